What follows belongs to an exercise in optimizing a design on an open flow for small area, a short achievable clock period and few clock cycles; a production flow would make more cautious choices. Where RTL was checked, it was by simulation tests only, not by an equivalence proof against the original. Order is by start time. A run may have started before the one above it ended, and the first run may already hold edits. The series may have gaps, and a smaller design here may also do less where the tests do not look. No functional check of the RTL was part of runs 2 to 9, 14 to 17 and 20.

`flow/run.sh`:
```
#!/bin/bash
# synth_recipe.tcl (not shown) runs the flow's synth.tcl, then flattens the netlist and writes it again
# the make line also repeats each setting of config.mk as NAME=value (left out here)
make -C /OpenROAD-flow-scripts/flow DESIGN_CONFIG=/design/flow/config.mk WORK_HOME=/design/flow/orfs CLKGATE_MAP_FILE= SYNTH_SCRIPT=/design/flow/synth_recipe.tcl finish
```
`flow/config.mk`:
```
export PLATFORM = sky130hd
export DESIGN_NAME = complex_mean_square
export DESIGN_NICKNAME = complex_mean_square
export VERILOG_FILES = /design/flow/design.v
export SDC_FILE = /design/flow/constraint.sdc
export NUM_CORES = 4
export LEC_CHECK = 0
export CAP_MARGIN = 20
export CORE_MARGIN = 2
export CORE_UTILIZATION = 40
export SLEW_MARGIN = 20
```
`flow/constraint.sdc`:
```
create_clock -name core_clock -period 13.5 [get_ports {i_clk}]
set_input_delay 2.7000 -clock core_clock [delete_from_list [all_inputs] [get_ports {i_clk}]]
set_output_delay 2.7000 -clock core_clock [all_outputs]
set_load 0.01 [all_outputs]
```
`flow/design.v`:
```
module complex_adder_subtractor #(
    parameter WIDTH=32
) (
    input [WIDTH-1:0] a,
    input [WIDTH-1:0] b,
    input addNotSub,
    output reg [WIDTH-1:0] result
);
    always @(*) begin
        if (addNotSub) begin
            result[WIDTH-1:WIDTH/2] = a[WIDTH-1:WIDTH/2] + b[WIDTH-1:WIDTH/2];
            result[WIDTH/2-1:0] = a[WIDTH/2-1:0] + b[WIDTH/2-1:0];
        end else begin
            result[WIDTH-1:WIDTH/2] = a[WIDTH-1:WIDTH/2] - b[WIDTH-1:WIDTH/2];
            result[WIDTH/2-1:0] = a[WIDTH/2-1:0] - b[WIDTH/2-1:0];
        end
    end
endmodule
module complex_multiplier #(
    parameter WIDTH=32
) (
    input [WIDTH-1:0] a,
    input [WIDTH-1:0] b,
    output [2*WIDTH-1:0] result
);
    wire signed [WIDTH-1:0] a_real = { {(WIDTH/2+1){a[WIDTH/2-1]}}, a[WIDTH/2-1:0] };
    wire signed [WIDTH-1:0] b_real = { {(WIDTH/2+1){b[WIDTH/2-1]}}, b[WIDTH/2-1:0] };
    wire signed [WIDTH-1:0] a_img = { {(WIDTH/2+1){a[WIDTH-1]}}, a[WIDTH-1:WIDTH/2] };
    wire signed [WIDTH-1:0] b_img = { {(WIDTH/2+1){b[WIDTH-1]}}, b[WIDTH-1:WIDTH/2] };
    wire signed [WIDTH-1:0] result_real = a_real * b_real - a_img * b_img;
    wire signed [WIDTH-1:0] result_img = a_real * b_img + a_img * b_real;
    assign result[WIDTH-1:0] = result_real;
    assign result[2*WIDTH-1:WIDTH] = result_img;
endmodule
module complex_mean_square (
    input wire i_clk,
    input wire i_arst,
    input wire i_en,
    input wire [2:0] i_log2_samples,
    input wire        i_valid,
    input wire [31:0] i_y,
    input wire [31:0] i_y_hat,
    output reg        o_valid,
    output reg [63:0] o_data
);
    wire [31:0] y_diff_w;
    wire [63:0] sq_diff_complex_w;
    wire        sq_diff_valid_w;
    wire [63:0] sum_res_w;
    wire [8:0]  num_samples_w = 1 << i_log2_samples;
    reg [8:0]  sample_rx_cnt_r;
    reg [8:0]  sample_proc_cnt_r;
    reg [1:0]  state_r, next_state_r;
    localparam S_IDLE      = 2'b00;
    localparam S_INIT      = 2'b01;
    localparam S_COMPUTING = 2'b10;
    localparam S_FINALIZE  = 2'b11;
    complex_adder_subtractor #(.WIDTH(32)) y_difference_module (
        .a(i_y),
        .b(i_y_hat),
        .addNotSub(1'b0),
        .result(y_diff_w)
    );
    complex_multiplier cpow_calculator (
        .a(y_diff_w),
        .b(y_diff_w),
        .result(sq_diff_complex_w)
    );
    assign sq_diff_valid_w = i_valid;
    complex_adder_subtractor #(.WIDTH(64)) square_sum (
        .a(o_data),  
        .b(sq_diff_complex_w),
        .addNotSub(1'b1),
        .result(sum_res_w)
    );
    always @(posedge i_clk or posedge i_arst) begin
        if (i_arst)
            state_r <= S_IDLE;
        else
            state_r <= next_state_r;
    end
    always @(*) begin
        next_state_r = state_r;
        case (state_r)
            S_IDLE:      if (i_en) next_state_r = S_INIT;
            S_INIT:      next_state_r = S_COMPUTING;
            S_COMPUTING: if (sample_rx_cnt_r == num_samples_w && sample_proc_cnt_r == num_samples_w)
                             next_state_r = S_FINALIZE;
            S_FINALIZE:  next_state_r = S_IDLE;
            default:     next_state_r = S_IDLE;
        endcase
    end
    always @(posedge i_clk or posedge i_arst) begin
        if (i_arst) begin
            o_valid           <= 1'b0;
            o_data            <= 64'b0;
            sample_rx_cnt_r   <= 9'b0;
            sample_proc_cnt_r <= 9'b0;
        end else begin
            o_valid <= 1'b0;  
            case (state_r)
                S_INIT: begin
                    o_data            <= 64'b0;
                    sample_rx_cnt_r   <= 9'b0;
                    sample_proc_cnt_r <= 9'b0;
                end
                S_COMPUTING: begin
                    sample_rx_cnt_r <= sample_rx_cnt_r;
                    sample_proc_cnt_r <= sample_proc_cnt_r;
                    if (i_valid && sample_rx_cnt_r < num_samples_w) begin
                        sample_rx_cnt_r <= sample_rx_cnt_r + 1;
                    end
                    if (sq_diff_valid_w && !(sample_proc_cnt_r == num_samples_w)) begin
                        sample_proc_cnt_r <= sample_proc_cnt_r + 1;
                        o_data <= sum_res_w;
                    end
                end
                S_FINALIZE: begin
					o_valid        <= 1'b1;  
					o_data[31:0]   <= $signed(o_data[31:0]) >>> i_log2_samples;
					o_data[63:32]  <= $signed(o_data[63:32]) >>> i_log2_samples;
                end
            endcase
        end
    end
endmodule
```
==> run_results.csv, run 1 <==
group,metric,value,unit
sta,worst_max_slew_margin_expressed_relative_to_the_limit,0.2597,
global_routing,via_count_of_the_first_global_routing_pass,29563,
sta,final-setup-viol-count,0,
clock_tree,root_buffer,"clkbuf_16",
clock_tree,tritoncts_num_sinks,85,
drt,routed_wl,108800,um
floorplanning,die_w,306.9,um
worst_setup_path,crit_path_start_kind,"primary input",
logic_synthesis,syn_avg_cell_area,9.129,um^2
drt,vias,27811,
worst_setup_path,timing.reg2reg.worst_path_depth,21,
global_routing,grt_pass1_wl,172900,um
clock_tree,clock_tree_from_tritoncts,"yes",
clock_tree,path_clk_slew,0.08,ns
worst_hold_path,min-delay-path-class,"flop to flop",
layout,layout-drive-gt1-share,0.06363,
sta,timing_hold_violations_final,0,
sta,finalCriticalPeriod,12.93,ns
worst_setup_path,crit_path_max_incr_delay,0.57,ns
drt,dr.first_iter.drc_count,2030,
floorplanning,die-height,306.9,um
placement,place_hpwl,88610,um
clock_tree,numCtsBuffers,9,
layout,fillCellCount,8775,
logic_synthesis,post_synth_num_cell_types,89,
sta,rsz0062_at_grt,"false",
drt,post_detailed_route_via_to_cell_ratio,5.229,
logic_synthesis,post_synth_inst_count,4019,
floorplanning,initial_utilization,0.4021,
logic_synthesis,synth_sequential_area_ratio,0.05797,
sta,fmaxAchievable,0.07736,GHz
sta,maxSlewViolCount,0,
sta,fin_tns_setup,0,ns
worst_setup_path,r2r_path_end,"o_data[31]$_DFFE_PP0P_",
logic_synthesis,muxShareOfSynthArea,0.03632,
logic_synthesis,synthTopCellsByArea,"fa_1 45%, ha_1 11%, inv_1 9.8%, dfrtp_1 5.8%, nand2_1 4.1%",
worst_setup_path,timing.critical_path.slowest_stage_cell,"fa_1",
sta,worstMarginPinSlew,1.106,ns
logic_synthesis,synth_async_sr_flop_share,1.000,
floorplanning,die_area,94160,um^2
logic_synthesis,synthMostInstantiatedCell,"inv_1",
sta,post_route_skew,0.01284,ns
logic_synthesis,yosys.area.top_type_share,0.4496,
worst_setup_path,rr_startpoint,"o_data[15]$_DFFE_PP0P_",
job,max_cap_viol_count,0,
worst_setup_path,critPathMostFrequentCell,"fa_1",
placement,globalplace.congestion,0.9146,
drt,post-route-drc-count,0,
clock_tree,clock_latency,0.37,ns
layout,n_antenna_cell,0,
worst_setup_path,setup.worst_path.end_class,"flop",
layout,syn_to_final_growth,9.743,%
logic_synthesis,synth_top_family_by_area,"adder cells",
logic_synthesis,most_frequent_cells_after_synthesis,"959 x inv_1, 824 x fa_1, 402 x nand2_1, 332 x nor2_1, 321 x ha_1",
worst_setup_path,reg2reg_slack,6.51,ns
placement,place.port_buffers,135,
floorplanning,design.portCount,136,
worst_setup_path,setup_crit_end,"o_data[31]$_DFFE_PP0P_",
logic_synthesis,syn_std_cell_area,36690,um^2
drt,final_antenna_net_count,0,
logic_synthesis,synth_compound_gate_area_share,0.08706,
worst_setup_path,critPathLaunch,"i_y_hat[0]",
clock_tree,max-clock-path-buffers,2,
logic_synthesis,synth_edf_count,0,
logic_synthesis,share_of_the_synthesized_netlist_area_taken_by_xor_and_xnor_gates,0.03724,
logic_synthesis,synth_warnings,3,
logic_synthesis,yosys_register_bits,85,
global_routing,initial_antenna_violation_count,1,
clock_tree,h_tree_depth,3,
worst_setup_path,cp_data_arrival_time,13.16,ns
floorplanning,row_count,111,
logic_synthesis,synth_flop_cell,"dfrtp_1",
worst_setup_path,crit_required,13.73,ns
logic_synthesis,synth_top_cell_by_area,"fa_1",
worst_setup_path,setup.worst_path.class,"primary input to flop",
floorplanning,core_area,91250,um^2
global_routing,gr-usage-all-layers,0.2398,
global_routing,grt_max_degree,77,
global_routing,globalRoute.totalOverflow,0,
layout,fin_nets,5344,
drt,drt_pass1_iterations,5,
logic_synthesis,synth-simple-area-share,0.1055,
worst_setup_path,worstPathMaxFanout,10,
drt,wl_per_cell,20.46,um
logic_synthesis,synth_fa_ha_area_frac,0.5591,
outcome,status,"timing/DRC/antenna clean",
sta,layout_worst_path_cycle_share,0.9575,
[logic make-up (layout without fill, tap and decap cells)]
kind of cell | count (synthesis) | in the layout
xor+xnor | 156 | 156
flops | 85 | 85
fa+ha+maj | 1145 | 1145
simple gates | 916 | 916
buf+inv | 1122 | 1236
compound gates | 494 | 494
mux | 101 | 101
[worst max-delay path: cells and delay by family]
family | cells | cell delay (ns)
adder cells (fa/ha/maj) | 11 | 4.96
buffers and inverters | 9 | 1.29
XOR/XNOR | 2 | 0.37
AO/OA/AOI/OAI | 16 | 3.29
AND/OR/NAND/NOR | 3 | 0.51
[worst min-delay path by stage]
stage | depth (start not counted) | from | end | slack [ns]
CTS | 1 | sample_rx_cnt_r[7]$_DFFE_PP0P_ | sample_rx_cnt_r[7]$_DFFE_PP0P_ | 0.52
global route | 1 | sample_rx_cnt_r[7]$_DFFE_PP0P_ | sample_rx_cnt_r[7]$_DFFE_PP0P_ | 0.54
detailed placement | 1 | sample_rx_cnt_r[7]$_DFFE_PP0P_ | sample_rx_cnt_r[7]$_DFFE_PP0P_ | 0.51
global placement | 1 | sample_rx_cnt_r[7]$_DFFE_PP0P_ | sample_rx_cnt_r[7]$_DFFE_PP0P_ | 0.50
floorplan | 1 | sample_rx_cnt_r[7]$_DFFE_PP0P_ | sample_rx_cnt_r[7]$_DFFE_PP0P_ | 0.47
finish | 1 | sample_rx_cnt_r[7]$_DFFE_PP0P_ | sample_rx_cnt_r[7]$_DFFE_PP0P_ | 0.52
[registers in the layout, summed over array words and instances, names as in the netlist]
name	count
sample_proc_cnt_r	9
sample_rx_cnt_r	9
o_data	64
o_valid	1
state_r	2
[metal layers]
metal | wire [um] | global-route usage
met5 | 0 | 0
met3 | 6355 | 0.03329
met1 | 45520 | 0.3238
met4 | 4273 | 0.07832
met2 | 52670 | 0.3985
[layout by cell type, fill, tap and decap left out, drive strengths merged, types with 18 or more instances in the layout]
cell type	count
and2	20
dfrtp	85
nand2b	34
mux4	21
a21oi	118
a22oi	34
clkdlybuf4s50	132
ha	321
xnor2	112
nor3	22
nand3	29
nor2b	18
nor2	332
xor2	44
a21o	44
fa	824
nand2	402
o211ai	21
inv	966
o21a	21
mux2i	33
o21ai	148
buf	114
mux2	47
[metrics by stage]
stage,cells,cell area (um^2),hold slack (ns),worst slack [ns],utilization
detailed placement,5302,39960,0.5077,0.1334,0.4380
CTS,5318,40240,0.5181,0.4831,0.4410
global placement,5302,39960,0.4965,0.2761,0.4380
finish,5319,40260,0.5215,0.5733,0.4413
global route,5319,40260,0.5408,0.03209,0.4413
floorplan,4019,36690,0.4682,1.261,-
[layout make-up]
class / count / area, um^2 / area share
multi-input cells: 2812 / 30490 / 0.7572
inverters: 974 / 3662 / 0.09095
repair buffers: 246 / 2225 / 0.05525
flip-flops and latches: 85 / 2127 / 0.05283
well taps: 1186 / 1484 / 0.03685
clock buffers: 12 / 246.5 / 0.006122
clock inverters: 4 / 30.03 / 0.0007458
[repair_timing]
action                     in CTS  in global routing
gates resized for setup         0                  4
setup endpoints to repair       0                  6
hold endpoints to repair        0                  0
hold buffers                    0                  0
setup buffers                   0                  1
Testbench counts, summed over its fixed seeds: cycles 15,043.
Power of run 1 is not shown: default switching activity piles up to over one toggle a cycle in this logic, so the estimate is an artifact.
==> run 2, diff against run 1 <==
==> flow/design.v (replaced) <==
module csa_fa (
    input  a,
    input  b,
    input  c,
    output s,
    output co
);
    assign s  = a ^ b ^ c;
    assign co = (a & b) | (a & c) | (b & c);
endmodule
module complex_adder_subtractor #(
    parameter WIDTH=32
) (
    input [WIDTH-1:0] a,
    input [WIDTH-1:0] b,
    input addNotSub,
    output reg [WIDTH-1:0] result
);
    always @(*) begin
        if (addNotSub) begin
            result[WIDTH-1:WIDTH/2] = a[WIDTH-1:WIDTH/2] + b[WIDTH-1:WIDTH/2];
            result[WIDTH/2-1:0] = a[WIDTH/2-1:0] + b[WIDTH/2-1:0];
        end else begin
            result[WIDTH-1:WIDTH/2] = a[WIDTH-1:WIDTH/2] - b[WIDTH-1:WIDTH/2];
            result[WIDTH/2-1:0] = a[WIDTH/2-1:0] - b[WIDTH/2-1:0];
        end
    end
endmodule
module complex_multiplier (
    input  [31:0] a,
    output [63:0] result
);
    wire [15:0] x = a[15:0];
    wire [15:0] y = a[31:16];
    wire r_0 = ~(x[0] ^ ~(y[0]));
    wire r_1 = x[0] | ~(y[0]);
    wire r_2 = ~(x[0] & x[1] ^ x[1]);
    wire r_3 = x[0] & x[1] | x[1];
    wire r_4, r_5;
    csa_fa r_fa2 (.a(~(y[0] & y[1])), .b(~(y[1])), .c(r_2), .s(r_4), .co(r_5));
    wire r_6 = ~(x[0] & x[2] ^ ~(y[0] & y[2]));
    wire r_7 = x[0] & x[2] | ~(y[0] & y[2]);
    wire r_8, r_9;
    csa_fa r_fa4 (.a(r_3), .b(r_6), .c(r_5), .s(r_8), .co(r_9));
    wire r_10 = ~(x[0] & x[3] ^ x[1] & x[2]);
    wire r_11 = x[0] & x[3] | x[1] & x[2];
    wire r_12, r_13;
    csa_fa r_fa6 (.a(x[2]), .b(~(y[0] & y[3])), .c(~(y[1] & y[2])), .s(r_12), .co(r_13));
    wire r_14, r_15;
    csa_fa r_fa7 (.a(~(y[2])), .b(r_7), .c(r_10), .s(r_14), .co(r_15));
    wire r_16, r_17;
    csa_fa r_fa8 (.a(r_12), .b(r_14), .c(r_9), .s(r_16), .co(r_17));
    wire r_18 = ~(x[0] & x[4] ^ x[1] & x[3]);
    wire r_19 = x[0] & x[4] | x[1] & x[3];
    wire r_20, r_21;
    csa_fa r_fa10 (.a(~(y[0] & y[4])), .b(~(y[1] & y[3])), .c(r_11), .s(r_20), .co(r_21));
    wire r_22, r_23;
    csa_fa r_fa11 (.a(r_13), .b(r_18), .c(r_15), .s(r_22), .co(r_23));
    wire r_24, r_25;
    csa_fa r_fa12 (.a(r_20), .b(r_22), .c(r_17), .s(r_24), .co(r_25));
    wire r_26 = ~(x[0] & x[5] ^ x[1] & x[4]);
    wire r_27 = x[0] & x[5] | x[1] & x[4];
    wire r_28, r_29;
    csa_fa r_fa14 (.a(x[2] & x[3]), .b(x[3]), .c(~(y[0] & y[5])), .s(r_28), .co(r_29));
    wire r_30, r_31;
    csa_fa r_fa15 (.a(~(y[1] & y[4])), .b(~(y[2] & y[3])), .c(~(y[3])), .s(r_30), .co(r_31));
    wire r_32, r_33;
    csa_fa r_fa16 (.a(r_19), .b(r_26), .c(r_28), .s(r_32), .co(r_33));
    wire r_34, r_35;
    csa_fa r_fa17 (.a(r_30), .b(r_21), .c(r_32), .s(r_34), .co(r_35));
    wire r_36, r_37;
    csa_fa r_fa18 (.a(r_23), .b(r_34), .c(r_25), .s(r_36), .co(r_37));
    wire r_38 = ~(x[0] & x[6] ^ x[1] & x[5]);
    wire r_39 = x[0] & x[6] | x[1] & x[5];
    wire r_40, r_41;
    csa_fa r_fa20 (.a(x[2] & x[4]), .b(~(y[0] & y[6])), .c(~(y[1] & y[5])), .s(r_40), .co(r_41));
    wire r_42, r_43;
    csa_fa r_fa21 (.a(~(y[2] & y[4])), .b(r_27), .c(r_29), .s(r_42), .co(r_43));
    wire r_44, r_45;
    csa_fa r_fa22 (.a(r_31), .b(r_38), .c(r_40), .s(r_44), .co(r_45));
    wire r_46, r_47;
    csa_fa r_fa23 (.a(r_33), .b(r_42), .c(r_44), .s(r_46), .co(r_47));
    wire r_48, r_49;
    csa_fa r_fa24 (.a(r_35), .b(r_46), .c(r_37), .s(r_48), .co(r_49));
    wire r_50 = ~(x[0] & x[7] ^ x[1] & x[6]);
    wire r_51 = x[0] & x[7] | x[1] & x[6];
    wire r_52, r_53;
    csa_fa r_fa26 (.a(x[2] & x[5]), .b(x[3] & x[4]), .c(x[4]), .s(r_52), .co(r_53));
    wire r_54, r_55;
    csa_fa r_fa27 (.a(~(y[0] & y[7])), .b(~(y[1] & y[6])), .c(~(y[2] & y[5])), .s(r_54), .co(r_55));
    wire r_56, r_57;
    csa_fa r_fa28 (.a(~(y[3] & y[4])), .b(~(y[4])), .c(r_39), .s(r_56), .co(r_57));
    wire r_58, r_59;
    csa_fa r_fa29 (.a(r_41), .b(r_50), .c(r_52), .s(r_58), .co(r_59));
    wire r_60, r_61;
    csa_fa r_fa30 (.a(r_54), .b(r_43), .c(r_45), .s(r_60), .co(r_61));
    wire r_62, r_63;
    csa_fa r_fa31 (.a(r_56), .b(r_58), .c(r_47), .s(r_62), .co(r_63));
    wire r_64, r_65;
    csa_fa r_fa32 (.a(r_60), .b(r_62), .c(r_49), .s(r_64), .co(r_65));
    wire r_66 = ~(x[0] & x[8] ^ x[1] & x[7]);
    wire r_67 = x[0] & x[8] | x[1] & x[7];
    wire r_68, r_69;
    csa_fa r_fa34 (.a(x[2] & x[6]), .b(x[3] & x[5]), .c(~(y[0] & y[8])), .s(r_68), .co(r_69));
    wire r_70, r_71;
    csa_fa r_fa35 (.a(~(y[1] & y[7])), .b(~(y[2] & y[6])), .c(~(y[3] & y[5])), .s(r_70), .co(r_71));
    wire r_72, r_73;
    csa_fa r_fa36 (.a(r_51), .b(r_53), .c(r_55), .s(r_72), .co(r_73));
    wire r_74, r_75;
    csa_fa r_fa37 (.a(r_66), .b(r_68), .c(r_70), .s(r_74), .co(r_75));
    wire r_76, r_77;
    csa_fa r_fa38 (.a(r_57), .b(r_59), .c(r_72), .s(r_76), .co(r_77));
    wire r_78, r_79;
    csa_fa r_fa39 (.a(r_74), .b(r_61), .c(r_76), .s(r_78), .co(r_79));
    wire r_80, r_81;
    csa_fa r_fa40 (.a(r_63), .b(r_78), .c(r_65), .s(r_80), .co(r_81));
    wire r_82 = ~(x[0] & x[9] ^ x[1] & x[8]);
    wire r_83 = x[0] & x[9] | x[1] & x[8];
    wire r_84, r_85;
    csa_fa r_fa42 (.a(x[2] & x[7]), .b(x[3] & x[6]), .c(x[4] & x[5]), .s(r_84), .co(r_85));
    wire r_86, r_87;
    csa_fa r_fa43 (.a(x[5]), .b(~(y[0] & y[9])), .c(~(y[1] & y[8])), .s(r_86), .co(r_87));
    wire r_88, r_89;
    csa_fa r_fa44 (.a(~(y[2] & y[7])), .b(~(y[3] & y[6])), .c(~(y[4] & y[5])), .s(r_88), .co(r_89));
    wire r_90, r_91;
    csa_fa r_fa45 (.a(~(y[5])), .b(r_67), .c(r_69), .s(r_90), .co(r_91));
    wire r_92, r_93;
    csa_fa r_fa46 (.a(r_71), .b(r_82), .c(r_84), .s(r_92), .co(r_93));
    wire r_94, r_95;
    csa_fa r_fa47 (.a(r_86), .b(r_88), .c(r_73), .s(r_94), .co(r_95));
    wire r_96, r_97;
    csa_fa r_fa48 (.a(r_75), .b(r_90), .c(r_92), .s(r_96), .co(r_97));
    wire r_98, r_99;
    csa_fa r_fa49 (.a(r_77), .b(r_94), .c(r_96), .s(r_98), .co(r_99));
    wire r_100, r_101;
    csa_fa r_fa50 (.a(r_79), .b(r_98), .c(r_81), .s(r_100), .co(r_101));
    wire r_102 = ~(x[0] & x[10] ^ x[1] & x[9]);
    wire r_103 = x[0] & x[10] | x[1] & x[9];
    wire r_104, r_105;
    csa_fa r_fa52 (.a(x[2] & x[8]), .b(x[3] & x[7]), .c(x[4] & x[6]), .s(r_104), .co(r_105));
    wire r_106, r_107;
    csa_fa r_fa53 (.a(~(y[0] & y[10])), .b(~(y[1] & y[9])), .c(~(y[2] & y[8])), .s(r_106), .co(r_107));
    wire r_108, r_109;
    csa_fa r_fa54 (.a(~(y[3] & y[7])), .b(~(y[4] & y[6])), .c(r_83), .s(r_108), .co(r_109));
    wire r_110, r_111;
    csa_fa r_fa55 (.a(r_85), .b(r_87), .c(r_89), .s(r_110), .co(r_111));
    wire r_112, r_113;
    csa_fa r_fa56 (.a(r_102), .b(r_104), .c(r_106), .s(r_112), .co(r_113));
    wire r_114, r_115;
    csa_fa r_fa57 (.a(r_91), .b(r_93), .c(r_108), .s(r_114), .co(r_115));
    wire r_116, r_117;
    csa_fa r_fa58 (.a(r_110), .b(r_112), .c(r_95), .s(r_116), .co(r_117));
    wire r_118, r_119;
    csa_fa r_fa59 (.a(r_97), .b(r_114), .c(r_116), .s(r_118), .co(r_119));
    wire r_120, r_121;
    csa_fa r_fa60 (.a(r_99), .b(r_118), .c(r_101), .s(r_120), .co(r_121));
    wire r_122 = ~(x[0] & x[11] ^ x[1] & x[10]);
    wire r_123 = x[0] & x[11] | x[1] & x[10];
    wire r_124, r_125;
    csa_fa r_fa62 (.a(x[2] & x[9]), .b(x[3] & x[8]), .c(x[4] & x[7]), .s(r_124), .co(r_125));
    wire r_126, r_127;
    csa_fa r_fa63 (.a(x[5] & x[6]), .b(x[6]), .c(~(y[0] & y[11])), .s(r_126), .co(r_127));
    wire r_128, r_129;
    csa_fa r_fa64 (.a(~(y[1] & y[10])), .b(~(y[2] & y[9])), .c(~(y[3] & y[8])), .s(r_128), .co(r_129));
    wire r_130, r_131;
    csa_fa r_fa65 (.a(~(y[4] & y[7])), .b(~(y[5] & y[6])), .c(~(y[6])), .s(r_130), .co(r_131));
    wire r_132, r_133;
    csa_fa r_fa66 (.a(r_103), .b(r_105), .c(r_107), .s(r_132), .co(r_133));
    wire r_134, r_135;
    csa_fa r_fa67 (.a(r_122), .b(r_124), .c(r_126), .s(r_134), .co(r_135));
    wire r_136, r_137;
    csa_fa r_fa68 (.a(r_128), .b(r_130), .c(r_109), .s(r_136), .co(r_137));
    wire r_138, r_139;
    csa_fa r_fa69 (.a(r_111), .b(r_113), .c(r_132), .s(r_138), .co(r_139));
    wire r_140, r_141;
    csa_fa r_fa70 (.a(r_134), .b(r_115), .c(r_136), .s(r_140), .co(r_141));
    wire r_142, r_143;
    csa_fa r_fa71 (.a(r_138), .b(r_117), .c(r_140), .s(r_142), .co(r_143));
    wire r_144, r_145;
    csa_fa r_fa72 (.a(r_119), .b(r_142), .c(r_121), .s(r_144), .co(r_145));
    wire r_146 = ~(x[0] & x[12] ^ x[1] & x[11]);
    wire r_147 = x[0] & x[12] | x[1] & x[11];
    wire r_148, r_149;
    csa_fa r_fa74 (.a(x[2] & x[10]), .b(x[3] & x[9]), .c(x[4] & x[8]), .s(r_148), .co(r_149));
    wire r_150, r_151;
    csa_fa r_fa75 (.a(x[5] & x[7]), .b(~(y[0] & y[12])), .c(~(y[1] & y[11])), .s(r_150), .co(r_151));
    wire r_152, r_153;
    csa_fa r_fa76 (.a(~(y[2] & y[10])), .b(~(y[3] & y[9])), .c(~(y[4] & y[8])), .s(r_152), .co(r_153));
    wire r_154, r_155;
    csa_fa r_fa77 (.a(~(y[5] & y[7])), .b(r_123), .c(r_125), .s(r_154), .co(r_155));
    wire r_156, r_157;
    csa_fa r_fa78 (.a(r_127), .b(r_129), .c(r_131), .s(r_156), .co(r_157));
    wire r_158, r_159;
    csa_fa r_fa79 (.a(r_146), .b(r_148), .c(r_150), .s(r_158), .co(r_159));
    wire r_160, r_161;
    csa_fa r_fa80 (.a(r_152), .b(r_133), .c(r_135), .s(r_160), .co(r_161));
    wire r_162, r_163;
    csa_fa r_fa81 (.a(r_154), .b(r_156), .c(r_158), .s(r_162), .co(r_163));
    wire r_164, r_165;
    csa_fa r_fa82 (.a(r_137), .b(r_139), .c(r_160), .s(r_164), .co(r_165));
    wire r_166, r_167;
    csa_fa r_fa83 (.a(r_162), .b(r_141), .c(r_164), .s(r_166), .co(r_167));
    wire r_168, r_169;
    csa_fa r_fa84 (.a(r_143), .b(r_166), .c(r_145), .s(r_168), .co(r_169));
    wire r_170 = ~(x[0] & x[13] ^ x[1] & x[12]);
    wire r_171 = x[0] & x[13] | x[1] & x[12];
    wire r_172, r_173;
    csa_fa r_fa86 (.a(x[2] & x[11]), .b(x[3] & x[10]), .c(x[4] & x[9]), .s(r_172), .co(r_173));
    wire r_174, r_175;
    csa_fa r_fa87 (.a(x[5] & x[8]), .b(x[6] & x[7]), .c(x[7]), .s(r_174), .co(r_175));
    wire r_176, r_177;
    csa_fa r_fa88 (.a(~(y[0] & y[13])), .b(~(y[1] & y[12])), .c(~(y[2] & y[11])), .s(r_176), .co(r_177));
    wire r_178, r_179;
    csa_fa r_fa89 (.a(~(y[3] & y[10])), .b(~(y[4] & y[9])), .c(~(y[5] & y[8])), .s(r_178), .co(r_179));
    wire r_180, r_181;
    csa_fa r_fa90 (.a(~(y[6] & y[7])), .b(~(y[7])), .c(r_147), .s(r_180), .co(r_181));
    wire r_182, r_183;
    csa_fa r_fa91 (.a(r_149), .b(r_151), .c(r_153), .s(r_182), .co(r_183));
    wire r_184, r_185;
    csa_fa r_fa92 (.a(r_170), .b(r_172), .c(r_174), .s(r_184), .co(r_185));
    wire r_186, r_187;
    csa_fa r_fa93 (.a(r_176), .b(r_178), .c(r_155), .s(r_186), .co(r_187));
    wire r_188, r_189;
    csa_fa r_fa94 (.a(r_157), .b(r_159), .c(r_180), .s(r_188), .co(r_189));
    wire r_190, r_191;
    csa_fa r_fa95 (.a(r_182), .b(r_184), .c(r_161), .s(r_190), .co(r_191));
    wire r_192, r_193;
    csa_fa r_fa96 (.a(r_186), .b(r_163), .c(r_188), .s(r_192), .co(r_193));
    wire r_194, r_195;
    csa_fa r_fa97 (.a(r_165), .b(r_190), .c(r_192), .s(r_194), .co(r_195));
    wire r_196, r_197;
    csa_fa r_fa98 (.a(r_167), .b(r_194), .c(r_169), .s(r_196), .co(r_197));
    wire r_198 = ~(x[0] & x[14] ^ x[1] & x[13]);
    wire r_199 = x[0] & x[14] | x[1] & x[13];
    wire r_200, r_201;
    csa_fa r_fa100 (.a(x[2] & x[12]), .b(x[3] & x[11]), .c(x[4] & x[10]), .s(r_200), .co(r_201));
    wire r_202, r_203;
    csa_fa r_fa101 (.a(x[5] & x[9]), .b(x[6] & x[8]), .c(~(y[0] & y[14])), .s(r_202), .co(r_203));
    wire r_204, r_205;
    csa_fa r_fa102 (.a(~(y[1] & y[13])), .b(~(y[2] & y[12])), .c(~(y[3] & y[11])), .s(r_204), .co(r_205));
    wire r_206, r_207;
    csa_fa r_fa103 (.a(~(y[4] & y[10])), .b(~(y[5] & y[9])), .c(~(y[6] & y[8])), .s(r_206), .co(r_207));
    wire r_208, r_209;
    csa_fa r_fa104 (.a(r_171), .b(r_173), .c(r_175), .s(r_208), .co(r_209));
    wire r_210, r_211;
    csa_fa r_fa105 (.a(r_177), .b(r_179), .c(r_198), .s(r_210), .co(r_211));
    wire r_212, r_213;
    csa_fa r_fa106 (.a(r_200), .b(r_202), .c(r_204), .s(r_212), .co(r_213));
    wire r_214, r_215;
    csa_fa r_fa107 (.a(r_206), .b(r_181), .c(r_183), .s(r_214), .co(r_215));
    wire r_216, r_217;
    csa_fa r_fa108 (.a(r_185), .b(r_208), .c(r_210), .s(r_216), .co(r_217));
    wire r_218, r_219;
    csa_fa r_fa109 (.a(r_212), .b(r_187), .c(r_189), .s(r_218), .co(r_219));
    wire r_220, r_221;
    csa_fa r_fa110 (.a(r_214), .b(r_216), .c(r_191), .s(r_220), .co(r_221));
    wire r_222, r_223;
    csa_fa r_fa111 (.a(r_193), .b(r_218), .c(r_220), .s(r_222), .co(r_223));
    wire r_224, r_225;
    csa_fa r_fa112 (.a(r_195), .b(r_222), .c(r_197), .s(r_224), .co(r_225));
    wire r_226 = ~(~(x[0] & x[15]) ^ x[1] & x[14]);
    wire r_227 = ~(x[0] & x[15]) | x[1] & x[14];
    wire r_228, r_229;
    csa_fa r_fa114 (.a(x[2] & x[13]), .b(x[3] & x[12]), .c(x[4] & x[11]), .s(r_228), .co(r_229));
    wire r_230, r_231;
    csa_fa r_fa115 (.a(x[5] & x[10]), .b(x[6] & x[9]), .c(x[7] & x[8]), .s(r_230), .co(r_231));
    wire r_232, r_233;
    csa_fa r_fa116 (.a(x[8]), .b(y[0] & y[15]), .c(~(y[1] & y[14])), .s(r_232), .co(r_233));
    wire r_234, r_235;
    csa_fa r_fa117 (.a(~(y[2] & y[13])), .b(~(y[3] & y[12])), .c(~(y[4] & y[11])), .s(r_234), .co(r_235));
    wire r_236, r_237;
    csa_fa r_fa118 (.a(~(y[5] & y[10])), .b(~(y[6] & y[9])), .c(~(y[7] & y[8])), .s(r_236), .co(r_237));
    wire r_238, r_239;
    csa_fa r_fa119 (.a(~(y[8])), .b(r_199), .c(r_201), .s(r_238), .co(r_239));
    wire r_240, r_241;
    csa_fa r_fa120 (.a(r_203), .b(r_205), .c(r_207), .s(r_240), .co(r_241));
    wire r_242, r_243;
    csa_fa r_fa121 (.a(r_226), .b(r_228), .c(r_230), .s(r_242), .co(r_243));
    wire r_244, r_245;
    csa_fa r_fa122 (.a(r_232), .b(r_234), .c(r_236), .s(r_244), .co(r_245));
    wire r_246, r_247;
    csa_fa r_fa123 (.a(r_209), .b(r_211), .c(r_213), .s(r_246), .co(r_247));
    wire r_248, r_249;
    csa_fa r_fa124 (.a(r_238), .b(r_240), .c(r_242), .s(r_248), .co(r_249));
    wire r_250, r_251;
    csa_fa r_fa125 (.a(r_244), .b(r_215), .c(r_217), .s(r_250), .co(r_251));
    wire r_252, r_253;
    csa_fa r_fa126 (.a(r_246), .b(r_248), .c(r_219), .s(r_252), .co(r_253));
    wire r_254, r_255;
    csa_fa r_fa127 (.a(r_250), .b(r_221), .c(r_252), .s(r_254), .co(r_255));
    wire r_256, r_257;
    csa_fa r_fa128 (.a(r_223), .b(r_254), .c(r_225), .s(r_256), .co(r_257));
    wire r_258, r_259;
    csa_fa r_fa129 (.a(~(x[1] & x[15])), .b(x[2] & x[14]), .c(x[3] & x[13]), .s(r_258), .co(r_259));
    wire r_260, r_261;
    csa_fa r_fa130 (.a(x[4] & x[12]), .b(x[5] & x[11]), .c(x[6] & x[10]), .s(r_260), .co(r_261));
    wire r_262, r_263;
    csa_fa r_fa131 (.a(x[7] & x[9]), .b(y[1] & y[15]), .c(~(y[2] & y[14])), .s(r_262), .co(r_263));
    wire r_264, r_265;
    csa_fa r_fa132 (.a(~(y[3] & y[13])), .b(~(y[4] & y[12])), .c(~(y[5] & y[11])), .s(r_264), .co(r_265));
    wire r_266, r_267;
    csa_fa r_fa133 (.a(~(y[6] & y[10])), .b(~(y[7] & y[9])), .c(r_227), .s(r_266), .co(r_267));
    wire r_268, r_269;
    csa_fa r_fa134 (.a(r_229), .b(r_231), .c(r_233), .s(r_268), .co(r_269));
    wire r_270, r_271;
    csa_fa r_fa135 (.a(r_235), .b(r_237), .c(r_258), .s(r_270), .co(r_271));
    wire r_272, r_273;
    csa_fa r_fa136 (.a(r_260), .b(r_262), .c(r_264), .s(r_272), .co(r_273));
    wire r_274, r_275;
    csa_fa r_fa137 (.a(r_239), .b(r_241), .c(r_243), .s(r_274), .co(r_275));
    wire r_276, r_277;
    csa_fa r_fa138 (.a(r_245), .b(r_266), .c(r_268), .s(r_276), .co(r_277));
    wire r_278, r_279;
    csa_fa r_fa139 (.a(r_270), .b(r_272), .c(r_247), .s(r_278), .co(r_279));
    wire r_280, r_281;
    csa_fa r_fa140 (.a(r_249), .b(r_274), .c(r_276), .s(r_280), .co(r_281));
    wire r_282, r_283;
    csa_fa r_fa141 (.a(r_251), .b(r_278), .c(r_280), .s(r_282), .co(r_283));
    wire r_284, r_285;
    csa_fa r_fa142 (.a(r_253), .b(r_282), .c(r_255), .s(r_284), .co(r_285));
    wire r_286, r_287;
    csa_fa r_fa143 (.a(~(x[2] & x[15])), .b(x[3] & x[14]), .c(x[4] & x[13]), .s(r_286), .co(r_287));
    wire r_288, r_289;
    csa_fa r_fa144 (.a(x[5] & x[12]), .b(x[6] & x[11]), .c(x[7] & x[10]), .s(r_288), .co(r_289));
    wire r_290, r_291;
    csa_fa r_fa145 (.a(x[8] & x[9]), .b(x[9]), .c(y[2] & y[15]), .s(r_290), .co(r_291));
    wire r_292, r_293;
    csa_fa r_fa146 (.a(~(y[3] & y[14])), .b(~(y[4] & y[13])), .c(~(y[5] & y[12])), .s(r_292), .co(r_293));
    wire r_294, r_295;
    csa_fa r_fa147 (.a(~(y[6] & y[11])), .b(~(y[7] & y[10])), .c(~(y[8] & y[9])), .s(r_294), .co(r_295));
    wire r_296, r_297;
    csa_fa r_fa148 (.a(~(y[9])), .b(r_259), .c(r_261), .s(r_296), .co(r_297));
    wire r_298, r_299;
    csa_fa r_fa149 (.a(r_263), .b(r_265), .c(r_286), .s(r_298), .co(r_299));
    wire r_300, r_301;
    csa_fa r_fa150 (.a(r_288), .b(r_290), .c(r_292), .s(r_300), .co(r_301));
    wire r_302, r_303;
    csa_fa r_fa151 (.a(r_294), .b(r_267), .c(r_269), .s(r_302), .co(r_303));
    wire r_304, r_305;
    csa_fa r_fa152 (.a(r_271), .b(r_273), .c(r_296), .s(r_304), .co(r_305));
    wire r_306, r_307;
    csa_fa r_fa153 (.a(r_298), .b(r_300), .c(r_275), .s(r_306), .co(r_307));
    wire r_308, r_309;
    csa_fa r_fa154 (.a(r_277), .b(r_302), .c(r_304), .s(r_308), .co(r_309));
    wire r_310, r_311;
    csa_fa r_fa155 (.a(r_279), .b(r_281), .c(r_306), .s(r_310), .co(r_311));
    wire r_312, r_313;
    csa_fa r_fa156 (.a(r_308), .b(r_283), .c(r_310), .s(r_312), .co(r_313));
    wire r_314, r_315;
    csa_fa r_fa157 (.a(~(x[3] & x[15])), .b(x[4] & x[14]), .c(x[5] & x[13]), .s(r_314), .co(r_315));
    wire r_316, r_317;
    csa_fa r_fa158 (.a(x[6] & x[12]), .b(x[7] & x[11]), .c(x[8] & x[10]), .s(r_316), .co(r_317));
    wire r_318, r_319;
    csa_fa r_fa159 (.a(y[3] & y[15]), .b(~(y[4] & y[14])), .c(~(y[5] & y[13])), .s(r_318), .co(r_319));
    wire r_320, r_321;
    csa_fa r_fa160 (.a(~(y[6] & y[12])), .b(~(y[7] & y[11])), .c(~(y[8] & y[10])), .s(r_320), .co(r_321));
    wire r_322, r_323;
    csa_fa r_fa161 (.a(r_287), .b(r_289), .c(r_291), .s(r_322), .co(r_323));
    wire r_324, r_325;
    csa_fa r_fa162 (.a(r_293), .b(r_295), .c(r_314), .s(r_324), .co(r_325));
    wire r_326, r_327;
    csa_fa r_fa163 (.a(r_316), .b(r_318), .c(r_320), .s(r_326), .co(r_327));
    wire r_328, r_329;
    csa_fa r_fa164 (.a(r_297), .b(r_299), .c(r_301), .s(r_328), .co(r_329));
    wire r_330, r_331;
    csa_fa r_fa165 (.a(r_322), .b(r_324), .c(r_326), .s(r_330), .co(r_331));
    wire r_332, r_333;
    csa_fa r_fa166 (.a(r_303), .b(r_305), .c(r_328), .s(r_332), .co(r_333));
    wire r_334, r_335;
    csa_fa r_fa167 (.a(r_330), .b(r_307), .c(r_309), .s(r_334), .co(r_335));
    wire r_336, r_337;
    csa_fa r_fa168 (.a(r_332), .b(r_311), .c(r_334), .s(r_336), .co(r_337));
    wire r_338, r_339;
    csa_fa r_fa169 (.a(~(x[4] & x[15])), .b(x[5] & x[14]), .c(x[6] & x[13]), .s(r_338), .co(r_339));
    wire r_340, r_341;
    csa_fa r_fa170 (.a(x[7] & x[12]), .b(x[8] & x[11]), .c(x[9] & x[10]), .s(r_340), .co(r_341));
    wire r_342, r_343;
    csa_fa r_fa171 (.a(x[10]), .b(y[4] & y[15]), .c(~(y[5] & y[14])), .s(r_342), .co(r_343));
    wire r_344, r_345;
    csa_fa r_fa172 (.a(~(y[6] & y[13])), .b(~(y[7] & y[12])), .c(~(y[8] & y[11])), .s(r_344), .co(r_345));
    wire r_346, r_347;
    csa_fa r_fa173 (.a(~(y[9] & y[10])), .b(~(y[10])), .c(r_315), .s(r_346), .co(r_347));
    wire r_348, r_349;
    csa_fa r_fa174 (.a(r_317), .b(r_319), .c(r_321), .s(r_348), .co(r_349));
    wire r_350, r_351;
    csa_fa r_fa175 (.a(r_338), .b(r_340), .c(r_342), .s(r_350), .co(r_351));
    wire r_352, r_353;
    csa_fa r_fa176 (.a(r_344), .b(r_323), .c(r_325), .s(r_352), .co(r_353));
    wire r_354, r_355;
    csa_fa r_fa177 (.a(r_327), .b(r_346), .c(r_348), .s(r_354), .co(r_355));
    wire r_356, r_357;
    csa_fa r_fa178 (.a(r_350), .b(r_329), .c(r_331), .s(r_356), .co(r_357));
    wire r_358, r_359;
    csa_fa r_fa179 (.a(r_352), .b(r_354), .c(r_333), .s(r_358), .co(r_359));
    wire r_360, r_361;
    csa_fa r_fa180 (.a(r_356), .b(r_335), .c(r_358), .s(r_360), .co(r_361));
    wire r_362, r_363;
    csa_fa r_fa181 (.a(~(x[5] & x[15])), .b(x[6] & x[14]), .c(x[7] & x[13]), .s(r_362), .co(r_363));
    wire r_364, r_365;
    csa_fa r_fa182 (.a(x[8] & x[12]), .b(x[9] & x[11]), .c(y[5] & y[15]), .s(r_364), .co(r_365));
    wire r_366, r_367;
    csa_fa r_fa183 (.a(~(y[6] & y[14])), .b(~(y[7] & y[13])), .c(~(y[8] & y[12])), .s(r_366), .co(r_367));
    wire r_368, r_369;
    csa_fa r_fa184 (.a(~(y[9] & y[11])), .b(r_339), .c(r_341), .s(r_368), .co(r_369));
    wire r_370, r_371;
    csa_fa r_fa185 (.a(r_343), .b(r_345), .c(r_362), .s(r_370), .co(r_371));
    wire r_372, r_373;
    csa_fa r_fa186 (.a(r_364), .b(r_366), .c(r_347), .s(r_372), .co(r_373));
    wire r_374, r_375;
    csa_fa r_fa187 (.a(r_349), .b(r_351), .c(r_368), .s(r_374), .co(r_375));
    wire r_376, r_377;
    csa_fa r_fa188 (.a(r_370), .b(r_353), .c(r_355), .s(r_376), .co(r_377));
    wire r_378, r_379;
    csa_fa r_fa189 (.a(r_372), .b(r_374), .c(r_357), .s(r_378), .co(r_379));
    wire r_380, r_381;
    csa_fa r_fa190 (.a(r_376), .b(r_359), .c(r_378), .s(r_380), .co(r_381));
    wire r_382, r_383;
    csa_fa r_fa191 (.a(~(x[6] & x[15])), .b(x[7] & x[14]), .c(x[8] & x[13]), .s(r_382), .co(r_383));
    wire r_384, r_385;
    csa_fa r_fa192 (.a(x[9] & x[12]), .b(x[10] & x[11]), .c(x[11]), .s(r_384), .co(r_385));
    wire r_386, r_387;
    csa_fa r_fa193 (.a(y[6] & y[15]), .b(~(y[7] & y[14])), .c(~(y[8] & y[13])), .s(r_386), .co(r_387));
    wire r_388, r_389;
    csa_fa r_fa194 (.a(~(y[9] & y[12])), .b(~(y[10] & y[11])), .c(~(y[11])), .s(r_388), .co(r_389));
    wire r_390, r_391;
    csa_fa r_fa195 (.a(r_363), .b(r_365), .c(r_367), .s(r_390), .co(r_391));
    wire r_392, r_393;
    csa_fa r_fa196 (.a(r_382), .b(r_384), .c(r_386), .s(r_392), .co(r_393));
    wire r_394, r_395;
    csa_fa r_fa197 (.a(r_388), .b(r_369), .c(r_371), .s(r_394), .co(r_395));
    wire r_396, r_397;
    csa_fa r_fa198 (.a(r_390), .b(r_392), .c(r_373), .s(r_396), .co(r_397));
    wire r_398, r_399;
    csa_fa r_fa199 (.a(r_375), .b(r_394), .c(r_377), .s(r_398), .co(r_399));
    wire r_400, r_401;
    csa_fa r_fa200 (.a(r_396), .b(r_379), .c(r_398), .s(r_400), .co(r_401));
    wire r_402, r_403;
    csa_fa r_fa201 (.a(~(x[7] & x[15])), .b(x[8] & x[14]), .c(x[9] & x[13]), .s(r_402), .co(r_403));
    wire r_404, r_405;
    csa_fa r_fa202 (.a(x[10] & x[12]), .b(y[7] & y[15]), .c(~(y[8] & y[14])), .s(r_404), .co(r_405));
    wire r_406, r_407;
    csa_fa r_fa203 (.a(~(y[9] & y[13])), .b(~(y[10] & y[12])), .c(r_383), .s(r_406), .co(r_407));
    wire r_408, r_409;
    csa_fa r_fa204 (.a(r_385), .b(r_387), .c(r_389), .s(r_408), .co(r_409));
    wire r_410, r_411;
    csa_fa r_fa205 (.a(r_402), .b(r_404), .c(r_391), .s(r_410), .co(r_411));
    wire r_412, r_413;
    csa_fa r_fa206 (.a(r_393), .b(r_406), .c(r_408), .s(r_412), .co(r_413));
    wire r_414, r_415;
    csa_fa r_fa207 (.a(r_395), .b(r_410), .c(r_412), .s(r_414), .co(r_415));
    wire r_416, r_417;
    csa_fa r_fa208 (.a(r_397), .b(r_414), .c(r_399), .s(r_416), .co(r_417));
    wire r_418, r_419;
    csa_fa r_fa209 (.a(~(x[8] & x[15])), .b(x[9] & x[14]), .c(x[10] & x[13]), .s(r_418), .co(r_419));
    wire r_420, r_421;
    csa_fa r_fa210 (.a(x[11] & x[12]), .b(x[12]), .c(y[8] & y[15]), .s(r_420), .co(r_421));
    wire r_422, r_423;
    csa_fa r_fa211 (.a(~(y[9] & y[14])), .b(~(y[10] & y[13])), .c(~(y[11] & y[12])), .s(r_422), .co(r_423));
    wire r_424, r_425;
    csa_fa r_fa212 (.a(~(y[12])), .b(r_403), .c(r_405), .s(r_424), .co(r_425));
    wire r_426, r_427;
    csa_fa r_fa213 (.a(r_418), .b(r_420), .c(r_422), .s(r_426), .co(r_427));
    wire r_428, r_429;
    csa_fa r_fa214 (.a(r_407), .b(r_409), .c(r_424), .s(r_428), .co(r_429));
    wire r_430, r_431;
    csa_fa r_fa215 (.a(r_426), .b(r_411), .c(r_413), .s(r_430), .co(r_431));
    wire r_432, r_433;
    csa_fa r_fa216 (.a(r_428), .b(r_415), .c(r_430), .s(r_432), .co(r_433));
    wire r_434, r_435;
    csa_fa r_fa217 (.a(~(x[9] & x[15])), .b(x[10] & x[14]), .c(x[11] & x[13]), .s(r_434), .co(r_435));
    wire r_436, r_437;
    csa_fa r_fa218 (.a(y[9] & y[15]), .b(~(y[10] & y[14])), .c(~(y[11] & y[13])), .s(r_436), .co(r_437));
    wire r_438, r_439;
    csa_fa r_fa219 (.a(r_419), .b(r_421), .c(r_423), .s(r_438), .co(r_439));
    wire r_440, r_441;
    csa_fa r_fa220 (.a(r_434), .b(r_436), .c(r_425), .s(r_440), .co(r_441));
    wire r_442, r_443;
    csa_fa r_fa221 (.a(r_427), .b(r_438), .c(r_429), .s(r_442), .co(r_443));
    wire r_444, r_445;
    csa_fa r_fa222 (.a(r_440), .b(r_431), .c(r_442), .s(r_444), .co(r_445));
    wire r_446, r_447;
    csa_fa r_fa223 (.a(~(x[10] & x[15])), .b(x[11] & x[14]), .c(x[12] & x[13]), .s(r_446), .co(r_447));
    wire r_448, r_449;
    csa_fa r_fa224 (.a(x[13]), .b(y[10] & y[15]), .c(~(y[11] & y[14])), .s(r_448), .co(r_449));
    wire r_450, r_451;
    csa_fa r_fa225 (.a(~(y[12] & y[13])), .b(~(y[13])), .c(r_435), .s(r_450), .co(r_451));
    wire r_452, r_453;
    csa_fa r_fa226 (.a(r_437), .b(r_446), .c(r_448), .s(r_452), .co(r_453));
    wire r_454, r_455;
    csa_fa r_fa227 (.a(r_439), .b(r_450), .c(r_452), .s(r_454), .co(r_455));
    wire r_456, r_457;
    csa_fa r_fa228 (.a(r_441), .b(r_454), .c(r_443), .s(r_456), .co(r_457));
    wire r_458, r_459;
    csa_fa r_fa229 (.a(~(x[11] & x[15])), .b(x[12] & x[14]), .c(y[11] & y[15]), .s(r_458), .co(r_459));
    wire r_460, r_461;
    csa_fa r_fa230 (.a(~(y[12] & y[14])), .b(r_447), .c(r_449), .s(r_460), .co(r_461));
    wire r_462, r_463;
    csa_fa r_fa231 (.a(r_458), .b(r_451), .c(r_453), .s(r_462), .co(r_463));
    wire r_464, r_465;
    csa_fa r_fa232 (.a(r_460), .b(r_455), .c(r_462), .s(r_464), .co(r_465));
    wire r_466, r_467;
    csa_fa r_fa233 (.a(~(x[12] & x[15])), .b(x[13] & x[14]), .c(x[14]), .s(r_466), .co(r_467));
    wire r_468, r_469;
    csa_fa r_fa234 (.a(y[12] & y[15]), .b(~(y[13] & y[14])), .c(~(y[14])), .s(r_468), .co(r_469));
    wire r_470, r_471;
    csa_fa r_fa235 (.a(r_459), .b(r_466), .c(r_468), .s(r_470), .co(r_471));
    wire r_472, r_473;
    csa_fa r_fa236 (.a(r_461), .b(r_470), .c(r_463), .s(r_472), .co(r_473));
    wire r_474, r_475;
    csa_fa r_fa237 (.a(~(x[13] & x[15])), .b(y[13] & y[15]), .c(r_467), .s(r_474), .co(r_475));
    wire r_476, r_477;
    csa_fa r_fa238 (.a(r_469), .b(r_471), .c(r_474), .s(r_476), .co(r_477));
    wire r_478, r_479;
    csa_fa r_fa239 (.a(~(x[14] & x[15])), .b(x[15]), .c(y[14] & y[15]), .s(r_478), .co(r_479));
    wire r_480, r_481;
    csa_fa r_fa240 (.a(~(y[15])), .b(r_478), .c(r_475), .s(r_480), .co(r_481));
    wire i_0, i_1;
    csa_fa i_fa0 (.a(x[0] & y[2]), .b(x[1] & y[1]), .c(x[2] & y[0]), .s(i_0), .co(i_1));
    wire i_2, i_3;
    csa_fa i_fa1 (.a(x[0] & y[3]), .b(x[1] & y[2]), .c(x[2] & y[1]), .s(i_2), .co(i_3));
    wire i_4, i_5;
    csa_fa i_fa2 (.a(x[3] & y[0]), .b(i_1), .c(i_2), .s(i_4), .co(i_5));
    wire i_6, i_7;
    csa_fa i_fa3 (.a(x[0] & y[4]), .b(x[1] & y[3]), .c(x[2] & y[2]), .s(i_6), .co(i_7));
    wire i_8, i_9;
    csa_fa i_fa4 (.a(x[3] & y[1]), .b(x[4] & y[0]), .c(i_3), .s(i_8), .co(i_9));
    wire i_10, i_11;
    csa_fa i_fa5 (.a(i_6), .b(i_5), .c(i_8), .s(i_10), .co(i_11));
    wire i_12, i_13;
    csa_fa i_fa6 (.a(x[0] & y[5]), .b(x[1] & y[4]), .c(x[2] & y[3]), .s(i_12), .co(i_13));
    wire i_14, i_15;
    csa_fa i_fa7 (.a(x[3] & y[2]), .b(x[4] & y[1]), .c(x[5] & y[0]), .s(i_14), .co(i_15));
    wire i_16, i_17;
    csa_fa i_fa8 (.a(i_7), .b(i_12), .c(i_14), .s(i_16), .co(i_17));
    wire i_18, i_19;
    csa_fa i_fa9 (.a(i_9), .b(i_16), .c(i_11), .s(i_18), .co(i_19));
    wire i_20, i_21;
    csa_fa i_fa10 (.a(x[0] & y[6]), .b(x[1] & y[5]), .c(x[2] & y[4]), .s(i_20), .co(i_21));
    wire i_22, i_23;
    csa_fa i_fa11 (.a(x[3] & y[3]), .b(x[4] & y[2]), .c(x[5] & y[1]), .s(i_22), .co(i_23));
    wire i_24, i_25;
    csa_fa i_fa12 (.a(x[6] & y[0]), .b(i_13), .c(i_15), .s(i_24), .co(i_25));
    wire i_26, i_27;
    csa_fa i_fa13 (.a(i_20), .b(i_22), .c(i_17), .s(i_26), .co(i_27));
    wire i_28, i_29;
    csa_fa i_fa14 (.a(i_24), .b(i_26), .c(i_19), .s(i_28), .co(i_29));
    wire i_30, i_31;
    csa_fa i_fa15 (.a(x[0] & y[7]), .b(x[1] & y[6]), .c(x[2] & y[5]), .s(i_30), .co(i_31));
    wire i_32, i_33;
    csa_fa i_fa16 (.a(x[3] & y[4]), .b(x[4] & y[3]), .c(x[5] & y[2]), .s(i_32), .co(i_33));
    wire i_34, i_35;
    csa_fa i_fa17 (.a(x[6] & y[1]), .b(x[7] & y[0]), .c(i_21), .s(i_34), .co(i_35));
    wire i_36, i_37;
    csa_fa i_fa18 (.a(i_23), .b(i_30), .c(i_32), .s(i_36), .co(i_37));
    wire i_38, i_39;
    csa_fa i_fa19 (.a(i_25), .b(i_34), .c(i_36), .s(i_38), .co(i_39));
    wire i_40, i_41;
    csa_fa i_fa20 (.a(i_27), .b(i_38), .c(i_29), .s(i_40), .co(i_41));
    wire i_42, i_43;
    csa_fa i_fa21 (.a(x[0] & y[8]), .b(x[1] & y[7]), .c(x[2] & y[6]), .s(i_42), .co(i_43));
    wire i_44, i_45;
    csa_fa i_fa22 (.a(x[3] & y[5]), .b(x[4] & y[4]), .c(x[5] & y[3]), .s(i_44), .co(i_45));
    wire i_46, i_47;
    csa_fa i_fa23 (.a(x[6] & y[2]), .b(x[7] & y[1]), .c(x[8] & y[0]), .s(i_46), .co(i_47));
    wire i_48, i_49;
    csa_fa i_fa24 (.a(i_31), .b(i_33), .c(i_42), .s(i_48), .co(i_49));
    wire i_50, i_51;
    csa_fa i_fa25 (.a(i_44), .b(i_46), .c(i_35), .s(i_50), .co(i_51));
    wire i_52, i_53;
    csa_fa i_fa26 (.a(i_37), .b(i_48), .c(i_50), .s(i_52), .co(i_53));
    wire i_54, i_55;
    csa_fa i_fa27 (.a(i_39), .b(i_52), .c(i_41), .s(i_54), .co(i_55));
    wire i_56, i_57;
    csa_fa i_fa28 (.a(x[0] & y[9]), .b(x[1] & y[8]), .c(x[2] & y[7]), .s(i_56), .co(i_57));
    wire i_58, i_59;
    csa_fa i_fa29 (.a(x[3] & y[6]), .b(x[4] & y[5]), .c(x[5] & y[4]), .s(i_58), .co(i_59));
    wire i_60, i_61;
    csa_fa i_fa30 (.a(x[6] & y[3]), .b(x[7] & y[2]), .c(x[8] & y[1]), .s(i_60), .co(i_61));
    wire i_62, i_63;
    csa_fa i_fa31 (.a(x[9] & y[0]), .b(i_43), .c(i_45), .s(i_62), .co(i_63));
    wire i_64, i_65;
    csa_fa i_fa32 (.a(i_47), .b(i_56), .c(i_58), .s(i_64), .co(i_65));
    wire i_66, i_67;
    csa_fa i_fa33 (.a(i_60), .b(i_49), .c(i_62), .s(i_66), .co(i_67));
    wire i_68, i_69;
    csa_fa i_fa34 (.a(i_64), .b(i_51), .c(i_66), .s(i_68), .co(i_69));
    wire i_70, i_71;
    csa_fa i_fa35 (.a(i_53), .b(i_68), .c(i_55), .s(i_70), .co(i_71));
    wire i_72, i_73;
    csa_fa i_fa36 (.a(x[0] & y[10]), .b(x[1] & y[9]), .c(x[2] & y[8]), .s(i_72), .co(i_73));
    wire i_74, i_75;
    csa_fa i_fa37 (.a(x[3] & y[7]), .b(x[4] & y[6]), .c(x[5] & y[5]), .s(i_74), .co(i_75));
    wire i_76, i_77;
    csa_fa i_fa38 (.a(x[6] & y[4]), .b(x[7] & y[3]), .c(x[8] & y[2]), .s(i_76), .co(i_77));
    wire i_78, i_79;
    csa_fa i_fa39 (.a(x[9] & y[1]), .b(x[10] & y[0]), .c(i_57), .s(i_78), .co(i_79));
    wire i_80, i_81;
    csa_fa i_fa40 (.a(i_59), .b(i_61), .c(i_72), .s(i_80), .co(i_81));
    wire i_82, i_83;
    csa_fa i_fa41 (.a(i_74), .b(i_76), .c(i_63), .s(i_82), .co(i_83));
    wire i_84, i_85;
    csa_fa i_fa42 (.a(i_65), .b(i_78), .c(i_80), .s(i_84), .co(i_85));
    wire i_86, i_87;
    csa_fa i_fa43 (.a(i_67), .b(i_82), .c(i_84), .s(i_86), .co(i_87));
    wire i_88, i_89;
    csa_fa i_fa44 (.a(i_69), .b(i_86), .c(i_71), .s(i_88), .co(i_89));
    wire i_90, i_91;
    csa_fa i_fa45 (.a(x[0] & y[11]), .b(x[1] & y[10]), .c(x[2] & y[9]), .s(i_90), .co(i_91));
    wire i_92, i_93;
    csa_fa i_fa46 (.a(x[3] & y[8]), .b(x[4] & y[7]), .c(x[5] & y[6]), .s(i_92), .co(i_93));
    wire i_94, i_95;
    csa_fa i_fa47 (.a(x[6] & y[5]), .b(x[7] & y[4]), .c(x[8] & y[3]), .s(i_94), .co(i_95));
    wire i_96, i_97;
    csa_fa i_fa48 (.a(x[9] & y[2]), .b(x[10] & y[1]), .c(x[11] & y[0]), .s(i_96), .co(i_97));
    wire i_98, i_99;
    csa_fa i_fa49 (.a(i_73), .b(i_75), .c(i_77), .s(i_98), .co(i_99));
    wire i_100, i_101;
    csa_fa i_fa50 (.a(i_90), .b(i_92), .c(i_94), .s(i_100), .co(i_101));
    wire i_102, i_103;
    csa_fa i_fa51 (.a(i_96), .b(i_79), .c(i_81), .s(i_102), .co(i_103));
    wire i_104, i_105;
    csa_fa i_fa52 (.a(i_98), .b(i_100), .c(i_83), .s(i_104), .co(i_105));
    wire i_106, i_107;
    csa_fa i_fa53 (.a(i_85), .b(i_102), .c(i_104), .s(i_106), .co(i_107));
    wire i_108, i_109;
    csa_fa i_fa54 (.a(i_87), .b(i_106), .c(i_89), .s(i_108), .co(i_109));
    wire i_110, i_111;
    csa_fa i_fa55 (.a(x[0] & y[12]), .b(x[1] & y[11]), .c(x[2] & y[10]), .s(i_110), .co(i_111));
    wire i_112, i_113;
    csa_fa i_fa56 (.a(x[3] & y[9]), .b(x[4] & y[8]), .c(x[5] & y[7]), .s(i_112), .co(i_113));
    wire i_114, i_115;
    csa_fa i_fa57 (.a(x[6] & y[6]), .b(x[7] & y[5]), .c(x[8] & y[4]), .s(i_114), .co(i_115));
    wire i_116, i_117;
    csa_fa i_fa58 (.a(x[9] & y[3]), .b(x[10] & y[2]), .c(x[11] & y[1]), .s(i_116), .co(i_117));
    wire i_118, i_119;
    csa_fa i_fa59 (.a(x[12] & y[0]), .b(i_91), .c(i_93), .s(i_118), .co(i_119));
    wire i_120, i_121;
    csa_fa i_fa60 (.a(i_95), .b(i_97), .c(i_110), .s(i_120), .co(i_121));
    wire i_122, i_123;
    csa_fa i_fa61 (.a(i_112), .b(i_114), .c(i_116), .s(i_122), .co(i_123));
    wire i_124, i_125;
    csa_fa i_fa62 (.a(i_99), .b(i_101), .c(i_118), .s(i_124), .co(i_125));
    wire i_126, i_127;
    csa_fa i_fa63 (.a(i_120), .b(i_122), .c(i_103), .s(i_126), .co(i_127));
    wire i_128, i_129;
    csa_fa i_fa64 (.a(i_124), .b(i_105), .c(i_126), .s(i_128), .co(i_129));
    wire i_130, i_131;
    csa_fa i_fa65 (.a(i_107), .b(i_128), .c(i_109), .s(i_130), .co(i_131));
    wire i_132, i_133;
    csa_fa i_fa66 (.a(x[0] & y[13]), .b(x[1] & y[12]), .c(x[2] & y[11]), .s(i_132), .co(i_133));
    wire i_134, i_135;
    csa_fa i_fa67 (.a(x[3] & y[10]), .b(x[4] & y[9]), .c(x[5] & y[8]), .s(i_134), .co(i_135));
    wire i_136, i_137;
    csa_fa i_fa68 (.a(x[6] & y[7]), .b(x[7] & y[6]), .c(x[8] & y[5]), .s(i_136), .co(i_137));
    wire i_138, i_139;
    csa_fa i_fa69 (.a(x[9] & y[4]), .b(x[10] & y[3]), .c(x[11] & y[2]), .s(i_138), .co(i_139));
    wire i_140, i_141;
    csa_fa i_fa70 (.a(x[12] & y[1]), .b(x[13] & y[0]), .c(i_111), .s(i_140), .co(i_141));
    wire i_142, i_143;
    csa_fa i_fa71 (.a(i_113), .b(i_115), .c(i_117), .s(i_142), .co(i_143));
    wire i_144, i_145;
    csa_fa i_fa72 (.a(i_132), .b(i_134), .c(i_136), .s(i_144), .co(i_145));
    wire i_146, i_147;
    csa_fa i_fa73 (.a(i_138), .b(i_119), .c(i_121), .s(i_146), .co(i_147));
    wire i_148, i_149;
    csa_fa i_fa74 (.a(i_123), .b(i_140), .c(i_142), .s(i_148), .co(i_149));
    wire i_150, i_151;
    csa_fa i_fa75 (.a(i_144), .b(i_125), .c(i_146), .s(i_150), .co(i_151));
    wire i_152, i_153;
    csa_fa i_fa76 (.a(i_148), .b(i_127), .c(i_150), .s(i_152), .co(i_153));
    wire i_154, i_155;
    csa_fa i_fa77 (.a(i_129), .b(i_152), .c(i_131), .s(i_154), .co(i_155));
    wire i_156, i_157;
    csa_fa i_fa78 (.a(x[0] & y[14]), .b(x[1] & y[13]), .c(x[2] & y[12]), .s(i_156), .co(i_157));
    wire i_158, i_159;
    csa_fa i_fa79 (.a(x[3] & y[11]), .b(x[4] & y[10]), .c(x[5] & y[9]), .s(i_158), .co(i_159));
    wire i_160, i_161;
    csa_fa i_fa80 (.a(x[6] & y[8]), .b(x[7] & y[7]), .c(x[8] & y[6]), .s(i_160), .co(i_161));
    wire i_162, i_163;
    csa_fa i_fa81 (.a(x[9] & y[5]), .b(x[10] & y[4]), .c(x[11] & y[3]), .s(i_162), .co(i_163));
    wire i_164, i_165;
    csa_fa i_fa82 (.a(x[12] & y[2]), .b(x[13] & y[1]), .c(x[14] & y[0]), .s(i_164), .co(i_165));
    wire i_166, i_167;
    csa_fa i_fa83 (.a(i_133), .b(i_135), .c(i_137), .s(i_166), .co(i_167));
    wire i_168, i_169;
    csa_fa i_fa84 (.a(i_139), .b(i_156), .c(i_158), .s(i_168), .co(i_169));
    wire i_170, i_171;
    csa_fa i_fa85 (.a(i_160), .b(i_162), .c(i_164), .s(i_170), .co(i_171));
    wire i_172, i_173;
    csa_fa i_fa86 (.a(i_141), .b(i_143), .c(i_145), .s(i_172), .co(i_173));
    wire i_174, i_175;
    csa_fa i_fa87 (.a(i_166), .b(i_168), .c(i_170), .s(i_174), .co(i_175));
    wire i_176, i_177;
    csa_fa i_fa88 (.a(i_147), .b(i_149), .c(i_172), .s(i_176), .co(i_177));
    wire i_178, i_179;
    csa_fa i_fa89 (.a(i_174), .b(i_151), .c(i_176), .s(i_178), .co(i_179));
    wire i_180, i_181;
    csa_fa i_fa90 (.a(i_153), .b(i_178), .c(i_155), .s(i_180), .co(i_181));
    wire i_182, i_183;
    csa_fa i_fa91 (.a(~(x[0] & y[15])), .b(x[1] & y[14]), .c(x[2] & y[13]), .s(i_182), .co(i_183));
    wire i_184, i_185;
    csa_fa i_fa92 (.a(x[3] & y[12]), .b(x[4] & y[11]), .c(x[5] & y[10]), .s(i_184), .co(i_185));
    wire i_186, i_187;
    csa_fa i_fa93 (.a(x[6] & y[9]), .b(x[7] & y[8]), .c(x[8] & y[7]), .s(i_186), .co(i_187));
    wire i_188, i_189;
    csa_fa i_fa94 (.a(x[9] & y[6]), .b(x[10] & y[5]), .c(x[11] & y[4]), .s(i_188), .co(i_189));
    wire i_190, i_191;
    csa_fa i_fa95 (.a(x[12] & y[3]), .b(x[13] & y[2]), .c(x[14] & y[1]), .s(i_190), .co(i_191));
    wire i_192, i_193;
    csa_fa i_fa96 (.a(~(x[15] & y[0])), .b(i_157), .c(i_159), .s(i_192), .co(i_193));
    wire i_194, i_195;
    csa_fa i_fa97 (.a(i_161), .b(i_163), .c(i_165), .s(i_194), .co(i_195));
    wire i_196, i_197;
    csa_fa i_fa98 (.a(i_182), .b(i_184), .c(i_186), .s(i_196), .co(i_197));
    wire i_198, i_199;
    csa_fa i_fa99 (.a(i_188), .b(i_190), .c(i_167), .s(i_198), .co(i_199));
    wire i_200, i_201;
    csa_fa i_fa100 (.a(i_169), .b(i_171), .c(i_192), .s(i_200), .co(i_201));
    wire i_202, i_203;
    csa_fa i_fa101 (.a(i_194), .b(i_196), .c(i_173), .s(i_202), .co(i_203));
    wire i_204, i_205;
    csa_fa i_fa102 (.a(i_198), .b(i_175), .c(i_200), .s(i_204), .co(i_205));
    wire i_206, i_207;
    csa_fa i_fa103 (.a(i_177), .b(i_202), .c(i_204), .s(i_206), .co(i_207));
    wire i_208, i_209;
    csa_fa i_fa104 (.a(i_179), .b(i_206), .c(i_181), .s(i_208), .co(i_209));
    wire i_210 = ~(~(x[1] & y[15]) ^ x[2] & y[14]);
    wire i_211 = ~(x[1] & y[15]) | x[2] & y[14];
    wire i_212, i_213;
    csa_fa i_fa106 (.a(x[3] & y[13]), .b(x[4] & y[12]), .c(x[5] & y[11]), .s(i_212), .co(i_213));
    wire i_214, i_215;
    csa_fa i_fa107 (.a(x[6] & y[10]), .b(x[7] & y[9]), .c(x[8] & y[8]), .s(i_214), .co(i_215));
    wire i_216, i_217;
    csa_fa i_fa108 (.a(x[9] & y[7]), .b(x[10] & y[6]), .c(x[11] & y[5]), .s(i_216), .co(i_217));
    wire i_218, i_219;
    csa_fa i_fa109 (.a(x[12] & y[4]), .b(x[13] & y[3]), .c(x[14] & y[2]), .s(i_218), .co(i_219));
    wire i_220, i_221;
    csa_fa i_fa110 (.a(~(x[15] & y[1])), .b(i_183), .c(i_185), .s(i_220), .co(i_221));
    wire i_222, i_223;
    csa_fa i_fa111 (.a(i_187), .b(i_189), .c(i_191), .s(i_222), .co(i_223));
    wire i_224, i_225;
    csa_fa i_fa112 (.a(i_210), .b(i_212), .c(i_214), .s(i_224), .co(i_225));
    wire i_226, i_227;
    csa_fa i_fa113 (.a(i_216), .b(i_218), .c(i_193), .s(i_226), .co(i_227));
    wire i_228, i_229;
    csa_fa i_fa114 (.a(i_195), .b(i_197), .c(i_220), .s(i_228), .co(i_229));
    wire i_230, i_231;
    csa_fa i_fa115 (.a(i_222), .b(i_224), .c(i_199), .s(i_230), .co(i_231));
    wire i_232, i_233;
    csa_fa i_fa116 (.a(i_201), .b(i_226), .c(i_228), .s(i_232), .co(i_233));
    wire i_234, i_235;
    csa_fa i_fa117 (.a(i_203), .b(i_230), .c(i_205), .s(i_234), .co(i_235));
    wire i_236, i_237;
    csa_fa i_fa118 (.a(i_232), .b(i_207), .c(i_234), .s(i_236), .co(i_237));
    wire i_238, i_239;
    csa_fa i_fa119 (.a(~(x[2] & y[15])), .b(x[3] & y[14]), .c(x[4] & y[13]), .s(i_238), .co(i_239));
    wire i_240, i_241;
    csa_fa i_fa120 (.a(x[5] & y[12]), .b(x[6] & y[11]), .c(x[7] & y[10]), .s(i_240), .co(i_241));
    wire i_242, i_243;
    csa_fa i_fa121 (.a(x[8] & y[9]), .b(x[9] & y[8]), .c(x[10] & y[7]), .s(i_242), .co(i_243));
    wire i_244, i_245;
    csa_fa i_fa122 (.a(x[11] & y[6]), .b(x[12] & y[5]), .c(x[13] & y[4]), .s(i_244), .co(i_245));
    wire i_246, i_247;
    csa_fa i_fa123 (.a(x[14] & y[3]), .b(~(x[15] & y[2])), .c(i_211), .s(i_246), .co(i_247));
    wire i_248, i_249;
    csa_fa i_fa124 (.a(i_213), .b(i_215), .c(i_217), .s(i_248), .co(i_249));
    wire i_250, i_251;
    csa_fa i_fa125 (.a(i_219), .b(i_238), .c(i_240), .s(i_250), .co(i_251));
    wire i_252, i_253;
    csa_fa i_fa126 (.a(i_242), .b(i_244), .c(i_221), .s(i_252), .co(i_253));
    wire i_254, i_255;
    csa_fa i_fa127 (.a(i_223), .b(i_225), .c(i_246), .s(i_254), .co(i_255));
    wire i_256, i_257;
    csa_fa i_fa128 (.a(i_248), .b(i_250), .c(i_227), .s(i_256), .co(i_257));
    wire i_258, i_259;
    csa_fa i_fa129 (.a(i_229), .b(i_252), .c(i_254), .s(i_258), .co(i_259));
    wire i_260, i_261;
    csa_fa i_fa130 (.a(i_231), .b(i_256), .c(i_233), .s(i_260), .co(i_261));
    wire i_262, i_263;
    csa_fa i_fa131 (.a(i_258), .b(i_235), .c(i_260), .s(i_262), .co(i_263));
    wire i_264, i_265;
    csa_fa i_fa132 (.a(~(x[3] & y[15])), .b(x[4] & y[14]), .c(x[5] & y[13]), .s(i_264), .co(i_265));
    wire i_266, i_267;
    csa_fa i_fa133 (.a(x[6] & y[12]), .b(x[7] & y[11]), .c(x[8] & y[10]), .s(i_266), .co(i_267));
    wire i_268, i_269;
    csa_fa i_fa134 (.a(x[9] & y[9]), .b(x[10] & y[8]), .c(x[11] & y[7]), .s(i_268), .co(i_269));
    wire i_270, i_271;
    csa_fa i_fa135 (.a(x[12] & y[6]), .b(x[13] & y[5]), .c(x[14] & y[4]), .s(i_270), .co(i_271));
    wire i_272, i_273;
    csa_fa i_fa136 (.a(~(x[15] & y[3])), .b(i_239), .c(i_241), .s(i_272), .co(i_273));
    wire i_274, i_275;
    csa_fa i_fa137 (.a(i_243), .b(i_245), .c(i_264), .s(i_274), .co(i_275));
    wire i_276, i_277;
    csa_fa i_fa138 (.a(i_266), .b(i_268), .c(i_270), .s(i_276), .co(i_277));
    wire i_278, i_279;
    csa_fa i_fa139 (.a(i_247), .b(i_249), .c(i_251), .s(i_278), .co(i_279));
    wire i_280, i_281;
    csa_fa i_fa140 (.a(i_272), .b(i_274), .c(i_276), .s(i_280), .co(i_281));
    wire i_282, i_283;
    csa_fa i_fa141 (.a(i_253), .b(i_255), .c(i_278), .s(i_282), .co(i_283));
    wire i_284, i_285;
    csa_fa i_fa142 (.a(i_280), .b(i_257), .c(i_259), .s(i_284), .co(i_285));
    wire i_286, i_287;
    csa_fa i_fa143 (.a(i_282), .b(i_261), .c(i_284), .s(i_286), .co(i_287));
    wire i_288, i_289;
    csa_fa i_fa144 (.a(~(x[4] & y[15])), .b(x[5] & y[14]), .c(x[6] & y[13]), .s(i_288), .co(i_289));
    wire i_290, i_291;
    csa_fa i_fa145 (.a(x[7] & y[12]), .b(x[8] & y[11]), .c(x[9] & y[10]), .s(i_290), .co(i_291));
    wire i_292, i_293;
    csa_fa i_fa146 (.a(x[10] & y[9]), .b(x[11] & y[8]), .c(x[12] & y[7]), .s(i_292), .co(i_293));
    wire i_294, i_295;
    csa_fa i_fa147 (.a(x[13] & y[6]), .b(x[14] & y[5]), .c(~(x[15] & y[4])), .s(i_294), .co(i_295));
    wire i_296, i_297;
    csa_fa i_fa148 (.a(i_265), .b(i_267), .c(i_269), .s(i_296), .co(i_297));
    wire i_298, i_299;
    csa_fa i_fa149 (.a(i_271), .b(i_288), .c(i_290), .s(i_298), .co(i_299));
    wire i_300, i_301;
    csa_fa i_fa150 (.a(i_292), .b(i_294), .c(i_273), .s(i_300), .co(i_301));
    wire i_302, i_303;
    csa_fa i_fa151 (.a(i_275), .b(i_277), .c(i_296), .s(i_302), .co(i_303));
    wire i_304, i_305;
    csa_fa i_fa152 (.a(i_298), .b(i_279), .c(i_300), .s(i_304), .co(i_305));
    wire i_306, i_307;
    csa_fa i_fa153 (.a(i_281), .b(i_302), .c(i_283), .s(i_306), .co(i_307));
    wire i_308, i_309;
    csa_fa i_fa154 (.a(i_304), .b(i_285), .c(i_306), .s(i_308), .co(i_309));
    wire i_310, i_311;
    csa_fa i_fa155 (.a(~(x[5] & y[15])), .b(x[6] & y[14]), .c(x[7] & y[13]), .s(i_310), .co(i_311));
    wire i_312, i_313;
    csa_fa i_fa156 (.a(x[8] & y[12]), .b(x[9] & y[11]), .c(x[10] & y[10]), .s(i_312), .co(i_313));
    wire i_314, i_315;
    csa_fa i_fa157 (.a(x[11] & y[9]), .b(x[12] & y[8]), .c(x[13] & y[7]), .s(i_314), .co(i_315));
    wire i_316, i_317;
    csa_fa i_fa158 (.a(x[14] & y[6]), .b(~(x[15] & y[5])), .c(i_289), .s(i_316), .co(i_317));
    wire i_318, i_319;
    csa_fa i_fa159 (.a(i_291), .b(i_293), .c(i_295), .s(i_318), .co(i_319));
    wire i_320, i_321;
    csa_fa i_fa160 (.a(i_310), .b(i_312), .c(i_314), .s(i_320), .co(i_321));
    wire i_322, i_323;
    csa_fa i_fa161 (.a(i_297), .b(i_299), .c(i_316), .s(i_322), .co(i_323));
    wire i_324, i_325;
    csa_fa i_fa162 (.a(i_318), .b(i_320), .c(i_301), .s(i_324), .co(i_325));
    wire i_326, i_327;
    csa_fa i_fa163 (.a(i_303), .b(i_322), .c(i_305), .s(i_326), .co(i_327));
    wire i_328, i_329;
    csa_fa i_fa164 (.a(i_324), .b(i_307), .c(i_326), .s(i_328), .co(i_329));
    wire i_330, i_331;
    csa_fa i_fa165 (.a(~(x[6] & y[15])), .b(x[7] & y[14]), .c(x[8] & y[13]), .s(i_330), .co(i_331));
    wire i_332, i_333;
    csa_fa i_fa166 (.a(x[9] & y[12]), .b(x[10] & y[11]), .c(x[11] & y[10]), .s(i_332), .co(i_333));
    wire i_334, i_335;
    csa_fa i_fa167 (.a(x[12] & y[9]), .b(x[13] & y[8]), .c(x[14] & y[7]), .s(i_334), .co(i_335));
    wire i_336, i_337;
    csa_fa i_fa168 (.a(~(x[15] & y[6])), .b(i_311), .c(i_313), .s(i_336), .co(i_337));
    wire i_338, i_339;
    csa_fa i_fa169 (.a(i_315), .b(i_330), .c(i_332), .s(i_338), .co(i_339));
    wire i_340, i_341;
    csa_fa i_fa170 (.a(i_334), .b(i_317), .c(i_319), .s(i_340), .co(i_341));
    wire i_342, i_343;
    csa_fa i_fa171 (.a(i_321), .b(i_336), .c(i_338), .s(i_342), .co(i_343));
    wire i_344, i_345;
    csa_fa i_fa172 (.a(i_323), .b(i_340), .c(i_342), .s(i_344), .co(i_345));
    wire i_346, i_347;
    csa_fa i_fa173 (.a(i_325), .b(i_344), .c(i_327), .s(i_346), .co(i_347));
    wire i_348, i_349;
    csa_fa i_fa174 (.a(~(x[7] & y[15])), .b(x[8] & y[14]), .c(x[9] & y[13]), .s(i_348), .co(i_349));
    wire i_350, i_351;
    csa_fa i_fa175 (.a(x[10] & y[12]), .b(x[11] & y[11]), .c(x[12] & y[10]), .s(i_350), .co(i_351));
    wire i_352, i_353;
    csa_fa i_fa176 (.a(x[13] & y[9]), .b(x[14] & y[8]), .c(~(x[15] & y[7])), .s(i_352), .co(i_353));
    wire i_354, i_355;
    csa_fa i_fa177 (.a(i_331), .b(i_333), .c(i_335), .s(i_354), .co(i_355));
    wire i_356, i_357;
    csa_fa i_fa178 (.a(i_348), .b(i_350), .c(i_352), .s(i_356), .co(i_357));
    wire i_358, i_359;
    csa_fa i_fa179 (.a(i_337), .b(i_339), .c(i_354), .s(i_358), .co(i_359));
    wire i_360, i_361;
    csa_fa i_fa180 (.a(i_356), .b(i_341), .c(i_343), .s(i_360), .co(i_361));
    wire i_362, i_363;
    csa_fa i_fa181 (.a(i_358), .b(i_360), .c(i_345), .s(i_362), .co(i_363));
    wire i_364, i_365;
    csa_fa i_fa182 (.a(~(x[8] & y[15])), .b(x[9] & y[14]), .c(x[10] & y[13]), .s(i_364), .co(i_365));
    wire i_366, i_367;
    csa_fa i_fa183 (.a(x[11] & y[12]), .b(x[12] & y[11]), .c(x[13] & y[10]), .s(i_366), .co(i_367));
    wire i_368, i_369;
    csa_fa i_fa184 (.a(x[14] & y[9]), .b(~(x[15] & y[8])), .c(i_349), .s(i_368), .co(i_369));
    wire i_370, i_371;
    csa_fa i_fa185 (.a(i_351), .b(i_353), .c(i_364), .s(i_370), .co(i_371));
    wire i_372, i_373;
    csa_fa i_fa186 (.a(i_366), .b(i_355), .c(i_357), .s(i_372), .co(i_373));
    wire i_374, i_375;
    csa_fa i_fa187 (.a(i_368), .b(i_370), .c(i_359), .s(i_374), .co(i_375));
    wire i_376, i_377;
    csa_fa i_fa188 (.a(i_372), .b(i_361), .c(i_374), .s(i_376), .co(i_377));
    wire i_378, i_379;
    csa_fa i_fa189 (.a(~(x[9] & y[15])), .b(x[10] & y[14]), .c(x[11] & y[13]), .s(i_378), .co(i_379));
    wire i_380, i_381;
    csa_fa i_fa190 (.a(x[12] & y[12]), .b(x[13] & y[11]), .c(x[14] & y[10]), .s(i_380), .co(i_381));
    wire i_382, i_383;
    csa_fa i_fa191 (.a(~(x[15] & y[9])), .b(i_365), .c(i_367), .s(i_382), .co(i_383));
    wire i_384, i_385;
    csa_fa i_fa192 (.a(i_378), .b(i_380), .c(i_369), .s(i_384), .co(i_385));
    wire i_386, i_387;
    csa_fa i_fa193 (.a(i_371), .b(i_382), .c(i_373), .s(i_386), .co(i_387));
    wire i_388, i_389;
    csa_fa i_fa194 (.a(i_384), .b(i_375), .c(i_386), .s(i_388), .co(i_389));
    wire i_390, i_391;
    csa_fa i_fa195 (.a(~(x[10] & y[15])), .b(x[11] & y[14]), .c(x[12] & y[13]), .s(i_390), .co(i_391));
    wire i_392, i_393;
    csa_fa i_fa196 (.a(x[13] & y[12]), .b(x[14] & y[11]), .c(~(x[15] & y[10])), .s(i_392), .co(i_393));
    wire i_394, i_395;
    csa_fa i_fa197 (.a(i_379), .b(i_381), .c(i_390), .s(i_394), .co(i_395));
    wire i_396, i_397;
    csa_fa i_fa198 (.a(i_392), .b(i_383), .c(i_394), .s(i_396), .co(i_397));
    wire i_398, i_399;
    csa_fa i_fa199 (.a(i_385), .b(i_396), .c(i_387), .s(i_398), .co(i_399));
    wire i_400, i_401;
    csa_fa i_fa200 (.a(~(x[11] & y[15])), .b(x[12] & y[14]), .c(x[13] & y[13]), .s(i_400), .co(i_401));
    wire i_402, i_403;
    csa_fa i_fa201 (.a(x[14] & y[12]), .b(~(x[15] & y[11])), .c(i_391), .s(i_402), .co(i_403));
    wire i_404, i_405;
    csa_fa i_fa202 (.a(i_393), .b(i_400), .c(i_395), .s(i_404), .co(i_405));
    wire i_406, i_407;
    csa_fa i_fa203 (.a(i_402), .b(i_397), .c(i_404), .s(i_406), .co(i_407));
    wire i_408, i_409;
    csa_fa i_fa204 (.a(~(x[12] & y[15])), .b(x[13] & y[14]), .c(x[14] & y[13]), .s(i_408), .co(i_409));
    wire i_410, i_411;
    csa_fa i_fa205 (.a(~(x[15] & y[12])), .b(i_401), .c(i_408), .s(i_410), .co(i_411));
    wire i_412, i_413;
    csa_fa i_fa206 (.a(i_403), .b(i_410), .c(i_405), .s(i_412), .co(i_413));
    wire i_414, i_415;
    csa_fa i_fa207 (.a(~(x[13] & y[15])), .b(x[14] & y[14]), .c(~(x[15] & y[13])), .s(i_414), .co(i_415));
    wire i_416, i_417;
    csa_fa i_fa208 (.a(i_409), .b(i_414), .c(i_411), .s(i_416), .co(i_417));
    wire i_418, i_419;
    csa_fa i_fa209 (.a(~(x[14] & y[15])), .b(~(x[15] & y[14])), .c(i_415), .s(i_418), .co(i_419));
    assign result[31:0]  = {r_479, r_477, r_476, r_465, r_464, r_445, r_433, r_432, r_416, r_381, r_361, r_337, r_313, r_312, r_284, r_256, r_224, r_196, r_168, r_144, r_120, r_100, r_80, r_64, r_48, r_36, r_24, r_16, r_8, r_4, 1'b1, r_0} + {r_481, r_480, r_473, r_472, r_457, r_456, r_444, r_417, r_401, r_400, r_380, r_360, r_336, r_285, r_257, 1'b0, 1'b0, 1'b0, 1'b0, 1'b0, 1'b0, 1'b0, 1'b0, 1'b0, 1'b0, 1'b0, 1'b0, 1'b0, 1'b0, 1'b0, r_1, 1'b0};
    assign result[63:32] = {x[15] & y[15], i_418, i_416, i_407, i_406, i_389, i_377, i_376, i_362, i_346, i_309, i_287, i_263, i_237, i_236, i_208, i_180, i_154, i_130, i_108, i_88, i_70, i_54, i_40, i_28, i_18, i_10, i_4, i_0, x[0] & y[1], x[0] & y[0], 1'b0} + {i_419, i_417, i_413, i_412, i_399, i_398, i_388, i_363, i_347, i_329, i_328, i_308, i_286, i_262, i_209, 1'b0, 1'b0, 1'b0, 1'b0, 1'b0, 1'b0, 1'b0, 1'b0, 1'b0, 1'b0, 1'b0, 1'b0, 1'b0, 1'b0, x[1] & y[0], 1'b0, 1'b0};
endmodule
module complex_mean_square (
    input wire i_clk,
    input wire i_arst,
    input wire i_en,
    input wire [2:0] i_log2_samples,
    input wire        i_valid,
    input wire [31:0] i_y,
    input wire [31:0] i_y_hat,
    output reg        o_valid,
    output reg [63:0] o_data
);
    reg        busy_r;       
    reg        skip_r;       
    reg        take_en_r;    
    reg  [6:0] cnt_r;        
    reg  [2:0] k_r;          
    reg        first1_r, last1_r, first2_r, last2_r;
    wire       start = ~busy_r & i_en;
    wire       take  = take_en_r & i_valid;
    wire [6:0] n_m1  = ~(7'h7f << k_r);
    wire       last  = take & (cnt_r == n_m1);
    always @(posedge i_clk or posedge i_arst) begin
        if (i_arst) begin
            busy_r    <= 1'b0;
            skip_r    <= 1'b0;
            take_en_r <= 1'b0;
            first1_r  <= 1'b0;
            last1_r   <= 1'b0;
            first2_r  <= 1'b0;
            last2_r   <= 1'b0;
            o_valid   <= 1'b0;
        end else begin
            if (start) begin
                busy_r <= 1'b1;
                skip_r <= 1'b1;
            end
            if (skip_r) begin
                skip_r    <= 1'b0;
                take_en_r <= 1'b1;
            end
            if (last)
                take_en_r <= 1'b0;
            first1_r <= take & (cnt_r == 7'd0);
            last1_r  <= last;
            first2_r <= first1_r;
            last2_r  <= last1_r;
            o_valid  <= last2_r;
            if (last2_r)
                busy_r <= 1'b0;
        end
    end
    always @(posedge i_clk) begin
        if (start) begin
            k_r   <= i_log2_samples;
            cnt_r <= 7'd0;
        end else if (take) begin
            cnt_r <= cnt_r + 7'd1;
        end
    end
    wire [31:0] diff;
    complex_adder_subtractor #(.WIDTH(32)) y_difference_module (
        .a(i_y),
        .b(i_y_hat),
        .addNotSub(1'b0),
        .result(diff)
    );
    reg [31:0] d1_r;
    always @(posedge i_clk)
        d1_r <= take ? diff : 32'd0;
    wire [63:0] sq;
    complex_multiplier cpow_calculator (
        .a(d1_r),
        .result(sq)
    );
    reg [63:0] p2_r;
    always @(posedge i_clk)
        p2_r <= sq;
    wire [31:0] sum_re = (first2_r ? 32'd0 : o_data[31:0])  + p2_r[31:0];
    wire [31:0] sum_im = (first2_r ? 32'd0 : o_data[63:32]) + p2_r[63:32];
    wire [2:0]  sh     = last2_r ? k_r : 3'd0;
    always @(posedge i_clk) begin
        o_data[31:0]  <= $signed(sum_re) >>> sh;
        o_data[63:32] <= $signed(sum_im) >>> sh;
    end
endmodule
--- a/flow/config.mk
+++ b/flow/config.mk
@@ -9,3 +9,5 @@
 export CORE_MARGIN = 2
 export CORE_UTILIZATION = 40
 export SLEW_MARGIN = 20
+export SYNTH_HIERARCHICAL = 1
+export SYNTH_MINIMUM_KEEP_SIZE = 0
==> run 2 against run 1 <==
Worst hold slack lost 0.17 ns. Final area shrank 28%. Largest cell class unchanged. Critical path type is now flop to flop. Worst setup slack gained 4.2 ns. Still clean. Critical endpoint is now p2_r[63]$_DFF_P_. Wire length shrank 29%.
==> run_results.csv, run 2 <==
group,metric,value,unit
layout,fin_nets,3528,
sta,fmaxAchievable,0.1144,GHz
worst_setup_path,crit_required,13.89,ns
floorplanning,die_w,261.5,um
clock_tree,numCtsBuffers,17,
floorplanning,die_area,68370,um^2
worst_setup_path,crit_path_max_incr_delay,0.78,ns
placement,placed_cells,3714,
layout,layout.cells.most_common_list,"438 x fa_1, 321 x nand2_1, 311 x and2_1, 167 x a21oi_1, 166 x dfxtp_1",
worst_setup_path,worstPathMaxFanout,17,
layout,instances_no_fill,3747,
placement,place.port_buffers,135,
floorplanning,design.portCount,136,
layout,final_util,0.4429,
global_routing,gr-usage-all-layers,0.2346,
logic_synthesis,yosys.area.top_type_share,0.3306,
drt,vias,20901,
logic_synthesis,synth_flop_cell,"dfxtp_1",
global_routing,via_count_of_the_first_global_routing_pass,22418,
clock_tree,h_tree_depth,4,
worst_setup_path,critPathMostFrequentCell,"fa_1",
sta,timing_hold_violations_final,0,
sta,rsz0062_at_grt,"false",
floorplanning,row_count,94,
logic_synthesis,synth_top_cell_by_area,"fa_1",
sta,worst_max_slew_margin_expressed_relative_to_the_limit,0.3086,
sta,hold-worst-slack,0.3525,ns
placement,globalplace.congestion,0.9289,
sta,layout_worst_path_cycle_share,0.6475,
drt,post_detailed_route_via_to_cell_ratio,5.578,
layout,syn_to_final_growth,9.814,%
layout,commonest_non_fill_non_tap_cell_in_the_layout,"fa_1",
drt,post-route-drc-count,0,
worst_setup_path,crit_path_start_kind,"flop",
drt,wl_per_cell,20.56,um
clock_tree,cts.repair_timing.setup_buffer_count,0,
outcome,status,"timing/DRC/antenna clean",
logic_synthesis,post_synth_num_cell_types,100,
clock_tree,max-clock-path-buffers,2,
layout,fillCellCount,6348,
layout,layout-drive-gt1-share,0.04650,
worst_setup_path,critical_path_cell_count,23,
worst_setup_path,cp_data_arrival_time,9.13,ns
drt,final_antenna_net_count,0,
worst_hold_path,timing.hold.worst_path_depth,0,
logic_synthesis,synthTopCellsByArea,"fa_1 33%, dfxtp_1 13%, and2_1 7.4%, ha_1 7.1%, nand2_1 4.6%",
global_routing,grt_pass1_wl,124100,um
logic_synthesis,yosys_register_bits,178,
logic_synthesis,post_synth_inst_count,2854,
clock_tree,path_clk_slew,0.09,ns
logic_synthesis,synth_sequential_area_ratio,0.1370,
worst_setup_path,timing.critical_path.max_delay_family,"adder cells",
sta,final-setup-viol-count,0,
clock_tree,tritoncts_num_sinks,178,
worst_setup_path,crit_chain,"inv_1 -> nor2_1 -> fa_1 -> fa_1 -> fa_1 -> fa_1 -> fa_1 -> fa_1 -> fa_1 -> fa_1 -> fa_1 -> fa_1 -> fa_1 -> fa_1 -> fa_1 -> fa_1 -> ha_1 -> nand3_1 -> nor3_2 -> nand3_1 -> a2111oi_0 -> nor3_1 -> xnor2_1",
global_routing,globalRoute.totalOverflow,0,
drt,drt_pass1_iterations,7,
logic_synthesis,syn_std_cell_area,26520,um^2
worst_setup_path,timing.reg2reg.worst_path_depth,23,
global_routing,grt_max_degree,65,
logic_synthesis,synth_edf_count,3,
worst_setup_path,crit_buf_inv,1,
job,max_cap_viol_count,0,
worst_setup_path,timing.critical_path.slowest_stage_cell,"dfxtp_1",
layout,layout_top_registers,"o_data (64), p2_r (64), d1_r (32)",
floorplanning,initial_utilization,0.4034,
logic_synthesis,syn_avg_cell_area,9.292,um^2
clock_tree,root_buffer,"clkbuf_16",
clock_tree,post_cts_sizing,0,
drt,routed_wl,77020,um
sta,worstMarginPinSlew,1.036,ns
logic_synthesis,most_frequent_cells_after_synthesis,"438 x fa_1, 324 x nand2_1, 313 x and2_1, 168 x clkbuf_1",
floorplanning,die-height,261.5,um
sta,fin_tns_setup,0,ns
worst_setup_path,setup.worst_path.end_class,"flop",
floorplanning,core_area,65750,um^2
clock_tree,clock_latency,0.51,ns
clock_tree,clock_tree_from_tritoncts,"yes",
global_routing,initial_antenna_violation_count,1,
worst_hold_path,min-delay-path-class,"flop to flop",
logic_synthesis,synth_warnings,8,
logic_synthesis,synth_async_sr_flop_share,0.04494,
sta,finalCriticalPeriod,8.742,ns
drt,dr.first_iter.drc_count,1357,
sta,maxSlewViolCount,0,
worst_setup_path,setup.worst_path.class,"flop to flop",
placement,place_hpwl,59780,um
logic_synthesis,synthMostInstantiatedCell,"fa_1",
clock_tree,quantity_of_hold_fixing_buffers_added_after_cts,0,
sta,post_route_skew,0.01668,ns
## run 2: kinds of logic (layout without fill, tap and decap cells)
family,Yosys count,count (layout),synth area share
simple gates,1057,1057,0.2070
fa+ha+maj,588,588,0.4014
compound gates,517,517,0.1270
buf+inv,262,288,0.03751
flops,178,178,0.1370
xor+xnor,171,171,0.05704
mux,79,79,0.03274
other cells,2,5,0.0002832
## run 2: worst paths after layout
path | slack, ns | end | from
setup / recovery | 4.76 | p2_r[63]$_DFF_P_ | d1_r[0]$_SDFF_PN0_
hold / removal | 0.35 | first2_r$_DFF_PP0_ | first1_r$_DFF_PP0_
hold reg to reg | 0.35 | first2_r$_DFF_PP0_ | first1_r$_DFF_PP0_
max in group asynchronous | 10.81 | first2_r$_DFF_PP0_ | i_arst
min in group asynchronous | 2.44 | o_valid$_DFF_PP0_ | i_arst
setup reg to reg | 4.76 | p2_r[63]$_DFF_P_ | d1_r[0]$_SDFF_PN0_
## run 2: Yosys stat by module (local to each module, per instance), excerpt
module | flip-flops and latches | copies in the design | cell area (um^2)
complex_multiplier | 0 | 1 | 5389
complex_mean_square | 178 | 1 | 10400
csa_fa | 0 | 434 | 20.02
## run 2: layer usage
layer | vias to the layer above | GRT usage | share of wire
met5 | - | 0 | 0
met1 | 10487 | 0.3060 | 0.44
li1 | 9607 | - | -
met4 | 0 | 0.08365 | 0.031
met3 | 141 | 0.03852 | 0.057
met2 | 666 | 0.3934 | 0.48
## run 2: final cells by class
cell class | count | area (um^2) | area share
Multi-Input combinational cell | 2416 | 21910 | 0.7523
Inverter | 84 | 315.3 | 0.01083
Tap cell | 864 | 1081 | 0.03712
Antenna cell | 1 | 2.502 | 0.00008593
Timing Repair Buffer | 172 | 1629 | 0.05594
Sequential cell | 178 | 3636 | 0.1249
Clock inverter | 15 | 123.9 | 0.004253
Clock buffer | 17 | 425.4 | 0.01461
## run 2: per-stage QoR
step                      cell area (um^2)  setup slack, ns
after floorplan                      26530            5.418
final                                29120            4.758
after global placement               28570            4.945
after CTS                            29120            4.728
after global routing                 29120            4.367
after detailed placement             28570            4.756
Power of run 2 is left out for the same reason.
==> run 3, diff against run 2 <==
==> flow/design.v (replaced) <==
module csa_fa (
    input  a,
    input  b,
    input  c,
    output s,
    output co
);
    assign s  = a ^ b ^ c;
    assign co = (a & b) | (a & c) | (b & c);
endmodule
module csa_ha (
    input  a,
    input  b,
    output s,
    output co
);
    assign s  = a ^ b;
    assign co = a & b;
endmodule
module complex_adder_subtractor #(
    parameter WIDTH=32
) (
    input [WIDTH-1:0] a,
    input [WIDTH-1:0] b,
    input addNotSub,
    output reg [WIDTH-1:0] result
);
    always @(*) begin
        if (addNotSub) begin
            result[WIDTH-1:WIDTH/2] = a[WIDTH-1:WIDTH/2] + b[WIDTH-1:WIDTH/2];
            result[WIDTH/2-1:0] = a[WIDTH/2-1:0] + b[WIDTH/2-1:0];
        end else begin
            result[WIDTH-1:WIDTH/2] = a[WIDTH-1:WIDTH/2] - b[WIDTH-1:WIDTH/2];
            result[WIDTH/2-1:0] = a[WIDTH/2-1:0] - b[WIDTH/2-1:0];
        end
    end
endmodule
module complex_multiplier (
    input  [31:0] a,
    output [63:0] result
);
    wire [15:0] x = a[15:0];
    wire [15:0] y = a[31:16];
    wire r_0 = ~(x[0] & x[11] ^ x[1] & x[10]);
    wire r_1 = x[0] & x[11] | x[1] & x[10];
    wire r_2 = ~(x[0] & x[12]);
    wire r_3 = ~(x[0] & x[13] ^ x[1] & x[12]);
    wire r_4 = x[0] & x[13] | x[1] & x[12];
    wire r_5, r_6;
    csa_fa r_fa2 (.a(x[2] & x[11]), .b(x[3] & x[10]), .c(x[4] & x[9]), .s(r_5), .co(r_6));
    wire r_7, r_8;
    csa_ha r_ha1 (.a(x[5] & x[8]), .b(x[6] & x[7]), .s(r_7), .co(r_8));
    wire r_9 = ~(x[0] & x[14] ^ x[1] & x[13]);
    wire r_10 = x[0] & x[14] | x[1] & x[13];
    wire r_11, r_12;
    csa_fa r_fa4 (.a(x[2] & x[12]), .b(x[3] & x[11]), .c(x[4] & x[10]), .s(r_11), .co(r_12));
    wire r_13, r_14;
    csa_ha r_ha2 (.a(x[5] & x[9]), .b(x[6] & x[8]), .s(r_13), .co(r_14));
    wire r_15 = ~(~(x[0] & x[15]) ^ x[1] & x[14]);
    wire r_16 = ~(x[0] & x[15]) | x[1] & x[14];
    wire r_17, r_18;
    csa_fa r_fa6 (.a(x[2] & x[13]), .b(x[3] & x[12]), .c(x[4] & x[11]), .s(r_17), .co(r_18));
    wire r_19, r_20;
    csa_fa r_fa7 (.a(x[5] & x[10]), .b(x[6] & x[9]), .c(x[7] & x[8]), .s(r_19), .co(r_20));
    wire r_21, r_22;
    csa_fa r_fa8 (.a(x[8]), .b(y[0] & y[15]), .c(~(y[1] & y[14])), .s(r_21), .co(r_22));
    wire r_23, r_24;
    csa_ha r_ha3 (.a(~(y[2] & y[13])), .b(~(y[3] & y[12])), .s(r_23), .co(r_24));
    wire r_25, r_26;
    csa_fa r_fa9 (.a(~(x[1] & x[15])), .b(x[2] & x[14]), .c(x[3] & x[13]), .s(r_25), .co(r_26));
    wire r_27, r_28;
    csa_fa r_fa10 (.a(x[4] & x[12]), .b(x[5] & x[11]), .c(x[6] & x[10]), .s(r_27), .co(r_28));
    wire r_29, r_30;
    csa_fa r_fa11 (.a(x[7] & x[9]), .b(y[1] & y[15]), .c(~(y[2] & y[14])), .s(r_29), .co(r_30));
    wire r_31, r_32;
    csa_fa r_fa12 (.a(~(x[2] & x[15])), .b(x[3] & x[14]), .c(x[4] & x[13]), .s(r_31), .co(r_32));
    wire r_33, r_34;
    csa_fa r_fa13 (.a(x[5] & x[12]), .b(x[6] & x[11]), .c(x[7] & x[10]), .s(r_33), .co(r_34));
    wire r_35, r_36;
    csa_fa r_fa14 (.a(x[8] & x[9]), .b(x[9]), .c(y[2] & y[15]), .s(r_35), .co(r_36));
    wire r_37, r_38;
    csa_fa r_fa15 (.a(~(x[3] & x[15])), .b(x[4] & x[14]), .c(x[5] & x[13]), .s(r_37), .co(r_38));
    wire r_39, r_40;
    csa_fa r_fa16 (.a(~(x[4] & x[15])), .b(x[5] & x[14]), .c(x[6] & x[13]), .s(r_39), .co(r_40));
    wire r_41 = ~(x[0] & x[7] ^ x[1] & x[6]);
    wire r_42 = x[0] & x[7] | x[1] & x[6];
    wire r_43 = ~(x[0] & x[8]);
    wire r_44 = ~(x[0] & x[9] ^ x[1] & x[8]);
    wire r_45 = x[0] & x[9] | x[1] & x[8];
    wire r_46, r_47;
    csa_fa r_fa19 (.a(x[2] & x[7]), .b(x[3] & x[6]), .c(x[4] & x[5]), .s(r_46), .co(r_47));
    wire r_48, r_49;
    csa_ha r_ha5 (.a(x[5]), .b(~(y[0] & y[9])), .s(r_48), .co(r_49));
    wire r_50 = ~(x[0] & x[10] ^ x[1] & x[9]);
    wire r_51 = x[0] & x[10] | x[1] & x[9];
    wire r_52, r_53;
    csa_fa r_fa21 (.a(x[2] & x[8]), .b(x[3] & x[7]), .c(x[4] & x[6]), .s(r_52), .co(r_53));
    wire r_54, r_55;
    csa_ha r_ha6 (.a(~(y[0] & y[10])), .b(~(y[1] & y[9])), .s(r_54), .co(r_55));
    wire r_56, r_57;
    csa_fa r_fa22 (.a(x[2] & x[9]), .b(x[3] & x[8]), .c(x[4] & x[7]), .s(r_56), .co(r_57));
    wire r_58, r_59;
    csa_fa r_fa23 (.a(x[5] & x[6]), .b(x[6]), .c(~(y[0] & y[11])), .s(r_58), .co(r_59));
    wire r_60, r_61;
    csa_fa r_fa24 (.a(~(y[1] & y[10])), .b(~(y[2] & y[9])), .c(~(y[3] & y[8])), .s(r_60), .co(r_61));
    wire r_62, r_63;
    csa_ha r_ha7 (.a(~(y[4] & y[7])), .b(~(y[5] & y[6])), .s(r_62), .co(r_63));
    wire r_64, r_65;
    csa_fa r_fa25 (.a(x[1] & x[11]), .b(x[2] & x[10]), .c(x[3] & x[9]), .s(r_64), .co(r_65));
    wire r_66, r_67;
    csa_fa r_fa26 (.a(x[4] & x[8]), .b(x[5] & x[7]), .c(~(y[0] & y[12])), .s(r_66), .co(r_67));
    wire r_68, r_69;
    csa_fa r_fa27 (.a(~(y[1] & y[11])), .b(~(y[2] & y[10])), .c(~(y[3] & y[9])), .s(r_68), .co(r_69));
    wire r_70, r_71;
    csa_fa r_fa28 (.a(~(y[4] & y[8])), .b(~(y[5] & y[7])), .c(r_2), .s(r_70), .co(r_71));
    wire r_72, r_73;
    csa_fa r_fa29 (.a(x[7]), .b(~(y[0] & y[13])), .c(~(y[1] & y[12])), .s(r_72), .co(r_73));
    wire r_74, r_75;
    csa_fa r_fa30 (.a(~(y[2] & y[11])), .b(~(y[3] & y[10])), .c(~(y[4] & y[9])), .s(r_74), .co(r_75));
    wire r_76, r_77;
    csa_fa r_fa31 (.a(~(y[5] & y[8])), .b(~(y[6] & y[7])), .c(~(y[7])), .s(r_76), .co(r_77));
    wire r_78, r_79;
    csa_fa r_fa32 (.a(x[0] & x[12]), .b(r_7), .c(r_3), .s(r_78), .co(r_79));
    wire r_80, r_81;
    csa_fa r_fa33 (.a(~(y[0] & y[14])), .b(~(y[1] & y[13])), .c(~(y[2] & y[12])), .s(r_80), .co(r_81));
    wire r_82, r_83;
    csa_fa r_fa34 (.a(~(y[3] & y[11])), .b(~(y[4] & y[10])), .c(~(y[5] & y[9])), .s(r_82), .co(r_83));
    wire r_84, r_85;
    csa_fa r_fa35 (.a(~(y[6] & y[8])), .b(r_8), .c(r_13), .s(r_84), .co(r_85));
    wire r_86, r_87;
    csa_fa r_fa36 (.a(r_4), .b(r_6), .c(r_9), .s(r_86), .co(r_87));
    wire r_88, r_89;
    csa_fa r_fa37 (.a(~(y[4] & y[11])), .b(~(y[5] & y[10])), .c(~(y[6] & y[9])), .s(r_88), .co(r_89));
    wire r_90, r_91;
    csa_fa r_fa38 (.a(~(y[7] & y[8])), .b(~(y[8])), .c(r_14), .s(r_90), .co(r_91));
    wire r_92, r_93;
    csa_fa r_fa39 (.a(r_23), .b(r_10), .c(r_12), .s(r_92), .co(r_93));
    wire r_94, r_95;
    csa_fa r_fa40 (.a(r_15), .b(r_17), .c(r_19), .s(r_94), .co(r_95));
    wire r_96, r_97;
    csa_fa r_fa41 (.a(~(y[3] & y[13])), .b(~(y[4] & y[12])), .c(~(y[5] & y[11])), .s(r_96), .co(r_97));
    wire r_98, r_99;
    csa_fa r_fa42 (.a(~(y[6] & y[10])), .b(~(y[7] & y[9])), .c(r_24), .s(r_98), .co(r_99));
    wire r_100, r_101;
    csa_fa r_fa43 (.a(r_16), .b(r_18), .c(r_20), .s(r_100), .co(r_101));
    wire r_102, r_103;
    csa_fa r_fa44 (.a(r_22), .b(r_25), .c(r_27), .s(r_102), .co(r_103));
    wire r_104, r_105;
    csa_fa r_fa45 (.a(~(y[3] & y[14])), .b(~(y[4] & y[13])), .c(~(y[5] & y[12])), .s(r_104), .co(r_105));
    wire r_106, r_107;
    csa_fa r_fa46 (.a(~(y[6] & y[11])), .b(~(y[7] & y[10])), .c(~(y[8] & y[9])), .s(r_106), .co(r_107));
    wire r_108, r_109;
    csa_fa r_fa47 (.a(~(y[9])), .b(r_26), .c(r_28), .s(r_108), .co(r_109));
    wire r_110, r_111;
    csa_fa r_fa48 (.a(r_30), .b(r_31), .c(r_33), .s(r_110), .co(r_111));
    wire r_112, r_113;
    csa_fa r_fa49 (.a(x[6] & x[12]), .b(x[7] & x[11]), .c(x[8] & x[10]), .s(r_112), .co(r_113));
    wire r_114, r_115;
    csa_fa r_fa50 (.a(y[3] & y[15]), .b(~(y[4] & y[14])), .c(~(y[5] & y[13])), .s(r_114), .co(r_115));
    wire r_116, r_117;
    csa_fa r_fa51 (.a(~(y[6] & y[12])), .b(~(y[7] & y[11])), .c(~(y[8] & y[10])), .s(r_116), .co(r_117));
    wire r_118, r_119;
    csa_fa r_fa52 (.a(r_32), .b(r_34), .c(r_36), .s(r_118), .co(r_119));
    wire r_120, r_121;
    csa_fa r_fa53 (.a(x[7] & x[12]), .b(x[8] & x[11]), .c(x[9] & x[10]), .s(r_120), .co(r_121));
    wire r_122, r_123;
    csa_fa r_fa54 (.a(x[10]), .b(y[4] & y[15]), .c(~(y[5] & y[14])), .s(r_122), .co(r_123));
    wire r_124, r_125;
    csa_fa r_fa55 (.a(~(y[6] & y[13])), .b(~(y[7] & y[12])), .c(~(y[8] & y[11])), .s(r_124), .co(r_125));
    wire r_126, r_127;
    csa_fa r_fa56 (.a(~(y[9] & y[10])), .b(~(y[10])), .c(r_38), .s(r_126), .co(r_127));
    wire r_128, r_129;
    csa_fa r_fa57 (.a(~(x[5] & x[15])), .b(x[6] & x[14]), .c(x[7] & x[13]), .s(r_128), .co(r_129));
    wire r_130, r_131;
    csa_fa r_fa58 (.a(x[8] & x[12]), .b(x[9] & x[11]), .c(y[5] & y[15]), .s(r_130), .co(r_131));
    wire r_132, r_133;
    csa_fa r_fa59 (.a(~(y[6] & y[14])), .b(~(y[7] & y[13])), .c(~(y[8] & y[12])), .s(r_132), .co(r_133));
    wire r_134, r_135;
    csa_fa r_fa60 (.a(~(x[6] & x[15])), .b(x[7] & x[14]), .c(x[8] & x[13]), .s(r_134), .co(r_135));
    wire r_136, r_137;
    csa_fa r_fa61 (.a(x[9] & x[12]), .b(x[10] & x[11]), .c(x[11]), .s(r_136), .co(r_137));
    wire r_138, r_139;
    csa_fa r_fa62 (.a(y[6] & y[15]), .b(~(y[7] & y[14])), .c(~(y[8] & y[13])), .s(r_138), .co(r_139));
    wire r_140, r_141;
    csa_fa r_fa63 (.a(~(x[7] & x[15])), .b(x[8] & x[14]), .c(x[9] & x[13]), .s(r_140), .co(r_141));
    wire r_142, r_143;
    csa_fa r_fa64 (.a(~(x[8] & x[15])), .b(x[9] & x[14]), .c(x[10] & x[13]), .s(r_142), .co(r_143));
    wire r_144 = ~(x[0] & x[3]);
    wire r_145 = ~(x[0] & x[5] ^ x[1] & x[4]);
    wire r_146 = x[0] & x[5] | x[1] & x[4];
    wire r_147, r_148;
    csa_ha r_ha9 (.a(x[2] & x[3]), .b(x[3]), .s(r_147), .co(r_148));
    wire r_149 = ~(x[0] & x[6] ^ x[1] & x[5]);
    wire r_150 = x[0] & x[6] | x[1] & x[5];
    wire r_151, r_152;
    csa_ha r_ha10 (.a(x[2] & x[4]), .b(~(y[0] & y[6])), .s(r_151), .co(r_152));
    wire r_153, r_154;
    csa_fa r_fa67 (.a(x[2] & x[5]), .b(x[3] & x[4]), .c(x[4]), .s(r_153), .co(r_154));
    wire r_155, r_156;
    csa_fa r_fa68 (.a(~(y[0] & y[7])), .b(~(y[1] & y[6])), .c(~(y[2] & y[5])), .s(r_155), .co(r_156));
    wire r_157, r_158;
    csa_ha r_ha11 (.a(~(y[3] & y[4])), .b(~(y[4])), .s(r_157), .co(r_158));
    wire r_159, r_160;
    csa_fa r_fa69 (.a(x[1] & x[7]), .b(x[2] & x[6]), .c(x[3] & x[5]), .s(r_159), .co(r_160));
    wire r_161, r_162;
    csa_fa r_fa70 (.a(~(y[0] & y[8])), .b(~(y[1] & y[7])), .c(~(y[2] & y[6])), .s(r_161), .co(r_162));
    wire r_163, r_164;
    csa_fa r_fa71 (.a(~(y[3] & y[5])), .b(r_43), .c(r_42), .s(r_163), .co(r_164));
    wire r_165, r_166;
    csa_fa r_fa72 (.a(~(y[1] & y[8])), .b(~(y[2] & y[7])), .c(~(y[3] & y[6])), .s(r_165), .co(r_166));
    wire r_167, r_168;
    csa_fa r_fa73 (.a(~(y[4] & y[5])), .b(~(y[5])), .c(x[0] & x[8]), .s(r_167), .co(r_168));
    wire r_169, r_170;
    csa_fa r_fa74 (.a(r_48), .b(r_44), .c(r_46), .s(r_169), .co(r_170));
    wire r_171, r_172;
    csa_fa r_fa75 (.a(~(y[2] & y[8])), .b(~(y[3] & y[7])), .c(~(y[4] & y[6])), .s(r_171), .co(r_172));
    wire r_173, r_174;
    csa_fa r_fa76 (.a(r_49), .b(r_54), .c(r_45), .s(r_173), .co(r_174));
    wire r_175, r_176;
    csa_fa r_fa77 (.a(r_47), .b(r_50), .c(r_52), .s(r_175), .co(r_176));
    wire r_177, r_178;
    csa_fa r_fa78 (.a(~(y[6])), .b(r_55), .c(r_62), .s(r_177), .co(r_178));
    wire r_179, r_180;
    csa_fa r_fa79 (.a(r_51), .b(r_53), .c(r_0), .s(r_179), .co(r_180));
    wire r_181, r_182;
    csa_fa r_fa80 (.a(r_56), .b(r_58), .c(r_60), .s(r_181), .co(r_182));
    wire r_183, r_184;
    csa_fa r_fa81 (.a(r_63), .b(r_1), .c(r_57), .s(r_183), .co(r_184));
    wire r_185, r_186;
    csa_fa r_fa82 (.a(r_59), .b(r_61), .c(r_64), .s(r_185), .co(r_186));
    wire r_187, r_188;
    csa_fa r_fa83 (.a(r_66), .b(r_68), .c(r_70), .s(r_187), .co(r_188));
    wire r_189, r_190;
    csa_fa r_fa84 (.a(r_65), .b(r_67), .c(r_69), .s(r_189), .co(r_190));
    wire r_191, r_192;
    csa_fa r_fa85 (.a(r_5), .b(r_72), .c(r_74), .s(r_191), .co(r_192));
    wire r_193, r_194;
    csa_fa r_fa86 (.a(r_76), .b(r_71), .c(r_78), .s(r_193), .co(r_194));
    wire r_195, r_196;
    csa_fa r_fa87 (.a(r_73), .b(r_75), .c(r_77), .s(r_195), .co(r_196));
    wire r_197, r_198;
    csa_fa r_fa88 (.a(r_11), .b(r_80), .c(r_82), .s(r_197), .co(r_198));
    wire r_199, r_200;
    csa_fa r_fa89 (.a(r_84), .b(r_79), .c(r_86), .s(r_199), .co(r_200));
    wire r_201, r_202;
    csa_fa r_fa90 (.a(r_81), .b(r_83), .c(r_21), .s(r_201), .co(r_202));
    wire r_203, r_204;
    csa_fa r_fa91 (.a(r_88), .b(r_90), .c(r_85), .s(r_203), .co(r_204));
    wire r_205, r_206;
    csa_fa r_fa92 (.a(r_87), .b(r_92), .c(r_94), .s(r_205), .co(r_206));
    wire r_207, r_208;
    csa_fa r_fa93 (.a(r_89), .b(r_29), .c(r_96), .s(r_207), .co(r_208));
    wire r_209, r_210;
    csa_fa r_fa94 (.a(r_91), .b(r_98), .c(r_93), .s(r_209), .co(r_210));
    wire r_211, r_212;
    csa_fa r_fa95 (.a(r_95), .b(r_100), .c(r_102), .s(r_211), .co(r_212));
    wire r_213, r_214;
    csa_fa r_fa96 (.a(r_97), .b(r_35), .c(r_104), .s(r_213), .co(r_214));
    wire r_215, r_216;
    csa_fa r_fa97 (.a(r_106), .b(r_99), .c(r_101), .s(r_215), .co(r_216));
    wire r_217, r_218;
    csa_fa r_fa98 (.a(r_103), .b(r_108), .c(r_110), .s(r_217), .co(r_218));
    wire r_219, r_220;
    csa_fa r_fa99 (.a(r_105), .b(r_107), .c(r_37), .s(r_219), .co(r_220));
    wire r_221, r_222;
    csa_fa r_fa100 (.a(r_112), .b(r_114), .c(r_116), .s(r_221), .co(r_222));
    wire r_223, r_224;
    csa_fa r_fa101 (.a(r_109), .b(r_111), .c(r_118), .s(r_223), .co(r_224));
    wire r_225, r_226;
    csa_fa r_fa102 (.a(r_113), .b(r_115), .c(r_117), .s(r_225), .co(r_226));
    wire r_227, r_228;
    csa_fa r_fa103 (.a(r_39), .b(r_120), .c(r_122), .s(r_227), .co(r_228));
    wire r_229, r_230;
    csa_fa r_fa104 (.a(r_124), .b(r_119), .c(r_126), .s(r_229), .co(r_230));
    wire r_231, r_232;
    csa_fa r_fa105 (.a(~(y[9] & y[11])), .b(r_40), .c(r_121), .s(r_231), .co(r_232));
    wire r_233, r_234;
    csa_fa r_fa106 (.a(r_123), .b(r_125), .c(r_128), .s(r_233), .co(r_234));
    wire r_235, r_236;
    csa_fa r_fa107 (.a(r_130), .b(r_132), .c(r_127), .s(r_235), .co(r_236));
    wire r_237, r_238;
    csa_fa r_fa108 (.a(~(y[9] & y[12])), .b(~(y[10] & y[11])), .c(~(y[11])), .s(r_237), .co(r_238));
    wire r_239, r_240;
    csa_fa r_fa109 (.a(r_129), .b(r_131), .c(r_133), .s(r_239), .co(r_240));
    wire r_241, r_242;
    csa_fa r_fa110 (.a(r_134), .b(r_136), .c(r_138), .s(r_241), .co(r_242));
    wire r_243, r_244;
    csa_fa r_fa111 (.a(x[10] & x[12]), .b(y[7] & y[15]), .c(~(y[8] & y[14])), .s(r_243), .co(r_244));
    wire r_245, r_246;
    csa_fa r_fa112 (.a(~(y[9] & y[13])), .b(~(y[10] & y[12])), .c(r_135), .s(r_245), .co(r_246));
    wire r_247, r_248;
    csa_fa r_fa113 (.a(r_137), .b(r_139), .c(r_140), .s(r_247), .co(r_248));
    wire r_249, r_250;
    csa_fa r_fa114 (.a(x[11] & x[12]), .b(x[12]), .c(y[8] & y[15]), .s(r_249), .co(r_250));
    wire r_251, r_252;
    csa_fa r_fa115 (.a(~(y[9] & y[14])), .b(~(y[10] & y[13])), .c(~(y[11] & y[12])), .s(r_251), .co(r_252));
    wire r_253, r_254;
    csa_fa r_fa116 (.a(~(y[12])), .b(r_141), .c(r_142), .s(r_253), .co(r_254));
    wire r_255, r_256;
    csa_fa r_fa117 (.a(~(x[9] & x[15])), .b(x[10] & x[14]), .c(x[11] & x[13]), .s(r_255), .co(r_256));
    wire r_257, r_258;
    csa_fa r_fa118 (.a(y[9] & y[15]), .b(~(y[10] & y[14])), .c(~(y[11] & y[13])), .s(r_257), .co(r_258));
    wire r_259, r_260;
    csa_fa r_fa119 (.a(~(x[10] & x[15])), .b(x[11] & x[14]), .c(x[12] & x[13]), .s(r_259), .co(r_260));
    wire r_261, r_262;
    csa_fa r_fa120 (.a(x[13]), .b(y[10] & y[15]), .c(~(y[11] & y[14])), .s(r_261), .co(r_262));
    wire r_263 = ~(x[0] & x[1]);
    wire r_264, r_265;
    csa_fa r_fa121 (.a(x[1] & x[2]), .b(x[2]), .c(~(y[0] & y[3])), .s(r_264), .co(r_265));
    wire r_266 = ~(x[0] & x[4] ^ x[1] & x[3]);
    wire r_267 = x[0] & x[4] | x[1] & x[3];
    wire r_268, r_269;
    csa_ha r_ha13 (.a(~(y[0] & y[4])), .b(~(y[1] & y[3])), .s(r_268), .co(r_269));
    wire r_270, r_271;
    csa_fa r_fa123 (.a(~(y[0] & y[5])), .b(~(y[1] & y[4])), .c(~(y[2] & y[3])), .s(r_270), .co(r_271));
    wire r_272, r_273;
    csa_fa r_fa124 (.a(~(y[3])), .b(r_147), .c(r_145), .s(r_272), .co(r_273));
    wire r_274, r_275;
    csa_fa r_fa125 (.a(~(y[1] & y[5])), .b(~(y[2] & y[4])), .c(r_148), .s(r_274), .co(r_275));
    wire r_276, r_277;
    csa_fa r_fa126 (.a(r_151), .b(r_146), .c(r_149), .s(r_276), .co(r_277));
    wire r_278, r_279;
    csa_fa r_fa127 (.a(r_152), .b(r_157), .c(r_150), .s(r_278), .co(r_279));
    wire r_280, r_281;
    csa_fa r_fa128 (.a(r_41), .b(r_153), .c(r_155), .s(r_280), .co(r_281));
    wire r_282, r_283;
    csa_fa r_fa129 (.a(r_158), .b(r_154), .c(r_156), .s(r_282), .co(r_283));
    wire r_284, r_285;
    csa_fa r_fa130 (.a(r_159), .b(r_161), .c(r_163), .s(r_284), .co(r_285));
    wire r_286, r_287;
    csa_fa r_fa131 (.a(r_160), .b(r_162), .c(r_165), .s(r_286), .co(r_287));
    wire r_288, r_289;
    csa_fa r_fa132 (.a(r_167), .b(r_164), .c(r_169), .s(r_288), .co(r_289));
    wire r_290, r_291;
    csa_fa r_fa133 (.a(r_166), .b(r_171), .c(r_168), .s(r_290), .co(r_291));
    wire r_292, r_293;
    csa_fa r_fa134 (.a(r_170), .b(r_173), .c(r_175), .s(r_292), .co(r_293));
    wire r_294, r_295;
    csa_fa r_fa135 (.a(r_172), .b(r_177), .c(r_174), .s(r_294), .co(r_295));
    wire r_296, r_297;
    csa_fa r_fa136 (.a(r_176), .b(r_179), .c(r_181), .s(r_296), .co(r_297));
    wire r_298, r_299;
    csa_fa r_fa137 (.a(r_178), .b(r_180), .c(r_182), .s(r_298), .co(r_299));
    wire r_300, r_301;
    csa_fa r_fa138 (.a(r_183), .b(r_185), .c(r_187), .s(r_300), .co(r_301));
    wire r_302, r_303;
    csa_fa r_fa139 (.a(r_184), .b(r_186), .c(r_189), .s(r_302), .co(r_303));
    wire r_304, r_305;
    csa_fa r_fa140 (.a(r_191), .b(r_188), .c(r_193), .s(r_304), .co(r_305));
    wire r_306, r_307;
    csa_fa r_fa141 (.a(r_190), .b(r_192), .c(r_195), .s(r_306), .co(r_307));
    wire r_308, r_309;
    csa_fa r_fa142 (.a(r_197), .b(r_194), .c(r_199), .s(r_308), .co(r_309));
    wire r_310, r_311;
    csa_fa r_fa143 (.a(r_196), .b(r_198), .c(r_201), .s(r_310), .co(r_311));
    wire r_312, r_313;
    csa_fa r_fa144 (.a(r_203), .b(r_200), .c(r_205), .s(r_312), .co(r_313));
    wire r_314, r_315;
    csa_fa r_fa145 (.a(r_202), .b(r_207), .c(r_204), .s(r_314), .co(r_315));
    wire r_316, r_317;
    csa_fa r_fa146 (.a(r_209), .b(r_206), .c(r_211), .s(r_316), .co(r_317));
    wire r_318, r_319;
    csa_fa r_fa147 (.a(r_208), .b(r_213), .c(r_210), .s(r_318), .co(r_319));
    wire r_320, r_321;
    csa_fa r_fa148 (.a(r_215), .b(r_212), .c(r_217), .s(r_320), .co(r_321));
    wire r_322, r_323;
    csa_fa r_fa149 (.a(r_214), .b(r_219), .c(r_221), .s(r_322), .co(r_323));
    wire r_324, r_325;
    csa_fa r_fa150 (.a(r_216), .b(r_218), .c(r_223), .s(r_324), .co(r_325));
    wire r_326, r_327;
    csa_fa r_fa151 (.a(r_220), .b(r_222), .c(r_225), .s(r_326), .co(r_327));
    wire r_328, r_329;
    csa_fa r_fa152 (.a(r_227), .b(r_224), .c(r_229), .s(r_328), .co(r_329));
    wire r_330, r_331;
    csa_fa r_fa153 (.a(r_226), .b(r_228), .c(r_231), .s(r_330), .co(r_331));
    wire r_332, r_333;
    csa_fa r_fa154 (.a(r_233), .b(r_230), .c(r_235), .s(r_332), .co(r_333));
    wire r_334, r_335;
    csa_fa r_fa155 (.a(r_237), .b(r_232), .c(r_234), .s(r_334), .co(r_335));
    wire r_336, r_337;
    csa_fa r_fa156 (.a(r_239), .b(r_241), .c(r_236), .s(r_336), .co(r_337));
    wire r_338, r_339;
    csa_fa r_fa157 (.a(r_238), .b(r_243), .c(r_240), .s(r_338), .co(r_339));
    wire r_340, r_341;
    csa_fa r_fa158 (.a(r_242), .b(r_245), .c(r_247), .s(r_340), .co(r_341));
    wire r_342, r_343;
    csa_fa r_fa159 (.a(r_244), .b(r_249), .c(r_251), .s(r_342), .co(r_343));
    wire r_344, r_345;
    csa_fa r_fa160 (.a(r_246), .b(r_248), .c(r_253), .s(r_344), .co(r_345));
    wire r_346, r_347;
    csa_fa r_fa161 (.a(r_143), .b(r_250), .c(r_252), .s(r_346), .co(r_347));
    wire r_348, r_349;
    csa_fa r_fa162 (.a(r_255), .b(r_257), .c(r_254), .s(r_348), .co(r_349));
    wire r_350, r_351;
    csa_fa r_fa163 (.a(~(y[12] & y[13])), .b(~(y[13])), .c(r_256), .s(r_350), .co(r_351));
    wire r_352, r_353;
    csa_fa r_fa164 (.a(r_258), .b(r_259), .c(r_261), .s(r_352), .co(r_353));
    wire r_354, r_355;
    csa_fa r_fa165 (.a(~(x[11] & x[15])), .b(x[12] & x[14]), .c(y[11] & y[15]), .s(r_354), .co(r_355));
    wire r_356, r_357;
    csa_fa r_fa166 (.a(~(y[12] & y[14])), .b(r_260), .c(r_262), .s(r_356), .co(r_357));
    wire r_358, r_359;
    csa_fa r_fa167 (.a(~(x[12] & x[15])), .b(x[13] & x[14]), .c(x[14]), .s(r_358), .co(r_359));
    wire r_360, r_361;
    csa_fa r_fa168 (.a(y[12] & y[15]), .b(~(y[13] & y[14])), .c(~(y[14])), .s(r_360), .co(r_361));
    wire r_362, r_363;
    csa_ha r_ha14 (.a(x[1]), .b(~(y[0] & y[1])), .s(r_362), .co(r_363));
    wire r_364 = ~(x[0] & x[2] ^ ~(y[0] & y[2]));
    wire r_365 = x[0] & x[2] | ~(y[0] & y[2]);
    wire r_366, r_367;
    csa_fa r_fa170 (.a(~(y[1] & y[2])), .b(~(y[2])), .c(r_144), .s(r_366), .co(r_367));
    wire r_368, r_369;
    csa_fa r_fa171 (.a(x[0] & x[3]), .b(r_268), .c(r_265), .s(r_368), .co(r_369));
    wire r_370, r_371;
    csa_fa r_fa172 (.a(r_269), .b(r_267), .c(r_270), .s(r_370), .co(r_371));
    wire r_372, r_373;
    csa_fa r_fa173 (.a(r_271), .b(r_274), .c(r_273), .s(r_372), .co(r_373));
    wire r_374, r_375;
    csa_fa r_fa174 (.a(r_275), .b(r_277), .c(r_278), .s(r_374), .co(r_375));
    wire r_376, r_377;
    csa_fa r_fa175 (.a(r_279), .b(r_281), .c(r_282), .s(r_376), .co(r_377));
    wire r_378, r_379;
    csa_fa r_fa176 (.a(r_283), .b(r_286), .c(r_285), .s(r_378), .co(r_379));
    wire r_380, r_381;
    csa_fa r_fa177 (.a(r_287), .b(r_290), .c(r_289), .s(r_380), .co(r_381));
    wire r_382, r_383;
    csa_fa r_fa178 (.a(r_291), .b(r_294), .c(r_293), .s(r_382), .co(r_383));
    wire r_384, r_385;
    csa_fa r_fa179 (.a(r_295), .b(r_297), .c(r_298), .s(r_384), .co(r_385));
    wire r_386, r_387;
    csa_fa r_fa180 (.a(r_299), .b(r_302), .c(r_301), .s(r_386), .co(r_387));
    wire r_388, r_389;
    csa_fa r_fa181 (.a(r_303), .b(r_306), .c(r_305), .s(r_388), .co(r_389));
    wire r_390, r_391;
    csa_fa r_fa182 (.a(r_307), .b(r_310), .c(r_309), .s(r_390), .co(r_391));
    wire r_392, r_393;
    csa_fa r_fa183 (.a(r_311), .b(r_314), .c(r_313), .s(r_392), .co(r_393));
    wire r_394, r_395;
    csa_fa r_fa184 (.a(r_315), .b(r_318), .c(r_317), .s(r_394), .co(r_395));
    wire r_396, r_397;
    csa_fa r_fa185 (.a(r_322), .b(r_319), .c(r_324), .s(r_396), .co(r_397));
    wire r_398, r_399;
    csa_fa r_fa186 (.a(r_323), .b(r_326), .c(r_325), .s(r_398), .co(r_399));
    wire r_400, r_401;
    csa_fa r_fa187 (.a(r_327), .b(r_330), .c(r_329), .s(r_400), .co(r_401));
    wire r_402, r_403;
    csa_fa r_fa188 (.a(r_331), .b(r_334), .c(r_333), .s(r_402), .co(r_403));
    wire r_404, r_405;
    csa_fa r_fa189 (.a(r_335), .b(r_338), .c(r_340), .s(r_404), .co(r_405));
    wire r_406, r_407;
    csa_fa r_fa190 (.a(r_342), .b(r_339), .c(r_341), .s(r_406), .co(r_407));
    wire r_408, r_409;
    csa_fa r_fa191 (.a(r_343), .b(r_346), .c(r_345), .s(r_408), .co(r_409));
    wire r_410, r_411;
    csa_fa r_fa192 (.a(r_347), .b(r_350), .c(r_352), .s(r_410), .co(r_411));
    wire r_412, r_413;
    csa_fa r_fa193 (.a(r_354), .b(r_351), .c(r_353), .s(r_412), .co(r_413));
    wire r_414, r_415;
    csa_fa r_fa194 (.a(r_355), .b(r_358), .c(r_360), .s(r_414), .co(r_415));
    wire r_416, r_417;
    csa_fa r_fa195 (.a(~(x[13] & x[15])), .b(y[13] & y[15]), .c(r_359), .s(r_416), .co(r_417));
    wire r_418, r_419;
    csa_fa r_fa196 (.a(~(x[14] & x[15])), .b(x[15]), .c(y[14] & y[15]), .s(r_418), .co(r_419));
    wire r_420 = ~(x[0]);
    wire r_421, r_422;
    csa_ha r_ha16 (.a(~(y[1])), .b(r_263), .s(r_421), .co(r_422));
    wire r_423, r_424;
    csa_fa r_fa197 (.a(x[0] & x[1]), .b(r_363), .c(r_364), .s(r_423), .co(r_424));
    wire r_425, r_426;
    csa_fa r_fa198 (.a(r_365), .b(r_264), .c(r_366), .s(r_425), .co(r_426));
    wire r_427, r_428;
    csa_fa r_fa199 (.a(r_266), .b(r_367), .c(r_368), .s(r_427), .co(r_428));
    wire r_429, r_430;
    csa_fa r_fa200 (.a(r_369), .b(r_272), .c(r_370), .s(r_429), .co(r_430));
    wire r_431, r_432;
    csa_fa r_fa201 (.a(r_371), .b(r_276), .c(r_372), .s(r_431), .co(r_432));
    wire r_433, r_434;
    csa_fa r_fa202 (.a(r_280), .b(r_373), .c(r_374), .s(r_433), .co(r_434));
    wire r_435, r_436;
    csa_fa r_fa203 (.a(r_375), .b(r_284), .c(r_376), .s(r_435), .co(r_436));
    wire r_437, r_438;
    csa_fa r_fa204 (.a(r_377), .b(r_288), .c(r_378), .s(r_437), .co(r_438));
    wire r_439, r_440;
    csa_fa r_fa205 (.a(r_292), .b(r_379), .c(r_380), .s(r_439), .co(r_440));
    wire r_441, r_442;
    csa_fa r_fa206 (.a(r_296), .b(r_381), .c(r_382), .s(r_441), .co(r_442));
    wire r_443, r_444;
    csa_fa r_fa207 (.a(r_300), .b(r_383), .c(r_384), .s(r_443), .co(r_444));
    wire r_445, r_446;
    csa_fa r_fa208 (.a(r_385), .b(r_304), .c(r_386), .s(r_445), .co(r_446));
    wire r_447, r_448;
    csa_fa r_fa209 (.a(r_308), .b(r_387), .c(r_388), .s(r_447), .co(r_448));
    wire r_449, r_450;
    csa_fa r_fa210 (.a(r_312), .b(r_389), .c(r_390), .s(r_449), .co(r_450));
    wire r_451, r_452;
    csa_fa r_fa211 (.a(r_316), .b(r_391), .c(r_392), .s(r_451), .co(r_452));
    wire r_453, r_454;
    csa_fa r_fa212 (.a(r_320), .b(r_393), .c(r_394), .s(r_453), .co(r_454));
    wire r_455, r_456;
    csa_fa r_fa213 (.a(r_321), .b(r_395), .c(r_396), .s(r_455), .co(r_456));
    wire r_457, r_458;
    csa_fa r_fa214 (.a(r_328), .b(r_397), .c(r_398), .s(r_457), .co(r_458));
    wire r_459, r_460;
    csa_fa r_fa215 (.a(r_332), .b(r_399), .c(r_400), .s(r_459), .co(r_460));
    wire r_461, r_462;
    csa_fa r_fa216 (.a(r_336), .b(r_401), .c(r_402), .s(r_461), .co(r_462));
    wire r_463, r_464;
    csa_fa r_fa217 (.a(r_337), .b(r_404), .c(r_403), .s(r_463), .co(r_464));
    wire r_465, r_466;
    csa_fa r_fa218 (.a(r_344), .b(r_406), .c(r_405), .s(r_465), .co(r_466));
    wire r_467, r_468;
    csa_fa r_fa219 (.a(r_348), .b(r_407), .c(r_408), .s(r_467), .co(r_468));
    wire r_469, r_470;
    csa_fa r_fa220 (.a(r_349), .b(r_410), .c(r_409), .s(r_469), .co(r_470));
    wire r_471, r_472;
    csa_fa r_fa221 (.a(r_356), .b(r_411), .c(r_412), .s(r_471), .co(r_472));
    wire r_473, r_474;
    csa_fa r_fa222 (.a(r_357), .b(r_414), .c(r_413), .s(r_473), .co(r_474));
    wire r_475, r_476;
    csa_fa r_fa223 (.a(r_361), .b(r_415), .c(r_416), .s(r_475), .co(r_476));
    wire r_477, r_478;
    csa_fa r_fa224 (.a(~(y[15])), .b(r_418), .c(r_417), .s(r_477), .co(r_478));
    wire i_0, i_1;
    csa_ha i_ha0 (.a(x[0] & y[13]), .b(x[1] & y[12]), .s(i_0), .co(i_1));
    wire i_2, i_3;
    csa_fa i_fa0 (.a(x[0] & y[14]), .b(x[1] & y[13]), .c(x[2] & y[12]), .s(i_2), .co(i_3));
    wire i_4, i_5;
    csa_ha i_ha1 (.a(x[3] & y[11]), .b(x[4] & y[10]), .s(i_4), .co(i_5));
    wire i_6, i_7;
    csa_fa i_fa1 (.a(~(x[0] & y[15])), .b(x[1] & y[14]), .c(x[2] & y[13]), .s(i_6), .co(i_7));
    wire i_8, i_9;
    csa_fa i_fa2 (.a(x[3] & y[12]), .b(x[4] & y[11]), .c(x[5] & y[10]), .s(i_8), .co(i_9));
    wire i_10, i_11;
    csa_ha i_ha2 (.a(x[6] & y[9]), .b(x[7] & y[8]), .s(i_10), .co(i_11));
    wire i_12 = ~(~(x[1] & y[15]) ^ x[2] & y[14]);
    wire i_13 = ~(x[1] & y[15]) | x[2] & y[14];
    wire i_14, i_15;
    csa_fa i_fa4 (.a(x[3] & y[13]), .b(x[4] & y[12]), .c(x[5] & y[11]), .s(i_14), .co(i_15));
    wire i_16, i_17;
    csa_fa i_fa5 (.a(x[6] & y[10]), .b(x[7] & y[9]), .c(x[8] & y[8]), .s(i_16), .co(i_17));
    wire i_18, i_19;
    csa_fa i_fa6 (.a(~(x[2] & y[15])), .b(x[3] & y[14]), .c(x[4] & y[13]), .s(i_18), .co(i_19));
    wire i_20, i_21;
    csa_fa i_fa7 (.a(x[5] & y[12]), .b(x[6] & y[11]), .c(x[7] & y[10]), .s(i_20), .co(i_21));
    wire i_22, i_23;
    csa_fa i_fa8 (.a(~(x[3] & y[15])), .b(x[4] & y[14]), .c(x[5] & y[13]), .s(i_22), .co(i_23));
    wire i_24, i_25;
    csa_ha i_ha3 (.a(x[0] & y[9]), .b(x[1] & y[8]), .s(i_24), .co(i_25));
    wire i_26, i_27;
    csa_fa i_fa9 (.a(x[0] & y[10]), .b(x[1] & y[9]), .c(x[2] & y[8]), .s(i_26), .co(i_27));
    wire i_28, i_29;
    csa_ha i_ha4 (.a(x[3] & y[7]), .b(x[4] & y[6]), .s(i_28), .co(i_29));
    wire i_30, i_31;
    csa_fa i_fa10 (.a(x[0] & y[11]), .b(x[1] & y[10]), .c(x[2] & y[9]), .s(i_30), .co(i_31));
    wire i_32, i_33;
    csa_fa i_fa11 (.a(x[3] & y[8]), .b(x[4] & y[7]), .c(x[5] & y[6]), .s(i_32), .co(i_33));
    wire i_34, i_35;
    csa_ha i_ha5 (.a(x[6] & y[5]), .b(x[7] & y[4]), .s(i_34), .co(i_35));
    wire i_36, i_37;
    csa_fa i_fa12 (.a(x[0] & y[12]), .b(x[1] & y[11]), .c(x[2] & y[10]), .s(i_36), .co(i_37));
    wire i_38, i_39;
    csa_fa i_fa13 (.a(x[3] & y[9]), .b(x[4] & y[8]), .c(x[5] & y[7]), .s(i_38), .co(i_39));
    wire i_40, i_41;
    csa_fa i_fa14 (.a(x[6] & y[6]), .b(x[7] & y[5]), .c(x[8] & y[4]), .s(i_40), .co(i_41));
    wire i_42, i_43;
    csa_ha i_ha6 (.a(x[9] & y[3]), .b(x[10] & y[2]), .s(i_42), .co(i_43));
    wire i_44, i_45;
    csa_fa i_fa15 (.a(x[2] & y[11]), .b(x[3] & y[10]), .c(x[4] & y[9]), .s(i_44), .co(i_45));
    wire i_46, i_47;
    csa_fa i_fa16 (.a(x[5] & y[8]), .b(x[6] & y[7]), .c(x[7] & y[6]), .s(i_46), .co(i_47));
    wire i_48, i_49;
    csa_fa i_fa17 (.a(x[8] & y[5]), .b(x[9] & y[4]), .c(x[10] & y[3]), .s(i_48), .co(i_49));
    wire i_50, i_51;
    csa_fa i_fa18 (.a(x[11] & y[2]), .b(x[12] & y[1]), .c(x[13] & y[0]), .s(i_50), .co(i_51));
    wire i_52, i_53;
    csa_fa i_fa19 (.a(x[5] & y[9]), .b(x[6] & y[8]), .c(x[7] & y[7]), .s(i_52), .co(i_53));
    wire i_54, i_55;
    csa_fa i_fa20 (.a(x[8] & y[6]), .b(x[9] & y[5]), .c(x[10] & y[4]), .s(i_54), .co(i_55));
    wire i_56, i_57;
    csa_fa i_fa21 (.a(x[11] & y[3]), .b(x[12] & y[2]), .c(x[13] & y[1]), .s(i_56), .co(i_57));
    wire i_58, i_59;
    csa_fa i_fa22 (.a(x[14] & y[0]), .b(i_1), .c(i_4), .s(i_58), .co(i_59));
    wire i_60, i_61;
    csa_fa i_fa23 (.a(x[8] & y[7]), .b(x[9] & y[6]), .c(x[10] & y[5]), .s(i_60), .co(i_61));
    wire i_62, i_63;
    csa_fa i_fa24 (.a(x[11] & y[4]), .b(x[12] & y[3]), .c(x[13] & y[2]), .s(i_62), .co(i_63));
    wire i_64, i_65;
    csa_fa i_fa25 (.a(x[14] & y[1]), .b(~(x[15] & y[0])), .c(i_5), .s(i_64), .co(i_65));
    wire i_66, i_67;
    csa_fa i_fa26 (.a(i_10), .b(i_3), .c(i_6), .s(i_66), .co(i_67));
    wire i_68, i_69;
    csa_fa i_fa27 (.a(x[9] & y[7]), .b(x[10] & y[6]), .c(x[11] & y[5]), .s(i_68), .co(i_69));
    wire i_70, i_71;
    csa_fa i_fa28 (.a(x[12] & y[4]), .b(x[13] & y[3]), .c(x[14] & y[2]), .s(i_70), .co(i_71));
    wire i_72, i_73;
    csa_fa i_fa29 (.a(~(x[15] & y[1])), .b(i_11), .c(i_7), .s(i_72), .co(i_73));
    wire i_74, i_75;
    csa_fa i_fa30 (.a(i_9), .b(i_12), .c(i_14), .s(i_74), .co(i_75));
    wire i_76, i_77;
    csa_fa i_fa31 (.a(x[8] & y[9]), .b(x[9] & y[8]), .c(x[10] & y[7]), .s(i_76), .co(i_77));
    wire i_78, i_79;
    csa_fa i_fa32 (.a(x[11] & y[6]), .b(x[12] & y[5]), .c(x[13] & y[4]), .s(i_78), .co(i_79));
    wire i_80, i_81;
    csa_fa i_fa33 (.a(x[14] & y[3]), .b(~(x[15] & y[2])), .c(i_13), .s(i_80), .co(i_81));
    wire i_82, i_83;
    csa_fa i_fa34 (.a(i_15), .b(i_17), .c(i_18), .s(i_82), .co(i_83));
    wire i_84, i_85;
    csa_fa i_fa35 (.a(x[6] & y[12]), .b(x[7] & y[11]), .c(x[8] & y[10]), .s(i_84), .co(i_85));
    wire i_86, i_87;
    csa_fa i_fa36 (.a(x[9] & y[9]), .b(x[10] & y[8]), .c(x[11] & y[7]), .s(i_86), .co(i_87));
    wire i_88, i_89;
    csa_fa i_fa37 (.a(x[12] & y[6]), .b(x[13] & y[5]), .c(x[14] & y[4]), .s(i_88), .co(i_89));
    wire i_90, i_91;
    csa_fa i_fa38 (.a(~(x[15] & y[3])), .b(i_19), .c(i_21), .s(i_90), .co(i_91));
    wire i_92, i_93;
    csa_fa i_fa39 (.a(~(x[4] & y[15])), .b(x[5] & y[14]), .c(x[6] & y[13]), .s(i_92), .co(i_93));
    wire i_94, i_95;
    csa_fa i_fa40 (.a(x[7] & y[12]), .b(x[8] & y[11]), .c(x[9] & y[10]), .s(i_94), .co(i_95));
    wire i_96, i_97;
    csa_fa i_fa41 (.a(x[10] & y[9]), .b(x[11] & y[8]), .c(x[12] & y[7]), .s(i_96), .co(i_97));
    wire i_98, i_99;
    csa_fa i_fa42 (.a(x[13] & y[6]), .b(x[14] & y[5]), .c(~(x[15] & y[4])), .s(i_98), .co(i_99));
    wire i_100, i_101;
    csa_fa i_fa43 (.a(~(x[5] & y[15])), .b(x[6] & y[14]), .c(x[7] & y[13]), .s(i_100), .co(i_101));
    wire i_102, i_103;
    csa_fa i_fa44 (.a(x[8] & y[12]), .b(x[9] & y[11]), .c(x[10] & y[10]), .s(i_102), .co(i_103));
    wire i_104, i_105;
    csa_fa i_fa45 (.a(x[11] & y[9]), .b(x[12] & y[8]), .c(x[13] & y[7]), .s(i_104), .co(i_105));
    wire i_106, i_107;
    csa_fa i_fa46 (.a(~(x[6] & y[15])), .b(x[7] & y[14]), .c(x[8] & y[13]), .s(i_106), .co(i_107));
    wire i_108, i_109;
    csa_fa i_fa47 (.a(x[9] & y[12]), .b(x[10] & y[11]), .c(x[11] & y[10]), .s(i_108), .co(i_109));
    wire i_110, i_111;
    csa_fa i_fa48 (.a(~(x[7] & y[15])), .b(x[8] & y[14]), .c(x[9] & y[13]), .s(i_110), .co(i_111));
    wire i_112, i_113;
    csa_ha i_ha7 (.a(x[0] & y[6]), .b(x[1] & y[5]), .s(i_112), .co(i_113));
    wire i_114, i_115;
    csa_fa i_fa49 (.a(x[0] & y[7]), .b(x[1] & y[6]), .c(x[2] & y[5]), .s(i_114), .co(i_115));
    wire i_116, i_117;
    csa_ha i_ha8 (.a(x[3] & y[4]), .b(x[4] & y[3]), .s(i_116), .co(i_117));
    wire i_118, i_119;
    csa_fa i_fa50 (.a(x[0] & y[8]), .b(x[1] & y[7]), .c(x[2] & y[6]), .s(i_118), .co(i_119));
    wire i_120, i_121;
    csa_fa i_fa51 (.a(x[3] & y[5]), .b(x[4] & y[4]), .c(x[5] & y[3]), .s(i_120), .co(i_121));
    wire i_122, i_123;
    csa_ha i_ha9 (.a(x[6] & y[2]), .b(x[7] & y[1]), .s(i_122), .co(i_123));
    wire i_124, i_125;
    csa_fa i_fa52 (.a(x[2] & y[7]), .b(x[3] & y[6]), .c(x[4] & y[5]), .s(i_124), .co(i_125));
    wire i_126, i_127;
    csa_fa i_fa53 (.a(x[5] & y[4]), .b(x[6] & y[3]), .c(x[7] & y[2]), .s(i_126), .co(i_127));
    wire i_128, i_129;
    csa_fa i_fa54 (.a(x[8] & y[1]), .b(x[9] & y[0]), .c(i_24), .s(i_128), .co(i_129));
    wire i_130, i_131;
    csa_fa i_fa55 (.a(x[5] & y[5]), .b(x[6] & y[4]), .c(x[7] & y[3]), .s(i_130), .co(i_131));
    wire i_132, i_133;
    csa_fa i_fa56 (.a(x[8] & y[2]), .b(x[9] & y[1]), .c(x[10] & y[0]), .s(i_132), .co(i_133));
    wire i_134, i_135;
    csa_fa i_fa57 (.a(i_25), .b(i_28), .c(i_26), .s(i_134), .co(i_135));
    wire i_136, i_137;
    csa_fa i_fa58 (.a(x[8] & y[3]), .b(x[9] & y[2]), .c(x[10] & y[1]), .s(i_136), .co(i_137));
    wire i_138, i_139;
    csa_fa i_fa59 (.a(x[11] & y[0]), .b(i_29), .c(i_34), .s(i_138), .co(i_139));
    wire i_140, i_141;
    csa_fa i_fa60 (.a(i_27), .b(i_30), .c(i_32), .s(i_140), .co(i_141));
    wire i_142, i_143;
    csa_fa i_fa61 (.a(x[11] & y[1]), .b(x[12] & y[0]), .c(i_35), .s(i_142), .co(i_143));
    wire i_144, i_145;
    csa_fa i_fa62 (.a(i_42), .b(i_31), .c(i_33), .s(i_144), .co(i_145));
    wire i_146, i_147;
    csa_fa i_fa63 (.a(i_36), .b(i_38), .c(i_40), .s(i_146), .co(i_147));
    wire i_148, i_149;
    csa_fa i_fa64 (.a(i_43), .b(i_0), .c(i_37), .s(i_148), .co(i_149));
    wire i_150, i_151;
    csa_fa i_fa65 (.a(i_39), .b(i_41), .c(i_44), .s(i_150), .co(i_151));
    wire i_152, i_153;
    csa_fa i_fa66 (.a(i_46), .b(i_48), .c(i_50), .s(i_152), .co(i_153));
    wire i_154, i_155;
    csa_fa i_fa67 (.a(i_45), .b(i_47), .c(i_49), .s(i_154), .co(i_155));
    wire i_156, i_157;
    csa_fa i_fa68 (.a(i_51), .b(i_2), .c(i_52), .s(i_156), .co(i_157));
    wire i_158, i_159;
    csa_fa i_fa69 (.a(i_54), .b(i_56), .c(i_58), .s(i_158), .co(i_159));
    wire i_160, i_161;
    csa_fa i_fa70 (.a(i_53), .b(i_55), .c(i_57), .s(i_160), .co(i_161));
    wire i_162, i_163;
    csa_fa i_fa71 (.a(i_8), .b(i_60), .c(i_62), .s(i_162), .co(i_163));
    wire i_164, i_165;
    csa_fa i_fa72 (.a(i_64), .b(i_59), .c(i_66), .s(i_164), .co(i_165));
    wire i_166, i_167;
    csa_fa i_fa73 (.a(i_61), .b(i_63), .c(i_16), .s(i_166), .co(i_167));
    wire i_168, i_169;
    csa_fa i_fa74 (.a(i_68), .b(i_70), .c(i_65), .s(i_168), .co(i_169));
    wire i_170, i_171;
    csa_fa i_fa75 (.a(i_67), .b(i_72), .c(i_74), .s(i_170), .co(i_171));
    wire i_172, i_173;
    csa_fa i_fa76 (.a(i_69), .b(i_71), .c(i_20), .s(i_172), .co(i_173));
    wire i_174, i_175;
    csa_fa i_fa77 (.a(i_76), .b(i_78), .c(i_73), .s(i_174), .co(i_175));
    wire i_176, i_177;
    csa_fa i_fa78 (.a(i_75), .b(i_80), .c(i_82), .s(i_176), .co(i_177));
    wire i_178, i_179;
    csa_fa i_fa79 (.a(i_77), .b(i_79), .c(i_22), .s(i_178), .co(i_179));
    wire i_180, i_181;
    csa_fa i_fa80 (.a(i_84), .b(i_86), .c(i_88), .s(i_180), .co(i_181));
    wire i_182, i_183;
    csa_fa i_fa81 (.a(i_81), .b(i_83), .c(i_90), .s(i_182), .co(i_183));
    wire i_184, i_185;
    csa_fa i_fa82 (.a(i_23), .b(i_85), .c(i_87), .s(i_184), .co(i_185));
    wire i_186, i_187;
    csa_fa i_fa83 (.a(i_89), .b(i_92), .c(i_94), .s(i_186), .co(i_187));
    wire i_188, i_189;
    csa_fa i_fa84 (.a(i_96), .b(i_98), .c(i_91), .s(i_188), .co(i_189));
    wire i_190, i_191;
    csa_fa i_fa85 (.a(x[14] & y[6]), .b(~(x[15] & y[5])), .c(i_93), .s(i_190), .co(i_191));
    wire i_192, i_193;
    csa_fa i_fa86 (.a(i_95), .b(i_97), .c(i_99), .s(i_192), .co(i_193));
    wire i_194, i_195;
    csa_fa i_fa87 (.a(i_100), .b(i_102), .c(i_104), .s(i_194), .co(i_195));
    wire i_196, i_197;
    csa_fa i_fa88 (.a(x[12] & y[9]), .b(x[13] & y[8]), .c(x[14] & y[7]), .s(i_196), .co(i_197));
    wire i_198, i_199;
    csa_fa i_fa89 (.a(~(x[15] & y[6])), .b(i_101), .c(i_103), .s(i_198), .co(i_199));
    wire i_200, i_201;
    csa_fa i_fa90 (.a(i_105), .b(i_106), .c(i_108), .s(i_200), .co(i_201));
    wire i_202, i_203;
    csa_fa i_fa91 (.a(x[10] & y[12]), .b(x[11] & y[11]), .c(x[12] & y[10]), .s(i_202), .co(i_203));
    wire i_204, i_205;
    csa_fa i_fa92 (.a(x[13] & y[9]), .b(x[14] & y[8]), .c(~(x[15] & y[7])), .s(i_204), .co(i_205));
    wire i_206, i_207;
    csa_fa i_fa93 (.a(i_107), .b(i_109), .c(i_110), .s(i_206), .co(i_207));
    wire i_208, i_209;
    csa_fa i_fa94 (.a(~(x[8] & y[15])), .b(x[9] & y[14]), .c(x[10] & y[13]), .s(i_208), .co(i_209));
    wire i_210, i_211;
    csa_fa i_fa95 (.a(x[11] & y[12]), .b(x[12] & y[11]), .c(x[13] & y[10]), .s(i_210), .co(i_211));
    wire i_212, i_213;
    csa_fa i_fa96 (.a(x[14] & y[9]), .b(~(x[15] & y[8])), .c(i_111), .s(i_212), .co(i_213));
    wire i_214, i_215;
    csa_fa i_fa97 (.a(~(x[9] & y[15])), .b(x[10] & y[14]), .c(x[11] & y[13]), .s(i_214), .co(i_215));
    wire i_216, i_217;
    csa_fa i_fa98 (.a(x[12] & y[12]), .b(x[13] & y[11]), .c(x[14] & y[10]), .s(i_216), .co(i_217));
    wire i_218, i_219;
    csa_fa i_fa99 (.a(~(x[10] & y[15])), .b(x[11] & y[14]), .c(x[12] & y[13]), .s(i_218), .co(i_219));
    wire i_220, i_221;
    csa_ha i_ha10 (.a(x[0] & y[4]), .b(x[1] & y[3]), .s(i_220), .co(i_221));
    wire i_222, i_223;
    csa_fa i_fa100 (.a(x[0] & y[5]), .b(x[1] & y[4]), .c(x[2] & y[3]), .s(i_222), .co(i_223));
    wire i_224, i_225;
    csa_ha i_ha11 (.a(x[3] & y[2]), .b(x[4] & y[1]), .s(i_224), .co(i_225));
    wire i_226, i_227;
    csa_fa i_fa101 (.a(x[2] & y[4]), .b(x[3] & y[3]), .c(x[4] & y[2]), .s(i_226), .co(i_227));
    wire i_228, i_229;
    csa_fa i_fa102 (.a(x[5] & y[1]), .b(x[6] & y[0]), .c(i_112), .s(i_228), .co(i_229));
    wire i_230, i_231;
    csa_fa i_fa103 (.a(x[5] & y[2]), .b(x[6] & y[1]), .c(x[7] & y[0]), .s(i_230), .co(i_231));
    wire i_232, i_233;
    csa_fa i_fa104 (.a(i_113), .b(i_116), .c(i_114), .s(i_232), .co(i_233));
    wire i_234, i_235;
    csa_fa i_fa105 (.a(x[8] & y[0]), .b(i_117), .c(i_122), .s(i_234), .co(i_235));
    wire i_236, i_237;
    csa_fa i_fa106 (.a(i_115), .b(i_118), .c(i_120), .s(i_236), .co(i_237));
    wire i_238, i_239;
    csa_fa i_fa107 (.a(i_123), .b(i_119), .c(i_121), .s(i_238), .co(i_239));
    wire i_240, i_241;
    csa_fa i_fa108 (.a(i_124), .b(i_126), .c(i_128), .s(i_240), .co(i_241));
    wire i_242, i_243;
    csa_fa i_fa109 (.a(i_125), .b(i_127), .c(i_130), .s(i_242), .co(i_243));
    wire i_244, i_245;
    csa_fa i_fa110 (.a(i_132), .b(i_129), .c(i_134), .s(i_244), .co(i_245));
    wire i_246, i_247;
    csa_fa i_fa111 (.a(i_131), .b(i_133), .c(i_136), .s(i_246), .co(i_247));
    wire i_248, i_249;
    csa_fa i_fa112 (.a(i_138), .b(i_135), .c(i_140), .s(i_248), .co(i_249));
    wire i_250, i_251;
    csa_fa i_fa113 (.a(i_137), .b(i_142), .c(i_139), .s(i_250), .co(i_251));
    wire i_252, i_253;
    csa_fa i_fa114 (.a(i_141), .b(i_144), .c(i_146), .s(i_252), .co(i_253));
    wire i_254, i_255;
    csa_fa i_fa115 (.a(i_143), .b(i_145), .c(i_147), .s(i_254), .co(i_255));
    wire i_256, i_257;
    csa_fa i_fa116 (.a(i_148), .b(i_150), .c(i_152), .s(i_256), .co(i_257));
    wire i_258, i_259;
    csa_fa i_fa117 (.a(i_149), .b(i_151), .c(i_153), .s(i_258), .co(i_259));
    wire i_260, i_261;
    csa_fa i_fa118 (.a(i_154), .b(i_156), .c(i_158), .s(i_260), .co(i_261));
    wire i_262, i_263;
    csa_fa i_fa119 (.a(i_155), .b(i_157), .c(i_160), .s(i_262), .co(i_263));
    wire i_264, i_265;
    csa_fa i_fa120 (.a(i_162), .b(i_159), .c(i_164), .s(i_264), .co(i_265));
    wire i_266, i_267;
    csa_fa i_fa121 (.a(i_161), .b(i_163), .c(i_166), .s(i_266), .co(i_267));
    wire i_268, i_269;
    csa_fa i_fa122 (.a(i_168), .b(i_165), .c(i_170), .s(i_268), .co(i_269));
    wire i_270, i_271;
    csa_fa i_fa123 (.a(i_167), .b(i_172), .c(i_169), .s(i_270), .co(i_271));
    wire i_272, i_273;
    csa_fa i_fa124 (.a(i_174), .b(i_171), .c(i_176), .s(i_272), .co(i_273));
    wire i_274, i_275;
    csa_fa i_fa125 (.a(i_173), .b(i_178), .c(i_180), .s(i_274), .co(i_275));
    wire i_276, i_277;
    csa_fa i_fa126 (.a(i_175), .b(i_177), .c(i_182), .s(i_276), .co(i_277));
    wire i_278, i_279;
    csa_fa i_fa127 (.a(i_179), .b(i_181), .c(i_184), .s(i_278), .co(i_279));
    wire i_280, i_281;
    csa_fa i_fa128 (.a(i_186), .b(i_183), .c(i_188), .s(i_280), .co(i_281));
    wire i_282, i_283;
    csa_fa i_fa129 (.a(i_185), .b(i_187), .c(i_190), .s(i_282), .co(i_283));
    wire i_284, i_285;
    csa_fa i_fa130 (.a(i_192), .b(i_194), .c(i_189), .s(i_284), .co(i_285));
    wire i_286, i_287;
    csa_fa i_fa131 (.a(i_196), .b(i_191), .c(i_193), .s(i_286), .co(i_287));
    wire i_288, i_289;
    csa_fa i_fa132 (.a(i_195), .b(i_198), .c(i_200), .s(i_288), .co(i_289));
    wire i_290, i_291;
    csa_fa i_fa133 (.a(i_197), .b(i_202), .c(i_204), .s(i_290), .co(i_291));
    wire i_292, i_293;
    csa_fa i_fa134 (.a(i_199), .b(i_201), .c(i_206), .s(i_292), .co(i_293));
    wire i_294, i_295;
    csa_fa i_fa135 (.a(i_203), .b(i_205), .c(i_208), .s(i_294), .co(i_295));
    wire i_296, i_297;
    csa_fa i_fa136 (.a(i_210), .b(i_207), .c(i_212), .s(i_296), .co(i_297));
    wire i_298, i_299;
    csa_fa i_fa137 (.a(~(x[15] & y[9])), .b(i_209), .c(i_211), .s(i_298), .co(i_299));
    wire i_300, i_301;
    csa_fa i_fa138 (.a(i_214), .b(i_216), .c(i_213), .s(i_300), .co(i_301));
    wire i_302, i_303;
    csa_fa i_fa139 (.a(x[13] & y[12]), .b(x[14] & y[11]), .c(~(x[15] & y[10])), .s(i_302), .co(i_303));
    wire i_304, i_305;
    csa_fa i_fa140 (.a(i_215), .b(i_217), .c(i_218), .s(i_304), .co(i_305));
    wire i_306, i_307;
    csa_fa i_fa141 (.a(~(x[11] & y[15])), .b(x[12] & y[14]), .c(x[13] & y[13]), .s(i_306), .co(i_307));
    wire i_308, i_309;
    csa_fa i_fa142 (.a(x[14] & y[12]), .b(~(x[15] & y[11])), .c(i_219), .s(i_308), .co(i_309));
    wire i_310, i_311;
    csa_fa i_fa143 (.a(~(x[12] & y[15])), .b(x[13] & y[14]), .c(x[14] & y[13]), .s(i_310), .co(i_311));
    wire i_312, i_313;
    csa_ha i_ha12 (.a(x[0] & y[3]), .b(x[1] & y[2]), .s(i_312), .co(i_313));
    wire i_314, i_315;
    csa_fa i_fa144 (.a(x[2] & y[2]), .b(x[3] & y[1]), .c(x[4] & y[0]), .s(i_314), .co(i_315));
    wire i_316, i_317;
    csa_fa i_fa145 (.a(x[5] & y[0]), .b(i_221), .c(i_224), .s(i_316), .co(i_317));
    wire i_318, i_319;
    csa_fa i_fa146 (.a(i_225), .b(i_223), .c(i_226), .s(i_318), .co(i_319));
    wire i_320, i_321;
    csa_fa i_fa147 (.a(i_227), .b(i_230), .c(i_229), .s(i_320), .co(i_321));
    wire i_322, i_323;
    csa_fa i_fa148 (.a(i_231), .b(i_234), .c(i_233), .s(i_322), .co(i_323));
    wire i_324, i_325;
    csa_fa i_fa149 (.a(i_235), .b(i_237), .c(i_238), .s(i_324), .co(i_325));
    wire i_326, i_327;
    csa_fa i_fa150 (.a(i_239), .b(i_242), .c(i_241), .s(i_326), .co(i_327));
    wire i_328, i_329;
    csa_fa i_fa151 (.a(i_243), .b(i_246), .c(i_245), .s(i_328), .co(i_329));
    wire i_330, i_331;
    csa_fa i_fa152 (.a(i_247), .b(i_250), .c(i_249), .s(i_330), .co(i_331));
    wire i_332, i_333;
    csa_fa i_fa153 (.a(i_251), .b(i_253), .c(i_254), .s(i_332), .co(i_333));
    wire i_334, i_335;
    csa_fa i_fa154 (.a(i_255), .b(i_257), .c(i_258), .s(i_334), .co(i_335));
    wire i_336, i_337;
    csa_fa i_fa155 (.a(i_259), .b(i_262), .c(i_261), .s(i_336), .co(i_337));
    wire i_338, i_339;
    csa_fa i_fa156 (.a(i_263), .b(i_266), .c(i_265), .s(i_338), .co(i_339));
    wire i_340, i_341;
    csa_fa i_fa157 (.a(i_267), .b(i_270), .c(i_269), .s(i_340), .co(i_341));
    wire i_342, i_343;
    csa_fa i_fa158 (.a(i_274), .b(i_271), .c(i_276), .s(i_342), .co(i_343));
    wire i_344, i_345;
    csa_fa i_fa159 (.a(i_275), .b(i_278), .c(i_277), .s(i_344), .co(i_345));
    wire i_346, i_347;
    csa_fa i_fa160 (.a(i_279), .b(i_282), .c(i_281), .s(i_346), .co(i_347));
    wire i_348, i_349;
    csa_fa i_fa161 (.a(i_283), .b(i_286), .c(i_288), .s(i_348), .co(i_349));
    wire i_350, i_351;
    csa_fa i_fa162 (.a(i_290), .b(i_287), .c(i_289), .s(i_350), .co(i_351));
    wire i_352, i_353;
    csa_fa i_fa163 (.a(i_291), .b(i_294), .c(i_293), .s(i_352), .co(i_353));
    wire i_354, i_355;
    csa_fa i_fa164 (.a(i_295), .b(i_298), .c(i_297), .s(i_354), .co(i_355));
    wire i_356, i_357;
    csa_fa i_fa165 (.a(i_302), .b(i_299), .c(i_304), .s(i_356), .co(i_357));
    wire i_358, i_359;
    csa_fa i_fa166 (.a(i_303), .b(i_306), .c(i_305), .s(i_358), .co(i_359));
    wire i_360, i_361;
    csa_fa i_fa167 (.a(~(x[15] & y[12])), .b(i_307), .c(i_310), .s(i_360), .co(i_361));
    wire i_362, i_363;
    csa_fa i_fa168 (.a(~(x[13] & y[15])), .b(x[14] & y[14]), .c(~(x[15] & y[13])), .s(i_362), .co(i_363));
    wire i_364, i_365;
    csa_ha i_ha13 (.a(x[0] & y[2]), .b(x[1] & y[1]), .s(i_364), .co(i_365));
    wire i_366, i_367;
    csa_fa i_fa169 (.a(x[2] & y[1]), .b(x[3] & y[0]), .c(i_312), .s(i_366), .co(i_367));
    wire i_368, i_369;
    csa_fa i_fa170 (.a(i_313), .b(i_220), .c(i_314), .s(i_368), .co(i_369));
    wire i_370, i_371;
    csa_fa i_fa171 (.a(i_315), .b(i_222), .c(i_316), .s(i_370), .co(i_371));
    wire i_372, i_373;
    csa_fa i_fa172 (.a(i_317), .b(i_228), .c(i_318), .s(i_372), .co(i_373));
    wire i_374, i_375;
    csa_fa i_fa173 (.a(i_319), .b(i_232), .c(i_320), .s(i_374), .co(i_375));
    wire i_376, i_377;
    csa_fa i_fa174 (.a(i_236), .b(i_321), .c(i_322), .s(i_376), .co(i_377));
    wire i_378, i_379;
    csa_fa i_fa175 (.a(i_240), .b(i_323), .c(i_324), .s(i_378), .co(i_379));
    wire i_380, i_381;
    csa_fa i_fa176 (.a(i_325), .b(i_244), .c(i_326), .s(i_380), .co(i_381));
    wire i_382, i_383;
    csa_fa i_fa177 (.a(i_248), .b(i_327), .c(i_328), .s(i_382), .co(i_383));
    wire i_384, i_385;
    csa_fa i_fa178 (.a(i_252), .b(i_329), .c(i_330), .s(i_384), .co(i_385));
    wire i_386, i_387;
    csa_fa i_fa179 (.a(i_256), .b(i_331), .c(i_332), .s(i_386), .co(i_387));
    wire i_388, i_389;
    csa_fa i_fa180 (.a(i_260), .b(i_333), .c(i_334), .s(i_388), .co(i_389));
    wire i_390, i_391;
    csa_fa i_fa181 (.a(i_335), .b(i_264), .c(i_336), .s(i_390), .co(i_391));
    wire i_392, i_393;
    csa_fa i_fa182 (.a(i_268), .b(i_337), .c(i_338), .s(i_392), .co(i_393));
    wire i_394, i_395;
    csa_fa i_fa183 (.a(i_272), .b(i_339), .c(i_340), .s(i_394), .co(i_395));
    wire i_396, i_397;
    csa_fa i_fa184 (.a(i_273), .b(i_341), .c(i_342), .s(i_396), .co(i_397));
    wire i_398, i_399;
    csa_fa i_fa185 (.a(i_280), .b(i_343), .c(i_344), .s(i_398), .co(i_399));
    wire i_400, i_401;
    csa_fa i_fa186 (.a(i_284), .b(i_345), .c(i_346), .s(i_400), .co(i_401));
    wire i_402, i_403;
    csa_fa i_fa187 (.a(i_285), .b(i_348), .c(i_347), .s(i_402), .co(i_403));
    wire i_404, i_405;
    csa_fa i_fa188 (.a(i_292), .b(i_350), .c(i_349), .s(i_404), .co(i_405));
    wire i_406, i_407;
    csa_fa i_fa189 (.a(i_296), .b(i_351), .c(i_352), .s(i_406), .co(i_407));
    wire i_408, i_409;
    csa_fa i_fa190 (.a(i_300), .b(i_353), .c(i_354), .s(i_408), .co(i_409));
    wire i_410, i_411;
    csa_fa i_fa191 (.a(i_301), .b(i_356), .c(i_355), .s(i_410), .co(i_411));
    wire i_412, i_413;
    csa_fa i_fa192 (.a(i_308), .b(i_357), .c(i_358), .s(i_412), .co(i_413));
    wire i_414, i_415;
    csa_fa i_fa193 (.a(i_309), .b(i_360), .c(i_359), .s(i_414), .co(i_415));
    wire i_416, i_417;
    csa_fa i_fa194 (.a(i_311), .b(i_362), .c(i_361), .s(i_416), .co(i_417));
    wire i_418, i_419;
    csa_fa i_fa195 (.a(~(x[14] & y[15])), .b(~(x[15] & y[14])), .c(i_363), .s(i_418), .co(i_419));
    assign result[31:0]  = {r_419, r_476, r_475, r_472, r_471, r_468, r_466, r_465, r_463, r_460, r_458, r_456, r_454, r_452, r_450, r_448, r_446, r_444, r_442, r_440, r_438, r_436, r_434, r_432, r_430, r_428, r_426, r_424, r_422, r_362, 1'b1, ~(y[0])} + {r_478, r_477, r_474, r_473, r_470, r_469, r_467, r_464, r_462, r_461, r_459, r_457, r_455, r_453, r_451, r_449, r_447, r_445, r_443, r_441, r_439, r_437, r_435, r_433, r_431, r_429, r_427, r_425, r_423, r_421, x[0], r_420};
    assign result[63:32] = {x[15] & y[15], i_418, i_416, i_413, i_412, i_409, i_407, i_405, i_404, i_402, i_399, i_397, i_395, i_393, i_391, i_389, i_387, i_385, i_383, i_381, i_379, i_377, i_375, i_373, i_371, i_369, i_367, i_365, x[2] & y[0], x[0] & y[1], x[0] & y[0], 1'b0} + {i_419, i_417, i_415, i_414, i_411, i_410, i_408, i_406, i_403, i_401, i_400, i_398, i_396, i_394, i_392, i_390, i_388, i_386, i_384, i_382, i_380, i_378, i_376, i_374, i_372, i_370, i_368, i_366, i_364, x[1] & y[0], 1'b0, 1'b0};
endmodule
module complex_mean_square (
    input wire i_clk,
    input wire i_arst,
    input wire i_en,
    input wire [2:0] i_log2_samples,
    input wire        i_valid,
    input wire [31:0] i_y,
    input wire [31:0] i_y_hat,
    output reg        o_valid,
    output reg [63:0] o_data
);
    reg        busy_r;       
    reg        skip_r;       
    reg        take_en_r;    
    reg  [6:0] cnt_r;        
    reg  [2:0] k_r;          
    reg        first1_r, last1_r, first2_r, last2_r;
    wire       start = ~busy_r & i_en;
    wire       take  = take_en_r & i_valid;
    wire [6:0] n_m1  = ~(7'h7f << k_r);
    wire       last  = take & (cnt_r == n_m1);
    always @(posedge i_clk or posedge i_arst) begin
        if (i_arst) begin
            busy_r    <= 1'b0;
            skip_r    <= 1'b0;
            take_en_r <= 1'b0;
            first1_r  <= 1'b0;
            last1_r   <= 1'b0;
            first2_r  <= 1'b0;
            last2_r   <= 1'b0;
            o_valid   <= 1'b0;
        end else begin
            if (start) begin
                busy_r <= 1'b1;
                skip_r <= 1'b1;
            end
            if (skip_r) begin
                skip_r    <= 1'b0;
                take_en_r <= 1'b1;
            end
            if (last)
                take_en_r <= 1'b0;
            first1_r <= take & (cnt_r == 7'd0);
            last1_r  <= last;
            first2_r <= first1_r;
            last2_r  <= last1_r;
            o_valid  <= last2_r;
            if (last2_r)
                busy_r <= 1'b0;
        end
    end
    always @(posedge i_clk) begin
        if (start) begin
            k_r   <= i_log2_samples;
            cnt_r <= 7'd0;
        end else if (take) begin
            cnt_r <= cnt_r + 7'd1;
        end
    end
    wire [15:0] diff_re = i_y[15:0]  - i_y_hat[15:0];
    wire [15:0] diff_im = i_y[31:16] - i_y_hat[31:16];
    wire [31:0] diff    = {diff_im, diff_re};
    reg [31:0] d1_r;
    always @(posedge i_clk)
        d1_r <= take ? diff : 32'd0;
    wire [63:0] sq;
    complex_multiplier cpow_calculator (
        .a(d1_r),
        .result(sq)
    );
    reg [63:0] p2_r;
    always @(posedge i_clk)
        p2_r <= sq;
    wire [31:0] sum_re = (first2_r ? 32'd0 : o_data[31:0])  + p2_r[31:0];
    wire [31:0] sum_im = (first2_r ? 32'd0 : o_data[63:32]) + p2_r[63:32];
    wire [2:0]  sh     = last2_r ? k_r : 3'd0;
    always @(posedge i_clk) begin
        o_data[31:0]  <= $signed(sum_re) >>> sh;
        o_data[63:32] <= $signed(sum_im) >>> sh;
    end
endmodule
==> run 3 against run 2 <==
Via count up 2.4%. Synthesized area up 0.59%. Count of clock-buffer cells in the layout up 3. Sequential share of layout area is essentially flat. Critical endpoint unchanged. Non-clock buffer count shrank 3. Clock skew increased by 0.00079 ns. Final area up 0.46%. Synthesized cell count grew 3.4%.
==> run_results.csv, run 3 <==
group,metric,value,unit
layout,layout-drive-gt1-share,0.04475,
worst_setup_path,crit_chain,"nand2_1 -> fa_1 -> fa_1 -> fa_1 -> fa_1 -> fa_1 -> fa_1 -> ha_1 -> nand2_1 -> or4_1 -> a21oi_1 -> a211oi_1 -> o21ai_0 -> a21oi_1 -> xnor2_1",
logic_synthesis,synth_fa_ha_area_frac,0.4012,
logic_synthesis,synth_sequential_area_ratio,0.1362,
worst_setup_path,critPathMostFrequentCell,"fa_1",
worst_setup_path,timing.reg2reg.worst_path_depth,15,
logic_synthesis,synthMostInstantiatedCell,"fa_1",
logic_synthesis,yosys_register_bits,178,
sta,final-setup-viol-count,0,
layout,commonest_non_fill_non_tap_cell_in_the_layout,"fa_1",
layout,layout_top_registers,"o_data (64), p2_r (64), d1_r (32)",
worst_hold_path,whs_endpoint,"last2_r$_DFF_PP0_",
logic_synthesis,share_of_the_synthesized_netlist_area_taken_by_xor_and_xnor_gates,0.04395,
worst_setup_path,setup.worst_path.class,"flop to flop",
clock_tree,clock_latency,0.51,ns
logic_synthesis,yosys.area.top_type_share,0.3107,
worst_setup_path,crit_path_max_incr_delay,1.05,ns
layout,instances_no_fill,3836,
drt,final_antenna_net_count,0,
placement,globalplace.congestion,0.8911,
floorplanning,row_count,94,
logic_synthesis,synth_top_family_by_area,"adder cells",
drt,dr.first_iter.drc_count,1359,
worst_setup_path,cp_data_arrival_time,6.55,ns
placement,place.port_buffers,135,
clock_tree,root_buffer,"clkbuf_16",
placement,placed_cells,3804,
worst_setup_path,rr_startpoint,"d1_r[2]$_SDFF_PN0_",
logic_synthesis,synth-simple-area-share,0.2021,
logic_synthesis,synthTopCellsByArea,"fa_1 31%, dfxtp_1 13%, ha_1 9.1%, and2_1 7.2%, nand2_1 4.8%",
worst_setup_path,r2r_path_end,"p2_r[63]$_DFF_P_",
sta,fmaxAchievable,0.1621,GHz
sta,post_route_skew,0.01747,ns
sta,worstMarginPinSlew,1.099,ns
layout,layout.cells.most_common_list,"414 x fa_1, 338 x nand2_1, 306 x and2_1, 193 x ha_1, 187 x nor2_1",
global_routing,initial_antenna_violation_count,0,
drt,drt_pass1_iterations,6,
job,max_cap_viol_count,0,
global_routing,grt_max_degree,67,
floorplanning,initial_utilization,0.4050,
global_routing,globalRoute.totalOverflow,0,
drt,vias,21402,
logic_synthesis,synth_async_sr_flop_share,0.04494,
sta,worst_max_slew_margin_expressed_relative_to_the_limit,0.2665,
clock_tree,max-clock-path-buffers,2,
floorplanning,die_area,68770,um^2
logic_synthesis,most_frequent_cells_after_synthesis,"414 x fa_1, 341 x nand2_1, 308 x and2_1, 193 x ha_1, 187 x nor2_1",
layout,multiInputGateArea,21900,um^2
drt,routed_wl,72860,um
worst_hold_path,timing.hold.worst_path_depth,0,
worst_setup_path,critPathLaunch,"d1_r[2]$_SDFF_PN0_",
clock_tree,quantity_of_hold_fixing_buffers_added_after_cts,0,
clock_tree,path_clk_slew,0.08,ns
floorplanning,die-height,262.2,um
global_routing,gr-usage-all-layers,0.2143,
worst_setup_path,reg2reg_slack,7.33,ns
sta,layout_worst_path_cycle_share,0.4569,
layout,n_antenna_cell,0,
drt,post-route-drc-count,0,
worst_setup_path,crit_required,13.88,ns
worst_hold_path,hold_path.startpoint,"last1_r$_DFF_PP0_",
clock_tree,tritoncts_num_sinks,178,
logic_synthesis,synth_warnings,7,
logic_synthesis,post_synth_inst_count,2950,
worst_setup_path,setup.worst_path.end_class,"flop",
worst_setup_path,timing.critical_path.slowest_stage_cell,"dfxtp_1",
global_routing,via_count_of_the_first_global_routing_pass,22243,
worst_setup_path,worstPathMaxFanout,32,
clock_tree,cts.repair_timing.setup_buffer_count,0,
clock_tree,post_cts_sizing,0,
global_routing,grt_pass1_wl,118600,um
logic_synthesis,syn_avg_cell_area,9.042,um^2
drt,post_detailed_route_via_to_cell_ratio,5.579,
sta,rsz0062_at_grt,"false",
sta,timing_hold_violations_final,0,
logic_synthesis,post_synth_num_cell_types,99,
layout,final-seq-area,3638,um^2
clock_tree,numCtsBuffers,17,
logic_synthesis,syn_std_cell_area,26670,um^2
drt,wl_per_cell,18.99,um
sta,maxSlewViolCount,0,
logic_synthesis,synth_compound_gate_area_share,0.1493,
sta,fin_tns_setup,0,ns
clock_tree,clock_tree_from_tritoncts,"yes",
logic_synthesis,synth_top_cell_by_area,"fa_1",
floorplanning,die_w,262.2,um
placement,place_hpwl,55000,um
placement,place_worst_setup_slack,7.349,ns
worst_setup_path,crit_path_start_kind,"flop",
floorplanning,design.portCount,136,
sta,worst_slack,7.332,ns
sta,finalCriticalPeriod,6.168,ns
layout,syn_to_final_growth,9.677,%
clock_tree,h_tree_depth,4,
logic_synthesis,muxShareOfSynthArea,0.02383,
layout,fillCellCount,6369,
outcome,status,"timing/DRC/antenna clean",
layout,fin_nets,3637,
floorplanning,core_area,65860,um^2
logic_synthesis,synth_flop_cell,"dfxtp_1",
logic_synthesis,synth_edf_count,3,
worst_hold_path,min-delay-path-class,"flop to flop",
-- run 3: final cells by class --
| type | count | area share |
|---|---|---|
| clock buffers | 20 | 0.01561 |
| clock inverters | 12 | 0.004063 |
| inverters | 121 | 0.01552 |
| multi-input cells | 2472 | 0.7486 |
| flip-flops and latches | 178 | 0.1244 |
| well taps | 864 | 0.03695 |
| repair buffers | 169 | 0.05491 |
-- run 3: stage by stage --
stage / util / hold slack (ns) / area (um^2)
after floorplan: - / 0.3312 / 26670
after global placement: 0.4354 / 0.3326 / 28680
after detailed placement: 0.4354 / 0.3364 / 28680
after CTS: 0.4441 / 0.3517 / 29250
after global routing: 0.4442 / 0.3562 / 29260
final: 0.4442 / 0.3506 / 29260
-- run 3: worst max-delay path: cells and delay by family (launching register included) --
family,cells,cell delay (ns)
compound gates,4,0.67
xor+xnor,1,0.14
fa+ha+maj,7,3.27
flops,1,1.05
simple gates,3,0.88
-- run 3: per-module statistics from Yosys (local to each module, per instance) --
module | copies in the design | cells
complex_mean_square | 1 | 1389
complex_multiplier | 1 | 1126
csa_fa | 409 | 1
csa_ha | 26 | 1
-- run 3: kinds of logic after synthesis --
group	count (synthesis)
other	1
flip-flops	178
adder cells (fa/ha/maj)	607
AND/OR/NAND/NOR	1082
AO/OA/AOI/OAI	588
multiplexers	61
buffers and inverters	300
XOR/XNOR	133
-- run 3: worst max-delay path by stage --
stage	cells after the start	slack, ns	endpoint
final	15	7.33	p2_r[63]$_DFF_P_
after global routing	15	7.02	p2_r[63]$_DFF_P_
after CTS	15	7.34	p2_r[63]$_DFF_P_
after detailed placement	15	7.35	p2_r[63]$_DFF_P_
after global placement	15	7.61	p2_r[63]$_DFF_P_
after floorplan	18	8.12	p2_r[63]$_DFF_P_
-- run 3: metal layers --
| layer | part of all wire | global-route usage |
|---|---|---|
| met5 | 0 | 0 |
| met4 | 0.025 | 0.06419 |
| met3 | 0.065 | 0.03539 |
| met2 | 0.46 | 0.3486 |
| met1 | 0.45 | 0.2926 |
Power of run 3 is left out for the same reason.
==> run 4, diff against run 3 <==
--- a/flow/design.v
+++ b/flow/design.v
@@ -37,7 +37,7 @@
 endmodule
 module complex_multiplier (
     input  [31:0] a,
-    output [63:0] result
+    output [31:0] re_s, re_c, im_s, im_c
 );
     wire [15:0] x = a[15:0];
     wire [15:0] y = a[31:16];
@@ -940,8 +940,10 @@
     csa_fa i_fa194 (.a(i_311), .b(i_362), .c(i_361), .s(i_416), .co(i_417));
     wire i_418, i_419;
     csa_fa i_fa195 (.a(~(x[14] & y[15])), .b(~(x[15] & y[14])), .c(i_363), .s(i_418), .co(i_419));
-    assign result[31:0]  = {r_419, r_476, r_475, r_472, r_471, r_468, r_466, r_465, r_463, r_460, r_458, r_456, r_454, r_452, r_450, r_448, r_446, r_444, r_442, r_440, r_438, r_436, r_434, r_432, r_430, r_428, r_426, r_424, r_422, r_362, 1'b1, ~(y[0])} + {r_478, r_477, r_474, r_473, r_470, r_469, r_467, r_464, r_462, r_461, r_459, r_457, r_455, r_453, r_451, r_449, r_447, r_445, r_443, r_441, r_439, r_437, r_435, r_433, r_431, r_429, r_427, r_425, r_423, r_421, x[0], r_420};
-    assign result[63:32] = {x[15] & y[15], i_418, i_416, i_413, i_412, i_409, i_407, i_405, i_404, i_402, i_399, i_397, i_395, i_393, i_391, i_389, i_387, i_385, i_383, i_381, i_379, i_377, i_375, i_373, i_371, i_369, i_367, i_365, x[2] & y[0], x[0] & y[1], x[0] & y[0], 1'b0} + {i_419, i_417, i_415, i_414, i_411, i_410, i_408, i_406, i_403, i_401, i_400, i_398, i_396, i_394, i_392, i_390, i_388, i_386, i_384, i_382, i_380, i_378, i_376, i_374, i_372, i_370, i_368, i_366, i_364, x[1] & y[0], 1'b0, 1'b0};
+    assign re_s = {r_419, r_476, r_475, r_472, r_471, r_468, r_466, r_465, r_463, r_460, r_458, r_456, r_454, r_452, r_450, r_448, r_446, r_444, r_442, r_440, r_438, r_436, r_434, r_432, r_430, r_428, r_426, r_424, r_422, r_362, 1'b1, ~(y[0])};
+    assign re_c = {r_478, r_477, r_474, r_473, r_470, r_469, r_467, r_464, r_462, r_461, r_459, r_457, r_455, r_453, r_451, r_449, r_447, r_445, r_443, r_441, r_439, r_437, r_435, r_433, r_431, r_429, r_427, r_425, r_423, r_421, x[0], r_420};
+    assign im_s = {x[15] & y[15], i_418, i_416, i_413, i_412, i_409, i_407, i_405, i_404, i_402, i_399, i_397, i_395, i_393, i_391, i_389, i_387, i_385, i_383, i_381, i_379, i_377, i_375, i_373, i_371, i_369, i_367, i_365, x[2] & y[0], x[0] & y[1], x[0] & y[0], 1'b0};
+    assign im_c = {i_419, i_417, i_415, i_414, i_411, i_410, i_408, i_406, i_403, i_401, i_400, i_398, i_396, i_394, i_392, i_390, i_388, i_386, i_384, i_382, i_380, i_378, i_376, i_374, i_372, i_370, i_368, i_366, i_364, x[1] & y[0], 1'b0, 1'b0};
 endmodule
 module complex_mean_square (
     input wire i_clk,
@@ -1008,16 +1010,32 @@
     reg [31:0] d1_r;
     always @(posedge i_clk)
         d1_r <= take ? diff : 32'd0;
-    wire [63:0] sq;
+    wire [31:0] re_s, re_c, im_s, im_c;
     complex_multiplier cpow_calculator (
         .a(d1_r),
-        .result(sq)
+        .re_s(re_s), .re_c(re_c), .im_s(im_s), .im_c(im_c)
     );
-    reg [63:0] p2_r;
-    always @(posedge i_clk)
-        p2_r <= sq;
-    wire [31:0] sum_re = (first2_r ? 32'd0 : o_data[31:0])  + p2_r[31:0];
-    wire [31:0] sum_im = (first2_r ? 32'd0 : o_data[63:32]) + p2_r[63:32];
+    reg [31:0] re_s2_r, re_c2_r, im_s2_r, im_c2_r;
+    always @(posedge i_clk) begin
+        re_s2_r <= re_s;
+        re_c2_r <= re_c;
+        im_s2_r <= im_s;
+        im_c2_r <= im_c;
+    end
+    wire [31:0] acc_re = first2_r ? 32'd0 : o_data[31:0];
+    wire [31:0] acc_im = first2_r ? 32'd0 : o_data[63:32];
+    wire [31:0] cs_re_s, cs_re_c, cs_im_s, cs_im_c;
+    genvar gi;
+    generate
+        for (gi = 0; gi < 32; gi = gi + 1) begin : g_csa
+            csa_fa fa_re (.a(acc_re[gi]), .b(re_s2_r[gi]), .c(re_c2_r[gi]),
+                          .s(cs_re_s[gi]), .co(cs_re_c[gi]));
+            csa_fa fa_im (.a(acc_im[gi]), .b(im_s2_r[gi]), .c(im_c2_r[gi]),
+                          .s(cs_im_s[gi]), .co(cs_im_c[gi]));
+        end
+    endgenerate
+    wire [31:0] sum_re = cs_re_s + {cs_re_c[30:0], 1'b0};
+    wire [31:0] sum_im = cs_im_s + {cs_im_c[30:0], 1'b0};
     wire [2:0]  sh     = last2_r ? k_r : 3'd0;
     always @(posedge i_clk) begin
         o_data[31:0]  <= $signed(sum_re) >>> sh;
==> run 4 against run 3 <==
Sequential share of layout area rose by 4.5 points. Worst hold slack got worse by 0.00085 ns. Utilization fell by 0.51 points. Largest cell class unchanged. Die area rose by 0.58%. Wire length fell by 6.4%. Register-to-register slack improved by 1.1 ns. Critical path type is now primary input to flop. Cell count fell by 8.3%. Global-route usage fell by 1.5 points.
==> run_results.csv, run 4 <==
group,metric,value,unit
layout,syn_to_final_growth,8.170,%
floorplanning,initial_utilization,0.4059,
drt,drt_pass1_iterations,5,
logic_synthesis,synthMostInstantiatedCell,"fa_1",
worst_setup_path,cp_data_arrival_time,5.65,ns
floorplanning,die_area,69160,um^2
logic_synthesis,synth-simple-area-share,0.1828,
logic_synthesis,yosys_register_bits,242,
outcome,status,"timing/DRC/antenna clean",
worst_setup_path,timing.reg2reg.worst_path_depth,15,
placement,place.port_buffers,135,
logic_synthesis,most_frequent_cells_after_synthesis,"477 x fa_1, 343 x and2_1, 323 x nand2_1, 231 x dfxtp_1, 130 x ha_1",
sta,final-setup-viol-count,0,
drt,vias,18920,
global_routing,initial_antenna_violation_count,0,
global_routing,globalRoute.totalOverflow,0,
clock_tree,clock_tree_from_tritoncts,"yes",
job,max_cap_viol_count,0,
sta,rsz0062_at_grt,"false",
logic_synthesis,muxShareOfSynthArea,0.03031,
sta,post_route_skew,0.02907,ns
clock_tree,numCtsBuffers,30,
sta,maxSlewViolCount,0,
logic_synthesis,synthTopCellsByArea,"fa_1 36%, dfxtp_1 17%, and2_1 8.0%, ha_1 6.1%, nand2_1 4.5%",
clock_tree,h_tree_depth,1,
drt,post-route-drc-count,0,
worst_setup_path,timing.critical_path.slowest_stage_cell,"or4b_2",
clock_tree,post_cts_sizing,0,
drt,final_antenna_net_count,0,
logic_synthesis,synth_sequential_area_ratio,0.1832,
logic_synthesis,post_synth_num_cell_types,86,
layout,largest_register,"o_data",
logic_synthesis,share_of_the_synthesized_netlist_area_taken_by_xor_and_xnor_gates,0.02481,
sta,timing_hold_violations_final,0,
placement,globalplace.congestion,0.9293,
worst_hold_path,min-delay-path-class,"flop to flop",
global_routing,gr-usage-all-layers,0.1998,
placement,place_hpwl,49070,um
worst_setup_path,crit_required,14.02,ns
floorplanning,die-height,263.0,um
sta,fmaxAchievable,0.1947,GHz
floorplanning,core_area,66100,um^2
drt,dr.first_iter.drc_count,1314,
layout,fin_nets,3310,
logic_synthesis,synth_async_sr_flop_share,0.03306,
layout,largest_reg_flops,64,
drt,wl_per_cell,19.38,um
worst_setup_path,crit_path_start_kind,"primary input",
clock_tree,tritoncts_num_sinks,242,
logic_synthesis,synth_edf_count,3,
clock_tree,quantity_of_hold_fixing_buffers_added_after_cts,0,
clock_tree,path_clk_slew,0.06,ns
worst_setup_path,setup_crit_end,"d1_r[31]$_SDFF_PN0_",
worst_setup_path,worstPathMaxFanout,3,
clock_tree,clock_latency,0.60,ns
logic_synthesis,synth_top_cell_by_area,"fa_1",
sta,layout_worst_path_cycle_share,0.3804,
worst_hold_path,hold_path.startpoint,"last1_r$_DFF_PP0_",
floorplanning,design.portCount,136,
worst_setup_path,rr_startpoint,"first2_r$_DFF_PP0_",
worst_setup_path,setup.worst_path.end_class,"flop",
clock_tree,cts.repair_timing.setup_buffer_count,0,
sta,worst_max_slew_margin_expressed_relative_to_the_limit,0.4019,
logic_synthesis,synth_fa_ha_area_frac,0.4165,
sta,finalCriticalPeriod,5.135,ns
layout,n_antenna_cell,0,
worst_setup_path,reg2reg_slack,8.46,ns
worst_setup_path,crit_path_max_incr_delay,0.61,ns
layout,fillCellCount,6309,
layout,layout.cells.most_common_list,"477 x fa_1, 342 x and2_1, 320 x nand2_1, 228 x dfxtp_1, 135 x clkdlybuf4s50_1",
drt,post_detailed_route_via_to_cell_ratio,5.377,
floorplanning,row_count,94,
floorplanning,die_w,263.0,um
worst_hold_path,timing.hold.worst_path_depth,0,
worst_setup_path,setup.worst_path.class,"primary input to flop",
logic_synthesis,syn_avg_cell_area,9.937,um^2
sta,worstMarginPinSlew,0.8972,ns
logic_synthesis,post_synth_inst_count,2700,
logic_synthesis,synth_compound_gate_area_share,0.08884,
worst_setup_path,critPathLaunch,"i_y_hat[17]",
worst_setup_path,r2r_path_end,"o_data[54]$_DFF_P_",
logic_synthesis,syn_std_cell_area,26830,um^2
clock_tree,max-clock-path-buffers,3,
logic_synthesis,synth_flop_cell,"dfxtp_1",
logic_synthesis,synth_top_family_by_area,"adder cells",
global_routing,grt_pass1_wl,110700,um
clock_tree,root_buffer,"clkbuf_16",
drt,routed_wl,68220,um
worst_setup_path,crit_chain,"clkdlybuf4s50_1 -> inv_1 -> ha_1 -> nor2b_1 -> o21ai_0 -> a21boi_0 -> o21ai_0 -> a21oi_1 -> a41o_1 -> o41ai_1 -> o21a_1 -> or4b_2 -> nand3_1",
worst_setup_path,critPathMostFrequentCell,"o21ai_0",
sta,fin_tns_setup,0,ns
global_routing,via_count_of_the_first_global_routing_pass,20322,
layout,commonest_non_fill_non_tap_cell_in_the_layout,"fa_1",
logic_synthesis,yosys.area.top_type_share,0.3559,
layout,layout-drive-gt1-share,0.05198,
logic_synthesis,synth_warnings,7,
global_routing,grt_max_degree,63,
==> run 4: changes by cell type in the layout (fill, tap and decap cells not counted), moves of 18 or more <==
cell / previous run / this run
nor2_1: 187 / 111
dfxtp_1: 164 / 228
fa_1: 414 / 477
ha_1: 193 / 130
a21oi_1: 151 / 99
a21o_1: 70 / 28
and2_1: 306 / 342
xnor2_1: 78 / 48
o21ai_0: 116 / 90
xor2_1: 54 / 28
inv_1: 121 / 100
nand2_1: 338 / 320
==> run 4: per-module statistics from Yosys (local to each module, per instance) <==
| module | times used | flops+latches |
|---|---|---|
| csa_ha | 26 | 0 |
| complex_mean_square | 1 | 242 |
| csa_fa | 473 | 0 |
| complex_multiplier | 1 | 0 |
==> run 4: area by class of cell <==
cell class              instances  area, um^2  share of cell area
clock buffers                  41       852.1             0.02936
clock inverters                14       190.2            0.006553
inverters                     100       375.4             0.01293
multi-input cells            2085       19970              0.6880
flip-flops and latches        242        4920              0.1695
well taps                     864        1081             0.03725
repair buffers                173        1637             0.05639
==> run 4: how the worst min path moves through the flow <==
stage                              end  slack (ns)
finish               last2_r$_DFF_PP0_        0.35
global placement     last2_r$_DFF_PP0_        0.33
detailed placement   last2_r$_DFF_PP0_        0.34
CTS                  last2_r$_DFF_PP0_        0.35
floorplan           first2_r$_DFF_PP0_        0.33
global route         last2_r$_DFF_PP0_        0.36
==> run 4: through the flow <==
step	util	std cells	hold slack [ns]	instance area, um^2	setup slack (ns)
after global routing	0.4391	3519	0.3555	29020	8.090
after floorplan	-	2702	0.3312	26840	8.629
after CTS	0.4391	3519	0.3502	29020	8.371
after global placement	0.4233	3464	0.3336	27980	7.877
after detailed placement	0.4233	3464	0.3356	27980	7.785
final	0.4391	3519	0.3497	29020	8.365
==> run 4: layer usage <==
metal / up-vias / wire length, um / track usage / share of wire
met5: - / 0 / 0 / 0
met1: 9623 / 29440 / 0.2644 / 0.43
met4: 0 / 2124 / 0.06224 / 0.031
met3: 114 / 3951 / 0.02610 / 0.058
met2: 678 / 32700 / 0.3404 / 0.48
li1: 8505 / - / - / -
==> run 4: kinds of logic (layout without fill, tap and decap cells) <==
group,after synthesis,count (layout)
buf+inv,375,328
simple gates,961,961
mux,78,78
flops,242,242
xor+xnor,76,76
fa+ha+maj,607,607
other cells,2,4
compound gates,359,359
==> run 4: critical path: cells and delay by family <==
family | cells | cell delay [ns]
compound gates | 7 | 1.28
simple gates | 3 | 0.83
buf+inv | 2 | 0.57
fa+ha+maj | 1 | 0.26
Power of run 4 is left out for the same reason.
--- run 5: outline of the changes from run 4 ---
flow/design.v: 1044 -> 1574 lines; modules unchanged: 3
  sub16: new, 41 lines
  complex_multiplier: edited, 910 -> 1401 lines, shown in part
  complex_mean_square: edited, 97 -> 95 lines
==> module sub16 as of run 5 <==
module sub16 (
    input  [15:0] a,
    input  [15:0] b,
    output [15:0] d
);
    wire [15:0] nb = ~b;
    wire [15:0] p  = a ^ nb;
    wire [15:0] g  = {a[15:1] & nb[15:1], a[0] | nb[0]};
    wire [15:0] g1, p1, g2, p2, g3, p3, g4;
    genvar i;
    generate
        for (i = 0; i < 16; i = i + 1) begin : l
            if (i >= 1) begin
                assign g1[i] = g[i] | p[i] & g[i-1];
                assign p1[i] = p[i] & p[i-1];
            end else begin
                assign g1[i] = g[i];
                assign p1[i] = p[i];
            end
            if (i >= 2) begin
                assign g2[i] = g1[i] | p1[i] & g1[i-2];
                assign p2[i] = p1[i] & p1[i-2];
            end else begin
                assign g2[i] = g1[i];
                assign p2[i] = p1[i];
            end
            if (i >= 4) begin
                assign g3[i] = g2[i] | p2[i] & g2[i-4];
                assign p3[i] = p2[i] & p2[i-4];
            end else begin
                assign g3[i] = g2[i];
                assign p3[i] = p2[i];
            end
            if (i >= 8)
                assign g4[i] = g3[i] | p3[i] & g3[i-8];
            else
                assign g4[i] = g3[i];
        end
    endgenerate
    assign d = p ^ {g4[14:0], 1'b1};
endmodule
==> module complex_multiplier as of run 5, first 54 of 1401 lines <==
module complex_multiplier (
    input  [31:0] na,
    output [31:0] re_s, re_c, im_s, im_c
);
    wire [15:0] nx = na[15:0];
    wire [15:0] ny = na[31:16];
    wire r_0 = ~(nx[0] | nx[1]);
    wire r_1 = ~(nx[0] | nx[2]);
    wire r_2 = ~(nx[0] | nx[3]);
    wire r_3 = ~(nx[0] | nx[4]);
    wire r_4 = ~(nx[0] | nx[5]);
    wire r_5 = ~(nx[0] | nx[6]);
    wire r_6 = ~(nx[0] | nx[7]);
    wire r_7 = ~(nx[0] | nx[8]);
    wire r_8 = ~(nx[0] | nx[9]);
    wire r_9 = ~(nx[0] | nx[10]);
    wire r_10 = ~(nx[0] | nx[11]);
    wire r_11 = ~(nx[0] | nx[12]);
    wire r_12 = ~(nx[0] | nx[13]);
    wire r_13 = ~(nx[0] | nx[14]);
    wire r_14 = ~(nx[0] | nx[15]);
    wire r_15 = ~(nx[1] | nx[2]);
    wire r_16 = ~(nx[1] | nx[3]);
    wire r_17 = ~(nx[1] | nx[4]);
    wire r_18 = ~(nx[1] | nx[5]);
    wire r_19 = ~(nx[1] | nx[6]);
    wire r_20 = ~(nx[1] | nx[7]);
    wire r_21 = ~(nx[1] | nx[8]);
    wire r_22 = ~(nx[1] | nx[9]);
    wire r_23 = ~(nx[1] | nx[10]);
    wire r_24 = ~(nx[1] | nx[11]);
    wire r_25 = ~(nx[1] | nx[12]);
    wire r_26 = ~(nx[1] | nx[13]);
    wire r_27 = ~(nx[1] | nx[14]);
    wire r_28 = ~(nx[1] | nx[15]);
    wire r_29 = ~(nx[2] | nx[3]);
    wire r_30 = ~(nx[2] | nx[4]);
    wire r_31 = ~(nx[2] | nx[5]);
    wire r_32 = ~(nx[2] | nx[6]);
    wire r_33 = ~(nx[2] | nx[7]);
    wire r_34 = ~(nx[2] | nx[8]);
    wire r_35 = ~(nx[2] | nx[9]);
    wire r_36 = ~(nx[2] | nx[10]);
    wire r_37 = ~(nx[2] | nx[11]);
    wire r_38 = ~(nx[2] | nx[12]);
    wire r_39 = ~(nx[2] | nx[13]);
    wire r_40 = ~(nx[2] | nx[14]);
    wire r_41 = ~(nx[2] | nx[15]);
    wire r_42 = ~(nx[3] | nx[4]);
    wire r_43 = ~(nx[3] | nx[5]);
    wire r_44 = ~(nx[3] | nx[6]);
    wire r_45 = ~(nx[3] | nx[7]);
    wire r_46 = ~(nx[3] | nx[8]);
    wire r_47 = ~(nx[3] | nx[9]);
==> module complex_mean_square as of run 5 <==
module complex_mean_square (
    input wire i_clk,
    input wire i_arst,
    input wire i_en,
    input wire [2:0] i_log2_samples,
    input wire        i_valid,
    input wire [31:0] i_y,
    input wire [31:0] i_y_hat,
    output reg        o_valid,
    output reg [63:0] o_data
);
    reg        busy_r;       
    reg        skip_r;       
    reg        take_en_r;    
    reg  [6:0] cnt_r;        
    reg  [2:0] k_r;          
    reg        v1_r;         
    reg        last1_r, last2_r;
    wire       start = ~busy_r & i_en;
    wire       take  = take_en_r & i_valid;
    wire [6:0] n_m1  = ~(7'h7f << k_r);
    wire       last  = take & (cnt_r == n_m1);
    always @(posedge i_clk or posedge i_arst) begin
        if (i_arst) begin
            busy_r    <= 1'b0;
            skip_r    <= 1'b0;
            take_en_r <= 1'b0;
            v1_r      <= 1'b0;
            last1_r   <= 1'b0;
            last2_r   <= 1'b0;
            o_valid   <= 1'b0;
        end else begin
            if (start) begin
                busy_r <= 1'b1;
                skip_r <= 1'b1;
            end
            if (skip_r) begin
                skip_r    <= 1'b0;
                take_en_r <= 1'b1;
            end
            if (last)
                take_en_r <= 1'b0;
            v1_r    <= take;
            last1_r <= last;
            last2_r <= last1_r;
            o_valid <= last2_r;
            if (last2_r)
                busy_r <= 1'b0;
        end
    end
    always @(posedge i_clk) begin
        if (start) begin
            k_r   <= i_log2_samples;
            cnt_r <= 7'd0;
        end else if (take) begin
            cnt_r <= cnt_r + 7'd1;
        end
    end
    wire [15:0] diff_re, diff_im;
    sub16 sub_re (.a(i_y[15:0]),  .b(i_y_hat[15:0]),  .d(diff_re));
    sub16 sub_im (.a(i_y[31:16]), .b(i_y_hat[31:16]), .d(diff_im));
    reg [31:0] nd1_r;
    always @(posedge i_clk)
        nd1_r <= ~{diff_im, diff_re};
    wire [31:0] nd1 = nd1_r | {32{~v1_r}};
    wire [31:0] re_s, re_c, im_s, im_c;
    complex_multiplier cpow_calculator (
        .na(nd1),
        .re_s(re_s), .re_c(re_c), .im_s(im_s), .im_c(im_c)
    );
    reg [31:0] re_s2_r, re_c2_r, im_s2_r, im_c2_r;
    always @(posedge i_clk) begin
        re_s2_r <= re_s;
        re_c2_r <= re_c;
        im_s2_r <= im_s;
        im_c2_r <= im_c;
    end
    wire [31:0] cs_re_s, cs_re_c, cs_im_s, cs_im_c;
    genvar gi;
    generate
        for (gi = 0; gi < 32; gi = gi + 1) begin : g_csa
            csa_fa fa_re (.a(o_data[gi]), .b(re_s2_r[gi]), .c(re_c2_r[gi]),
                          .s(cs_re_s[gi]), .co(cs_re_c[gi]));
            csa_fa fa_im (.a(o_data[32+gi]), .b(im_s2_r[gi]), .c(im_c2_r[gi]),
                          .s(cs_im_s[gi]), .co(cs_im_c[gi]));
        end
    endgenerate
    wire [31:0] sum_re = cs_re_s + {cs_re_c[30:0], 1'b0};
    wire [31:0] sum_im = cs_im_s + {cs_im_c[30:0], 1'b0};
    wire [2:0]  sh     = last2_r ? k_r : 3'd0;
    wire [31:0] res_re = $signed(sum_re) >>> sh;
    wire [31:0] res_im = $signed(sum_im) >>> sh;
    always @(posedge i_clk)
        o_data <= busy_r ? {res_im, res_re} : 64'd0;
endmodule
==> run 5 against run 4 <==
Count of clock-buffer cells in the layout down 6. Worst setup slack better by 0.20 ns. Maximum frequency up 4.1%. Cell count up 3.0%. Global-route usage up 1.7 points. Flip-flop and latch count down 1. Via count up 3.7%. Critical path depth down 2. Register-to-register slack better by 0.10 ns. Wire length up 5.9%. Largest cell class unchanged. Worst hold slack better by 0.016 ns. First-iteration DRC count down 1.8%.
==> run_results.csv, run 5 <==
group,metric,value,unit
logic_synthesis,yosys.area.top_type_share,0.3603,
placement,place_hpwl,53620,um
worst_setup_path,setup.worst_path.class,"flop to flop",
drt,post_detailed_route_via_to_cell_ratio,5.414,
global_routing,grt_max_degree,45,
worst_setup_path,rr_startpoint,"v1_r$_DFF_PP0_",
logic_synthesis,synthTopCellsByArea,"fa_1 36%, dfxtp_1 17%, nor2_1 7.6%, ha_1 6.1%, inv_1 3.4%",
logic_synthesis,yosys_register_bits,241,
sta,finalCriticalPeriod,4.935,ns
floorplanning,row_count,94,
worst_setup_path,worstPathMaxFanout,32,
outcome,status,"timing/DRC/antenna clean",
job,max_cap_viol_count,0,
global_routing,gr-usage-all-layers,0.2171,
worst_hold_path,timing.hold.worst_path_depth,0,
clock_tree,h_tree_depth,1,
clock_tree,quantity_of_hold_fixing_buffers_added_after_cts,0,
worst_setup_path,cp_data_arrival_time,5.43,ns
layout,largest_register,"o_data",
drt,wl_per_cell,19.94,um
worst_setup_path,timing.reg2reg.worst_path_depth,11,
sta,maxSlewViolCount,0,
drt,dr.first_iter.drc_count,1291,
layout,largest_reg_flops,64,
layout,commonest_non_fill_non_tap_cell_in_the_layout,"nor2_1",
clock_tree,clock_tree_from_tritoncts,"yes",
floorplanning,die_w,261.4,um
logic_synthesis,synth_top_cell_by_area,"fa_1",
sta,rsz0062_at_grt,"false",
worst_setup_path,crit_required,13.99,ns
logic_synthesis,synth_top_family_by_area,"adder cells",
logic_synthesis,most_frequent_cells_after_synthesis,"534 x nor2_1, 477 x fa_1, 243 x inv_1, 231 x dfxtp_1, 130 x nand2_1",
logic_synthesis,synth_fa_ha_area_frac,0.4212,
floorplanning,die-height,261.4,um
layout,fin_nets,3415,
global_routing,via_count_of_the_first_global_routing_pass,21130,
worst_hold_path,hold_path.startpoint,"last1_r$_DFF_PP0_",
floorplanning,die_area,68340,um^2
clock_tree,post_cts_sizing,0,
logic_synthesis,synth_warnings,7,
sta,layout_worst_path_cycle_share,0.3656,
clock_tree,cts.repair_timing.setup_buffer_count,0,
floorplanning,core_area,65630,um^2
drt,vias,19614,
clock_tree,clock_latency,0.59,ns
global_routing,globalRoute.totalOverflow,0,
logic_synthesis,share_of_the_synthesized_netlist_area_taken_by_xor_and_xnor_gates,0.02743,
logic_synthesis,syn_std_cell_area,26500,um^2
sta,post_route_skew,0.02169,ns
worst_setup_path,r2r_path_end,"re_c2_r[17]$_DFF_P_",
logic_synthesis,muxShareOfSynthArea,0.01978,
clock_tree,root_buffer,"clkbuf_16",
logic_synthesis,synth_async_sr_flop_share,0.02905,
placement,place.port_buffers,135,
floorplanning,initial_utilization,0.4039,
clock_tree,path_clk_slew,0.06,ns
logic_synthesis,post_synth_num_cell_types,87,
layout,layout.cells.most_common_list,"534 x nor2_1, 477 x fa_1, 243 x inv_1, 231 x dfxtp_1, 135 x clkdlybuf4s50_1",
sta,worst_max_slew_margin_expressed_relative_to_the_limit,0.3125,
logic_synthesis,synth_flop_cell,"dfxtp_1",
sta,timing_hold_violations_final,0,
worst_setup_path,crit_path_start_kind,"flop",
drt,post-route-drc-count,0,
logic_synthesis,synthMostInstantiatedCell,"nor2_1",
layout,layout-drive-gt1-share,0.05256,
worst_hold_path,whs_endpoint,"last2_r$_DFF_PP0_",
logic_synthesis,synth_edf_count,3,
drt,routed_wl,72230,um
clock_tree,numCtsBuffers,29,
placement,globalplace.congestion,0.8912,
clock_tree,max-clock-path-buffers,3,
sta,worstMarginPinSlew,1.031,ns
layout,n_antenna_cell,0,
sta,fmaxAchievable,0.2026,GHz
drt,final_antenna_net_count,0,
logic_synthesis,synth_sequential_area_ratio,0.1845,
worst_setup_path,setup.worst_path.end_class,"flop",
worst_setup_path,reg2reg_slack,8.56,ns
floorplanning,design.portCount,136,
logic_synthesis,synth-simple-area-share,0.1459,
logic_synthesis,syn_avg_cell_area,9.489,um^2
layout,syn_to_final_growth,8.752,%
logic_synthesis,post_synth_inst_count,2793,
global_routing,initial_antenna_violation_count,0,
worst_hold_path,min-delay-path-class,"flop to flop",
global_routing,grt_pass1_wl,115800,um
drt,drt_pass1_iterations,5,
sta,final-setup-viol-count,0,
logic_synthesis,synth_compound_gate_area_share,0.1098,
sta,fin_tns_setup,0,ns
clock_tree,tritoncts_num_sinks,241,
==> run 5: cell types whose count changed after synthesis, moves of 47 or more <==
cell	delta
buf_2	+47
nand2_1	-193
nor2b_1	-72
nor2_1	+423
inv_1	+143
and2_1	-327
or2_1	+60
==> run 5: final cells by class <==
class / instances / area (um^2)
Clock buffer: 35 / 810.8
Fill cell: 6230 / 36800
Clock inverter: 17 / 270.3
Sequential cell: 241 / 4890
Multi-Input combinational cell: 2051 / 19230
Tap cell: 864 / 1081
Inverter: 243 / 912.1
Timing Repair Buffer: 172 / 1629
==> run 5: per-module statistics from Yosys (local to each module, per instance) <==
module               cell area (um^2)  times used  flops+latches
complex_mean_square             10970           1            241
complex_multiplier               4090           1              0
sub16                           873.3           2              0
csa_fa                          20.02         473              0
csa_ha                          12.51          18              0
==> run 5: how the worst max path moves through the flow <==
stage | from | end | slack [ns] | depth (start not counted)
after floorplan | i_y_hat[4] | nd1_r[15]$_DFF_P_ | 9.23 | 8
after global placement | i_y[0] | nd1_r[12]$_DFF_P_ | 8.54 | 10
after detailed placement | i_y_hat[24] | nd1_r[31]$_DFF_P_ | 8.54 | 9
after CTS | v1_r$_DFF_PP0_ | re_c2_r[17]$_DFF_P_ | 8.60 | 11
after global routing | v1_r$_DFF_PP0_ | re_c2_r[17]$_DFF_P_ | 8.41 | 11
final | v1_r$_DFF_PP0_ | re_c2_r[17]$_DFF_P_ | 8.56 | 11
==> run 5: metrics by stage <==
| step | setup slack (ns) | area [um^2] | instances | util | hold slack [ns] |
|---|---|---|---|---|---|
| 3_5_place_dp | 8.540 | 27740 | 3571 | 0.4227 | 0.3523 |
| 6_report | 8.565 | 28820 | 3623 | 0.4392 | 0.3658 |
| 4_1_cts | 8.597 | 28820 | 3623 | 0.4392 | 0.3689 |
| 2_1_floorplan | 9.233 | 26510 | 2795 | - | 0.3312 |
| 5_1_grt | 8.414 | 28820 | 3623 | 0.4392 | 0.3754 |
| 3_3_place_gp | 8.541 | 27740 | 3571 | 0.4227 | 0.3360 |
==> run 5: metal layers <==
layer | global-route usage | share of wire | vias up
met2 | 0.3718 | 0.49 | 770
met3 | 0.03058 | 0.064 | 160
met4 | 0.08112 | 0.041 | 0
li1 | - | - | 8776
met1 | 0.2791 | 0.41 | 9908
met5 | 0 | 0 | -
==> run 5: kinds of logic (layout without fill, tap and decap cells) <==
| kind of cell | Yosys count | after routing |
|---|---|---|
| xor+xnor | 83 | 83 |
| mux | 50 | 50 |
| flops | 241 | 241 |
| buf+inv | 503 | 467 |
| fa+ha+maj | 606 | 606 |
| other cells | 2 | 4 |
| compound gates | 418 | 418 |
| simple gates | 890 | 890 |
==> run 5: critical path, stage by stage (launching register included) <==
cell and delay (ns):
dfrtp_1 0.47, buf_4 0.42, nand2b_1 0.62, or2_1 0.44, ha_1 0.32, fa_1 0.46, fa_1 0.44, fa_1 0.54
fa_1 0.52, inv_1 0.05, fa_1 0.47, inv_1 0.04
Power of run 5 is left out for the same reason.
==> run 6, diff against run 5 <==
--- a/flow/design.v
+++ b/flow/design.v
@@ -1493,7 +1493,6 @@
     reg        take_en_r;    
     reg  [6:0] cnt_r;        
     reg  [2:0] k_r;          
-    reg        v1_r;         
     reg        last1_r, last2_r;
     wire       start = ~busy_r & i_en;
     wire       take  = take_en_r & i_valid;
@@ -1504,7 +1503,6 @@
             busy_r    <= 1'b0;
             skip_r    <= 1'b0;
             take_en_r <= 1'b0;
-            v1_r      <= 1'b0;
             last1_r   <= 1'b0;
             last2_r   <= 1'b0;
             o_valid   <= 1'b0;
@@ -1519,7 +1517,6 @@
             end
             if (last)
                 take_en_r <= 1'b0;
-            v1_r    <= take;
             last1_r <= last;
             last2_r <= last1_r;
             o_valid <= last2_r;
@@ -1540,11 +1537,10 @@
     sub16 sub_im (.a(i_y[31:16]), .b(i_y_hat[31:16]), .d(diff_im));
     reg [31:0] nd1_r;
     always @(posedge i_clk)
-        nd1_r <= ~{diff_im, diff_re};
-    wire [31:0] nd1 = nd1_r | {32{~v1_r}};
+        nd1_r <= take ? ~{diff_im, diff_re} : 32'hffffffff;
     wire [31:0] re_s, re_c, im_s, im_c;
     complex_multiplier cpow_calculator (
-        .na(nd1),
+        .na(nd1_r),
         .re_s(re_s), .re_c(re_c), .im_s(im_s), .im_c(im_c)
     );
     reg [31:0] re_s2_r, re_c2_r, im_s2_r, im_c2_r;
==> flow/flow/run.sh (new file) <==
#!/bin/bash
# The standard layout, with timing repair aimed at a shorter period than the
# clock's (the constraints are unchanged; only repair_timing's setup margin).
set -euo pipefail
bash standard.sh SETUP_SLACK_MARGIN=9.0 finish > standard_flow.log 2>&1
==> flow/standard.sh (new file) <==
#!/bin/bash
# synth_recipe.tcl (not shown) runs the flow's synth.tcl, then flattens the netlist and writes it again
# the make line also repeats each setting of config.mk as NAME=value (left out here)
make -C /OpenROAD-flow-scripts/flow DESIGN_CONFIG=/design/flow/config.mk WORK_HOME=/design/flow/orfs CLKGATE_MAP_FILE= SYNTH_SCRIPT=/design/flow/synth_recipe.tcl "${@:-finish}"
removed: flow/run.sh
==> run 6 against run 5 <==
Largest cell class unchanged. Wire length shrank 4.4%. Worst hold slack lost 0.015 ns. Critical path type is now flop to primary output. Critical path depth shrank 10. Cell count shrank 0.41%. Die area shrank 0.32%. Global-route usage shrank 0.98 points. Count of clock-buffer cells in the layout is the same. Still clean. Final area shrank 0.59%.
==> run_results.csv, run 6 <==
group,metric,value,unit
clock_tree,quantity_of_hold_fixing_buffers_added_after_cts,0,
global_routing,via_count_of_the_first_global_routing_pass,20735,
drt,routed_wl,69080,um
placement,place.port_buffers,135,
floorplanning,die_area,68120,um^2
clock_tree,max-clock-path-buffers,3,
logic_synthesis,most_frequent_cells_after_synthesis,"548 x nor2_1, 477 x fa_1, 231 x dfxtp_1, 216 x inv_1, 157 x nand2_1",
sta,finalCriticalPeriod,4.441,ns
layout,multiInputGateArea,19260,um^2
worst_setup_path,crit_buf_inv,1,
worst_setup_path,cp_data_arrival_time,1.74,ns
logic_synthesis,syn_avg_cell_area,9.462,um^2
floorplanning,design.portCount,136,
layout,fillCellCount,6291,
logic_synthesis,post_synth_num_cell_types,93,
drt,final_antenna_net_count,0,
worst_setup_path,crit_path_max_incr_delay,0.64,ns
layout,commonest_non_fill_non_tap_cell_in_the_layout,"nor2_1",
job,max_cap_viol_count,0,
logic_synthesis,synthMostInstantiatedCell,"nor2_1",
global_routing,grt_pass1_wl,112000,um
placement,place_area,27550,um^2
placement,place_hpwl,51100,um
outcome,status,"timing/DRC/antenna clean",
sta,fin_tns_setup,0,ns
logic_synthesis,synth_flop_cell,"dfxtp_1",
floorplanning,core_area,65630,um^2
global_routing,gr-usage-all-layers,0.2073,
drt,dr.first_iter.drc_count,1445,
layout,largest_reg_flops,64,
clock_tree,clock_latency,0.59,ns
drt,post-route-drc-count,0,
layout,final_util,0.4366,
logic_synthesis,yosys_register_bits,240,
logic_synthesis,post_synth_inst_count,2792,
global_routing,initial_antenna_violation_count,0,
worst_hold_path,min-delay-path-class,"flop to flop",
worst_setup_path,crit_required,10.80,ns
floorplanning,die-height,261.0,um
logic_synthesis,synthTopCellsByArea,"fa_1 36%, dfxtp_1 18%, nor2_1 7.8%, ha_1 6.1%, inv_1 3.1%",
logic_synthesis,synth_async_sr_flop_share,0.02500,
clock_tree,root_buffer,"clkbuf_16",
drt,wl_per_cell,19.15,um
global_routing,globalRoute.totalOverflow,0,
logic_synthesis,synth_top_cell_by_area,"fa_1",
global_routing,met3_demand_to_capacity_share_in_global_routing,0.03407,
sta,post_route_skew,0.01648,ns
floorplanning,initial_utilization,0.4026,
sta,timing_hold_violations_final,0,
clock_tree,tritoncts_num_sinks,240,
placement,globalplace.congestion,0.8780,
drt,drt_pass1_iterations,5,
worst_setup_path,setup.worst_path.class,"flop to primary output",
layout,largest_register,"o_data",
global_routing,global_route.usage.met1,0.2762,
drt,post_detailed_route_via_to_cell_ratio,5.426,
global_routing,global_route.usage.met2,0.3481,
layout,fin_nets,3400,
worst_setup_path,crit_path_start_kind,"flop",
layout,postLayoutCellArea,28650,um^2
clock_tree,path_clk_slew,0.06,ns
logic_synthesis,synth_sequential_area_ratio,0.1841,
worst_setup_path,worstPathMaxFanout,2,
layout,n_antenna_cell,0,
logic_synthesis,syn_std_cell_area,26420,um^2
worst_setup_path,timing.critical_path.slowest_stage_cell,"clkdlybuf4s50_1",
worst_setup_path,crit_chain,"clkdlybuf4s50_1",
layout,syn_to_final_growth,8.454,%
logic_synthesis,synth_warnings,7,
logic_synthesis,synth_edf_count,3,
sta,final-setup-viol-count,0,
clock_tree,numCtsBuffers,29,
sta,hold-worst-slack,0.3506,ns
layout,final-seq-area,4893,um^2
global_routing,grt_max_degree,71,
layout,layout.cells.most_common_list,"548 x nor2_1, 477 x fa_1, 216 x inv_1, 210 x dfxtp_1, 155 x nand2_1",
sta,maxSlewViolCount,0,
sta,layout_worst_path_cycle_share,0.3290,
clock_tree,h_tree_depth,1,
floorplanning,die_w,261.0,um
logic_synthesis,yosys.area.top_type_share,0.3614,
drt,vias,19578,
sta,fmaxAchievable,0.2252,GHz
floorplanning,row_count,94,
layout,layout-drive-gt1-share,0.05722,
sta,worstMarginPinSlew,1.028,ns
sta,worst_max_slew_margin_expressed_relative_to_the_limit,0.3119,
worst_setup_path,setup.worst_path.end_class,"primary output",
worst_setup_path,timing.critical_path.max_delay_family,"buffers and inverters",
clock_tree,clock_tree_from_tritoncts,"yes",
sta,rsz0062_at_grt,"true",
global_routing,grt_most_used_layer,"met2",
## run 6: layer usage
metal  share of wire  up-vias
li1                -     8788
met4           0.032        0
met1            0.43     9848
met2            0.47      783
met3           0.070      159
met5               0        -
## run 6: cell families (layout without fill, tap and decap cells)
group / count (synthesis) / count (layout) / share of synthesized area
AO/OA/AOI/OAI: 411 / 411 / 0.1083
XOR/XNOR: 81 / 81 / 0.02685
adder cells (fa/ha/maj): 606 / 606 / 0.4225
buffers and inverters: 480 / 430 / 0.08833
flip-flops: 240 / 240 / 0.1841
multiplexers: 52 / 52 / 0.02070
other: 2 / 4 / 0.0002843
AND/OR/NAND/NOR: 920 / 920 / 0.1489
## run 6: final cells by class
cell class / instances / share of cell area
inverters: 216 / 0.02830
clock buffers: 35 / 0.02755
flip-flops and latches: 240 / 0.1708
clock inverters: 17 / 0.009127
repair buffers: 162 / 0.05424
multi-input cells: 2074 / 0.6723
well taps: 864 / 0.03773
## run 6: metrics by stage
step / cells / worst slack (ns)
CTS: 3605 / 9.015
global route: 3608 / 8.960
floorplan: 2794 / 9.222
finish: 3608 / 9.059
global placement: 3553 / 8.526
detailed placement: 3553 / 8.519
## run 6: what timing repair did
item | 4_1_cts | 5_1_grt
setup endpoints to repair | 1 | 10
setup buffers | 0 | 3
pin swaps | 0 | 2
resized for setup | 1 | 6
endpoints found under the hold margin | 0 | 0
## run 6: worst paths after layout
check,cells past startpoint,slack (ns),end,startpoint
min in group asynchronous,2,2.34,last2_r$_DFF_PP0_,i_arst
min,0,0.35,last2_r$_DFF_PP0_,last1_r$_DFF_PP0_
min reg2reg,0,0.35,last2_r$_DFF_PP0_,last1_r$_DFF_PP0_
max reg2reg,13,9.18,o_data[28]$_SDFF_PN0_,o_data[1]$_SDFF_PN0_
max,1,9.06,o_data[63],o_data[63]$_SDFF_PN0_
max in group asynchronous,2,10.97,skip_r$_DFF_PP0_,i_arst
## run 6: Yosys stat by module, one instance, submodules excluded
module / cell area, um^2 / flops+latches / cells inside
csa_ha: 12.51 / 0 / 1
csa_fa: 20.02 / 0 / 1
complex_mean_square: 10890 / 240 / 1181
complex_multiplier: 4090 / 0 / 868
sub16: 873.3 / 0 / 126
Power of run 6 is left out for the same reason.
==> run 7, diff against run 6 <==
==> flow/run.sh (new file) <==
#!/bin/bash
# synth_recipe.tcl (not shown) runs the flow's synth.tcl, then flattens the netlist and writes it again
# the make line also repeats each setting of config.mk as NAME=value (left out here)
make -C /OpenROAD-flow-scripts/flow DESIGN_CONFIG=/design/flow/config.mk WORK_HOME=/design/flow/orfs CLKGATE_MAP_FILE= SYNTH_SCRIPT=/design/flow/synth_recipe.tcl finish
removed: flow/flow/run.sh
removed: flow/standard.sh
==> run 7 against run 6 <==
Global-route usage about the same. Register-to-register slack got worse by 0.29 ns. Maximum frequency decreased by 3.7%. Utilization decreased by 0.084 points. Die area unchanged. Clock skew increased by 0.0019 ns. Highest routed layer unchanged. Worst setup slack got worse by 0.17 ns. Worst hold slack about the same. Still clean on timing, DRC and antenna. Sequential share of layout area about the same. First-iteration DRC count increased by 7.0%.
==> run_results.csv, run 7 <==
group,metric,value,unit
outcome,status,"timing/DRC/antenna clean",
layout,syn_to_final_growth,8.245,%
global_routing,gr-usage-all-layers,0.2073,
sta,fmaxAchievable,0.2169,GHz
clock_tree,h_tree_depth,1,
drt,dr.first_iter.drc_count,1546,
sta,post_route_skew,0.01834,ns
sta,layout_worst_path_cycle_share,0.3415,
sta,maxSlewViolCount,0,
placement,place_worst_setup_slack,8.519,ns
clock_tree,post_cts_sizing,0,
layout,n_antenna_cell,0,
clock_tree,cts.repair_timing.setup_buffer_count,0,
placement,place_hpwl,51100,um
placement,placed_cells,3553,
layout,fin_nets,3397,
worst_hold_path,min-delay-path-class,"flop to flop",
drt,route.met3.wl,5012,um
drt,drt_pass1_iterations,6,
drt,routed_wl,69010,um
floorplanning,initial_utilization,0.4026,
worst_setup_path,setup.worst_path.class,"flop to flop",
sta,worst_slack,8.890,ns
worst_setup_path,setup.worst_path.end_class,"flop",
floorplanning,core_area,65630,um^2
drt,vias,19529,
drt,final_antenna_net_count,0,
logic_synthesis,synth_async_sr_flop_share,0.02500,
clock_tree,clock_latency,0.59,ns
sta,worst_max_slew_margin_expressed_relative_to_the_limit,0.3171,
worst_setup_path,crit_required,13.98,ns
job,max_cap_viol_count,0,
clock_tree,quantity_of_hold_fixing_buffers_added_after_cts,0,
layout,commonest_non_fill_non_tap_cell_in_the_layout,"nor2_1",
logic_synthesis,synthTopCellsByArea,"fa_1 36%, dfxtp_1 18%, nor2_1 7.8%, ha_1 6.1%, inv_1 3.1%",
clock_tree,max-clock-path-buffers,3,
logic_synthesis,synth_flop_cell,"dfxtp_1",
logic_synthesis,post_synth_num_cell_types,93,
layout,fillCellCount,6296,
layout,layout-drive-gt1-share,0.05399,
drt,met2_length,32760,um
logic_synthesis,synth_sequential_area_ratio,0.1841,
layout,largest_reg_flops,64,
floorplanning,die_w,261.0,um
worst_setup_path,worstPathMaxFanout,7,
logic_synthesis,most_frequent_cells_after_synthesis,"548 x nor2_1, 477 x fa_1, 231 x dfxtp_1, 216 x inv_1, 157 x nand2_1",
drt,post_detailed_route_via_to_cell_ratio,5.417,
logic_synthesis,yosys_register_bits,240,
worst_setup_path,cp_data_arrival_time,5.09,ns
clock_tree,path_clk_slew,0.07,ns
logic_synthesis,syn_std_cell_area,26420,um^2
layout,instances_no_fill,3605,
placement,globalplace.congestion,0.8780,
clock_tree,clock_tree_from_tritoncts,"yes",
sta,timing_hold_violations_final,0,
drt,post-route-drc-count,0,
floorplanning,design.portCount,136,
logic_synthesis,syn_avg_cell_area,9.462,um^2
logic_synthesis,synth_warnings,7,
drt,highest_signal_layer_in_the_routed_design,"met4",
sta,final-setup-viol-count,0,
layout,layout.cells.most_common_list,"548 x nor2_1, 477 x fa_1, 216 x inv_1, 211 x dfxtp_1, 155 x nand2_1",
clock_tree,tritoncts_num_sinks,240,
layout,multiInputGateArea,19230,um^2
logic_synthesis,synth_edf_count,3,
worst_setup_path,crit_path_start_kind,"flop",
sta,finalCriticalPeriod,4.610,ns
floorplanning,die_area,68120,um^2
logic_synthesis,synth_top_cell_by_area,"fa_1",
logic_synthesis,synthMostInstantiatedCell,"nor2_1",
logic_synthesis,post_synth_inst_count,2792,
drt,wl_per_cell,19.14,um
global_routing,initial_antenna_violation_count,0,
clock_tree,numCtsBuffers,29,
global_routing,globalRoute.totalOverflow,0,
sta,worstMarginPinSlew,1.021,ns
sta,rsz0062_at_grt,"false",
global_routing,grt_max_degree,71,
layout,largest_register,"o_data",
drt,m1WireLength,29250,um
floorplanning,row_count,94,
floorplanning,die-height,261.0,um
logic_synthesis,yosys.area.top_type_share,0.3614,
placement,place.port_buffers,135,
clock_tree,root_buffer,"clkbuf_16",
layout,final-seq-area,4890,um^2
sta,fin_tns_setup,0,ns
global_routing,grt_pass1_wl,112000,um
global_routing,via_count_of_the_first_global_routing_pass,20723,
sta,hold-worst-slack,0.3507,ns
-- run 7: path summary, 6_finish.rpt --
kind / start / endpoint / slack, ns / cells after the start
max: o_data[1]$_SDFF_PN0_ / o_data[28]$_SDFF_PN0_ / 8.89 / 13
min: last1_r$_DFF_PP0_ / last2_r$_DFF_PP0_ / 0.35 / 0
max reg2reg: o_data[1]$_SDFF_PN0_ / o_data[28]$_SDFF_PN0_ / 8.89 / 13
min reg2reg: last1_r$_DFF_PP0_ / last2_r$_DFF_PP0_ / 0.35 / 0
max in group asynchronous: i_arst / skip_r$_DFF_PP0_ / 10.97 / 2
min in group asynchronous: i_arst / last2_r$_DFF_PP0_ / 2.34 / 2
-- run 7: Yosys stat by module (local to each module, per instance) --
module	area (um^2)	cells inside
complex_mean_square	10890	1181
csa_ha	12.51	1
csa_fa	20.02	1
sub16	873.3	126
complex_multiplier	4090	868
-- run 7: through the flow --
step / cell area [um^2] / utilization
2_1_floorplan: 26430 / -
3_3_place_gp: 27550 / 0.4197
3_5_place_dp: 27550 / 0.4197
4_1_cts: 28600 / 0.4358
5_1_grt: 28600 / 0.4358
6_report: 28600 / 0.4358
-- run 7: per-layer routing --
| layer | global-route usage | up-vias |
|---|---|---|
| met3 | 0.03407 | 126 |
| met4 | 0.06108 | 0 |
| met1 | 0.2763 | 9824 |
| met2 | 0.3479 | 790 |
| li1 | - | 8789 |
| met5 | 0 | - |
-- run 7: critical path, stage by stage, from the launching register on --
cell and delay [ns]:
dfxtp_1 0.35, fa_1 0.49, ha_1 0.25, fa_1 0.45
a211oi_2 0.35, o2111ai_1 0.22, a31oi_1 0.44, o221ai_1 0.38
a221o_1 0.44, a21oi_1 0.18, xnor2_1 0.33, nor3_1 0.09
a211o_1 0.27, o21ai_0 0.27
-- run 7: final cells by class --
| cell class | instances | share of cell area |
|---|---|---|
| clock buffer | 35 | 0.02761 |
| clock inverter | 17 | 0.009144 |
| inverter | 216 | 0.02835 |
| multi-input combinational | 2074 | 0.6726 |
| sequential | 240 | 0.1710 |
| tap | 864 | 0.03780 |
| timing repair buffer | 159 | 0.05355 |
-- run 7: logic make-up after synthesis --
kind of cell	Yosys count	synth area share
compound gates	411	0.1083
other cells	2	0.0002843
xor+xnor	81	0.02685
fa+ha+maj	606	0.4225
simple gates	920	0.1489
buf+inv	480	0.08833
mux	52	0.02070
flops	240	0.1841
Power of run 7 is left out for the same reason.
==> run 8, diff against run 7 <==
==> flow/flow/run.sh (new file) <==
#!/bin/bash
# The standard layout, with timing repair aimed at a shorter period than the
# clock's: the constraints are unchanged, repair_timing gets a setup margin
# and may resize cells to other footprints.
set -euo pipefail
bash standard.sh SETUP_SLACK_MARGIN=9.5 MATCH_CELL_FOOTPRINT=0 finish > standard_flow.log 2>&1
==> flow/standard.sh (new file) <==
#!/bin/bash
# synth_recipe.tcl (not shown) runs the flow's synth.tcl, then flattens the netlist and writes it again
# the make line also repeats each setting of config.mk as NAME=value (left out here)
make -C /OpenROAD-flow-scripts/flow DESIGN_CONFIG=/design/flow/config.mk WORK_HOME=/design/flow/orfs CLKGATE_MAP_FILE= SYNTH_SCRIPT=/design/flow/synth_recipe.tcl "${@:-finish}"
removed: flow/run.sh
==> run 8 against run 7 <==
Flip-flop and latch count unchanged. Non-clock buffer count is 61 higher. First-iteration DRC count hardly changed. Highest routed layer unchanged. Critical path depth shrank 4. Worst hold slack improved by 0.00089 ns.
==> run_results.csv, run 8 <==
group,metric,value,unit
drt,wl_per_cell,19.83,um
clock_tree,h_tree_depth,1,
clock_tree,clock_tree_from_tritoncts,"yes",
logic_synthesis,post_synth_num_cell_types,93,
layout,fin_nets,3457,
outcome,status,"timing/DRC/antenna clean",
logic_synthesis,synthTopCellsByArea,"fa_1 36%, dfxtp_1 18%, nor2_1 7.8%, ha_1 6.1%, inv_1 3.1%",
sta,finalCriticalPeriod,3.965,ns
placement,place_hpwl,51120,um
logic_synthesis,synth_warnings,7,
logic_synthesis,syn_std_cell_area,26420,um^2
sta,post_route_skew,0.01778,ns
worst_setup_path,crit_path_start_kind,"primary input",
logic_synthesis,synth_sequential_area_ratio,0.1841,
layout,layout-drive-gt1-share,0.1238,
logic_synthesis,synth_top_cell_by_area,"fa_1",
sta,fin_tns_setup,0,ns
layout,commonest_non_fill_non_tap_cell_in_the_layout,"nor2_1",
floorplanning,die_area,68120,um^2
job,max_cap_viol_count,0,
layout,fillCellCount,6134,
sta,fmaxAchievable,0.2522,GHz
worst_setup_path,crit_chain,"clkdlybuf4s50_1 -> inv_1 -> ha_4 -> a21oi_4 -> nor3_2 -> a211oi_2 -> a221oi_2 -> o311ai_1 -> nand2_1",
logic_synthesis,most_frequent_cells_after_synthesis,"548 x nor2_1, 477 x fa_1, 231 x dfxtp_1, 216 x inv_1, 157 x nand2_1",
floorplanning,design.portCount,136,
layout,layout.cells.most_common_list,"546 x nor2_1, 473 x fa_1, 193 x inv_1, 173 x dfxtp_1, 155 x nand2_1",
layout,syn_to_final_growth,15.01,%
clock_tree,quantity_of_hold_fixing_buffers_added_after_cts,0,
worst_setup_path,setup.worst_path.end_class,"flop",
global_routing,grt_max_degree,49,
logic_synthesis,synth_edf_count,3,
sta,maxSlewViolCount,0,
global_routing,grt_pass1_wl,114300,um
logic_synthesis,synth_flop_cell,"dfxtp_1",
placement,globalplace.congestion,0.8557,
layout,largest_reg_flops,64,
layout,n_antenna_cell,0,
worst_setup_path,crit_required,14.00,ns
clock_tree,clock_latency,0.57,ns
clock_tree,root_buffer,"clkbuf_16",
global_routing,via_count_of_the_first_global_routing_pass,20982,
global_routing,gr-usage-all-layers,0.2117,
logic_synthesis,syn_avg_cell_area,9.462,um^2
clock_tree,path_clk_slew,0.06,ns
worst_setup_path,worstPathMaxFanout,8,
worst_hold_path,min-delay-path-class,"flop to flop",
sta,timing_hold_violations_final,0,
floorplanning,core_area,65630,um^2
floorplanning,die_w,261.0,um
worst_setup_path,timing.critical_path.slowest_stage_cell,"clkdlybuf4s50_1",
drt,post-route-drc-count,0,
clock_tree,numCtsBuffers,28,
logic_synthesis,post_synth_inst_count,2792,
drt,routed_wl,72700,um
logic_synthesis,yosys.area.top_type_share,0.3614,
logic_synthesis,synthMostInstantiatedCell,"nor2_1",
drt,drt_pass1_iterations,6,
drt,dr.first_iter.drc_count,1545,
worst_setup_path,crit_path_max_incr_delay,0.46,ns
clock_tree,tritoncts_num_sinks,240,
global_routing,globalRoute.totalOverflow,0,
worst_setup_path,setup.worst_path.class,"primary input to flop",
placement,place.port_buffers,135,
worst_setup_path,cp_data_arrival_time,4.47,ns
drt,vias,19944,
sta,rsz0062_at_grt,"true",
layout,largest_register,"o_data",
drt,final_antenna_net_count,0,
drt,post_detailed_route_via_to_cell_ratio,5.440,
worst_setup_path,timing.critical_path.max_delay_family,"compound AO/OA/AOI/OAI gates",
sta,worst_max_slew_margin_expressed_relative_to_the_limit,0.2426,
sta,worst_slack,9.535,ns
sta,final-setup-viol-count,0,
clock_tree,max-clock-path-buffers,3,
floorplanning,die-height,261.0,um
floorplanning,initial_utilization,0.4026,
logic_synthesis,yosys_register_bits,240,
placement,place_worst_setup_slack,8.504,ns
logic_synthesis,synth_async_sr_flop_share,0.02500,
global_routing,initial_antenna_violation_count,1,
worst_setup_path,crit_buf_inv,2,
sta,layout_worst_path_cycle_share,0.2937,
sta,worstMarginPinSlew,1.132,ns
floorplanning,row_count,94,
## run 8: cell counts after synthesis
Identical to the previous run, type by type.
## run 8: cells by family (layout without fill, tap and decap cells)
family / after synthesis / count (layout) / synth area share
AND/OR/NAND/NOR: 920 / 920 / 0.1489
adder cells (fa/ha/maj): 606 / 606 / 0.4225
buffers and inverters: 480 / 488 / 0.08833
AO/OA/AOI/OAI: 411 / 411 / 0.1083
flip-flops: 240 / 240 / 0.1841
XOR/XNOR: 81 / 81 / 0.02685
multiplexers: 52 / 52 / 0.02070
other: 2 / 4 / 0.0002843
## run 8: worst paths after layout
kind                       cells after the start                    end                 start  slack [ns]
setup / recovery                               9   nd1_r[15]$_SDFF_PN1_            i_y_hat[8]        9.53
hold / removal                                 0      last2_r$_DFF_PP0_     last1_r$_DFF_PP0_        0.35
setup reg to reg                              13  o_data[28]$_SDFF_PN0_  o_data[1]$_SDFF_PN0_        9.54
hold reg to reg                                0      last2_r$_DFF_PP0_     last1_r$_DFF_PP0_        0.35
max in group asynchronous                      2      o_valid$_DFF_PP0_                i_arst       10.96
min in group asynchronous                      2       skip_r$_DFF_PP0_                i_arst        2.35
## run 8: modules after synthesis (local to each module, per instance)
| module | cells | times used | flip-flops and latches | area (um^2) |
|---|---|---|---|---|
| complex_mean_square | 1181 | 1 | 240 | 10890 |
| complex_multiplier | 868 | 1 | 0 | 4090 |
| sub16 | 126 | 2 | 0 | 873.3 |
| csa_fa | 1 | 473 | 0 | 20.02 |
| csa_ha | 1 | 18 | 0 | 12.51 |
## run 8: what timing repair did
item	in CTS	in global routing
gates resized for setup	202	93
setup endpoints to repair	119	54
pin swaps	37	47
setup buffers	27	35
## run 8: final cells by class
| cell class | count | area [um^2] | share of cell area |
|---|---|---|---|
| multi-input combinational | 2074 | 19930 | 0.6559 |
| sequential | 240 | 4992 | 0.1643 |
| timing repair buffer | 220 | 2476 | 0.08149 |
| tap | 864 | 1081 | 0.03558 |
| clock buffer | 39 | 834.6 | 0.02747 |
| inverter | 216 | 833.3 | 0.02743 |
| clock inverter | 13 | 236.5 | 0.007783 |
## run 8: routing by layer
layer / routed length (um) / part of all wire / global-route usage
met1: 30310 / 0.42 / 0.2832
met5: 0 / 0 / 0
met4: 2103 / 0.029 / 0.05950
met2: 35230 / 0.48 / 0.3629
met3: 5055 / 0.070 / 0.02497
## run 8: worst register-to-register path, cell delays in order, from the launching register on
cell and delay [ns]:
dfxtp_2 0.34, fa_1 0.48, ha_1 0.26, fa_2 0.40
a211oi_4 0.31, o2111ai_2 0.22, a31oi_4 0.26, o221ai_2 0.20
a221o_1 0.41, a21oi_2 0.18, xnor2_2 0.21, nor3_1 0.09
a211o_1 0.27, o21ai_1 0.22
## run 8: per-stage QoR
step	std cells	utilization	hold slack (ns)	instance area [um^2]
after floorplan	2794	-	0.3312	26600
after global placement	3552	0.4223	0.3316	27720
after detailed placement	3552	0.4223	0.3451	27720
after CTS	3631	0.4518	0.3588	29650
after global routing	3666	0.4630	0.3608	30380
final	3666	0.4630	0.3516	30380
Power of run 8 is left out for the same reason.
==> run 9, diff against run 8 <==
==> flow/flow/run.sh (replaced) <==
#!/bin/bash
# The standard layout, with timing repair aimed at a shorter period than the
# clock's: the constraints are unchanged, repair_timing gets a setup margin
# and may resize cells to other footprints.
set -euo pipefail
bash standard.sh SETUP_SLACK_MARGIN=10.0 MATCH_CELL_FOOTPRINT=0 finish > standard_flow.log 2>&1
==> run 9 against run 8 <==
Worst hold slack about the same. Sequential share of layout area shrank 1.0 points. Clock skew grew 0.017 ns. Flip-flop and latch count is the same.
==> run_results.csv, run 9 <==
group,metric,value,unit
outcome,status,"timing/DRC/antenna clean",
sta,finalCriticalPeriod,3.858,ns
floorplanning,initial_utilization,0.4026,
clock_tree,quantity_of_hold_fixing_buffers_added_after_cts,0,
floorplanning,row_count,94,
sta,fmaxAchievable,0.2592,GHz
logic_synthesis,syn_std_cell_area,26420,um^2
drt,final_antenna_net_count,0,
logic_synthesis,synthTopCellsByArea,"fa_1 36%, dfxtp_1 18%, nor2_1 7.8%, ha_1 6.1%, inv_1 3.1%",
sta,layout_worst_path_cycle_share,0.2858,
floorplanning,design.portCount,136,
floorplanning,die_area,68120,um^2
logic_synthesis,most_frequent_cells_after_synthesis,"548 x nor2_1, 477 x fa_1, 231 x dfxtp_1, 216 x inv_1, 157 x nand2_1",
floorplanning,die-height,261.0,um
drt,dr.first_iter.drc_count,1623,
worst_setup_path,crit_buf_inv,2,
clock_tree,path_clk_slew,0.06,ns
clock_tree,h_tree_depth,1,
drt,routed_wl,82500,um
logic_synthesis,syn_avg_cell_area,9.462,um^2
logic_synthesis,synth_sequential_area_ratio,0.1841,
worst_setup_path,worstPathMaxFanout,2,
global_routing,initial_antenna_violation_count,1,
drt,drt_pass1_iterations,7,
placement,place.port_buffers,135,
drt,post_detailed_route_via_to_cell_ratio,5.485,
floorplanning,die_w,261.0,um
layout,layout-drive-gt1-share,0.2953,
worst_setup_path,setup.worst_path.end_class,"primary output",
worst_setup_path,crit_required,10.80,ns
clock_tree,numCtsBuffers,30,
sta,fin_tns_setup,0,ns
sta,rsz0062_at_grt,"true",
global_routing,grt_max_degree,49,
drt,post-route-drc-count,0,
sta,worst_max_slew_margin_expressed_relative_to_the_limit,0.2643,
global_routing,via_count_of_the_first_global_routing_pass,22339,
worst_setup_path,setup.worst_path.class,"flop to primary output",
clock_tree,max-clock-path-buffers,3,
worst_setup_path,crit_path_start_kind,"flop",
sta,final-setup-viol-count,0,
clock_tree,clock_tree_from_tritoncts,"yes",
worst_setup_path,crit_path_max_incr_delay,0.35,ns
placement,globalplace.congestion,0.8790,
sta,worstMarginPinSlew,1.100,ns
layout,largest_reg_flops,64,
clock_tree,root_buffer,"clkbuf_16",
logic_synthesis,synth_top_cell_by_area,"fa_1",
layout,largest_register,"o_data",
logic_synthesis,yosys_register_bits,240,
drt,wl_per_cell,21.23,um
layout,commonest_non_fill_non_tap_cell_in_the_layout,"nor2_1",
logic_synthesis,yosys.area.top_type_share,0.3614,
clock_tree,clock_latency,0.60,ns
global_routing,globalRoute.totalOverflow,0,
placement,place_hpwl,51760,um
logic_synthesis,synth_warnings,7,
logic_synthesis,synth_flop_cell,"dfxtp_1",
clock_tree,tritoncts_num_sinks,240,
global_routing,grt_pass1_wl,125300,um
job,max_cap_viol_count,0,
drt,vias,21315,
worst_setup_path,timing.critical_path.slowest_stage_cell,"dfxtp_4",
logic_synthesis,post_synth_num_cell_types,93,
sta,maxSlewViolCount,0,
logic_synthesis,post_synth_inst_count,2792,
worst_setup_path,crit_chain,"buf_4 -> buf_6",
worst_setup_path,cp_data_arrival_time,1.16,ns
worst_setup_path,timing.critical_path.max_delay_family,"flip-flops",
worst_hold_path,min-delay-path-class,"flop to flop",
layout,layout.cells.most_common_list,"513 x nor2_1, 414 x fa_1, 225 x buf_4, 170 x inv_1, 150 x nand2_1",
logic_synthesis,synth_edf_count,3,
logic_synthesis,synth_async_sr_flop_share,0.02500,
logic_synthesis,synthMostInstantiatedCell,"nor2_1",
layout,fillCellCount,5762,
sta,timing_hold_violations_final,0,
sta,post_route_skew,0.03455,ns
layout,fin_nets,3674,
layout,syn_to_final_growth,27.20,%
global_routing,gr-usage-all-layers,0.2371,
floorplanning,core_area,65630,um^2
==> run 9: cell counts after synthesis <==
No cell type changed its count.
==> run 9: per-stage QoR <==
| step | area (um^2) | util | setup WS, ns | instances | hold WS [ns] |
|---|---|---|---|---|---|
| 2_1_floorplan | 26950 | - | 9.336 | 2794 | 0.3312 |
| 3_3_place_gp | 27820 | 0.4239 | 8.575 | 3546 | 0.3314 |
| 3_5_place_dp | 27820 | 0.4239 | 8.537 | 3546 | 0.3362 |
| 4_1_cts | 31960 | 0.4870 | 9.668 | 3790 | 0.3494 |
| 5_1_grt | 33600 | 0.5120 | 9.557 | 3886 | 0.3605 |
| 6_report | 33600 | 0.5120 | 9.642 | 3886 | 0.3514 |
==> run 9: what timing repair did <==
action | in CTS | in global routing
resized for setup | 656 | 234
cloned | 2 | 2
pin swaps | 124 | 137
buffers inserted | 186 | 93
setup endpoints to repair | 206 | 183
==> run 9: worst reg2reg max path, stage by stage, from the launching register on <==
cell and delay [ns]:
dfxtp_4 0.35, fa_1 0.48, ha_2 0.21, fa_2 0.37
a211oi_4 0.39, o21ai_2 0.10, a21o_1 0.25, a31oi_4 0.33
o31ai_4 0.11, o31ai_4 0.23, xor2_2 0.28, mux2i_1 0.16
o221ai_1 0.29, o21ai_1 0.14
==> run 9: kinds of logic (layout without fill, tap and decap cells) <==
logic type	after synthesis	in the layout	share of synthesized area
buf+inv	480	707	0.08833
other cells	2	5	0.0002843
fa+ha+maj	606	606	0.4225
flops	240	240	0.1841
compound gates	411	411	0.1083
xor+xnor	81	81	0.02685
mux	52	52	0.02070
simple gates	920	920	0.1489
==> run 9: Yosys stat by module (local to each module, per instance) <==
module | flip-flops and latches | cells | cell area (um^2)
csa_ha | 0 | 1 | 12.51
complex_mean_square | 240 | 1181 | 10890
csa_fa | 0 | 1 | 20.02
sub16 | 0 | 126 | 873.3
complex_multiplier | 0 | 868 | 4090
==> run 9: final timing paths <==
| check | slack, ns | end | startpoint | cells after the start |
|---|---|---|---|---|
| max | 9.64 | o_data[1] | o_data[1]$_SDFF_PN0_ | 2 |
| min | 0.35 | last2_r$_DFF_PP0_ | last1_r$_DFF_PP0_ | 0 |
| max reg2reg | 9.67 | o_data[27]$_SDFF_PN0_ | o_data[1]$_SDFF_PN0_ | 13 |
| min reg2reg | 0.35 | last2_r$_DFF_PP0_ | last1_r$_DFF_PP0_ | 0 |
| max in group asynchronous | 10.95 | busy_r$_DFFE_PP0P_ | i_arst | 2 |
| min in group asynchronous | 2.36 | last1_r$_DFF_PP0_ | i_arst | 2 |
==> run 9: area by class of cell <==
| type | instances | area (um^2) | share of cell area |
|---|---|---|---|
| Multi-Input combinational cell | 2074 | 20920 | 0.6226 |
| Clock buffer | 44 | 905.9 | 0.02696 |
| Sequential cell | 240 | 5185 | 0.1543 |
| Tap cell | 864 | 1081 | 0.03217 |
| Clock inverter | 12 | 86.33 | 0.002569 |
| Inverter | 216 | 855.8 | 0.02547 |
| Antenna cell | 1 | 2.502 | 0.00007447 |
| Timing Repair Buffer | 435 | 4567 | 0.1359 |
==> run 9: per-layer routing <==
metal | GRT usage | share of wire
met1 | 0.3127 | 0.40
met3 | 0.04288 | 0.083
met5 | 0 | 0
met2 | 0.3933 | 0.47
met4 | 0.08223 | 0.042
Power of run 9 is left out for the same reason.
==> run 10, diff against run 9 <==
--- a/flow/design.v
+++ b/flow/design.v
@@ -76,252 +76,509 @@
         end
     end
 endmodule
+module pp_nor (
+    input  a,
+    input  b,
+    output y
+);
+    assign y = ~(a | b);
+endmodule
+module pp_booth (
+    input  a,
+    input  b,
+    input  c,
+    input  d,
+    input  e,
+    output y
+);
+    assign y = ((a & ~d) | (b & ~e)) ^ c;
+endmodule
 module complex_multiplier (
     input  [31:0] na,
     output [31:0] re_s, re_c, im_s, im_c
 );
     wire [15:0] nx = na[15:0];
     wire [15:0] ny = na[31:16];
-    wire r_0 = ~(nx[0] | nx[1]);
-    wire r_1 = ~(nx[0] | nx[2]);
-    wire r_2 = ~(nx[0] | nx[3]);
-    wire r_3 = ~(nx[0] | nx[4]);
-    wire r_4 = ~(nx[0] | nx[5]);
-    wire r_5 = ~(nx[0] | nx[6]);
-    wire r_6 = ~(nx[0] | nx[7]);
-    wire r_7 = ~(nx[0] | nx[8]);
-    wire r_8 = ~(nx[0] | nx[9]);
-    wire r_9 = ~(nx[0] | nx[10]);
-    wire r_10 = ~(nx[0] | nx[11]);
-    wire r_11 = ~(nx[0] | nx[12]);
-    wire r_12 = ~(nx[0] | nx[13]);
-    wire r_13 = ~(nx[0] | nx[14]);
-    wire r_14 = ~(nx[0] | nx[15]);
-    wire r_15 = ~(nx[1] | nx[2]);
-    wire r_16 = ~(nx[1] | nx[3]);
-    wire r_17 = ~(nx[1] | nx[4]);
-    wire r_18 = ~(nx[1] | nx[5]);
-    wire r_19 = ~(nx[1] | nx[6]);
-    wire r_20 = ~(nx[1] | nx[7]);
-    wire r_21 = ~(nx[1] | nx[8]);
-    wire r_22 = ~(nx[1] | nx[9]);
-    wire r_23 = ~(nx[1] | nx[10]);
-    wire r_24 = ~(nx[1] | nx[11]);
-    wire r_25 = ~(nx[1] | nx[12]);
-    wire r_26 = ~(nx[1] | nx[13]);
-    wire r_27 = ~(nx[1] | nx[14]);
-    wire r_28 = ~(nx[1] | nx[15]);
-    wire r_29 = ~(nx[2] | nx[3]);
-    wire r_30 = ~(nx[2] | nx[4]);
-    wire r_31 = ~(nx[2] | nx[5]);
-    wire r_32 = ~(nx[2] | nx[6]);
-    wire r_33 = ~(nx[2] | nx[7]);
-    wire r_34 = ~(nx[2] | nx[8]);
-    wire r_35 = ~(nx[2] | nx[9]);
-    wire r_36 = ~(nx[2] | nx[10]);
-    wire r_37 = ~(nx[2] | nx[11]);
-    wire r_38 = ~(nx[2] | nx[12]);
-    wire r_39 = ~(nx[2] | nx[13]);
-    wire r_40 = ~(nx[2] | nx[14]);
-    wire r_41 = ~(nx[2] | nx[15]);
-    wire r_42 = ~(nx[3] | nx[4]);
-    wire r_43 = ~(nx[3] | nx[5]);
-    wire r_44 = ~(nx[3] | nx[6]);
-    wire r_45 = ~(nx[3] | nx[7]);
-    wire r_46 = ~(nx[3] | nx[8]);
-    wire r_47 = ~(nx[3] | nx[9]);
-    wire r_48 = ~(nx[3] | nx[10]);
-    wire r_49 = ~(nx[3] | nx[11]);
-    wire r_50 = ~(nx[3] | nx[12]);
-    wire r_51 = ~(nx[3] | nx[13]);
-    wire r_52 = ~(nx[3] | nx[14]);
-    wire r_53 = ~(nx[3] | nx[15]);
-    wire r_54 = ~(nx[4] | nx[5]);
-    wire r_55 = ~(nx[4] | nx[6]);
-    wire r_56 = ~(nx[4] | nx[7]);
-    wire r_57 = ~(nx[4] | nx[8]);
-    wire r_58 = ~(nx[4] | nx[9]);
-    wire r_59 = ~(nx[4] | nx[10]);
-    wire r_60 = ~(nx[4] | nx[11]);
-    wire r_61 = ~(nx[4] | nx[12]);
-    wire r_62 = ~(nx[4] | nx[13]);
-    wire r_63 = ~(nx[4] | nx[14]);
-    wire r_64 = ~(nx[4] | nx[15]);
-    wire r_65 = ~(nx[5] | nx[6]);
-    wire r_66 = ~(nx[5] | nx[7]);
-    wire r_67 = ~(nx[5] | nx[8]);
-    wire r_68 = ~(nx[5] | nx[9]);
-    wire r_69 = ~(nx[5] | nx[10]);
-    wire r_70 = ~(nx[5] | nx[11]);
-    wire r_71 = ~(nx[5] | nx[12]);
-    wire r_72 = ~(nx[5] | nx[13]);
-    wire r_73 = ~(nx[5] | nx[14]);
-    wire r_74 = ~(nx[5] | nx[15]);
-    wire r_75 = ~(nx[6] | nx[7]);
-    wire r_76 = ~(nx[6] | nx[8]);
-    wire r_77 = ~(nx[6] | nx[9]);
-    wire r_78 = ~(nx[6] | nx[10]);
-    wire r_79 = ~(nx[6] | nx[11]);
-    wire r_80 = ~(nx[6] | nx[12]);
-    wire r_81 = ~(nx[6] | nx[13]);
-    wire r_82 = ~(nx[6] | nx[14]);
-    wire r_83 = ~(nx[6] | nx[15]);
-    wire r_84 = ~(nx[7] | nx[8]);
-    wire r_85 = ~(nx[7] | nx[9]);
-    wire r_86 = ~(nx[7] | nx[10]);
-    wire r_87 = ~(nx[7] | nx[11]);
-    wire r_88 = ~(nx[7] | nx[12]);
-    wire r_89 = ~(nx[7] | nx[13]);
-    wire r_90 = ~(nx[7] | nx[14]);
-    wire r_91 = ~(nx[7] | nx[15]);
-    wire r_92 = ~(nx[8] | nx[9]);
-    wire r_93 = ~(nx[8] | nx[10]);
-    wire r_94 = ~(nx[8] | nx[11]);
-    wire r_95 = ~(nx[8] | nx[12]);
-    wire r_96 = ~(nx[8] | nx[13]);
-    wire r_97 = ~(nx[8] | nx[14]);
-    wire r_98 = ~(nx[8] | nx[15]);
-    wire r_99 = ~(nx[9] | nx[10]);
-    wire r_100 = ~(nx[9] | nx[11]);
-    wire r_101 = ~(nx[9] | nx[12]);
-    wire r_102 = ~(nx[9] | nx[13]);
-    wire r_103 = ~(nx[9] | nx[14]);
-    wire r_104 = ~(nx[9] | nx[15]);
-    wire r_105 = ~(nx[10] | nx[11]);
-    wire r_106 = ~(nx[10] | nx[12]);
-    wire r_107 = ~(nx[10] | nx[13]);
-    wire r_108 = ~(nx[10] | nx[14]);
-    wire r_109 = ~(nx[10] | nx[15]);
-    wire r_110 = ~(nx[11] | nx[12]);
-    wire r_111 = ~(nx[11] | nx[13]);
-    wire r_112 = ~(nx[11] | nx[14]);
-    wire r_113 = ~(nx[11] | nx[15]);
-    wire r_114 = ~(nx[12] | nx[13]);
-    wire r_115 = ~(nx[12] | nx[14]);
-    wire r_116 = ~(nx[12] | nx[15]);
-    wire r_117 = ~(nx[13] | nx[14]);
-    wire r_118 = ~(nx[13] | nx[15]);
-    wire r_119 = ~(nx[14] | nx[15]);
-    wire r_120 = ~(ny[0] | ny[1]);
-    wire r_121 = ~(ny[0] | ny[2]);
-    wire r_122 = ~(ny[0] | ny[3]);
-    wire r_123 = ~(ny[0] | ny[4]);
-    wire r_124 = ~(ny[0] | ny[5]);
-    wire r_125 = ~(ny[0] | ny[6]);
-    wire r_126 = ~(ny[0] | ny[7]);
-    wire r_127 = ~(ny[0] | ny[8]);
-    wire r_128 = ~(ny[0] | ny[9]);
-    wire r_129 = ~(ny[0] | ny[10]);
-    wire r_130 = ~(ny[0] | ny[11]);
-    wire r_131 = ~(ny[0] | ny[12]);
-    wire r_132 = ~(ny[0] | ny[13]);
-    wire r_133 = ~(ny[0] | ny[14]);
-    wire r_134 = ~(ny[0] | ny[15]);
-    wire r_135 = ~(ny[1] | ny[2]);
-    wire r_136 = ~(ny[1] | ny[3]);
-    wire r_137 = ~(ny[1] | ny[4]);
-    wire r_138 = ~(ny[1] | ny[5]);
-    wire r_139 = ~(ny[1] | ny[6]);
-    wire r_140 = ~(ny[1] | ny[7]);
-    wire r_141 = ~(ny[1] | ny[8]);
-    wire r_142 = ~(ny[1] | ny[9]);
-    wire r_143 = ~(ny[1] | ny[10]);
-    wire r_144 = ~(ny[1] | ny[11]);
-    wire r_145 = ~(ny[1] | ny[12]);
-    wire r_146 = ~(ny[1] | ny[13]);
-    wire r_147 = ~(ny[1] | ny[14]);
-    wire r_148 = ~(ny[1] | ny[15]);
-    wire r_149 = ~(ny[2] | ny[3]);
-    wire r_150 = ~(ny[2] | ny[4]);
-    wire r_151 = ~(ny[2] | ny[5]);
-    wire r_152 = ~(ny[2] | ny[6]);
-    wire r_153 = ~(ny[2] | ny[7]);
-    wire r_154 = ~(ny[2] | ny[8]);
-    wire r_155 = ~(ny[2] | ny[9]);
-    wire r_156 = ~(ny[2] | ny[10]);
-    wire r_157 = ~(ny[2] | ny[11]);
-    wire r_158 = ~(ny[2] | ny[12]);
-    wire r_159 = ~(ny[2] | ny[13]);
-    wire r_160 = ~(ny[2] | ny[14]);
-    wire r_161 = ~(ny[2] | ny[15]);
-    wire r_162 = ~(ny[3] | ny[4]);
-    wire r_163 = ~(ny[3] | ny[5]);
-    wire r_164 = ~(ny[3] | ny[6]);
-    wire r_165 = ~(ny[3] | ny[7]);
-    wire r_166 = ~(ny[3] | ny[8]);
-    wire r_167 = ~(ny[3] | ny[9]);
-    wire r_168 = ~(ny[3] | ny[10]);
-    wire r_169 = ~(ny[3] | ny[11]);
-    wire r_170 = ~(ny[3] | ny[12]);
-    wire r_171 = ~(ny[3] | ny[13]);
-    wire r_172 = ~(ny[3] | ny[14]);
-    wire r_173 = ~(ny[3] | ny[15]);
-    wire r_174 = ~(ny[4] | ny[5]);
-    wire r_175 = ~(ny[4] | ny[6]);
-    wire r_176 = ~(ny[4] | ny[7]);
-    wire r_177 = ~(ny[4] | ny[8]);
-    wire r_178 = ~(ny[4] | ny[9]);
-    wire r_179 = ~(ny[4] | ny[10]);
-    wire r_180 = ~(ny[4] | ny[11]);
-    wire r_181 = ~(ny[4] | ny[12]);
-    wire r_182 = ~(ny[4] | ny[13]);
-    wire r_183 = ~(ny[4] | ny[14]);
-    wire r_184 = ~(ny[4] | ny[15]);
-    wire r_185 = ~(ny[5] | ny[6]);
-    wire r_186 = ~(ny[5] | ny[7]);
-    wire r_187 = ~(ny[5] | ny[8]);
-    wire r_188 = ~(ny[5] | ny[9]);
-    wire r_189 = ~(ny[5] | ny[10]);
-    wire r_190 = ~(ny[5] | ny[11]);
-    wire r_191 = ~(ny[5] | ny[12]);
-    wire r_192 = ~(ny[5] | ny[13]);
-    wire r_193 = ~(ny[5] | ny[14]);
-    wire r_194 = ~(ny[5] | ny[15]);
-    wire r_195 = ~(ny[6] | ny[7]);
-    wire r_196 = ~(ny[6] | ny[8]);
-    wire r_197 = ~(ny[6] | ny[9]);
-    wire r_198 = ~(ny[6] | ny[10]);
-    wire r_199 = ~(ny[6] | ny[11]);
-    wire r_200 = ~(ny[6] | ny[12]);
-    wire r_201 = ~(ny[6] | ny[13]);
-    wire r_202 = ~(ny[6] | ny[14]);
-    wire r_203 = ~(ny[6] | ny[15]);
-    wire r_204 = ~(ny[7] | ny[8]);
-    wire r_205 = ~(ny[7] | ny[9]);
-    wire r_206 = ~(ny[7] | ny[10]);
-    wire r_207 = ~(ny[7] | ny[11]);
-    wire r_208 = ~(ny[7] | ny[12]);
-    wire r_209 = ~(ny[7] | ny[13]);
-    wire r_210 = ~(ny[7] | ny[14]);
-    wire r_211 = ~(ny[7] | ny[15]);
-    wire r_212 = ~(ny[8] | ny[9]);
-    wire r_213 = ~(ny[8] | ny[10]);
-    wire r_214 = ~(ny[8] | ny[11]);
-    wire r_215 = ~(ny[8] | ny[12]);
-    wire r_216 = ~(ny[8] | ny[13]);
-    wire r_217 = ~(ny[8] | ny[14]);
-    wire r_218 = ~(ny[8] | ny[15]);
-    wire r_219 = ~(ny[9] | ny[10]);
-    wire r_220 = ~(ny[9] | ny[11]);
-    wire r_221 = ~(ny[9] | ny[12]);
-    wire r_222 = ~(ny[9] | ny[13]);
-    wire r_223 = ~(ny[9] | ny[14]);
-    wire r_224 = ~(ny[9] | ny[15]);
-    wire r_225 = ~(ny[10] | ny[11]);
-    wire r_226 = ~(ny[10] | ny[12]);
-    wire r_227 = ~(ny[10] | ny[13]);
-    wire r_228 = ~(ny[10] | ny[14]);
-    wire r_229 = ~(ny[10] | ny[15]);
-    wire r_230 = ~(ny[11] | ny[12]);
-    wire r_231 = ~(ny[11] | ny[13]);
-    wire r_232 = ~(ny[11] | ny[14]);
-    wire r_233 = ~(ny[11] | ny[15]);
-    wire r_234 = ~(ny[12] | ny[13]);
-    wire r_235 = ~(ny[12] | ny[14]);
-    wire r_236 = ~(ny[12] | ny[15]);
-    wire r_237 = ~(ny[13] | ny[14]);
-    wire r_238 = ~(ny[13] | ny[15]);
-    wire r_239 = ~(ny[14] | ny[15]);
+    wire r_0;
+    pp_nor r_0_u (.a(nx[0]), .b(nx[1]), .y(r_0));
+    wire r_1;
+    pp_nor r_1_u (.a(nx[0]), .b(nx[2]), .y(r_1));
+    wire r_2;
+    pp_nor r_2_u (.a(nx[0]), .b(nx[3]), .y(r_2));
+    wire r_3;
+    pp_nor r_3_u (.a(nx[0]), .b(nx[4]), .y(r_3));
+    wire r_4;
+    pp_nor r_4_u (.a(nx[0]), .b(nx[5]), .y(r_4));
+    wire r_5;
+    pp_nor r_5_u (.a(nx[0]), .b(nx[6]), .y(r_5));
+    wire r_6;
+    pp_nor r_6_u (.a(nx[0]), .b(nx[7]), .y(r_6));
+    wire r_7;
+    pp_nor r_7_u (.a(nx[0]), .b(nx[8]), .y(r_7));
+    wire r_8;
+    pp_nor r_8_u (.a(nx[0]), .b(nx[9]), .y(r_8));
+    wire r_9;
+    pp_nor r_9_u (.a(nx[0]), .b(nx[10]), .y(r_9));
+    wire r_10;
+    pp_nor r_10_u (.a(nx[0]), .b(nx[11]), .y(r_10));
+    wire r_11;
+    pp_nor r_11_u (.a(nx[0]), .b(nx[12]), .y(r_11));
+    wire r_12;
+    pp_nor r_12_u (.a(nx[0]), .b(nx[13]), .y(r_12));
+    wire r_13;
+    pp_nor r_13_u (.a(nx[0]), .b(nx[14]), .y(r_13));
+    wire r_14;
+    pp_nor r_14_u (.a(nx[0]), .b(nx[15]), .y(r_14));
+    wire r_15;
+    pp_nor r_15_u (.a(nx[1]), .b(nx[2]), .y(r_15));
+    wire r_16;
+    pp_nor r_16_u (.a(nx[1]), .b(nx[3]), .y(r_16));
+    wire r_17;
+    pp_nor r_17_u (.a(nx[1]), .b(nx[4]), .y(r_17));
+    wire r_18;
+    pp_nor r_18_u (.a(nx[1]), .b(nx[5]), .y(r_18));
+    wire r_19;
+    pp_nor r_19_u (.a(nx[1]), .b(nx[6]), .y(r_19));
+    wire r_20;
+    pp_nor r_20_u (.a(nx[1]), .b(nx[7]), .y(r_20));
+    wire r_21;
+    pp_nor r_21_u (.a(nx[1]), .b(nx[8]), .y(r_21));
+    wire r_22;
+    pp_nor r_22_u (.a(nx[1]), .b(nx[9]), .y(r_22));
+    wire r_23;
+    pp_nor r_23_u (.a(nx[1]), .b(nx[10]), .y(r_23));
+    wire r_24;
+    pp_nor r_24_u (.a(nx[1]), .b(nx[11]), .y(r_24));
+    wire r_25;
+    pp_nor r_25_u (.a(nx[1]), .b(nx[12]), .y(r_25));
+    wire r_26;
+    pp_nor r_26_u (.a(nx[1]), .b(nx[13]), .y(r_26));
+    wire r_27;
+    pp_nor r_27_u (.a(nx[1]), .b(nx[14]), .y(r_27));
+    wire r_28;
+    pp_nor r_28_u (.a(nx[1]), .b(nx[15]), .y(r_28));
+    wire r_29;
+    pp_nor r_29_u (.a(nx[2]), .b(nx[3]), .y(r_29));
+    wire r_30;
+    pp_nor r_30_u (.a(nx[2]), .b(nx[4]), .y(r_30));
+    wire r_31;
+    pp_nor r_31_u (.a(nx[2]), .b(nx[5]), .y(r_31));
+    wire r_32;
+    pp_nor r_32_u (.a(nx[2]), .b(nx[6]), .y(r_32));
+    wire r_33;
+    pp_nor r_33_u (.a(nx[2]), .b(nx[7]), .y(r_33));
+    wire r_34;
+    pp_nor r_34_u (.a(nx[2]), .b(nx[8]), .y(r_34));
+    wire r_35;
+    pp_nor r_35_u (.a(nx[2]), .b(nx[9]), .y(r_35));
+    wire r_36;
+    pp_nor r_36_u (.a(nx[2]), .b(nx[10]), .y(r_36));
+    wire r_37;
+    pp_nor r_37_u (.a(nx[2]), .b(nx[11]), .y(r_37));
+    wire r_38;
+    pp_nor r_38_u (.a(nx[2]), .b(nx[12]), .y(r_38));
+    wire r_39;
+    pp_nor r_39_u (.a(nx[2]), .b(nx[13]), .y(r_39));
+    wire r_40;
+    pp_nor r_40_u (.a(nx[2]), .b(nx[14]), .y(r_40));
+    wire r_41;
+    pp_nor r_41_u (.a(nx[2]), .b(nx[15]), .y(r_41));
+    wire r_42;
+    pp_nor r_42_u (.a(nx[3]), .b(nx[4]), .y(r_42));
+    wire r_43;
+    pp_nor r_43_u (.a(nx[3]), .b(nx[5]), .y(r_43));
+    wire r_44;
+    pp_nor r_44_u (.a(nx[3]), .b(nx[6]), .y(r_44));
+    wire r_45;
+    pp_nor r_45_u (.a(nx[3]), .b(nx[7]), .y(r_45));
+    wire r_46;
+    pp_nor r_46_u (.a(nx[3]), .b(nx[8]), .y(r_46));
+    wire r_47;
+    pp_nor r_47_u (.a(nx[3]), .b(nx[9]), .y(r_47));
+    wire r_48;
+    pp_nor r_48_u (.a(nx[3]), .b(nx[10]), .y(r_48));
+    wire r_49;
+    pp_nor r_49_u (.a(nx[3]), .b(nx[11]), .y(r_49));
+    wire r_50;
+    pp_nor r_50_u (.a(nx[3]), .b(nx[12]), .y(r_50));
+    wire r_51;
+    pp_nor r_51_u (.a(nx[3]), .b(nx[13]), .y(r_51));
+    wire r_52;
+    pp_nor r_52_u (.a(nx[3]), .b(nx[14]), .y(r_52));
+    wire r_53;
+    pp_nor r_53_u (.a(nx[3]), .b(nx[15]), .y(r_53));
+    wire r_54;
+    pp_nor r_54_u (.a(nx[4]), .b(nx[5]), .y(r_54));
+    wire r_55;
+    pp_nor r_55_u (.a(nx[4]), .b(nx[6]), .y(r_55));
+    wire r_56;
+    pp_nor r_56_u (.a(nx[4]), .b(nx[7]), .y(r_56));
+    wire r_57;
+    pp_nor r_57_u (.a(nx[4]), .b(nx[8]), .y(r_57));
+    wire r_58;
+    pp_nor r_58_u (.a(nx[4]), .b(nx[9]), .y(r_58));
+    wire r_59;
+    pp_nor r_59_u (.a(nx[4]), .b(nx[10]), .y(r_59));
+    wire r_60;
+    pp_nor r_60_u (.a(nx[4]), .b(nx[11]), .y(r_60));
+    wire r_61;
+    pp_nor r_61_u (.a(nx[4]), .b(nx[12]), .y(r_61));
+    wire r_62;
+    pp_nor r_62_u (.a(nx[4]), .b(nx[13]), .y(r_62));
+    wire r_63;
+    pp_nor r_63_u (.a(nx[4]), .b(nx[14]), .y(r_63));
+    wire r_64;
+    pp_nor r_64_u (.a(nx[4]), .b(nx[15]), .y(r_64));
+    wire r_65;
+    pp_nor r_65_u (.a(nx[5]), .b(nx[6]), .y(r_65));
+    wire r_66;
+    pp_nor r_66_u (.a(nx[5]), .b(nx[7]), .y(r_66));
+    wire r_67;
+    pp_nor r_67_u (.a(nx[5]), .b(nx[8]), .y(r_67));
+    wire r_68;
+    pp_nor r_68_u (.a(nx[5]), .b(nx[9]), .y(r_68));
+    wire r_69;
+    pp_nor r_69_u (.a(nx[5]), .b(nx[10]), .y(r_69));
+    wire r_70;
+    pp_nor r_70_u (.a(nx[5]), .b(nx[11]), .y(r_70));
+    wire r_71;
+    pp_nor r_71_u (.a(nx[5]), .b(nx[12]), .y(r_71));
+    wire r_72;
+    pp_nor r_72_u (.a(nx[5]), .b(nx[13]), .y(r_72));
+    wire r_73;
+    pp_nor r_73_u (.a(nx[5]), .b(nx[14]), .y(r_73));
+    wire r_74;
+    pp_nor r_74_u (.a(nx[5]), .b(nx[15]), .y(r_74));
+    wire r_75;
+    pp_nor r_75_u (.a(nx[6]), .b(nx[7]), .y(r_75));
+    wire r_76;
+    pp_nor r_76_u (.a(nx[6]), .b(nx[8]), .y(r_76));
+    wire r_77;
+    pp_nor r_77_u (.a(nx[6]), .b(nx[9]), .y(r_77));
+    wire r_78;
+    pp_nor r_78_u (.a(nx[6]), .b(nx[10]), .y(r_78));
+    wire r_79;
+    pp_nor r_79_u (.a(nx[6]), .b(nx[11]), .y(r_79));
+    wire r_80;
+    pp_nor r_80_u (.a(nx[6]), .b(nx[12]), .y(r_80));
+    wire r_81;
+    pp_nor r_81_u (.a(nx[6]), .b(nx[13]), .y(r_81));
+    wire r_82;
+    pp_nor r_82_u (.a(nx[6]), .b(nx[14]), .y(r_82));
+    wire r_83;
+    pp_nor r_83_u (.a(nx[6]), .b(nx[15]), .y(r_83));
+    wire r_84;
+    pp_nor r_84_u (.a(nx[7]), .b(nx[8]), .y(r_84));
+    wire r_85;
+    pp_nor r_85_u (.a(nx[7]), .b(nx[9]), .y(r_85));
+    wire r_86;
+    pp_nor r_86_u (.a(nx[7]), .b(nx[10]), .y(r_86));
+    wire r_87;
+    pp_nor r_87_u (.a(nx[7]), .b(nx[11]), .y(r_87));
+    wire r_88;
+    pp_nor r_88_u (.a(nx[7]), .b(nx[12]), .y(r_88));
+    wire r_89;
+    pp_nor r_89_u (.a(nx[7]), .b(nx[13]), .y(r_89));
+    wire r_90;
+    pp_nor r_90_u (.a(nx[7]), .b(nx[14]), .y(r_90));
+    wire r_91;
+    pp_nor r_91_u (.a(nx[7]), .b(nx[15]), .y(r_91));
+    wire r_92;
+    pp_nor r_92_u (.a(nx[8]), .b(nx[9]), .y(r_92));
+    wire r_93;
+    pp_nor r_93_u (.a(nx[8]), .b(nx[10]), .y(r_93));
+    wire r_94;
+    pp_nor r_94_u (.a(nx[8]), .b(nx[11]), .y(r_94));
+    wire r_95;
+    pp_nor r_95_u (.a(nx[8]), .b(nx[12]), .y(r_95));
+    wire r_96;
+    pp_nor r_96_u (.a(nx[8]), .b(nx[13]), .y(r_96));
+    wire r_97;
+    pp_nor r_97_u (.a(nx[8]), .b(nx[14]), .y(r_97));
+    wire r_98;
+    pp_nor r_98_u (.a(nx[8]), .b(nx[15]), .y(r_98));
+    wire r_99;
+    pp_nor r_99_u (.a(nx[9]), .b(nx[10]), .y(r_99));
+    wire r_100;
+    pp_nor r_100_u (.a(nx[9]), .b(nx[11]), .y(r_100));
+    wire r_101;
+    pp_nor r_101_u (.a(nx[9]), .b(nx[12]), .y(r_101));
+    wire r_102;
+    pp_nor r_102_u (.a(nx[9]), .b(nx[13]), .y(r_102));
+    wire r_103;
+    pp_nor r_103_u (.a(nx[9]), .b(nx[14]), .y(r_103));
+    wire r_104;
+    pp_nor r_104_u (.a(nx[9]), .b(nx[15]), .y(r_104));
+    wire r_105;
+    pp_nor r_105_u (.a(nx[10]), .b(nx[11]), .y(r_105));
+    wire r_106;
+    pp_nor r_106_u (.a(nx[10]), .b(nx[12]), .y(r_106));
+    wire r_107;
+    pp_nor r_107_u (.a(nx[10]), .b(nx[13]), .y(r_107));
+    wire r_108;
+    pp_nor r_108_u (.a(nx[10]), .b(nx[14]), .y(r_108));
+    wire r_109;
+    pp_nor r_109_u (.a(nx[10]), .b(nx[15]), .y(r_109));
+    wire r_110;
+    pp_nor r_110_u (.a(nx[11]), .b(nx[12]), .y(r_110));
+    wire r_111;
+    pp_nor r_111_u (.a(nx[11]), .b(nx[13]), .y(r_111));
+    wire r_112;
+    pp_nor r_112_u (.a(nx[11]), .b(nx[14]), .y(r_112));
+    wire r_113;
+    pp_nor r_113_u (.a(nx[11]), .b(nx[15]), .y(r_113));
+    wire r_114;
+    pp_nor r_114_u (.a(nx[12]), .b(nx[13]), .y(r_114));
+    wire r_115;
+    pp_nor r_115_u (.a(nx[12]), .b(nx[14]), .y(r_115));
+    wire r_116;
+    pp_nor r_116_u (.a(nx[12]), .b(nx[15]), .y(r_116));
+    wire r_117;
+    pp_nor r_117_u (.a(nx[13]), .b(nx[14]), .y(r_117));
+    wire r_118;
+    pp_nor r_118_u (.a(nx[13]), .b(nx[15]), .y(r_118));
+    wire r_119;
+    pp_nor r_119_u (.a(nx[14]), .b(nx[15]), .y(r_119));
+    wire r_120;
+    pp_nor r_120_u (.a(ny[0]), .b(ny[1]), .y(r_120));
+    wire r_121;
+    pp_nor r_121_u (.a(ny[0]), .b(ny[2]), .y(r_121));
+    wire r_122;
+    pp_nor r_122_u (.a(ny[0]), .b(ny[3]), .y(r_122));
+    wire r_123;
+    pp_nor r_123_u (.a(ny[0]), .b(ny[4]), .y(r_123));
+    wire r_124;
+    pp_nor r_124_u (.a(ny[0]), .b(ny[5]), .y(r_124));
+    wire r_125;
+    pp_nor r_125_u (.a(ny[0]), .b(ny[6]), .y(r_125));
+    wire r_126;
+    pp_nor r_126_u (.a(ny[0]), .b(ny[7]), .y(r_126));
+    wire r_127;
+    pp_nor r_127_u (.a(ny[0]), .b(ny[8]), .y(r_127));
+    wire r_128;
+    pp_nor r_128_u (.a(ny[0]), .b(ny[9]), .y(r_128));
+    wire r_129;
+    pp_nor r_129_u (.a(ny[0]), .b(ny[10]), .y(r_129));
+    wire r_130;
+    pp_nor r_130_u (.a(ny[0]), .b(ny[11]), .y(r_130));
+    wire r_131;
+    pp_nor r_131_u (.a(ny[0]), .b(ny[12]), .y(r_131));
+    wire r_132;
+    pp_nor r_132_u (.a(ny[0]), .b(ny[13]), .y(r_132));
+    wire r_133;
+    pp_nor r_133_u (.a(ny[0]), .b(ny[14]), .y(r_133));
+    wire r_134;
+    pp_nor r_134_u (.a(ny[0]), .b(ny[15]), .y(r_134));
+    wire r_135;
+    pp_nor r_135_u (.a(ny[1]), .b(ny[2]), .y(r_135));
+    wire r_136;
+    pp_nor r_136_u (.a(ny[1]), .b(ny[3]), .y(r_136));
+    wire r_137;
+    pp_nor r_137_u (.a(ny[1]), .b(ny[4]), .y(r_137));
+    wire r_138;
+    pp_nor r_138_u (.a(ny[1]), .b(ny[5]), .y(r_138));
+    wire r_139;
+    pp_nor r_139_u (.a(ny[1]), .b(ny[6]), .y(r_139));
+    wire r_140;
+    pp_nor r_140_u (.a(ny[1]), .b(ny[7]), .y(r_140));
+    wire r_141;
+    pp_nor r_141_u (.a(ny[1]), .b(ny[8]), .y(r_141));
+    wire r_142;
+    pp_nor r_142_u (.a(ny[1]), .b(ny[9]), .y(r_142));
+    wire r_143;
+    pp_nor r_143_u (.a(ny[1]), .b(ny[10]), .y(r_143));
+    wire r_144;
+    pp_nor r_144_u (.a(ny[1]), .b(ny[11]), .y(r_144));
+    wire r_145;
+    pp_nor r_145_u (.a(ny[1]), .b(ny[12]), .y(r_145));
+    wire r_146;
+    pp_nor r_146_u (.a(ny[1]), .b(ny[13]), .y(r_146));
+    wire r_147;
+    pp_nor r_147_u (.a(ny[1]), .b(ny[14]), .y(r_147));
+    wire r_148;
+    pp_nor r_148_u (.a(ny[1]), .b(ny[15]), .y(r_148));
+    wire r_149;
+    pp_nor r_149_u (.a(ny[2]), .b(ny[3]), .y(r_149));
+    wire r_150;
+    pp_nor r_150_u (.a(ny[2]), .b(ny[4]), .y(r_150));
+    wire r_151;
+    pp_nor r_151_u (.a(ny[2]), .b(ny[5]), .y(r_151));
+    wire r_152;
+    pp_nor r_152_u (.a(ny[2]), .b(ny[6]), .y(r_152));
+    wire r_153;
+    pp_nor r_153_u (.a(ny[2]), .b(ny[7]), .y(r_153));
+    wire r_154;
+    pp_nor r_154_u (.a(ny[2]), .b(ny[8]), .y(r_154));
+    wire r_155;
+    pp_nor r_155_u (.a(ny[2]), .b(ny[9]), .y(r_155));
+    wire r_156;
+    pp_nor r_156_u (.a(ny[2]), .b(ny[10]), .y(r_156));
+    wire r_157;
+    pp_nor r_157_u (.a(ny[2]), .b(ny[11]), .y(r_157));
+    wire r_158;
+    pp_nor r_158_u (.a(ny[2]), .b(ny[12]), .y(r_158));
+    wire r_159;
+    pp_nor r_159_u (.a(ny[2]), .b(ny[13]), .y(r_159));
+    wire r_160;
+    pp_nor r_160_u (.a(ny[2]), .b(ny[14]), .y(r_160));
+    wire r_161;
+    pp_nor r_161_u (.a(ny[2]), .b(ny[15]), .y(r_161));
+    wire r_162;
+    pp_nor r_162_u (.a(ny[3]), .b(ny[4]), .y(r_162));
+    wire r_163;
+    pp_nor r_163_u (.a(ny[3]), .b(ny[5]), .y(r_163));
+    wire r_164;
+    pp_nor r_164_u (.a(ny[3]), .b(ny[6]), .y(r_164));
+    wire r_165;
+    pp_nor r_165_u (.a(ny[3]), .b(ny[7]), .y(r_165));
+    wire r_166;
+    pp_nor r_166_u (.a(ny[3]), .b(ny[8]), .y(r_166));
+    wire r_167;
+    pp_nor r_167_u (.a(ny[3]), .b(ny[9]), .y(r_167));
+    wire r_168;
+    pp_nor r_168_u (.a(ny[3]), .b(ny[10]), .y(r_168));
+    wire r_169;
+    pp_nor r_169_u (.a(ny[3]), .b(ny[11]), .y(r_169));
+    wire r_170;
+    pp_nor r_170_u (.a(ny[3]), .b(ny[12]), .y(r_170));
+    wire r_171;
+    pp_nor r_171_u (.a(ny[3]), .b(ny[13]), .y(r_171));
+    wire r_172;
+    pp_nor r_172_u (.a(ny[3]), .b(ny[14]), .y(r_172));
+    wire r_173;
+    pp_nor r_173_u (.a(ny[3]), .b(ny[15]), .y(r_173));
+    wire r_174;
+    pp_nor r_174_u (.a(ny[4]), .b(ny[5]), .y(r_174));
+    wire r_175;
+    pp_nor r_175_u (.a(ny[4]), .b(ny[6]), .y(r_175));
+    wire r_176;
+    pp_nor r_176_u (.a(ny[4]), .b(ny[7]), .y(r_176));
+    wire r_177;
+    pp_nor r_177_u (.a(ny[4]), .b(ny[8]), .y(r_177));
+    wire r_178;
+    pp_nor r_178_u (.a(ny[4]), .b(ny[9]), .y(r_178));
+    wire r_179;
+    pp_nor r_179_u (.a(ny[4]), .b(ny[10]), .y(r_179));
+    wire r_180;
+    pp_nor r_180_u (.a(ny[4]), .b(ny[11]), .y(r_180));
+    wire r_181;
+    pp_nor r_181_u (.a(ny[4]), .b(ny[12]), .y(r_181));
+    wire r_182;
+    pp_nor r_182_u (.a(ny[4]), .b(ny[13]), .y(r_182));
+    wire r_183;
+    pp_nor r_183_u (.a(ny[4]), .b(ny[14]), .y(r_183));
+    wire r_184;
+    pp_nor r_184_u (.a(ny[4]), .b(ny[15]), .y(r_184));
+    wire r_185;
+    pp_nor r_185_u (.a(ny[5]), .b(ny[6]), .y(r_185));
+    wire r_186;
+    pp_nor r_186_u (.a(ny[5]), .b(ny[7]), .y(r_186));
+    wire r_187;
+    pp_nor r_187_u (.a(ny[5]), .b(ny[8]), .y(r_187));
+    wire r_188;
+    pp_nor r_188_u (.a(ny[5]), .b(ny[9]), .y(r_188));
+    wire r_189;
+    pp_nor r_189_u (.a(ny[5]), .b(ny[10]), .y(r_189));
+    wire r_190;
+    pp_nor r_190_u (.a(ny[5]), .b(ny[11]), .y(r_190));
+    wire r_191;
+    pp_nor r_191_u (.a(ny[5]), .b(ny[12]), .y(r_191));
+    wire r_192;
+    pp_nor r_192_u (.a(ny[5]), .b(ny[13]), .y(r_192));
+    wire r_193;
+    pp_nor r_193_u (.a(ny[5]), .b(ny[14]), .y(r_193));
+    wire r_194;
+    pp_nor r_194_u (.a(ny[5]), .b(ny[15]), .y(r_194));
+    wire r_195;
+    pp_nor r_195_u (.a(ny[6]), .b(ny[7]), .y(r_195));
+    wire r_196;
+    pp_nor r_196_u (.a(ny[6]), .b(ny[8]), .y(r_196));
+    wire r_197;
+    pp_nor r_197_u (.a(ny[6]), .b(ny[9]), .y(r_197));
+    wire r_198;
+    pp_nor r_198_u (.a(ny[6]), .b(ny[10]), .y(r_198));
+    wire r_199;
+    pp_nor r_199_u (.a(ny[6]), .b(ny[11]), .y(r_199));
+    wire r_200;
+    pp_nor r_200_u (.a(ny[6]), .b(ny[12]), .y(r_200));
+    wire r_201;
+    pp_nor r_201_u (.a(ny[6]), .b(ny[13]), .y(r_201));
+    wire r_202;
+    pp_nor r_202_u (.a(ny[6]), .b(ny[14]), .y(r_202));
+    wire r_203;
+    pp_nor r_203_u (.a(ny[6]), .b(ny[15]), .y(r_203));
+    wire r_204;
+    pp_nor r_204_u (.a(ny[7]), .b(ny[8]), .y(r_204));
+    wire r_205;
+    pp_nor r_205_u (.a(ny[7]), .b(ny[9]), .y(r_205));
+    wire r_206;
+    pp_nor r_206_u (.a(ny[7]), .b(ny[10]), .y(r_206));
+    wire r_207;
+    pp_nor r_207_u (.a(ny[7]), .b(ny[11]), .y(r_207));
+    wire r_208;
+    pp_nor r_208_u (.a(ny[7]), .b(ny[12]), .y(r_208));
+    wire r_209;
+    pp_nor r_209_u (.a(ny[7]), .b(ny[13]), .y(r_209));
+    wire r_210;
+    pp_nor r_210_u (.a(ny[7]), .b(ny[14]), .y(r_210));
+    wire r_211;
+    pp_nor r_211_u (.a(ny[7]), .b(ny[15]), .y(r_211));
+    wire r_212;
+    pp_nor r_212_u (.a(ny[8]), .b(ny[9]), .y(r_212));
+    wire r_213;
+    pp_nor r_213_u (.a(ny[8]), .b(ny[10]), .y(r_213));
+    wire r_214;
+    pp_nor r_214_u (.a(ny[8]), .b(ny[11]), .y(r_214));
+    wire r_215;
+    pp_nor r_215_u (.a(ny[8]), .b(ny[12]), .y(r_215));
+    wire r_216;
+    pp_nor r_216_u (.a(ny[8]), .b(ny[13]), .y(r_216));
+    wire r_217;
+    pp_nor r_217_u (.a(ny[8]), .b(ny[14]), .y(r_217));
+    wire r_218;
+    pp_nor r_218_u (.a(ny[8]), .b(ny[15]), .y(r_218));
+    wire r_219;
+    pp_nor r_219_u (.a(ny[9]), .b(ny[10]), .y(r_219));
+    wire r_220;
+    pp_nor r_220_u (.a(ny[9]), .b(ny[11]), .y(r_220));
+    wire r_221;
+    pp_nor r_221_u (.a(ny[9]), .b(ny[12]), .y(r_221));
+    wire r_222;
+    pp_nor r_222_u (.a(ny[9]), .b(ny[13]), .y(r_222));
+    wire r_223;
+    pp_nor r_223_u (.a(ny[9]), .b(ny[14]), .y(r_223));
+    wire r_224;
+    pp_nor r_224_u (.a(ny[9]), .b(ny[15]), .y(r_224));
+    wire r_225;
+    pp_nor r_225_u (.a(ny[10]), .b(ny[11]), .y(r_225));
+    wire r_226;
+    pp_nor r_226_u (.a(ny[10]), .b(ny[12]), .y(r_226));
+    wire r_227;
+    pp_nor r_227_u (.a(ny[10]), .b(ny[13]), .y(r_227));
+    wire r_228;
+    pp_nor r_228_u (.a(ny[10]), .b(ny[14]), .y(r_228));
+    wire r_229;
+    pp_nor r_229_u (.a(ny[10]), .b(ny[15]), .y(r_229));
+    wire r_230;
+    pp_nor r_230_u (.a(ny[11]), .b(ny[12]), .y(r_230));
+    wire r_231;
+    pp_nor r_231_u (.a(ny[11]), .b(ny[13]), .y(r_231));
+    wire r_232;
+    pp_nor r_232_u (.a(ny[11]), .b(ny[14]), .y(r_232));
+    wire r_233;
+    pp_nor r_233_u (.a(ny[11]), .b(ny[15]), .y(r_233));
+    wire r_234;
+    pp_nor r_234_u (.a(ny[12]), .b(ny[13]), .y(r_234));
+    wire r_235;
+    pp_nor r_235_u (.a(ny[12]), .b(ny[14]), .y(r_235));
+    wire r_236;
+    pp_nor r_236_u (.a(ny[12]), .b(ny[15]), .y(r_236));
+    wire r_237;
+    pp_nor r_237_u (.a(ny[13]), .b(ny[14]), .y(r_237));
+    wire r_238;
+    pp_nor r_238_u (.a(ny[13]), .b(ny[15]), .y(r_238));
+    wire r_239;
+    pp_nor r_239_u (.a(ny[14]), .b(ny[15]), .y(r_239));
     wire r_240 = ~(r_10 ^ r_23);
     wire r_241 = r_10 | r_23;
     wire r_242 = ~(r_12 ^ r_25);
@@ -796,262 +1053,518 @@
     csa_fa r_fa212 (.a(r_597), .b(r_651), .c(~r_652), .s(r_710), .co(r_711));
     wire r_712, r_713;
     csa_fa r_fa213 (.a(~ny[15]), .b(r_654), .c(r_653), .s(r_712), .co(r_713));
-    wire i_0 = ~(nx[0] | ny[0]);
-    wire i_1 = ~(nx[0] | ny[1]);
-    wire i_2 = ~(nx[0] | ny[2]);
-    wire i_3 = ~(nx[0] | ny[3]);
-    wire i_4 = ~(nx[0] | ny[4]);
-    wire i_5 = ~(nx[0] | ny[5]);
-    wire i_6 = ~(nx[0] | ny[6]);
-    wire i_7 = ~(nx[0] | ny[7]);
-    wire i_8 = ~(nx[0] | ny[8]);
-    wire i_9 = ~(nx[0] | ny[9]);
-    wire i_10 = ~(nx[0] | ny[10]);
-    wire i_11 = ~(nx[0] | ny[11]);
-    wire i_12 = ~(nx[0] | ny[12]);
-    wire i_13 = ~(nx[0] | ny[13]);
-    wire i_14 = ~(nx[0] | ny[14]);
-    wire i_15 = ~(nx[0] | ny[15]);
-    wire i_16 = ~(nx[1] | ny[0]);
-    wire i_17 = ~(nx[1] | ny[1]);
-    wire i_18 = ~(nx[1] | ny[2]);
-    wire i_19 = ~(nx[1] | ny[3]);
-    wire i_20 = ~(nx[1] | ny[4]);
-    wire i_21 = ~(nx[1] | ny[5]);
-    wire i_22 = ~(nx[1] | ny[6]);
-    wire i_23 = ~(nx[1] | ny[7]);
-    wire i_24 = ~(nx[1] | ny[8]);
-    wire i_25 = ~(nx[1] | ny[9]);
-    wire i_26 = ~(nx[1] | ny[10]);
-    wire i_27 = ~(nx[1] | ny[11]);
-    wire i_28 = ~(nx[1] | ny[12]);
-    wire i_29 = ~(nx[1] | ny[13]);
-    wire i_30 = ~(nx[1] | ny[14]);
-    wire i_31 = ~(nx[1] | ny[15]);
-    wire i_32 = ~(nx[2] | ny[0]);
-    wire i_33 = ~(nx[2] | ny[1]);
-    wire i_34 = ~(nx[2] | ny[2]);
-    wire i_35 = ~(nx[2] | ny[3]);
-    wire i_36 = ~(nx[2] | ny[4]);
-    wire i_37 = ~(nx[2] | ny[5]);
-    wire i_38 = ~(nx[2] | ny[6]);
-    wire i_39 = ~(nx[2] | ny[7]);
-    wire i_40 = ~(nx[2] | ny[8]);
-    wire i_41 = ~(nx[2] | ny[9]);
-    wire i_42 = ~(nx[2] | ny[10]);
-    wire i_43 = ~(nx[2] | ny[11]);
-    wire i_44 = ~(nx[2] | ny[12]);
-    wire i_45 = ~(nx[2] | ny[13]);
-    wire i_46 = ~(nx[2] | ny[14]);
-    wire i_47 = ~(nx[2] | ny[15]);
-    wire i_48 = ~(nx[3] | ny[0]);
-    wire i_49 = ~(nx[3] | ny[1]);
-    wire i_50 = ~(nx[3] | ny[2]);
-    wire i_51 = ~(nx[3] | ny[3]);
-    wire i_52 = ~(nx[3] | ny[4]);
-    wire i_53 = ~(nx[3] | ny[5]);
-    wire i_54 = ~(nx[3] | ny[6]);
-    wire i_55 = ~(nx[3] | ny[7]);
-    wire i_56 = ~(nx[3] | ny[8]);
-    wire i_57 = ~(nx[3] | ny[9]);
-    wire i_58 = ~(nx[3] | ny[10]);
-    wire i_59 = ~(nx[3] | ny[11]);
-    wire i_60 = ~(nx[3] | ny[12]);
-    wire i_61 = ~(nx[3] | ny[13]);
-    wire i_62 = ~(nx[3] | ny[14]);
-    wire i_63 = ~(nx[3] | ny[15]);
-    wire i_64 = ~(nx[4] | ny[0]);
-    wire i_65 = ~(nx[4] | ny[1]);
-    wire i_66 = ~(nx[4] | ny[2]);
-    wire i_67 = ~(nx[4] | ny[3]);
-    wire i_68 = ~(nx[4] | ny[4]);
-    wire i_69 = ~(nx[4] | ny[5]);
-    wire i_70 = ~(nx[4] | ny[6]);
-    wire i_71 = ~(nx[4] | ny[7]);
-    wire i_72 = ~(nx[4] | ny[8]);
-    wire i_73 = ~(nx[4] | ny[9]);
-    wire i_74 = ~(nx[4] | ny[10]);
-    wire i_75 = ~(nx[4] | ny[11]);
-    wire i_76 = ~(nx[4] | ny[12]);
-    wire i_77 = ~(nx[4] | ny[13]);
-    wire i_78 = ~(nx[4] | ny[14]);
-    wire i_79 = ~(nx[4] | ny[15]);
-    wire i_80 = ~(nx[5] | ny[0]);
-    wire i_81 = ~(nx[5] | ny[1]);
-    wire i_82 = ~(nx[5] | ny[2]);
-    wire i_83 = ~(nx[5] | ny[3]);
-    wire i_84 = ~(nx[5] | ny[4]);
-    wire i_85 = ~(nx[5] | ny[5]);
-    wire i_86 = ~(nx[5] | ny[6]);
-    wire i_87 = ~(nx[5] | ny[7]);
-    wire i_88 = ~(nx[5] | ny[8]);
-    wire i_89 = ~(nx[5] | ny[9]);
-    wire i_90 = ~(nx[5] | ny[10]);
-    wire i_91 = ~(nx[5] | ny[11]);
-    wire i_92 = ~(nx[5] | ny[12]);
-    wire i_93 = ~(nx[5] | ny[13]);
-    wire i_94 = ~(nx[5] | ny[14]);
-    wire i_95 = ~(nx[5] | ny[15]);
-    wire i_96 = ~(nx[6] | ny[0]);
-    wire i_97 = ~(nx[6] | ny[1]);
-    wire i_98 = ~(nx[6] | ny[2]);
-    wire i_99 = ~(nx[6] | ny[3]);
-    wire i_100 = ~(nx[6] | ny[4]);
-    wire i_101 = ~(nx[6] | ny[5]);
-    wire i_102 = ~(nx[6] | ny[6]);
-    wire i_103 = ~(nx[6] | ny[7]);
-    wire i_104 = ~(nx[6] | ny[8]);
-    wire i_105 = ~(nx[6] | ny[9]);
-    wire i_106 = ~(nx[6] | ny[10]);
-    wire i_107 = ~(nx[6] | ny[11]);
-    wire i_108 = ~(nx[6] | ny[12]);
-    wire i_109 = ~(nx[6] | ny[13]);
-    wire i_110 = ~(nx[6] | ny[14]);
-    wire i_111 = ~(nx[6] | ny[15]);
-    wire i_112 = ~(nx[7] | ny[0]);
-    wire i_113 = ~(nx[7] | ny[1]);
-    wire i_114 = ~(nx[7] | ny[2]);
-    wire i_115 = ~(nx[7] | ny[3]);
-    wire i_116 = ~(nx[7] | ny[4]);
-    wire i_117 = ~(nx[7] | ny[5]);
-    wire i_118 = ~(nx[7] | ny[6]);
-    wire i_119 = ~(nx[7] | ny[7]);
-    wire i_120 = ~(nx[7] | ny[8]);
-    wire i_121 = ~(nx[7] | ny[9]);
-    wire i_122 = ~(nx[7] | ny[10]);
-    wire i_123 = ~(nx[7] | ny[11]);
-    wire i_124 = ~(nx[7] | ny[12]);
-    wire i_125 = ~(nx[7] | ny[13]);
-    wire i_126 = ~(nx[7] | ny[14]);
-    wire i_127 = ~(nx[7] | ny[15]);
-    wire i_128 = ~(nx[8] | ny[0]);
-    wire i_129 = ~(nx[8] | ny[1]);
-    wire i_130 = ~(nx[8] | ny[2]);
-    wire i_131 = ~(nx[8] | ny[3]);
-    wire i_132 = ~(nx[8] | ny[4]);
-    wire i_133 = ~(nx[8] | ny[5]);
-    wire i_134 = ~(nx[8] | ny[6]);
-    wire i_135 = ~(nx[8] | ny[7]);
-    wire i_136 = ~(nx[8] | ny[8]);
-    wire i_137 = ~(nx[8] | ny[9]);
-    wire i_138 = ~(nx[8] | ny[10]);
-    wire i_139 = ~(nx[8] | ny[11]);
-    wire i_140 = ~(nx[8] | ny[12]);
-    wire i_141 = ~(nx[8] | ny[13]);
-    wire i_142 = ~(nx[8] | ny[14]);
-    wire i_143 = ~(nx[8] | ny[15]);
-    wire i_144 = ~(nx[9] | ny[0]);
-    wire i_145 = ~(nx[9] | ny[1]);
-    wire i_146 = ~(nx[9] | ny[2]);
-    wire i_147 = ~(nx[9] | ny[3]);
-    wire i_148 = ~(nx[9] | ny[4]);
-    wire i_149 = ~(nx[9] | ny[5]);
-    wire i_150 = ~(nx[9] | ny[6]);
-    wire i_151 = ~(nx[9] | ny[7]);
-    wire i_152 = ~(nx[9] | ny[8]);
-    wire i_153 = ~(nx[9] | ny[9]);
-    wire i_154 = ~(nx[9] | ny[10]);
-    wire i_155 = ~(nx[9] | ny[11]);
-    wire i_156 = ~(nx[9] | ny[12]);
-    wire i_157 = ~(nx[9] | ny[13]);
-    wire i_158 = ~(nx[9] | ny[14]);
-    wire i_159 = ~(nx[9] | ny[15]);
-    wire i_160 = ~(nx[10] | ny[0]);
-    wire i_161 = ~(nx[10] | ny[1]);
-    wire i_162 = ~(nx[10] | ny[2]);
-    wire i_163 = ~(nx[10] | ny[3]);
-    wire i_164 = ~(nx[10] | ny[4]);
-    wire i_165 = ~(nx[10] | ny[5]);
-    wire i_166 = ~(nx[10] | ny[6]);
-    wire i_167 = ~(nx[10] | ny[7]);
-    wire i_168 = ~(nx[10] | ny[8]);
-    wire i_169 = ~(nx[10] | ny[9]);
-    wire i_170 = ~(nx[10] | ny[10]);
-    wire i_171 = ~(nx[10] | ny[11]);
-    wire i_172 = ~(nx[10] | ny[12]);
-    wire i_173 = ~(nx[10] | ny[13]);
-    wire i_174 = ~(nx[10] | ny[14]);
-    wire i_175 = ~(nx[10] | ny[15]);
-    wire i_176 = ~(nx[11] | ny[0]);
-    wire i_177 = ~(nx[11] | ny[1]);
-    wire i_178 = ~(nx[11] | ny[2]);
-    wire i_179 = ~(nx[11] | ny[3]);
-    wire i_180 = ~(nx[11] | ny[4]);
-    wire i_181 = ~(nx[11] | ny[5]);
-    wire i_182 = ~(nx[11] | ny[6]);
-    wire i_183 = ~(nx[11] | ny[7]);
-    wire i_184 = ~(nx[11] | ny[8]);
-    wire i_185 = ~(nx[11] | ny[9]);
-    wire i_186 = ~(nx[11] | ny[10]);
-    wire i_187 = ~(nx[11] | ny[11]);
-    wire i_188 = ~(nx[11] | ny[12]);
-    wire i_189 = ~(nx[11] | ny[13]);
-    wire i_190 = ~(nx[11] | ny[14]);
-    wire i_191 = ~(nx[11] | ny[15]);
-    wire i_192 = ~(nx[12] | ny[0]);
-    wire i_193 = ~(nx[12] | ny[1]);
-    wire i_194 = ~(nx[12] | ny[2]);
-    wire i_195 = ~(nx[12] | ny[3]);
-    wire i_196 = ~(nx[12] | ny[4]);
-    wire i_197 = ~(nx[12] | ny[5]);
-    wire i_198 = ~(nx[12] | ny[6]);
-    wire i_199 = ~(nx[12] | ny[7]);
-    wire i_200 = ~(nx[12] | ny[8]);
-    wire i_201 = ~(nx[12] | ny[9]);
-    wire i_202 = ~(nx[12] | ny[10]);
-    wire i_203 = ~(nx[12] | ny[11]);
-    wire i_204 = ~(nx[12] | ny[12]);
-    wire i_205 = ~(nx[12] | ny[13]);
-    wire i_206 = ~(nx[12] | ny[14]);
-    wire i_207 = ~(nx[12] | ny[15]);
-    wire i_208 = ~(nx[13] | ny[0]);
-    wire i_209 = ~(nx[13] | ny[1]);
-    wire i_210 = ~(nx[13] | ny[2]);
-    wire i_211 = ~(nx[13] | ny[3]);
-    wire i_212 = ~(nx[13] | ny[4]);
-    wire i_213 = ~(nx[13] | ny[5]);
-    wire i_214 = ~(nx[13] | ny[6]);
-    wire i_215 = ~(nx[13] | ny[7]);
-    wire i_216 = ~(nx[13] | ny[8]);
-    wire i_217 = ~(nx[13] | ny[9]);
-    wire i_218 = ~(nx[13] | ny[10]);
-    wire i_219 = ~(nx[13] | ny[11]);
-    wire i_220 = ~(nx[13] | ny[12]);
-    wire i_221 = ~(nx[13] | ny[13]);
-    wire i_222 = ~(nx[13] | ny[14]);
-    wire i_223 = ~(nx[13] | ny[15]);
-    wire i_224 = ~(nx[14] | ny[0]);
-    wire i_225 = ~(nx[14] | ny[1]);
-    wire i_226 = ~(nx[14] | ny[2]);
-    wire i_227 = ~(nx[14] | ny[3]);
-    wire i_228 = ~(nx[14] | ny[4]);
-    wire i_229 = ~(nx[14] | ny[5]);
-    wire i_230 = ~(nx[14] | ny[6]);
-    wire i_231 = ~(nx[14] | ny[7]);
-    wire i_232 = ~(nx[14] | ny[8]);
-    wire i_233 = ~(nx[14] | ny[9]);
-    wire i_234 = ~(nx[14] | ny[10]);
-    wire i_235 = ~(nx[14] | ny[11]);
-    wire i_236 = ~(nx[14] | ny[12]);
-    wire i_237 = ~(nx[14] | ny[13]);
-    wire i_238 = ~(nx[14] | ny[14]);
-    wire i_239 = ~(nx[14] | ny[15]);
-    wire i_240 = ~(nx[15] | ny[0]);
-    wire i_241 = ~(nx[15] | ny[1]);
-    wire i_242 = ~(nx[15] | ny[2]);
-    wire i_243 = ~(nx[15] | ny[3]);
-    wire i_244 = ~(nx[15] | ny[4]);
-    wire i_245 = ~(nx[15] | ny[5]);
-    wire i_246 = ~(nx[15] | ny[6]);
-    wire i_247 = ~(nx[15] | ny[7]);
-    wire i_248 = ~(nx[15] | ny[8]);
-    wire i_249 = ~(nx[15] | ny[9]);
-    wire i_250 = ~(nx[15] | ny[10]);
-    wire i_251 = ~(nx[15] | ny[11]);
-    wire i_252 = ~(nx[15] | ny[12]);
-    wire i_253 = ~(nx[15] | ny[13]);
-    wire i_254 = ~(nx[15] | ny[14]);
-    wire i_255 = ~(nx[15] | ny[15]);
+    wire i_0;
+    pp_nor i_0_u (.a(nx[0]), .b(ny[0]), .y(i_0));
+    wire i_1;
+    pp_nor i_1_u (.a(nx[0]), .b(ny[1]), .y(i_1));
+    wire i_2;
+    pp_nor i_2_u (.a(nx[0]), .b(ny[2]), .y(i_2));
+    wire i_3;
+    pp_nor i_3_u (.a(nx[0]), .b(ny[3]), .y(i_3));
+    wire i_4;
+    pp_nor i_4_u (.a(nx[0]), .b(ny[4]), .y(i_4));
+    wire i_5;
+    pp_nor i_5_u (.a(nx[0]), .b(ny[5]), .y(i_5));
+    wire i_6;
+    pp_nor i_6_u (.a(nx[0]), .b(ny[6]), .y(i_6));
+    wire i_7;
+    pp_nor i_7_u (.a(nx[0]), .b(ny[7]), .y(i_7));
+    wire i_8;
+    pp_nor i_8_u (.a(nx[0]), .b(ny[8]), .y(i_8));
+    wire i_9;
+    pp_nor i_9_u (.a(nx[0]), .b(ny[9]), .y(i_9));
+    wire i_10;
+    pp_nor i_10_u (.a(nx[0]), .b(ny[10]), .y(i_10));
+    wire i_11;
+    pp_nor i_11_u (.a(nx[0]), .b(ny[11]), .y(i_11));
+    wire i_12;
+    pp_nor i_12_u (.a(nx[0]), .b(ny[12]), .y(i_12));
+    wire i_13;
+    pp_nor i_13_u (.a(nx[0]), .b(ny[13]), .y(i_13));
+    wire i_14;
+    pp_nor i_14_u (.a(nx[0]), .b(ny[14]), .y(i_14));
+    wire i_15;
+    pp_nor i_15_u (.a(nx[0]), .b(ny[15]), .y(i_15));
+    wire i_16;
+    pp_nor i_16_u (.a(nx[1]), .b(ny[0]), .y(i_16));
+    wire i_17;
+    pp_nor i_17_u (.a(nx[1]), .b(ny[1]), .y(i_17));
+    wire i_18;
+    pp_nor i_18_u (.a(nx[1]), .b(ny[2]), .y(i_18));
+    wire i_19;
+    pp_nor i_19_u (.a(nx[1]), .b(ny[3]), .y(i_19));
+    wire i_20;
+    pp_nor i_20_u (.a(nx[1]), .b(ny[4]), .y(i_20));
+    wire i_21;
+    pp_nor i_21_u (.a(nx[1]), .b(ny[5]), .y(i_21));
+    wire i_22;
+    pp_nor i_22_u (.a(nx[1]), .b(ny[6]), .y(i_22));
+    wire i_23;
+    pp_nor i_23_u (.a(nx[1]), .b(ny[7]), .y(i_23));
+    wire i_24;
+    pp_nor i_24_u (.a(nx[1]), .b(ny[8]), .y(i_24));
+    wire i_25;
+    pp_nor i_25_u (.a(nx[1]), .b(ny[9]), .y(i_25));
+    wire i_26;
+    pp_nor i_26_u (.a(nx[1]), .b(ny[10]), .y(i_26));
+    wire i_27;
+    pp_nor i_27_u (.a(nx[1]), .b(ny[11]), .y(i_27));
+    wire i_28;
+    pp_nor i_28_u (.a(nx[1]), .b(ny[12]), .y(i_28));
+    wire i_29;
+    pp_nor i_29_u (.a(nx[1]), .b(ny[13]), .y(i_29));
+    wire i_30;
+    pp_nor i_30_u (.a(nx[1]), .b(ny[14]), .y(i_30));
+    wire i_31;
+    pp_nor i_31_u (.a(nx[1]), .b(ny[15]), .y(i_31));
+    wire i_32;
+    pp_nor i_32_u (.a(nx[2]), .b(ny[0]), .y(i_32));
+    wire i_33;
+    pp_nor i_33_u (.a(nx[2]), .b(ny[1]), .y(i_33));
+    wire i_34;
+    pp_nor i_34_u (.a(nx[2]), .b(ny[2]), .y(i_34));
+    wire i_35;
+    pp_nor i_35_u (.a(nx[2]), .b(ny[3]), .y(i_35));
+    wire i_36;
+    pp_nor i_36_u (.a(nx[2]), .b(ny[4]), .y(i_36));
+    wire i_37;
+    pp_nor i_37_u (.a(nx[2]), .b(ny[5]), .y(i_37));
+    wire i_38;
+    pp_nor i_38_u (.a(nx[2]), .b(ny[6]), .y(i_38));
+    wire i_39;
+    pp_nor i_39_u (.a(nx[2]), .b(ny[7]), .y(i_39));
+    wire i_40;
+    pp_nor i_40_u (.a(nx[2]), .b(ny[8]), .y(i_40));
+    wire i_41;
+    pp_nor i_41_u (.a(nx[2]), .b(ny[9]), .y(i_41));
+    wire i_42;
+    pp_nor i_42_u (.a(nx[2]), .b(ny[10]), .y(i_42));
+    wire i_43;
+    pp_nor i_43_u (.a(nx[2]), .b(ny[11]), .y(i_43));
+    wire i_44;
+    pp_nor i_44_u (.a(nx[2]), .b(ny[12]), .y(i_44));
+    wire i_45;
+    pp_nor i_45_u (.a(nx[2]), .b(ny[13]), .y(i_45));
+    wire i_46;
+    pp_nor i_46_u (.a(nx[2]), .b(ny[14]), .y(i_46));
+    wire i_47;
+    pp_nor i_47_u (.a(nx[2]), .b(ny[15]), .y(i_47));
+    wire i_48;
+    pp_nor i_48_u (.a(nx[3]), .b(ny[0]), .y(i_48));
+    wire i_49;
+    pp_nor i_49_u (.a(nx[3]), .b(ny[1]), .y(i_49));
+    wire i_50;
+    pp_nor i_50_u (.a(nx[3]), .b(ny[2]), .y(i_50));
+    wire i_51;
+    pp_nor i_51_u (.a(nx[3]), .b(ny[3]), .y(i_51));
+    wire i_52;
+    pp_nor i_52_u (.a(nx[3]), .b(ny[4]), .y(i_52));
+    wire i_53;
+    pp_nor i_53_u (.a(nx[3]), .b(ny[5]), .y(i_53));
+    wire i_54;
+    pp_nor i_54_u (.a(nx[3]), .b(ny[6]), .y(i_54));
+    wire i_55;
+    pp_nor i_55_u (.a(nx[3]), .b(ny[7]), .y(i_55));
+    wire i_56;
+    pp_nor i_56_u (.a(nx[3]), .b(ny[8]), .y(i_56));
+    wire i_57;
+    pp_nor i_57_u (.a(nx[3]), .b(ny[9]), .y(i_57));
+    wire i_58;
+    pp_nor i_58_u (.a(nx[3]), .b(ny[10]), .y(i_58));
+    wire i_59;
+    pp_nor i_59_u (.a(nx[3]), .b(ny[11]), .y(i_59));
+    wire i_60;
+    pp_nor i_60_u (.a(nx[3]), .b(ny[12]), .y(i_60));
+    wire i_61;
+    pp_nor i_61_u (.a(nx[3]), .b(ny[13]), .y(i_61));
+    wire i_62;
+    pp_nor i_62_u (.a(nx[3]), .b(ny[14]), .y(i_62));
+    wire i_63;
+    pp_nor i_63_u (.a(nx[3]), .b(ny[15]), .y(i_63));
+    wire i_64;
+    pp_nor i_64_u (.a(nx[4]), .b(ny[0]), .y(i_64));
+    wire i_65;
+    pp_nor i_65_u (.a(nx[4]), .b(ny[1]), .y(i_65));
+    wire i_66;
+    pp_nor i_66_u (.a(nx[4]), .b(ny[2]), .y(i_66));
+    wire i_67;
+    pp_nor i_67_u (.a(nx[4]), .b(ny[3]), .y(i_67));
+    wire i_68;
+    pp_nor i_68_u (.a(nx[4]), .b(ny[4]), .y(i_68));
+    wire i_69;
+    pp_nor i_69_u (.a(nx[4]), .b(ny[5]), .y(i_69));
+    wire i_70;
+    pp_nor i_70_u (.a(nx[4]), .b(ny[6]), .y(i_70));
+    wire i_71;
+    pp_nor i_71_u (.a(nx[4]), .b(ny[7]), .y(i_71));
+    wire i_72;
+    pp_nor i_72_u (.a(nx[4]), .b(ny[8]), .y(i_72));
+    wire i_73;
+    pp_nor i_73_u (.a(nx[4]), .b(ny[9]), .y(i_73));
+    wire i_74;
+    pp_nor i_74_u (.a(nx[4]), .b(ny[10]), .y(i_74));
+    wire i_75;
+    pp_nor i_75_u (.a(nx[4]), .b(ny[11]), .y(i_75));
+    wire i_76;
+    pp_nor i_76_u (.a(nx[4]), .b(ny[12]), .y(i_76));
+    wire i_77;
+    pp_nor i_77_u (.a(nx[4]), .b(ny[13]), .y(i_77));
+    wire i_78;
+    pp_nor i_78_u (.a(nx[4]), .b(ny[14]), .y(i_78));
+    wire i_79;
+    pp_nor i_79_u (.a(nx[4]), .b(ny[15]), .y(i_79));
+    wire i_80;
+    pp_nor i_80_u (.a(nx[5]), .b(ny[0]), .y(i_80));
+    wire i_81;
+    pp_nor i_81_u (.a(nx[5]), .b(ny[1]), .y(i_81));
+    wire i_82;
+    pp_nor i_82_u (.a(nx[5]), .b(ny[2]), .y(i_82));
+    wire i_83;
+    pp_nor i_83_u (.a(nx[5]), .b(ny[3]), .y(i_83));
+    wire i_84;
+    pp_nor i_84_u (.a(nx[5]), .b(ny[4]), .y(i_84));
+    wire i_85;
+    pp_nor i_85_u (.a(nx[5]), .b(ny[5]), .y(i_85));
+    wire i_86;
+    pp_nor i_86_u (.a(nx[5]), .b(ny[6]), .y(i_86));
+    wire i_87;
+    pp_nor i_87_u (.a(nx[5]), .b(ny[7]), .y(i_87));
+    wire i_88;
+    pp_nor i_88_u (.a(nx[5]), .b(ny[8]), .y(i_88));
+    wire i_89;
+    pp_nor i_89_u (.a(nx[5]), .b(ny[9]), .y(i_89));
+    wire i_90;
+    pp_nor i_90_u (.a(nx[5]), .b(ny[10]), .y(i_90));
+    wire i_91;
+    pp_nor i_91_u (.a(nx[5]), .b(ny[11]), .y(i_91));
+    wire i_92;
+    pp_nor i_92_u (.a(nx[5]), .b(ny[12]), .y(i_92));
+    wire i_93;
+    pp_nor i_93_u (.a(nx[5]), .b(ny[13]), .y(i_93));
+    wire i_94;
+    pp_nor i_94_u (.a(nx[5]), .b(ny[14]), .y(i_94));
+    wire i_95;
+    pp_nor i_95_u (.a(nx[5]), .b(ny[15]), .y(i_95));
+    wire i_96;
+    pp_nor i_96_u (.a(nx[6]), .b(ny[0]), .y(i_96));
+    wire i_97;
+    pp_nor i_97_u (.a(nx[6]), .b(ny[1]), .y(i_97));
+    wire i_98;
+    pp_nor i_98_u (.a(nx[6]), .b(ny[2]), .y(i_98));
+    wire i_99;
+    pp_nor i_99_u (.a(nx[6]), .b(ny[3]), .y(i_99));
+    wire i_100;
+    pp_nor i_100_u (.a(nx[6]), .b(ny[4]), .y(i_100));
+    wire i_101;
+    pp_nor i_101_u (.a(nx[6]), .b(ny[5]), .y(i_101));
+    wire i_102;
+    pp_nor i_102_u (.a(nx[6]), .b(ny[6]), .y(i_102));
+    wire i_103;
+    pp_nor i_103_u (.a(nx[6]), .b(ny[7]), .y(i_103));
+    wire i_104;
+    pp_nor i_104_u (.a(nx[6]), .b(ny[8]), .y(i_104));
+    wire i_105;
+    pp_nor i_105_u (.a(nx[6]), .b(ny[9]), .y(i_105));
+    wire i_106;
+    pp_nor i_106_u (.a(nx[6]), .b(ny[10]), .y(i_106));
+    wire i_107;
+    pp_nor i_107_u (.a(nx[6]), .b(ny[11]), .y(i_107));
+    wire i_108;
+    pp_nor i_108_u (.a(nx[6]), .b(ny[12]), .y(i_108));
+    wire i_109;
+    pp_nor i_109_u (.a(nx[6]), .b(ny[13]), .y(i_109));
+    wire i_110;
+    pp_nor i_110_u (.a(nx[6]), .b(ny[14]), .y(i_110));
+    wire i_111;
+    pp_nor i_111_u (.a(nx[6]), .b(ny[15]), .y(i_111));
+    wire i_112;
+    pp_nor i_112_u (.a(nx[7]), .b(ny[0]), .y(i_112));
+    wire i_113;
+    pp_nor i_113_u (.a(nx[7]), .b(ny[1]), .y(i_113));
+    wire i_114;
+    pp_nor i_114_u (.a(nx[7]), .b(ny[2]), .y(i_114));
+    wire i_115;
+    pp_nor i_115_u (.a(nx[7]), .b(ny[3]), .y(i_115));
+    wire i_116;
+    pp_nor i_116_u (.a(nx[7]), .b(ny[4]), .y(i_116));
+    wire i_117;
+    pp_nor i_117_u (.a(nx[7]), .b(ny[5]), .y(i_117));
+    wire i_118;
+    pp_nor i_118_u (.a(nx[7]), .b(ny[6]), .y(i_118));
+    wire i_119;
+    pp_nor i_119_u (.a(nx[7]), .b(ny[7]), .y(i_119));
+    wire i_120;
+    pp_nor i_120_u (.a(nx[7]), .b(ny[8]), .y(i_120));
+    wire i_121;
+    pp_nor i_121_u (.a(nx[7]), .b(ny[9]), .y(i_121));
+    wire i_122;
+    pp_nor i_122_u (.a(nx[7]), .b(ny[10]), .y(i_122));
+    wire i_123;
+    pp_nor i_123_u (.a(nx[7]), .b(ny[11]), .y(i_123));
+    wire i_124;
+    pp_nor i_124_u (.a(nx[7]), .b(ny[12]), .y(i_124));
+    wire i_125;
+    pp_nor i_125_u (.a(nx[7]), .b(ny[13]), .y(i_125));
+    wire i_126;
+    pp_nor i_126_u (.a(nx[7]), .b(ny[14]), .y(i_126));
+    wire i_127;
+    pp_nor i_127_u (.a(nx[7]), .b(ny[15]), .y(i_127));
+    wire i_128;
+    pp_nor i_128_u (.a(nx[8]), .b(ny[0]), .y(i_128));
+    wire i_129;
+    pp_nor i_129_u (.a(nx[8]), .b(ny[1]), .y(i_129));
+    wire i_130;
+    pp_nor i_130_u (.a(nx[8]), .b(ny[2]), .y(i_130));
+    wire i_131;
+    pp_nor i_131_u (.a(nx[8]), .b(ny[3]), .y(i_131));
+    wire i_132;
+    pp_nor i_132_u (.a(nx[8]), .b(ny[4]), .y(i_132));
+    wire i_133;
+    pp_nor i_133_u (.a(nx[8]), .b(ny[5]), .y(i_133));
+    wire i_134;
+    pp_nor i_134_u (.a(nx[8]), .b(ny[6]), .y(i_134));
+    wire i_135;
+    pp_nor i_135_u (.a(nx[8]), .b(ny[7]), .y(i_135));
+    wire i_136;
+    pp_nor i_136_u (.a(nx[8]), .b(ny[8]), .y(i_136));
+    wire i_137;
+    pp_nor i_137_u (.a(nx[8]), .b(ny[9]), .y(i_137));
+    wire i_138;
+    pp_nor i_138_u (.a(nx[8]), .b(ny[10]), .y(i_138));
+    wire i_139;
+    pp_nor i_139_u (.a(nx[8]), .b(ny[11]), .y(i_139));
+    wire i_140;
+    pp_nor i_140_u (.a(nx[8]), .b(ny[12]), .y(i_140));
+    wire i_141;
+    pp_nor i_141_u (.a(nx[8]), .b(ny[13]), .y(i_141));
+    wire i_142;
+    pp_nor i_142_u (.a(nx[8]), .b(ny[14]), .y(i_142));
+    wire i_143;
+    pp_nor i_143_u (.a(nx[8]), .b(ny[15]), .y(i_143));
+    wire i_144;
+    pp_nor i_144_u (.a(nx[9]), .b(ny[0]), .y(i_144));
+    wire i_145;
+    pp_nor i_145_u (.a(nx[9]), .b(ny[1]), .y(i_145));
+    wire i_146;
+    pp_nor i_146_u (.a(nx[9]), .b(ny[2]), .y(i_146));
+    wire i_147;
+    pp_nor i_147_u (.a(nx[9]), .b(ny[3]), .y(i_147));
+    wire i_148;
+    pp_nor i_148_u (.a(nx[9]), .b(ny[4]), .y(i_148));
+    wire i_149;
+    pp_nor i_149_u (.a(nx[9]), .b(ny[5]), .y(i_149));
+    wire i_150;
+    pp_nor i_150_u (.a(nx[9]), .b(ny[6]), .y(i_150));
+    wire i_151;
+    pp_nor i_151_u (.a(nx[9]), .b(ny[7]), .y(i_151));
+    wire i_152;
+    pp_nor i_152_u (.a(nx[9]), .b(ny[8]), .y(i_152));
+    wire i_153;
+    pp_nor i_153_u (.a(nx[9]), .b(ny[9]), .y(i_153));
+    wire i_154;
+    pp_nor i_154_u (.a(nx[9]), .b(ny[10]), .y(i_154));
+    wire i_155;
+    pp_nor i_155_u (.a(nx[9]), .b(ny[11]), .y(i_155));
+    wire i_156;
+    pp_nor i_156_u (.a(nx[9]), .b(ny[12]), .y(i_156));
+    wire i_157;
+    pp_nor i_157_u (.a(nx[9]), .b(ny[13]), .y(i_157));
+    wire i_158;
+    pp_nor i_158_u (.a(nx[9]), .b(ny[14]), .y(i_158));
+    wire i_159;
+    pp_nor i_159_u (.a(nx[9]), .b(ny[15]), .y(i_159));
+    wire i_160;
+    pp_nor i_160_u (.a(nx[10]), .b(ny[0]), .y(i_160));
+    wire i_161;
+    pp_nor i_161_u (.a(nx[10]), .b(ny[1]), .y(i_161));
+    wire i_162;
+    pp_nor i_162_u (.a(nx[10]), .b(ny[2]), .y(i_162));
+    wire i_163;
+    pp_nor i_163_u (.a(nx[10]), .b(ny[3]), .y(i_163));
+    wire i_164;
+    pp_nor i_164_u (.a(nx[10]), .b(ny[4]), .y(i_164));
+    wire i_165;
+    pp_nor i_165_u (.a(nx[10]), .b(ny[5]), .y(i_165));
+    wire i_166;
+    pp_nor i_166_u (.a(nx[10]), .b(ny[6]), .y(i_166));
+    wire i_167;
+    pp_nor i_167_u (.a(nx[10]), .b(ny[7]), .y(i_167));
+    wire i_168;
+    pp_nor i_168_u (.a(nx[10]), .b(ny[8]), .y(i_168));
+    wire i_169;
+    pp_nor i_169_u (.a(nx[10]), .b(ny[9]), .y(i_169));
+    wire i_170;
+    pp_nor i_170_u (.a(nx[10]), .b(ny[10]), .y(i_170));
+    wire i_171;
+    pp_nor i_171_u (.a(nx[10]), .b(ny[11]), .y(i_171));
+    wire i_172;
+    pp_nor i_172_u (.a(nx[10]), .b(ny[12]), .y(i_172));
+    wire i_173;
+    pp_nor i_173_u (.a(nx[10]), .b(ny[13]), .y(i_173));
+    wire i_174;
+    pp_nor i_174_u (.a(nx[10]), .b(ny[14]), .y(i_174));
+    wire i_175;
+    pp_nor i_175_u (.a(nx[10]), .b(ny[15]), .y(i_175));
+    wire i_176;
+    pp_nor i_176_u (.a(nx[11]), .b(ny[0]), .y(i_176));
+    wire i_177;
+    pp_nor i_177_u (.a(nx[11]), .b(ny[1]), .y(i_177));
+    wire i_178;
+    pp_nor i_178_u (.a(nx[11]), .b(ny[2]), .y(i_178));
+    wire i_179;
+    pp_nor i_179_u (.a(nx[11]), .b(ny[3]), .y(i_179));
+    wire i_180;
+    pp_nor i_180_u (.a(nx[11]), .b(ny[4]), .y(i_180));
+    wire i_181;
+    pp_nor i_181_u (.a(nx[11]), .b(ny[5]), .y(i_181));
+    wire i_182;
+    pp_nor i_182_u (.a(nx[11]), .b(ny[6]), .y(i_182));
+    wire i_183;
+    pp_nor i_183_u (.a(nx[11]), .b(ny[7]), .y(i_183));
+    wire i_184;
+    pp_nor i_184_u (.a(nx[11]), .b(ny[8]), .y(i_184));
+    wire i_185;
+    pp_nor i_185_u (.a(nx[11]), .b(ny[9]), .y(i_185));
+    wire i_186;
+    pp_nor i_186_u (.a(nx[11]), .b(ny[10]), .y(i_186));
+    wire i_187;
+    pp_nor i_187_u (.a(nx[11]), .b(ny[11]), .y(i_187));
+    wire i_188;
+    pp_nor i_188_u (.a(nx[11]), .b(ny[12]), .y(i_188));
+    wire i_189;
+    pp_nor i_189_u (.a(nx[11]), .b(ny[13]), .y(i_189));
+    wire i_190;
+    pp_nor i_190_u (.a(nx[11]), .b(ny[14]), .y(i_190));
+    wire i_191;
+    pp_nor i_191_u (.a(nx[11]), .b(ny[15]), .y(i_191));
+    wire i_192;
+    pp_nor i_192_u (.a(nx[12]), .b(ny[0]), .y(i_192));
+    wire i_193;
+    pp_nor i_193_u (.a(nx[12]), .b(ny[1]), .y(i_193));
+    wire i_194;
+    pp_nor i_194_u (.a(nx[12]), .b(ny[2]), .y(i_194));
+    wire i_195;
+    pp_nor i_195_u (.a(nx[12]), .b(ny[3]), .y(i_195));
+    wire i_196;
+    pp_nor i_196_u (.a(nx[12]), .b(ny[4]), .y(i_196));
+    wire i_197;
+    pp_nor i_197_u (.a(nx[12]), .b(ny[5]), .y(i_197));
+    wire i_198;
+    pp_nor i_198_u (.a(nx[12]), .b(ny[6]), .y(i_198));
+    wire i_199;
+    pp_nor i_199_u (.a(nx[12]), .b(ny[7]), .y(i_199));
+    wire i_200;
+    pp_nor i_200_u (.a(nx[12]), .b(ny[8]), .y(i_200));
+    wire i_201;
+    pp_nor i_201_u (.a(nx[12]), .b(ny[9]), .y(i_201));
+    wire i_202;
+    pp_nor i_202_u (.a(nx[12]), .b(ny[10]), .y(i_202));
+    wire i_203;
+    pp_nor i_203_u (.a(nx[12]), .b(ny[11]), .y(i_203));
+    wire i_204;
+    pp_nor i_204_u (.a(nx[12]), .b(ny[12]), .y(i_204));
+    wire i_205;
+    pp_nor i_205_u (.a(nx[12]), .b(ny[13]), .y(i_205));
+    wire i_206;
+    pp_nor i_206_u (.a(nx[12]), .b(ny[14]), .y(i_206));
+    wire i_207;
+    pp_nor i_207_u (.a(nx[12]), .b(ny[15]), .y(i_207));
+    wire i_208;
+    pp_nor i_208_u (.a(nx[13]), .b(ny[0]), .y(i_208));
+    wire i_209;
+    pp_nor i_209_u (.a(nx[13]), .b(ny[1]), .y(i_209));
+    wire i_210;
+    pp_nor i_210_u (.a(nx[13]), .b(ny[2]), .y(i_210));
+    wire i_211;
+    pp_nor i_211_u (.a(nx[13]), .b(ny[3]), .y(i_211));
+    wire i_212;
+    pp_nor i_212_u (.a(nx[13]), .b(ny[4]), .y(i_212));
+    wire i_213;
+    pp_nor i_213_u (.a(nx[13]), .b(ny[5]), .y(i_213));
+    wire i_214;
+    pp_nor i_214_u (.a(nx[13]), .b(ny[6]), .y(i_214));
+    wire i_215;
+    pp_nor i_215_u (.a(nx[13]), .b(ny[7]), .y(i_215));
+    wire i_216;
+    pp_nor i_216_u (.a(nx[13]), .b(ny[8]), .y(i_216));
+    wire i_217;
+    pp_nor i_217_u (.a(nx[13]), .b(ny[9]), .y(i_217));
+    wire i_218;
+    pp_nor i_218_u (.a(nx[13]), .b(ny[10]), .y(i_218));
+    wire i_219;
+    pp_nor i_219_u (.a(nx[13]), .b(ny[11]), .y(i_219));
+    wire i_220;
+    pp_nor i_220_u (.a(nx[13]), .b(ny[12]), .y(i_220));
+    wire i_221;
+    pp_nor i_221_u (.a(nx[13]), .b(ny[13]), .y(i_221));
+    wire i_222;
+    pp_nor i_222_u (.a(nx[13]), .b(ny[14]), .y(i_222));
+    wire i_223;
+    pp_nor i_223_u (.a(nx[13]), .b(ny[15]), .y(i_223));
+    wire i_224;
+    pp_nor i_224_u (.a(nx[14]), .b(ny[0]), .y(i_224));
+    wire i_225;
+    pp_nor i_225_u (.a(nx[14]), .b(ny[1]), .y(i_225));
+    wire i_226;
+    pp_nor i_226_u (.a(nx[14]), .b(ny[2]), .y(i_226));
+    wire i_227;
+    pp_nor i_227_u (.a(nx[14]), .b(ny[3]), .y(i_227));
+    wire i_228;
+    pp_nor i_228_u (.a(nx[14]), .b(ny[4]), .y(i_228));
+    wire i_229;
+    pp_nor i_229_u (.a(nx[14]), .b(ny[5]), .y(i_229));
+    wire i_230;
+    pp_nor i_230_u (.a(nx[14]), .b(ny[6]), .y(i_230));
+    wire i_231;
+    pp_nor i_231_u (.a(nx[14]), .b(ny[7]), .y(i_231));
+    wire i_232;
+    pp_nor i_232_u (.a(nx[14]), .b(ny[8]), .y(i_232));
+    wire i_233;
+    pp_nor i_233_u (.a(nx[14]), .b(ny[9]), .y(i_233));
+    wire i_234;
+    pp_nor i_234_u (.a(nx[14]), .b(ny[10]), .y(i_234));
+    wire i_235;
+    pp_nor i_235_u (.a(nx[14]), .b(ny[11]), .y(i_235));
+    wire i_236;
+    pp_nor i_236_u (.a(nx[14]), .b(ny[12]), .y(i_236));
+    wire i_237;
+    pp_nor i_237_u (.a(nx[14]), .b(ny[13]), .y(i_237));
+    wire i_238;
+    pp_nor i_238_u (.a(nx[14]), .b(ny[14]), .y(i_238));
+    wire i_239;
+    pp_nor i_239_u (.a(nx[14]), .b(ny[15]), .y(i_239));
+    wire i_240;
+    pp_nor i_240_u (.a(nx[15]), .b(ny[0]), .y(i_240));
+    wire i_241;
+    pp_nor i_241_u (.a(nx[15]), .b(ny[1]), .y(i_241));
+    wire i_242;
+    pp_nor i_242_u (.a(nx[15]), .b(ny[2]), .y(i_242));
+    wire i_243;
+    pp_nor i_243_u (.a(nx[15]), .b(ny[3]), .y(i_243));
+    wire i_244;
+    pp_nor i_244_u (.a(nx[15]), .b(ny[4]), .y(i_244));
+    wire i_245;
+    pp_nor i_245_u (.a(nx[15]), .b(ny[5]), .y(i_245));
+    wire i_246;
+    pp_nor i_246_u (.a(nx[15]), .b(ny[6]), .y(i_246));
+    wire i_247;
+    pp_nor i_247_u (.a(nx[15]), .b(ny[7]), .y(i_247));
+    wire i_248;
+    pp_nor i_248_u (.a(nx[15]), .b(ny[8]), .y(i_248));
+    wire i_249;
+    pp_nor i_249_u (.a(nx[15]), .b(ny[9]), .y(i_249));
+    wire i_250;
+    pp_nor i_250_u (.a(nx[15]), .b(ny[10]), .y(i_250));
+    wire i_251;
+    pp_nor i_251_u (.a(nx[15]), .b(ny[11]), .y(i_251));
+    wire i_252;
+    pp_nor i_252_u (.a(nx[15]), .b(ny[12]), .y(i_252));
+    wire i_253;
+    pp_nor i_253_u (.a(nx[15]), .b(ny[13]), .y(i_253));
+    wire i_254;
+    pp_nor i_254_u (.a(nx[15]), .b(ny[14]), .y(i_254));
+    wire i_255;
+    pp_nor i_255_u (.a(nx[15]), .b(ny[15]), .y(i_255));
     wire i_256, i_257;
     csa_ha i_ha0 (.a(i_13), .b(i_28), .s(i_256), .co(i_257));
     wire i_258, i_259;
==> flow/flow/run.sh (replaced) <==
#!/bin/bash
# The standard layout, with timing repair aimed at a shorter period than the
# clock's: the constraints are unchanged, repair_timing gets a setup margin
# and may resize cells to other footprints.
set -euo pipefail
bash standard.sh SETUP_SLACK_MARGIN=9.5 MATCH_CELL_FOOTPRINT=0 finish > standard_flow.log 2>&1
==> run 10 against run 9 <==
Maximum frequency shrank 3.1%. Via count shrank 4.6%. Register-to-register slack lost 0.11 ns. First-iteration DRC count grew 1.5%. Synthesized cell count shrank 1.8%. Non-clock buffer count shrank 198. Die area shrank 1.4%. Clock skew shrank 0.016 ns. Sequential share of layout area grew 0.87 points. Still clean on timing, DRC and antenna. Global-route usage shrank 2.0 points.
==> run_results.csv, run 10 <==
group,metric,value,unit
drt,final_antenna_net_count,0,
drt,wl_per_cell,20.31,um
worst_setup_path,worstPathMaxFanout,6,
worst_setup_path,crit_required,14.01,ns
drt,dr.first_iter.drc_count,1647,
logic_synthesis,synth_sequential_area_ratio,0.1869,
logic_synthesis,most_frequent_cells_after_synthesis,"595 x nor2_1, 477 x fa_1, 269 x inv_1, 231 x dfxtp_1, 167 x nand2_1",
global_routing,globalRoute.totalOverflow,0,
global_routing,initial_antenna_violation_count,1,
drt,post-route-drc-count,0,
placement,place_hpwl,50990,um
clock_tree,tritoncts_num_sinks,240,
global_routing,grt_pass1_wl,115900,um
outcome,status,"timing/DRC/antenna clean",
drt,vias,20341,
logic_synthesis,synth_top_cell_by_area,"fa_1",
sta,maxSlewViolCount,0,
drt,post_detailed_route_via_to_cell_ratio,5.458,
logic_synthesis,yosys.area.top_type_share,0.3668,
sta,worst_max_slew_margin_expressed_relative_to_the_limit,0.3987,
sta,post_route_skew,0.01846,ns
floorplanning,design.portCount,136,
worst_hold_path,timing.hold.worst_path_depth,0,
placement,globalplace.congestion,0.8805,
logic_synthesis,synthTopCellsByArea,"fa_1 37%, dfxtp_1 18%, nor2_1 8.6%, ha_1 6.2%, inv_1 3.9%",
drt,drt_pass1_iterations,5,
logic_synthesis,synth_edf_count,3,
worst_setup_path,timing.reg2reg.worst_path_depth,12,
placement,place.port_buffers,135,
floorplanning,die_area,67140,um^2
layout,fin_nets,3527,
layout,layout.cells.most_common_list,"592 x nor2_1, 474 x fa_1, 247 x inv_1, 181 x dfxtp_1, 165 x nand2_1",
layout,fillCellCount,5897,
floorplanning,initial_utilization,0.4046,
logic_synthesis,post_synth_inst_count,2742,
clock_tree,numCtsBuffers,30,
layout,largest_register,"o_data",
sta,finalCriticalPeriod,3.981,ns
worst_setup_path,cp_data_arrival_time,4.49,ns
floorplanning,die-height,259.1,um
layout,multiInputGateArea,19770,um^2
worst_setup_path,reg2reg_slack,9.56,ns
sta,final-setup-viol-count,0,
clock_tree,clock_tree_from_tritoncts,"yes",
logic_synthesis,synth_warnings,7,
floorplanning,die_w,259.1,um
sta,fmaxAchievable,0.2512,GHz
worst_setup_path,crit_path_start_kind,"primary input",
layout,largest_reg_flops,64,
layout,commonest_non_fill_non_tap_cell_in_the_layout,"nor2_1",
logic_synthesis,post_synth_num_cell_types,86,
drt,routed_wl,75700,um
global_routing,grt_max_degree,73,
layout,syn_to_final_growth,17.39,%
clock_tree,root_buffer,"clkbuf_16",
layout,n_antenna_cell,0,
logic_synthesis,syn_avg_cell_area,9.495,um^2
sta,timing_hold_violations_final,0,
floorplanning,row_count,93,
global_routing,gr-usage-all-layers,0.2174,
global_routing,via_count_of_the_first_global_routing_pass,21475,
sta,rsz0062_at_grt,"true",
logic_synthesis,synth_async_sr_flop_share,0.02500,
sta,fin_tns_setup,0,ns
logic_synthesis,synth_flop_cell,"dfxtp_1",
worst_hold_path,min-delay-path-class,"flop to flop",
layout,final-seq-area,4982,um^2
sta,layout_worst_path_cycle_share,0.2949,
layout,layout-drive-gt1-share,0.1215,
clock_tree,path_clk_slew,0.06,ns
job,max_cap_viol_count,0,
logic_synthesis,syn_std_cell_area,26030,um^2
sta,worstMarginPinSlew,0.9019,ns
clock_tree,h_tree_depth,1,
worst_setup_path,setup.worst_path.end_class,"flop",
logic_synthesis,synthMostInstantiatedCell,"nor2_1",
worst_setup_path,setup.worst_path.class,"primary input to flop",
clock_tree,clock_latency,0.58,ns
clock_tree,max-clock-path-buffers,3,
floorplanning,core_area,64350,um^2
logic_synthesis,yosys_register_bits,240,
## run 10: cell types whose count changed in the layout (fill, tap and decap cells not counted), moves of 69 or more
cell | previous run | this run
inv_1 | 170 | 247
nor2_1 | 513 | 592
buf_4 | 225 | 81
dlymetal6s2s_1 | 38 | 107
buf_6 | 88 | 4
## run 10: modules after synthesis, one instance, submodules excluded
module | area, um^2 | flops+latches | copies in the design
pp_nor | 3.754 | 0 | 496
complex_mean_square | 10920 | 240 | 1
csa_fa | 20.02 | 0 | 473
csa_ha | 12.51 | 0 | 18
complex_multiplier | 1812 | 0 | 1
sub16 | 873.3 | 0 | 2
## run 10: final cells by class
cell class	instances	share of cell area
clock buffers	42	0.02870
clock inverters	12	0.006428
inverters	269	0.03369
multi-input cells	2072	0.6468
flip-flops and latches	240	0.1630
well taps	855	0.03500
repair buffers	237	0.08638
## run 10: cell families after synthesis
logic type	after synthesis	synth area share
other	2	0.0002885
adder cells (fa/ha/maj)	606	0.4288
AO/OA/AOI/OAI	387	0.1011
XOR/XNOR	83	0.02850
multiplexers	65	0.02547
flip-flops	240	0.1869
AND/OR/NAND/NOR	927	0.1478
buffers and inverters	432	0.08122
## run 10: worst paths after layout
| path | startpoint | end |
|---|---|---|
| worst min register to register | last1_r$_DFF_PP0_ | last2_r$_DFF_PP0_ |
| worst min-delay path | last1_r$_DFF_PP0_ | last2_r$_DFF_PP0_ |
| worst max register to register | o_data[33]$_SDFF_PN0_ | o_data[54]$_SDFF_PN0_ |
| worst max-delay path | i_y_hat[29] | nd1_r[31]$_SDFF_PN1_ |
| min in group asynchronous | i_arst | take_en_r$_DFFE_PP0P_ |
| max in group asynchronous | i_arst | busy_r$_DFFE_PP0P_ |
## run 10: per-layer routing
metal	vias to the layer above	global-route usage	share of wire
met4	0	0.08157	0.045
met3	208	0.02988	0.080
met1	10208	0.2984	0.42
li1	9032	-	-
met2	893	0.3499	0.46
met5	-	0	0
## run 10: stage by stage
| step | setup slack (ns) | hold WS (ns) | cells | utilization | instance area, um^2 |
|---|---|---|---|---|---|
| after floorplan | 9.336 | 0.3312 | 2744 | - | 26220 |
| after global placement | 8.553 | 0.3347 | 3595 | 0.4312 | 27750 |
| after detailed placement | 8.544 | 0.3385 | 3595 | 0.4312 | 27750 |
| after CTS | 9.214 | 0.3533 | 3680 | 0.4612 | 29670 |
| after global routing | 9.437 | 0.3650 | 3727 | 0.4749 | 30560 |
| final | 9.519 | 0.3508 | 3727 | 0.4749 | 30560 |
## run 10: critical path, cell delays in order
cell             delay (ns)
clkdlybuf4s50_1        0.45
inv_1                  0.04
ha_2                   0.38
inv_1                  0.13
nor3_4                 0.25
a211oi_2               0.10
a221oi_2               0.25
o311ai_1               0.13
nand2_1                0.07
## run 10: what timing repair did
item	CTS	global route
endpoints found under the setup margin	118	49
buffers inserted	31	46
gates cloned	0	1
endpoints found under the hold margin	0	0
pin swaps	47	53
hold buffers	0	0
gates resized for setup	199	87
Testbench counts for the RTL of run 10, summed over its fixed seeds: cycles 15,043.
Power of run 10 is not shown: the default activity estimate is doubtful for this run.
==> run 11, diff against run 10 <==
==> flow/flow/run.sh (replaced) <==
#!/bin/bash
# The standard layout, with timing repair aimed at a shorter period than the
# clock's: the constraints are unchanged, repair_timing gets a setup margin
# and may resize cells to other footprints, and the buffers that synthesis
# put in are taken out at floorplan (repair puts back those that are needed).
set -euo pipefail
bash standard.sh SETUP_SLACK_MARGIN=9.5 MATCH_CELL_FOOTPRINT=0 REMOVE_ABC_BUFFERS=1 finish > standard_flow.log 2>&1
==> run 11 against run 10 <==
Still clean. Sequential share of layout area barely moved. Clock skew rose by 0.0022 ns. Worst setup slack got worse by 0.089 ns. First-iteration DRC count fell by 13%. Maximum frequency fell by 2.2%. Synthesized area did not move. Die area did not move. Cell count fell by 0.19%. Final area fell by 0.43%. Register-to-register slack improved by 0.05 ns.
==> run_results.csv, run 11 <==
group,metric,value,unit
logic_synthesis,synth_async_sr_flop_share,0.02500,
placement,place.port_buffers,135,
sta,layout_worst_path_cycle_share,0.3015,
floorplanning,die-height,259.1,um
logic_synthesis,synthTopCellsByArea,"fa_1 37%, dfxtp_1 18%, nor2_1 8.6%, ha_1 6.2%, inv_1 3.9%",
logic_synthesis,synthMostInstantiatedCell,"nor2_1",
drt,wl_per_cell,20.76,um
clock_tree,numCtsBuffers,29,
sta,finalCriticalPeriod,4.070,ns
floorplanning,die_w,259.1,um
worst_setup_path,crit_path_start_kind,"primary input",
drt,vias,20471,
drt,post-route-drc-count,0,
layout,layout.cells.most_common_list,"590 x nor2_1, 475 x fa_1, 253 x inv_1, 198 x dfxtp_1, 165 x nand2_1",
floorplanning,design.portCount,136,
worst_setup_path,crit_chain,"clkdlybuf4s50_1 -> xnor2_1 -> mux2_2 -> a221oi_2 -> o311ai_2 -> nand2_1",
worst_setup_path,setup.worst_path.class,"primary input to flop",
clock_tree,h_tree_depth,1,
drt,routed_wl,77220,um
sta,rsz0062_at_grt,"true",
logic_synthesis,syn_avg_cell_area,9.495,um^2
logic_synthesis,yosys.area.top_type_share,0.3668,
floorplanning,core_area,64350,um^2
worst_setup_path,crit_required,14.03,ns
layout,instances_no_fill,3720,
logic_synthesis,synth_warnings,7,
outcome,status,"timing/DRC/antenna clean",
clock_tree,clock_tree_from_tritoncts,"yes",
sta,hold-worst-slack,0.3673,ns
placement,globalplace.congestion,0.8613,
logic_synthesis,post_synth_num_cell_types,86,
global_routing,met3_demand_to_capacity_share_in_global_routing,0.03476,
global_routing,grt_pass1_wl,118700,um
global_routing,via_count_of_the_first_global_routing_pass,21760,
global_routing,global_route.usage.met2,0.3904,
worst_setup_path,timing.critical_path.max_delay_family,"XOR/XNOR gates",
layout,final_util,0.4729,
logic_synthesis,yosys_register_bits,240,
global_routing,grt_most_used_layer,"met2",
sta,fmaxAchievable,0.2457,GHz
layout,layout-drive-gt1-share,0.1114,
worst_hold_path,min-delay-path-class,"flop to flop",
worst_setup_path,cp_data_arrival_time,4.60,ns
sta,worst_max_slew_margin_expressed_relative_to_the_limit,0.2801,
job,max_cap_viol_count,0,
placement,placed_cells,3603,
clock_tree,max-clock-path-buffers,3,
global_routing,gr-usage-all-layers,0.2258,
worst_setup_path,worstPathMaxFanout,5,
logic_synthesis,syn_std_cell_area,26030,um^2
logic_synthesis,most_frequent_cells_after_synthesis,"595 x nor2_1, 477 x fa_1, 269 x inv_1, 231 x dfxtp_1, 167 x nand2_1",
placement,place_hpwl,52590,um
floorplanning,row_count,93,
logic_synthesis,synth_flop_cell,"dfxtp_1",
global_routing,grt_max_degree,66,
layout,largest_register,"o_data",
drt,post_detailed_route_via_to_cell_ratio,5.503,
clock_tree,clock_latency,0.59,ns
clock_tree,root_buffer,"clkbuf_16",
worst_setup_path,crit_buf_inv,1,
logic_synthesis,synth_edf_count,3,
clock_tree,tritoncts_num_sinks,240,
worst_setup_path,setup.worst_path.end_class,"flop",
worst_setup_path,crit_path_max_incr_delay,0.60,ns
sta,fin_tns_setup,0,ns
logic_synthesis,post_synth_inst_count,2742,
sta,timing_hold_violations_final,0,
floorplanning,initial_utilization,0.4046,
logic_synthesis,synth_top_cell_by_area,"fa_1",
layout,largest_reg_flops,64,
drt,final_antenna_net_count,0,
logic_synthesis,synth_sequential_area_ratio,0.1869,
worst_setup_path,timing.critical_path.slowest_stage_cell,"xnor2_1",
layout,syn_to_final_growth,16.88,%
clock_tree,quantity_of_hold_fixing_buffers_added_after_cts,0,
layout,commonest_non_fill_non_tap_cell_in_the_layout,"nor2_1",
sta,final-setup-viol-count,0,
global_routing,globalRoute.totalOverflow,0,
drt,dr.first_iter.drc_count,1436,
sta,worstMarginPinSlew,1.079,ns
clock_tree,path_clk_slew,0.06,ns
sta,maxSlewViolCount,0,
layout,fin_nets,3518,
floorplanning,die_area,67140,um^2
layout,fillCellCount,6018,
sta,post_route_skew,0.02065,ns
drt,drt_pass1_iterations,5,
global_routing,global_route.usage.met1,0.2843,
global_routing,initial_antenna_violation_count,0,
## run 11: cell count changes in the layout (fill, tap and decap cells not counted), sizes merged
cell,change
clkbuf,-5
clkinv,+7
clkdlybuf4s50,+1
diode,+1
buf,-13
clkinvlp,+4
bufinv,-2
## run 11: path summary, 6_finish.rpt
| path | endpoint | slack (ns) | cells after the start | startpoint |
|---|---|---|---|---|
| worst max-delay path | nd1_r[15]$_SDFF_PN1_ | 9.43 | 6 | i_y[15] |
| worst min-delay path | last2_r$_DFF_PP0_ | 0.37 | 0 | last1_r$_DFF_PP0_ |
| worst max register to register | re_c2_r[17]$_DFF_P_ | 9.61 | 10 | nd1_r[8]$_SDFF_PN1_ |
| worst min register to register | last2_r$_DFF_PP0_ | 0.37 | 0 | last1_r$_DFF_PP0_ |
| max in group asynchronous | take_en_r$_DFFE_PP0P_ | 10.97 | 2 | i_arst |
| min in group asynchronous | skip_r$_DFF_PP0_ | 2.33 | 2 | i_arst |
## run 11: final cells by class
type	instances	area, um^2	area share
Inverter	269	1010	0.03318
Antenna cell	1	2.502	0.00008224
Multi-Input combinational cell	2072	19780	0.6500
Tap cell	855	1070	0.03516
Timing Repair Buffer	229	2659	0.08738
Sequential cell	240	4946	0.1625
Clock inverter	21	201.4	0.006620
Clock buffer	33	760.7	0.02500
## run 11: cells by family after synthesis
kind of cell             after synthesis  share of synthesized area
buffers and inverters                432                    0.08122
other                                  2                  0.0002885
AO/OA/AOI/OAI                        387                     0.1011
XOR/XNOR                              83                    0.02850
flip-flops                           240                     0.1869
adder cells (fa/ha/maj)              606                     0.4288
multiplexers                          65                    0.02547
AND/OR/NAND/NOR                      927                     0.1478
## run 11: Yosys stat by module (local to each module, per instance)
module	copies in the design	flops+latches	area, um^2
complex_mean_square	1	240	10920
complex_multiplier	1	0	1812
sub16	2	0	873.3
csa_fa	473	0	20.02
csa_ha	18	0	12.51
pp_nor	496	0	3.754
## run 11: metrics by stage
stage / setup WS (ns) / cell area, um^2
floorplan: 9.196 / 24940
global placement: 8.559 / 27620
detailed placement: 8.487 / 27620
CTS: 9.482 / 29630
global route: 9.327 / 30430
finish: 9.430 / 30430
## run 11: repair_timing
| action | in CTS | in global routing |
|---|---|---|
| gates resized for setup | 212 | 126 |
| setup buffers | 32 | 25 |
| cloned | 0 | 5 |
| pin swaps | 45 | 46 |
| setup endpoints to repair | 127 | 54 |
## run 11: metal layers
layer,wire [um],share of wire
met1,30640,0.40
met2,37870,0.49
met3,5460,0.071
met4,3252,0.042
met5,0,0
Power of run 11 is not shown: the default activity estimate is doubtful for this run.
==> run 12, diff against run 11 <==
==> flow/flow/run.sh (replaced) <==
#!/bin/bash
# The standard layout, with timing repair aimed at a shorter period than the
# clock's: the constraints are unchanged, repair_timing gets a setup margin
# and may resize cells to other footprints; the ports get plain buffers.
set -euo pipefail
bash standard.sh SETUP_SLACK_MARGIN=9.5 MATCH_CELL_FOOTPRINT=0 \
  "BUFFER_PORTS_ARGS=-buffer_cell sky130_fd_sc_hd__buf_2" finish > standard_flow.log 2>&1
==> run 12 against run 11 <==
Worst setup slack improved by 0.096 ns. Clock skew fell by 0.00073 ns. Wire length fell by 4.1%. Non-clock buffer count fell by 34. Critical path depth fell by 5. Maximum frequency rose by 2.4%. Worst hold slack got worse by 0.010 ns. Cell count fell by 1.0%. Global-route usage fell by 0.85 points. Register-to-register slack barely moved. Synthesized area did not move. Die area did not move. Critical endpoint is now o_data[29].
==> run_results.csv, run 12 <==
group,metric,value,unit
outcome,status,"timing/DRC/antenna clean",
floorplanning,die_w,259.1,um
floorplanning,die-height,259.1,um
logic_synthesis,syn_std_cell_area,26030,um^2
global_routing,grt_pass1_wl,115400,um
placement,place_area,27120,um^2
drt,post-route-drc-count,0,
logic_synthesis,yosys.area.top_type_share,0.3668,
sta,timing_hold_violations_final,0,
clock_tree,h_tree_depth,1,
logic_synthesis,synth_sequential_area_ratio,0.1869,
sta,finalCriticalPeriod,3.974,ns
logic_synthesis,synthTopCellsByArea,"fa_1 37%, dfxtp_1 18%, nor2_1 8.6%, ha_1 6.2%, inv_1 3.9%",
worst_hold_path,whs_endpoint,"last2_r$_DFF_PP0_",
worst_setup_path,crit_chain,"buf_2",
sta,final-setup-viol-count,0,
sta,worst_slack,9.526,ns
worst_setup_path,crit_path_max_incr_delay,0.48,ns
worst_hold_path,timing.hold.worst_path_depth,0,
sta,worst_max_slew_margin_expressed_relative_to_the_limit,0.4651,
drt,vias,20036,
worst_setup_path,timing.critical_path.max_delay_family,"flip-flops",
logic_synthesis,synthMostInstantiatedCell,"nor2_1",
floorplanning,design.portCount,136,
logic_synthesis,post_synth_num_cell_types,86,
logic_synthesis,synth_warnings,7,
layout,final_util,0.4489,
worst_hold_path,hold_path.startpoint,"last1_r$_DFF_PP0_",
clock_tree,clock_latency,0.59,ns
sta,worstMarginPinSlew,0.8008,ns
drt,drt_pass1_iterations,6,
worst_setup_path,r2r_path_end,"im_c2_r[18]$_DFF_P_",
worst_setup_path,setup.worst_path.class,"flop to primary output",
global_routing,grt_max_degree,54,
layout,fillCellCount,6164,
global_routing,initial_antenna_violation_count,0,
worst_hold_path,min-delay-path-class,"flop to flop",
clock_tree,clock_tree_from_tritoncts,"yes",
layout,largest_reg_flops,64,
worst_setup_path,reg2reg_slack,9.60,ns
logic_synthesis,synth_top_cell_by_area,"fa_1",
layout,syn_to_final_growth,10.94,%
logic_synthesis,most_frequent_cells_after_synthesis,"595 x nor2_1, 477 x fa_1, 269 x inv_1, 231 x dfxtp_1, 167 x nand2_1",
layout,layout.cells.most_common_list,"594 x nor2_1, 473 x fa_1, 265 x inv_1, 213 x dfxtp_1, 165 x nand2_1",
worst_setup_path,crit_buf_inv,1,
floorplanning,row_count,93,
layout,layout-drive-gt1-share,0.1288,
layout,largest_register,"o_data",
layout,postLayoutCellArea,28880,um^2
logic_synthesis,syn_avg_cell_area,9.495,um^2
drt,dr.first_iter.drc_count,1666,
worst_setup_path,rr_startpoint,"nd1_r[24]$_SDFF_PN1_",
placement,place_worst_setup_slack,8.999,ns
worst_setup_path,timing.reg2reg.worst_path_depth,8,
clock_tree,path_clk_slew,0.06,ns
drt,routed_wl,74050,um
placement,place.port_buffers,135,
sta,maxSlewViolCount,0,
drt,final_antenna_net_count,0,
global_routing,via_count_of_the_first_global_routing_pass,21174,
logic_synthesis,synth_flop_cell,"dfxtp_1",
clock_tree,quantity_of_hold_fixing_buffers_added_after_cts,0,
clock_tree,max-clock-path-buffers,3,
worst_setup_path,cp_data_arrival_time,1.27,ns
worst_setup_path,crit_path_start_kind,"flop",
floorplanning,core_area,64350,um^2
logic_synthesis,post_synth_inst_count,2742,
logic_synthesis,synth_async_sr_flop_share,0.02500,
clock_tree,numCtsBuffers,30,
layout,commonest_non_fill_non_tap_cell_in_the_layout,"nor2_1",
layout,n_antenna_cell,0,
worst_setup_path,worstPathMaxFanout,2,
sta,rsz0062_at_grt,"true",
floorplanning,die_area,67140,um^2
floorplanning,initial_utilization,0.4046,
sta,fin_tns_setup,0,ns
clock_tree,tritoncts_num_sinks,240,
placement,place_hpwl,51990,um
drt,post_detailed_route_via_to_cell_ratio,5.442,
sta,post_route_skew,0.01992,ns
drt,wl_per_cell,20.11,um
placement,globalplace.congestion,0.8955,
sta,layout_worst_path_cycle_share,0.2944,
logic_synthesis,yosys_register_bits,240,
global_routing,globalRoute.totalOverflow,0,
job,max_cap_viol_count,0,
worst_setup_path,setup.worst_path.end_class,"primary output",
clock_tree,root_buffer,"clkbuf_16",
logic_synthesis,synth_edf_count,3,
worst_setup_path,timing.critical_path.slowest_stage_cell,"dfxtp_1",
layout,fin_nets,3485,
worst_setup_path,crit_required,10.80,ns
global_routing,gr-usage-all-layers,0.2173,
sta,fmaxAchievable,0.2516,GHz
[run 12: cell counts after synthesis]
Identical to the previous run, type by type.
[run 12: per-stage QoR]
stage	cells	hold WS, ns
global placement	3603	0.3405
detailed placement	3603	0.3484
CTS	3656	0.3614
finish	3682	0.3571
floorplan	2744	0.3312
global route	3682	0.3655
[run 12: final cells by class]
class	count	area, um^2	area share
repair buffers	195	1364	0.04722
clock inverters	9	131.4	0.004548
inverters	269	1030	0.03565
clock buffers	42	877.1	0.03037
well taps	855	1070	0.03704
flip-flops and latches	240	4920	0.1703
multi-input cells	2072	19490	0.6749
[run 12: repair_timing]
action / CTS / global route
setup buffers: 2 / 25
resized for setup: 25 / 54
cloned: 0 / 1
pin swaps: 5 / 31
endpoints found under the setup margin: 36 / 44
[run 12: worst max path at each step]
| stage | from | to | slack [ns] | depth (start not counted) |
|---|---|---|---|---|
| final | o_data[29]$_SDFF_PN0_ | o_data[29] | 9.53 | 1 |
| after global routing | o_data[15]$_SDFF_PN0_ | o_data[23]$_SDFF_PN0_ | 9.48 | 11 |
| after CTS | nd1_r[12]$_SDFF_PN1_ | re_c2_r[17]$_DFF_P_ | 9.43 | 12 |
| after detailed placement | i_y[0] | nd1_r[12]$_SDFF_PN1_ | 9.00 | 10 |
| after global placement | i_y[0] | nd1_r[12]$_SDFF_PN1_ | 9.01 | 10 |
| after floorplan | i_y[0] | nd1_r[12]$_SDFF_PN1_ | 9.34 | 9 |
[run 12: kinds of logic (layout without fill, tap and decap cells)]
kind of cell / after synthesis / after routing / synth area share
other: 2 / 4 / 0.0002885
adders and majority gates: 606 / 606 / 0.4288
and+or+nand+nor: 927 / 927 / 0.1478
AOI/OAI and AO/OA: 387 / 387 / 0.1011
muxes: 65 / 65 / 0.02547
xor gates and xnor gates: 83 / 83 / 0.02850
buffers and inverters: 432 / 515 / 0.08122
DFF: 240 / 240 / 0.1869
[run 12: per-layer routing]
layer  GRT usage  up-vias  wire length (um)
met2      0.3543      853             34380
met1      0.2963    10071             31100
met3     0.02861      156              5469
met4     0.07916        0              3097
li1            -     8956                 -
met5           0        -                 0
[run 12: per-module statistics from Yosys (local to each module, per instance)]
module               area (um^2)  copies in the design  cells
pp_nor                     3.754                   496      1
complex_multiplier          1812                     1    336
csa_fa                     20.02                   473      1
complex_mean_square        10920                     1   1167
sub16                      873.3                     2    126
csa_ha                     12.51                    18      1
Power of run 12 is left out: the tool's default activity adds up to more than one toggle a clock period on the data nets, which glitch-free logic cannot reach.
==> run 13, diff against run 12 <==
--- a/flow/config.mk
+++ b/flow/config.mk
@@ -8,6 +8,7 @@
 export CAP_MARGIN = 20
 export CORE_MARGIN = 2
 export CORE_UTILIZATION = 40
+export CTS_BUF_LIST = sky130_fd_sc_hd__clkbuf_4
 export SLEW_MARGIN = 20
 export SYNTH_HIERARCHICAL = 1
 export SYNTH_MINIMUM_KEEP_SIZE = 0
==> run 13 against run 12 <==
First-iteration DRC count is 2.5% lower. Maximum frequency is 1.0% lower. Cell count is 3.5% higher. Wire length is 1.3% higher. Worst setup slack worse by 0.040 ns. Non-clock buffer count is 52 higher. Critical path depth stayed put. Via count is 2.9% higher. Still clean on timing, DRC and antenna.
==> run_results.csv, run 13 <==
group,metric,value,unit
outcome,status,"timing/DRC/antenna clean",
worst_setup_path,cp_data_arrival_time,1.31,ns
layout,syn_to_final_growth,14.39,%
worst_setup_path,crit_path_start_kind,"flop",
logic_synthesis,post_synth_inst_count,2742,
logic_synthesis,synth_async_sr_flop_share,0.02500,
drt,wl_per_cell,19.68,um
layout,multiInputGateArea,19500,um^2
drt,highest_signal_layer_in_the_routed_design,"met4",
logic_synthesis,syn_std_cell_area,26030,um^2
layout,largest_reg_flops,64,
logic_synthesis,yosys_register_bits,240,
placement,place_hpwl,51990,um
clock_tree,root_buffer,"clkbuf_4",
layout,layout.cells.most_common_list,"594 x nor2_1, 473 x fa_1, 265 x inv_1, 165 x nand2_1, 150 x dfxtp_1",
worst_setup_path,crit_path_max_incr_delay,0.37,ns
global_routing,grt_max_degree,54,
worst_setup_path,critPathLaunch,"o_data[61]$_SDFF_PN0_",
floorplanning,core_area,64350,um^2
drt,post_detailed_route_via_to_cell_ratio,5.410,
worst_setup_path,crit_required,10.80,ns
drt,route.met3.wl,5921,um
worst_hold_path,min-delay-path-class,"flop to flop",
worst_setup_path,setup.worst_path.class,"flop to primary output",
sta,hold-worst-slack,0.3506,ns
logic_synthesis,post_synth_num_cell_types,86,
drt,dr.first_iter.drc_count,1625,
clock_tree,quantity_of_hold_fixing_buffers_added_after_cts,0,
clock_tree,clock_tree_from_tritoncts,"yes",
worst_setup_path,worstPathMaxFanout,2,
worst_setup_path,rr_startpoint,"o_data[11]$_SDFF_PN0_",
sta,fin_tns_setup,0,ns
sta,maxSlewViolCount,0,
floorplanning,design.portCount,136,
worst_hold_path,hold_path.startpoint,"last1_r$_DFF_PP0_",
sta,rsz0062_at_grt,"true",
worst_setup_path,crit_buf_inv,1,
drt,drt_pass1_iterations,5,
drt,post-route-drc-count,0,
sta,layout_worst_path_cycle_share,0.2974,
floorplanning,initial_utilization,0.4046,
placement,place_worst_setup_slack,8.999,ns
logic_synthesis,synth_warnings,7,
worst_setup_path,setup.worst_path.end_class,"primary output",
global_routing,via_count_of_the_first_global_routing_pass,21898,
clock_tree,path_clk_slew,0.08,ns
drt,vias,20612,
sta,worstMarginPinSlew,0.7678,ns
layout,largest_register,"o_data",
placement,place.port_buffers,135,
logic_synthesis,synth_flop_cell,"dfxtp_1",
global_routing,grt_pass1_wl,117600,um
worst_setup_path,crit_chain,"buf_6",
clock_tree,tritoncts_num_sinks,240,
placement,placed_cells,3603,
drt,met2_length,35090,um
layout,layout-drive-gt1-share,0.1862,
sta,timing_hold_violations_final,0,
layout,fin_nets,3580,
drt,routed_wl,74990,um
job,max_cap_viol_count,0,
logic_synthesis,synthMostInstantiatedCell,"nor2_1",
global_routing,globalRoute.totalOverflow,0,
drt,final_antenna_net_count,0,
worst_setup_path,timing.critical_path.max_delay_family,"flip-flops",
layout,fillCellCount,6142,
clock_tree,h_tree_depth,3,
sta,fmaxAchievable,0.2491,GHz
drt,m1WireLength,30990,um
floorplanning,die-height,259.1,um
logic_synthesis,synthTopCellsByArea,"fa_1 37%, dfxtp_1 18%, nor2_1 8.6%, ha_1 6.2%, inv_1 3.9%",
sta,post_route_skew,0.09031,ns
floorplanning,die_area,67140,um^2
floorplanning,die_w,259.1,um
layout,commonest_non_fill_non_tap_cell_in_the_layout,"nor2_1",
logic_synthesis,synth_edf_count,3,
clock_tree,max-clock-path-buffers,3,
logic_synthesis,synth_top_cell_by_area,"fa_1",
global_routing,initial_antenna_violation_count,2,
global_routing,gr-usage-all-layers,0.2227,
worst_setup_path,timing.critical_path.slowest_stage_cell,"dfxtp_4",
clock_tree,numCtsBuffers,73,
logic_synthesis,synth_sequential_area_ratio,0.1869,
sta,final-setup-viol-count,0,
placement,globalplace.congestion,0.8955,
sta,worst_max_slew_margin_expressed_relative_to_the_limit,0.4814,
layout,final-seq-area,5099,um^2
logic_synthesis,syn_avg_cell_area,9.495,um^2
clock_tree,clock_latency,0.83,ns
layout,instances_no_fill,3810,
sta,worst_slack,9.485,ns
logic_synthesis,yosys.area.top_type_share,0.3668,
logic_synthesis,most_frequent_cells_after_synthesis,"595 x nor2_1, 477 x fa_1, 269 x inv_1, 231 x dfxtp_1, 167 x nand2_1",
sta,finalCriticalPeriod,4.015,ns
floorplanning,row_count,93,
-- run 13: cell count changes in the layout (fill, tap and decap cells not counted), moves of 23 or more --
cell	previous run	this run
buf_2	135	72
buf_4	40	89
buf_6	6	72
clkbuf_16	33	3
clkbuf_4	0	96
dfxtp_1	213	150
dfxtp_2	5	28
dfxtp_4	13	53
-- run 13: timing repair --
item	CTS	global route
buffers inserted	53	25
resized for setup	191	69
pin swaps	5	24
setup endpoints to repair	105	102
cloned	0	2
-- run 13: Yosys stat by module (local to each module, per instance) --
module	cell area, um^2	cells	flip-flops and latches
csa_fa	20.02	1	0
sub16	873.3	126	0
pp_nor	3.754	1	0
complex_mean_square	10920	1167	240
complex_multiplier	1812	336	0
csa_ha	12.51	1	0
-- run 13: cell families (layout without fill, tap and decap cells) --
group / count (synthesis) / in the layout / share of synthesized area
fa+ha+maj: 606 / 606 / 0.4288
compound gates: 387 / 387 / 0.1011
buf+inv: 432 / 642 / 0.08122
mux: 65 / 65 / 0.02547
xor+xnor: 83 / 83 / 0.02850
simple gates: 927 / 927 / 0.1478
flops: 240 / 240 / 0.1869
other cells: 2 / 5 / 0.0002885
-- run 13: cell type report --
class,instances,share of cell area
Timing Repair Buffer,247,0.07268
Multi-Input combinational cell,2072,0.6549
Clock buffer,96,0.02420
Tap cell,855,0.03592
Inverter,269,0.03458
Clock inverter,30,0.006428
Antenna cell,1,0.00008403
Sequential cell,240,0.1712
-- run 13: final timing paths --
| check | to | slack, ns | cells past startpoint |
|---|---|---|---|
| setup / recovery | o_data[61] | 9.49 | 1 |
| hold / removal | last2_r$_DFF_PP0_ | 0.35 | 0 |
| setup reg to reg | o_data[19]$_SDFF_PN0_ | 9.58 | 12 |
| hold reg to reg | last2_r$_DFF_PP0_ | 0.35 | 0 |
| max in group asynchronous | skip_r$_DFF_PP0_ | 11.51 | 2 |
| min in group asynchronous | busy_r$_DFFE_PP0P_ | 1.78 | 2 |
-- run 13: layer usage --
layer / GRT usage / up-vias
met5: 0 / -
met4: 0.08510 / 0
met3: 0.03730 / 199
met2: 0.3622 / 957
met1: 0.2979 / 10261
li1: - / 9195
-- run 13: stage by stage --
stage / util / area (um^2)
after floorplan: - / 26220
after global placement: 0.4215 / 27120
after detailed placement: 0.4215 / 27120
after CTS: 0.4521 / 29090
after global routing: 0.4628 / 29780
final: 0.4628 / 29780
Power of run 13 is left out for the same reason.
==> run 14, diff against run 13 <==
--- a/flow/design.v
+++ b/flow/design.v
@@ -17,46 +17,37 @@
     assign s  = a ^ b;
     assign co = a & b;
 endmodule
-module sub16 (
-    input  [15:0] a,
-    input  [15:0] b,
-    output [15:0] d
+module add_sk #(
+    parameter W = 32
+) (
+    input  [W-1:0] a,
+    input  [W-1:0] b,
+    input          ci,
+    output [W-1:0] s
 );
-    wire [15:0] nb = ~b;
-    wire [15:0] p  = a ^ nb;
-    wire [15:0] g  = {a[15:1] & nb[15:1], a[0] | nb[0]};
-    wire [15:0] g1, p1, g2, p2, g3, p3, g4;
-    genvar i;
+    localparam L = $clog2(W);
+    wire [W-1:0] p = a ^ b;
+    wire [W-1:0] g = a & b;
+    wire [W-1:0] gg [0:L];
+    wire [W-1:0] pp [0:L];
+    assign gg[0] = {g[W-1:1], g[0] | p[0] & ci};
+    assign pp[0] = p;
+    genvar l, i;
     generate
-        for (i = 0; i < 16; i = i + 1) begin : l
-            if (i >= 1) begin
-                assign g1[i] = g[i] | p[i] & g[i-1];
-                assign p1[i] = p[i] & p[i-1];
-            end else begin
-                assign g1[i] = g[i];
-                assign p1[i] = p[i];
-            end
-            if (i >= 2) begin
-                assign g2[i] = g1[i] | p1[i] & g1[i-2];
-                assign p2[i] = p1[i] & p1[i-2];
-            end else begin
-                assign g2[i] = g1[i];
-                assign p2[i] = p1[i];
-            end
-            if (i >= 4) begin
-                assign g3[i] = g2[i] | p2[i] & g2[i-4];
-                assign p3[i] = p2[i] & p2[i-4];
-            end else begin
-                assign g3[i] = g2[i];
-                assign p3[i] = p2[i];
+        for (l = 0; l < L; l = l + 1) begin : lv
+            for (i = 0; i < W; i = i + 1) begin : bt
+                if ((i >> l) & 1) begin
+                    localparam integer J = ((i >> l) << l) - 1;
+                    assign gg[l+1][i] = gg[l][i] | pp[l][i] & gg[l][J];
+                    assign pp[l+1][i] = pp[l][i] & pp[l][J];
+                end else begin
+                    assign gg[l+1][i] = gg[l][i];
+                    assign pp[l+1][i] = pp[l][i];
+                end
             end
-            if (i >= 8)
-                assign g4[i] = g3[i] | p3[i] & g3[i-8];
-            else
-                assign g4[i] = g3[i];
         end
     endgenerate
-    assign d = p ^ {g4[14:0], 1'b1};
+    assign s = p ^ {gg[L][W-2:0], ci};
 endmodule
 module complex_adder_subtractor #(
     parameter WIDTH=32
@@ -2046,8 +2037,8 @@
         end
     end
     wire [15:0] diff_re, diff_im;
-    sub16 sub_re (.a(i_y[15:0]),  .b(i_y_hat[15:0]),  .d(diff_re));
-    sub16 sub_im (.a(i_y[31:16]), .b(i_y_hat[31:16]), .d(diff_im));
+    add_sk #(.W(16)) sub_re (.a(i_y[15:0]),  .b(~i_y_hat[15:0]),  .ci(1'b1), .s(diff_re));
+    add_sk #(.W(16)) sub_im (.a(i_y[31:16]), .b(~i_y_hat[31:16]), .ci(1'b1), .s(diff_im));
     reg [31:0] nd1_r;
     always @(posedge i_clk)
         nd1_r <= take ? ~{diff_im, diff_re} : 32'hffffffff;
@@ -2073,8 +2064,9 @@
                           .s(cs_im_s[gi]), .co(cs_im_c[gi]));
         end
     endgenerate
-    wire [31:0] sum_re = cs_re_s + {cs_re_c[30:0], 1'b0};
-    wire [31:0] sum_im = cs_im_s + {cs_im_c[30:0], 1'b0};
+    wire [31:0] sum_re, sum_im;
+    add_sk #(.W(32)) add_re (.a(cs_re_s), .b({cs_re_c[30:0], 1'b0}), .ci(1'b0), .s(sum_re));
+    add_sk #(.W(32)) add_im (.a(cs_im_s), .b({cs_im_c[30:0], 1'b0}), .ci(1'b0), .s(sum_im));
     wire [2:0]  sh     = last2_r ? k_r : 3'd0;
     wire [31:0] res_re = $signed(sum_re) >>> sh;
     wire [31:0] res_im = $signed(sum_im) >>> sh;
--- a/flow/config.mk
+++ b/flow/config.mk
@@ -8,7 +8,6 @@
 export CAP_MARGIN = 20
 export CORE_MARGIN = 2
 export CORE_UTILIZATION = 40
-export CTS_BUF_LIST = sky130_fd_sc_hd__clkbuf_4
 export SLEW_MARGIN = 20
 export SYNTH_HIERARCHICAL = 1
 export SYNTH_MINIMUM_KEEP_SIZE = 0
==> run 14 against run 13 <==
Sequential share of layout area increased by 0.57 points. Utilization decreased by 1.8 points. Synthesized area decreased by 2.8%. Critical path type is now primary input to flop. Final area decreased by 6.2%.
==> run_results.csv, run 14 <==
group,metric,value,unit
worst_setup_path,worstPathMaxFanout,3,
global_routing,grt_max_degree,66,
outcome,status,"timing/DRC/antenna clean",
floorplanning,initial_utilization,0.4025,
layout,final-seq-area,4943,um^2
logic_synthesis,syn_avg_cell_area,10.27,um^2
worst_setup_path,timing.reg2reg.worst_path_depth,10,
placement,place_hpwl,44420,um
worst_setup_path,crit_required,13.95,ns
layout,n_antenna_cell,0,
drt,post-route-drc-count,0,
worst_hold_path,whs_endpoint,"last2_r$_DFF_PP0_",
global_routing,via_count_of_the_first_global_routing_pass,19855,
floorplanning,design.portCount,136,
logic_synthesis,synth_warnings,9,
drt,dr.first_iter.drc_count,1195,
drt,wl_per_cell,18.79,um
worst_setup_path,timing.critical_path.slowest_stage_cell,"or4_1",
layout,multiInputGateArea,18580,um^2
logic_synthesis,synth_async_sr_flop_share,0.02500,
sta,rsz0062_at_grt,"true",
drt,drt_pass1_iterations,5,
worst_hold_path,timing.hold.worst_path_depth,0,
layout,layout-drive-gt1-share,0.1597,
global_routing,globalRoute.totalOverflow,0,
worst_setup_path,reg2reg_slack,9.31,ns
logic_synthesis,synthTopCellsByArea,"fa_1 39%, dfxtp_1 18%, nor2_1 7.9%, ha_1 6.1%, mux4_2 5.2%",
clock_tree,clock_tree_from_tritoncts,"yes",
logic_synthesis,post_synth_inst_count,2464,
logic_synthesis,synthMostInstantiatedCell,"nor2_1",
layout,final_util,0.4445,
placement,place.port_buffers,135,
placement,globalplace.congestion,0.8058,
layout,fin_nets,3230,
sta,fmaxAchievable,0.2319,GHz
layout,commonest_non_fill_non_tap_cell_in_the_layout,"nor2_1",
logic_synthesis,post_synth_num_cell_types,62,
worst_setup_path,setup.worst_path.end_class,"flop",
layout,largest_register,"o_data",
floorplanning,die-height,255.5,um
worst_setup_path,crit_chain,"buf_8 -> clkinv_8 -> clkinv_4 -> fa_2 -> inv_2 -> fa_2 -> a211oi_2 -> buf_4 -> buf_6 -> nor3_4 -> or4_1 -> a21oi_2 -> xnor2_1 -> nand2_1",
job,max_cap_viol_count,0,
global_routing,grt_pass1_wl,104200,um
logic_synthesis,synth_flop_cell,"dfxtp_1",
worst_hold_path,hold_path.startpoint,"last1_r$_DFF_PP0_",
clock_tree,max-clock-path-buffers,3,
sta,worstMarginPinSlew,0.9798,ns
layout,layout.cells.most_common_list,"524 x nor2_1, 484 x fa_1, 299 x inv_1, 205 x dfxtp_1, 173 x nand2_1",
worst_setup_path,r2r_path_end,"re_c2_r[19]$_DFF_P_",
logic_synthesis,synth_edf_count,3,
worst_setup_path,timing.critical_path.max_delay_family,"simple AND/OR/NAND/NOR gates",
drt,final_antenna_net_count,0,
drt,post_detailed_route_via_to_cell_ratio,5.189,
floorplanning,row_count,92,
logic_synthesis,syn_std_cell_area,25290,um^2
floorplanning,die_area,65260,um^2
sta,layout_worst_path_cycle_share,0.3194,
logic_synthesis,yosys_register_bits,240,
worst_setup_path,setup.worst_path.class,"primary input to flop",
sta,finalCriticalPeriod,4.312,ns
worst_setup_path,rr_startpoint,"nd1_r[19]$_SDFF_PN1_",
layout,syn_to_final_growth,10.45,%
clock_tree,tritoncts_num_sinks,240,
layout,fillCellCount,5986,
worst_setup_path,crit_path_max_incr_delay,0.50,ns
worst_setup_path,crit_buf_inv,6,
sta,maxSlewViolCount,0,
logic_synthesis,most_frequent_cells_after_synthesis,"532 x nor2_1, 495 x fa_1, 308 x inv_1, 231 x dfxtp_1, 177 x nand2_1",
logic_synthesis,yosys.area.top_type_share,0.3918,
global_routing,gr-usage-all-layers,0.1994,
sta,timing_hold_violations_final,0,
global_routing,initial_antenna_violation_count,0,
worst_setup_path,critPathMostFrequentCell,"fa_2",
sta,hold-worst-slack,0.3503,ns
clock_tree,root_buffer,"clkbuf_16",
sta,fin_tns_setup,0,ns
clock_tree,numCtsBuffers,29,
clock_tree,quantity_of_hold_fixing_buffers_added_after_cts,0,
drt,routed_wl,64030,um
logic_synthesis,synth_sequential_area_ratio,0.1923,
sta,final-setup-viol-count,0,
clock_tree,clock_latency,0.57,ns
sta,worst_max_slew_margin_expressed_relative_to_the_limit,0.3468,
clock_tree,h_tree_depth,1,
logic_synthesis,synth_top_cell_by_area,"fa_1",
floorplanning,core_area,62850,um^2
drt,vias,17680,
worst_setup_path,crit_path_start_kind,"primary input",
clock_tree,path_clk_slew,0.06,ns
worst_hold_path,min-delay-path-class,"flop to flop",
sta,post_route_skew,0.009601,ns
layout,largest_reg_flops,64,
worst_setup_path,cp_data_arrival_time,4.76,ns
floorplanning,die_w,255.5,um
## run 14: metrics by stage
step           cells  area [um^2]  setup slack [ns]
2_1_floorplan   2470        25400             8.822
3_3_place_gp    3325        26330             8.460
3_5_place_dp    3325        26330             8.442
4_1_cts         3396        27720             9.058
5_1_grt         3407        27940             9.089
6_report        3407        27940             9.188
## run 14: logic make-up (layout without fill, tap and decap cells)
family | after synthesis | in the layout | share of synthesized area
buffers and inverters | 451 | 542 | 0.08360
DFF | 240 | 240 | 0.1923
muxes | 61 | 61 | 0.05283
and+or+nand+nor | 792 | 792 | 0.1261
xor gates and xnor gates | 74 | 74 | 0.02562
other | 4 | 10 | 0.0005934
AOI/OAI and AO/OA | 224 | 224 | 0.06628
adders and majority gates | 618 | 618 | 0.4526
## run 14: repair_timing
action / in CTS / in global routing
pin swaps: 28 / 31
setup endpoints to repair: 59 / 88
buffers inserted: 20 / 11
resized for setup: 48 / 31
## run 14: final cells by class
cell class              count  share of cell area
inverters                 310             0.04300
well taps                 846             0.03789
repair buffers            181             0.04223
clock buffers              34             0.02808
clock inverters            17            0.006942
multi-input cells        1779              0.6649
flip-flops and latches    240              0.1770
## run 14: how the worst max path moves through the flow
stage	from	endpoint	slack [ns]	depth (start not counted)
after CTS	i_y_hat[16]	nd1_r[24]$_SDFF_PN1_	9.06	14
after global placement	i_y_hat[16]	nd1_r[24]$_SDFF_PN1_	8.46	14
after detailed placement	i_y_hat[16]	nd1_r[24]$_SDFF_PN1_	8.44	14
after floorplan	i_y_hat[16]	nd1_r[24]$_SDFF_PN1_	8.82	13
final	i_y_hat[0]	nd1_r[10]$_SDFF_PN1_	9.19	14
after global routing	i_y_hat[16]	nd1_r[24]$_SDFF_PN1_	9.09	14
## run 14: per-module statistics from Yosys, one instance, submodules excluded, a selection
| module | area (um^2) | flip-flops and latches |
|---|---|---|
| complex_mean_square | 7978 | 240 |
| csa_fa | 20.02 | 0 |
| complex_multiplier | 1812 | 0 |
| pp_nor | 3.754 | 0 |
| csa_ha | 12.51 | 0 |
## run 14: metal layers
metal,up-vias,track usage,part of all wire
met5,-,0,0
met4,0,0.05815,0.030
met3,115,0.02748,0.058
met2,601,0.3565,0.51
met1,9173,0.2510,0.40
li1,7791,-,-
Power of run 14 is not shown: the default activity estimate is doubtful for this run.
==> run 15, diff against run 14 <==
==> flow/flow/run.sh (replaced) <==
#!/bin/bash
# The standard layout, with timing repair aimed at a shorter period than the
# clock's: the constraints are unchanged, repair_timing gets a setup margin
# and may resize cells to other footprints; the ports get plain buffers.
set -euo pipefail
bash standard.sh SETUP_SLACK_MARGIN=9.7 MATCH_CELL_FOOTPRINT=0 \
  "BUFFER_PORTS_ARGS=-buffer_cell sky130_fd_sc_hd__buf_2" finish > standard_flow.log 2>&1
==> run 15 against run 14 <==
Synthesized area unchanged. Sequential share of layout area decreased by 0.62 points. Via count increased by 4.0%. Highest routed layer unchanged. Maximum frequency decreased by 1.5%. Critical path type unchanged. Critical endpoint is now nd1_r[24]$_SDFF_PN1_.
==> run_results.csv, run 15 <==
group,metric,value,unit
outcome,status,"timing/DRC/antenna clean",
worst_setup_path,setup.worst_path.class,"primary input to flop",
sta,timing_hold_violations_final,0,
job,max_cap_viol_count,0,
logic_synthesis,synth_sequential_area_ratio,0.1923,
global_routing,grt_max_degree,66,
drt,post_detailed_route_via_to_cell_ratio,5.243,
logic_synthesis,synthTopCellsByArea,"fa_1 39%, dfxtp_1 18%, nor2_1 7.9%, ha_1 6.1%, mux4_2 5.2%",
worst_setup_path,critPathMostFrequentCell,"fa_2",
layout,n_antenna_cell,0,
worst_setup_path,worstPathMaxFanout,2,
logic_synthesis,most_frequent_cells_after_synthesis,"532 x nor2_1, 495 x fa_1, 308 x inv_1, 231 x dfxtp_1, 177 x nand2_1",
layout,layout-drive-gt1-share,0.2370,
worst_setup_path,crit_chain,"buf_8 -> clkinv_8 -> clkinv_4 -> fa_2 -> inv_2 -> fa_2 -> a211oi_4 -> o21ai_2 -> and2_4 -> o21a_1 -> nor2_2 -> fa_2 -> inv_1 -> nand2_1",
placement,place_area,26350,um^2
global_routing,via_count_of_the_first_global_routing_pass,20142,
layout,commonest_non_fill_non_tap_cell_in_the_layout,"nor2_1",
logic_synthesis,synth_flop_cell,"dfxtp_1",
sta,worstMarginPinSlew,0.9586,ns
layout,syn_to_final_growth,18.99,%
floorplanning,row_count,92,
logic_synthesis,synth_async_sr_flop_share,0.02500,
placement,place_hpwl,44560,um
drt,final_antenna_net_count,0,
logic_synthesis,synth_warnings,9,
sta,worst_max_slew_margin_expressed_relative_to_the_limit,0.3610,
drt,routed_wl,70030,um
logic_synthesis,post_synth_inst_count,2464,
layout,layout.cells.most_common_list,"519 x nor2_1, 479 x fa_1, 298 x inv_1, 163 x nand2_1, 137 x dfxtp_1",
worst_setup_path,setup.worst_path.end_class,"flop",
clock_tree,path_clk_slew,0.06,ns
sta,fmaxAchievable,0.2285,GHz
logic_synthesis,post_synth_num_cell_types,62,
floorplanning,initial_utilization,0.4025,
clock_tree,numCtsBuffers,30,
worst_setup_path,crit_buf_inv,5,
floorplanning,design.portCount,136,
global_routing,gr-usage-all-layers,0.2111,
clock_tree,h_tree_depth,1,
worst_hold_path,min-delay-path-class,"flop to flop",
layout,largest_register,"o_data",
sta,finalCriticalPeriod,4.376,ns
worst_setup_path,cp_data_arrival_time,4.83,ns
worst_setup_path,crit_required,13.96,ns
layout,fillCellCount,5774,
drt,vias,18391,
layout,postLayoutCellArea,30100,um^2
worst_setup_path,timing.critical_path.slowest_stage_cell,"fa_2",
drt,drt_pass1_iterations,5,
logic_synthesis,synth_top_cell_by_area,"fa_1",
clock_tree,clock_tree_from_tritoncts,"yes",
clock_tree,quantity_of_hold_fixing_buffers_added_after_cts,0,
global_routing,globalRoute.totalOverflow,0,
logic_synthesis,syn_std_cell_area,25290,um^2
floorplanning,core_area,62850,um^2
layout,largest_reg_flops,64,
placement,place_worst_setup_slack,8.397,ns
sta,maxSlewViolCount,0,
clock_tree,root_buffer,"clkbuf_16",
worst_setup_path,crit_path_start_kind,"primary input",
logic_synthesis,synthMostInstantiatedCell,"nor2_1",
global_routing,grt_pass1_wl,108700,um
sta,rsz0062_at_grt,"true",
sta,post_route_skew,0.01251,ns
floorplanning,die-height,255.5,um
placement,globalplace.congestion,0.8093,
logic_synthesis,syn_avg_cell_area,10.27,um^2
clock_tree,clock_latency,0.59,ns
drt,wl_per_cell,19.96,um
sta,worst_slack,9.124,ns
logic_synthesis,yosys.area.top_type_share,0.3918,
drt,post-route-drc-count,0,
sta,final-setup-viol-count,0,
worst_setup_path,crit_path_max_incr_delay,0.44,ns
layout,fin_nets,3329,
placement,place.port_buffers,135,
worst_setup_path,timing.critical_path.max_delay_family,"adder cells",
clock_tree,tritoncts_num_sinks,240,
floorplanning,die_w,255.5,um
clock_tree,max-clock-path-buffers,3,
logic_synthesis,synth_edf_count,3,
floorplanning,die_area,65260,um^2
sta,fin_tns_setup,0,ns
global_routing,initial_antenna_violation_count,0,
logic_synthesis,yosys_register_bits,240,
drt,dr.first_iter.drc_count,1438,
sta,layout_worst_path_cycle_share,0.3241,
run 15: cell types whose count changed in the layout (fill, tap and decap cells not counted), sizes merged:
cell and change:
clkbuf +17, clkinv -5, buf +92, inv -1
bufinv -2
run 15: cell type report:
cell class / count / area, um^2 / area share
clock buffers: 45 / 898.4 / 0.02985
clock inverters: 9 / 103.9 / 0.003450
inverters: 310 / 1201 / 0.03991
multi-input cells: 1779 / 18970 / 0.6302
flip-flops and latches: 240 / 5139 / 0.1707
well taps: 846 / 1059 / 0.03517
repair buffers: 279 / 2729 / 0.09066
run 15: Yosys stat by module (local to each module, per instance), excerpt:
module               cells inside  cell area (um^2)  times used  flops+latches
complex_mean_square           657              7978           1            240
complex_multiplier            336              1812           1              0
csa_fa                          1             20.02         473              0
csa_ha                          1             12.51          18              0
pp_nor                          1             3.754         496              0
run 15: worst paths after layout:
path                                       from                     to  slack, ns  cells after the start
setup / recovery                    i_y_hat[16]   nd1_r[24]$_SDFF_PN1_       9.12                     14
hold / removal                last1_r$_DFF_PP0_      last2_r$_DFF_PP0_       0.36                      0
setup reg to reg           o_data[2]$_SDFF_PN0_  o_data[27]$_SDFF_PN0_       9.71                     15
hold reg to reg               last1_r$_DFF_PP0_      last2_r$_DFF_PP0_       0.36                      0
max in group asynchronous                i_arst     busy_r$_DFFE_PP0P_      11.28                      2
min in group asynchronous                i_arst  take_en_r$_DFFE_PP0P_       2.01                      2
run 15: timing repair:
item                       CTS  global route
setup endpoints to repair  161           142
pin swaps                   49            70
gates resized for setup    240           118
setup buffers               70            52
gates cloned                 3             2
run 15: per-layer routing:
| layer | GRT usage | wire length, um | vias up | share of wire |
|---|---|---|---|---|
| li1 | - | - | 8017 | - |
| met1 | 0.2605 | 26710 | 9555 | 0.38 |
| met2 | 0.3717 | 35490 | 656 | 0.51 |
| met3 | 0.03591 | 4954 | 163 | 0.071 |
| met4 | 0.07619 | 2880 | 0 | 0.041 |
| met5 | 0 | 0 | - | 0 |
run 15: per-stage QoR:
step / utilization / std cells / hold WS [ns]
final: 0.4789 / 3508 / 0.3594
after global routing: 0.4789 / 3508 / 0.3651
after CTS: 0.4609 / 3454 / 0.3596
after detailed placement: 0.4193 / 3327 / 0.3457
after global placement: 0.4193 / 3327 / 0.3331
after floorplan: - / 2470 / 0.3312
run 15: cell families after synthesis:
family,after synthesis,synth area share
other cells,4,0.0005934
mux,61,0.05283
fa+ha+maj,618,0.4526
buf+inv,451,0.08360
compound gates,224,0.06628
xor+xnor,74,0.02562
simple gates,792,0.1261
flops,240,0.1923
Power of run 15 is not shown: the default activity estimate is doubtful for this run.
==> run 16, diff against run 15 <==
--- a/flow/design.v
+++ b/flow/design.v
@@ -49,6 +49,47 @@
     endgenerate
     assign s = p ^ {gg[L][W-2:0], ci};
 endmodule
+module sub16 (
+    input  [15:0] a,
+    input  [15:0] b,
+    output [15:0] d
+);
+    wire [15:0] nb = ~b;
+    wire [15:0] p  = a ^ nb;
+    wire [15:0] g  = {a[15:1] & nb[15:1], a[0] | nb[0]};
+    wire [15:0] g1, p1, g2, p2, g3, p3, g4;
+    genvar i;
+    generate
+        for (i = 0; i < 16; i = i + 1) begin : l
+            if (i >= 1) begin
+                assign g1[i] = g[i] | p[i] & g[i-1];
+                assign p1[i] = p[i] & p[i-1];
+            end else begin
+                assign g1[i] = g[i];
+                assign p1[i] = p[i];
+            end
+            if (i >= 2) begin
+                assign g2[i] = g1[i] | p1[i] & g1[i-2];
+                assign p2[i] = p1[i] & p1[i-2];
+            end else begin
+                assign g2[i] = g1[i];
+                assign p2[i] = p1[i];
+            end
+            if (i >= 4) begin
+                assign g3[i] = g2[i] | p2[i] & g2[i-4];
+                assign p3[i] = p2[i] & p2[i-4];
+            end else begin
+                assign g3[i] = g2[i];
+                assign p3[i] = p2[i];
+            end
+            if (i >= 8)
+                assign g4[i] = g3[i] | p3[i] & g3[i-8];
+            else
+                assign g4[i] = g3[i];
+        end
+    endgenerate
+    assign d = p ^ {g4[14:0], 1'b1};
+endmodule
 module complex_adder_subtractor #(
     parameter WIDTH=32
 ) (
@@ -2037,8 +2078,8 @@
         end
     end
     wire [15:0] diff_re, diff_im;
-    add_sk #(.W(16)) sub_re (.a(i_y[15:0]),  .b(~i_y_hat[15:0]),  .ci(1'b1), .s(diff_re));
-    add_sk #(.W(16)) sub_im (.a(i_y[31:16]), .b(~i_y_hat[31:16]), .ci(1'b1), .s(diff_im));
+    sub16 sub_re (.a(i_y[15:0]),  .b(i_y_hat[15:0]),  .d(diff_re));
+    sub16 sub_im (.a(i_y[31:16]), .b(i_y_hat[31:16]), .d(diff_im));
     reg [31:0] nd1_r;
     always @(posedge i_clk)
         nd1_r <= take ? ~{diff_im, diff_re} : 32'hffffffff;
==> flow/flow/run.sh (replaced) <==
#!/bin/bash
# The standard layout, with timing repair aimed at a shorter period than the
# clock's: the constraints are unchanged, repair_timing gets a setup margin
# and may resize cells to other footprints; the ports get plain buffers.
set -euo pipefail
bash standard.sh SETUP_SLACK_MARGIN=9.5 MATCH_CELL_FOOTPRINT=0 \
  "BUFFER_PORTS_ARGS=-buffer_cell sky130_fd_sc_hd__buf_2" finish > standard_flow.log 2>&1
==> run 16 against run 15 <==
Die area is 0.89% higher. Wire length is 7.6% lower. Register-to-register slack worse by 0.09 ns. Still clean on timing, DRC and antenna.
==> run_results.csv, run 16 <==
group,metric,value,unit
logic_synthesis,synth_edf_count,3,
worst_setup_path,cp_data_arrival_time,1.25,ns
placement,place.port_buffers,135,
logic_synthesis,syn_avg_cell_area,10.17,um^2
floorplanning,design.portCount,136,
global_routing,globalRoute.totalOverflow,0,
logic_synthesis,syn_std_cell_area,25520,um^2
layout,fillCellCount,6079,
global_routing,initial_antenna_violation_count,0,
logic_synthesis,muxShareOfSynthArea,0.05402,
sta,worst_slack,9.548,ns
logic_synthesis,synth-simple-area-share,0.1313,
worst_hold_path,min-delay-path-class,"flop to flop",
layout,commonest_non_fill_non_tap_cell_in_the_layout,"nor2_1",
drt,wl_per_cell,18.82,um
floorplanning,row_count,92,
logic_synthesis,share_of_the_synthesized_netlist_area_taken_by_xor_and_xnor_gates,0.02608,
clock_tree,numCtsBuffers,30,
logic_synthesis,yosys.area.top_type_share,0.3820,
sta,timing_hold_violations_final,0,
logic_synthesis,synthMostInstantiatedCell,"nor2_1",
worst_setup_path,crit_buf_inv,1,
floorplanning,core_area,63080,um^2
placement,place_worst_setup_slack,8.977,ns
logic_synthesis,post_synth_inst_count,2509,
drt,routed_wl,64730,um
worst_setup_path,crit_path_start_kind,"flop",
worst_setup_path,crit_chain,"buf_2",
layout,fin_nets,3255,
worst_setup_path,crit_path_max_incr_delay,0.47,ns
worst_setup_path,crit_required,10.80,ns
clock_tree,tritoncts_num_sinks,240,
layout,largest_reg_flops,64,
clock_tree,clock_tree_from_tritoncts,"yes",
clock_tree,root_buffer,"clkbuf_16",
job,max_cap_viol_count,0,
clock_tree,clock_latency,0.59,ns
layout,largest_register,"o_data",
worst_setup_path,worstPathMaxFanout,2,
floorplanning,die_area,65840,um^2
sta,fin_tns_setup,0,ns
floorplanning,initial_utilization,0.4046,
sta,layout_worst_path_cycle_share,0.2928,
floorplanning,die_w,256.6,um
drt,final_antenna_net_count,0,
logic_synthesis,synth_fa_ha_area_frac,0.4442,
worst_setup_path,timing.critical_path.slowest_stage_cell,"dfxtp_1",
layout,layout-drive-gt1-share,0.1527,
placement,place_hpwl,45340,um
sta,worstMarginPinSlew,0.9880,ns
placement,globalplace.congestion,0.8583,
logic_synthesis,synth_flop_cell,"dfxtp_1",
layout,layout.cells.most_common_list,"543 x nor2_1, 482 x fa_1, 284 x inv_1, 208 x dfxtp_1, 192 x nand2_1",
logic_synthesis,synth_async_sr_flop_share,0.02500,
logic_synthesis,yosys_register_bits,240,
clock_tree,path_clk_slew,0.06,ns
logic_synthesis,synth_warnings,8,
logic_synthesis,post_synth_num_cell_types,66,
drt,post_detailed_route_via_to_cell_ratio,5.288,
logic_synthesis,synth_sequential_area_ratio,0.1906,
sta,finalCriticalPeriod,3.952,ns
layout,n_antenna_cell,0,
drt,vias,18190,
worst_setup_path,timing.critical_path.max_delay_family,"flip-flops",
worst_setup_path,setup.worst_path.end_class,"primary output",
sta,final-setup-viol-count,0,
sta,maxSlewViolCount,0,
sta,worst_max_slew_margin_expressed_relative_to_the_limit,0.3344,
sta,rsz0062_at_grt,"true",
logic_synthesis,most_frequent_cells_after_synthesis,"544 x nor2_1, 487 x fa_1, 288 x inv_1, 231 x dfxtp_1, 195 x nand2_1",
drt,dr.first_iter.drc_count,1275,
sta,hold-worst-slack,0.3468,ns
global_routing,grt_max_degree,66,
global_routing,grt_pass1_wl,104400,um
sta,post_route_skew,0.02181,ns
logic_synthesis,synth_compound_gate_area_share,0.07196,
layout,final_util,0.4485,
logic_synthesis,synth_top_family_by_area,"adder cells",
logic_synthesis,synth_top_cell_by_area,"fa_1",
global_routing,via_count_of_the_first_global_routing_pass,19997,
clock_tree,h_tree_depth,1,
drt,drt_pass1_iterations,5,
clock_tree,max-clock-path-buffers,3,
layout,syn_to_final_growth,10.85,%
floorplanning,die-height,256.6,um
worst_setup_path,setup.worst_path.class,"flop to primary output",
drt,post-route-drc-count,0,
logic_synthesis,synthTopCellsByArea,"fa_1 38%, dfxtp_1 18%, nor2_1 8.0%, ha_1 6.2%, mux4_2 5.1%",
global_routing,gr-usage-all-layers,0.1976,
outcome,status,"timing/DRC/antenna clean",
sta,fmaxAchievable,0.2530,GHz
[run 16: stage by stage]
stage,area [um^2],std cells
floorplan,25740,2514
global placement,26690,3372
detailed placement,26690,3372
CTS,27830,3428
global route,28290,3440
finish,28290,3440
[run 16: layer usage]
layer,up-vias,track usage,wire (um)
li1,7985,-,-
met1,9406,0.2490,26080
met2,671,0.3480,32500
met3,128,0.03055,4067
met4,0,0.06169,2081
met5,-,0,0
[run 16: worst paths after layout]
check | from | slack (ns) | cells past startpoint | endpoint
worst max-delay path | o_data[22]$_SDFF_PN0_ | 9.55 | 1 | o_data[22]
worst min-delay path | last1_r$_DFF_PP0_ | 0.35 | 0 | last2_r$_DFF_PP0_
worst max register to register | nd1_r[17]$_SDFF_PN1_ | 9.62 | 10 | re_c2_r[17]$_DFF_P_
worst min register to register | last1_r$_DFF_PP0_ | 0.35 | 0 | last2_r$_DFF_PP0_
max in group asynchronous | i_arst | 11.26 | 2 | busy_r$_DFFE_PP0P_
min in group asynchronous | i_arst | 2.03 | 2 | o_valid$_DFF_PP0_
[run 16: kinds of logic after synthesis]
family	Yosys count
compound gates	246
xor+xnor	76
fa+ha+maj	614
buf+inv	435
flops	240
mux	65
other cells	3
simple gates	830
[run 16: repair_timing]
item	4_1_cts	5_1_grt
pin swaps	0	19
setup buffers	0	10
endpoints found under the setup margin	24	65
gates cloned	0	2
hold buffers	0	0
gates resized for setup	18	53
[run 16: cell type report]
type | count | area (um^2) | share of cell area
multi-input cells | 1839 | 18910 | 0.6683
inverters | 288 | 1106 | 0.03909
clock inverters | 16 | 192.7 | 0.006810
well taps | 846 | 1059 | 0.03741
flip-flops and latches | 240 | 4940 | 0.1746
clock buffers | 40 | 910.9 | 0.03219
repair buffers | 171 | 1177 | 0.04161
[run 16: Yosys stat by module, one instance, submodules excluded, a selection]
module	cell area, um^2	copies in the design	flip-flops and latches	cells
sub16	873.3	2	0	126
pp_nor	3.754	496	0	1
csa_fa	20.02	473	0	1
complex_multiplier	1812	1	0	336
csa_ha	12.51	18	0	1
complex_mean_square	7854	1	240	624
Power of run 16 is not shown: the default activity estimate is doubtful for this run.
==> run 17, diff against run 16 <==
--- a/flow/config.mk
+++ b/flow/config.mk
@@ -7,7 +7,7 @@
 export LEC_CHECK = 0
 export CAP_MARGIN = 20
 export CORE_MARGIN = 2
-export CORE_UTILIZATION = 40
+export CORE_UTILIZATION = 60
 export SLEW_MARGIN = 20
 export SYNTH_HIERARCHICAL = 1
 export SYNTH_MINIMUM_KEEP_SIZE = 0
==> run 17 against run 16 <==
Cell count fell by 8.9%. Register-to-register slack got worse by 0.04 ns. Worst hold slack improved by 0.0028 ns. Utilization rose by 21 points. Non-clock buffer count rose by 4. Critical path depth rose by 11. Still clean on timing, DRC and antenna. Maximum frequency rose by 0.88%.
==> run_results.csv, run 17 <==
group,metric,value,unit
outcome,status,"timing/DRC/antenna clean",
job,max_cap_viol_count,0,
layout,instances_no_fill,3133,
sta,post_route_skew,0.01078,ns
worst_setup_path,setup.worst_path.end_class,"flop",
logic_synthesis,synth_compound_gate_area_share,0.07196,
logic_synthesis,synth_edf_count,3,
drt,post_detailed_route_via_to_cell_ratio,5.806,
floorplanning,core_area,41950,um^2
clock_tree,path_clk_slew,0.06,ns
sta,worstMarginPinSlew,0.8904,ns
logic_synthesis,synth_sequential_area_ratio,0.1906,
placement,place_area,26300,um^2
drt,final_antenna_net_count,0,
sta,worst_max_slew_margin_expressed_relative_to_the_limit,0.4001,
logic_synthesis,yosys_register_bits,240,
logic_synthesis,most_frequent_cells_after_synthesis,"544 x nor2_1, 487 x fa_1, 288 x inv_1, 231 x dfxtp_1, 195 x nand2_1",
layout,largest_register,"o_data",
layout,fillCellCount,3454,
clock_tree,max-clock-path-buffers,3,
logic_synthesis,muxShareOfSynthArea,0.05402,
clock_tree,h_tree_depth,1,
global_routing,initial_antenna_violation_count,0,
floorplanning,die_w,210.3,um
sta,rsz0062_at_grt,"false",
clock_tree,quantity_of_hold_fixing_buffers_added_after_cts,0,
drt,drt_pass1_iterations,5,
global_routing,via_count_of_the_first_global_routing_pass,19808,
placement,placed_cells,3065,
logic_synthesis,synth_async_sr_flop_share,0.02500,
sta,fmaxAchievable,0.2553,GHz
floorplanning,die_area,44210,um^2
logic_synthesis,synth_flop_cell,"dfxtp_1",
sta,finalCriticalPeriod,3.918,ns
placement,place.port_buffers,135,
worst_setup_path,crit_path_start_kind,"flop",
layout,postLayoutCellArea,27820,um^2
logic_synthesis,synth-simple-area-share,0.1313,
logic_synthesis,yosys.area.top_type_share,0.3820,
global_routing,grt_max_degree,66,
sta,maxSlewViolCount,0,
layout,n_antenna_cell,0,
floorplanning,design.portCount,136,
logic_synthesis,synth_fa_ha_area_frac,0.4442,
layout,syn_to_final_growth,9.015,%
logic_synthesis,share_of_the_synthesized_netlist_area_taken_by_xor_and_xnor_gates,0.02608,
drt,wl_per_cell,20.42,um
sta,timing_hold_violations_final,0,
global_routing,grt_pass1_wl,103000,um
global_routing,gr-usage-all-layers,0.3003,
drt,routed_wl,63990,um
layout,largest_reg_flops,64,
layout,layout-drive-gt1-share,0.1527,
logic_synthesis,synthMostInstantiatedCell,"nor2_1",
logic_synthesis,synthTopCellsByArea,"fa_1 38%, dfxtp_1 18%, nor2_1 8.0%, ha_1 6.2%, mux4_2 5.1%",
logic_synthesis,synth_top_family_by_area,"adder cells",
clock_tree,clock_latency,0.57,ns
placement,place_hpwl,44690,um
worst_setup_path,crit_required,13.96,ns
clock_tree,tritoncts_num_sinks,240,
drt,vias,18190,
sta,layout_worst_path_cycle_share,0.2902,
clock_tree,root_buffer,"clkbuf_16",
sta,final-setup-viol-count,0,
logic_synthesis,syn_avg_cell_area,10.17,um^2
logic_synthesis,post_synth_num_cell_types,66,
worst_hold_path,min-delay-path-class,"flop to flop",
drt,dr.first_iter.drc_count,1180,
floorplanning,row_count,75,
clock_tree,numCtsBuffers,28,
clock_tree,clock_tree_from_tritoncts,"yes",
worst_setup_path,worstPathMaxFanout,32,
layout,fin_nets,3257,
global_routing,globalRoute.totalOverflow,0,
layout,layout.cells.most_common_list,"543 x nor2_1, 483 x fa_1, 284 x inv_1, 210 x dfxtp_1, 192 x nand2_1",
sta,fin_tns_setup,0,ns
logic_synthesis,synth_warnings,8,
logic_synthesis,synth_top_cell_by_area,"fa_1",
layout,commonest_non_fill_non_tap_cell_in_the_layout,"nor2_1",
worst_setup_path,cp_data_arrival_time,4.38,ns
floorplanning,initial_utilization,0.6085,
worst_setup_path,setup.worst_path.class,"flop to flop",
drt,post-route-drc-count,0,
logic_synthesis,syn_std_cell_area,25520,um^2
logic_synthesis,post_synth_inst_count,2509,
floorplanning,die-height,210.3,um
placement,globalplace.congestion,0.8437,
run 17: changes by cell type in the layout (fill, tap and decap cells not counted), sizes merged:
cell | before | now
clkinvlp | 3 | 1
inv | 290 | 288
bufinv | 4 | 5
clkinv | 7 | 9
clkbuf | 45 | 41
buf | 166 | 171
run 17: logic make-up (layout without fill, tap and decap cells):
| group | Yosys count | count (layout) |
|---|---|---|
| adder cells (fa/ha/maj) | 614 | 614 |
| AO/OA/AOI/OAI | 246 | 246 |
| AND/OR/NAND/NOR | 830 | 830 |
| XOR/XNOR | 76 | 76 |
| multiplexers | 65 | 65 |
| flip-flops | 240 | 240 |
| buffers and inverters | 435 | 515 |
| other | 3 | 8 |
run 17: final cells by class:
class                           count  area [um^2]  share of cell area
Inverter                          288         1106             0.03975
Clock buffer                       37        817.0             0.02936
Sequential cell                   240         4932              0.1773
Multi-Input combinational cell   1839        18910              0.6795
Tap cell                          539        674.4             0.02424
Timing Repair Buffer              175         1179             0.04236
Clock inverter                     15        210.2            0.007555
run 17: metrics by stage:
step                      setup WS, ns  hold WS, ns  utilization
final                            9.582       0.3496       0.6633
after global routing             9.478       0.3554       0.6633
after CTS                        9.503       0.3532       0.6534
after detailed placement         9.016       0.3393       0.6271
after global placement           9.036       0.3327       0.6271
after floorplan                  9.336       0.3312            -
run 17: worst paths after layout:
path / from / to / slack, ns / cells past startpoint
max: nd1_r[13]$_SDFF_PN1_ / re_c2_r[19]$_DFF_P_ / 9.58 / 12
min: last1_r$_DFF_PP0_ / last2_r$_DFF_PP0_ / 0.35 / 0
max reg2reg: nd1_r[13]$_SDFF_PN1_ / re_c2_r[19]$_DFF_P_ / 9.58 / 12
min reg2reg: last1_r$_DFF_PP0_ / last2_r$_DFF_PP0_ / 0.35 / 0
max in group asynchronous: i_arst / busy_r$_DFFE_PP0P_ / 11.25 / 2
min in group asynchronous: i_arst / skip_r$_DFF_PP0_ / 2.04 / 2
run 17: timing repair:
action	in CTS	in global routing
endpoints found under the setup margin	36	49
gates resized for setup	21	49
gates cloned	0	2
setup buffers	3	11
pin swaps	4	18
run 17: worst max-delay path, cell delays in order, from the launching register on:
cell,delay (ns)
dfxtp_1,0.31
clkbuf_8,0.30
nor2_1,0.13
fa_1,0.52
inv_1,0.05
fa_1,0.37
inv_1,0.10
fa_1,0.43
fa_1,0.49
inv_1,0.05
fa_1,0.47
fa_1,0.50
inv_1,0.04
run 17: per-layer routing:
metal | track usage | part of all wire | vias to the layer above
li1 | - | - | 7997
met1 | 0.3874 | 0.39 | 9288
met2 | 0.5201 | 0.50 | 735
met3 | 0.04589 | 0.071 | 170
met4 | 0.1039 | 0.034 | 0
met5 | 0 | 0 | -
run 17: per-module statistics from Yosys (local to each module, per instance), excerpt:
module / times used / flops+latches / cell area (um^2) / cells
sub16: 2 / 0 / 873.3 / 126
pp_nor: 496 / 0 / 3.754 / 1
csa_ha: 18 / 0 / 12.51 / 1
csa_fa: 473 / 0 / 20.02 / 1
complex_multiplier: 1 / 0 / 1812 / 336
complex_mean_square: 1 / 240 / 7854 / 624
Power of run 17 is not shown: the default activity estimate is doubtful for this run.
==> run 18, diff against run 17 <==
--- a/flow/design.v
+++ b/flow/design.v
@@ -18,14 +18,14 @@
     assign co = a & b;
 endmodule
 module add_sk #(
-    parameter W = 32
+    parameter W = 32,
+    parameter L = 5         
 ) (
     input  [W-1:0] a,
     input  [W-1:0] b,
     input          ci,
     output [W-1:0] s
 );
-    localparam L = $clog2(W);
     wire [W-1:0] p = a ^ b;
     wire [W-1:0] g = a & b;
     wire [W-1:0] gg [0:L];
@@ -115,16 +115,6 @@
 );
     assign y = ~(a | b);
 endmodule
-module pp_booth (
-    input  a,
-    input  b,
-    input  c,
-    input  d,
-    input  e,
-    output y
-);
-    assign y = ((a & ~d) | (b & ~e)) ^ c;
-endmodule
 module complex_multiplier (
     input  [31:0] na,
     output [31:0] re_s, re_c, im_s, im_c
==> run 18 against run 17 <==
First-iteration DRC count down 0.68%. Global-route usage down 0.22 points. Highest routed layer unchanged. Cell count about the same. Final area about the same. Flip-flop and latch count unchanged.
==> run_results.csv, run 18 <==
group,metric,value,unit
logic_synthesis,most_frequent_cells_after_synthesis,"544 x nor2_1, 487 x fa_1, 288 x inv_1, 231 x dfxtp_1, 195 x nand2_1",
sta,rsz0062_at_grt,"true",
floorplanning,core_area,41950,um^2
worst_setup_path,critPathLaunch,"i_y[0]",
logic_synthesis,share_of_the_synthesized_netlist_area_taken_by_xor_and_xnor_gates,0.02608,
sta,worstMarginPinSlew,0.8862,ns
layout,fillCellCount,3399,
logic_synthesis,synth_top_family_by_area,"adder cells",
sta,worst_max_slew_margin_expressed_relative_to_the_limit,0.4029,
global_routing,via_count_of_the_first_global_routing_pass,19813,
logic_synthesis,synthMostInstantiatedCell,"nor2_1",
clock_tree,clock_tree_from_tritoncts,"yes",
logic_synthesis,post_synth_num_cell_types,66,
sta,finalCriticalPeriod,3.922,ns
job,max_cap_viol_count,0,
placement,globalplace.congestion,0.8384,
clock_tree,numCtsBuffers,27,
drt,post-route-drc-count,0,
layout,layout-drive-gt1-share,0.1551,
logic_synthesis,syn_std_cell_area,25520,um^2
logic_synthesis,synth_top_cell_by_area,"fa_1",
global_routing,initial_antenna_violation_count,0,
clock_tree,tritoncts_num_sinks,240,
logic_synthesis,synth_async_sr_flop_share,0.02500,
clock_tree,max-clock-path-buffers,3,
logic_synthesis,synth_sequential_area_ratio,0.1906,
drt,dr.first_iter.drc_count,1172,
logic_synthesis,synth_edf_count,3,
drt,post_detailed_route_via_to_cell_ratio,5.791,
sta,final-setup-viol-count,0,
worst_hold_path,hold_path.startpoint,"last1_r$_DFF_PP0_",
logic_synthesis,synth_warnings,8,
floorplanning,initial_utilization,0.6085,
placement,place_hpwl,44200,um
drt,final_antenna_net_count,0,
clock_tree,root_buffer,"clkbuf_16",
layout,syn_to_final_growth,8.907,%
global_routing,gr-usage-all-layers,0.2981,
layout,largest_reg_flops,64,
clock_tree,clock_latency,0.56,ns
worst_setup_path,setup.worst_path.end_class,"flop",
logic_synthesis,synth_compound_gate_area_share,0.07196,
drt,wl_per_cell,20.51,um
sta,fin_tns_setup,0,ns
logic_synthesis,yosys_register_bits,240,
layout,multiInputGateArea,18950,um^2
worst_setup_path,rr_startpoint,"nd1_r[28]$_SDFF_PN1_",
worst_setup_path,crit_required,13.92,ns
worst_setup_path,worstPathMaxFanout,3,
worst_setup_path,setup.worst_path.class,"primary input to flop",
global_routing,grt_max_degree,66,
logic_synthesis,synth-simple-area-share,0.1313,
sta,post_route_skew,0.01257,ns
floorplanning,row_count,75,
logic_synthesis,muxShareOfSynthArea,0.05402,
logic_synthesis,synth_flop_cell,"dfxtp_1",
outcome,status,"timing/DRC/antenna clean",
floorplanning,die_area,44210,um^2
worst_setup_path,cp_data_arrival_time,4.34,ns
logic_synthesis,post_synth_inst_count,2509,
sta,maxSlewViolCount,0,
layout,n_antenna_cell,0,
logic_synthesis,synth_fa_ha_area_frac,0.4442,
layout,final-seq-area,4933,um^2
clock_tree,quantity_of_hold_fixing_buffers_added_after_cts,0,
layout,layout.cells.most_common_list,"543 x nor2_1, 482 x fa_1, 284 x inv_1, 209 x dfxtp_1, 191 x nand2_1",
placement,place.port_buffers,135,
clock_tree,h_tree_depth,1,
global_routing,grt_pass1_wl,102500,um
logic_synthesis,synthTopCellsByArea,"fa_1 38%, dfxtp_1 18%, nor2_1 8.0%, ha_1 6.2%, mux4_2 5.1%",
logic_synthesis,syn_avg_cell_area,10.17,um^2
drt,drt_pass1_iterations,6,
global_routing,globalRoute.totalOverflow,0,
floorplanning,design.portCount,136,
clock_tree,path_clk_slew,0.07,ns
worst_setup_path,crit_path_start_kind,"primary input",
drt,vias,18133,
sta,timing_hold_violations_final,0,
layout,largest_register,"o_data",
floorplanning,die_w,210.3,um
sta,fmaxAchievable,0.2550,GHz
sta,layout_worst_path_cycle_share,0.2905,
layout,fin_nets,3257,
worst_hold_path,min-delay-path-class,"flop to flop",
floorplanning,die-height,210.3,um
logic_synthesis,yosys.area.top_type_share,0.3820,
drt,routed_wl,64230,um
layout,commonest_non_fill_non_tap_cell_in_the_layout,"nor2_1",
run 18: cell types whose count changed in the layout (fill, tap and decap cells not counted), moves of 2 or more:
cell        previous run  this run
xnor2_1               47        45
clkbuf_16             33        31
buf_4                 23        20
a21oi_2                8        10
xnor2_2                4         6
clkinvlp_4             1         4
bufinv_16              5         3
run 18: Yosys stat by module (local to each module, per instance), a selection:
| module | flip-flops and latches | copies in the design | area [um^2] | cells |
|---|---|---|---|---|
| complex_multiplier | 0 | 1 | 1812 | 336 |
| complex_mean_square | 240 | 1 | 7854 | 624 |
| csa_ha | 0 | 18 | 12.51 | 1 |
| pp_nor | 0 | 496 | 3.754 | 1 |
| csa_fa | 0 | 473 | 20.02 | 1 |
| sub16 | 0 | 2 | 873.3 | 126 |
run 18: timing repair:
item                                    in CTS  in global routing
setup buffers                                2                 12
cloned                                       0                  3
endpoints found under the setup margin      39                 58
resized for setup                           21                 61
pin swaps                                    2                 28
run 18: cells by family after synthesis:
| group | Yosys count |
|---|---|
| adders and majority gates | 614 |
| xor gates and xnor gates | 76 |
| AOI/OAI and AO/OA | 246 |
| muxes | 65 |
| and+or+nand+nor | 830 |
| other | 3 |
| buffers and inverters | 435 |
| DFF | 240 |
run 18: layer usage:
layer	vias up	part of all wire	global-route usage
li1	7987	-	-
met3	148	0.066	0.04112
met2	626	0.50	0.5156
met4	0	0.032	0.09538
met1	9372	0.40	0.3912
met5	-	0	0
run 18: critical path, cell delays in order:
cell and delay (ns):
buf_2 0.13, inv_8 0.03, ha_4 0.15, fa_2 0.37
nor2b_2 0.16, o2111ai_2 0.19, a21boi_2 0.26, a211oi_2 0.11
xnor2_1 0.17, nand2_1 0.07
run 18: layout make-up:
class	instances	area share
inverters	288	0.03979
repair buffers	176	0.04416
clock inverters	16	0.006077
multi-input cells	1839	0.6817
well taps	539	0.02426
clock buffers	33	0.02656
flip-flops and latches	240	0.1775
run 18: through the flow:
step | hold slack, ns | worst slack (ns) | util | instance area (um^2) | cells
after floorplan | 0.3312 | 9.336 | - | 25740 | 2514
after global placement | 0.3326 | 9.037 | 0.6271 | 26300 | 3065
after detailed placement | 0.3485 | 9.000 | 0.6271 | 26300 | 3065
after CTS | 0.3632 | 9.412 | 0.6505 | 27290 | 3116
after global routing | 0.3913 | 9.453 | 0.6627 | 27800 | 3131
final | 0.3590 | 9.578 | 0.6627 | 27800 | 3131
run 18: path summary, 6_finish.rpt:
path | endpoint | slack (ns) | cells past startpoint
worst max-delay path | nd1_r[12]$_SDFF_PN1_ | 9.58 | 10
worst min register to register | last2_r$_DFF_PP0_ | 0.36 | 0
min in group asynchronous | o_valid$_DFF_PP0_ | 2.04 | 2
worst max register to register | im_c2_r[19]$_DFF_P_ | 9.59 | 10
max in group asynchronous | busy_r$_DFFE_PP0P_ | 11.25 | 2
worst min-delay path | last2_r$_DFF_PP0_ | 0.36 | 0
Testbench counts for the RTL of run 18, summed over its fixed seeds: cycles 15,043.
Power of run 18 is not shown: the default activity estimate is doubtful for this run.
==> run 19, diff against run 18 <==
--- a/flow/config.mk
+++ b/flow/config.mk
@@ -8,6 +8,8 @@
 export CAP_MARGIN = 20
 export CORE_MARGIN = 2
 export CORE_UTILIZATION = 60
+export CTS_CLUSTER_DIAMETER = 60
+export CTS_CLUSTER_SIZE = 40
 export SLEW_MARGIN = 20
 export SYNTH_HIERARCHICAL = 1
 export SYNTH_MINIMUM_KEEP_SIZE = 0
==> run 19 against run 18 <==
Sequential share of layout area is essentially flat. Final area grew 0.15%. Worst setup slack lost 0.0083 ns. Register-to-register slack lost 0.02 ns. Still clean on timing, DRC and antenna. Non-clock buffer count grew 2. Flip-flop and latch count is the same. Critical endpoint is now o_data[28]$_SDFF_PN0_. Synthesized cell count is the same. Count of clock-buffer cells in the layout shrank 3. Critical path depth grew 3. Die area is the same.
==> run_results.csv, run 19 <==
group,metric,value,unit
outcome,status,"timing/DRC/antenna clean",
logic_synthesis,synth_async_sr_flop_share,0.02500,
logic_synthesis,synthTopCellsByArea,"fa_1 38%, dfxtp_1 18%, nor2_1 8.0%, ha_1 6.2%, mux4_2 5.1%",
global_routing,gr-usage-all-layers,0.2979,
logic_synthesis,synthMostInstantiatedCell,"nor2_1",
placement,place_area,26300,um^2
global_routing,grt_max_degree,66,
drt,routed_wl,64550,um
logic_synthesis,synth_edf_count,3,
clock_tree,clock_latency,0.56,ns
sta,layout_worst_path_cycle_share,0.2911,
logic_synthesis,synth_top_cell_by_area,"fa_1",
global_routing,initial_antenna_violation_count,0,
drt,post-route-drc-count,0,
worst_hold_path,min-delay-path-class,"flop to flop",
clock_tree,tritoncts_num_sinks,240,
drt,vias,18226,
sta,maxSlewViolCount,0,
worst_setup_path,crit_path_start_kind,"flop",
worst_setup_path,cp_data_arrival_time,4.39,ns
logic_synthesis,post_synth_inst_count,2509,
clock_tree,max-clock-path-buffers,3,
sta,rsz0062_at_grt,"true",
worst_setup_path,crit_required,13.96,ns
job,max_cap_viol_count,0,
layout,syn_to_final_growth,9.069,%
drt,post_detailed_route_via_to_cell_ratio,5.817,
drt,drt_pass1_iterations,6,
sta,post_route_skew,0.01559,ns
layout,fin_nets,3259,
floorplanning,die_w,210.3,um
sta,final-setup-viol-count,0,
layout,postLayoutCellArea,27840,um^2
logic_synthesis,syn_std_cell_area,25520,um^2
drt,met2_length,32570,um
clock_tree,path_clk_slew,0.07,ns
global_routing,via_count_of_the_first_global_routing_pass,19778,
layout,layout-drive-gt1-share,0.1550,
floorplanning,die-height,210.3,um
floorplanning,core_area,41950,um^2
worst_setup_path,crit_path_max_incr_delay,0.49,ns
global_routing,globalRoute.totalOverflow,0,
drt,highest_signal_layer_in_the_routed_design,"met4",
sta,fin_tns_setup,0,ns
clock_tree,quantity_of_hold_fixing_buffers_added_after_cts,0,
logic_synthesis,syn_avg_cell_area,10.17,um^2
drt,dr.first_iter.drc_count,1334,
layout,commonest_non_fill_non_tap_cell_in_the_layout,"nor2_1",
logic_synthesis,yosys_register_bits,240,
placement,place_hpwl,44200,um
layout,n_antenna_cell,0,
drt,route.met3.wl,4322,um
sta,timing_hold_violations_final,0,
logic_synthesis,post_synth_num_cell_types,66,
logic_synthesis,most_frequent_cells_after_synthesis,"544 x nor2_1, 487 x fa_1, 288 x inv_1, 231 x dfxtp_1, 195 x nand2_1",
global_routing,grt_pass1_wl,102500,um
layout,largest_reg_flops,64,
worst_setup_path,setup.worst_path.class,"flop to flop",
layout,fillCellCount,3392,
logic_synthesis,synth_flop_cell,"dfxtp_1",
worst_setup_path,crit_chain,"fa_1 -> ha_1 -> o21ai_1 -> a2111oi_4 -> a32oi_2 -> o21ai_4 -> and4_1 -> o21a_2 -> o21ai_2 -> a221oi_2 -> mux4_2 -> nand2_1 -> a21boi_0",
worst_setup_path,timing.critical_path.slowest_stage_cell,"fa_1",
placement,globalplace.congestion,0.8384,
floorplanning,die_area,44210,um^2
worst_setup_path,worstPathMaxFanout,4,
clock_tree,clock_tree_from_tritoncts,"yes",
placement,place.port_buffers,135,
clock_tree,h_tree_depth,1,
clock_tree,numCtsBuffers,27,
layout,largest_register,"o_data",
sta,worstMarginPinSlew,0.9264,ns
drt,m1WireLength,25820,um
floorplanning,row_count,75,
logic_synthesis,yosys.area.top_type_share,0.3820,
worst_setup_path,crit_buf_inv,0,
floorplanning,design.portCount,136,
sta,worst_slack,9.570,ns
sta,finalCriticalPeriod,3.930,ns
layout,layout.cells.most_common_list,"544 x nor2_1, 482 x fa_1, 284 x inv_1, 208 x dfxtp_1, 191 x nand2_1",
drt,wl_per_cell,20.60,um
worst_setup_path,timing.critical_path.max_delay_family,"compound AO/OA/AOI/OAI gates",
logic_synthesis,synth_sequential_area_ratio,0.1906,
floorplanning,initial_utilization,0.6085,
sta,worst_max_slew_margin_expressed_relative_to_the_limit,0.3759,
sta,fmaxAchievable,0.2545,GHz
logic_synthesis,synth_warnings,8,
sta,hold-worst-slack,0.3603,ns
placement,place_worst_setup_slack,9.000,ns
worst_setup_path,setup.worst_path.end_class,"flop",
drt,final_antenna_net_count,0,
clock_tree,root_buffer,"clkbuf_16",
==> run 19: cell counts after synthesis <==
No cell type changed its count.
==> run 19: per-module statistics from Yosys, one instance, submodules excluded, excerpt <==
module | times used | flip-flops and latches | cell area, um^2
complex_mean_square | 1 | 240 | 7854
complex_multiplier | 1 | 0 | 1812
pp_nor | 496 | 0 | 3.754
csa_fa | 473 | 0 | 20.02
sub16 | 2 | 0 | 873.3
csa_ha | 18 | 0 | 12.51
==> run 19: stage by stage <==
stage | utilization | instances
4_1_cts | 0.6512 | 3116
6_report | 0.6637 | 3133
5_1_grt | 0.6637 | 3133
2_1_floorplan | - | 2514
3_5_place_dp | 0.6271 | 3065
3_3_place_gp | 0.6271 | 3065
==> run 19: kinds of logic after synthesis <==
family	Yosys count	share of synthesized area
and+or+nand+nor	830	0.1313
adders and majority gates	614	0.4442
buffers and inverters	435	0.08138
AOI/OAI and AO/OA	246	0.07197
DFF	240	0.1906
xor gates and xnor gates	76	0.02608
muxes	65	0.05402
other	3	0.0004412
==> run 19: layer usage <==
metal | vias up | GRT usage
met4 | 0 | 0.09122
met1 | 9410 | 0.3948
met3 | 124 | 0.03620
met5 | - | 0
li1 | 8003 | -
met2 | 689 | 0.5169
==> run 19: final timing paths <==
path                                 startpoint                     to  slack, ns  depth (start not counted)
max                        o_data[7]$_SDFF_PN0_  o_data[28]$_SDFF_PN0_       9.57                         13
min in group asynchronous                i_arst      o_valid$_DFF_PP0_       2.03                          2
min                           last1_r$_DFF_PP0_      last2_r$_DFF_PP0_       0.36                          0
max in group asynchronous                i_arst     busy_r$_DFFE_PP0P_      11.25                          2
min reg2reg                   last1_r$_DFF_PP0_      last2_r$_DFF_PP0_       0.36                          0
max reg2reg                o_data[7]$_SDFF_PN0_  o_data[28]$_SDFF_PN0_       9.57                         13
==> run 19: area by class of cell <==
cell class	count	area, um^2	area share
clock buffer	30	706.9	0.02539
inverter	288	1106	0.03973
tap	539	674.4	0.02423
timing repair buffer	178	1257	0.04517
sequential	240	4942	0.1775
clock inverter	19	224.0	0.008045
multi-input combinational	1839	18930	0.6799
==> run 19: timing repair <==
item	4_1_cts	5_1_grt
gates cloned	0	4
endpoints found under the setup margin	40	58
setup buffers	2	13
resized for setup	22	56
pin swaps	2	23
Power of run 19 is not shown: the default activity estimate is doubtful for this run.
## Run 20: large edit since run 19, in outline
flow/design.v: 2106 -> 1974 lines; modules unchanged: 7
  pp_sel: new, 9 lines
  pp_xnor: new, 7 lines
  complex_multiplier: edited, 1897 -> 1749 lines, shown in part
==> module pp_sel as of run 20 <==
module pp_sel (
    input  a,
    input  b,
    input  c,
    input  d,
    output y
);
    assign y = (a | b) & (c | d);
endmodule
==> module pp_xnor as of run 20 <==
module pp_xnor (
    input  a,
    input  b,
    output y
);
    assign y = ~(a ^ b);
endmodule
==> module complex_multiplier, changes in run 20, first 42 of 1388 lines <==
@@ -958,940 +958,792 @@
     csa_fa r_fa212 (.a(r_597), .b(r_651), .c(~r_652), .s(r_710), .co(r_711));
     wire r_712, r_713;
     csa_fa r_fa213 (.a(~ny[15]), .b(r_654), .c(r_653), .s(r_712), .co(r_713));
-    wire i_0;
-    pp_nor i_0_u (.a(nx[0]), .b(ny[0]), .y(i_0));
-    wire i_1;
-    pp_nor i_1_u (.a(nx[0]), .b(ny[1]), .y(i_1));
-    wire i_2;
-    pp_nor i_2_u (.a(nx[0]), .b(ny[2]), .y(i_2));
+    wire i_0 = ~(~ny[0] ^ 1'b0);
+    wire i_1 = ~((~ny[1] & ~(~ny[0]) & ~(1'b0)) | (~(~ny[1]) & ~ny[0] & 1'b0));
+    wire i_2 = ~ny[1];
     wire i_3;
-    pp_nor i_3_u (.a(nx[0]), .b(ny[3]), .y(i_3));
+    pp_sel i_3_u (.a(i_0), .b(nx[0]), .c(1'b1), .d(1'b1), .y(i_3));
     wire i_4;
-    pp_nor i_4_u (.a(nx[0]), .b(ny[4]), .y(i_4));
+    pp_xnor i_4_u (.a(i_3), .b(i_2), .y(i_4));
     wire i_5;
-    pp_nor i_5_u (.a(nx[0]), .b(ny[5]), .y(i_5));
+    pp_sel i_5_u (.a(i_0), .b(nx[1]), .c(i_1), .d(nx[0]), .y(i_5));
     wire i_6;
-    pp_nor i_6_u (.a(nx[0]), .b(ny[6]), .y(i_6));
+    pp_xnor i_6_u (.a(i_5), .b(i_2), .y(i_6));
     wire i_7;
-    pp_nor i_7_u (.a(nx[0]), .b(ny[7]), .y(i_7));
+    pp_sel i_7_u (.a(i_0), .b(nx[2]), .c(i_1), .d(nx[1]), .y(i_7));
     wire i_8;
-    pp_nor i_8_u (.a(nx[0]), .b(ny[8]), .y(i_8));
+    pp_xnor i_8_u (.a(i_7), .b(i_2), .y(i_8));
     wire i_9;
-    pp_nor i_9_u (.a(nx[0]), .b(ny[9]), .y(i_9));
+    pp_sel i_9_u (.a(i_0), .b(nx[3]), .c(i_1), .d(nx[2]), .y(i_9));
     wire i_10;
-    pp_nor i_10_u (.a(nx[0]), .b(ny[10]), .y(i_10));
+    pp_xnor i_10_u (.a(i_9), .b(i_2), .y(i_10));
     wire i_11;
-    pp_nor i_11_u (.a(nx[0]), .b(ny[11]), .y(i_11));
+    pp_sel i_11_u (.a(i_0), .b(nx[4]), .c(i_1), .d(nx[3]), .y(i_11));
     wire i_12;
-    pp_nor i_12_u (.a(nx[0]), .b(ny[12]), .y(i_12));
--- a/flow/config.mk
+++ b/flow/config.mk
@@ -8,8 +8,6 @@
 export CAP_MARGIN = 20
 export CORE_MARGIN = 2
 export CORE_UTILIZATION = 60
-export CTS_CLUSTER_DIAMETER = 60
-export CTS_CLUSTER_SIZE = 40
 export SLEW_MARGIN = 20
 export SYNTH_HIERARCHICAL = 1
 export SYNTH_MINIMUM_KEEP_SIZE = 0
==> run 20 against run 19 <==
Global-route usage fell by 0.91 points. Maximum frequency fell by 0.81%. Worst setup slack worse by 0.032 ns. Worst hold slack worse by 0.014 ns. Synthesized area is 2.0% lower. Flip-flop and latch count did not move. First-iteration DRC count down 3.7%.
==> run_results.csv, run 20 <==
group,metric,value,unit
layout,largest_reg_flops,64,
clock_tree,path_clk_slew,0.06,ns
sta,post_route_skew,0.01092,ns
layout,syn_to_final_growth,10.32,%
logic_synthesis,synth_async_sr_flop_share,0.02500,
global_routing,grt_max_degree,67,
layout,fin_nets,3128,
sta,layout_worst_path_cycle_share,0.2935,
worst_setup_path,crit_buf_inv,2,
clock_tree,root_buffer,"clkbuf_16",
worst_setup_path,timing.critical_path.slowest_stage_cell,"a21oi_1",
floorplanning,row_count,74,
sta,worst_slack,9.538,ns
floorplanning,core_area,41020,um^2
worst_setup_path,cp_data_arrival_time,4.40,ns
global_routing,globalRoute.totalOverflow,0,
worst_setup_path,setup.worst_path.class,"primary input to flop",
layout,layout-drive-gt1-share,0.1601,
worst_setup_path,worstPathMaxFanout,4,
drt,drt_pass1_iterations,7,
sta,timing_hold_violations_final,0,
logic_synthesis,synthTopCellsByArea,"fa_1 30%, dfxtp_1 18%, xnor2_1 6.8%, ha_1 6.6%, mux4_2 5.2%",
layout,layout.cells.most_common_list,"375 x fa_1, 289 x nor2_1, 276 x inv_1, 215 x dfxtp_1, 193 x nand2_1",
clock_tree,clock_latency,0.56,ns
logic_synthesis,synth_top_cell_by_area,"fa_1",
logic_synthesis,synth_sequential_area_ratio,0.1944,
logic_synthesis,synth_flop_cell,"dfxtp_1",
drt,vias,18157,
logic_synthesis,yosys.area.top_type_share,0.3032,
sta,worstMarginPinSlew,1.108,ns
clock_tree,clock_tree_from_tritoncts,"yes",
global_routing,initial_antenna_violation_count,1,
placement,place_worst_setup_slack,8.997,ns
clock_tree,max-clock-path-buffers,3,
job,max_cap_viol_count,0,
logic_synthesis,most_frequent_cells_after_synthesis,"379 x fa_1, 290 x nor2_1, 281 x inv_1, 231 x dfxtp_1, 196 x nand2_1",
drt,final_antenna_net_count,0,
logic_synthesis,synthMostInstantiatedCell,"fa_1",
sta,fin_tns_setup,0,ns
global_routing,gr-usage-all-layers,0.2888,
sta,fmaxAchievable,0.2524,GHz
floorplanning,die_w,208.2,um
clock_tree,tritoncts_num_sinks,240,
layout,largest_register,"o_data",
floorplanning,initial_utilization,0.6101,
floorplanning,die_area,43360,um^2
worst_setup_path,crit_chain,"buf_2 -> inv_8 -> ha_4 -> a21o_1 -> a21oi_1 -> a21oi_2 -> o41ai_1 -> xnor2_1 -> nand2_1",
worst_hold_path,min-delay-path-class,"flop to flop",
sta,worst_max_slew_margin_expressed_relative_to_the_limit,0.2602,
worst_setup_path,crit_required,13.93,ns
worst_setup_path,timing.critical_path.max_delay_family,"compound AO/OA/AOI/OAI gates",
floorplanning,die-height,208.2,um
clock_tree,numCtsBuffers,28,
logic_synthesis,post_synth_num_cell_types,67,
logic_synthesis,syn_avg_cell_area,10.24,um^2
sta,finalCriticalPeriod,3.962,ns
global_routing,via_count_of_the_first_global_routing_pass,19126,
logic_synthesis,synth_warnings,8,
sta,maxSlewViolCount,0,
outcome,status,"timing/DRC/antenna clean",
worst_setup_path,crit_path_max_incr_delay,0.38,ns
placement,place.port_buffers,135,
logic_synthesis,synth_edf_count,3,
sta,rsz0062_at_grt,"true",
logic_synthesis,yosys_register_bits,240,
worst_setup_path,crit_path_start_kind,"primary input",
global_routing,grt_pass1_wl,100100,um
clock_tree,h_tree_depth,1,
placement,place_hpwl,43450,um
drt,routed_wl,62190,um
drt,wl_per_cell,20.06,um
floorplanning,design.portCount,136,
layout,commonest_non_fill_non_tap_cell_in_the_layout,"fa_1",
logic_synthesis,syn_std_cell_area,25030,um^2
worst_setup_path,setup.worst_path.end_class,"flop",
placement,globalplace.congestion,0.8564,
logic_synthesis,post_synth_inst_count,2445,
drt,post_detailed_route_via_to_cell_ratio,5.857,
drt,dr.first_iter.drc_count,1285,
clock_tree,quantity_of_hold_fixing_buffers_added_after_cts,0,
sta,final-setup-viol-count,0,
drt,post-route-drc-count,0,
-- run 20: repair_timing --
item,4_1_cts,5_1_grt
endpoints found under the setup margin,53,47
buffers inserted,5,13
resized for setup,29,46
pin swaps,9,20
gates cloned,0,3
-- run 20: stage by stage --
stage	hold slack, ns	instances	util	cell area (um^2)
3_5_place_dp	0.3347	3026	0.6334	25980
6_report	0.3459	3100	0.6731	27610
2_1_floorplan	0.3312	2466	-	25300
3_3_place_gp	0.3377	3026	0.6334	25980
5_1_grt	0.3541	3100	0.6731	27610
4_1_cts	0.3480	3083	0.6629	27190
-- run 20: path summary, 6_finish.rpt --
check / start / endpoint / slack [ns] / cells past startpoint
setup / recovery: i_y_hat[20] / nd1_r[26]$_SDFF_PN1_ / 9.54 / 9
max in group asynchronous: i_arst / busy_r$_DFFE_PP0P_ / 11.15 / 2
hold / removal: last1_r$_DFF_PP0_ / last2_r$_DFF_PP0_ / 0.35 / 0
setup reg to reg: nd1_r[6]$_SDFF_PN1_ / re_c2_r[19]$_DFF_P_ / 9.58 / 10
hold reg to reg: last1_r$_DFF_PP0_ / last2_r$_DFF_PP0_ / 0.35 / 0
min in group asynchronous: i_arst / last2_r$_DFF_PP0_ / 2.11 / 2
-- run 20: Yosys stat by module (local to each module, per instance), a selection --
module,flip-flops and latches,area [um^2],cells
complex_mean_square,240,7854,624
complex_multiplier,0,2004,360
csa_fa,0,20.02,1
csa_ha,0,12.51,1
pp_nor,0,3.754,1
pp_sel,0,8.758,1
pp_xnor,0,8.758,1
sub16,0,873.3,126
-- run 20: cells by family after synthesis --
kind of cell | synth area share
buffers and inverters | 0.08195
other | 0.0004499
DFF | 0.1944
adders and majority gates | 0.3697
and+or+nand+nor | 0.09939
AOI/OAI and AO/OA | 0.1224
xor gates and xnor gates | 0.07665
muxes | 0.05510
-- run 20: area by class of cell --
type                       instances  area, um^2
tap                              532       665.6
fill                            3269       13410
antenna                            1       2.502
sequential                       240        4916
clock inverter                    13       227.7
inverter                         281        1084
multi-input combinational       1798       18550
timing repair buffer             196        1339
clock buffer                      39       823.3
-- run 20: routing by layer --
| layer | track usage | share of wire |
|---|---|---|
| met5 | 0 | 0 |
| met4 | 0.07591 | 0.022 |
| met3 | 0.03864 | 0.057 |
| met2 | 0.5029 | 0.51 |
| met1 | 0.3815 | 0.41 |
Power of run 20 is left out: the tool's default activity adds up to more than one toggle a clock period on the data nets, which glitch-free logic cannot reach.
## Run 21: large edit since run 20, in outline
flow/design.v: 1974 -> 1983 lines; modules unchanged: 8
  pp_nand: new, 7 lines
  complex_multiplier: edited, 1749 -> 1751 lines, shown in part
  complex_mean_square: edited, 92 -> 92 lines
==> module pp_nand as of run 21 <==
module pp_nand (
    input  a,
    input  b,
    output y
);
    assign y = ~(a & b);
endmodule
==> module complex_multiplier, changes in run 21, first 46 of 1147 lines <==
@@ -3,7 +3,7 @@
     output [31:0] re_s, re_c, im_s, im_c
 );
     wire [15:0] nx = na[15:0];
-    wire [15:0] ny = na[31:16];
+    wire [15:0] y  = na[31:16];
     wire r_0;
     pp_nor r_0_u (.a(nx[0]), .b(nx[1]), .y(r_0));
     wire r_1;
@@ -245,245 +245,245 @@
     wire r_119;
     pp_nor r_119_u (.a(nx[14]), .b(nx[15]), .y(r_119));
     wire r_120;
-    pp_nor r_120_u (.a(ny[0]), .b(ny[1]), .y(r_120));
+    pp_nand r_120_u (.a(y[0]), .b(y[1]), .y(r_120));
     wire r_121;
-    pp_nor r_121_u (.a(ny[0]), .b(ny[2]), .y(r_121));
+    pp_nand r_121_u (.a(y[0]), .b(y[2]), .y(r_121));
     wire r_122;
-    pp_nor r_122_u (.a(ny[0]), .b(ny[3]), .y(r_122));
+    pp_nand r_122_u (.a(y[0]), .b(y[3]), .y(r_122));
     wire r_123;
-    pp_nor r_123_u (.a(ny[0]), .b(ny[4]), .y(r_123));
+    pp_nand r_123_u (.a(y[0]), .b(y[4]), .y(r_123));
     wire r_124;
-    pp_nor r_124_u (.a(ny[0]), .b(ny[5]), .y(r_124));
+    pp_nand r_124_u (.a(y[0]), .b(y[5]), .y(r_124));
     wire r_125;
-    pp_nor r_125_u (.a(ny[0]), .b(ny[6]), .y(r_125));
+    pp_nand r_125_u (.a(y[0]), .b(y[6]), .y(r_125));
     wire r_126;
-    pp_nor r_126_u (.a(ny[0]), .b(ny[7]), .y(r_126));
+    pp_nand r_126_u (.a(y[0]), .b(y[7]), .y(r_126));
     wire r_127;
-    pp_nor r_127_u (.a(ny[0]), .b(ny[8]), .y(r_127));
+    pp_nand r_127_u (.a(y[0]), .b(y[8]), .y(r_127));
     wire r_128;
-    pp_nor r_128_u (.a(ny[0]), .b(ny[9]), .y(r_128));
+    pp_nand r_128_u (.a(y[0]), .b(y[9]), .y(r_128));
     wire r_129;
-    pp_nor r_129_u (.a(ny[0]), .b(ny[10]), .y(r_129));
+    pp_nand r_129_u (.a(y[0]), .b(y[10]), .y(r_129));
     wire r_130;
-    pp_nor r_130_u (.a(ny[0]), .b(ny[11]), .y(r_130));
+    pp_nand r_130_u (.a(y[0]), .b(y[11]), .y(r_130));
     wire r_131;
==> module complex_mean_square, changes in run 21 <==
@@ -58,7 +58,7 @@
     sub16 sub_im (.a(i_y[31:16]), .b(i_y_hat[31:16]), .d(diff_im));
     reg [31:0] nd1_r;
     always @(posedge i_clk)
-        nd1_r <= take ? ~{diff_im, diff_re} : 32'hffffffff;
+        nd1_r <= take ? {diff_im, ~diff_re} : 32'h0000ffff;
     wire [31:0] re_s, re_c, im_s, im_c;
     complex_multiplier cpow_calculator (
         .na(nd1_r),
==> run 21 against run 20 <==
Via count is 2.1% lower. Flip-flop and latch count stayed put. Sequential share of layout area is 0.23 points higher. Synthesized area is 0.15% lower. Synthesized cell count is 1.6% lower. Die area is 0.15% lower. Critical endpoint is now nd1_r[28]$_SDFF_PN0_. Largest cell class unchanged.
==> run_results.csv, run 21 <==
group,metric,value,unit
outcome,status,"timing/DRC/antenna clean",
global_routing,grt_pass1_wl,96580,um
drt,final_antenna_net_count,0,
layout,layout-drive-gt1-share,0.1657,
layout,layout.cells.most_common_list,"374 x fa_1, 295 x nand2_1, 217 x inv_1, 214 x dfxtp_1, 184 x xnor2_1",
floorplanning,design.portCount,136,
logic_synthesis,synth_compound_gate_area_share,0.1226,
clock_tree,clock_latency,0.56,ns
worst_setup_path,crit_chain,"buf_4 -> inv_8 -> ha_4 -> fa_2 -> nor2b_2 -> o2111ai_2 -> a21boi_2 -> a211oi_2 -> xnor2_1 -> and3_1",
floorplanning,initial_utilization,0.6106,
sta,fin_tns_setup,0,ns
floorplanning,die_area,43290,um^2
logic_synthesis,yosys.area.top_type_share,0.3037,
placement,place_hpwl,41960,um
floorplanning,die-height,208.1,um
sta,worst_max_slew_margin_expressed_relative_to_the_limit,0.3076,
logic_synthesis,synth_top_family_by_area,"adder cells",
global_routing,gr-usage-all-layers,0.2756,
worst_hold_path,whs_endpoint,"last2_r$_DFF_PP0_",
worst_setup_path,timing.critical_path.max_delay_family,"compound AO/OA/AOI/OAI gates",
global_routing,globalRoute.totalOverflow,0,
logic_synthesis,synth_fa_ha_area_frac,0.3708,
sta,rsz0062_at_grt,"true",
clock_tree,max-clock-path-buffers,3,
logic_synthesis,syn_avg_cell_area,10.39,um^2
logic_synthesis,synth_sequential_area_ratio,0.1947,
placement,place.port_buffers,135,
drt,post_detailed_route_via_to_cell_ratio,5.865,
worst_setup_path,setup.worst_path.end_class,"flop",
worst_setup_path,crit_path_start_kind,"primary input",
logic_synthesis,post_synth_inst_count,2405,
logic_synthesis,synthTopCellsByArea,"fa_1 30%, dfxtp_1 19%, xnor2_1 6.8%, ha_1 6.7%, mux4_2 5.2%",
floorplanning,core_area,40920,um^2
worst_setup_path,crit_path_max_incr_delay,0.34,ns
logic_synthesis,most_frequent_cells_after_synthesis,"379 x fa_1, 300 x nand2_1, 231 x dfxtp_1, 222 x inv_1, 194 x xnor2_1",
floorplanning,die_w,208.1,um
global_routing,grt_max_degree,66,
worst_setup_path,setup.worst_path.class,"primary input to flop",
logic_synthesis,post_synth_num_cell_types,67,
layout,largest_reg_flops,64,
worst_hold_path,hold_path.startpoint,"last1_r$_DFF_PP0_",
drt,dr.first_iter.drc_count,1304,
logic_synthesis,yosys_register_bits,240,
worst_setup_path,rr_startpoint,"nd1_r[5]$_SDFF_PN1_",
job,max_cap_viol_count,0,
worst_setup_path,timing.reg2reg.worst_path_depth,10,
drt,routed_wl,58120,um
layout,largest_register,"o_data",
logic_synthesis,synth_warnings,8,
layout,n_antenna_cell,0,
sta,finalCriticalPeriod,3.960,ns
clock_tree,numCtsBuffers,28,
sta,fmaxAchievable,0.2525,GHz
layout,syn_to_final_growth,8.613,%
clock_tree,path_clk_slew,0.06,ns
clock_tree,root_buffer,"clkbuf_16",
worst_hold_path,timing.hold.worst_path_depth,0,
sta,worstMarginPinSlew,1.034,ns
sta,timing_hold_violations_final,0,
worst_setup_path,worstPathMaxFanout,3,
logic_synthesis,synth_async_sr_flop_share,0.02500,
clock_tree,quantity_of_hold_fixing_buffers_added_after_cts,0,
worst_setup_path,r2r_path_end,"re_c2_r[18]$_DFF_P_",
logic_synthesis,share_of_the_synthesized_netlist_area_taken_by_xor_and_xnor_gates,0.07677,
sta,maxSlewViolCount,0,
placement,globalplace.congestion,0.8538,
logic_synthesis,synth_flop_cell,"dfxtp_1",
floorplanning,row_count,74,
logic_synthesis,syn_std_cell_area,24990,um^2
worst_setup_path,crit_required,13.95,ns
worst_setup_path,timing.critical_path.slowest_stage_cell,"fa_2",
worst_setup_path,crit_buf_inv,2,
drt,wl_per_cell,19.18,um
clock_tree,clock_tree_from_tritoncts,"yes",
logic_synthesis,synth-simple-area-share,0.1010,
logic_synthesis,synth_top_cell_by_area,"fa_1",
sta,post_route_skew,0.01367,ns
worst_hold_path,min-delay-path-class,"flop to flop",
clock_tree,h_tree_depth,1,
worst_setup_path,cp_data_arrival_time,4.41,ns
layout,commonest_non_fill_non_tap_cell_in_the_layout,"fa_1",
logic_synthesis,synth_edf_count,3,
logic_synthesis,muxShareOfSynthArea,0.05518,
layout,fin_nets,3061,
drt,drt_pass1_iterations,6,
sta,final-setup-viol-count,0,
global_routing,initial_antenna_violation_count,0,
drt,vias,17772,
global_routing,via_count_of_the_first_global_routing_pass,18945,
sta,layout_worst_path_cycle_share,0.2934,
clock_tree,tritoncts_num_sinks,240,
worst_setup_path,reg2reg_slack,9.59,ns
drt,post-route-drc-count,0,
logic_synthesis,synthMostInstantiatedCell,"fa_1",
[run 21: per-stage QoR]
step	hold WS (ns)	worst slack (ns)	util	area (um^2)	cells
after floorplan	0.3312	9.222	-	25280	2427
after global placement	0.3349	8.966	0.6313	25830	2968
after detailed placement	0.3347	8.919	0.6313	25830	2968
after CTS	0.3482	9.488	0.6555	26830	3019
after global routing	0.3537	9.459	0.6631	27140	3030
final	0.3483	9.540	0.6631	27140	3030
[run 21: per-module statistics from Yosys (local to each module, per instance), excerpt]
module | cell area, um^2 | times used
complex_multiplier | 1888 | 1
csa_fa | 20.02 | 365
csa_ha | 12.51 | 25
pp_nand | 3.754 | 120
pp_sel | 8.758 | 136
sub16 | 873.3 | 2
[run 21: what timing repair did]
item	CTS	global route
gates resized for setup	13	57
endpoints found under the hold margin	0	0
pin swaps	2	28
setup buffers	0	10
setup endpoints to repair	28	77
[run 21: per-layer routing]
layer / GRT usage / vias to the layer above / wire length, um
met5: 0 / - / 0
met4: 0.09049 / 0 / 1545
met2: 0.4762 / 606 / 29570
met1: 0.3611 / 9012 / 23510
li1: - / 8044 / -
met3: 0.03532 / 110 / 3496
[run 21: worst max path at each step]
stage	depth (start not counted)	slack [ns]	from	endpoint
global route	9	9.46	i_y_hat[19]	nd1_r[31]$_SDFF_PN0_
CTS	7	9.49	nd1_r[26]$_SDFF_PN0_	im_c2_r[18]$_DFF_P_
finish	10	9.54	i_y[16]	nd1_r[28]$_SDFF_PN0_
global placement	10	8.97	i_y[16]	nd1_r[28]$_SDFF_PN0_
detailed placement	10	8.92	i_y[16]	nd1_r[28]$_SDFF_PN0_
floorplan	8	9.22	i_y_hat[20]	nd1_r[31]$_SDFF_PN0_
[run 21: layout make-up]
cell class	instances	area [um^2]
clock buffers	40	837.1
clock inverters	11	90.09
fillers	3311	13790
inverters	222	862.1
multi-input cells	1800	18670
flip-flops and latches	240	4893
well taps	532	665.6
repair buffers	185	1125
[run 21: logic make-up after synthesis]
logic type / after synthesis
simple gates: 589
fa+ha+maj: 513
compound gates: 389
buf+inv: 387
flops: 240
xor+xnor: 219
mux: 65
other cells: 3
Testbench counts for the RTL of run 21, summed over its fixed seeds: cycles 15,043.
Power of run 21 is left out for the same reason.
==> run 22, diff against run 21 <==
==> flow/flow/run.sh (replaced) <==
#!/bin/bash
# The standard layout, with timing repair aimed at a shorter period than the
# clock's: the constraints are unchanged, repair_timing gets a setup margin
# and may resize cells to other footprints; the ports get plain buffers.
set -euo pipefail
bash standard.sh SETUP_SLACK_MARGIN=9.3 MATCH_CELL_FOOTPRINT=0 \
  "BUFFER_PORTS_ARGS=-buffer_cell sky130_fd_sc_hd__buf_2" finish > standard_flow.log 2>&1
==> run 22 against run 21 <==
Via count hardly changed. Register-to-register slack got worse by 0.15 ns. Worst setup slack got worse by 0.095 ns. Cell count shrank 0.17%. Still clean. Final area is 1.2% lower. Wire length rose by 0.60%. Clock skew increased by 0.0013 ns. Critical path depth is 3 lower. Worst hold slack improved by 0.0049 ns. Flip-flop and latch count stayed put. Die area unchanged. Count of clock-buffer cells in the layout up 3.
==> run_results.csv, run 22 <==
group,metric,value,unit
layout,largest_register,"o_data",
worst_setup_path,reg2reg_slack,9.44,ns
worst_setup_path,crit_path_max_incr_delay,0.90,ns
clock_tree,root_buffer,"clkbuf_16",
drt,dr.first_iter.drc_count,1253,
sta,hold-worst-slack,0.3532,ns
job,max_cap_viol_count,0,
worst_setup_path,critPathMostFrequentCell,"fa_1",
drt,post-route-drc-count,0,
drt,drt_pass1_iterations,5,
drt,routed_wl,58470,um
clock_tree,path_clk_slew,0.06,ns
layout,layout-drive-gt1-share,0.1468,
logic_synthesis,syn_std_cell_area,24990,um^2
placement,place.port_buffers,135,
sta,maxSlewViolCount,0,
floorplanning,core_area,40920,um^2
layout,n_antenna_cell,0,
floorplanning,initial_utilization,0.6106,
sta,fin_tns_setup,0,ns
logic_synthesis,post_synth_num_cell_types,67,
placement,globalplace.congestion,0.8669,
floorplanning,die_w,208.1,um
logic_synthesis,syn_avg_cell_area,10.39,um^2
layout,largest_reg_flops,64,
drt,post_detailed_route_via_to_cell_ratio,5.870,
global_routing,gr-usage-all-layers,0.2774,
logic_synthesis,synthTopCellsByArea,"fa_1 30%, dfxtp_1 19%, xnor2_1 6.8%, ha_1 6.7%, mux4_2 5.2%",
layout,layout.cells.most_common_list,"376 x fa_1, 296 x nand2_1, 219 x inv_1, 219 x dfxtp_1, 187 x xnor2_1",
sta,worst_max_slew_margin_expressed_relative_to_the_limit,0.2419,
worst_setup_path,setup.worst_path.end_class,"flop",
sta,layout_worst_path_cycle_share,0.3004,
placement,place_hpwl,42520,um
logic_synthesis,synth_warnings,8,
logic_synthesis,synth_top_cell_by_area,"fa_1",
floorplanning,die-height,208.1,um
layout,final_util,0.6554,
sta,final-setup-viol-count,0,
sta,rsz0062_at_grt,"true",
worst_setup_path,cp_data_arrival_time,4.50,ns
logic_synthesis,yosys.area.top_type_share,0.3037,
worst_hold_path,min-delay-path-class,"flop to flop",
worst_setup_path,crit_buf_inv,0,
layout,syn_to_final_growth,7.351,%
clock_tree,quantity_of_hold_fixing_buffers_added_after_cts,0,
drt,wl_per_cell,19.33,um
drt,vias,17757,
layout,fin_nets,3056,
logic_synthesis,synth_sequential_area_ratio,0.1947,
logic_synthesis,synth_edf_count,3,
global_routing,globalRoute.totalOverflow,0,
logic_synthesis,most_frequent_cells_after_synthesis,"379 x fa_1, 300 x nand2_1, 231 x dfxtp_1, 222 x inv_1, 194 x xnor2_1",
clock_tree,clock_tree_from_tritoncts,"yes",
clock_tree,tritoncts_num_sinks,240,
clock_tree,h_tree_depth,1,
global_routing,grt_pass1_wl,97180,um
floorplanning,row_count,74,
logic_synthesis,post_synth_inst_count,2405,
worst_setup_path,timing.critical_path.max_delay_family,"adder cells",
layout,commonest_non_fill_non_tap_cell_in_the_layout,"fa_1",
drt,final_antenna_net_count,0,
outcome,status,"timing/DRC/antenna clean",
global_routing,initial_antenna_violation_count,0,
sta,finalCriticalPeriod,4.055,ns
sta,fmaxAchievable,0.2466,GHz
clock_tree,clock_latency,0.57,ns
clock_tree,max-clock-path-buffers,3,
floorplanning,die_area,43290,um^2
worst_setup_path,crit_chain,"nor2_1 -> fa_1 -> fa_1 -> fa_1 -> fa_1 -> fa_1 -> fa_1",
logic_synthesis,synth_async_sr_flop_share,0.02500,
logic_synthesis,synth_flop_cell,"dfxtp_1",
clock_tree,numCtsBuffers,28,
sta,timing_hold_violations_final,0,
sta,post_route_skew,0.01499,ns
worst_setup_path,timing.critical_path.slowest_stage_cell,"dfxtp_2",
floorplanning,design.portCount,136,
worst_setup_path,crit_required,13.95,ns
global_routing,grt_max_degree,67,
sta,worstMarginPinSlew,1.137,ns
global_routing,via_count_of_the_first_global_routing_pass,18955,
worst_setup_path,crit_path_start_kind,"flop",
logic_synthesis,yosys_register_bits,240,
logic_synthesis,synthMostInstantiatedCell,"fa_1",
worst_setup_path,setup.worst_path.class,"flop to flop",
worst_setup_path,worstPathMaxFanout,32,
==> run 22: cell count changes in the layout (fill, tap and decap cells not counted), sizes merged <==
cell / change
clkinv: -3
bufinv: +2
clkinvlp: -1
inv: -1
clkbuf: +2
buf: -4
==> run 22: stage by stage <==
| stage | cell area (um^2) | setup slack (ns) | instances |
|---|---|---|---|
| after floorplan | 25180 | 9.222 | 2427 |
| after global placement | 25780 | 8.976 | 2974 |
| after detailed placement | 25780 | 8.923 | 2974 |
| after CTS | 26770 | 9.407 | 3025 |
| after global routing | 26820 | 9.254 | 3025 |
| final | 26820 | 9.445 | 3025 |
==> run 22: Yosys stat by module, one instance, submodules excluded, a selection <==
| module | cells | copies in the design | flip-flops and latches |
|---|---|---|---|
| pp_nor | 1 | 120 | 0 |
| complex_multiplier | 317 | 1 | 0 |
| csa_fa | 1 | 365 | 0 |
| complex_mean_square | 624 | 1 | 240 |
| pp_nand | 1 | 120 | 0 |
| pp_xnor | 1 | 136 | 0 |
==> run 22: area by class of cell <==
type,instances,area [um^2]
inverter,222,852.1
timing repair buffer,180,1013
clock buffer,43,857.1
tap,532,665.6
clock inverter,8,126.4
multi-input combinational,1800,18430
sequential,240,4881
fill,3416,14100
==> run 22: cell families after synthesis <==
family	share of synthesized area
XOR/XNOR	0.07677
other	0.0004506
AND/OR/NAND/NOR	0.1010
flip-flops	0.1947
adder cells (fa/ha/maj)	0.3708
multiplexers	0.05518
AO/OA/AOI/OAI	0.1226
buffers and inverters	0.07862
==> run 22: worst paths after layout <==
| kind | to | startpoint | cells after the start |
|---|---|---|---|
| worst max-delay path | re_c2_r[19]$_DFF_P_ | nd1_r[7]$_SDFF_PN1_ | 7 |
| worst min-delay path | last2_r$_DFF_PP0_ | last1_r$_DFF_PP0_ | 0 |
| worst max register to register | re_c2_r[19]$_DFF_P_ | nd1_r[7]$_SDFF_PN1_ | 7 |
| worst min register to register | last2_r$_DFF_PP0_ | last1_r$_DFF_PP0_ | 0 |
| max in group asynchronous | busy_r$_DFFE_PP0P_ | i_arst | 2 |
| min in group asynchronous | last1_r$_DFF_PP0_ | i_arst | 2 |
==> run 22: routing by layer <==
metal,global-route usage,wire length (um)
met1,0.3749,24240
met2,0.4722,28900
met3,0.02974,3467
met4,0.08804,1854
met5,0,0
==> run 22: timing repair <==
| action | CTS | global route |
|---|---|---|
| pin swaps | 0 | 3 |
| setup buffers | 0 | 0 |
| setup endpoints to repair | 12 | 18 |
| resized for setup | 2 | 11 |
Power of run 22 is left out for the same reason.
==> run 23, diff against run 22 <==
==> flow/flow/run.sh (replaced) <==
#!/bin/bash
# The standard layout, with timing repair aimed at a shorter period than the
# clock's: the constraints are unchanged, repair_timing gets a setup margin
# and may resize cells to other footprints; the ports get plain buffers.
set -euo pipefail
bash standard.sh SETUP_SLACK_MARGIN=9.7 MATCH_CELL_FOOTPRINT=0 \
  "BUFFER_PORTS_ARGS=-buffer_cell sky130_fd_sc_hd__buf_2" finish > standard_flow.log 2>&1
==> run 23 against run 22 <==
Maximum frequency increased by 1.7%. Wire length increased by 7.3%. Non-clock buffer count increased by 74. Synthesized cell count unchanged. Final area increased by 6.7%. Sequential share of layout area fell by 0.69 points. Largest cell class unchanged.
==> run_results.csv, run 23 <==
group,metric,value,unit
sta,rsz0062_at_grt,"true",
logic_synthesis,post_synth_num_cell_types,67,
layout,layout.cells.most_common_list,"374 x fa_1, 285 x nand2_1, 214 x inv_1, 180 x xnor2_1, 171 x nor2_1",
layout,largest_reg_flops,64,
global_routing,initial_antenna_violation_count,1,
drt,final_antenna_net_count,0,
layout,n_antenna_cell,0,
logic_synthesis,syn_avg_cell_area,10.39,um^2
drt,post_detailed_route_via_to_cell_ratio,5.904,
sta,finalCriticalPeriod,3.986,ns
sta,post_route_skew,0.03384,ns
floorplanning,die-height,208.1,um
logic_synthesis,synth_sequential_area_ratio,0.1947,
logic_synthesis,synth_async_sr_flop_share,0.02500,
global_routing,grt_max_degree,66,
drt,drt_pass1_iterations,5,
clock_tree,root_buffer,"clkbuf_16",
floorplanning,initial_utilization,0.6106,
global_routing,grt_pass1_wl,100300,um
global_routing,via_count_of_the_first_global_routing_pass,19703,
layout,largest_register,"o_data",
floorplanning,die_w,208.1,um
global_routing,gr-usage-all-layers,0.2872,
clock_tree,quantity_of_hold_fixing_buffers_added_after_cts,0,
clock_tree,max-clock-path-buffers,3,
sta,worst_max_slew_margin_expressed_relative_to_the_limit,0.2358,
floorplanning,core_area,40920,um^2
logic_synthesis,post_synth_inst_count,2405,
clock_tree,h_tree_depth,1,
sta,fin_tns_setup,0,ns
drt,post-route-drc-count,0,
sta,timing_hold_violations_final,0,
clock_tree,clock_latency,0.57,ns
layout,layout-drive-gt1-share,0.2298,
clock_tree,tritoncts_num_sinks,240,
logic_synthesis,synthMostInstantiatedCell,"fa_1",
layout,syn_to_final_growth,14.50,%
worst_setup_path,crit_required,13.97,ns
sta,hold-worst-slack,0.3477,ns
placement,place.port_buffers,135,
drt,routed_wl,62760,um
drt,dr.first_iter.drc_count,1444,
floorplanning,die_area,43290,um^2
drt,vias,18297,
clock_tree,clock_tree_from_tritoncts,"yes",
layout,fillCellCount,3113,
layout,fin_nets,3130,
job,max_cap_viol_count,0,
worst_hold_path,min-delay-path-class,"flop to flop",
placement,place_hpwl,42310,um
worst_setup_path,crit_path_start_kind,"primary input",
logic_synthesis,most_frequent_cells_after_synthesis,"379 x fa_1, 300 x nand2_1, 231 x dfxtp_1, 222 x inv_1, 194 x xnor2_1",
clock_tree,path_clk_slew,0.06,ns
logic_synthesis,synth_flop_cell,"dfxtp_1",
clock_tree,numCtsBuffers,28,
sta,worstMarginPinSlew,1.134,ns
worst_setup_path,setup.worst_path.end_class,"flop",
logic_synthesis,syn_std_cell_area,24990,um^2
drt,wl_per_cell,20.25,um
floorplanning,row_count,74,
logic_synthesis,synth_top_cell_by_area,"fa_1",
global_routing,globalRoute.totalOverflow,0,
outcome,status,"timing/DRC/antenna clean",
logic_synthesis,synth_warnings,8,
logic_synthesis,synthTopCellsByArea,"fa_1 30%, dfxtp_1 19%, xnor2_1 6.8%, ha_1 6.7%, mux4_2 5.2%",
logic_synthesis,yosys.area.top_type_share,0.3037,
logic_synthesis,yosys_register_bits,240,
worst_setup_path,cp_data_arrival_time,4.45,ns
worst_setup_path,worstPathMaxFanout,6,
sta,maxSlewViolCount,0,
floorplanning,design.portCount,136,
layout,commonest_non_fill_non_tap_cell_in_the_layout,"fa_1",
placement,globalplace.congestion,0.8654,
sta,fmaxAchievable,0.2509,GHz
logic_synthesis,synth_edf_count,3,
sta,final-setup-viol-count,0,
worst_setup_path,setup.worst_path.class,"primary input to flop",
sta,layout_worst_path_cycle_share,0.2952,
[run 23: cell counts after synthesis]
Identical to the previous run, type by type.
[run 23: routing by layer]
| layer | vias to the layer above | track usage | share of wire |
|---|---|---|---|
| met5 | - | 0 | 0 |
| met2 | 674 | 0.5022 | 0.51 |
| met3 | 112 | 0.03547 | 0.063 |
| li1 | 8195 | - | - |
| met4 | 0 | 0.1103 | 0.031 |
| met1 | 9316 | 0.3653 | 0.39 |
[run 23: cell type report]
class / instances / area [um^2] / share of cell area
clock inverter: 14 / 186.4 / 0.006516
tap: 532 / 665.6 / 0.02327
inverter: 222 / 862.1 / 0.03013
sequential: 240 / 5010 / 0.1751
timing repair buffer: 254 / 2013 / 0.07037
clock buffer: 37 / 785.8 / 0.02746
multi-input combinational: 1800 / 19090 / 0.6672
[run 23: final timing paths]
check / start / endpoint / slack, ns / cells past startpoint
setup / recovery: i_y_hat[26] / nd1_r[31]$_SDFF_PN0_ / 9.51 / 9
max in group asynchronous: i_arst / busy_r$_DFFE_PP0P_ / 11.29 / 2
hold / removal: last1_r$_DFF_PP0_ / last2_r$_DFF_PP0_ / 0.35 / 0
setup reg to reg: re_s2_r[1]$_DFF_P_ / o_data[28]$_SDFF_PN0_ / 9.76 / 13
min in group asynchronous: i_arst / o_valid$_DFF_PP0_ / 2.02 / 2
hold reg to reg: last1_r$_DFF_PP0_ / last2_r$_DFF_PP0_ / 0.35 / 0
[run 23: cell families after synthesis]
kind of cell    count (synthesis)  synth area share
simple gates                  589            0.1010
fa+ha+maj                     513            0.3708
compound gates                389            0.1226
buf+inv                       387           0.07862
flops                         240            0.1947
xor+xnor                      219           0.07677
mux                            65           0.05518
other cells                     3         0.0004506
[run 23: modules after synthesis (local to each module, per instance), excerpt]
module	flip-flops and latches	area [um^2]	times used	cells
complex_mean_square	240	7894	1	624
complex_multiplier	0	1888	1	317
csa_fa	0	20.02	365	1
csa_ha	0	12.51	25	1
pp_nand	0	3.754	120	1
pp_nor	0	3.754	120	1
pp_sel	0	8.758	136	1
pp_xnor	0	8.758	136	1
sub16	0	873.3	2	126
[run 23: through the flow]
| stage | worst slack, ns | instances | instance area, um^2 | util |
|---|---|---|---|---|
| 2_1_floorplan | 9.222 | 2427 | 25320 | - |
| 3_3_place_gp | 8.982 | 2959 | 25800 | 0.6303 |
| 3_5_place_dp | 8.856 | 2959 | 25800 | 0.6303 |
| 4_1_cts | 9.574 | 3047 | 27520 | 0.6726 |
| 5_1_grt | 9.433 | 3099 | 28610 | 0.6991 |
| 6_report | 9.514 | 3099 | 28610 | 0.6991 |
[run 23: repair_timing]
action / 4_1_cts / 5_1_grt
setup buffers: 37 / 50
endpoints found under the hold margin: 0 / 0
cloned: 0 / 2
pin swaps: 45 / 71
resized for setup: 127 / 125
endpoints found under the setup margin: 147 / 99
[run 23: worst max-delay path, cell delays in order]
cell	delay [ns]
buf_2	0.07
inv_1	0.05
ha_4	0.30
nand4_1	0.25
nor3_2	0.34
a211oi_2	0.12
a221oi_2	0.30
o311ai_2	0.13
and3_1	0.19
Power of run 23 is left out for the same reason.
==> run 24, diff against run 23 <==
==> flow/flow/run.sh (replaced) <==
#!/bin/bash
# The standard layout, with timing repair aimed at a shorter period than the
# clock's: the constraints are unchanged, repair_timing gets a setup margin
# and may resize cells to other footprints; the ports get plain buffers.
set -euo pipefail
bash standard.sh SETUP_SLACK_MARGIN=9.5 MATCH_CELL_FOOTPRINT=0 REMOVE_ABC_BUFFERS=1 \
  "BUFFER_PORTS_ARGS=-buffer_cell sky130_fd_sc_hd__buf_2" finish > standard_flow.log 2>&1
==> run 24 against run 23 <==
Global-route usage shrank 0.17 points. Still clean on timing, DRC and antenna. Wire length is 4.5% lower. Register-to-register slack got worse by 0.18 ns. Die area did not move. Via count fell by 1.9%. Final area shrank 5.0%. Synthesized cell count did not move. First-iteration DRC count decreased by 23%. Critical path type unchanged.
==> run_results.csv, run 24 <==
group,metric,value,unit
logic_synthesis,post_synth_inst_count,2405,
logic_synthesis,synth_flop_cell,"dfxtp_1",
clock_tree,tritoncts_num_sinks,240,
global_routing,grt_most_used_layer,"met2",
layout,commonest_non_fill_non_tap_cell_in_the_layout,"fa_1",
drt,routed_wl,59930,um
logic_synthesis,syn_avg_cell_area,10.39,um^2
global_routing,via_count_of_the_first_global_routing_pass,19376,
clock_tree,max-clock-path-buffers,3,
global_routing,initial_antenna_violation_count,0,
floorplanning,initial_utilization,0.6106,
sta,maxSlewViolCount,0,
logic_synthesis,synth_sequential_area_ratio,0.1947,
layout,final-seq-area,4885,um^2
clock_tree,numCtsBuffers,30,
logic_synthesis,synth_async_sr_flop_share,0.02500,
logic_synthesis,yosys_register_bits,240,
drt,final_antenna_net_count,0,
clock_tree,h_tree_depth,1,
logic_synthesis,yosys.area.top_type_share,0.3037,
global_routing,global_route.usage.met1,0.3652,
drt,drt_pass1_iterations,5,
logic_synthesis,post_synth_num_cell_types,67,
placement,place.port_buffers,135,
drt,post_detailed_route_via_to_cell_ratio,5.904,
logic_synthesis,synth_edf_count,3,
layout,multiInputGateArea,18630,um^2
clock_tree,path_clk_slew,0.07,ns
floorplanning,die_w,208.1,um
sta,timing_hold_violations_final,0,
drt,dr.first_iter.drc_count,1116,
sta,worstMarginPinSlew,1.115,ns
sta,post_route_skew,0.01830,ns
worst_setup_path,setup.worst_path.class,"primary input to flop",
clock_tree,quantity_of_hold_fixing_buffers_added_after_cts,0,
global_routing,grt_max_degree,67,
layout,fin_nets,3068,
clock_tree,root_buffer,"clkbuf_16",
logic_synthesis,syn_std_cell_area,24990,um^2
job,max_cap_viol_count,0,
global_routing,grt_pass1_wl,99430,um
sta,final-setup-viol-count,0,
sta,layout_worst_path_cycle_share,0.2930,
worst_hold_path,min-delay-path-class,"flop to flop",
floorplanning,core_area,40920,um^2
layout,largest_reg_flops,64,
sta,fin_tns_setup,0,ns
global_routing,globalRoute.totalOverflow,0,
global_routing,met3_demand_to_capacity_share_in_global_routing,0.03094,
outcome,status,"timing/DRC/antenna clean",
floorplanning,die-height,208.1,um
drt,wl_per_cell,19.72,um
logic_synthesis,synth_top_cell_by_area,"fa_1",
layout,fillCellCount,3328,
floorplanning,die_area,43290,um^2
layout,syn_to_final_growth,8.783,%
layout,largest_register,"o_data",
layout,layout-drive-gt1-share,0.1607,
logic_synthesis,synthTopCellsByArea,"fa_1 30%, dfxtp_1 19%, xnor2_1 6.8%, ha_1 6.7%, mux4_2 5.2%",
floorplanning,design.portCount,136,
logic_synthesis,most_frequent_cells_after_synthesis,"379 x fa_1, 300 x nand2_1, 231 x dfxtp_1, 222 x inv_1, 194 x xnor2_1",
global_routing,global_route.usage.met2,0.5115,
worst_setup_path,worstPathMaxFanout,3,
layout,instances_no_fill,3039,
layout,n_antenna_cell,0,
sta,rsz0062_at_grt,"true",
placement,placed_cells,2971,
sta,fmaxAchievable,0.2528,GHz
clock_tree,clock_tree_from_tritoncts,"yes",
sta,finalCriticalPeriod,3.956,ns
worst_setup_path,setup.worst_path.end_class,"flop",
placement,place_hpwl,41350,um
drt,post-route-drc-count,0,
global_routing,gr-usage-all-layers,0.2855,
worst_setup_path,crit_path_start_kind,"primary input",
clock_tree,clock_latency,0.58,ns
logic_synthesis,synthMostInstantiatedCell,"fa_1",
worst_setup_path,cp_data_arrival_time,4.42,ns
layout,layout.cells.most_common_list,"376 x fa_1, 296 x nand2_1, 219 x inv_1, 218 x dfxtp_1, 184 x xnor2_1",
placement,globalplace.congestion,0.8752,
logic_synthesis,synth_warnings,8,
drt,vias,17941,
sta,worst_max_slew_margin_expressed_relative_to_the_limit,0.2528,
worst_setup_path,crit_required,13.96,ns
floorplanning,row_count,74,
worst_setup_path,reg2reg_slack,9.58,ns
## run 24: cell counts after synthesis
No cell type changed its count.
## run 24: metrics by stage
| stage | util | hold WS, ns | cell area (um^2) | worst slack, ns |
|---|---|---|---|---|
| CTS | 0.6542 | 0.3748 | 26770 | 9.500 |
| finish | 0.6642 | 0.3726 | 27180 | 9.544 |
| floorplan | - | 0.3312 | 23940 | 9.057 |
| detailed placement | 0.6273 | 0.3448 | 25670 | 8.796 |
| global placement | 0.6273 | 0.3332 | 25670 | 8.819 |
| global route | 0.6642 | 0.3886 | 27180 | 9.464 |
## run 24: layout make-up
cell class,instances,share of cell area
clock inverters,14,0.005892
clock buffers,41,0.03103
multi-input cells,1800,0.6856
flip-flops and latches,240,0.1797
inverters,222,0.03089
repair buffers,190,0.04244
well taps,532,0.02449
## run 24: logic make-up after synthesis
kind of cell / after synthesis / share of synthesized area
simple gates: 589 / 0.1010
fa+ha+maj: 513 / 0.3708
compound gates: 389 / 0.1226
buf+inv: 387 / 0.07862
flops: 240 / 0.1947
xor+xnor: 219 / 0.07677
mux: 65 / 0.05518
other cells: 3 / 0.0004506
## run 24: layer usage
metal	vias to the layer above	share of wire
met4	0	0.033
met5	-	0
li1	8052	-
met3	130	0.048
met1	9243	0.40
met2	516	0.52
## run 24: per-module statistics from Yosys, one instance, submodules excluded, excerpt
module | area (um^2) | flops+latches | copies in the design | cells
pp_sel | 8.758 | 0 | 136 | 1
complex_multiplier | 1888 | 0 | 1 | 317
csa_fa | 20.02 | 0 | 365 | 1
pp_nand | 3.754 | 0 | 120 | 1
csa_ha | 12.51 | 0 | 25 | 1
complex_mean_square | 7894 | 240 | 1 | 624
## run 24: critical path, cell delays in order
cell and delay (ns):
buf_2 0.11, ha_4 0.16, fa_2 0.37, nor2b_2 0.15
o2111ai_2 0.19, a21boi_2 0.30, a211oi_2 0.12, xnor2_1 0.13
and3_1 0.17
## run 24: worst paths after layout
kind,start,to,depth (start not counted)
setup / recovery,i_y_hat[16],nd1_r[28]$_SDFF_PN0_,9
hold / removal,last1_r$_DFF_PP0_,last2_r$_DFF_PP0_,0
setup reg to reg,nd1_r[12]$_SDFF_PN1_,re_c2_r[18]$_DFF_P_,10
hold reg to reg,last1_r$_DFF_PP0_,last2_r$_DFF_PP0_,0
max in group asynchronous,i_arst,busy_r$_DFFE_PP0P_,2
min in group asynchronous,i_arst,last1_r$_DFF_PP0_,2
## run 24: repair_timing
item / in CTS / in global routing
buffers inserted: 5 / 8
endpoints found under the setup margin: 43 / 73
gates resized for setup: 12 / 68
hold endpoints to repair: 0 / 0
pin swaps: 8 / 32
Power of run 24 is left out for the same reason.
==> run 25, diff against run 24 <==
==> flow/flow/run.sh (replaced) <==
#!/bin/bash
# The standard layout, with timing repair aimed at a shorter period than the
# clock's: the constraints are unchanged, repair_timing gets a setup margin
# and may resize cells to other footprints; the ports get plain buffers.
set -euo pipefail
bash standard.sh SETUP_SLACK_MARGIN=9.5 MATCH_CELL_FOOTPRINT=0 \
  "BUFFER_PORTS_ARGS=-buffer_cell sky130_fd_sc_hd__buf_2" finish > standard_flow.log 2>&1
--- a/flow/config.mk
+++ b/flow/config.mk
@@ -5,9 +5,9 @@
 export SDC_FILE = /design/flow/constraint.sdc
 export NUM_CORES = 4
 export LEC_CHECK = 0
-export CAP_MARGIN = 20
+export CAP_MARGIN = 0
 export CORE_MARGIN = 2
 export CORE_UTILIZATION = 60
-export SLEW_MARGIN = 20
+export SLEW_MARGIN = 0
 export SYNTH_HIERARCHICAL = 1
 export SYNTH_MINIMUM_KEEP_SIZE = 0
==> run 25 against run 24 <==
Still clean. Largest cell class unchanged. Maximum frequency about the same. Register-to-register slack about the same. Worst setup slack worse by 0.0037 ns. Critical path depth up 1.
==> run_results.csv, run 25 <==
group,metric,value,unit
logic_synthesis,synth_warnings,8,
worst_setup_path,crit_required,13.95,ns
global_routing,initial_antenna_violation_count,0,
logic_synthesis,post_synth_num_cell_types,67,
sta,worstMarginPinSlew,1.038,ns
global_routing,via_count_of_the_first_global_routing_pass,18945,
worst_setup_path,setup.worst_path.class,"primary input to flop",
global_routing,grt_max_degree,66,
sta,post_route_skew,0.01028,ns
worst_setup_path,timing.critical_path.slowest_stage_cell,"fa_2",
sta,worst_max_slew_margin_expressed_relative_to_the_limit,0.3047,
logic_synthesis,synthMostInstantiatedCell,"fa_1",
placement,place.port_buffers,135,
placement,globalplace.congestion,0.8538,
drt,vias,17852,
clock_tree,tritoncts_num_sinks,240,
worst_hold_path,hold_path.startpoint,"last1_r$_DFF_PP0_",
worst_setup_path,rr_startpoint,"nd1_r[5]$_SDFF_PN1_",
outcome,status,"timing/DRC/antenna clean",
logic_synthesis,most_frequent_cells_after_synthesis,"379 x fa_1, 300 x nand2_1, 231 x dfxtp_1, 222 x inv_1, 194 x xnor2_1",
clock_tree,clock_tree_from_tritoncts,"yes",
clock_tree,clock_latency,0.56,ns
logic_synthesis,synth_sequential_area_ratio,0.1947,
sta,fin_tns_setup,0,ns
logic_synthesis,synth_top_cell_by_area,"fa_1",
global_routing,gr-usage-all-layers,0.2756,
drt,post_detailed_route_via_to_cell_ratio,5.894,
clock_tree,root_buffer,"clkbuf_16",
layout,commonest_non_fill_non_tap_cell_in_the_layout,"fa_1",
drt,drt_pass1_iterations,8,
sta,hold-worst-slack,0.3483,ns
logic_synthesis,yosys.area.top_type_share,0.3037,
sta,layout_worst_path_cycle_share,0.2933,
global_routing,globalRoute.totalOverflow,0,
worst_hold_path,min-delay-path-class,"flop to flop",
clock_tree,numCtsBuffers,28,
job,max_cap_viol_count,0,
worst_setup_path,crit_path_start_kind,"primary input",
clock_tree,h_tree_depth,1,
layout,syn_to_final_growth,8.598,%
sta,maxSlewViolCount,0,
layout,layout.cells.most_common_list,"374 x fa_1, 295 x nand2_1, 217 x inv_1, 214 x dfxtp_1, 184 x xnor2_1",
logic_synthesis,syn_avg_cell_area,10.39,um^2
drt,post-route-drc-count,0,
floorplanning,die-height,208.1,um
worst_setup_path,setup.worst_path.end_class,"flop",
worst_setup_path,worstPathMaxFanout,3,
logic_synthesis,yosys_register_bits,240,
layout,largest_reg_flops,64,
floorplanning,core_area,40920,um^2
worst_setup_path,crit_chain,"buf_4 -> inv_8 -> ha_4 -> fa_2 -> nor2b_2 -> o2111ai_2 -> a21boi_2 -> a211oi_2 -> xnor2_1 -> and3_1",
layout,largest_register,"o_data",
sta,timing_hold_violations_final,0,
logic_synthesis,post_synth_inst_count,2405,
floorplanning,die_w,208.1,um
floorplanning,row_count,74,
worst_setup_path,crit_path_max_incr_delay,0.34,ns
sta,rsz0062_at_grt,"true",
drt,routed_wl,58150,um
drt,wl_per_cell,19.20,um
placement,place_hpwl,41960,um
clock_tree,quantity_of_hold_fixing_buffers_added_after_cts,0,
floorplanning,initial_utilization,0.6106,
floorplanning,die_area,43290,um^2
clock_tree,max-clock-path-buffers,3,
logic_synthesis,synth_edf_count,3,
layout,layout-drive-gt1-share,0.1654,
drt,dr.first_iter.drc_count,1252,
global_routing,grt_pass1_wl,96580,um
sta,final-setup-viol-count,0,
layout,fin_nets,3060,
logic_synthesis,synthTopCellsByArea,"fa_1 30%, dfxtp_1 19%, xnor2_1 6.8%, ha_1 6.7%, mux4_2 5.2%",
worst_setup_path,cp_data_arrival_time,4.41,ns
sta,finalCriticalPeriod,3.959,ns
logic_synthesis,syn_std_cell_area,24990,um^2
drt,final_antenna_net_count,0,
layout,n_antenna_cell,0,
sta,fmaxAchievable,0.2526,GHz
worst_setup_path,critPathLaunch,"i_y[16]",
floorplanning,design.portCount,136,
logic_synthesis,synth_async_sr_flop_share,0.02500,
clock_tree,path_clk_slew,0.06,ns
logic_synthesis,synth_flop_cell,"dfxtp_1",
-- run 25: cell count changes in the layout (fill, tap and decap cells not counted), sizes merged --
cell / previous run / this run
bufinv: 3 / 1
clkbuf: 42 / 41
buf: 189 / 183
clkinvlp: 3 / 2
-- run 25: worst paths after layout --
kind | to | depth (start not counted) | slack (ns)
hold reg to reg | last2_r$_DFF_PP0_ | 0 | 0.35
max in group asynchronous | last2_r$_DFF_PP0_ | 2 | 11.28
setup reg to reg | re_c2_r[18]$_DFF_P_ | 10 | 9.58
hold / removal | last2_r$_DFF_PP0_ | 0 | 0.35
min in group asynchronous | busy_r$_DFFE_PP0P_ | 2 | 2.04
setup / recovery | nd1_r[28]$_SDFF_PN0_ | 10 | 9.54
-- run 25: worst max-delay path: cells and delay by family --
family	cells	cell delay, ns
AOI/OAI and AO/OA	3	0.62
buffers and inverters	2	0.14
adders and majority gates	2	0.49
xor gates and xnor gates	1	0.13
and+or+nand+nor	2	0.32
-- run 25: logic make-up (layout without fill, tap and decap cells) --
group                    count (synthesis)  in the layout  share of synthesized area
buffers and inverters                  387            457                    0.07862
AO/OA/AOI/OAI                          389            389                     0.1226
flip-flops                             240            240                     0.1947
adder cells (fa/ha/maj)                513            513                     0.3708
other                                    3             25                  0.0004506
multiplexers                            65             65                    0.05518
AND/OR/NAND/NOR                        589            589                     0.1010
XOR/XNOR                               219            219                    0.07677
-- run 25: per-module statistics from Yosys (local to each module, per instance), a selection --
module               cells  copies in the design  flip-flops and latches
complex_mean_square    624                     1                     240
complex_multiplier     317                     1                       0
csa_fa                   1                   365                       0
csa_ha                   1                    25                       0
pp_nand                  1                   120                       0
pp_nor                   1                   120                       0
pp_sel                   1                   136                       0
pp_xnor                  1                   136                       0
sub16                  126                     2                       0
-- run 25: per-layer routing --
metal	wire length [um]	vias up	global-route usage
met5	0	-	0
met4	1609	0	0.09049
met3	3655	121	0.03532
met2	29610	639	0.4762
met1	23270	9052	0.3611
li1	-	8040	-
-- run 25: metrics by stage --
stage	util	instance area, um^2	worst slack (ns)	std cells
after floorplan	-	25280	9.222	2427
after global placement	0.6313	25830	8.966	2968
after detailed placement	0.6313	25830	8.919	2968
after CTS	0.6555	26830	9.488	3019
after global routing	0.6630	27130	9.459	3029
final	0.6630	27130	9.541	3029
-- run 25: area by class of cell --
type                       instances  area (um^2)
timing repair buffer             184         1110
clock inverter                    11        90.09
multi-input combinational       1800        18680
tap                              532        665.6
inverter                         222        862.1
fill                            3311        13790
clock buffer                      40        837.1
sequential                       240         4893
-- run 25: timing repair --
item                       4_1_cts  5_1_grt
buffers inserted                 0       10
pin swaps                        2       28
setup endpoints to repair       28       77
hold endpoints to repair         0        0
resized for setup               13       58
Power of run 25 is left out for the same reason.
==> run 26, diff against run 25 <==
--- a/flow/config.mk
+++ b/flow/config.mk
@@ -5,9 +5,10 @@
 export SDC_FILE = /design/flow/constraint.sdc
 export NUM_CORES = 4
 export LEC_CHECK = 0
-export CAP_MARGIN = 0
+export CAP_MARGIN = 20
 export CORE_MARGIN = 2
 export CORE_UTILIZATION = 60
-export SLEW_MARGIN = 0
+export PLACE_DENSITY = 0.8
+export SLEW_MARGIN = 20
 export SYNTH_HIERARCHICAL = 1
 export SYNTH_MINIMUM_KEEP_SIZE = 0
==> run 26 against run 25 <==
Wire length increased by 2.1%. Flip-flop and latch count unchanged. Count of clock-buffer cells in the layout unchanged. First-iteration DRC count decreased by 3.0%. Final area decreased by 0.28%. Critical path depth decreased by 1. Global-route usage increased by 0.49 points. Synthesized cell count unchanged.
==> run_results.csv, run 26 <==
group,metric,value,unit
sta,post_route_skew,0.01680,ns
layout,instances_no_fill,3029,
logic_synthesis,post_synth_num_cell_types,67,
clock_tree,clock_latency,0.57,ns
sta,timing_hold_violations_final,0,
layout,layout.cells.most_common_list,"375 x fa_1, 296 x nand2_1, 220 x dfxtp_1, 216 x inv_1, 187 x xnor2_1",
sta,fin_tns_setup,0,ns
logic_synthesis,syn_avg_cell_area,10.39,um^2
worst_setup_path,worstPathMaxFanout,3,
sta,maxSlewViolCount,0,
drt,final_antenna_net_count,0,
worst_setup_path,timing.critical_path.slowest_stage_cell,"a221o_1",
layout,largest_register,"o_data",
worst_setup_path,reg2reg_slack,9.60,ns
placement,placed_cells,2968,
sta,layout_worst_path_cycle_share,0.2940,
placement,place.port_buffers,135,
worst_setup_path,critPathMostFrequentCell,"a21o_1",
sta,final-setup-viol-count,0,
worst_setup_path,crit_path_max_incr_delay,0.44,ns
floorplanning,die-height,208.1,um
logic_synthesis,yosys.area.top_type_share,0.3037,
global_routing,via_count_of_the_first_global_routing_pass,20197,
logic_synthesis,share_of_the_synthesized_netlist_area_taken_by_xor_and_xnor_gates,0.07677,
logic_synthesis,synth_sequential_area_ratio,0.1947,
floorplanning,initial_utilization,0.6106,
logic_synthesis,synth_compound_gate_area_share,0.1226,
worst_setup_path,setup.worst_path.end_class,"flop",
worst_hold_path,min-delay-path-class,"flop to flop",
clock_tree,max-clock-path-buffers,3,
logic_synthesis,synthMostInstantiatedCell,"fa_1",
logic_synthesis,synth-simple-area-share,0.1010,
clock_tree,numCtsBuffers,29,
floorplanning,die_w,208.1,um
logic_synthesis,synthTopCellsByArea,"fa_1 30%, dfxtp_1 19%, xnor2_1 6.8%, ha_1 6.7%, mux4_2 5.2%",
layout,syn_to_final_growth,8.297,%
outcome,status,"timing/DRC/antenna clean",
placement,place_area,25810,um^2
sta,worst_max_slew_margin_expressed_relative_to_the_limit,0.2960,
logic_synthesis,synth_edf_count,3,
worst_setup_path,setup.worst_path.class,"primary input to flop",
drt,post-route-drc-count,0,
clock_tree,tritoncts_num_sinks,240,
worst_setup_path,crit_required,13.95,ns
floorplanning,die_area,43290,um^2
drt,wl_per_cell,19.60,um
clock_tree,quantity_of_hold_fixing_buffers_added_after_cts,0,
logic_synthesis,post_synth_inst_count,2405,
clock_tree,h_tree_depth,1,
layout,n_antenna_cell,0,
sta,fmaxAchievable,0.2519,GHz
floorplanning,core_area,40920,um^2
floorplanning,design.portCount,136,
logic_synthesis,yosys_register_bits,240,
layout,largest_reg_flops,64,
global_routing,initial_antenna_violation_count,0,
logic_synthesis,most_frequent_cells_after_synthesis,"379 x fa_1, 300 x nand2_1, 231 x dfxtp_1, 222 x inv_1, 194 x xnor2_1",
drt,drt_pass1_iterations,6,
placement,place_hpwl,42510,um
global_routing,grt_max_degree,66,
worst_setup_path,crit_path_start_kind,"primary input",
drt,post_detailed_route_via_to_cell_ratio,6.024,
layout,fillCellCount,3166,
logic_synthesis,synth_fa_ha_area_frac,0.3708,
worst_setup_path,crit_chain,"buf_6 -> inv_8 -> ha_4 -> a21o_1 -> a21o_1 -> a221o_1 -> a221oi_2 -> o311ai_1 -> and3_1",
sta,finalCriticalPeriod,3.969,ns
placement,globalplace.congestion,0.8770,
worst_setup_path,cp_data_arrival_time,4.42,ns
worst_setup_path,critPathLaunch,"i_y_hat[20]",
clock_tree,clock_tree_from_tritoncts,"yes",
clock_tree,path_clk_slew,0.06,ns
logic_synthesis,synth_flop_cell,"dfxtp_1",
logic_synthesis,syn_std_cell_area,24990,um^2
worst_setup_path,rr_startpoint,"nd1_r[13]$_SDFF_PN1_",
drt,routed_wl,59380,um
drt,dr.first_iter.drc_count,1214,
job,max_cap_viol_count,0,
layout,fin_nets,3058,
clock_tree,root_buffer,"clkbuf_16",
layout,commonest_non_fill_non_tap_cell_in_the_layout,"fa_1",
layout,postLayoutCellArea,27060,um^2
layout,layout-drive-gt1-share,0.1590,
logic_synthesis,synth_top_family_by_area,"adder cells",
drt,vias,18246,
sta,worstMarginPinSlew,1.051,ns
global_routing,gr-usage-all-layers,0.2805,
logic_synthesis,synth_async_sr_flop_share,0.02500,
sta,rsz0062_at_grt,"true",
floorplanning,row_count,74,
worst_hold_path,hold_path.startpoint,"last1_r$_DFF_PP0_",
global_routing,grt_pass1_wl,99140,um
logic_synthesis,synth_top_cell_by_area,"fa_1",
logic_synthesis,muxShareOfSynthArea,0.05518,
logic_synthesis,synth_warnings,8,
global_routing,globalRoute.totalOverflow,0,
[run 26: timing repair]
item,in CTS,in global routing
endpoints found under the hold margin,0,0
pin swaps,1,23
setup endpoints to repair,26,74
gates resized for setup,11,48
setup buffers,0,7
[run 26: cell families (layout without fill, tap and decap cells)]
kind of cell    count (synthesis)  count (layout)
flops                         240             240
other cells                     3              25
simple gates                  589             589
compound gates                389             389
buf+inv                       387             457
mux                            65              65
xor+xnor                      219             219
fa+ha+maj                     513             513
[run 26: worst max-delay path, delay by kind of cell]
kind / cells / cell delay, ns
compound gates: 5 / 1.22
fa+ha+maj: 1 / 0.19
buf+inv: 2 / 0.14
simple gates: 1 / 0.17
[run 26: area by class of cell]
class / instances / area [um^2] / share of cell area
inverters: 222 / 862.1 / 0.03186
clock buffers: 40 / 807.0 / 0.02982
multi-input cells: 1800 / 18640 / 0.6889
flip-flops and latches: 240 / 4883 / 0.1805
repair buffers: 181 / 1085 / 0.04009
well taps: 532 / 665.6 / 0.02460
clock inverters: 14 / 116.4 / 0.004300
[run 26: worst paths after layout]
path,end,depth (start not counted)
setup / recovery,nd1_r[31]$_SDFF_PN0_,9
min in group asynchronous,last2_r$_DFF_PP0_,2
setup reg to reg,re_c2_r[18]$_DFF_P_,10
hold / removal,last2_r$_DFF_PP0_,0
hold reg to reg,last2_r$_DFF_PP0_,0
max in group asynchronous,take_en_r$_DFFE_PP0P_,2
[run 26: modules after synthesis (local to each module, per instance), excerpt]
module,flops+latches,cells,times used
complex_mean_square,240,624,1
complex_multiplier,0,317,1
sub16,0,126,2
csa_fa,0,1,365
csa_ha,0,1,25
pp_sel,0,1,136
pp_xnor,0,1,136
pp_nand,0,1,120
pp_nor,0,1,120
[run 26: metrics by stage]
stage	hold slack, ns	setup slack [ns]	utilization
2_1_floorplan	0.3312	9.222	-
3_3_place_gp	0.3344	8.941	0.6308
5_1_grt	0.3792	9.475	0.6612
6_report	0.3589	9.531	0.6612
3_5_place_dp	0.3397	8.908	0.6308
4_1_cts	0.3536	9.486	0.6547
[run 26: metal layers]
layer	vias up	routed length, um	GRT usage
met4	0	3037	0.1350
li1	8039	-	-
met1	9109	22030	0.3400
met5	-	0	0
met2	872	30200	0.4924
met3	226	4117	0.04030
Power of run 26 is left out for the same reason.
==> run 27, diff against run 26 <==
==> flow/run.sh (new file) <==
#!/bin/bash
# synth_recipe.tcl (not shown) runs the flow's synth.tcl, then flattens the netlist and writes it again
# the make line also repeats each setting of config.mk as NAME=value (left out here)
make -C /OpenROAD-flow-scripts/flow DESIGN_CONFIG=/design/flow/config.mk WORK_HOME=/design/flow/orfs CLKGATE_MAP_FILE= SYNTH_SCRIPT=/design/flow/synth_recipe.tcl finish
--- a/flow/config.mk
+++ b/flow/config.mk
@@ -8,7 +8,6 @@
 export CAP_MARGIN = 20
 export CORE_MARGIN = 2
 export CORE_UTILIZATION = 60
-export PLACE_DENSITY = 0.8
 export SLEW_MARGIN = 20
 export SYNTH_HIERARCHICAL = 1
 export SYNTH_MINIMUM_KEEP_SIZE = 0
removed: flow/flow/run.sh
removed: flow/standard.sh
==> run 27 against run 26 <==
Still clean. Clock skew shrank 0.0028 ns. Critical path depth rose by 1. Register-to-register slack worse by 0.41 ns. Critical path type unchanged. Critical endpoint is now nd1_r[30]$_SDFF_PN0_. Largest cell class unchanged.
==> run_results.csv, run 27 <==
group,metric,value,unit
clock_tree,path_clk_slew,0.06,ns
layout,fin_nets,3057,
global_routing,globalRoute.totalOverflow,0,
logic_synthesis,synth_async_sr_flop_share,0.02500,
outcome,status,"timing/DRC/antenna clean",
clock_tree,root_buffer,"clkbuf_16",
logic_synthesis,synth_warnings,8,
worst_setup_path,setup.worst_path.class,"primary input to flop",
layout,syn_to_final_growth,9.585,%
worst_setup_path,cp_data_arrival_time,5.02,ns
floorplanning,design.portCount,136,
logic_synthesis,synthTopCellsByArea,"fa_1 30%, dfxtp_1 19%, xnor2_1 6.8%, ha_1 6.7%, mux4_2 5.2%",
clock_tree,clock_latency,0.56,ns
clock_tree,numCtsBuffers,28,
layout,final_util,0.6691,
layout,largest_register,"o_data",
floorplanning,core_area,40920,um^2
logic_synthesis,post_synth_inst_count,2405,
placement,placed_cells,2975,
drt,routed_wl,58730,um
placement,globalplace.congestion,0.8626,
worst_setup_path,crit_required,13.95,ns
worst_setup_path,timing.critical_path.slowest_stage_cell,"clkdlybuf4s50_1",
worst_hold_path,min-delay-path-class,"flop to flop",
layout,layout.cells.most_common_list,"379 x fa_1, 297 x nand2_1, 222 x inv_1, 219 x dfxtp_1, 190 x xnor2_1",
floorplanning,initial_utilization,0.6106,
clock_tree,clock_tree_from_tritoncts,"yes",
sta,finalCriticalPeriod,4.571,ns
clock_tree,quantity_of_hold_fixing_buffers_added_after_cts,0,
sta,maxSlewViolCount,0,
sta,worstMarginPinSlew,1.083,ns
sta,rsz0062_at_grt,"false",
drt,wl_per_cell,19.40,um
sta,fin_tns_setup,0,ns
sta,fmaxAchievable,0.2188,GHz
global_routing,via_count_of_the_first_global_routing_pass,18898,
sta,layout_worst_path_cycle_share,0.3386,
logic_synthesis,most_frequent_cells_after_synthesis,"379 x fa_1, 300 x nand2_1, 231 x dfxtp_1, 222 x inv_1, 194 x xnor2_1",
logic_synthesis,synth_sequential_area_ratio,0.1947,
worst_setup_path,worstPathMaxFanout,3,
logic_synthesis,post_synth_num_cell_types,67,
logic_synthesis,synth_top_cell_by_area,"fa_1",
floorplanning,die_area,43290,um^2
drt,post_detailed_route_via_to_cell_ratio,5.900,
drt,final_antenna_net_count,0,
logic_synthesis,synth_flop_cell,"dfxtp_1",
clock_tree,post_cts_sizing,0,
layout,commonest_non_fill_non_tap_cell_in_the_layout,"fa_1",
floorplanning,die_w,208.1,um
floorplanning,row_count,74,
drt,drt_pass1_iterations,7,
logic_synthesis,syn_std_cell_area,24990,um^2
placement,place_hpwl,42430,um
worst_hold_path,timing.hold.worst_path_depth,0,
logic_synthesis,synth_edf_count,3,
sta,post_route_skew,0.01402,ns
global_routing,gr-usage-all-layers,0.2785,
global_routing,grt_pass1_wl,97260,um
layout,layout-drive-gt1-share,0.08377,
logic_synthesis,yosys.area.top_type_share,0.3037,
sta,worst_max_slew_margin_expressed_relative_to_the_limit,0.2705,
global_routing,grt_max_degree,66,
clock_tree,h_tree_depth,1,
logic_synthesis,syn_avg_cell_area,10.39,um^2
worst_setup_path,crit_path_max_incr_delay,0.45,ns
drt,post-route-drc-count,0,
sta,timing_hold_violations_final,0,
logic_synthesis,yosys_register_bits,240,
sta,final-setup-viol-count,0,
placement,place.port_buffers,135,
clock_tree,tritoncts_num_sinks,240,
layout,n_antenna_cell,0,
logic_synthesis,synthMostInstantiatedCell,"fa_1",
global_routing,initial_antenna_violation_count,0,
drt,vias,17860,
job,max_cap_viol_count,0,
clock_tree,max-clock-path-buffers,3,
floorplanning,die-height,208.1,um
worst_setup_path,setup.worst_path.end_class,"flop",
worst_setup_path,crit_path_start_kind,"primary input",
layout,instances_no_fill,3027,
worst_setup_path,timing.reg2reg.worst_path_depth,10,
worst_setup_path,crit_chain,"clkdlybuf4s50_1 -> inv_1 -> ha_1 -> fa_1 -> nor2b_1 -> o2111ai_1 -> a21boi_1 -> a211oi_1 -> xnor2_1 -> and3_1",
drt,dr.first_iter.drc_count,1249,
layout,largest_reg_flops,64,
clock_tree,cts.repair_timing.setup_buffer_count,0,
run 27: cell counts after synthesis:
No cell type changed its count.
run 27: layout make-up:
type	count	area (um^2)
sequential	240	4880
clock inverter	14	181.4
inverter	222	833.3
tap	532	665.6
multi-input combinational	1800	18280
timing repair buffer	181	1697
fill	3269	13540
clock buffer	38	840.8
run 27: final timing paths:
check / from / to / slack (ns)
max: i_y[16] / nd1_r[30]$_SDFF_PN0_ / 8.93
min: last1_r$_DFF_PP0_ / last2_r$_DFF_PP0_ / 0.34
max reg2reg: nd1_r[14]$_SDFF_PN1_ / re_c2_r[18]$_DFF_P_ / 9.19
min reg2reg: last1_r$_DFF_PP0_ / last2_r$_DFF_PP0_ / 0.34
max in group asynchronous: i_arst / last1_r$_DFF_PP0_ / 10.96
min in group asynchronous: i_arst / o_valid$_DFF_PP0_ / 2.34
run 27: per-layer routing:
layer / up-vias / part of all wire / track usage
met1: 9021 / 0.40 / 0.3601
li1: 8036 / - / -
met4: 0 / 0.044 / 0.1123
met3: 149 / 0.061 / 0.03668
met2: 654 / 0.49 / 0.4758
met5: - / 0 / 0
run 27: modules after synthesis (local to each module, per instance), a selection:
| module | cell area (um^2) | copies in the design | cells inside |
|---|---|---|---|
| csa_ha | 12.51 | 25 | 1 |
| complex_mean_square | 7894 | 1 | 624 |
| pp_sel | 8.758 | 136 | 1 |
| csa_fa | 20.02 | 365 | 1 |
| sub16 | 873.3 | 2 | 126 |
| pp_xnor | 8.758 | 136 | 1 |
| complex_multiplier | 1888 | 1 | 317 |
| pp_nor | 3.754 | 120 | 1 |
| pp_nand | 3.754 | 120 | 1 |
run 27: worst max-delay path: cells and delay by family:
family	cells	cell delay, ns
AO/OA/AOI/OAI	3	0.69
adder cells (fa/ha/maj)	2	0.63
buffers and inverters	2	0.49
XOR/XNOR	1	0.16
AND/OR/NAND/NOR	2	0.34
run 27: kinds of logic (layout without fill, tap and decap cells):
kind of cell             Yosys count  in the layout  share of synthesized area
AND/OR/NAND/NOR                  589            589                     0.1010
adder cells (fa/ha/maj)          513            513                     0.3708
AO/OA/AOI/OAI                    389            389                     0.1226
buffers and inverters            387            455                    0.07862
flip-flops                       240            240                     0.1947
XOR/XNOR                         219            219                    0.07677
multiplexers                      65             65                    0.05518
other                              3             25                  0.0004506
run 27: metrics by stage:
step	cell area [um^2]	setup WS, ns	hold slack, ns
after floorplan	25070	8.991	0.3312
after global placement	26360	8.466	0.3325
after detailed placement	26360	8.393	0.3347
after CTS	27380	8.981	0.3468
after global routing	27380	8.850	0.3654
final	27380	8.929	0.3434
Power of run 27 is left out for the same reason.

-- static timing again, ports no longer ideal --
Ports are ideal in the flow. The routed layouts listed here were re-timed in OpenROAD. Step 1, drivers: a clkbuf_16 drives i_clk and a buf_2 each remaining input, both assumed. Step 2 adds t to the input delays and takes it off the output delays; t is the mean of the earliest and latest rising clock arrival at the registers after step 1. Input paths then give back, and output paths get back, about the clock's delay inside the block. Slacks: no drivers / after step 1 / after step 2; pairs: no drivers / after step 1.
run	shift t [ns]	setup slack, ns	hold slack, ns	clock arrival spread, ns
run 1	0.419	0.573 / 0.604 / 0.185	0.522 / 0.522 / 0.522	0.012 / 0.012
run 2	0.560	4.758 / 4.758 / 4.758	0.352 / 0.352 / 0.352	0.018 / 0.018
run 3	0.565	7.332 / 7.332 / 7.332	0.351 / 0.351 / 0.351	0.019 / 0.019
run 4	0.645	8.365 / 8.404 / 7.759	0.350 / 0.350 / 0.350	0.030 / 0.029
run 5	0.641	8.565 / 8.565 / 8.418	0.366 / 0.366 / 0.366	0.022 / 0.023
run 6	0.638	9.059 / 9.003 / 8.509	0.351 / 0.351 / 0.351	0.018 / 0.018
run 7	0.637	8.890 / 8.890 / 8.502	0.351 / 0.351 / 0.351	0.019 / 0.018
run 8	0.625	9.535 / 9.530 / 8.947	0.352 / 0.352 / 0.352	0.019 / 0.019
run 9	0.639	9.642 / 9.587 / 9.048	0.351 / 0.351 / 0.351	0.036 / 0.036
run 10	0.633	9.519 / 9.519 / 8.917	0.351 / 0.351 / 0.351	0.019 / 0.019
run 11	0.637	9.430 / 9.463 / 8.827	0.367 / 0.367 / 0.367	0.021 / 0.021
run 12	0.633	9.526 / 9.470 / 9.016	0.357 / 0.357 / 0.357	0.022 / 0.023
run 13	0.843	9.485 / 9.427 / 9.014	0.351 / 0.351 / 0.351	0.090 / 0.090
run 14	0.625	9.188 / 9.176 / 8.550	0.350 / 0.350 / 0.350	0.011 / 0.011
run 15	0.639	9.124 / 9.124 / 8.486	0.359 / 0.359 / 0.359	0.013 / 0.013
run 16	0.638	9.548 / 9.486 / 8.983	0.347 / 0.347 / 0.347	0.022 / 0.022
run 17	0.624	9.582 / 9.542 / 9.009	0.350 / 0.350 / 0.350	0.010 / 0.010
run 18	0.613	9.578 / 9.559 / 9.006	0.359 / 0.359 / 0.359	0.012 / 0.013
run 19	0.615	9.570 / 9.551 / 9.003	0.360 / 0.360 / 0.360	0.017 / 0.017
run 20	0.609	9.538 / 9.557 / 8.965	0.346 / 0.346 / 0.346	0.010 / 0.011
run 21	0.615	9.540 / 9.578 / 8.963	0.348 / 0.348 / 0.348	0.016 / 0.016
run 22	0.625	9.445 / 9.445 / 8.913	0.353 / 0.353 / 0.353	0.016 / 0.016
run 23	0.618	9.514 / 9.547 / 8.929	0.348 / 0.348 / 0.348	0.034 / 0.034
run 24	0.623	9.544 / 9.576 / 8.952	0.373 / 0.373 / 0.373	0.019 / 0.019
run 25	0.613	9.541 / 9.579 / 8.966	0.348 / 0.348 / 0.348	0.012 / 0.013
run 26	0.616	9.531 / 9.554 / 8.938	0.359 / 0.359 / 0.359	0.017 / 0.018
run 27	0.614	8.929 / 8.966 / 8.352	0.343 / 0.343 / 0.343	0.016 / 0.016
After both steps every run listed still meets setup and hold.
